Background: an optimization exercise with open tools, aiming at a short achievable clock period and few clock cycles. Do not read the settings as production practice. At most, simulation tests tie the RTL to the original design; equivalence was not proved. Order is by start time. A run may have started before the one above it ended, and the first run may already hold edits. The series may have gaps, and a smaller design here may also do less where the tests do not look. Only the layout flow was run in runs 5 to 19, 21 to 24 and 29; the RTL was not checked for function there.

===== run.sh =====
#!/bin/bash
# synth_recipe.tcl (not shown) runs the flow's synth.tcl, then flattens the netlist and writes it again
# the make line also repeats each setting of config.mk as NAME=value (left out here)
make -C /OpenROAD-flow-scripts/flow DESIGN_CONFIG=/design/flow/config.mk WORK_HOME=/design/flow/orfs CLKGATE_MAP_FILE= SYNTH_SCRIPT=/design/flow/synth_recipe.tcl finish

===== config.mk =====
export PLATFORM = sky130hd
export DESIGN_NAME = microprocessor
export DESIGN_NICKNAME = microprocessor
export VERILOG_FILES = /design/flow/design.v
export SDC_FILE = /design/flow/constraint.sdc
export NUM_CORES = 4
export LEC_CHECK = 0
export CAP_MARGIN = 20
export CORE_MARGIN = 2
export CORE_UTILIZATION = 40
export SLEW_MARGIN = 20

===== constraint.sdc =====
create_clock -name core_clock -period 6.0 [get_ports {clk}]
set_input_delay 1.2000 -clock core_clock [delete_from_list [all_inputs] [get_ports {clk}]]
set_output_delay 1.2000 -clock core_clock [all_outputs]
set_load 0.01 [all_outputs]

===== design.v =====
parameter ADD     = 4'b0000;
parameter SUB     = 4'b0001;
parameter AND     = 4'b0010;
parameter OR      = 4'b0011;
parameter XOR     = 4'b0100;
parameter NOT     = 4'b0101;
parameter MOV     = 4'b0110;
parameter NOP     = 4'b0111;
parameter LOAD    = 4'b1000;
parameter STORE   = 4'b1001;
parameter LOAD_IM = 4'b1010;
parameter BRN_Z   = 4'b1011;
parameter BRN_N   = 4'b1100;
parameter BRN_O   = 4'b1101;
parameter BRN     = 4'b1110;
module ALU  #(parameter N = 8) (
    input logic clk, arstn, rst, en,
    input logic [2:0] OP, 
    input logic signed [N-1:0] A, 
    input logic signed [N-1:0] B, 
    output logic  [2:0] ONZ,
    output logic signed [N-1:0] Result 
);
logic [2:0] temp_ONZ;
logic signed [N-1:0] temp_result;
always_comb begin
    logic Overflow;
    Overflow = 1'b0;
    case (OP)
        3'b000: begin  
            {Overflow, temp_result} = A + B;
            temp_ONZ[2] = Overflow ^ temp_result[N-1];
            temp_ONZ[1] = temp_result[N-1];
            temp_ONZ[0] = &(~temp_result);
        end
        3'b001: begin  
            {Overflow, temp_result} = A - B;
            temp_ONZ[2] = Overflow ^ temp_result[N-1];
            temp_ONZ[1] = temp_result[N-1];
            temp_ONZ[0] = &(~temp_result);
        end
        3'b010: begin  
            temp_result = A & B;
            temp_ONZ[2] = 0;
            temp_ONZ[1] = temp_result[N-1];
            temp_ONZ[0] = &(~temp_result);
        end
        3'b011: begin  
            temp_result = A | B;
            temp_ONZ[2] = 0;
            temp_ONZ[1] = temp_result[N-1];
            temp_ONZ[0] = &(~temp_result);
        end
        3'b100 : begin  
            temp_result = A ^ B;
            temp_ONZ[2] = 0;
            temp_ONZ[1] = temp_result[N-1];
            temp_ONZ[0] = &(~temp_result);
            end
        3'b101 : begin  
            {Overflow, temp_result} = A + 1;
            temp_ONZ[2] = Overflow ^ temp_result[N-1];
            temp_ONZ[1] = temp_result[N-1];
            temp_ONZ[0] = &(~temp_result);
            end
        3'b110 : begin  
            temp_result = A;
            temp_ONZ[2] = 0;
            temp_ONZ[1] = temp_result[N-1];
            temp_ONZ[0] = &(~temp_result);      
            end
        3'b111 : begin  
            temp_result = B;
            temp_ONZ[2] = 0;
            temp_ONZ[1] = temp_result[N-1];
            temp_ONZ[0] = &(~temp_result);
            end
        default: begin
            temp_ONZ = 3'h0;
            temp_result = 0;
        end
    endcase
end
always_ff @(posedge clk or negedge arstn) begin
    if (!arstn) begin
        Result <= 0;
    end
    else begin
        Result <= temp_result;
    end
end
always_ff @(posedge clk or negedge arstn) begin
    if (!arstn) begin
        ONZ <= 0;
    end 
    else if (rst) begin
        ONZ <= 0;
    end 
    else if (en) begin
        ONZ <= temp_ONZ;
    end
end
endmodule
module RF  #(parameter N = 8, parameter addressBits = 2) ( 
    input logic clk,
    input logic rst_n,
    input logic selectDestinationA,
    input logic selectDestinationB,
    input logic [1:0] selectSource,
    input logic [addressBits-1:0] writeAddress,
    input logic write_en,
    input logic [addressBits-1:0] readAddressA,
    input logic [addressBits-1:0] readAddressB,
    input logic [N-1:0] A, 
    input logic [N-1:0] B, 
    input logic [N-1:0] C, 
    output logic [N-1:0] destination1A,
    output logic [N-1:0] destination2A,
    output logic [N-1:0] destination1B,
    output logic [N-1:0] destination2B
);
    logic [N-1:0] mem [(2**addressBits)-1:0];
    logic [N-1:0] sourceData;
    logic [N-1:0] readA, readB;
    always_ff @(posedge clk, negedge rst_n) begin
        if(!rst_n) begin
            for(int i = 0; i < 2**addressBits; i++) begin
                if (i == 1) begin
                    mem[i] <= -1;
                end else begin
                    mem[i] <= 0;
                end
            end
        end else begin
            for(int i = 0; i < 2**addressBits; i++) begin
                if(write_en && writeAddress == i) begin
                    mem[i] <= sourceData;
                end
            end
        end
    end
    always_comb begin
        case (selectSource)
            2'b00: sourceData = A;
            2'b01: sourceData = B;
            2'b10: sourceData = C;
            default: sourceData = 0;
        endcase
        readA = 0;
        readB = 0;
        for(int i = 0; i < 2**addressBits; i++) begin
            if(readAddressA == i) begin
                readA = mem[i];
            end
            if(readAddressB == i) begin
                readB = mem[i];
            end
        end
        if(selectDestinationA) begin
            destination1A = 0;
            destination2A = readA;
        end else begin
            destination1A = readA;
            destination2A = 0;
        end
        if(selectDestinationB) begin
            destination1B = 0;
            destination2B = readB;
        end else begin
            destination1B = readB;
            destination2B = 0;
        end
    end
endmodule
module FSM #(
  parameter M = 4,  
  parameter N = 4,  
  parameter P = 6   
) (
  input  logic clk,
  input  logic rst_n,
  output logic ov_warning,
  output logic [  1:0] select_source,
  output logic [M-1:0] write_address,
  output logic             write_en,
  output logic [M-1:0] read_address_A, read_address_B,
  output logic select_destination_A, select_destination_B,
  output logic [N-1:0] immediate_value,
  output logic [2:0] OP,
  output logic       s_rst,
  input  logic [2:0] ONZ,
  output logic enable,
  input  logic [4+2*M-1:0] instruction_in,
  output logic              en_read_instr,
  output logic [P-1:0] read_address_instr,
  output logic SRAM_readEnable,
  output logic SRAM_writeEnable
);
parameter ADD     = 4'b0000;
parameter SUB     = 4'b0001;
parameter AND     = 4'b0010;
parameter OR      = 4'b0011;
parameter XOR     = 4'b0100;
parameter NOT     = 4'b0101;
parameter MOV     = 4'b0110;
parameter NOP     = 4'b0111;
parameter LOAD    = 4'b1000;
parameter STORE   = 4'b1001;
parameter LOAD_IM = 4'b1010;
parameter BRN_Z   = 4'b1011;
parameter BRN_N   = 4'b1100;
parameter BRN_O   = 4'b1101;
parameter BRN     = 4'b1110;
enum logic [1:0] { idle = 2'b11, fetch = 2'b00, decode = 2'b01, execute= 2'b10} state, next;
logic [  P-1:0] PC     ;
logic [  P-1:0] PC_next;
logic           ov     ;
logic           ov_reg ;
logic [2*M-1:0] offset ;
logic [3:0]       instruction_code;
logic [M-1:0]     ra, rb;
logic [2:0]       ONZ_next, ONZ_reg;
logic [4+2*M-1:0] instruction_next, instruction_reg;
assign ov_warning = ov_reg;
always @(posedge clk, negedge rst_n) begin
  if (!rst_n) begin
    state <= idle;
  end else begin
    state <= next;
  end
end
always_comb begin
  case (state)
    idle:    next = ov_reg ? idle : fetch;
    fetch:   next = decode;
    decode:  next = execute;
    execute: next = ov ? idle : fetch;
    default: next = idle;
  endcase
end
always_comb begin
  instruction_code     = 0;
  read_address_instr   = PC;
  en_read_instr        = 0;
  enable               = 0;
  read_address_A       = 0;
  read_address_B       = 0;
  OP                   = 0;
  select_destination_A = 0;
  select_destination_B = 0;
  SRAM_readEnable      = 0;
  SRAM_writeEnable     = 0;
  select_source        = 0;
  immediate_value      = 0;
  write_address        = 0;
  write_en             = 0;
  s_rst                = 0;
  PC_next              = PC;
  ONZ_next             = 0;
  ov                   = ov_reg;
  offset               = 1;
  ra                   = 0;
  rb                   = 0;
  instruction_next     = instruction_reg;
  case (state)
    idle: begin
      select_source        = 2'b00;
      write_address        = 0;
      write_en             = 1'b0;
      read_address_A       = 0;    
      read_address_B       = 0;
      select_destination_A = 1'b0;
      select_destination_B = 1'b0;
      immediate_value      = 0;
      OP                   = 3'b000;
      s_rst                = 1'b0;
      enable               = 1'b0;
      en_read_instr        = 1'b0;
      read_address_instr   = PC;
      offset               = 1;
      SRAM_readEnable      = 1'b0;
      SRAM_writeEnable     = 1'b0;
    end
    fetch: begin
      select_source        = 2'b00;
      write_address        = 0;
      write_en             = 1'b0;
      read_address_A       = 0;    
      read_address_B       = 0;
      select_destination_A = 1'b0;
      select_destination_B = 1'b0;
      immediate_value      = 0;
      OP                   = 3'b000;
      s_rst                = 1'b0;
      enable               = 1'b0;
      en_read_instr        = 1'b1;
      read_address_instr   = PC;
    end
    decode: begin 
      ONZ_next         = ONZ;
      instruction_next = instruction_in;
      instruction_code = instruction_in[4+2*M-1:2*M];
      ra               = instruction_in[2*M-1 : M];
      rb               = instruction_in[M-1:0];
      case (instruction_code)
        ADD, SUB, AND, OR, XOR     : begin
          read_address_A       = ra;    
          read_address_B       = rb;
          OP                   = instruction_code[2:0];
          enable               = 1'b1;
        end
        NOT     : begin
          read_address_A       = 1;    
          read_address_B       = rb;
          OP                   = 3'b100;
          enable               = 1'b1;
        end
        MOV     : begin
          read_address_A       = ra;    
          read_address_B       = rb;
          OP                   = 3'b111;
          enable               = 1'b1;
        end
        NOP     : begin
        end
        LOAD    : begin
          read_address_A       = ra;    
          read_address_B       = rb;
          select_destination_A = 1'b1;
          select_destination_B = 1'b1;
          SRAM_readEnable      = 1'b1;
        end
        STORE   : begin
          read_address_A       = rb;    
          read_address_B       = ra;
          select_destination_A = 1'b1;
          select_destination_B = 1'b1;
          SRAM_writeEnable     = 1'b1;
        end
        LOAD_IM : begin
          select_source        = 2'b10;
          write_address        = ra;
          write_en             = 1'b1;
          immediate_value      = $signed(rb);
        end
        BRN_Z, BRN_N, BRN_O, BRN : begin
          s_rst                = 1'b1;
        end
      endcase
    end
    execute: begin
      instruction_code = instruction_reg[4+2*M-1:2*M];
      ra               = instruction_reg[2*M-1 : M];
      rb               = instruction_reg[M-1:0];
      case (instruction_code)
        ADD, SUB, AND, OR, XOR, NOT, MOV: begin
          select_source        = 2'b00;
          write_address        = ra;
          write_en             = 1'b1;
          enable               = 1'b0;
          {ov,PC_next}         = PC+1;          
        end
        NOP     : begin
          {ov,PC_next}         = PC+1; 
        end
        LOAD    : begin
          select_source        = 2'b01;
          write_address        = ra;
          write_en             = 1'b1;
          {ov,PC_next}         = PC+1;
        end
        STORE   : begin
          {ov,PC_next}         = PC+1;
        end
        LOAD_IM : begin
          {ov,PC_next}         = PC+1;
        end
        BRN_Z   : begin
          s_rst = 0;
          if(ONZ_reg[0] == 1) 
            offset  = {ra, rb};
          else 
            offset = 1;
          if (offset[2*M-1]==1) begin
            {ov,PC_next} = PC - offset[2*M-2:0];
          end else begin
            {ov,PC_next} = PC + offset[2*M-2:0];
          end
        end
        BRN_N : begin
          s_rst = 0;
          if(ONZ_reg[1] == 1) 
            offset  = {ra, rb};
          else 
            offset = 1;
          if (offset[2*M-1]==1) begin
            {ov,PC_next} = PC - offset[2*M-2:0];
          end else begin
            {ov,PC_next} = PC + offset[2*M-2:0];
          end
        end
        BRN_O   : begin
          s_rst = 0;
          if(ONZ_reg[2] == 1) 
            offset  = {ra, rb};
          else 
            offset = 1;
          if (offset[2*M-1]==1) begin
            {ov,PC_next} = PC - offset[2*M-2:0];
          end else begin
            {ov,PC_next} = PC + offset[2*M-2:0];
          end
        end
        BRN     : begin
          s_rst  = 0;
          offset = {ra, rb};
          if (offset[2*M-1]==1) begin
            {ov,PC_next} = PC - offset[2*M-2:0];
          end else begin
            {ov,PC_next} = PC + offset[2*M-2:0];
          end
        end
      endcase
    end
  endcase
end
always_ff @(posedge clk, negedge rst_n) begin
  if (!rst_n) begin
    instruction_reg <= 0;
    ONZ_reg         <= 0;
    ov_reg          <= 0;
    PC              <= 0;
  end else begin
    instruction_reg <= instruction_next;
    ONZ_reg         <= ONZ_next;
    ov_reg          <= ov;
    PC              <= PC_next;
  end
end
endmodule
module microprocessor #(parameter N = 8, ROM_addressBits = 6, RF_addressBits = 3) (
  input  logic                           clk             ,
  input  logic                           rst_n           ,
  input  logic [ 3+2*(RF_addressBits):0] ROM_data        ,
  input  logic [                  N-1:0] SRAM_data       ,
  output logic                           overflowPC      ,
  output logic                           ROM_readEnable  ,
  output logic                           SRAM_readEnable ,
  output logic                           SRAM_writeEnable,
  output logic [    ROM_addressBits-1:0] ROM_address     ,
  output logic [(2**RF_addressBits)-1:0] SRAM_address    ,
  output logic [                  N-1:0] SRAM_data_in
);
  logic RF_selectDestA, RF_selectDestB, RF_writeEnable;
  logic [1:0] RF_selectSource;
  logic [RF_addressBits-1:0] RF_writeAddress, RF_readAddressA, RF_readAddressB;
  logic [N-1:0] RF_AluRes, RF_Im, RF_destAluA, RF_destAluB;
  RF #(.N(N), .addressBits(RF_addressBits)) rf (
    clk,
    rst_n,
    RF_selectDestA,
    RF_selectDestB,
    RF_selectSource,
    RF_writeAddress,
    RF_writeEnable,
    RF_readAddressA,
    RF_readAddressB,
    RF_AluRes, SRAM_data, RF_Im,
    RF_destAluA, SRAM_data_in, RF_destAluB, SRAM_address);
  logic ALU_rst, ALU_en;
  logic [2:0] ALU_OP, ALU_ONZ;
  ALU #(N) alu (
    clk,
    rst_n,
    ALU_rst,
    ALU_en,
    ALU_OP,
    RF_destAluA,
    RF_destAluB,
    ALU_ONZ,
    RF_AluRes
  );
  FSM #(.N(N), .M(RF_addressBits), .P(ROM_addressBits)) fsm (
    clk,
    rst_n,
    overflowPC,
    RF_selectSource,
    RF_writeAddress,
    RF_writeEnable,
    RF_readAddressA,
    RF_readAddressB,
    RF_selectDestA,
    RF_selectDestB,
    RF_Im,
    ALU_OP,
    ALU_rst,
    ALU_ONZ,
    ALU_en,
    ROM_data,
    ROM_readEnable,
    ROM_address,
    SRAM_readEnable,
    SRAM_writeEnable
  );
endmodule

==> results.py, run 1 <==
metrics = {
    "critical_path": {
        "worstPathMaxFanout": 8,
        "crit_path_start_kind": "input pin",
        "r2r_end": "alu.ONZ[2]",
        "r2r_setup_slack_ns": 0.90,
        "endpoint_kind": "output pin",
        "reg2reg_depth": 20,
        "timing.rr.start": "fsm.state[0]",
        "crit_type": "in2out",
        "cp.required_ns": 4.80,
        "cp_data_arrival_time_ns": 4.60,
    },
    "clock_tree": {
        "numCtsBuffers": 9,
        "path_clk_slew_ns": 0.08,
        "post_cts_buffers": 0,
        "clock_latency_ns": 0.37,
        "clock_path_buffers": 2,
        "cts_max_level": 3,
        "cts_tree": "yes",
        "root_buffer": "clkbuf_16",
        "clock-sinks": 97,
    },
    "cells_and_area": {
        "multi_input_area_mm2": 0.00583,
        "design_area_mm2": 0.0101,
        "fin_cells": 1476,
        "final_layout_size_suffix_gt1_frac": 0.110,
        "fillers": 2197,
        "area_growth_pct": 15.6,
        "largest_reg_flops": 64,
        "nNetsFinal": 1272,
        "register_area_mm2": 0.00244,
    },
    "timing": {
        "setup_viol": 0,
        "report.final.slew_viol_count": 0,
        "rsz0062_at_grt": "no",
        "fin_skew_ns": 0.0148,
        "worstMarginPinSlew_ns": 1.15,
        "period_share": 0.967,
        "slew_headroom": 0.233,
        "hold_viol_final": 0,
        "max_freq_mhz": 172,
        "min_period_ns": 5.80,
    },
    "route": {
        "vias_per_cell": 5.96,
        "drt-pass1-iter-count": 6,
        "drtIter0Drc": 858,
        "ant_nets": 0,
        "drt-wirelength-per-cell_um": 20.3,
        "vias": 8796,
        "routed_wl_um": 30000,
        "drcViolationCount": 0,
    },
    "logic_synthesis": {
        "synthesis.area_mm2": 0.00875,
        "synth_edf_count": 0,
        "yosys_register_bits": 97,
        "yosysTopAreaCellShare": 0.249,
        "yosysSeqAreaShare": 0.279,
        "syn_nets": 1216,
        "ys_top_cells_by_count": "nand2_1 (168), o21ai_0 (123), dfrtp_1 (87), a21oi_1 (85), nor2_1 (78)",
        "synth-async-reset-ratio": 1.00,
        "synth_warnings": 4,
        "ys_types": 85,
        "yosysTopAreaCell": "dfrtp_1",
        "syn_area_per_cell_um2": 7.72,
        "yosysMostFrequentCell": "nand2_1",
        "synth_area_leaders": "dfrtp_1 (25%), ha_1 (8.0%), nand2_1 (7.2%)",
        "syn_inst": 1134,
        "synthFlopType": "dfrtp_1",
    },
    "global_routing": {
        "grt_pass1_vias": 8386,
        "overflow": 0,
        "track_usage": 0.259,
        "antenna_found_initial": 0,
        "grt_start_max_net_pins": 61,
        "grt_pass1_wl_um": 47900,
    },
    "placed_design": {
        "place_area_mm2": 0.00979,
        "finalWeightedCongestion": 0.986,
        "dp.cells": 1459,
        "portBuffers": 45,
        "dpl.hpwl_um": 23100,
    },
    "floorplan": {
        "initial_core_util": 0.405,
        "die_h_um": 152,
        "rows": 54,
        "core_mm2": 0.0216,
        "die_w_um": 152,
        "dieArea_mm2": 0.0231,
        "ios": 46,
    },
    "hold_path": {
        "hp-class": "reg2reg",
        "min-delay-start": "rf.mem[1][3]",
        "min_to": "rf.mem[1][3]",
        "hold_depth": 2,
    },
    "status": {
        "run_status": "finished clean",
    },
    "flow_run": {
        "maxCapViolCount": 0,
    },
}
-- layout make-up --
class                   instances  area share
diodes                          1    0.000247
clock buffers                   9      0.0223
clock inverters                 7     0.00928
inverters                      58      0.0215
multi-input cells             916       0.576
flip-flops and latches         97       0.241
well taps                     280      0.0346
repair buffers                108      0.0947
-- worst max path at each step --
stage	start	end	slack [ns]	cells after the start
2_1_floorplan	ROM_data[7]	alu.ONZ[1]	0.57	22
4_1_cts	ROM_data[7]	SRAM_data_in[4]	0.17	13
3_3_place_gp	ROM_data[7]	alu.ONZ[1]	-0.02	20
5_1_grt	ROM_data[7]	SRAM_data_in[7]	0.02	12
6_report	ROM_data[7]	SRAM_data_in[7]	0.20	12
3_5_place_dp	ROM_data[7]	alu.Result[6]	-0.09	21
-- routing by layer --
metal  GRT usage  up-vias  wire (um)
li1            -     4191          -
met1       0.373     4210      14100
met2       0.401      330      13200
met3      0.0382       65       1890
met4      0.0810        0        806
met5           0        -          0
-- worst max-delay path, stage by stage --
cell and delay [ns]:
clkdlybuf4s50_1 0.56, buf_4 0.24, o21ai_2 0.31, a32o_1 0.49, buf_4 0.23, nand2_1 0.18
a221oi_1 0.29, a21oi_1 0.08, o21ai_0 0.09, o41a_1 0.25, and2_1 0.15, clkdlybuf4s50_1 0.54
-- through the flow --
stage               setup slack, ns  hold WS [ns]  TNS [ns]   util
finish                        0.196         0.496         0  0.468
global route                 0.0186         0.515         0  0.468
CTS                           0.175         0.496         0  0.467
detailed placement          -0.0889         0.480    -0.290  0.453
global placement            -0.0223         0.472   -0.0436  0.453
floorplan                     0.575         0.448         0      -
-- cells in the final DEF (no fill, tap or decap), types with 6 or more instances in the layout --
cell	count
clkbuf_16	9
o21ai_0	123
mux2i_1	19
mux2_2	7
inv_1	58
and2_1	22
a21boi_0	9
nand4_1	8
a31oi_1	24
o21ai_1	9
nor2b_1	22
nor3_1	19
dfrtp_1	87
ha_1	56
nand3_1	36
xor2_1	10
nand2_1	168
dfstp_2	10
a211oi_1	12
xnor2_1	16
buf_4	61
a21oi_1	84
and3_1	9
o211ai_1	11
a22o_1	6
fa_1	6
a21o_1	8
o22ai_1	10
clkdlybuf4s50_1	44
nand2b_1	15
a22oi_1	11
nor2_1	78
a221oi_1	8
or2_2	8
-- repair_timing --
item	in CTS	in global routing
endpoints found under the hold margin	0	0
hold buffers	0	0
resized for setup	0	1
setup endpoints to repair	0	2
-- logic make-up after synthesis --
group,share of synthesized area
simple gates,0.224
mux,0.0307
compound gates,0.288
flops,0.279
xor+xnor,0.0279
fa+ha+maj,0.0938
buf+inv,0.0565
Power of run 1 is not shown: the default activity estimate is doubtful for this run.
==> run 2: changes to the inputs <==
==> design.v (replaced) <==
parameter ADD     = 4'b0000;
parameter SUB     = 4'b0001;
parameter AND     = 4'b0010;
parameter OR      = 4'b0011;
parameter XOR     = 4'b0100;
parameter NOT     = 4'b0101;
parameter MOV     = 4'b0110;
parameter NOP     = 4'b0111;
parameter LOAD    = 4'b1000;
parameter STORE   = 4'b1001;
parameter LOAD_IM = 4'b1010;
parameter BRN_Z   = 4'b1011;
parameter BRN_N   = 4'b1100;
parameter BRN_O   = 4'b1101;
parameter BRN     = 4'b1110;
module microprocessor #(parameter N = 8, ROM_addressBits = 6, RF_addressBits = 3) (
  input  logic                           clk             ,
  input  logic                           rst_n           ,
  input  logic [ 3+2*(RF_addressBits):0] ROM_data        ,
  input  logic [                  N-1:0] SRAM_data       ,
  output logic                           overflowPC      ,
  output logic                           ROM_readEnable  ,
  output logic                           SRAM_readEnable ,
  output logic                           SRAM_writeEnable,
  output logic [    ROM_addressBits-1:0] ROM_address     ,
  output logic [(2**RF_addressBits)-1:0] SRAM_address    ,
  output logic [                  N-1:0] SRAM_data_in
);
parameter ADD     = 4'b0000;
parameter SUB     = 4'b0001;
parameter AND     = 4'b0010;
parameter OR      = 4'b0011;
parameter XOR     = 4'b0100;
parameter NOT     = 4'b0101;
parameter MOV     = 4'b0110;
parameter NOP     = 4'b0111;
parameter LOAD    = 4'b1000;
parameter STORE   = 4'b1001;
parameter LOAD_IM = 4'b1010;
parameter BRN_Z   = 4'b1011;
parameter BRN_N   = 4'b1100;
parameter BRN_O   = 4'b1101;
parameter BRN     = 4'b1110;
  logic [7:0] R [0:7];           
  logic [2:0] F;                 
  logic       ov_reg;            
  logic       dead;              
  logic [5:0] FA;                
  logic       dv;                
  logic [5:0] dpc;               
  logic       dpred;             
  logic       stl;               
  logic [9:0] skid_ir;
  logic [5:0] skid_pc;
  logic [63:0] pv;               
  logic [5:0]  pt [0:63];
  logic       e_v;
  logic       e_wr;              
  logic       e_fl;              
  logic       e_clr;             
  logic       e_ld;              
  logic [2:0] e_dst;
  logic [1:0] e_fn;              
  logic [7:0] e_A, e_B;
  logic       e_cin;
  logic       e_cbr;             
  logic [1:0] e_csel;            
  logic [5:0] e_tgt;
  logic       e_toor;            
  logic       e_last;            
  logic       w_v;
  logic [2:0] w_dst;
  logic [8:0] sum;
  logic [7:0] e_res;
  logic       e_ovf;
  always_comb begin
    sum = {1'b0, e_A} + {1'b0, e_B} + {8'd0, e_cin};
    case (e_fn)
      2'd0: e_res = sum[7:0];
      2'd1: e_res = e_A & e_B;
      2'd2: e_res = e_A | e_B;
      default: e_res = e_A ^ e_B;
    endcase
    e_ovf = (e_fn == 2'd0) & (e_A[7] == e_B[7]) & (sum[7] != e_A[7]);
  end
  logic e_cond, e_redirect, e_halt;
  always_comb begin
    case (e_csel)
      2'd0: e_cond = F[0];
      2'd1: e_cond = F[1];
      default: e_cond = F[2];
    endcase
    e_redirect = e_v & e_cbr & e_cond & ~e_toor;
    e_halt     = e_v & e_cbr & (e_cond ? e_toor : e_last);
  end
  wire e_kill = e_redirect | e_halt;
  wire e_wen  = e_v & e_wr;
  wire [9:0] ir   = stl ? skid_ir : ROM_data;
  wire [5:0] pc   = stl ? skid_pc : dpc;
  wire       ivld = (stl | dv) & ~e_kill & ~ov_reg & ~dead;
  wire [3:0] op   = ir[9:6];
  wire [2:0] fa   = ir[5:3];
  wire [2:0] fb   = ir[2:0];
  wire is_alu2 = (op == ADD) | (op == SUB) | (op == AND) | (op == OR) | (op == XOR);
  wire is_not  = (op == NOT);
  wire is_mov  = (op == MOV);
  wire is_ld   = (op == LOAD);
  wire is_st   = (op == STORE);
  wire is_ldi  = (op == LOAD_IM);
  wire is_cbr  = (op == BRN_Z) | (op == BRN_N) | (op == BRN_O);
  wire is_brn  = (op == BRN);
  wire is_und  = (op == 4'hF);
  wire is_br   = is_cbr | is_brn;
  wire [2:0] sa = is_not ? 3'd1 : fa;
  logic [7:0] va, vb;
  always_comb begin
    if (e_wen && e_dst == sa)    va = e_res;
    else if (w_v && w_dst == sa) va = SRAM_data;
    else                         va = R[sa];
    if (e_wen && e_dst == fb)    vb = e_res;
    else if (w_v && w_dst == fb) vb = SRAM_data;
    else                         vb = R[fb];
  end
  wire uses_a = is_alu2 | is_not | is_st;
  wire uses_b = is_alu2 | is_not | is_mov | is_ld | is_st;
  wire stall  = ivld & e_v & e_ld & ((uses_a & (e_dst == sa)) | (uses_b & (e_dst == fb)));
  wire go     = ivld & ~stall;
  wire [6:0] tgt7 = fa[2] ? ({1'b0, pc} - {2'b00, fa[1:0], fb})
                          : ({1'b0, pc} + {2'b00, fa[1:0], fb});
  wire       toor = tgt7[6];
  wire       last = (pc == 6'd63);
  wire       brn_redirect = go & is_brn & ~toor & ~dpred;
  assign ROM_address    = e_redirect ? e_tgt : FA;
  assign ROM_readEnable = ~stl;
  wire [5:0] ra_next    = pv[ROM_address] ? pt[ROM_address] : ROM_address + 6'd1;
  wire d_halt = go & ((is_brn & toor) | (~is_br & ~is_und & last));
  assign overflowPC = ov_reg;
  always_ff @(posedge clk or negedge rst_n) begin
    if (!rst_n) begin
      FA <= 0; dv <= 0; dpred <= 0; stl <= 0;
      ov_reg <= 0; dead <= 0;
      pv <= 0;
      e_v <= 0; w_v <= 0;
      SRAM_readEnable <= 0; SRAM_writeEnable <= 0;
      F <= 0;
    end else begin
      if (stl) begin
        stl <= 0;
      end else begin
        dpred <= pv[ROM_address];
        dv    <= ~brn_redirect;
        if (brn_redirect) FA <= tgt7[5:0];
        else              FA <= ra_next;
        if (stall)        stl <= 1;
      end
      if (go & is_brn & ~toor) pv[pc] <= 1'b1;
      if (d_halt | e_halt) ov_reg <= 1;
      if (go & is_und) dead <= 1;
      e_v <= go;
      w_v <= e_v & e_ld;
      SRAM_readEnable  <= go & is_ld;
      SRAM_writeEnable <= go & is_st;
      if (e_v & e_fl)       F <= {e_ovf, e_res[7], e_res == 8'd0};
      else if (e_v & e_clr) F <= 3'b000;
    end
  end
  always_ff @(posedge clk) begin
    if (!stl) begin
      dpc <= ROM_address;
      if (stall) begin
        skid_ir <= ROM_data;
        skid_pc <= dpc;
      end
    end
    e_wr  <= is_alu2 | is_not | is_mov | is_ldi;
    e_fl  <= is_alu2 | is_not | is_mov;
    e_clr <= is_br;
    e_ld  <= is_ld;
    e_cbr <= is_cbr;
    e_dst <= fa;
    e_csel <= (op == BRN_Z) ? 2'd0 : (op == BRN_N) ? 2'd1 : 2'd2;
    e_tgt  <= tgt7[5:0];
    e_toor <= toor;
    e_last <= last;
    case (op)
      ADD:     begin e_fn <= 2'd0; e_A <= va;   e_B <= vb;  e_cin <= 0; end
      SUB:     begin e_fn <= 2'd0; e_A <= va;   e_B <= ~vb; e_cin <= 1; end
      AND:     begin e_fn <= 2'd1; e_A <= va;   e_B <= vb;  e_cin <= 0; end
      OR:      begin e_fn <= 2'd2; e_A <= va;   e_B <= vb;  e_cin <= 0; end
      XOR,NOT: begin e_fn <= 2'd3; e_A <= va;   e_B <= vb;  e_cin <= 0; end
      MOV:     begin e_fn <= 2'd2; e_A <= 8'd0; e_B <= vb;  e_cin <= 0; end
      default: begin e_fn <= 2'd2; e_A <= 8'd0; e_B <= {{5{fb[2]}}, fb}; e_cin <= 0; end
    endcase
    SRAM_address <= is_st ? va : vb;
    SRAM_data_in <= vb;
    w_dst <= e_dst;
  end
  always_ff @(posedge clk) begin
    if (go & is_brn & ~toor) pt[pc] <= tgt7[5:0];
  end
  always_ff @(posedge clk or negedge rst_n) begin
    if (!rst_n) begin
      for (int i = 0; i < 8; i++) R[i] <= (i == 1) ? 8'hFF : 8'h00;
    end else begin
      for (int i = 0; i < 8; i++) begin
        if (e_wen && e_dst == i)      R[i] <= e_res;
        else if (w_v && w_dst == i)   R[i] <= SRAM_data;
      end
    end
  end
endmodule
==> run 2 against run 1 <==
Sequential share of layout area increased by 30 points. Critical endpoint is now pt[9][4]. Maximum frequency increased by 12%. Utilization decreased by 0.37 points.
==> results.py, run 2 <==
metrics = {
    "status": {
        "run_status": "finished clean",
    },
    "cells_and_area": {
        "n_antenna_cell": 0,
        "final_layout_size_suffix_gt1_frac": 0.0972,
        "area_growth_pct": 14.4,
        "fin_cells": 3363,
        "layout_common_cells": "nand2_1 (490), edfxtp_1 (406), nor2_1 (165)",
        "fillers": 6050,
        "largest_reg_flops": 384,
        "nNetsFinal": 2495,
        "top_register": "pt",
        "final_common_cell": "nand2_1",
    },
    "placed_design": {
        "dpl.hpwl_um": 53000,
        "portBuffers": 45,
        "dp.cells": 3244,
        "finalWeightedCongestion": 0.934,
    },
    "critical_path": {
        "crit_path_top_delay_cell": "clkdlybuf4s50_1",
        "reg2reg_depth": 17,
        "endpoint_kind": "flop",
        "crit_path_start_kind": "input pin",
        "r2r_end": "pt[9][4]",
        "timing.rr.start": "stl",
        "worstPathMaxFanout": 6,
        "cp.required_ns": 6.27,
        "path_cells": "clkdlybuf4s50_1, mux2i_1, ha_1, ha_1, nand2_1, o21ai_0, ha_1, a21o_1, a21oi_1, o21bai_1, a21oi_1, xor2_1, a2111oi_2, buf_4, and2_1, nand3_1, buf_4, nor2_1",
        "slowest_delay_ns": 0.60,
        "cp_data_arrival_time_ns": 5.46,
        "crit_family": "compound AO/OA/AOI/OAI gates",
        "crit_buf_inv": 3,
        "crit_type": "in2reg",
        "r2r_setup_slack_ns": 0.93,
        "crit_top_cell": "ha_1",
    },
    "timing": {
        "period_share": 0.866,
        "setup_viol": 0,
        "max_freq_mhz": 192,
        "hold_viol_final": 0,
        "min_period_ns": 5.20,
        "report.final.slew_viol_count": 0,
        "slew_headroom": 0.319,
        "rsz0062_at_grt": "no",
        "fin_tns_setup_ns": 0,
        "worstMarginPinSlew_ns": 1.02,
        "fin_skew_ns": 0.0347,
        "hold_ws_ns": 0.421,
    },
    "route": {
        "drt-wirelength-per-cell_um": 24.4,
        "routed_wl_um": 82100,
        "ant_nets": 0,
        "vias_per_cell": 5.90,
        "vias": 19800,
        "drcViolationCount": 0,
        "drtIter0Drc": 2218,
        "drt-pass1-iter-count": 6,
    },
    "floorplan": {
        "die_h_um": 266,
        "rows": 95,
        "die_w_um": 266,
        "ios": 46,
        "core_mm2": 0.0675,
        "initial_core_util": 0.406,
        "dieArea_mm2": 0.0706,
    },
    "logic_synthesis": {
        "synth-async-reset-ratio": 0.240,
        "synthFlopType": "edfxtp_1",
        "yosys_register_bits": 608,
        "yosysTopAreaCell": "edfxtp_1",
        "syn_inst": 2382,
        "ys_top_cells_by_count": "nand2_1 (490), edfxtp_1 (406), nor2_1 (174), mux2i_1 (165), dfrtp_1 (138)",
        "syn_nets": 2437,
        "synth_area_leaders": "edfxtp_1 (45%), dfrtp_1 (13%), nand2_1 (6.7%)",
        "synth_warnings": 2,
        "yosysTopAreaCellShare": 0.445,
        "yosysSeqAreaShare": 0.620,
        "synthesis.area_mm2": 0.0274,
        "synth_edf_count": 406,
        "yosysMostFrequentCell": "nand2_1",
        "ys_types": 74,
        "syn_area_per_cell_um2": 11.5,
    },
    "clock_tree": {
        "cts_max_level": 3,
        "clock-sinks": 608,
        "cts_tree": "yes",
        "cts_hold_buffers": 0,
        "clock_latency_ns": 0.63,
        "numCtsBuffers": 67,
        "path_clk_slew_ns": 0.06,
        "root_buffer": "clkbuf_16",
        "post_cts_buffers": 0,
        "clock_path_buffers": 3,
        "cts-resized-gates": 0,
    },
    "hold_path": {
        "min_to": "w_dst[0]",
        "hold_depth": 0,
        "min-delay-start": "e_dst[0]",
        "hp-class": "reg2reg",
    },
    "global_routing": {
        "grt_pass1_vias": 19500,
        "overflow": 0,
        "track_usage": 0.232,
        "antenna_found_initial": 2,
        "grt_pass1_wl_um": 123000,
        "grt_start_max_net_pins": 129,
    },
    "flow_run": {
        "maxCapViolCount": 0,
    },
}
## run 2: cell count changes after synthesis, moves of 25 or more
cell / change
nor2_1: +96
nand3_1: +72
o21bai_1: +58
dfrtp_1: +51
dfxtp_1: +56
a32oi_1: +25
mux2i_1: +146
clkbuf_1: +28
edfxtp_1: +406
nand2_1: +322
## run 2: worst max path at each step
stage	startpoint	to	slack (ns)	cells past startpoint
2_1_floorplan	ROM_data[2]	pt[0][5]	0.43	11
3_3_place_gp	ROM_data[1]	pt[8][1]	0.30	17
3_5_place_dp	ROM_data[1]	pt[9][4]	0.23	18
4_1_cts	ROM_data[1]	pt[9][4]	0.85	18
5_1_grt	ROM_data[1]	pt[9][3]	0.56	18
6_report	ROM_data[1]	pt[9][4]	0.80	18
## run 2: layer usage
metal / global-route usage / wire (um) / up-vias
met2: 0.368 / 37900 / 1067
li1: - / - / 8788
met3: 0.0398 / 6660 / 210
met4: 0.0922 / 3010 / 2
met5: 0 / 13 / -
met1: 0.318 / 34500 / 9782
## run 2: area by class of cell
cell class / instances / area (um2) / share of cell area
flip-flops and latches: 608 / 17000 / 0.542
multi-input cells: 1582 / 9740 / 0.311
clock buffers: 88 / 1840 / 0.0586
well taps: 873 / 1090 / 0.0349
repair buffers: 114 / 1060 / 0.0337
clock inverters: 31 / 373 / 0.0119
inverters: 67 / 259 / 0.00826
## run 2: logic make-up after synthesis
family | synth area share
AO/OA/AOI/OAI | 0.111
XOR/XNOR | 0.00991
adder cells (fa/ha/maj) | 0.0168
buffers and inverters | 0.0286
flip-flops | 0.620
multiplexers | 0.0814
AND/OR/NAND/NOR | 0.133
## run 2: per-stage QoR
| stage | util | area (um2) | setup slack, ns |
|---|---|---|---|
| floorplan | - | 27400 | 0.430 |
| global placement | 0.431 | 29100 | 0.305 |
| detailed placement | 0.431 | 29100 | 0.230 |
| CTS | 0.464 | 31300 | 0.846 |
| global route | 0.464 | 31300 | 0.564 |
| finish | 0.464 | 31300 | 0.801 |
Testbench counts for the RTL of run 2, summed over its fixed seeds: cycles 23,296.
Power of run 2 is not shown: the default activity estimate is doubtful for this run.
==> run 3: changes to the inputs <==
--- a/config.mk
+++ b/config.mk
@@ -6,6 +6,8 @@
 export NUM_CORES = 4
 export LEC_CHECK = 0
+export ABC_CLOCK_PERIOD_IN_PS = 2500
 export CAP_MARGIN = 20
 export CORE_MARGIN = 2
 export CORE_UTILIZATION = 40
+export SETUP_SLACK_MARGIN = 3.5
 export SLEW_MARGIN = 20
==> run 3 against run 2 <==
Maximum frequency increased by 30%. Synthesized area unchanged. Clock-buffer cell count shrank 12. Register-to-register slack better by 1.1 ns. Final cell count grew 7.4%. Clock skew rose by 0.0096 ns. Wire length up 19%. First-iteration DRC count increased by 13%. Synthesized cell count is the same. Critical endpoint is now pt[50][2]. Design area rose by 19%. Via count is 9.7% higher. Flip-flop and latch count unchanged.
==> results.py, run 3 <==
metrics = {
    "logic_synthesis": {
        "synthesis.area_mm2": 0.0274,
        "synth_edf_count": 406,
        "yosysSeqAreaShare": 0.620,
        "synth-compound-area-share": 0.111,
        "yosys_register_bits": 608,
        "yosysMostFrequentCell": "nand2_1",
        "syn_nets": 2437,
        "synth_top_family_by_area": "simple AND/OR/NAND/NOR gates",
        "ys_types": 74,
        "synth-adder-area-share": 0.0168,
        "syn_area_per_cell_um2": 11.5,
        "synthFlopType": "edfxtp_1",
        "synthSimpleGateAreaFrac": 0.133,
        "synth-async-reset-ratio": 0.240,
        "yosysTopAreaCell": "edfxtp_1",
        "synthMuxAreaShare": 0.0814,
        "yosysTopAreaCellShare": 0.445,
        "syn_inst": 2382,
        "synth_warnings": 2,
        "synth_area_leaders": "edfxtp_1 (45%), dfrtp_1 (13%), nand2_1 (6.7%)",
        "synth_xor_area_frac": 0.00991,
        "ys_top_cells_by_count": "nand2_1 (490), edfxtp_1 (406), nor2_1 (174), mux2i_1 (165), dfrtp_1 (138)",
    },
    "timing": {
        "hold_viol_final": 0,
        "slew_headroom": 0.0721,
        "report.final.slew_viol_count": 0,
        "fin_skew_ns": 0.0443,
        "setup_viol": 0,
        "min_period_ns": 3.99,
        "worstMarginPinSlew_ns": 1.39,
        "period_share": 0.665,
        "hold_ws_ns": 0.418,
        "rsz0062_at_grt": "yes",
        "max_freq_mhz": 250,
        "fin_tns_setup_ns": 0,
        "finalWorstSetupSlack_ns": 2.01,
    },
    "clock_tree": {
        "clock-sinks": 608,
        "root_buffer": "clkbuf_16",
        "cts_hold_buffers": 0,
        "path_clk_slew_ns": 0.06,
        "cts_tree": "yes",
        "clock_latency_ns": 0.64,
        "clock_path_buffers": 3,
        "cts_max_level": 3,
        "numCtsBuffers": 67,
    },
    "global_routing": {
        "antenna_found_initial": 3,
        "grt_pass1_vias": 21300,
        "grt_pass1_wl_um": 139000,
        "track_usage": 0.266,
        "overflow": 0,
        "grt_start_max_net_pins": 100,
    },
    "cells_and_area": {
        "top_register": "pt",
        "largest_reg_flops": 384,
        "fin_cells": 3613,
        "final_layout_size_suffix_gt1_frac": 0.291,
        "area_growth_pct": 36.5,
        "final_common_cell": "nand2_1",
        "layout_common_cells": "nand2_1 (443), edfxtp_1 (406), mux2i_1 (145)",
        "nNetsFinal": 2738,
    },
    "floorplan": {
        "ios": 46,
        "core_mm2": 0.0675,
        "dieArea_mm2": 0.0706,
        "rows": 95,
        "die_h_um": 266,
        "initial_core_util": 0.406,
        "die_w_um": 266,
    },
    "route": {
        "drt-wirelength-per-cell_um": 27.1,
        "ant_nets": 0,
        "vias_per_cell": 6.03,
        "drcViolationCount": 0,
        "drtIter0Drc": 2508,
        "vias": 21800,
        "drt-pass1-iter-count": 7,
        "routed_wl_um": 97900,
    },
    "hold_path": {
        "hold_depth": 0,
        "hp-class": "reg2reg",
    },
    "critical_path": {
        "cp_data_arrival_time_ns": 4.28,
        "crit_type": "in2reg",
        "cp.required_ns": 6.29,
        "reg2reg_depth": 18,
        "crit_path_start_kind": "input pin",
        "worstPathMaxFanout": 8,
        "endpoint_kind": "flop",
    },
    "placed_design": {
        "pre_cts_ws_ns": 0.134,
        "dp.cells": 3232,
        "finalWeightedCongestion": 0.899,
        "dpl.hpwl_um": 52700,
        "portBuffers": 45,
    },
    "status": {
        "run_status": "finished clean",
    },
    "flow_run": {
        "maxCapViolCount": 0,
    },
}
[run 3: per-layer routing]
layer / routed length (um) / vias to the layer above / track usage
met1: 37300 / 10800 / 0.336
li1: - / 9363 / -
met3: 8930 / 332 / 0.0527
met4: 5620 / 2 / 0.141
met2: 46100 / 1320 / 0.434
met5: 12 / - / 0
[run 3: worst paths after layout]
check	endpoint	slack, ns	startpoint
min	w_dst[0]	0.42	e_dst[0]
max reg2reg	pt[50][2]	2.04	stl
min in group asynchronous	R[7][4]	0.71	rst_n
max	pt[50][2]	2.01	ROM_data[0]
min reg2reg	w_dst[0]	0.42	e_dst[0]
max in group asynchronous	pv[28]	4.09	rst_n
[run 3: stage by stage]
stage / utilization / instance area, um2
after global placement: 0.440 / 29700
after floorplan: - / 28400
after detailed placement: 0.441 / 29700
after global routing: 0.554 / 37400
final: 0.554 / 37400
after CTS: 0.534 / 36000
[run 3: kinds of logic (layout without fill, tap and decap cells)]
logic type / after synthesis / in the layout
AND/OR/NAND/NOR: 868 / 869
flip-flops: 608 / 608
AO/OA/AOI/OAI: 452 / 452
multiplexers: 196 / 196
buffers and inverters: 192 / 547
adder cells (fa/ha/maj): 35 / 35
XOR/XNOR: 31 / 31
other: 0 / 2
[run 3: cell type report]
type                    instances  area, um2
clock inverters                48        636
inverters                      67        339
diodes                          2       5.00
flip-flops and latches        608      17000
repair buffers                352       4730
multi-input cells            1583      11800
well taps                     873       1090
repair inverters                4       35.0
fillers                      5377      30100
clock buffers                  76       1760
[run 3: timing repair]
| item | in CTS | in global routing |
|---|---|---|
| pin swaps | 92 | 81 |
| gates cloned | 46 | 7 |
| gates resized for setup | 428 | 181 |
| setup endpoints to repair | 964 | 879 |
| buffers inserted | 141 | 60 |
[run 3: worst max-delay path, stage by stage]
cell and delay (ns):
buf_4 0.12, mux2i_4 0.27, ha_4 0.21, ha_4 0.21, nand2_4 0.06, o21ai_4 0.06, ha_4 0.22, a21o_1 0.20
a21oi_4 0.14, o21bai_1 0.10, a21oi_2 0.20, xor2_2 0.13, a2111oi_4 0.23, buf_6 0.18, and2_4 0.23, buf_12 0.12
nand2_8 0.14, nor2_4 0.25
Power of run 3 is not shown: the default activity estimate is doubtful for this run.
==> run 4: changes to the inputs <==
--- a/config.mk
+++ b/config.mk
@@ -6,8 +6,7 @@
 export NUM_CORES = 4
 export LEC_CHECK = 0
-export ABC_CLOCK_PERIOD_IN_PS = 2500
 export CAP_MARGIN = 20
 export CORE_MARGIN = 2
 export CORE_UTILIZATION = 40
-export SETUP_SLACK_MARGIN = 3.5
+export SETUP_SLACK_MARGIN = 2.5
 export SLEW_MARGIN = 20
==> run 4 against run 3 <==
Still clean on timing, DRC and antenna. Maximum frequency down 4.9%. Synthesized area did not move. Critical path depth down 1. Clock skew shrank 0.018 ns. Critical path type unchanged. Largest cell class unchanged. Highest routed layer is now met4.
==> results.py, run 4 <==
metrics = {
    "status": {
        "run_status": "finished clean",
    },
    "global_routing": {
        "track_usage": 0.248,
        "grt_start_max_net_pins": 78,
        "grt_pass1_vias": 20300,
        "antenna_found_initial": 1,
        "grt_pass1_wl_um": 131000,
        "overflow": 0,
    },
    "floorplan": {
        "core_mm2": 0.0675,
        "initial_core_util": 0.406,
        "rows": 95,
        "dieArea_mm2": 0.0706,
        "die_w_um": 266,
        "die_h_um": 266,
        "ios": 46,
    },
    "logic_synthesis": {
        "syn_nets": 2437,
        "synthSimpleGateAreaFrac": 0.133,
        "yosys_register_bits": 608,
        "syn_area_per_cell_um2": 11.5,
        "synth_xor_area_frac": 0.00991,
        "synthesis.area_mm2": 0.0274,
        "synth-async-reset-ratio": 0.240,
        "yosysTopAreaCell": "edfxtp_1",
        "yosysMostFrequentCell": "nand2_1",
        "syn_inst": 2382,
        "synth_area_leaders": "edfxtp_1 (45%), dfrtp_1 (13%), nand2_1 (6.7%)",
        "yosysTopAreaCellShare": 0.445,
        "synth-compound-area-share": 0.111,
        "synth_warnings": 2,
        "yosysSeqAreaShare": 0.620,
        "synth_edf_count": 406,
        "synth-adder-area-share": 0.0168,
        "synth_top_family_by_area": "simple AND/OR/NAND/NOR gates",
        "synthMuxAreaShare": 0.0814,
        "ys_types": 74,
        "ys_top_cells_by_count": "nand2_1 (490), edfxtp_1 (406), nor2_1 (174), mux2i_1 (165), dfrtp_1 (138)",
        "synthFlopType": "edfxtp_1",
    },
    "cells_and_area": {
        "largest_reg_flops": 384,
        "n_antenna_cell": 0,
        "top_register": "pt",
        "nNetsFinal": 2603,
        "final_layout_size_suffix_gt1_frac": 0.202,
        "area_growth_pct": 24.8,
        "layout_common_cells": "nand2_1 (472), edfxtp_1 (406), mux2i_1 (153)",
        "fin_util": 0.506,
        "final_common_cell": "nand2_1",
    },
    "route": {
        "vias_per_cell": 5.95,
        "vias": 20700,
        "drcViolationCount": 0,
        "drt-wirelength-per-cell_um": 25.3,
        "ant_nets": 0,
        "drtIter0Drc": 2667,
        "routed_wl_um": 88000,
        "drt-pass1-iter-count": 6,
    },
    "hold_path": {
        "min-delay-start": "e_dst[0]",
        "hold_depth": 0,
        "hp-class": "reg2reg",
        "min_to": "w_dst[0]",
    },
    "timing": {
        "setup_viol": 0,
        "slew_headroom": 0.296,
        "hold_viol_final": 0,
        "report.final.slew_viol_count": 0,
        "fin_tns_setup_ns": 0,
        "rsz0062_at_grt": "yes",
        "min_period_ns": 4.20,
        "worstMarginPinSlew_ns": 1.05,
        "max_freq_mhz": 238,
        "fin_skew_ns": 0.0261,
        "period_share": 0.699,
    },
    "clock_tree": {
        "path_clk_slew_ns": 0.06,
        "clock_path_buffers": 3,
        "numCtsBuffers": 69,
        "cts_tree": "yes",
        "clock-sinks": 608,
        "cts_hold_buffers": 0,
        "root_buffer": "clkbuf_16",
        "cts_max_level": 3,
        "clock_latency_ns": 0.63,
    },
    "critical_path": {
        "r2r_setup_slack_ns": 1.80,
        "crit_path_top_delay_cell": "a2111oi_4",
        "reg2reg_depth": 18,
        "slowest_delay_ns": 0.45,
        "path_cells": "buf_2, mux2i_4, buf_4, nand3_1, nand2_1, xnor2_1, ha_2, a21oi_4, o21bai_1, a21oi_2, xor2_2, a2111oi_4, buf_4, and2_4, nand3_4, buf_12, nor2_4",
        "crit_start": "ROM_data[0]",
        "endpoint_kind": "flop",
        "crit_type": "in2reg",
        "cp_data_arrival_time_ns": 4.48,
        "crit_family": "compound AO/OA/AOI/OAI gates",
        "timing.rr.start": "stl",
        "crit_buf_inv": 4,
        "crit_top_cell": "buf_4",
        "worstPathMaxFanout": 6,
        "r2r_end": "pt[41][3]",
        "crit_path_start_kind": "input pin",
        "cp.required_ns": 6.29,
    },
    "placed_design": {
        "dpl.hpwl_um": 53700,
        "finalWeightedCongestion": 0.924,
        "portBuffers": 45,
    },
    "flow_run": {
        "maxCapViolCount": 0,
    },
}
[run 4: worst max-delay path by stage]
stage / end / cells after the start
5_1_grt: pt[41][3] / 17
2_1_floorplan: pt[6][0] / 16
4_1_cts: pt[62][2] / 17
6_report: pt[41][3] / 17
3_3_place_gp: pt[42][1] / 16
3_5_place_dp: pt[42][4] / 16
[run 4: cells by family after synthesis]
| family | after synthesis |
|---|---|
| and+or+nand+nor | 868 |
| buffers and inverters | 192 |
| xor gates and xnor gates | 31 |
| AOI/OAI and AO/OA | 452 |
| adders and majority gates | 35 |
| DFF | 608 |
| muxes | 196 |
[run 4: routing by layer]
metal / vias up / share of wire / global-route usage
li1: 9031 / - / -
met3: 219 / 0.089 / 0.0482
met2: 1095 / 0.46 / 0.389
met1: 10300 / 0.41 / 0.342
met4: 0 / 0.035 / 0.0916
met5: - / 0 / 0
[run 4: per-stage QoR]
step                      std cells  hold slack (ns)  cell area (um2)  worst slack (ns)
after global placement         3239            0.401            29500             0.209
after detailed placement       3239            0.415            29500             0.134
after floorplan                2382            0.329            27900              1.54
after global routing           3477            0.442            34200              1.68
final                          3477            0.432            34200              1.80
after CTS                      3458            0.424            33700              1.91
[run 4: timing repair]
action                     4_1_cts  5_1_grt
pin swaps                       63       46
setup endpoints to repair      641      507
resized for setup              245       68
gates cloned                     9        0
buffers inserted                83       18
[run 4: layout make-up]
type / count / area, um2
inverters: 67 / 309
multi-input cells: 1582 / 11000
clock inverters: 37 / 430
well taps: 873 / 1090
repair inverters: 3 / 33.8
flip-flops and latches: 608 / 17000
clock buffers: 90 / 1940
fillers: 5761 / 33300
repair buffers: 217 / 2350
Power of run 4 is not shown: the default activity estimate is doubtful for this run.
==> run 5: changes to the inputs <==
--- a/design.v
+++ b/design.v
@@ -50,9 +50,17 @@
   logic [5:0] dpc;               
   logic       dpred;             
+  logic       dfold;             
   logic       stl;               
   logic [9:0] skid_ir;
   logic [5:0] skid_pc;
+  logic       skid_fold;
   logic [63:0] pv;               
-  logic [5:0]  pt [0:63];
+  logic [63:0] pf;               
+  logic [5:0]  pt [0:63];        
+  logic       ta_v, tb_v;
+  logic [5:0] ta_i, t_tgt;
+  logic       l_v;               
+  logic [5:0] l_pc;              
+  logic       l_brn;             
   logic       e_v;
   logic       e_wr;              
@@ -64,39 +72,32 @@
   logic [7:0] e_A, e_B;
   logic       e_cin;
-  logic       e_cbr;             
-  logic [1:0] e_csel;            
-  logic [5:0] e_tgt;
-  logic       e_toor;            
-  logic       e_last;            
   logic       w_v;
   logic [2:0] w_dst;
   logic [8:0] sum;
-  logic [7:0] e_res;
-  logic       e_ovf;
+  logic [7:0] e_lg, e_res;
+  logic       e_ovf, e_z;
   always_comb begin
     sum = {1'b0, e_A} + {1'b0, e_B} + {8'd0, e_cin};
     case (e_fn)
-      2'd0: e_res = sum[7:0];
-      2'd1: e_res = e_A & e_B;
-      2'd2: e_res = e_A | e_B;
-      default: e_res = e_A ^ e_B;
+      2'd1: e_lg = e_A & e_B;
+      2'd2: e_lg = e_A | e_B;
+      default: e_lg = e_A ^ e_B;
     endcase
+    e_res = (e_fn == 2'd0) ? sum[7:0] : e_lg;
     e_ovf = (e_fn == 2'd0) & (e_A[7] == e_B[7]) & (sum[7] != e_A[7]);
-  end
-  logic e_cond, e_redirect, e_halt;
-  always_comb begin
-    case (e_csel)
-      2'd0: e_cond = F[0];
-      2'd1: e_cond = F[1];
-      default: e_cond = F[2];
-    endcase
-    e_redirect = e_v & e_cbr & e_cond & ~e_toor;
-    e_halt     = e_v & e_cbr & (e_cond ? e_toor : e_last);
-  end
-  wire e_kill = e_redirect | e_halt;
-  wire e_wen  = e_v & e_wr;
+    e_z   = (e_fn == 2'd0) ? &(~((e_A ^ e_B) ^ {e_A[6:0] | e_B[6:0], e_cin}))
+                           : ~|e_lg;
+  end
+  wire e_wen = e_v & e_wr;
+  logic [2:0] Fn;
+  always_comb begin
+    if (e_v & e_clr)     Fn = 3'b000;
+    else if (e_v & e_fl) Fn = {e_ovf, e_res[7], e_z};
+    else                 Fn = F;
+  end
   wire [9:0] ir   = stl ? skid_ir : ROM_data;
   wire [5:0] pc   = stl ? skid_pc : dpc;
-  wire       ivld = (stl | dv) & ~e_kill & ~ov_reg & ~dead;
+  wire       fold = stl ? skid_fold : dfold;
+  wire       ivld = (stl | dv) & ~ov_reg & ~dead;
   wire [3:0] op   = ir[9:6];
   wire [2:0] fa   = ir[5:3];
@@ -126,19 +127,31 @@
   wire stall  = ivld & e_v & e_ld & ((uses_a & (e_dst == sa)) | (uses_b & (e_dst == fb)));
   wire go     = ivld & ~stall;
-  wire [6:0] tgt7 = fa[2] ? ({1'b0, pc} - {2'b00, fa[1:0], fb})
-                          : ({1'b0, pc} + {2'b00, fa[1:0], fb});
+  wire [6:0] tpl  = {1'b0, pc} + {2'b00, fa[1:0], fb};
+  wire [6:0] tmi  = {1'b0, pc} - {2'b00, fa[1:0], fb};
+  wire [6:0] tgt7 = fa[2] ? tmi : tpl;
   wire       toor = tgt7[6];
   wire       last = (pc == 6'd63);
-  wire       brn_redirect = go & is_brn & ~toor & ~dpred;
-  assign ROM_address    = e_redirect ? e_tgt : FA;
+  logic cond;
+  always_comb begin
+    case (op)
+      BRN_Z:   cond = Fn[0];
+      BRN_N:   cond = Fn[1];
+      BRN_O:   cond = Fn[2];
+      default: cond = 1'b1;
+    endcase
+  end
+  wire taken    = is_brn | (is_cbr & cond);
+  wire redirect = go & ~toor & ((is_brn & ~dpred) | (is_cbr & cond));
+  wire d_halt   = go & (taken ? toor : (~is_und & last));
+  assign ROM_address    = FA;
   assign ROM_readEnable = ~stl;
-  wire [5:0] ra_next    = pv[ROM_address] ? pt[ROM_address] : ROM_address + 6'd1;
-  wire d_halt = go & ((is_brn & toor) | (~is_br & ~is_und & last));
-  assign overflowPC = ov_reg;
+  assign overflowPC     = ov_reg;
+  wire [5:0] fa_next    = pv[FA] ? pt[FA] : FA + 6'd1;
   always_ff @(posedge clk or negedge rst_n) begin
     if (!rst_n) begin
-      FA <= 0; dv <= 0; dpred <= 0; stl <= 0;
+      FA <= 0; dv <= 0; dpred <= 0; dfold <= 0; stl <= 0;
+      ta_v <= 0; tb_v <= 0; l_v <= 0;
       ov_reg <= 0; dead <= 0;
-      pv <= 0;
+      pv <= 0; pf <= 0;
       e_v <= 0; w_v <= 0;
       SRAM_readEnable <= 0; SRAM_writeEnable <= 0;
@@ -148,12 +161,16 @@
         stl <= 0;
       end else begin
-        dpred <= pv[ROM_address];
-        dv    <= ~brn_redirect;
-        if (brn_redirect) FA <= tgt7[5:0];
-        else              FA <= ra_next;
-        if (stall)        stl <= 1;
+        dpred <= pv[FA];
+        dfold <= pf[FA];
+        dv    <= ~redirect;
+        FA    <= redirect ? tgt7[5:0] : fa_next;
+        if (stall) stl <= 1;
       end
-      if (go & is_brn & ~toor) pv[pc] <= 1'b1;
-      if (d_halt | e_halt) ov_reg <= 1;
+      ta_v <= go & is_brn & ~toor;
+      tb_v <= go & is_brn & ~toor & l_v & ~l_brn & (l_pc == pc - 6'd1);
+      if (go) l_v <= 1;
+      if (ta_v) begin pv[ta_i] <= 1'b1; pf[ta_i] <= 1'b0; end
+      if (tb_v) begin pv[ta_i - 6'd1] <= 1'b1; pf[ta_i - 6'd1] <= 1'b1; end
+      if (d_halt) ov_reg <= 1;
       if (go & is_und) dead <= 1;
       e_v <= go;
@@ -161,26 +178,21 @@
       SRAM_readEnable  <= go & is_ld;
       SRAM_writeEnable <= go & is_st;
-      if (e_v & e_fl)       F <= {e_ovf, e_res[7], e_res == 8'd0};
-      else if (e_v & e_clr) F <= 3'b000;
+      F <= Fn;
     end
   end
   always_ff @(posedge clk) begin
     if (!stl) begin
-      dpc <= ROM_address;
+      dpc <= FA;
       if (stall) begin
-        skid_ir <= ROM_data;
-        skid_pc <= dpc;
+        skid_ir   <= ROM_data;
+        skid_pc   <= dpc;
+        skid_fold <= dfold;
       end
     end
     e_wr  <= is_alu2 | is_not | is_mov | is_ldi;
     e_fl  <= is_alu2 | is_not | is_mov;
-    e_clr <= is_br;
+    e_clr <= is_br | fold;
     e_ld  <= is_ld;
-    e_cbr <= is_cbr;
     e_dst <= fa;
-    e_csel <= (op == BRN_Z) ? 2'd0 : (op == BRN_N) ? 2'd1 : 2'd2;
-    e_tgt  <= tgt7[5:0];
-    e_toor <= toor;
-    e_last <= last;
     case (op)
       ADD:     begin e_fn <= 2'd0; e_A <= va;   e_B <= vb;  e_cin <= 0; end
@@ -195,7 +207,12 @@
     SRAM_data_in <= vb;
     w_dst <= e_dst;
-  end
-  always_ff @(posedge clk) begin
-    if (go & is_brn & ~toor) pt[pc] <= tgt7[5:0];
+    ta_i  <= pc;
+    t_tgt <= tgt7[5:0];
+    if (go) begin
+      l_pc  <= pc;
+      l_brn <= is_brn;
+    end
+    if (ta_v) pt[ta_i] <= t_tgt;
+    if (tb_v) pt[ta_i - 6'd1] <= t_tgt;
   end
   always_ff @(posedge clk or negedge rst_n) begin
--- a/config.mk
+++ b/config.mk
@@ -9,4 +9,4 @@
 export CORE_MARGIN = 2
 export CORE_UTILIZATION = 40
-export SETUP_SLACK_MARGIN = 2.5
+export SETUP_SLACK_MARGIN = 3.5
 export SLEW_MARGIN = 20
==> run 5 against run 4 <==
Synthesized cell count is 4.7% higher. Register-to-register slack better by 0.69 ns. Clock skew is 0.0053 ns higher. First-iteration DRC count is 6.3% lower. Die area is 15% higher. Wire length is 15% higher. Design area is 18% higher. Critical path depth is 2 higher. Setup slack better by 0.69 ns. Non-clock buffer count is 72 higher. Maximum frequency is 20% higher. Critical path type is now reg2reg. Critical endpoint is now FA[3]. Largest cell class unchanged.
==> results.py, run 5 <==
metrics = {
    "floorplan": {
        "rows": 103,
        "ios": 46,
        "dieArea_mm2": 0.0813,
        "die_h_um": 285,
        "initial_core_util": 0.402,
        "core_mm2": 0.0786,
        "die_w_um": 285,
    },
    "cells_and_area": {
        "nNetsFinal": 2778,
        "area_growth_pct": 27.1,
        "final_common_cell": "edfxtp_1",
        "largest_reg_flops": 384,
        "n_antenna_cell": 0,
        "layout_common_cells": "edfxtp_1 (414), o21ai_0 (232), nand2_1 (221)",
        "fillers": 6459,
        "final_layout_size_suffix_gt1_frac": 0.312,
        "top_register": "pt",
    },
    "logic_synthesis": {
        "synth-compound-area-share": 0.113,
        "synthesis.area_mm2": 0.0316,
        "synthFlopType": "edfxtp_1",
        "yosysSeqAreaShare": 0.599,
        "synth-async-reset-ratio": 0.312,
        "yosys_register_bits": 685,
        "yosysMostFrequentCell": "edfxtp_1",
        "synth_edf_count": 414,
        "synthMuxAreaShare": 0.129,
        "synth_warnings": 2,
        "synthSimpleGateAreaFrac": 0.0964,
        "syn_nets": 2556,
        "yosysTopAreaCellShare": 0.393,
        "synth-adder-area-share": 0.0173,
        "synth_top_family_by_area": "multiplexers",
        "synth_area_leaders": "edfxtp_1 (39%), dfrtp_1 (16%), mux4_2 (8.5%)",
        "synth_xor_area_frac": 0.0141,
        "syn_inst": 2494,
        "yosysTopAreaCell": "edfxtp_1",
        "ys_types": 90,
        "syn_area_per_cell_um2": 12.7,
        "ys_top_cells_by_count": "edfxtp_1 (414), o21ai_0 (270), nand2_1 (266), nor2_1 (218), dfrtp_1 (206)",
    },
    "timing": {
        "fin_skew_ns": 0.0314,
        "report.final.slew_viol_count": 0,
        "setup_viol": 0,
        "max_freq_mhz": 285,
        "min_period_ns": 3.50,
        "worstMarginPinSlew_ns": 1.08,
        "hold_viol_final": 0,
        "slew_headroom": 0.275,
        "period_share": 0.584,
        "rsz0062_at_grt": "yes",
        "fin_tns_setup_ns": 0,
    },
    "route": {
        "drcViolationCount": 0,
        "drtIter0Drc": 2499,
        "drt-wirelength-per-cell_um": 26.5,
        "vias_per_cell": 6.06,
        "routed_wl_um": 101000,
        "vias": 23200,
        "drt-pass1-iter-count": 6,
        "ant_nets": 0,
    },
    "global_routing": {
        "grt_pass1_wl_um": 149000,
        "overflow": 0,
        "antenna_found_initial": 1,
        "track_usage": 0.244,
        "grt_pass1_vias": 22800,
        "grt_start_max_net_pins": 105,
    },
    "clock_tree": {
        "path_clk_slew_ns": 0.06,
        "cts_max_level": 3,
        "root_buffer": "clkbuf_16",
        "clock_path_buffers": 3,
        "clock_latency_ns": 0.66,
        "numCtsBuffers": 74,
        "cts_hold_buffers": 0,
        "cts_tree": "yes",
        "clock-sinks": 685,
    },
    "critical_path": {
        "crit_type": "reg2reg",
        "crit_top_cell": "a21oi_2",
        "crit_path_start_kind": "flop",
        "path_cells": "buf_12, buf_8, mux2i_4, inv_2, ha_4, nand2_2, o21ai_2, ha_1, a21o_1, a21oi_2, o21bai_1, a21oi_2, xor2_1, buf_4, nand2_4, a31oi_4, buf_6, a21oi_1, a2bb2oi_1",
        "cp.required_ns": 6.53,
        "endpoint_kind": "flop",
        "slowest_delay_ns": 0.52,
        "worstPathMaxFanout": 4,
        "cp_data_arrival_time_ns": 4.03,
        "crit_path_top_delay_cell": "dfrtp_4",
        "reg2reg_depth": 19,
    },
    "placed_design": {
        "portBuffers": 45,
        "finalWeightedCongestion": 0.900,
        "dpl.hpwl_um": 60600,
    },
    "hold_path": {
        "hp-class": "reg2reg",
        "hold_depth": 0,
    },
    "status": {
        "run_status": "finished clean",
    },
    "flow_run": {
        "maxCapViolCount": 0,
    },
}
## run 5: changes by cell type in the layout (fill, tap and decap cells not counted), sizes merged, moves of 27 or more
| cell | previous run | this run |
|---|---|---|
| nand3 | 108 | 41 |
| buf | 176 | 249 |
| nor2 | 174 | 218 |
| o22ai | 18 | 84 |
| o21bai | 62 | 2 |
| mux4 | 19 | 128 |
| dfrtp | 138 | 206 |
| a32oi | 30 | 3 |
| nand2 | 490 | 274 |
| o21ai | 107 | 278 |
| mux2i | 167 | 84 |
## run 5: worst paths after layout
path                               start       end  slack (ns)
worst min register to register  e_dst[0]  w_dst[0]        0.44
worst max-delay path                 stl     FA[3]        2.50
worst min-delay path            e_dst[0]  w_dst[0]        0.44
max in group asynchronous          rst_n    pv[27]        4.22
min in group asynchronous          rst_n   R[4][2]        0.50
worst max register to register       stl     FA[3]        2.50
## run 5: worst max-delay path, delay by kind of cell, from the launching register on
family / cells / cell delay [ns]
and+or+nand+nor: 2 / 0.12
DFF: 1 / 0.52
xor gates and xnor gates: 1 / 0.15
muxes: 1 / 0.24
buffers and inverters: 5 / 0.68
adders and majority gates: 2 / 0.54
AOI/OAI and AO/OA: 8 / 1.13
## run 5: cell families (layout without fill, tap and decap cells)
family,Yosys count,after routing
DFF,685,685
and+or+nand+nor,685,692
AOI/OAI and AO/OA,590,590
muxes,235,235
buffers and inverters,207,482
xor gates and xnor gates,50,50
adders and majority gates,42,42
## run 5: area by class of cell
cell class | count | area, um2 | share of cell area
flip-flops and latches | 685 | 19000 | 0.473
well taps | 1050 | 1310 | 0.0327
clock inverters | 40 | 455 | 0.0113
clock buffers | 96 | 2000 | 0.0497
inverters | 57 | 277 | 0.00688
repair buffers | 289 | 3150 | 0.0783
multi-input cells | 1609 | 14000 | 0.348
## run 5: per-stage QoR
stage | hold slack [ns] | utilization | cells | setup WS [ns] | instance area [um2]
floorplan | 0.329 | - | 2494 | 2.14 | 32200
global placement | 0.417 | 0.426 | 3474 | 1.33 | 33500
detailed placement | 0.424 | 0.426 | 3475 | 1.28 | 33500
CTS | 0.434 | 0.498 | 3773 | 2.59 | 39200
global route | 0.446 | 0.511 | 3826 | 2.33 | 40200
finish | 0.440 | 0.511 | 3826 | 2.50 | 40200
## run 5: repair_timing
| action | in CTS | in global routing |
|---|---|---|
| endpoints found under the setup margin | 643 | 618 |
| gates resized for setup | 434 | 131 |
| pin swaps | 73 | 54 |
| hold endpoints to repair | 0 | 0 |
| cloned | 13 | 2 |
| setup buffers | 149 | 51 |
## run 5: routing by layer
layer  GRT usage  share of wire  up-vias
met3      0.0433          0.087      251
met5           0       0.000069        -
met4      0.0880          0.036        2
li1            -              -     9881
met2       0.381           0.46     1218
met1       0.344           0.41    11800
Power of run 5 is not shown: the default activity estimate is doubtful for this run.
==> run 6: changes to the inputs <==
--- a/config.mk
+++ b/config.mk
@@ -6,4 +6,5 @@
 export NUM_CORES = 4
 export LEC_CHECK = 0
+export ABC_CLOCK_PERIOD_IN_PS = 2000
 export CAP_MARGIN = 20
 export CORE_MARGIN = 2
==> run 6 against run 5 <==
Clock skew did not move. Design area unchanged. Critical path depth unchanged. Die area unchanged. Worst hold slack stayed put. First-iteration DRC count unchanged. Synthesized cell count unchanged. Via count unchanged.
==> results.py, run 6 <==
metrics = {
    "status": {
        "run_status": "finished clean",
    },
    "route": {
        "drt-wirelength-per-cell_um": 26.5,
        "vias": 23200,
        "vias_per_cell": 6.06,
        "drt-pass1-iter-count": 6,
        "drcViolationCount": 0,
        "ant_nets": 0,
        "routed_wl_um": 101000,
        "drtIter0Drc": 2499,
    },
    "floorplan": {
        "die_h_um": 285,
        "rows": 103,
        "die_w_um": 285,
        "dieArea_mm2": 0.0813,
        "ios": 46,
        "initial_core_util": 0.402,
        "core_mm2": 0.0786,
    },
    "hold_path": {
        "hp-class": "reg2reg",
        "hold_depth": 0,
        "min_to": "w_dst[0]",
        "min-delay-start": "e_dst[0]",
    },
    "clock_tree": {
        "numCtsBuffers": 74,
        "clock_latency_ns": 0.66,
        "path_clk_slew_ns": 0.06,
        "cts_tree": "yes",
        "cts_hold_buffers": 0,
        "clock-sinks": 685,
        "clock_path_buffers": 3,
        "root_buffer": "clkbuf_16",
        "cts_max_level": 3,
    },
    "flow_run": {
        "maxCapViolCount": 0,
    },
    "cells_and_area": {
        "fillers": 6459,
        "final_common_cell": "edfxtp_1",
        "design_area_mm2": 0.0402,
        "n_antenna_cell": 0,
        "nNetsFinal": 2778,
        "register_area_mm2": 0.0190,
        "final_layout_size_suffix_gt1_frac": 0.312,
        "area_growth_pct": 27.1,
        "top_register": "pt",
        "largest_reg_flops": 384,
        "multi_input_area_mm2": 0.0140,
        "layout_common_cells": "edfxtp_1 (414), o21ai_0 (232), nand2_1 (221)",
    },
    "logic_synthesis": {
        "yosysSeqAreaShare": 0.599,
        "syn_inst": 2494,
        "yosysMostFrequentCell": "edfxtp_1",
        "ys_top_cells_by_count": "edfxtp_1 (414), o21ai_0 (270), nand2_1 (266), nor2_1 (218), dfrtp_1 (206)",
        "ys_types": 90,
        "synth_edf_count": 414,
        "syn_area_per_cell_um2": 12.7,
        "synthFlopType": "edfxtp_1",
        "yosysTopAreaCell": "edfxtp_1",
        "yosys_register_bits": 685,
        "synthesis.area_mm2": 0.0316,
        "yosysTopAreaCellShare": 0.393,
        "synth_warnings": 2,
        "syn_nets": 2556,
        "synth-async-reset-ratio": 0.312,
        "synth_area_leaders": "edfxtp_1 (39%), dfrtp_1 (16%), mux4_2 (8.5%)",
    },
    "critical_path": {
        "path_cells": "buf_12, buf_8, mux2i_4, inv_2, ha_4, nand2_2, o21ai_2, ha_1, a21o_1, a21oi_2, o21bai_1, a21oi_2, xor2_1, buf_4, nand2_4, a31oi_4, buf_6, a21oi_1, a2bb2oi_1",
        "crit_path_start_kind": "flop",
        "worstPathMaxFanout": 4,
        "crit_type": "reg2reg",
        "endpoint_kind": "flop",
        "crit_buf_inv": 5,
        "r2r_setup_slack_ns": 2.50,
        "cp.required_ns": 6.53,
        "crit_family": "compound AO/OA/AOI/OAI gates",
        "r2r_end": "FA[3]",
        "crit_path_top_delay_cell": "dfrtp_4",
        "crit_top_cell": "a21oi_2",
        "slowest_delay_ns": 0.52,
        "cp_data_arrival_time_ns": 4.03,
        "timing.rr.start": "stl",
        "reg2reg_depth": 19,
    },
    "timing": {
        "worstMarginPinSlew_ns": 1.08,
        "hold_viol_final": 0,
        "min_period_ns": 3.50,
        "max_freq_mhz": 285,
        "hold_ws_ns": 0.440,
        "rsz0062_at_grt": "yes",
        "period_share": 0.584,
        "fin_tns_setup_ns": 0,
        "slew_headroom": 0.275,
        "setup_viol": 0,
        "report.final.slew_viol_count": 0,
        "fin_skew_ns": 0.0314,
    },
    "global_routing": {
        "grt_pass1_wl_um": 149000,
        "grt_start_max_net_pins": 105,
        "overflow": 0,
        "track_usage": 0.244,
        "grt_pass1_vias": 22800,
        "antenna_found_initial": 1,
    },
    "placed_design": {
        "place_area_mm2": 0.0335,
        "finalWeightedCongestion": 0.900,
        "portBuffers": 45,
        "dpl.hpwl_um": 60600,
    },
}
-- run 6: how the worst max path moves through the flow --
stage                      from  endpoint  depth (start not counted)
global placement    ROM_data[0]     FA[2]                         16
floorplan           ROM_data[2]     FA[2]                         16
CTS                         stl     FA[2]                         18
detailed placement  ROM_data[1]     FA[2]                         16
global route                stl     FA[3]                         19
finish                      stl     FA[3]                         19
-- run 6: cells by family (layout without fill, tap and decap cells) --
logic type	Yosys count	in the layout	synth area share
flip-flops	685	685	0.599
AND/OR/NAND/NOR	685	692	0.0964
AO/OA/AOI/OAI	590	590	0.113
multiplexers	235	235	0.129
buffers and inverters	207	482	0.0305
XOR/XNOR	50	50	0.0141
adder cells (fa/ha/maj)	42	42	0.0173
-- run 6: repair_timing --
action / 4_1_cts / 5_1_grt
pin swaps: 73 / 54
endpoints found under the setup margin: 643 / 618
resized for setup: 434 / 131
setup buffers: 149 / 51
cloned: 13 / 2
-- run 6: per-stage QoR --
step	setup WS (ns)	util	instances
floorplan	2.14	-	2494
global placement	1.33	0.426	3474
detailed placement	1.28	0.426	3475
CTS	2.59	0.498	3773
global route	2.33	0.511	3826
finish	2.50	0.511	3826
-- run 6: layer usage --
layer  vias to the layer above  GRT usage  share of wire  routed length (um)
met5                         -          0       0.000069                   7
met4                         2     0.0880          0.036                3670
met3                       251     0.0433          0.087                8840
met2                      1218      0.381           0.46               47100
met1                     11800      0.344           0.41               41700
li1                       9881          -              -                   -
-- run 6: final cells by class --
type,count,area share
Tap cell,1050,0.0327
Timing Repair Buffer,289,0.0783
Multi-Input combinational cell,1609,0.348
Inverter,57,0.00688
Clock inverter,40,0.0113
Clock buffer,96,0.0497
Sequential cell,685,0.473
Power of run 6 is not shown: the default activity estimate is doubtful for this run.
==> run 7: changes to the inputs <==
--- a/design.v
+++ b/design.v
@@ -42,4 +42,7 @@
 parameter BRN_O   = 4'b1101;
 parameter BRN     = 4'b1110;
+  function automatic logic [5:0] inc6(input logic [5:0] x);
+    inc6 = x ^ {&x[4:0], &x[3:0], &x[2:0], &x[1:0], x[0], 1'b1};
+  endfunction
   logic [7:0] R [0:7];           
   logic [2:0] F;                 
@@ -49,15 +52,23 @@
   logic       dv;                
   logic [5:0] dpc;               
+  logic       dfold;             
   logic       dpred;             
-  logic       dfold;             
+  logic       dcv;               
+  logic [5:0] dcT;               
+  logic       dctoor;            
   logic       stl;               
   logic [9:0] skid_ir;
-  logic [5:0] skid_pc;
-  logic       skid_fold;
-  logic [63:0] pv;               
-  logic [63:0] pf;               
-  logic [5:0]  pt [0:63];        
-  logic       ta_v, tb_v;
-  logic [5:0] ta_i, t_tgt;
+  logic [5:0] pc;                
+  logic       fold;              
+  logic       pend;              
+  logic [5:0] p_tgt;
+  logic       p_toor;
+  logic [63:0] nv, nf;
+  logic [5:0]  nT [0:63];
+  logic [63:0] cv, ctoor;
+  logic [5:0]  cT [0:63];
+  logic       ta_v, tb_v, tc_v;
+  logic [5:0] t_i, t_tgt;
+  logic       t_toor;
   logic       l_v;               
   logic [5:0] l_pc;              
@@ -97,7 +108,5 @@
   end
   wire [9:0] ir   = stl ? skid_ir : ROM_data;
-  wire [5:0] pc   = stl ? skid_pc : dpc;
-  wire       fold = stl ? skid_fold : dfold;
-  wire       ivld = (stl | dv) & ~ov_reg & ~dead;
+  wire       ivld = (stl | dv) & ~pend & ~ov_reg & ~dead;
   wire [3:0] op   = ir[9:6];
   wire [2:0] fa   = ir[5:3];
@@ -130,5 +139,4 @@
   wire [6:0] tmi  = {1'b0, pc} - {2'b00, fa[1:0], fb};
   wire [6:0] tgt7 = fa[2] ? tmi : tpl;
-  wire       toor = tgt7[6];
   wire       last = (pc == 6'd63);
   logic cond;
@@ -138,20 +146,22 @@
       BRN_N:   cond = Fn[1];
       BRN_O:   cond = Fn[2];
-      default: cond = 1'b1;
+      default: cond = 1'b0;
     endcase
   end
-  wire taken    = is_brn | (is_cbr & cond);
-  wire redirect = go & ~toor & ((is_brn & ~dpred) | (is_cbr & cond));
-  wire d_halt   = go & (taken ? toor : (~is_und & last));
+  wire c_tk     = is_cbr & cond;                        
+  wire redirect = go & c_tk & dcv & ~dctoor;            
+  wire pend_set = go & ((is_brn & ~dpred) | (c_tk & ~dcv));
+  wire d_halt   = go & ((c_tk & dcv & dctoor) | (~is_brn & ~c_tk & ~is_und & last));
   assign ROM_address    = FA;
   assign ROM_readEnable = ~stl;
   assign overflowPC     = ov_reg;
-  wire [5:0] fa_next    = pv[FA] ? pt[FA] : FA + 6'd1;
+  wire [5:0] fa_next    = nv[FA] ? nT[FA] : inc6(FA);
   always_ff @(posedge clk or negedge rst_n) begin
     if (!rst_n) begin
-      FA <= 0; dv <= 0; dpred <= 0; dfold <= 0; stl <= 0;
-      ta_v <= 0; tb_v <= 0; l_v <= 0;
+      FA <= 0; dv <= 0; stl <= 0; pend <= 0;
+      dpred <= 0; dcv <= 0;
+      ta_v <= 0; tb_v <= 0; tc_v <= 0; l_v <= 0;
       ov_reg <= 0; dead <= 0;
-      pv <= 0; pf <= 0;
+      nv <= 0; nf <= 0; cv <= 0; ctoor <= 0;
       e_v <= 0; w_v <= 0;
       SRAM_readEnable <= 0; SRAM_writeEnable <= 0;
@@ -161,17 +171,23 @@
         stl <= 0;
       end else begin
-        dpred <= pv[FA];
-        dfold <= pf[FA];
-        dv    <= ~redirect;
-        FA    <= redirect ? tgt7[5:0] : fa_next;
+        dpred <= nv[FA] & ~nf[FA];
+        dcv   <= cv[FA];
+        dv    <= ~pend & ~redirect;
+        if (pend)          FA <= p_tgt;
+        else if (redirect) FA <= dcT;
+        else               FA <= fa_next;
         if (stall) stl <= 1;
       end
-      ta_v <= go & is_brn & ~toor;
-      tb_v <= go & is_brn & ~toor & l_v & ~l_brn & (l_pc == pc - 6'd1);
-      if (go) l_v <= 1;
-      if (ta_v) begin pv[ta_i] <= 1'b1; pf[ta_i] <= 1'b0; end
-      if (tb_v) begin pv[ta_i - 6'd1] <= 1'b1; pf[ta_i - 6'd1] <= 1'b1; end
+      pend <= pend_set;
+      if (pend & p_toor) ov_reg <= 1;
       if (d_halt) ov_reg <= 1;
       if (go & is_und) dead <= 1;
+      ta_v <= go & is_brn;
+      tb_v <= go & is_brn & l_v & ~l_brn & (inc6(l_pc) == pc);
+      tc_v <= go & is_cbr;
+      if (go) l_v <= 1;
+      if (ta_v & ~t_toor) begin nv[t_i] <= 1'b1; nf[t_i] <= 1'b0; end
+      if (tb_v & ~t_toor) begin nv[t_i - 6'd1] <= 1'b1; nf[t_i - 6'd1] <= 1'b1; end
+      if (tc_v) begin cv[t_i] <= 1'b1; ctoor[t_i] <= t_toor; end
       e_v <= go;
       w_v <= e_v & e_ld;
@@ -183,11 +199,19 @@
   always_ff @(posedge clk) begin
     if (!stl) begin
-      dpc <= FA;
-      if (stall) begin
-        skid_ir   <= ROM_data;
-        skid_pc   <= dpc;
-        skid_fold <= dfold;
+      dpc    <= FA;
+      dfold  <= nv[FA] & nf[FA];
+      dcT    <= cT[FA];
+      dctoor <= ctoor[FA];
+      if (stall) skid_ir <= ROM_data;
+      else begin
+        pc   <= FA;
+        fold <= nv[FA] & nf[FA];
       end
-    end
+    end else begin
+      pc   <= dpc;
+      fold <= dfold;
+    end
+    p_tgt  <= tgt7[5:0];
+    p_toor <= tgt7[6];
     e_wr  <= is_alu2 | is_not | is_mov | is_ldi;
     e_fl  <= is_alu2 | is_not | is_mov;
@@ -207,12 +231,14 @@
     SRAM_data_in <= vb;
     w_dst <= e_dst;
-    ta_i  <= pc;
-    t_tgt <= tgt7[5:0];
+    t_i    <= pc;
+    t_tgt  <= tgt7[5:0];
+    t_toor <= tgt7[6];
     if (go) begin
       l_pc  <= pc;
       l_brn <= is_brn;
     end
-    if (ta_v) pt[ta_i] <= t_tgt;
-    if (tb_v) pt[ta_i - 6'd1] <= t_tgt;
+    if (ta_v & ~t_toor) nT[t_i] <= t_tgt;
+    if (tb_v & ~t_toor) nT[t_i - 6'd1] <= t_tgt;
+    if (tc_v) cT[t_i] <= t_tgt;
   end
   always_ff @(posedge clk or negedge rst_n) begin
--- a/config.mk
+++ b/config.mk
@@ -6,5 +6,4 @@
 export NUM_CORES = 4
 export LEC_CHECK = 0
-export ABC_CLOCK_PERIOD_IN_PS = 2000
 export CAP_MARGIN = 20
 export CORE_MARGIN = 2
==> run 7 against run 6 <==
Still clean on timing, DRC and antenna. Final cell count up 51%. Die area up 65%. Non-clock buffer count rose by 148. Clock-buffer cell count grew 96. Wire length grew 64%. Global-route usage decreased by 0.92 points. First-iteration DRC count grew 75%. Worst hold slack got worse by 0.058 ns. Critical path type unchanged.
==> results.py, run 7 <==
metrics = {
    "status": {
        "run_status": "finished clean",
    },
    "logic_synthesis": {
        "syn_area_per_cell_um2": 14.6,
        "synth_edf_count": 806,
        "synth-async-reset-ratio": 0.285,
        "synthFlopType": "edfxtp_1",
        "yosysTopAreaCell": "edfxtp_1",
        "synthesis.area_mm2": 0.0524,
        "synth_area_leaders": "edfxtp_1 (46%), dfrtp_1 (16%), mux4_2 (11%)",
        "yosysSeqAreaShare": 0.649,
        "yosys_register_bits": 1208,
        "syn_nets": 3654,
        "ys_types": 87,
        "synth_warnings": 2,
        "syn_inst": 3589,
        "ys_top_cells_by_count": "edfxtp_1 (806), o21ai_0 (350), dfrtp_1 (336), nor2_1 (308), mux4_2 (266)",
        "yosysTopAreaCellShare": 0.462,
        "yosysMostFrequentCell": "edfxtp_1",
    },
    "route": {
        "drt-wirelength-per-cell_um": 28.7,
        "vias_per_cell": 6.06,
        "drcViolationCount": 0,
        "drtIter0Drc": 4361,
        "drt-pass1-iter-count": 6,
        "ant_nets": 0,
        "vias": 35000,
        "routed_wl_um": 166000,
    },
    "floorplan": {
        "ios": 46,
        "initial_core_util": 0.404,
        "die_h_um": 366,
        "rows": 132,
        "dieArea_mm2": 0.134,
        "core_mm2": 0.130,
        "die_w_um": 366,
    },
    "cells_and_area": {
        "layout_common_cells": "edfxtp_1 (806), dfrtp_1 (330), mux4_2 (266)",
        "final_common_cell": "edfxtp_1",
        "area_growth_pct": 28.5,
        "final_layout_size_suffix_gt1_frac": 0.362,
        "n_antenna_cell": 0,
        "nNetsFinal": 4002,
    },
    "critical_path": {
        "crit_path_start_kind": "flop",
        "cp_data_arrival_time_ns": 3.54,
        "endpoint_kind": "flop",
        "crit_type": "reg2reg",
        "worstPathMaxFanout": 7,
        "cp.required_ns": 6.48,
        "r2r_setup_slack_ns": 2.93,
    },
    "clock_tree": {
        "cts_max_level": 4,
        "cts_tree": "yes",
        "clock-sinks": 1208,
        "clock_latency_ns": 0.79,
        "clock_path_buffers": 3,
        "numCtsBuffers": 131,
        "root_buffer": "clkbuf_16",
        "path_clk_slew_ns": 0.06,
    },
    "timing": {
        "hold_viol_final": 0,
        "fin_skew_ns": 0.0241,
        "rsz0062_at_grt": "yes",
        "period_share": 0.511,
        "worstMarginPinSlew_ns": 1.07,
        "setup_viol": 0,
        "slew_headroom": 0.289,
        "fin_tns_setup_ns": 0,
        "min_period_ns": 3.07,
        "report.final.slew_viol_count": 0,
        "max_freq_mhz": 326,
    },
    "placed_design": {
        "finalWeightedCongestion": 0.897,
        "portBuffers": 45,
        "dpl.hpwl_um": 90100,
    },
    "global_routing": {
        "track_usage": 0.235,
        "overflow": 0,
        "grt_pass1_vias": 34100,
        "grt_start_max_net_pins": 126,
        "grt_pass1_wl_um": 234000,
        "antenna_found_initial": 1,
    },
    "hold_path": {
        "hp-class": "in2async",
    },
    "flow_run": {
        "maxCapViolCount": 0,
    },
}
==> run 7: cell count changes after synthesis, sizes merged, moves of 65 or more <==
| cell | before | now |
|---|---|---|
| nor2 | 218 | 309 |
| edfxtp | 414 | 806 |
| clkbuf | 97 | 169 |
| mux2i | 84 | 153 |
| nand2 | 270 | 205 |
| dfrtp | 206 | 336 |
| o21ai | 278 | 380 |
| mux4 | 128 | 266 |
==> run 7: path summary, 6_finish.rpt <==
| check | from | end | depth (start not counted) |
|---|---|---|---|
| min in group core_clock | nv[8] | nv[8] | 2 |
| worst min register to register | nv[8] | nv[8] | 2 |
| worst min-delay path | rst_n | R[5][4] | 1 |
| max in group asynchronous | rst_n | ctoor[54] | 2 |
| worst max-delay path | FA[0] | dcT[2] | 7 |
| worst max register to register | FA[0] | dcT[2] | 7 |
==> run 7: per-layer routing <==
metal / track usage / part of all wire / vias to the layer above
li1: - / - / 14700
met1: 0.321 / 0.39 / 18000
met2: 0.374 / 0.48 / 1898
met3: 0.0494 / 0.092 / 452
met4: 0.0829 / 0.040 / 2
met5: 0 / 0.00012 / -
==> run 7: final cells by class <==
class / count / area, um2
clock buffer: 192 / 3720
clock inverter: 45 / 562
fill: 10400 / 62500
inverter: 55 / 283
multi-input combinational: 2103 / 21000
sequential: 1208 / 34100
tap: 1742 / 2180
timing repair buffer: 437 / 5510
timing repair inverter: 1 / 8.76
==> run 7: cells by family after synthesis <==
logic type      after synthesis  synth area share
fa+ha+maj                    45            0.0112
simple gates                738            0.0633
mux                         460             0.153
buf+inv                     295            0.0225
flops                      1208             0.649
compound gates              794            0.0927
xor+xnor                     49           0.00877
==> run 7: through the flow <==
stage                     area [um2]  hold WS [ns]   util  worst slack (ns)  std cells
after global routing           67300         0.427  0.518              2.92       5783
after global placement         55400         0.433  0.427              1.55       5208
after CTS                      64200         0.379  0.495              2.93       5655
after detailed placement       55500         0.444  0.427              1.46       5208
after floorplan                53500         0.329      -              2.69       3589
final                          67300         0.381  0.518              2.93       5783
==> run 7: worst max-delay path, cell delays in order, from the launching register on <==
cell	delay, ns
dfrtp_4	0.54
buf_6	0.14
buf_12	0.16
buf_12	0.13
buf_16	0.13
mux4_2	0.49
mux4_2	0.51
mux4_2	0.62
==> run 7: what timing repair did <==
action | in CTS | in global routing
resized for setup | 565 | 530
pin swaps | 90 | 159
hold buffers | 0 | 0
endpoints found under the setup margin | 877 | 815
buffers inserted | 170 | 107
cloned | 40 | 21
Power of run 7 is not shown: the default activity estimate is doubtful for this run.
==> run 8: changes to the inputs <==
--- a/design.v
+++ b/design.v
@@ -50,25 +50,24 @@
   logic       dead;              
   logic [5:0] FA;                
-  logic       dv;                
-  logic [5:0] dpc;               
-  logic       dfold;             
-  logic       dpred;             
-  logic       dcv;               
-  logic [5:0] dcT;               
-  logic       dctoor;            
+  logic       rv;                
+  logic [5:0] rpc;               
+  logic       rpred;             
+  logic       rfold;             
   logic       stl;               
-  logic [9:0] skid_ir;
-  logic [5:0] pc;                
-  logic       fold;              
-  logic       pend;              
-  logic [5:0] p_tgt;
-  logic       p_toor;
+  logic       kv;
+  logic [9:0] kir;
+  logic [5:0] kpc;
+  logic       kpred, kfold;
+  logic       iv;
+  logic [9:0] ir;
+  logic [5:0] ipc;
+  logic       ipred, ifold;
+  logic [5:0] itgt;              
+  logic       itoor;             
+  logic       ilast;             
   logic [63:0] nv, nf;
   logic [5:0]  nT [0:63];
-  logic [63:0] cv, ctoor;
-  logic [5:0]  cT [0:63];
-  logic       ta_v, tb_v, tc_v;
+  logic       ta_v, tb_v;
   logic [5:0] t_i, t_tgt;
-  logic       t_toor;
   logic       l_v;               
   logic [5:0] l_pc;              
@@ -107,6 +106,5 @@
     else                 Fn = F;
   end
-  wire [9:0] ir   = stl ? skid_ir : ROM_data;
-  wire       ivld = (stl | dv) & ~pend & ~ov_reg & ~dead;
+  wire       ivld = iv & ~ov_reg & ~dead;
   wire [3:0] op   = ir[9:6];
   wire [2:0] fa   = ir[5:3];
@@ -136,8 +134,4 @@
   wire stall  = ivld & e_v & e_ld & ((uses_a & (e_dst == sa)) | (uses_b & (e_dst == fb)));
   wire go     = ivld & ~stall;
-  wire [6:0] tpl  = {1'b0, pc} + {2'b00, fa[1:0], fb};
-  wire [6:0] tmi  = {1'b0, pc} - {2'b00, fa[1:0], fb};
-  wire [6:0] tgt7 = fa[2] ? tmi : tpl;
-  wire       last = (pc == 6'd63);
   logic cond;
   always_comb begin
@@ -149,8 +143,15 @@
     endcase
   end
-  wire c_tk     = is_cbr & cond;                        
-  wire redirect = go & c_tk & dcv & ~dctoor;            
-  wire pend_set = go & ((is_brn & ~dpred) | (c_tk & ~dcv));
-  wire d_halt   = go & ((c_tk & dcv & dctoor) | (~is_brn & ~c_tk & ~is_und & last));
+  wire c_tk     = is_cbr & cond;
+  wire redirect = go & ~itoor & ((is_brn & ~ipred) | c_tk);
+  wire d_halt   = go & ((is_brn | c_tk) ? itoor : (~is_und & ilast));
+  wire [9:0] s_ir   = stl ? kir   : ROM_data;
+  wire       s_v    = stl ? kv    : rv;
+  wire [5:0] s_pc   = stl ? kpc   : rpc;
+  wire       s_pred = stl ? kpred : rpred;
+  wire       s_fold = stl ? kfold : rfold;
+  wire [4:0] s_off  = s_ir[4:0];
+  wire [6:0] s_tgt  = s_ir[5] ? ({1'b0, s_pc} - {2'b00, s_off})
+                              : ({1'b0, s_pc} + {2'b00, s_off});
   assign ROM_address    = FA;
   assign ROM_readEnable = ~stl;
@@ -159,35 +160,41 @@
   always_ff @(posedge clk or negedge rst_n) begin
     if (!rst_n) begin
-      FA <= 0; dv <= 0; stl <= 0; pend <= 0;
-      dpred <= 0; dcv <= 0;
-      ta_v <= 0; tb_v <= 0; tc_v <= 0; l_v <= 0;
+      FA <= 0; rv <= 0; rpred <= 0; stl <= 0; kv <= 0; kpred <= 0;
+      iv <= 0; ipred <= 0;
+      ta_v <= 0; tb_v <= 0; l_v <= 0;
       ov_reg <= 0; dead <= 0;
-      nv <= 0; nf <= 0; cv <= 0; ctoor <= 0;
+      nv <= 0; nf <= 0;
       e_v <= 0; w_v <= 0;
       SRAM_readEnable <= 0; SRAM_writeEnable <= 0;
       F <= 0;
     end else begin
-      if (stl) begin
+      if (redirect) begin
+        FA  <= itgt;
+        rv  <= 0;
         stl <= 0;
+        iv  <= 0;
       end else begin
-        dpred <= nv[FA] & ~nf[FA];
-        dcv   <= cv[FA];
-        dv    <= ~pend & ~redirect;
-        if (pend)          FA <= p_tgt;
-        else if (redirect) FA <= dcT;
-        else               FA <= fa_next;
-        if (stall) stl <= 1;
+        if (!stl) begin
+          FA    <= fa_next;
+          rv    <= 1'b1;
+          rpred <= nv[FA] & ~nf[FA];
+        end
+        if (stall) begin
+          stl   <= 1;
+          kv    <= rv;
+          kpred <= rpred;
+        end else begin
+          stl   <= 0;
+          iv    <= s_v;
+          ipred <= s_pred;
+        end
       end
-      pend <= pend_set;
-      if (pend & p_toor) ov_reg <= 1;
       if (d_halt) ov_reg <= 1;
       if (go & is_und) dead <= 1;
-      ta_v <= go & is_brn;
-      tb_v <= go & is_brn & l_v & ~l_brn & (inc6(l_pc) == pc);
-      tc_v <= go & is_cbr;
+      ta_v <= go & is_brn & ~itoor;
+      tb_v <= go & is_brn & ~itoor & l_v & ~l_brn & (inc6(l_pc) == ipc);
       if (go) l_v <= 1;
-      if (ta_v & ~t_toor) begin nv[t_i] <= 1'b1; nf[t_i] <= 1'b0; end
-      if (tb_v & ~t_toor) begin nv[t_i - 6'd1] <= 1'b1; nf[t_i - 6'd1] <= 1'b1; end
-      if (tc_v) begin cv[t_i] <= 1'b1; ctoor[t_i] <= t_toor; end
+      if (ta_v) begin nv[t_i] <= 1'b1; nf[t_i] <= 1'b0; end
+      if (tb_v) begin nv[t_i - 6'd1] <= 1'b1; nf[t_i - 6'd1] <= 1'b1; end
       e_v <= go;
       w_v <= e_v & e_ld;
@@ -199,22 +206,22 @@
   always_ff @(posedge clk) begin
     if (!stl) begin
-      dpc    <= FA;
-      dfold  <= nv[FA] & nf[FA];
-      dcT    <= cT[FA];
-      dctoor <= ctoor[FA];
-      if (stall) skid_ir <= ROM_data;
-      else begin
-        pc   <= FA;
-        fold <= nv[FA] & nf[FA];
-      end
+      rpc   <= FA;
+      rfold <= nv[FA] & nf[FA];
+    end
+    if (stall) begin
+      kir   <= ROM_data;
+      kpc   <= rpc;
+      kfold <= rfold;
     end else begin
-      pc   <= dpc;
-      fold <= dfold;
-    end
-    p_tgt  <= tgt7[5:0];
-    p_toor <= tgt7[6];
+      ir    <= s_ir;
+      ipc   <= s_pc;
+      ifold <= s_fold;
+      itgt  <= s_tgt[5:0];
+      itoor <= s_tgt[6];
+      ilast <= (s_pc == 6'd63);
+    end
     e_wr  <= is_alu2 | is_not | is_mov | is_ldi;
     e_fl  <= is_alu2 | is_not | is_mov;
-    e_clr <= is_br | fold;
+    e_clr <= is_br | ifold;
     e_ld  <= is_ld;
     e_dst <= fa;
@@ -231,14 +238,12 @@
     SRAM_data_in <= vb;
     w_dst <= e_dst;
-    t_i    <= pc;
-    t_tgt  <= tgt7[5:0];
-    t_toor <= tgt7[6];
+    t_i   <= ipc;
+    t_tgt <= itgt;
     if (go) begin
-      l_pc  <= pc;
+      l_pc  <= ipc;
       l_brn <= is_brn;
     end
-    if (ta_v & ~t_toor) nT[t_i] <= t_tgt;
-    if (tb_v & ~t_toor) nT[t_i - 6'd1] <= t_tgt;
-    if (tc_v) cT[t_i] <= t_tgt;
+    if (ta_v) nT[t_i] <= t_tgt;
+    if (tb_v) nT[t_i - 6'd1] <= t_tgt;
   end
   always_ff @(posedge clk or negedge rst_n) begin
==> run 8 against run 7 <==
Still clean. Maximum frequency increased by 8.2%. Utilization decreased by 0.47 points. Global-route usage increased by 0.54 points. Largest cell class unchanged.
==> results.py, run 8 <==
metrics = {
    "placed_design": {
        "finalWeightedCongestion": 0.888,
        "portBuffers": 45,
        "dpl.hpwl_um": 60400,
    },
    "timing": {
        "setup_viol": 0,
        "worstMarginPinSlew_ns": 0.997,
        "rsz0062_at_grt": "yes",
        "period_share": 0.473,
        "fin_tns_setup_ns": 0,
        "min_period_ns": 2.84,
        "max_freq_mhz": 353,
        "hold_viol_final": 0,
        "fin_skew_ns": 0.0267,
        "slew_headroom": 0.335,
        "report.final.slew_viol_count": 0,
    },
    "logic_synthesis": {
        "yosysTopAreaCell": "edfxtp_1",
        "syn_area_per_cell_um2": 13.3,
        "synth_warnings": 2,
        "yosysMostFrequentCell": "edfxtp_1",
        "syn_inst": 2449,
        "syn_nets": 2510,
        "synthFlopType": "edfxtp_1",
        "yosys_register_bits": 714,
        "yosysTopAreaCellShare": 0.405,
        "synth-async-reset-ratio": 0.304,
        "yosysSeqAreaShare": 0.607,
        "synth_area_leaders": "edfxtp_1 (41%), dfrtp_1 (16%), mux4_2 (9.4%)",
        "ys_top_cells_by_count": "edfxtp_1 (440), o21ai_0 (221), dfrtp_1 (209), nand2_1 (167), mux4_2 (136)",
        "synth_edf_count": 440,
        "synthesis.area_mm2": 0.0326,
        "ys_types": 88,
    },
    "clock_tree": {
        "clock-sinks": 714,
        "clock_path_buffers": 3,
        "clock_latency_ns": 0.63,
        "numCtsBuffers": 78,
        "root_buffer": "clkbuf_16",
        "cts_hold_buffers": 0,
        "cts_tree": "yes",
        "path_clk_slew_ns": 0.06,
        "cts_max_level": 3,
    },
    "cells_and_area": {
        "largest_reg_flops": 384,
        "fillers": 6581,
        "final_common_cell": "edfxtp_1",
        "area_growth_pct": 27.1,
        "final_layout_size_suffix_gt1_frac": 0.335,
        "layout_common_cells": "edfxtp_1 (440), dfrtp_1 (202), buf_4 (175)",
        "nNetsFinal": 2732,
        "top_register": "nT",
    },
    "route": {
        "drcViolationCount": 0,
        "routed_wl_um": 102000,
        "vias_per_cell": 6.14,
        "drt-pass1-iter-count": 7,
        "ant_nets": 0,
        "drt-wirelength-per-cell_um": 26.9,
        "drtIter0Drc": 2911,
        "vias": 23300,
    },
    "flow_run": {
        "maxCapViolCount": 0,
    },
    "floorplan": {
        "die_w_um": 290,
        "initial_core_util": 0.404,
        "core_mm2": 0.0807,
        "dieArea_mm2": 0.0839,
        "rows": 104,
        "die_h_um": 290,
        "ios": 46,
    },
    "global_routing": {
        "grt_start_max_net_pins": 158,
        "grt_pass1_wl_um": 150000,
        "grt_pass1_vias": 22800,
        "antenna_found_initial": 3,
        "track_usage": 0.240,
        "overflow": 0,
    },
    "critical_path": {
        "worstPathMaxFanout": 7,
        "crit_path_start_kind": "flop",
        "cp_data_arrival_time_ns": 3.35,
        "endpoint_kind": "flop",
        "crit_type": "reg2reg",
        "cp.required_ns": 6.52,
    },
    "status": {
        "run_status": "finished clean",
    },
    "hold_path": {
        "hp-class": "reg2reg",
    },
}
[run 8: worst max-delay path, cell delays in order, from the launching register on]
cell,delay [ns]
dfrtp_4,0.44
buf_12,0.15
buf_16,0.16
mux4_2,0.53
a32oi_2,0.30
nand4_1,0.18
mux2i_4,0.21
buf_6,0.19
nand4b_1,0.19
a2bb2oi_2,0.08
mux2_2,0.26
[run 8: cell families after synthesis]
| kind of cell | after synthesis | share of synthesized area |
|---|---|---|
| flops | 714 | 0.607 |
| compound gates | 657 | 0.124 |
| simple gates | 504 | 0.0742 |
| mux | 266 | 0.136 |
| buf+inv | 220 | 0.0289 |
| xor+xnor | 47 | 0.0134 |
| fa+ha+maj | 41 | 0.0164 |
[run 8: repair_timing]
item	4_1_cts	5_1_grt
pin swaps	68	67
gates resized for setup	337	167
endpoints found under the setup margin	668	502
endpoints found under the hold margin	0	0
cloned	19	5
setup buffers	137	53
[run 8: layer usage]
| metal | wire (um) | GRT usage |
|---|---|---|
| met4 | 3740 | 0.0801 |
| met3 | 8960 | 0.0499 |
| met5 | 7 | 0 |
| met1 | 41800 | 0.332 |
| met2 | 47600 | 0.380 |
[run 8: final timing paths]
kind | depth (start not counted) | end | from | slack (ns)
min | 0 | t_tgt[0] | itgt[0] | 0.42
min reg2reg | 0 | t_tgt[0] | itgt[0] | 0.42
min in group asynchronous | 1 | R[7][1] | rst_n | 0.52
max | 10 | FA[1] | FA[0] | 3.16
max in group asynchronous | 2 | nv[50] | rst_n | 4.14
max reg2reg | 10 | FA[1] | FA[0] | 3.16
[run 8: area by class of cell]
cell class	instances	area (um2)	share of cell area
Antenna cell	1	2.50	0.0000604
Clock buffer	103	2150	0.0519
Clock inverter	39	450	0.0109
Inverter	60	265	0.00640
Multi-Input combinational cell	1524	14300	0.344
Sequential cell	714	19800	0.479
Tap cell	1060	1330	0.0320
Timing Repair Buffer	292	3140	0.0758
Timing Repair inverter	1	7.51	0.000181
[run 8: metrics by stage]
step / instance area [um2] / cells / hold slack, ns / utilization / worst slack [ns]
3_3_place_gp: 34900 / 3436 / 0.407 / 0.432 / 2.22
6_report: 41400 / 3794 / 0.420 / 0.514 / 3.16
2_1_floorplan: 33500 / 2449 / 0.329 / - / 3.08
5_1_grt: 41400 / 3794 / 0.430 / 0.514 / 3.14
3_5_place_dp: 34900 / 3437 / 0.414 / 0.432 / 2.09
4_1_cts: 40300 / 3735 / 0.422 / 0.500 / 3.22
Power of run 8 is not shown: the default activity estimate is doubtful for this run.
==> run 9: changes to the inputs <==
--- a/design.v
+++ b/design.v
@@ -50,4 +50,6 @@
   logic       dead;              
   logic [5:0] FA;                
+  logic [5:0] FAo;               
+  logic       re;                
   logic       rv;                
   logic [5:0] rpc;               
@@ -66,7 +68,8 @@
   logic       itoor;             
   logic       ilast;             
+  logic [5:0] ipc1;              
   logic [63:0] nv, nf;
   logic [5:0]  nT [0:63];
-  logic       ta_v, tb_v;
+  logic       ta_v, tb_v, tc_v, tn_v;
   logic [5:0] t_i, t_tgt;
   logic       l_v;               
@@ -144,5 +147,8 @@
   end
   wire c_tk     = is_cbr & cond;
-  wire redirect = go & ~itoor & ((is_brn & ~ipred) | c_tk);
+  wire c_nt     = is_cbr & ~cond;
+  wire redirect = go & ((~itoor & ((is_brn & ~ipred) | (c_tk & ~ipred))) |
+                        (c_nt & ipred & ~ilast));
+  wire [5:0] rd_tgt = c_nt ? ipc1 : itgt;
   wire d_halt   = go & ((is_brn | c_tk) ? itoor : (~is_und & ilast));
   wire [9:0] s_ir   = stl ? kir   : ROM_data;
@@ -154,13 +160,24 @@
   wire [6:0] s_tgt  = s_ir[5] ? ({1'b0, s_pc} - {2'b00, s_off})
                               : ({1'b0, s_pc} + {2'b00, s_off});
-  assign ROM_address    = FA;
-  assign ROM_readEnable = ~stl;
+  wire r_redirect   = s_v & (s_ir[9:6] == BRN) & ~s_pred & ~stall;
+  assign ROM_address    = FAo;
+  assign ROM_readEnable = re;
   assign overflowPC     = ov_reg;
   wire [5:0] fa_next    = nv[FA] ? nT[FA] : inc6(FA);
+  logic [5:0] FA_n;
+  logic       stl_n;
+  always_comb begin
+    if (redirect)        begin FA_n = rd_tgt;     stl_n = 0; end
+    else if (r_redirect) begin FA_n = s_tgt[5:0]; stl_n = 0; end
+    else begin
+      FA_n  = stl ? FA : fa_next;
+      stl_n = stall;
+    end
+  end
   always_ff @(posedge clk or negedge rst_n) begin
     if (!rst_n) begin
-      FA <= 0; rv <= 0; rpred <= 0; stl <= 0; kv <= 0; kpred <= 0;
+      FA <= 0; FAo <= 0; re <= 1; rv <= 0; rpred <= 0; stl <= 0; kv <= 0; kpred <= 0;
       iv <= 0; ipred <= 0;
-      ta_v <= 0; tb_v <= 0; l_v <= 0;
+      ta_v <= 0; tb_v <= 0; tc_v <= 0; tn_v <= 0; l_v <= 0;
       ov_reg <= 0; dead <= 0;
       nv <= 0; nf <= 0;
@@ -169,21 +186,24 @@
       F <= 0;
     end else begin
+      FA  <= FA_n;
+      FAo <= FA_n;
+      stl <= stl_n;
+      re  <= ~stl_n;
       if (redirect) begin
-        FA  <= itgt;
         rv  <= 0;
-        stl <= 0;
         iv  <= 0;
+      end else if (r_redirect) begin
+        rv    <= 0;
+        iv    <= 1;
+        ipred <= 1;
       end else begin
         if (!stl) begin
-          FA    <= fa_next;
           rv    <= 1'b1;
           rpred <= nv[FA] & ~nf[FA];
         end
         if (stall) begin
-          stl   <= 1;
           kv    <= rv;
           kpred <= rpred;
         end else begin
-          stl   <= 0;
           iv    <= s_v;
           ipred <= s_pred;
@@ -194,6 +214,9 @@
       ta_v <= go & is_brn & ~itoor;
       tb_v <= go & is_brn & ~itoor & l_v & ~l_brn & (inc6(l_pc) == ipc);
+      tc_v <= go & c_tk & ~itoor & ~ipred;
+      tn_v <= go & c_nt & ipred;
       if (go) l_v <= 1;
-      if (ta_v) begin nv[t_i] <= 1'b1; nf[t_i] <= 1'b0; end
+      if (ta_v | tc_v) begin nv[t_i] <= 1'b1; nf[t_i] <= 1'b0; end
+      if (tn_v) nv[t_i] <= 1'b0;
       if (tb_v) begin nv[t_i - 6'd1] <= 1'b1; nf[t_i - 6'd1] <= 1'b1; end
       e_v <= go;
@@ -220,4 +243,5 @@
       itoor <= s_tgt[6];
       ilast <= (s_pc == 6'd63);
+      ipc1  <= inc6(s_pc);
     end
     e_wr  <= is_alu2 | is_not | is_mov | is_ldi;
@@ -244,5 +268,5 @@
       l_brn <= is_brn;
     end
-    if (ta_v) nT[t_i] <= t_tgt;
+    if (ta_v | tc_v) nT[t_i] <= t_tgt;
     if (tb_v) nT[t_i - 6'd1] <= t_tgt;
   end
==> run 9 against run 8 <==
Global-route usage up 0.49 points. Via count up 7.9%. Setup slack worse by 0.16 ns. Critical endpoint is now rfold. Critical path depth down 3. First-iteration DRC count up 3.3%. Sequential share of layout area down 2.0 points. Maximum frequency down 5.4%. Synthesized cell count up 5.0%.
==> results.py, run 9 <==
metrics = {
    "status": {
        "run_status": "finished clean",
    },
    "critical_path": {
        "endpoint_kind": "flop",
        "crit_top_cell": "mux4_2",
        "path_cells": "buf_4, buf_12, buf_12, mux4_2, mux4_2, mux4_2, and2_4",
        "worstPathMaxFanout": 6,
        "crit_path_start_kind": "flop",
        "cp_data_arrival_time_ns": 3.41,
        "r2r_setup_slack_ns": 3.00,
        "crit_path_top_delay_cell": "mux4_2",
        "slowest_delay_ns": 0.60,
        "crit_type": "reg2reg",
        "cp.required_ns": 6.42,
    },
    "cells_and_area": {
        "top_register": "nT",
        "layout_common_cells": "edfxtp_1 (446), buf_4 (212), dfrtp_1 (203)",
        "final_layout_size_suffix_gt1_frac": 0.364,
        "area_growth_pct": 30.5,
        "fillers": 6674,
        "largest_reg_flops": 384,
        "nNetsFinal": 2923,
        "final_common_cell": "edfxtp_1",
        "fin_util": 0.526,
    },
    "route": {
        "drcViolationCount": 0,
        "drt-wirelength-per-cell_um": 28.0,
        "drt-pass1-iter-count": 9,
        "drtIter0Drc": 3006,
        "vias_per_cell": 6.28,
        "routed_wl_um": 112000,
        "ant_nets": 0,
        "vias": 25200,
    },
    "floorplan": {
        "ios": 46,
        "dieArea_mm2": 0.0864,
        "die_w_um": 294,
        "rows": 106,
        "core_mm2": 0.0834,
        "die_h_um": 294,
        "initial_core_util": 0.403,
    },
    "global_routing": {
        "track_usage": 0.245,
        "antenna_found_initial": 3,
        "grt_start_max_net_pins": 147,
        "overflow": 0,
        "grt_pass1_vias": 24500,
        "grt_pass1_wl_um": 159000,
    },
    "timing": {
        "period_share": 0.499,
        "fin_skew_ns": 0.0501,
        "worstMarginPinSlew_ns": 1.09,
        "min_period_ns": 3.00,
        "max_freq_mhz": 334,
        "finalWorstSetupSlack_ns": 3.00,
        "hold_viol_final": 0,
        "fin_tns_setup_ns": 0,
        "rsz0062_at_grt": "yes",
        "setup_viol": 0,
        "report.final.slew_viol_count": 0,
        "slew_headroom": 0.277,
    },
    "logic_synthesis": {
        "syn_nets": 2636,
        "yosysMostFrequentCell": "edfxtp_1",
        "syn_area_per_cell_um2": 13.1,
        "syn_inst": 2572,
        "ys_types": 85,
        "synthFlopType": "edfxtp_1",
        "yosysTopAreaCell": "edfxtp_1",
        "synth-async-reset-ratio": 0.304,
        "yosysTopAreaCellShare": 0.398,
        "ys_top_cells_by_count": "edfxtp_1 (446), o21ai_0 (250), dfrtp_1 (211), nor2_1 (182), nand2_1 (167)",
        "synthesis.area_mm2": 0.0336,
        "yosys_register_bits": 723,
        "synth_area_leaders": "edfxtp_1 (40%), dfrtp_1 (16%), mux4_2 (10%)",
        "yosysSeqAreaShare": 0.596,
        "synth_edf_count": 446,
        "synth_warnings": 2,
    },
    "hold_path": {
        "hp-class": "reg2reg",
    },
    "placed_design": {
        "portBuffers": 45,
        "dpl.hpwl_um": 62300,
        "finalWeightedCongestion": 0.877,
        "pre_cts_ws_ns": 1.73,
    },
    "clock_tree": {
        "cts_tree": "yes",
        "clock-sinks": 723,
        "cts_hold_buffers": 0,
        "clock_path_buffers": 3,
        "root_buffer": "clkbuf_16",
        "clock_latency_ns": 0.69,
        "cts_max_level": 3,
        "path_clk_slew_ns": 0.06,
        "numCtsBuffers": 78,
    },
    "flow_run": {
        "maxCapViolCount": 0,
    },
}
[run 9: cell types whose count changed after synthesis, sizes merged, moves of 10 or more]
cell	before	now
o22ai	73	136
nor2	126	182
a21oi	127	83
clkbuf	98	129
a22oi	38	18
mux4	136	155
a31oi	29	16
buf	62	49
nand3	40	52
o2bb2ai	15	5
[run 9: layout make-up]
cell class,instances,area [um2],area share
diodes,1,2.50,0.0000570
clock buffers,106,2110,0.0480
clock inverters,37,437,0.00995
inverters,63,270,0.00616
multi-input cells,1621,15500,0.353
flip-flops and latches,723,20100,0.458
well taps,1080,1350,0.0308
repair buffers,372,4110,0.0936
[run 9: worst max-delay path, delay by kind of cell (launching register included)]
kind / cells / cell delay, ns
mux: 3 / 1.64
buf+inv: 3 / 0.44
flops: 1 / 0.46
simple gates: 1 / 0.20
[run 9: final timing paths]
| check | startpoint | endpoint | cells after the start |
|---|---|---|---|
| worst max-delay path | FAo[0] | rfold | 7 |
| worst min-delay path | itgt[2] | t_tgt[2] | 0 |
| worst max register to register | FAo[0] | rfold | 7 |
| worst min register to register | itgt[2] | t_tgt[2] | 0 |
| max in group asynchronous | rst_n | R[2][0] | 2 |
| min in group asynchronous | rst_n | R[2][5] | 1 |
[run 9: logic make-up (layout without fill, tap and decap cells)]
kind of cell / Yosys count / after routing / share of synthesized area
adder cells (fa/ha/maj): 44 / 44 / 0.0170
AO/OA/AOI/OAI: 647 / 647 / 0.117
other: 0 / 1 / 0
multiplexers: 288 / 288 / 0.146
buffers and inverters: 241 / 578 / 0.0297
AND/OR/NAND/NOR: 585 / 596 / 0.0826
flip-flops: 723 / 723 / 0.596
XOR/XNOR: 44 / 46 / 0.0115
[run 9: layer usage]
layer	global-route usage	up-vias	wire [um]
li1	-	10500	-
met1	0.314	12700	41400
met2	0.408	1516	54600
met3	0.0422	452	9450
met4	0.110	0	6540
met5	0	-	0
[run 9: stage by stage]
stage	cell area (um2)	instances	hold WS (ns)
global route	43900	4003	0.419
CTS	41800	3888	0.392
detailed placement	35600	3561	0.362
floorplan	34200	2572	0.326
global placement	35500	3559	0.362
finish	43900	4003	0.393
[run 9: what timing repair did]
| action | in CTS | in global routing |
|---|---|---|
| setup buffers | 161 | 103 |
| gates resized for setup | 481 | 231 |
| endpoints found under the setup margin | 688 | 606 |
| gates cloned | 23 | 11 |
| pin swaps | 99 | 102 |
Power of run 9 is not shown: the default activity estimate is doubtful for this run.
==> run 10: changes to the inputs <==
--- a/design.v
+++ b/design.v
@@ -51,4 +51,5 @@
   logic [5:0] FA;                
   logic [5:0] FAo;               
+  logic [63:0] FAh;              
   logic       re;                
   logic       rv;                
@@ -164,5 +165,14 @@
   assign ROM_readEnable = re;
   assign overflowPC     = ov_reg;
-  wire [5:0] fa_next    = nv[FA] ? nT[FA] : inc6(FA);
+  logic       f_hit, f_pred, f_fold;
+  logic [5:0] f_tgt;
+  always_comb begin
+    f_hit  = |(FAh & nv);
+    f_pred = |(FAh & nv & ~nf);
+    f_fold = |(FAh & nv & nf);
+    f_tgt  = 6'd0;
+    for (int i = 0; i < 64; i++) f_tgt = f_tgt | (nT[i] & {6{FAh[i]}});
+  end
+  wire [5:0] fa_next    = f_hit ? f_tgt : inc6(FA);
   logic [5:0] FA_n;
   logic       stl_n;
@@ -177,5 +187,5 @@
   always_ff @(posedge clk or negedge rst_n) begin
     if (!rst_n) begin
-      FA <= 0; FAo <= 0; re <= 1; rv <= 0; rpred <= 0; stl <= 0; kv <= 0; kpred <= 0;
+      FA <= 0; FAo <= 0; FAh <= 64'd1; re <= 1; rv <= 0; rpred <= 0; stl <= 0; kv <= 0; kpred <= 0;
       iv <= 0; ipred <= 0;
       ta_v <= 0; tb_v <= 0; tc_v <= 0; tn_v <= 0; l_v <= 0;
@@ -188,4 +198,5 @@
       FA  <= FA_n;
       FAo <= FA_n;
+      FAh <= 64'd1 << FA_n;
       stl <= stl_n;
       re  <= ~stl_n;
@@ -200,5 +211,5 @@
         if (!stl) begin
           rv    <= 1'b1;
-          rpred <= nv[FA] & ~nf[FA];
+          rpred <= f_pred;
         end
         if (stall) begin
@@ -230,5 +241,5 @@
     if (!stl) begin
       rpc   <= FA;
-      rfold <= nv[FA] & nf[FA];
+      rfold <= f_fold;
     end
     if (stall) begin
==> run 10 against run 9 <==
Synthesized area rose by 5.1%. Still clean. Die area is 5.1% higher. First-iteration DRC count rose by 48%. Maximum frequency shrank 17%. Sequential share of layout area decreased by 0.55 points. Critical path depth grew 1. Wire length rose by 40%. Flip-flop and latch count grew 64. Synthesized cell count is 19% higher. Highest routed layer is now met5. Clock-buffer cell count increased by 18.
==> results.py, run 10 <==
metrics = {
    "critical_path": {
        "cp_data_arrival_time_ns": 4.16,
        "path_cells": "a22o_1, a221oi_2, nand4_1, nor3_2, a311oi_2, o22ai_2, nand4b_1, o22ai_1",
        "crit_type": "reg2reg",
        "cp.required_ns": 6.56,
        "reg2reg_depth": 8,
        "slowest_delay_ns": 0.60,
        "endpoint_kind": "flop",
        "timing.rr.start": "FAh[58]",
        "crit_path_top_delay_cell": "dfrtp_4",
        "crit_path_start_kind": "flop",
        "worstPathMaxFanout": 9,
        "r2r_end": "FAh[12]",
        "r2r_setup_slack_ns": 2.40,
    },
    "timing": {
        "hold_viol_final": 0,
        "fin_skew_ns": 0.0473,
        "slew_headroom": 0.249,
        "rsz0062_at_grt": "yes",
        "max_freq_mhz": 278,
        "worstMarginPinSlew_ns": 1.12,
        "period_share": 0.600,
        "report.final.slew_viol_count": 0,
        "hold_ws_ns": 0.447,
        "fin_tns_setup_ns": 0,
        "min_period_ns": 3.60,
        "setup_viol": 0,
    },
    "hold_path": {
        "min-delay-start": "rpc[3]",
        "hp-class": "reg2reg",
        "hold_depth": 0,
        "min_to": "kpc[3]",
    },
    "clock_tree": {
        "numCtsBuffers": 86,
        "cts_max_level": 3,
        "path_clk_slew_ns": 0.06,
        "root_buffer": "clkbuf_16",
        "clock_latency_ns": 0.69,
        "cts_hold_buffers": 0,
        "clock_path_buffers": 3,
        "clock-sinks": 787,
        "cts_tree": "yes",
    },
    "cells_and_area": {
        "top_register": "nT",
        "final_layout_size_suffix_gt1_frac": 0.355,
        "area_growth_pct": 36.1,
        "multi_input_area_mm2": 0.0166,
        "nNetsFinal": 3473,
        "layout_common_cells": "edfxtp_1 (446), dfrtp_1 (221), buf_4 (217)",
        "final_common_cell": "edfxtp_1",
        "register_area_mm2": 0.0218,
        "largest_reg_flops": 384,
        "fillers": 7025,
    },
    "route": {
        "vias_per_cell": 6.58,
        "drt-pass1-iter-count": 6,
        "drtIter0Drc": 4451,
        "routed-wl-met3_um": 16800,
        "drcViolationCount": 0,
        "dr.max_layer_used": "met5",
        "wirelength_met1_um": 58500,
        "vias": 30600,
        "drt-wirelength-per-cell_um": 33.8,
        "wl_met2_um": 71200,
        "ant_nets": 0,
        "routed_wl_um": 157000,
    },
    "logic_synthesis": {
        "synthFlopType": "edfxtp_1",
        "syn_area_per_cell_um2": 11.5,
        "yosysSeqAreaShare": 0.612,
        "synth_area_leaders": "edfxtp_1 (38%), dfrtp_1 (19%), o22ai_1 (3.9%)",
        "syn_nets": 3133,
        "synthesis.area_mm2": 0.0354,
        "synth_warnings": 2,
        "ys_top_cells_by_count": "edfxtp_1 (446), dfrtp_1 (274), o21ai_0 (270), nand2_1 (250), o22ai_1 (222)",
        "yosysTopAreaCellShare": 0.379,
        "yosys_register_bits": 787,
        "synth_edf_count": 446,
        "syn_inst": 3069,
        "yosysMostFrequentCell": "edfxtp_1",
        "ys_types": 84,
        "yosysTopAreaCell": "edfxtp_1",
        "synth-async-reset-ratio": 0.361,
    },
    "global_routing": {
        "antenna_found_initial": 1,
        "grt_pass1_vias": 27800,
        "track_usage": 0.325,
        "overflow": 0,
        "grt_pass1_wl_um": 211000,
        "grt_start_max_net_pins": 111,
    },
    "floorplan": {
        "initial_core_util": 0.402,
        "rows": 109,
        "die_w_um": 301,
        "die_h_um": 301,
        "core_mm2": 0.0880,
        "dieArea_mm2": 0.0908,
        "ios": 46,
    },
    "placed_design": {
        "finalWeightedCongestion": 0.997,
        "dpl.hpwl_um": 97100,
        "portBuffers": 45,
    },
    "flow_run": {
        "maxCapViolCount": 0,
    },
    "status": {
        "run_status": "finished clean",
    },
}
[run 10: cell families after synthesis]
logic type	Yosys count	share of synthesized area
AO/OA/AOI/OAI	905	0.166
AND/OR/NAND/NOR	857	0.118
adder cells (fa/ha/maj)	44	0.0162
multiplexers	148	0.0443
flip-flops	787	0.612
XOR/XNOR	45	0.0111
buffers and inverters	283	0.0314
[run 10: repair_timing]
action,CTS,global route
pin swaps,129,137
setup buffers,175,123
gates resized for setup,599,529
gates cloned,18,19
setup endpoints to repair,746,592
[run 10: critical path, delay by kind of cell, from the launching register on]
| kind | cells | cell delay [ns] |
|---|---|---|
| and+or+nand+nor | 3 | 1.16 |
| DFF | 1 | 0.60 |
| AOI/OAI and AO/OA | 5 | 1.69 |
[run 10: how the worst max path moves through the flow]
stage	start	endpoint	slack, ns	depth (start not counted)
finish	FAh[58]	FAh[12]	2.40	8
global route	e_A[1]	FAh[27]	2.36	15
CTS	e_A[1]	FAh[27]	2.51	15
detailed placement	ROM_data[1]	FAh[62]	1.25	13
global placement	ROM_data[1]	FAh[62]	1.31	13
floorplan	ROM_data[1]	FAh[30]	2.23	13
[run 10: through the flow]
stage	util	instances	area, um2	setup slack [ns]
final	0.547	4649	48100	2.40
after global routing	0.547	4648	48100	2.36
after CTS	0.508	4506	44700	2.51
after detailed placement	0.427	4151	37500	1.25
after global placement	0.426	4146	37500	1.31
after floorplan	-	3069	35800	2.23
[run 10: per-layer routing]
metal	track usage	vias up
met1	0.427	15500
met2	0.503	2091
li1	-	12500
met4	0.177	2
met3	0.0700	481
met5	0	-
[run 10: layout make-up]
class,count,area share
diodes,1,0.0000520
repair buffers,449,0.104
clock inverters,38,0.00993
inverters,66,0.00582
well taps,1165,0.0303
repair inverters,3,0.000416
clock buffers,124,0.0513
flip-flops and latches,787,0.453
multi-input cells,2016,0.345
Power of run 10 is not shown: the default activity estimate is doubtful for this run.
==> run 11: changes to the inputs <==
--- a/design.v
+++ b/design.v
@@ -42,4 +42,22 @@
 parameter BRN_O   = 4'b1101;
 parameter BRN     = 4'b1110;
+  function automatic logic [15:0] prefix8(input logic [7:0] g, input logic [7:0] t);
+    logic [7:0] G, T;
+    G = g; T = t;
+    for (int l = 0; l < 3; l++)
+      for (int i = 0; i < 8; i++)
+        if ((i >> l) & 1) begin
+          G[i] = G[i] | (T[i] & G[((i >> l) << l) - 1]);
+          T[i] = T[i] & T[((i >> l) << l) - 1];
+        end
+    prefix8 = {G, T};
+  endfunction
+  function automatic logic [7:0] add8(input logic [7:0] a, input logic [7:0] b,
+                                      input logic cin);
+    logic [7:0] G, T, c;
+    {G, T} = prefix8(a & b, a | b);
+    c = {G[6:0] | (T[6:0] & {7{cin}}), cin};
+    add8 = (a ^ c) ^ b;
+  endfunction
   function automatic logic [5:0] inc6(input logic [5:0] x);
     inc6 = x ^ {&x[4:0], &x[3:0], &x[2:0], &x[1:0], x[0], 1'b1};
@@ -51,5 +69,4 @@
   logic [5:0] FA;                
   logic [5:0] FAo;               
-  logic [63:0] FAh;              
   logic       re;                
   logic       rv;                
@@ -66,12 +83,17 @@
   logic [5:0] ipc;
   logic       ipred, ifold;
-  logic [5:0] itgt;              
-  logic       itoor;             
   logic       ilast;             
   logic [5:0] ipc1;              
-  logic [63:0] nv, nf;
-  logic [5:0]  nT [0:63];
+  localparam int NA = 8, NB = 4;
+  logic [NA-1:0] av;
+  logic [5:0]    atag [NA];
+  logic [5:0]    aT   [NA];
+  logic [2:0]    aptr;
+  logic [NB-1:0] bv;
+  logic [5:0]    btag [NB];
+  logic [5:0]    bT   [NB];
+  logic [1:0]    bptr;
   logic       ta_v, tb_v, tc_v, tn_v;
-  logic [5:0] t_i, t_tgt;
+  logic [5:0] t_i, t_im1, t_tgt;
   logic       l_v;               
   logic [5:0] l_pc;              
@@ -83,23 +105,23 @@
   logic       e_ld;              
   logic [2:0] e_dst;
-  logic [1:0] e_fn;              
+  logic       e_cen;             
+  logic       e_and, e_or;       
   logic [7:0] e_A, e_B;
   logic       e_cin;
   logic       w_v;
   logic [2:0] w_dst;
-  logic [8:0] sum;
-  logic [7:0] e_lg, e_res;
-  logic       e_ovf, e_z;
-  always_comb begin
-    sum = {1'b0, e_A} + {1'b0, e_B} + {8'd0, e_cin};
-    case (e_fn)
-      2'd1: e_lg = e_A & e_B;
-      2'd2: e_lg = e_A | e_B;
-      default: e_lg = e_A ^ e_B;
-    endcase
-    e_res = (e_fn == 2'd0) ? sum[7:0] : e_lg;
-    e_ovf = (e_fn == 2'd0) & (e_A[7] == e_B[7]) & (sum[7] != e_A[7]);
-    e_z   = (e_fn == 2'd0) ? &(~((e_A ^ e_B) ^ {e_A[6:0] | e_B[6:0], e_cin}))
-                           : ~|e_lg;
+  logic [7:0] e_g, e_t, e_G, e_T, e_c, e_k, sum, e_res;
+  logic       e_cout, e_ovf, e_z;
+  always_comb begin
+    e_g   = e_A & e_B;
+    e_t   = e_A | e_B;
+    {e_G, e_T} = prefix8(e_g, e_t);
+    e_c   = {(e_G[6:0] & {7{e_cen}}) | (e_T[6:0] & {7{e_cin}}), e_cin};
+    sum   = (e_A ^ e_c) ^ e_B;
+    e_res = e_and ? e_g : e_or ? e_t : sum;
+    e_cout = e_G[7] | (e_T[7] & e_cin);
+    e_ovf = e_cen & (e_c[7] ^ e_cout);
+    e_k   = e_cen ? {e_t[6:0], e_cin} : 8'd0;
+    e_z   = e_and ? ~|e_g : e_or ? ~|e_t : &(~((e_A ^ e_k) ^ e_B));
   end
   wire e_wen = e_v & e_wr;
@@ -138,4 +160,7 @@
   wire stall  = ivld & e_v & e_ld & ((uses_a & (e_dst == sa)) | (uses_b & (e_dst == fb)));
   wire go     = ivld & ~stall;
+  wire [7:0] tsum  = add8({2'b00, ipc}, {3'b000, ir[4:0]} ^ {8{ir[5]}}, ir[5]);
+  wire [5:0] itgt  = tsum[5:0];
+  wire       itoor = tsum[6];
   logic cond;
   always_comb begin
@@ -158,38 +183,42 @@
   wire       s_pred = stl ? kpred : rpred;
   wire       s_fold = stl ? kfold : rfold;
-  wire [4:0] s_off  = s_ir[4:0];
-  wire [6:0] s_tgt  = s_ir[5] ? ({1'b0, s_pc} - {2'b00, s_off})
-                              : ({1'b0, s_pc} + {2'b00, s_off});
-  wire r_redirect   = s_v & (s_ir[9:6] == BRN) & ~s_pred & ~stall;
   assign ROM_address    = FAo;
   assign ROM_readEnable = re;
   assign overflowPC     = ov_reg;
-  logic       f_hit, f_pred, f_fold;
-  logic [5:0] f_tgt;
+  logic       f_hita, f_hitb;
+  logic [5:0] f_ta, f_tb;
+  always_comb begin
+    f_hita = 1'b0; f_ta = 6'd0;
+    for (int i = 0; i < NA; i++)
+      if (av[i] && atag[i] == FA) begin f_hita = 1'b1; f_ta = f_ta | aT[i]; end
+    f_hitb = 1'b0; f_tb = 6'd0;
+    for (int i = 0; i < NB; i++)
+      if (bv[i] && btag[i] == FA) begin f_hitb = 1'b1; f_tb = f_tb | bT[i]; end
+  end
+  wire [5:0] fa_next    = f_hita ? f_ta : f_hitb ? f_tb : inc6(FA);
+  logic [NA-1:0] wa_m;
+  logic [NB-1:0] wb_m;
   always_comb begin
-    f_hit  = |(FAh & nv);
-    f_pred = |(FAh & nv & ~nf);
-    f_fold = |(FAh & nv & nf);
-    f_tgt  = 6'd0;
-    for (int i = 0; i < 64; i++) f_tgt = f_tgt | (nT[i] & {6{FAh[i]}});
+    for (int i = 0; i < NA; i++) wa_m[i] = av[i] && atag[i] == t_i;
+    for (int i = 0; i < NB; i++) wb_m[i] = bv[i] && btag[i] == t_im1;
   end
-  wire [5:0] fa_next    = f_hit ? f_tgt : inc6(FA);
-  logic [5:0] FA_n;
+  logic [5:0] FA_n, FAo_n;
   logic       stl_n;
   always_comb begin
     if (redirect)        begin FA_n = rd_tgt;     stl_n = 0; end
-    else if (r_redirect) begin FA_n = s_tgt[5:0]; stl_n = 0; end
     else begin
       FA_n  = stl ? FA : fa_next;
       stl_n = stall;
     end
+    if (redirect)        FAo_n = rd_tgt;
+    else                 FAo_n = stl ? FAo : fa_next;
   end
   always_ff @(posedge clk or negedge rst_n) begin
     if (!rst_n) begin
-      FA <= 0; FAo <= 0; FAh <= 64'd1; re <= 1; rv <= 0; rpred <= 0; stl <= 0; kv <= 0; kpred <= 0;
+      FA <= 0; FAo <= 0; re <= 1; rv <= 0; rpred <= 0; stl <= 0; kv <= 0; kpred <= 0;
       iv <= 0; ipred <= 0;
       ta_v <= 0; tb_v <= 0; tc_v <= 0; tn_v <= 0; l_v <= 0;
       ov_reg <= 0; dead <= 0;
-      nv <= 0; nf <= 0;
+      av <= 0; aptr <= 0; bv <= 0; bptr <= 0;
       e_v <= 0; w_v <= 0;
       SRAM_readEnable <= 0; SRAM_writeEnable <= 0;
@@ -197,6 +226,5 @@
     end else begin
       FA  <= FA_n;
-      FAo <= FA_n;
-      FAh <= 64'd1 << FA_n;
+      FAo <= FAo_n;
       stl <= stl_n;
       re  <= ~stl_n;
@@ -204,12 +232,8 @@
         rv  <= 0;
         iv  <= 0;
-      end else if (r_redirect) begin
-        rv    <= 0;
-        iv    <= 1;
-        ipred <= 1;
       end else begin
         if (!stl) begin
           rv    <= 1'b1;
-          rpred <= f_pred;
+          rpred <= f_hita;
         end
         if (stall) begin
@@ -228,7 +252,11 @@
       tn_v <= go & c_nt & ipred;
       if (go) l_v <= 1;
-      if (ta_v | tc_v) begin nv[t_i] <= 1'b1; nf[t_i] <= 1'b0; end
-      if (tn_v) nv[t_i] <= 1'b0;
-      if (tb_v) begin nv[t_i - 6'd1] <= 1'b1; nf[t_i - 6'd1] <= 1'b1; end
+      if (ta_v | tc_v) begin
+        if (wa_m == 0) begin av[aptr] <= 1'b1; aptr <= aptr + 3'd1; end
+      end
+      if (tn_v) av <= av & ~wa_m;
+      if (tb_v) begin
+        if (wb_m == 0) begin bv[bptr] <= 1'b1; bptr <= bptr + 2'd1; end
+      end
       e_v <= go;
       w_v <= e_v & e_ld;
@@ -241,5 +269,5 @@
     if (!stl) begin
       rpc   <= FA;
-      rfold <= f_fold;
+      rfold <= ~f_hita & f_hitb;
     end
     if (stall) begin
@@ -251,6 +279,4 @@
       ipc   <= s_pc;
       ifold <= s_fold;
-      itgt  <= s_tgt[5:0];
-      itoor <= s_tgt[6];
       ilast <= (s_pc == 6'd63);
       ipc1  <= inc6(s_pc);
@@ -261,17 +287,15 @@
     e_ld  <= is_ld;
     e_dst <= fa;
-    case (op)
-      ADD:     begin e_fn <= 2'd0; e_A <= va;   e_B <= vb;  e_cin <= 0; end
-      SUB:     begin e_fn <= 2'd0; e_A <= va;   e_B <= ~vb; e_cin <= 1; end
-      AND:     begin e_fn <= 2'd1; e_A <= va;   e_B <= vb;  e_cin <= 0; end
-      OR:      begin e_fn <= 2'd2; e_A <= va;   e_B <= vb;  e_cin <= 0; end
-      XOR,NOT: begin e_fn <= 2'd3; e_A <= va;   e_B <= vb;  e_cin <= 0; end
-      MOV:     begin e_fn <= 2'd2; e_A <= 8'd0; e_B <= vb;  e_cin <= 0; end
-      default: begin e_fn <= 2'd2; e_A <= 8'd0; e_B <= {{5{fb[2]}}, fb}; e_cin <= 0; end
-    endcase
+    e_cen <= (op == ADD) | (op == SUB);
+    e_and <= (op == AND);
+    e_or  <= (op == OR) | (op == MOV) | ~(is_alu2 | is_not);
+    e_A   <= (is_mov | ~(is_alu2 | is_not)) ? 8'd0 : va;
+    e_B   <= (op == SUB) ? ~vb : (is_alu2 | is_not | is_mov) ? vb : {{5{fb[2]}}, fb};
+    e_cin <= (op == SUB);
     SRAM_address <= is_st ? va : vb;
     SRAM_data_in <= vb;
     w_dst <= e_dst;
     t_i   <= ipc;
+    t_im1 <= ipc - 6'd1;
     t_tgt <= itgt;
     if (go) begin
@@ -279,6 +303,14 @@
       l_brn <= is_brn;
     end
-    if (ta_v | tc_v) nT[t_i] <= t_tgt;
-    if (tb_v) nT[t_i - 6'd1] <= t_tgt;
+    for (int i = 0; i < NA; i++)
+      if ((ta_v | tc_v) && (wa_m[i] || (wa_m == 0 && aptr == i))) begin
+        atag[i] <= t_i;
+        aT[i]   <= t_tgt;
+      end
+    for (int i = 0; i < NB; i++)
+      if (tb_v && (wb_m[i] || (wb_m == 0 && bptr == i))) begin
+        btag[i] <= t_im1;
+        bT[i]   <= t_tgt;
+      end
   end
   always_ff @(posedge clk or negedge rst_n) begin
==> run 11 against run 10 <==
Die area shrank 46%. Setup slack gained 0.84 ns. Final cell count fell by 45%. Clock-buffer cell count is 71 lower. Synthesized cell count decreased by 44%. Utilization is 4.2 points lower. Critical path depth increased by 4. Synthesized area down 46%. Design area shrank 50%. Register-to-register slack better by 0.84 ns. Worst hold slack got worse by 0.0080 ns. Critical endpoint is now FAo[5]. Largest cell class unchanged.
==> results.py, run 11 <==
metrics = {
    "status": {
        "run_status": "finished clean",
    },
    "clock_tree": {
        "numCtsBuffers": 42,
        "clock_path_buffers": 3,
        "path_clk_slew_ns": 0.06,
        "root_buffer": "clkbuf_16",
        "clock_latency_ns": 0.58,
        "cts_hold_buffers": 0,
        "cts_max_level": 2,
        "cts_tree": "yes",
        "clock-sinks": 372,
    },
    "route": {
        "vias_per_cell": 5.68,
        "drt-wirelength-per-cell_um": 21.6,
        "routed_wl_um": 55100,
        "vias": 14500,
        "drcViolationCount": 0,
        "drt-pass1-iter-count": 6,
        "ant_nets": 0,
        "drtIter0Drc": 1522,
    },
    "placed_design": {
        "finalWeightedCongestion": 0.849,
        "dpl.hpwl_um": 34600,
        "portBuffers": 45,
        "dp.cells": 2287,
    },
    "logic_synthesis": {
        "yosysMostFrequentCell": "edfxtp_1",
        "synth-async-reset-ratio": 0.293,
        "synthesis.area_mm2": 0.0191,
        "syn_inst": 1727,
        "synth_area_leaders": "edfxtp_1 (31%), dfrtp_1 (13%), dfxtp_1 (6.7%)",
        "ys_top_cells_by_count": "edfxtp_1 (199), nand2_1 (158), xnor2_1 (111), dfrtp_1 (100), o21ai_0 (89)",
        "synthFlopType": "edfxtp_1",
        "synth_warnings": 6,
        "yosysSeqAreaShare": 0.524,
        "syn_nets": 1772,
        "synth_edf_count": 199,
        "syn_area_per_cell_um2": 11.0,
        "ys_types": 91,
        "yosysTopAreaCell": "edfxtp_1",
        "yosys_register_bits": 372,
        "yosysTopAreaCellShare": 0.313,
    },
    "floorplan": {
        "rows": 80,
        "die_h_um": 222,
        "core_mm2": 0.0474,
        "die_w_um": 222,
        "initial_core_util": 0.402,
        "ios": 46,
        "dieArea_mm2": 0.0494,
    },
    "global_routing": {
        "grt_pass1_vias": 13700,
        "track_usage": 0.211,
        "grt_start_max_net_pins": 110,
        "overflow": 0,
        "grt_pass1_wl_um": 81600,
        "antenna_found_initial": 0,
    },
    "critical_path": {
        "crit_path_start_kind": "flop",
        "cp_data_arrival_time_ns": 3.22,
        "r2r_setup_slack_ns": 3.24,
        "cp.required_ns": 6.46,
        "crit_type": "reg2reg",
        "r2r_end": "FAo[5]",
        "worstPathMaxFanout": 5,
        "timing.rr.start": "ir[0]",
        "reg2reg_depth": 12,
        "endpoint_kind": "flop",
    },
    "cells_and_area": {
        "area_growth_pct": 25.6,
        "final_common_cell": "edfxtp_1",
        "top_register": "R",
        "n_antenna_cell": 0,
        "fin_cells": 2548,
        "layout_common_cells": "edfxtp_1 (199), buf_4 (154), nand2_1 (141)",
        "fillers": 4161,
        "nNetsFinal": 1944,
        "final_layout_size_suffix_gt1_frac": 0.267,
        "largest_reg_flops": 64,
    },
    "timing": {
        "min_period_ns": 2.76,
        "setup_viol": 0,
        "max_freq_mhz": 362,
        "report.final.slew_viol_count": 0,
        "rsz0062_at_grt": "yes",
        "hold_viol_final": 0,
        "period_share": 0.460,
        "hold_ws_ns": 0.439,
        "fin_skew_ns": 0.0299,
        "slew_headroom": 0.349,
        "fin_tns_setup_ns": 0,
        "worstMarginPinSlew_ns": 0.974,
    },
    "hold_path": {
        "min_to": "e_clr",
        "hold_depth": 1,
        "min-delay-start": "ifold",
        "hp-class": "reg2reg",
    },
    "flow_run": {
        "maxCapViolCount": 0,
    },
}
-- run 11: changes by cell type in the layout (fill, tap and decap cells not counted), sizes merged, moves of 114 or more --
cell / previous run / this run
buf: 402 / 196
dfrtp: 274 / 100
edfxtp: 446 / 199
nor2: 199 / 85
o21ai: 274 / 101
o22ai: 223 / 16
-- run 11: stage by stage --
stage | instance area (um2) | setup WS, ns | util
5_1_grt | 24000 | 3.16 | 0.505
2_1_floorplan | 19400 | 3.42 | -
3_3_place_gp | 20200 | 2.52 | 0.426
6_report | 24000 | 3.24 | 0.505
4_1_cts | 22700 | 3.26 | 0.479
3_5_place_dp | 20200 | 2.50 | 0.426
-- run 11: how the worst max path moves through the flow --
stage,start,endpoint,cells past startpoint
4_1_cts,ir[9],FAo[5],10
2_1_floorplan,e_B[1],FAo[3],11
6_report,ir[0],FAo[5],12
5_1_grt,e_A[2],FAo[3],9
3_5_place_dp,ir[2],FAo[5],9
3_3_place_gp,ir[2],FAo[3],8
-- run 11: layout make-up --
cell class / count / area (um2) / share of cell area
Sequential cell: 372 / 10100 / 0.422
Multi-Input combinational cell: 1199 / 9380 / 0.392
Timing Repair Buffer: 240 / 2140 / 0.0892
Clock buffer: 53 / 1140 / 0.0477
Tap cell: 615 / 769 / 0.0321
Clock inverter: 25 / 233 / 0.00971
Inverter: 43 / 178 / 0.00741
Timing Repair inverter: 1 / 5.00 / 0.000209
-- run 11: per-layer routing --
| metal | global-route usage | up-vias | share of wire |
|---|---|---|---|
| met5 | 0 | - | 0 |
| met4 | 0.0576 | 0 | 0.020 |
| met3 | 0.0350 | 81 | 0.069 |
| met2 | 0.326 | 517 | 0.45 |
| met1 | 0.308 | 7187 | 0.46 |
| li1 | - | 6691 | - |
-- run 11: logic make-up after synthesis --
family,synth area share
xor+xnor,0.0900
buf+inv,0.0350
compound gates,0.129
flops,0.524
simple gates,0.125
mux,0.0793
fa+ha+maj,0.0174
-- run 11: repair_timing --
item                                    in CTS  in global routing
resized for setup                          162                131
endpoints found under the setup margin     304                234
setup buffers                               90                 81
cloned                                       1                 10
pin swaps                                   26                 49
-- run 11: worst max-delay path: stages, from the launching register on --
cell,delay (ns)
edfxtp_1,0.43
buf_12,0.16
nand3b_1,0.19
o2111ai_4,0.13
buf_4,0.17
a221oi_2,0.07
nor4_2,0.30
buf_4,0.17
a221o_1,0.16
nand3_2,0.09
o21bai_4,0.21
o32ai_4,0.22
mux2_4,0.33
Power of run 11 is not shown: the default activity estimate is doubtful for this run.
==> run 12: changes to the inputs <==
--- a/design.v
+++ b/design.v
@@ -75,4 +75,5 @@
   logic       rfold;             
   logic       stl;               
+  logic       hz;                
   logic       kv;
   logic [9:0] kir;
@@ -156,7 +157,5 @@
     else                         vb = R[fb];
   end
-  wire uses_a = is_alu2 | is_not | is_st;
-  wire uses_b = is_alu2 | is_not | is_mov | is_ld | is_st;
-  wire stall  = ivld & e_v & e_ld & ((uses_a & (e_dst == sa)) | (uses_b & (e_dst == fb)));
+  wire stall  = ivld & hz;
   wire go     = ivld & ~stall;
   wire [7:0] tsum  = add8({2'b00, ipc}, {3'b000, ir[4:0]} ^ {8{ir[5]}}, ir[5]);
@@ -179,4 +178,11 @@
   wire d_halt   = go & ((is_brn | c_tk) ? itoor : (~is_und & ilast));
   wire [9:0] s_ir   = stl ? kir   : ROM_data;
+  wire [3:0] s_op   = s_ir[9:6];
+  wire       s_not  = (s_op == NOT);
+  wire       s_alu2 = (s_op == ADD) | (s_op == SUB) | (s_op == AND) | (s_op == OR) | (s_op == XOR);
+  wire       s_usea = s_alu2 | s_not | (s_op == STORE);
+  wire       s_useb = s_alu2 | s_not | (s_op == MOV) | (s_op == LOAD) | (s_op == STORE);
+  wire [2:0] s_sa   = s_not ? 3'd1 : s_ir[5:3];
+  wire       hz_n   = go & is_ld & s_v & ((s_usea & (s_sa == fa)) | (s_useb & (s_ir[2:0] == fa)));
   wire       s_v    = stl ? kv    : rv;
   wire [5:0] s_pc   = stl ? kpc   : rpc;
@@ -221,5 +227,5 @@
       ov_reg <= 0; dead <= 0;
       av <= 0; aptr <= 0; bv <= 0; bptr <= 0;
-      e_v <= 0; w_v <= 0;
+      e_v <= 0; w_v <= 0; hz <= 0;
       SRAM_readEnable <= 0; SRAM_writeEnable <= 0;
       F <= 0;
@@ -261,4 +267,5 @@
       e_v <= go;
       w_v <= e_v & e_ld;
+      hz  <= hz_n;
       SRAM_readEnable  <= go & is_ld;
       SRAM_writeEnable <= go & is_st;
==> run 12 against run 11 <==
Still clean on timing, DRC and antenna. Maximum frequency shrank 1.6%. Setup slack got worse by 0.046 ns. Clock skew decreased by 0.0099 ns. Final cell count shrank 2.5%. Design area decreased by 0.57%. Wire length grew 0.52%. Critical path type unchanged. Highest routed layer unchanged.
==> results.py, run 12 <==
metrics = {
    "critical_path": {
        "slowest_delay_ns": 0.52,
        "cp_data_arrival_time_ns": 3.27,
        "crit_family": "compound AO/OA/AOI/OAI gates",
        "crit_path_top_delay_cell": "edfxtp_1",
        "cp.required_ns": 6.47,
        "endpoint_kind": "flop",
        "worstPathMaxFanout": 7,
        "crit_path_start_kind": "flop",
        "crit_type": "reg2reg",
        "crit_buf_inv": 2,
        "path_cells": "buf_6, a21oi_4, o31ai_4, nor2_4, a211o_1, maj3_2, a22oi_2, buf_4, a31o_4, mux2_4",
    },
    "logic_synthesis": {
        "yosys_register_bits": 373,
        "synth-async-reset-ratio": 0.295,
        "syn_nets": 1745,
        "synthesis.area_mm2": 0.0191,
        "syn_inst": 1701,
        "syn_area_per_cell_um2": 11.2,
        "yosysMostFrequentCell": "edfxtp_1",
        "yosysSeqAreaShare": 0.525,
        "ys_top_cells_by_count": "edfxtp_1 (199), nand2_1 (157), xnor2_1 (108), dfrtp_1 (101), mux2i_1 (99)",
        "synth_warnings": 6,
        "yosysTopAreaCell": "edfxtp_1",
        "yosysTopAreaCellShare": 0.313,
        "ys_types": 98,
        "synth_area_leaders": "edfxtp_1 (31%), dfrtp_1 (13%), dfxtp_1 (6.7%)",
        "synth_edf_count": 199,
        "synthFlopType": "edfxtp_1",
    },
    "placed_design": {
        "dpl.hpwl_um": 35600,
        "portBuffers": 45,
        "dp.cells": 2279,
        "finalWeightedCongestion": 0.866,
    },
    "floorplan": {
        "ios": 46,
        "die_h_um": 222,
        "die_w_um": 222,
        "initial_core_util": 0.402,
        "dieArea_mm2": 0.0495,
        "rows": 80,
        "core_mm2": 0.0474,
    },
    "route": {
        "ant_nets": 0,
        "drt-wirelength-per-cell_um": 22.3,
        "vias": 14400,
        "vias_per_cell": 5.79,
        "drtIter0Drc": 1491,
        "drt-pass1-iter-count": 7,
        "routed_wl_um": 55400,
        "drcViolationCount": 0,
    },
    "cells_and_area": {
        "fillers": 4110,
        "fin_util": 0.502,
        "n_antenna_cell": 0,
        "fin_cells": 2484,
        "final_layout_size_suffix_gt1_frac": 0.266,
        "area_growth_pct": 24.8,
        "top_register": "R",
        "final_common_cell": "edfxtp_1",
        "nNetsFinal": 1880,
        "largest_reg_flops": 64,
        "layout_common_cells": "edfxtp_1 (199), nand2_1 (142), buf_4 (125)",
    },
    "global_routing": {
        "track_usage": 0.222,
        "busiest_layer": "met2",
        "use_met3": 0.0341,
        "grtUsageMet1": 0.288,
        "use_met2": 0.377,
        "overflow": 0,
        "antenna_found_initial": 0,
        "grt_start_max_net_pins": 68,
        "grt_pass1_wl_um": 85300,
        "grt_pass1_vias": 14300,
    },
    "timing": {
        "report.final.slew_viol_count": 0,
        "slew_headroom": 0.203,
        "fin_tns_setup_ns": 0,
        "rsz0062_at_grt": "yes",
        "min_period_ns": 2.81,
        "fin_skew_ns": 0.0199,
        "hold_viol_final": 0,
        "setup_viol": 0,
        "period_share": 0.468,
        "max_freq_mhz": 356,
        "worstMarginPinSlew_ns": 1.19,
    },
    "clock_tree": {
        "cts_tree": "yes",
        "clock-sinks": 373,
        "numCtsBuffers": 41,
        "path_clk_slew_ns": 0.07,
        "cts_max_level": 2,
        "clock_latency_ns": 0.58,
        "clock_path_buffers": 3,
        "root_buffer": "clkbuf_16",
    },
    "hold_path": {
        "hp-class": "reg2reg",
    },
    "flow_run": {
        "maxCapViolCount": 0,
    },
    "status": {
        "run_status": "finished clean",
    },
}
run 12: changes by cell type after synthesis, moves of 6 or more:
| cell | change |
|---|---|
| nor3_1 | +11 |
| o21a_1 | -9 |
| a21oi_1 | +10 |
| or3_1 | -8 |
| mux2i_1 | +12 |
| nor2_1 | +9 |
| a221o_1 | -6 |
| o211ai_1 | -19 |
| nand3_1 | -7 |
| a31oi_1 | +10 |
| nand3b_1 | -6 |
run 12: cells by family after synthesis:
kind of cell,after synthesis,synth area share
and+or+nand+nor,450,0.116
DFF,373,0.525
AOI/OAI and AO/OA,344,0.124
xor gates and xnor gates,196,0.0899
buffers and inverters,156,0.0348
muxes,156,0.0932
adders and majority gates,26,0.0168
run 12: cell type report:
class / count / area [um2] / share of cell area
Tap cell: 615 / 769 / 0.0323
Multi-Input combinational cell: 1173 / 9440 / 0.396
Inverter: 40 / 159 / 0.00667
Clock buffer: 53 / 1100 / 0.0462
Clock inverter: 23 / 280 / 0.0118
Timing Repair Buffer: 207 / 1970 / 0.0829
Sequential cell: 373 / 10100 / 0.424
run 12: through the flow:
stage / area [um2] / worst slack, ns / hold WS [ns]
finish: 23800 / 3.19 / 0.441
CTS: 23300 / 3.24 / 0.442
detailed placement: 20300 / 2.68 / 0.430
global placement: 20300 / 2.72 / 0.437
global route: 23800 / 3.16 / 0.450
floorplan: 19400 / 3.38 / 0.329
run 12: what timing repair did:
item	CTS	global route
pin swaps	41	32
cloned	4	1
resized for setup	206	97
hold buffers	0	0
buffers inserted	101	22
endpoints found under the setup margin	255	89
run 12: worst paths after layout:
kind,start,end,slack [ns],depth (start not counted)
hold reg to reg,ifold,e_clr,0.44,1
min in group asynchronous,rst_n,R[0][4],0.75,1
max in group asynchronous,rst_n,FAo[1],3.95,2
hold / removal,ifold,e_clr,0.44,1
setup reg to reg,ir[0],FAo[3],3.19,10
setup / recovery,ir[0],FAo[3],3.19,10
run 12: routing by layer:
layer  vias to the layer above  share of wire
met5                         -              0
met2                       541           0.49
met3                       120          0.059
li1                       6515              -
met4                         0          0.034
met1                      7203           0.42
Power of run 12 is not shown: the default activity estimate is doubtful for this run.
==> run 13: changes to the inputs <==
--- a/config.mk
+++ b/config.mk
@@ -8,5 +8,5 @@
 export CAP_MARGIN = 20
 export CORE_MARGIN = 2
-export CORE_UTILIZATION = 40
+export CORE_UTILIZATION = 65
 export SETUP_SLACK_MARGIN = 3.5
 export SLEW_MARGIN = 20
==> run 13 against run 12 <==
Still clean. Utilization rose by 30 points. Design area fell by 3.1%. Maximum frequency grew 0.43%. Final cell count decreased by 10%. Via count grew 0.27%. Critical endpoint is now FAo[2]. Largest cell class unchanged. Highest routed layer is now met5.
==> results.py, run 13 <==
metrics = {
    "global_routing": {
        "antenna_found_initial": 1,
        "track_usage": 0.332,
        "grt_start_max_net_pins": 57,
        "grt_pass1_vias": 14300,
        "grt_pass1_wl_um": 79600,
        "overflow": 0,
    },
    "logic_synthesis": {
        "syn_area_per_cell_um2": 11.2,
        "synthFlopType": "edfxtp_1",
        "yosysTopAreaCellShare": 0.313,
        "yosys_register_bits": 373,
        "synth_warnings": 6,
        "ys_top_cells_by_count": "edfxtp_1 (199), nand2_1 (157), xnor2_1 (108), dfrtp_1 (101), mux2i_1 (99)",
        "synthesis.area_mm2": 0.0191,
        "synth-async-reset-ratio": 0.295,
        "synth_area_leaders": "edfxtp_1 (31%), dfrtp_1 (13%), dfxtp_1 (6.7%)",
        "syn_inst": 1701,
        "ys_types": 98,
        "yosysSeqAreaShare": 0.525,
        "yosysMostFrequentCell": "edfxtp_1",
        "syn_nets": 1745,
        "synth_edf_count": 199,
        "yosysTopAreaCell": "edfxtp_1",
    },
    "timing": {
        "min_period_ns": 2.79,
        "worstMarginPinSlew_ns": 1.12,
        "max_freq_mhz": 358,
        "fin_skew_ns": 0.0253,
        "period_share": 0.466,
        "slew_headroom": 0.250,
        "fin_tns_setup_ns": 0,
        "rsz0062_at_grt": "yes",
        "hold_ws_ns": 0.432,
        "setup_viol": 0,
        "hold_viol_final": 0,
        "report.final.slew_viol_count": 0,
    },
    "hold_path": {
        "hp-class": "reg2reg",
    },
    "clock_tree": {
        "root_buffer": "clkbuf_16",
        "cts_max_level": 2,
        "numCtsBuffers": 37,
        "clock_path_buffers": 3,
        "clock_latency_ns": 0.55,
        "path_clk_slew_ns": 0.07,
        "cts_hold_buffers": 0,
        "cts_tree": "yes",
        "clock-sinks": 373,
    },
    "critical_path": {
        "slowest_delay_ns": 0.42,
        "r2r_setup_slack_ns": 3.21,
        "cp_data_arrival_time_ns": 3.25,
        "endpoint_kind": "flop",
        "crit_path_top_delay_cell": "edfxtp_1",
        "crit_type": "reg2reg",
        "worstPathMaxFanout": 6,
        "cp.required_ns": 6.45,
        "crit_path_start_kind": "flop",
        "path_cells": "buf_12, nor2b_4, o32ai_4, a211oi_2, a211o_1, maj3_2, a22oi_2, buf_4, a31o_4, buf_6, mux2i_1",
    },
    "cells_and_area": {
        "layout_common_cells": "edfxtp_1 (199), nand2_1 (148), buf_4 (119)",
        "fillers": 1754,
        "multi_input_area_mm2": 0.00925,
        "register_area_mm2": 0.0101,
        "fin_cells": 2231,
        "final_layout_size_suffix_gt1_frac": 0.240,
        "largest_reg_flops": 64,
        "top_register": "R",
        "area_growth_pct": 20.9,
        "final_common_cell": "edfxtp_1",
        "n_antenna_cell": 0,
        "nNetsFinal": 1862,
    },
    "floorplan": {
        "core_mm2": 0.0288,
        "die_h_um": 175,
        "rows": 62,
        "die_w_um": 175,
        "ios": 46,
        "initial_core_util": 0.663,
        "dieArea_mm2": 0.0308,
    },
    "route": {
        "vias_per_cell": 6.46,
        "ant_nets": 0,
        "drt-pass1-iter-count": 5,
        "vias": 14400,
        "drtIter0Drc": 1439,
        "drt-wirelength-per-cell_um": 23.3,
        "drcViolationCount": 0,
        "routed_wl_um": 52000,
    },
    "placed_design": {
        "portBuffers": 45,
        "finalWeightedCongestion": 0.920,
        "dp.cells": 2041,
        "dpl.hpwl_um": 32300,
    },
    "flow_run": {
        "maxCapViolCount": 0,
    },
    "status": {
        "run_status": "finished clean",
    },
}
-- run 13: cell counts after synthesis --
Identical to the previous run, type by type.
-- run 13: cell type report --
type                       count  share of cell area
sequential                   373               0.438
tap                          384              0.0208
clock buffer                  57              0.0479
clock inverter                11             0.00569
timing repair buffer         194              0.0797
inverter                      40             0.00699
multi-input combinational   1172               0.401
-- run 13: critical path, delay by kind of cell, from the launching register on --
kind | cells | cell delay, ns
compound gates | 5 | 1.18
fa+ha+maj | 1 | 0.31
buf+inv | 3 | 0.44
flops | 1 | 0.42
mux | 1 | 0.22
simple gates | 1 | 0.12
-- run 13: logic make-up after synthesis --
family          count (synthesis)  synth area share
simple gates                  450             0.116
flops                         373             0.525
compound gates                344             0.124
xor+xnor                      196            0.0899
buf+inv                       156            0.0348
mux                           156            0.0932
fa+ha+maj                      26            0.0168
-- run 13: final timing paths --
| path | start | endpoint | cells past startpoint |
|---|---|---|---|
| max in group asynchronous | rst_n | R[0][0] | 2 |
| min reg2reg | e_ld | w_v | 1 |
| max | ir[1] | FAo[2] | 11 |
| max reg2reg | ir[1] | FAo[2] | 11 |
| min in group asynchronous | rst_n | aptr[0] | 1 |
| min | e_ld | w_v | 1 |
-- run 13: timing repair --
item,CTS,global route
endpoints found under the setup margin,238,198
setup buffers,80,39
resized for setup,150,98
cloned,2,1
pin swaps,28,32
-- run 13: through the flow --
step	instance area (um2)	worst slack, ns	utilization
CTS	22400	3.24	0.777
finish	23100	3.21	0.802
floorplan	19400	3.38	-
global placement	20000	2.83	0.694
detailed placement	20000	2.73	0.694
global route	23100	3.08	0.802
-- run 13: per-layer routing --
| metal | GRT usage | wire, um |
|---|---|---|
| met5 | 0 | 13 |
| met1 | 0.425 | 20200 |
| met4 | 0.134 | 2110 |
| met2 | 0.579 | 26400 |
| met3 | 0.0390 | 3270 |
Power of run 13 is not shown: the default activity estimate is doubtful for this run.
==> run 14: changes to the inputs <==
--- a/design.v
+++ b/design.v
@@ -84,5 +84,11 @@
   logic [5:0] ipc;
   logic       ipred, ifold;
+  logic       i_brn_np;          
+  logic       i_cbr_np;          
+  logic       i_cbr_p;           
+  logic [2:0] i_csel;            
   logic       ilast;             
+  logic [2:0] i_sa, i_sm;        
+  logic [5:0] i_pcm1;            
   logic [5:0] ipc1;              
   localparam int NA = 8, NB = 4;
@@ -97,4 +103,5 @@
   logic       ta_v, tb_v, tc_v, tn_v;
   logic [5:0] t_i, t_im1, t_tgt;
+  logic       t_toor;
   logic       l_v;               
   logic [5:0] l_pc;              
@@ -129,6 +136,6 @@
   logic [2:0] Fn;
   always_comb begin
-    if (e_v & e_clr)     Fn = 3'b000;
-    else if (e_v & e_fl) Fn = {e_ovf, e_res[7], e_z};
+    if (e_clr)     Fn = 3'b000;
+    else if (e_fl) Fn = {e_ovf, e_res[7], e_z};
     else                 Fn = F;
   end
@@ -147,13 +154,15 @@
   wire is_und  = (op == 4'hF);
   wire is_br   = is_cbr | is_brn;
-  wire [2:0] sa = is_not ? 3'd1 : fa;
-  logic [7:0] va, vb;
+  logic [7:0] va, vb, vm;
   always_comb begin
-    if (e_wen && e_dst == sa)    va = e_res;
-    else if (w_v && w_dst == sa) va = SRAM_data;
-    else                         va = R[sa];
-    if (e_wen && e_dst == fb)    vb = e_res;
-    else if (w_v && w_dst == fb) vb = SRAM_data;
-    else                         vb = R[fb];
+    if (e_wen && e_dst == i_sa)    va = e_res;
+    else if (w_v && w_dst == i_sa) va = SRAM_data;
+    else                           va = R[i_sa];
+    if (e_wen && e_dst == fb)      vb = e_res;
+    else if (w_v && w_dst == fb)   vb = SRAM_data;
+    else                           vb = R[fb];
+    if (e_wen && e_dst == i_sm)    vm = e_res;
+    else if (w_v && w_dst == i_sm) vm = SRAM_data;
+    else                           vm = R[i_sm];
   end
   wire stall  = ivld & hz;
@@ -162,26 +171,19 @@
   wire [5:0] itgt  = tsum[5:0];
   wire       itoor = tsum[6];
-  logic cond;
-  always_comb begin
-    case (op)
-      BRN_Z:   cond = Fn[0];
-      BRN_N:   cond = Fn[1];
-      BRN_O:   cond = Fn[2];
-      default: cond = 1'b0;
-    endcase
-  end
+  wire cond = |(i_csel & Fn);
   wire c_tk     = is_cbr & cond;
   wire c_nt     = is_cbr & ~cond;
-  wire redirect = go & ((~itoor & ((is_brn & ~ipred) | (c_tk & ~ipred))) |
-                        (c_nt & ipred & ~ilast));
-  wire [5:0] rd_tgt = c_nt ? ipc1 : itgt;
+  wire redirect = go & (i_brn_np | (i_cbr_np & cond) | (i_cbr_p & ~cond));
+  wire [5:0] rd_tgt = ipred ? ipc1 : itgt;
   wire d_halt   = go & ((is_brn | c_tk) ? itoor : (~is_und & ilast));
   wire [9:0] s_ir   = stl ? kir   : ROM_data;
   wire [3:0] s_op   = s_ir[9:6];
   wire       s_not  = (s_op == NOT);
+  wire       s_cbr  = (s_op == BRN_Z) | (s_op == BRN_N) | (s_op == BRN_O);
   wire       s_alu2 = (s_op == ADD) | (s_op == SUB) | (s_op == AND) | (s_op == OR) | (s_op == XOR);
   wire       s_usea = s_alu2 | s_not | (s_op == STORE);
   wire       s_useb = s_alu2 | s_not | (s_op == MOV) | (s_op == LOAD) | (s_op == STORE);
   wire [2:0] s_sa   = s_not ? 3'd1 : s_ir[5:3];
+  wire [2:0] s_sm   = (s_op == STORE) ? s_ir[5:3] : s_ir[2:0];
   wire       hz_n   = go & is_ld & s_v & ((s_usea & (s_sa == fa)) | (s_useb & (s_ir[2:0] == fa)));
   wire       s_v    = stl ? kv    : rv;
@@ -203,9 +205,9 @@
   end
   wire [5:0] fa_next    = f_hita ? f_ta : f_hitb ? f_tb : inc6(FA);
-  logic [NA-1:0] wa_m;
-  logic [NB-1:0] wb_m;
+  logic [NA-1:0] wa_m, wa_mn;
+  logic [NB-1:0] wb_m, wb_mn;
   always_comb begin
-    for (int i = 0; i < NA; i++) wa_m[i] = av[i] && atag[i] == t_i;
-    for (int i = 0; i < NB; i++) wb_m[i] = bv[i] && btag[i] == t_im1;
+    for (int i = 0; i < NA; i++) wa_mn[i] = av[i] && atag[i] == ipc;
+    for (int i = 0; i < NB; i++) wb_mn[i] = bv[i] && btag[i] == i_pcm1;
   end
   logic [5:0] FA_n, FAo_n;
@@ -223,9 +225,9 @@
     if (!rst_n) begin
       FA <= 0; FAo <= 0; re <= 1; rv <= 0; rpred <= 0; stl <= 0; kv <= 0; kpred <= 0;
-      iv <= 0; ipred <= 0;
+      iv <= 0; ipred <= 0; i_brn_np <= 0; i_cbr_np <= 0; i_cbr_p <= 0;
       ta_v <= 0; tb_v <= 0; tc_v <= 0; tn_v <= 0; l_v <= 0;
       ov_reg <= 0; dead <= 0;
       av <= 0; aptr <= 0; bv <= 0; bptr <= 0;
-      e_v <= 0; w_v <= 0; hz <= 0;
+      e_v <= 0; w_v <= 0; hz <= 0; e_fl <= 0; e_clr <= 0;
       SRAM_readEnable <= 0; SRAM_writeEnable <= 0;
       F <= 0;
@@ -235,35 +237,39 @@
       stl <= stl_n;
       re  <= ~stl_n;
+      if (!stl) rpred <= f_hita;
+      if (stall) begin
+        kv    <= rv;
+        kpred <= rpred;
+      end else
+        ipred <= s_pred;
       if (redirect) begin
         rv  <= 0;
         iv  <= 0;
       end else begin
-        if (!stl) begin
-          rv    <= 1'b1;
-          rpred <= f_hita;
-        end
-        if (stall) begin
-          kv    <= rv;
-          kpred <= rpred;
-        end else begin
-          iv    <= s_v;
-          ipred <= s_pred;
-        end
+        if (!stl)   rv <= 1'b1;
+        if (!stall) iv <= s_v;
+      end
+      if (!stall) begin
+        i_brn_np <= (s_ir[9:6] == BRN) & ~s_pred;
+        i_cbr_np <= s_cbr & ~s_pred;
+        i_cbr_p  <= s_cbr & s_pred & (s_pc != 6'd63);
       end
       if (d_halt) ov_reg <= 1;
       if (go & is_und) dead <= 1;
-      ta_v <= go & is_brn & ~itoor;
-      tb_v <= go & is_brn & ~itoor & l_v & ~l_brn & (inc6(l_pc) == ipc);
-      tc_v <= go & c_tk & ~itoor & ~ipred;
+      ta_v <= go & is_brn;
+      tb_v <= go & is_brn & l_v & ~l_brn & (inc6(l_pc) == ipc);
+      tc_v <= go & c_tk & ~ipred;
       tn_v <= go & c_nt & ipred;
       if (go) l_v <= 1;
-      if (ta_v | tc_v) begin
+      if ((ta_v | tc_v) & ~t_toor) begin
         if (wa_m == 0) begin av[aptr] <= 1'b1; aptr <= aptr + 3'd1; end
       end
       if (tn_v) av <= av & ~wa_m;
-      if (tb_v) begin
+      if (tb_v & ~t_toor) begin
         if (wb_m == 0) begin bv[bptr] <= 1'b1; bptr <= bptr + 2'd1; end
       end
-      e_v <= go;
+      e_v   <= go;
+      e_fl  <= go & (is_alu2 | is_not | is_mov);
+      e_clr <= go & (is_br | ifold);
       w_v <= e_v & e_ld;
       hz  <= hz_n;
@@ -284,4 +290,8 @@
     end else begin
       ir    <= s_ir;
+      i_sa  <= s_sa;
+      i_csel <= {s_op == BRN_O, s_op == BRN_N, s_op == BRN_Z};
+      i_sm  <= s_sm;
+      i_pcm1 <= s_pc - 6'd1;
       ipc   <= s_pc;
       ifold <= s_fold;
@@ -290,6 +300,4 @@
     end
     e_wr  <= is_alu2 | is_not | is_mov | is_ldi;
-    e_fl  <= is_alu2 | is_not | is_mov;
-    e_clr <= is_br | ifold;
     e_ld  <= is_ld;
     e_dst <= fa;
@@ -300,10 +308,13 @@
     e_B   <= (op == SUB) ? ~vb : (is_alu2 | is_not | is_mov) ? vb : {{5{fb[2]}}, fb};
     e_cin <= (op == SUB);
-    SRAM_address <= is_st ? va : vb;
+    SRAM_address <= vm;
     SRAM_data_in <= vb;
     w_dst <= e_dst;
     t_i   <= ipc;
-    t_im1 <= ipc - 6'd1;
+    t_im1 <= i_pcm1;
+    wa_m  <= wa_mn;
+    wb_m  <= wb_mn;
     t_tgt <= itgt;
+    t_toor <= itoor;
     if (go) begin
       l_pc  <= ipc;
@@ -311,10 +322,10 @@
     end
     for (int i = 0; i < NA; i++)
-      if ((ta_v | tc_v) && (wa_m[i] || (wa_m == 0 && aptr == i))) begin
+      if ((ta_v | tc_v) && !t_toor && (wa_m[i] || (wa_m == 0 && aptr == i))) begin
         atag[i] <= t_i;
         aT[i]   <= t_tgt;
       end
     for (int i = 0; i < NB; i++)
-      if (tb_v && (wb_m[i] || (wb_m == 0 && bptr == i))) begin
+      if (tb_v && !t_toor && (wb_m[i] || (wb_m == 0 && bptr == i))) begin
         btag[i] <= t_im1;
         bT[i]   <= t_tgt;
--- a/config.mk
+++ b/config.mk
@@ -8,5 +8,5 @@
 export CAP_MARGIN = 20
 export CORE_MARGIN = 2
-export CORE_UTILIZATION = 65
+export CORE_UTILIZATION = 40
 export SETUP_SLACK_MARGIN = 3.5
 export SLEW_MARGIN = 20
==> run 14 against run 13 <==
Clock skew about the same. Synthesized area up 7.1%. Die area rose by 72%. Via count grew 6.1%. Worst hold slack gained 0.011 ns. Final cell count increased by 19%. Design area is 6.9% higher. Setup slack worse by 0.049 ns. Maximum frequency fell by 1.7%. First-iteration DRC count decreased by 2.0%. Global-route usage down 11 points. Largest cell class unchanged. Highest routed layer is now met4.
==> results.py, run 14 <==
metrics = {
    "status": {
        "run_status": "finished clean",
    },
    "logic_synthesis": {
        "syn_area_per_cell_um2": 11.0,
        "synth_warnings": 6,
        "synth-async-reset-ratio": 0.285,
        "yosysTopAreaCellShare": 0.313,
        "ys_types": 80,
        "syn_nets": 1901,
        "yosysMostFrequentCell": "edfxtp_1",
        "yosysSeqAreaShare": 0.528,
        "ys_top_cells_by_count": "edfxtp_1 (213), nand2_1 (141), nor2_1 (118), xnor2_1 (111), dfrtp_1 (106)",
        "syn_inst": 1857,
        "synthesis.area_mm2": 0.0204,
        "yosys_register_bits": 403,
        "synth_edf_count": 213,
        "synth_area_leaders": "edfxtp_1 (31%), dfrtp_1 (13%), dfxtp_1 (7.3%)",
        "synthFlopType": "edfxtp_1",
        "yosysTopAreaCell": "edfxtp_1",
    },
    "route": {
        "drtIter0Drc": 1410,
        "vias_per_cell": 5.74,
        "ant_nets": 0,
        "drt-wirelength-per-cell_um": 22.3,
        "vias": 15300,
        "routed_wl_um": 59400,
        "drt-pass1-iter-count": 5,
        "drcViolationCount": 0,
    },
    "global_routing": {
        "grt_pass1_vias": 15000,
        "track_usage": 0.220,
        "grt_start_max_net_pins": 49,
        "grt_pass1_wl_um": 89900,
        "antenna_found_initial": 1,
        "overflow": 0,
    },
    "hold_path": {
        "hold_depth": 0,
        "hp-class": "reg2reg",
        "min_to": "kpc[1]",
        "min-delay-start": "rpc[1]",
    },
    "critical_path": {
        "crit_type": "reg2reg",
        "r2r_setup_slack_ns": 3.16,
        "cp.required_ns": 6.49,
        "endpoint_kind": "flop",
        "crit_path_start_kind": "flop",
        "r2r_end": "FAo[3]",
        "timing.rr.start": "e_B[3]",
        "worstPathMaxFanout": 11,
        "crit_start": "e_B[3]",
        "reg2reg_depth": 10,
        "cp_data_arrival_time_ns": 3.33,
    },
    "floorplan": {
        "core_mm2": 0.0503,
        "die_h_um": 230,
        "rows": 82,
        "ios": 46,
        "initial_core_util": 0.407,
        "die_w_um": 230,
        "dieArea_mm2": 0.0529,
    },
    "timing": {
        "period_share": 0.474,
        "setup_viol": 0,
        "min_period_ns": 2.84,
        "report.final.slew_viol_count": 0,
        "fin_skew_ns": 0.0257,
        "max_freq_mhz": 352,
        "fin_tns_setup_ns": 0,
        "hold_viol_final": 0,
        "worstMarginPinSlew_ns": 1.04,
        "rsz0062_at_grt": "yes",
        "slew_headroom": 0.304,
    },
    "cells_and_area": {
        "final_layout_size_suffix_gt1_frac": 0.213,
        "top_register": "R",
        "fin_util": 0.491,
        "layout_common_cells": "edfxtp_1 (213), nand2_1 (130), buf_4 (114)",
        "nNetsFinal": 1999,
        "largest_reg_flops": 64,
        "n_antenna_cell": 0,
        "fillers": 4491,
        "area_growth_pct": 20.7,
        "final_common_cell": "edfxtp_1",
    },
    "clock_tree": {
        "cts_tree": "yes",
        "clock-sinks": 403,
        "cts_max_level": 2,
        "clock_path_buffers": 3,
        "cts_hold_buffers": 0,
        "clock_latency_ns": 0.60,
        "numCtsBuffers": 44,
        "root_buffer": "clkbuf_16",
        "path_clk_slew_ns": 0.06,
    },
    "placed_design": {
        "dpl.hpwl_um": 38100,
        "finalWeightedCongestion": 0.907,
        "portBuffers": 45,
    },
    "flow_run": {
        "maxCapViolCount": 0,
    },
}
run 14: how the worst max path moves through the flow:
stage | end | slack, ns | cells after the start
4_1_cts | FAo[3] | 3.18 | 9
6_report | FAo[3] | 3.16 | 10
5_1_grt | FAo[1] | 3.04 | 8
3_5_place_dp | FAo[3] | 2.29 | 9
3_3_place_gp | FAo[3] | 2.38 | 9
2_1_floorplan | FAo[3] | 3.29 | 10
run 14: area by class of cell:
class | instances | area, um2 | share of cell area
flip-flops and latches | 403 | 10900 | 0.440
multi-input cells | 1274 | 9720 | 0.394
repair buffers | 178 | 1540 | 0.0625
clock buffers | 62 | 1290 | 0.0524
well taps | 672 | 841 | 0.0341
inverters | 54 | 219 | 0.00887
clock inverters | 20 | 194 | 0.00786
run 14: cells by family after synthesis:
group | after synthesis | synth area share
and+or+nand+nor | 467 | 0.110
AOI/OAI and AO/OA | 426 | 0.139
DFF | 403 | 0.528
xor gates and xnor gates | 210 | 0.0900
buffers and inverters | 180 | 0.0362
muxes | 147 | 0.0820
adders and majority gates | 24 | 0.0147
run 14: metal layers:
layer | vias to the layer above | part of all wire | track usage | routed length (um)
li1 | 7042 | - | - | -
met1 | 7556 | 0.42 | 0.288 | 25200
met2 | 541 | 0.48 | 0.364 | 28200
met3 | 156 | 0.061 | 0.0389 | 3640
met4 | 0 | 0.040 | 0.0808 | 2400
met5 | - | 0 | 0 | 0
run 14: timing repair:
| action | in CTS | in global routing |
|---|---|---|
| endpoints found under the setup margin | 196 | 66 |
| pin swaps | 14 | 33 |
| hold endpoints to repair | 0 | 0 |
| cloned | 1 | 1 |
| buffers inserted | 51 | 50 |
| resized for setup | 144 | 113 |
run 14: stage by stage:
| step | instance area, um2 | std cells | setup slack, ns | hold slack (ns) |
|---|---|---|---|---|
| after floorplan | 20600 | 1857 | 3.29 | 0.329 |
| after global placement | 21600 | 2478 | 2.38 | 0.425 |
| after detailed placement | 21600 | 2478 | 2.29 | 0.432 |
| after CTS | 23800 | 2612 | 3.18 | 0.440 |
| after global routing | 24700 | 2663 | 3.04 | 0.451 |
| final | 24700 | 2663 | 3.16 | 0.443 |
run 14: worst max-delay path: stages, from the launching register on:
cell and delay [ns]:
dfxtp_4 0.43, o22ai_4 0.12, a211oi_4 0.28, o31ai_4 0.10, buf_4 0.16, o31a_1 0.26
nor4b_4 0.38, a311oi_4 0.20, nand2b_4 0.19, a21oi_4 0.29, mux2_4 0.33
Power of run 14 is not shown: the default activity estimate is doubtful for this run.
==> run 15: changes to the inputs <==
--- a/design.v
+++ b/design.v
@@ -84,8 +84,4 @@
   logic [5:0] ipc;
   logic       ipred, ifold;
-  logic       i_brn_np;          
-  logic       i_cbr_np;          
-  logic       i_cbr_p;           
-  logic [2:0] i_csel;            
   logic       ilast;             
   logic [2:0] i_sa, i_sm;        
@@ -103,5 +99,4 @@
   logic       ta_v, tb_v, tc_v, tn_v;
   logic [5:0] t_i, t_im1, t_tgt;
-  logic       t_toor;
   logic       l_v;               
   logic [5:0] l_pc;              
@@ -136,6 +131,6 @@
   logic [2:0] Fn;
   always_comb begin
-    if (e_clr)     Fn = 3'b000;
-    else if (e_fl) Fn = {e_ovf, e_res[7], e_z};
+    if (e_v & e_clr)     Fn = 3'b000;
+    else if (e_v & e_fl) Fn = {e_ovf, e_res[7], e_z};
     else                 Fn = F;
   end
@@ -171,14 +166,22 @@
   wire [5:0] itgt  = tsum[5:0];
   wire       itoor = tsum[6];
-  wire cond = |(i_csel & Fn);
+  logic cond;
+  always_comb begin
+    case (op)
+      BRN_Z:   cond = Fn[0];
+      BRN_N:   cond = Fn[1];
+      BRN_O:   cond = Fn[2];
+      default: cond = 1'b0;
+    endcase
+  end
   wire c_tk     = is_cbr & cond;
   wire c_nt     = is_cbr & ~cond;
-  wire redirect = go & (i_brn_np | (i_cbr_np & cond) | (i_cbr_p & ~cond));
-  wire [5:0] rd_tgt = ipred ? ipc1 : itgt;
+  wire redirect = go & ((~itoor & ((is_brn & ~ipred) | (c_tk & ~ipred))) |
+                        (c_nt & ipred & ~ilast));
+  wire [5:0] rd_tgt = c_nt ? ipc1 : itgt;
   wire d_halt   = go & ((is_brn | c_tk) ? itoor : (~is_und & ilast));
   wire [9:0] s_ir   = stl ? kir   : ROM_data;
   wire [3:0] s_op   = s_ir[9:6];
   wire       s_not  = (s_op == NOT);
-  wire       s_cbr  = (s_op == BRN_Z) | (s_op == BRN_N) | (s_op == BRN_O);
   wire       s_alu2 = (s_op == ADD) | (s_op == SUB) | (s_op == AND) | (s_op == OR) | (s_op == XOR);
   wire       s_usea = s_alu2 | s_not | (s_op == STORE);
@@ -225,9 +228,9 @@
     if (!rst_n) begin
       FA <= 0; FAo <= 0; re <= 1; rv <= 0; rpred <= 0; stl <= 0; kv <= 0; kpred <= 0;
-      iv <= 0; ipred <= 0; i_brn_np <= 0; i_cbr_np <= 0; i_cbr_p <= 0;
+      iv <= 0; ipred <= 0;
       ta_v <= 0; tb_v <= 0; tc_v <= 0; tn_v <= 0; l_v <= 0;
       ov_reg <= 0; dead <= 0;
       av <= 0; aptr <= 0; bv <= 0; bptr <= 0;
-      e_v <= 0; w_v <= 0; hz <= 0; e_fl <= 0; e_clr <= 0;
+      e_v <= 0; w_v <= 0; hz <= 0;
       SRAM_readEnable <= 0; SRAM_writeEnable <= 0;
       F <= 0;
@@ -237,39 +240,35 @@
       stl <= stl_n;
       re  <= ~stl_n;
-      if (!stl) rpred <= f_hita;
-      if (stall) begin
-        kv    <= rv;
-        kpred <= rpred;
-      end else
-        ipred <= s_pred;
       if (redirect) begin
         rv  <= 0;
         iv  <= 0;
       end else begin
-        if (!stl)   rv <= 1'b1;
-        if (!stall) iv <= s_v;
-      end
-      if (!stall) begin
-        i_brn_np <= (s_ir[9:6] == BRN) & ~s_pred;
-        i_cbr_np <= s_cbr & ~s_pred;
-        i_cbr_p  <= s_cbr & s_pred & (s_pc != 6'd63);
+        if (!stl) begin
+          rv    <= 1'b1;
+          rpred <= f_hita;
+        end
+        if (stall) begin
+          kv    <= rv;
+          kpred <= rpred;
+        end else begin
+          iv    <= s_v;
+          ipred <= s_pred;
+        end
       end
       if (d_halt) ov_reg <= 1;
       if (go & is_und) dead <= 1;
-      ta_v <= go & is_brn;
-      tb_v <= go & is_brn & l_v & ~l_brn & (inc6(l_pc) == ipc);
-      tc_v <= go & c_tk & ~ipred;
+      ta_v <= go & is_brn & ~itoor;
+      tb_v <= go & is_brn & ~itoor & l_v & ~l_brn & (inc6(l_pc) == ipc);
+      tc_v <= go & c_tk & ~itoor & ~ipred;
       tn_v <= go & c_nt & ipred;
       if (go) l_v <= 1;
-      if ((ta_v | tc_v) & ~t_toor) begin
+      if (ta_v | tc_v) begin
         if (wa_m == 0) begin av[aptr] <= 1'b1; aptr <= aptr + 3'd1; end
       end
       if (tn_v) av <= av & ~wa_m;
-      if (tb_v & ~t_toor) begin
+      if (tb_v) begin
         if (wb_m == 0) begin bv[bptr] <= 1'b1; bptr <= bptr + 2'd1; end
       end
-      e_v   <= go;
-      e_fl  <= go & (is_alu2 | is_not | is_mov);
-      e_clr <= go & (is_br | ifold);
+      e_v <= go;
       w_v <= e_v & e_ld;
       hz  <= hz_n;
@@ -291,5 +290,4 @@
       ir    <= s_ir;
       i_sa  <= s_sa;
-      i_csel <= {s_op == BRN_O, s_op == BRN_N, s_op == BRN_Z};
       i_sm  <= s_sm;
       i_pcm1 <= s_pc - 6'd1;
@@ -300,4 +298,6 @@
     end
     e_wr  <= is_alu2 | is_not | is_mov | is_ldi;
+    e_fl  <= is_alu2 | is_not | is_mov;
+    e_clr <= is_br | ifold;
     e_ld  <= is_ld;
     e_dst <= fa;
@@ -316,5 +316,4 @@
     wb_m  <= wb_mn;
     t_tgt <= itgt;
-    t_toor <= itoor;
     if (go) begin
       l_pc  <= ipc;
@@ -322,10 +321,10 @@
     end
     for (int i = 0; i < NA; i++)
-      if ((ta_v | tc_v) && !t_toor && (wa_m[i] || (wa_m == 0 && aptr == i))) begin
+      if ((ta_v | tc_v) && (wa_m[i] || (wa_m == 0 && aptr == i))) begin
         atag[i] <= t_i;
         aT[i]   <= t_tgt;
       end
     for (int i = 0; i < NB; i++)
-      if (tb_v && !t_toor && (wb_m[i] || (wb_m == 0 && bptr == i))) begin
+      if (tb_v && (wb_m[i] || (wb_m == 0 && bptr == i))) begin
         btag[i] <= t_im1;
         bT[i]   <= t_tgt;
==> run 15 against run 14 <==
Still clean on timing, DRC and antenna. Synthesized cell count down 1.3%. Design area down 0.31%. Register-to-register slack about the same. First-iteration DRC count up 12%. Final cell count down 0.53%. Utilization down 0.15 points. Non-clock buffer count up 14. Critical path depth unchanged.
==> results.py, run 15 <==
metrics = {
    "status": {
        "run_status": "finished clean",
    },
    "floorplan": {
        "rows": 82,
        "die_h_um": 230,
        "die_w_um": 230,
        "dieArea_mm2": 0.0528,
        "ios": 46,
        "initial_core_util": 0.406,
        "core_mm2": 0.0503,
    },
    "clock_tree": {
        "clock_latency_ns": 0.60,
        "clock_path_buffers": 3,
        "root_buffer": "clkbuf_16",
        "path_clk_slew_ns": 0.06,
        "cts_hold_buffers": 0,
        "cts_max_level": 2,
        "cts_tree": "yes",
        "numCtsBuffers": 44,
        "clock-sinks": 396,
    },
    "logic_synthesis": {
        "synthMuxAreaShare": 0.0822,
        "ys_top_cells_by_count": "edfxtp_1 (210), nand2_1 (117), a21oi_1 (113), nor2_1 (109), xnor2_1 (107)",
        "syn_nets": 1876,
        "yosysSeqAreaShare": 0.519,
        "synth-compound-area-share": 0.145,
        "ys_types": 99,
        "syn_inst": 1832,
        "synth_edf_count": 210,
        "syn_area_per_cell_um2": 11.1,
        "synth_warnings": 6,
        "synth_top_family_by_area": "compound AO/OA/AOI/OAI gates",
        "synthSimpleGateAreaFrac": 0.108,
        "synthesis.area_mm2": 0.0204,
        "synth-async-reset-ratio": 0.278,
        "yosys_register_bits": 396,
        "yosysMostFrequentCell": "edfxtp_1",
        "synth-adder-area-share": 0.0153,
        "yosysTopAreaCell": "edfxtp_1",
        "synth_xor_area_frac": 0.0906,
        "synth_area_leaders": "edfxtp_1 (31%), dfrtp_1 (12%), dfxtp_1 (7.5%)",
        "yosysTopAreaCellShare": 0.309,
        "synthFlopType": "edfxtp_1",
    },
    "placed_design": {
        "finalWeightedCongestion": 0.940,
        "pre_cts_ws_ns": 2.56,
        "portBuffers": 45,
        "dpl.hpwl_um": 37800,
    },
    "global_routing": {
        "overflow": 0,
        "grt_pass1_vias": 15100,
        "antenna_found_initial": 1,
        "grt_start_max_net_pins": 61,
        "grt_pass1_wl_um": 90500,
        "track_usage": 0.220,
    },
    "timing": {
        "report.final.slew_viol_count": 0,
        "fin_tns_setup_ns": 0,
        "period_share": 0.474,
        "hold_viol_final": 0,
        "setup_viol": 0,
        "min_period_ns": 2.85,
        "worstMarginPinSlew_ns": 0.969,
        "fin_skew_ns": 0.0491,
        "max_freq_mhz": 351,
        "finalWorstSetupSlack_ns": 3.15,
        "rsz0062_at_grt": "yes",
        "slew_headroom": 0.354,
    },
    "cells_and_area": {
        "largest_reg_flops": 64,
        "top_register": "R",
        "n_antenna_cell": 0,
        "nNetsFinal": 1985,
        "final_layout_size_suffix_gt1_frac": 0.223,
        "layout_common_cells": "edfxtp_1 (210), buf_4 (124), nand2_1 (114)",
        "area_growth_pct": 20.6,
        "final_common_cell": "edfxtp_1",
        "fin_util": 0.489,
        "fillers": 4507,
    },
    "hold_path": {
        "hp-class": "reg2reg",
    },
    "flow_run": {
        "maxCapViolCount": 0,
    },
    "critical_path": {
        "crit_type": "reg2reg",
        "cp.required_ns": 6.48,
        "cp_data_arrival_time_ns": 3.33,
        "endpoint_kind": "flop",
        "worstPathMaxFanout": 15,
        "crit_path_start_kind": "flop",
    },
    "route": {
        "drtIter0Drc": 1576,
        "vias": 15400,
        "wirelength_met1_um": 26200,
        "vias_per_cell": 5.80,
        "drcViolationCount": 0,
        "drt-wirelength-per-cell_um": 22.4,
        "wl_met2_um": 27000,
        "routed_wl_um": 59300,
        "routed-wl-met3_um": 4070,
        "drt-pass1-iter-count": 5,
        "ant_nets": 0,
        "dr.max_layer_used": "met4",
    },
}
-- run 15: cell count changes in the layout (fill, tap and decap cells not counted), sizes merged, moves of 6 or more --
cell    previous run  this run
nand2            142       117
mux2              41        35
a211oi            18        29
buf              138       153
o21ai            106        97
nand2b            17        10
nor3b              6        12
clkinv            19        10
a22oi             32        21
nor2             119       109
a21oi             98       114
-- run 15: timing repair --
item / CTS / global route
setup endpoints to repair: 120 / 104
cloned: 2 / 0
pin swaps: 30 / 41
resized for setup: 154 / 102
buffers inserted: 71 / 32
-- run 15: per-stage QoR --
step                      instances  hold WS, ns  cell area, um2
after floorplan                1832        0.329           20400
final                          2649        0.443           24600
after global placement         2462        0.427           21500
after global routing           2649        0.459           24600
after detailed placement       2462        0.433           21500
after CTS                      2617        0.445           24000
-- run 15: cell families after synthesis --
| kind of cell | Yosys count |
|---|---|
| fa+ha+maj | 25 |
| mux | 144 |
| simple gates | 438 |
| compound gates | 439 |
| xor+xnor | 210 |
| flops | 396 |
| buf+inv | 180 |
-- run 15: worst max-delay path: stages (launching register included) --
cell and delay [ns]:
dfxtp_4 0.47, o21ai_0 0.18, xnor2_1 0.16, or4_1 0.50, a2111o_1 0.39, a31oi_2 0.19
or3_1 0.14, a21o_2 0.12, o2111ai_4 0.17, o211ai_4 0.13, mux2_4 0.31
-- run 15: worst paths after layout --
kind                       slack, ns  cells after the start  startpoint      end
setup reg to reg                3.15                     10       e_cen    rpred
max in group asynchronous       3.98                      2       rst_n  R[2][1]
hold reg to reg                 0.44                      1        e_ld      w_v
setup / recovery                3.15                     10       e_cen    rpred
min in group asynchronous       0.73                      1       rst_n    av[2]
hold / removal                  0.44                      1        e_ld      w_v
-- run 15: area by class of cell --
type / instances / area [um2] / share of cell area
clock buffers: 66 / 1260 / 0.0514
clock inverters: 16 / 226 / 0.00921
inverters: 51 / 226 / 0.00921
multi-input cells: 1256 / 9640 / 0.392
flip-flops and latches: 396 / 10700 / 0.433
well taps: 672 / 841 / 0.0342
repair buffers: 192 / 1750 / 0.0710
-- run 15: metal layers --
metal	track usage	up-vias
met5	0	-
met4	0.0782	0
met3	0.0327	124
met2	0.345	577
met1	0.309	7665
li1	-	6990
Power of run 15 is not shown: the default activity estimate is doubtful for this run.
==> run 16: changes to the inputs <==
--- a/design.v
+++ b/design.v
@@ -84,4 +84,8 @@
   logic [5:0] ipc;
   logic       ipred, ifold;
+  logic       i_brn_np;          
+  logic       i_cbr_np;          
+  logic       i_cbr_p;           
+  logic [2:0] i_csel;            
   logic       ilast;             
   logic [2:0] i_sa, i_sm;        
@@ -99,4 +103,5 @@
   logic       ta_v, tb_v, tc_v, tn_v;
   logic [5:0] t_i, t_im1, t_tgt;
+  logic       t_toor;
   logic       l_v;               
   logic [5:0] l_pc;              
@@ -112,4 +117,10 @@
   logic [7:0] e_A, e_B;
   logic       e_cin;
+  logic       e_cbr_np, e_cbr_p;   
+  logic       e_cbr_l;           
+  logic [2:0] e_csel;
+  logic [5:0] e_tgt, e_pc, e_pc1;
+  logic       e_toor;
+  logic [7:0] e_wam;             
   logic       w_v;
   logic [2:0] w_dst;
@@ -131,9 +142,15 @@
   logic [2:0] Fn;
   always_comb begin
-    if (e_v & e_clr)     Fn = 3'b000;
-    else if (e_v & e_fl) Fn = {e_ovf, e_res[7], e_z};
+    if (e_clr)     Fn = 3'b000;
+    else if (e_fl) Fn = {e_ovf, e_res[7], e_z};
     else                 Fn = F;
   end
-  wire       ivld = iv & ~ov_reg & ~dead;
+  wire       e_cond  = |(e_csel & F);
+  wire       e_cbr   = e_cbr_np | e_cbr_p | e_cbr_l;
+  wire       e_redir = (e_cbr_np & e_cond & ~e_toor) | (e_cbr_p & ~e_cond);
+  wire       e_halt  = e_cbr & (e_cond ? e_toor : e_cbr_l);
+  wire       e_kill  = e_redir | e_halt;
+  wire [5:0] e_rdt   = e_cond ? e_tgt : e_pc1;
+  wire       ivld = iv & ~ov_reg & ~dead & ~e_kill;
   wire [3:0] op   = ir[9:6];
   wire [2:0] fa   = ir[5:3];
@@ -166,22 +183,11 @@
   wire [5:0] itgt  = tsum[5:0];
   wire       itoor = tsum[6];
-  logic cond;
-  always_comb begin
-    case (op)
-      BRN_Z:   cond = Fn[0];
-      BRN_N:   cond = Fn[1];
-      BRN_O:   cond = Fn[2];
-      default: cond = 1'b0;
-    endcase
-  end
-  wire c_tk     = is_cbr & cond;
-  wire c_nt     = is_cbr & ~cond;
-  wire redirect = go & ((~itoor & ((is_brn & ~ipred) | (c_tk & ~ipred))) |
-                        (c_nt & ipred & ~ilast));
-  wire [5:0] rd_tgt = c_nt ? ipc1 : itgt;
-  wire d_halt   = go & ((is_brn | c_tk) ? itoor : (~is_und & ilast));
+  wire redirect = e_redir | (go & i_brn_np);
+  wire [5:0] rd_tgt = e_redir ? e_rdt : itgt;
+  wire d_halt   = go & (is_brn ? itoor : (~is_cbr & ~is_und & ilast));
   wire [9:0] s_ir   = stl ? kir   : ROM_data;
   wire [3:0] s_op   = s_ir[9:6];
   wire       s_not  = (s_op == NOT);
+  wire       s_cbr  = (s_op == BRN_Z) | (s_op == BRN_N) | (s_op == BRN_O);
   wire       s_alu2 = (s_op == ADD) | (s_op == SUB) | (s_op == AND) | (s_op == OR) | (s_op == XOR);
   wire       s_usea = s_alu2 | s_not | (s_op == STORE);
@@ -222,15 +228,14 @@
       stl_n = stall;
     end
-    if (redirect)        FAo_n = rd_tgt;
-    else                 FAo_n = stl ? FAo : fa_next;
+    FAo_n = stl_n ? 6'd0 : FA_n;
   end
   always_ff @(posedge clk or negedge rst_n) begin
     if (!rst_n) begin
       FA <= 0; FAo <= 0; re <= 1; rv <= 0; rpred <= 0; stl <= 0; kv <= 0; kpred <= 0;
-      iv <= 0; ipred <= 0;
+      iv <= 0; ipred <= 0; i_brn_np <= 0; i_cbr_np <= 0; i_cbr_p <= 0;
       ta_v <= 0; tb_v <= 0; tc_v <= 0; tn_v <= 0; l_v <= 0;
       ov_reg <= 0; dead <= 0;
       av <= 0; aptr <= 0; bv <= 0; bptr <= 0;
-      e_v <= 0; w_v <= 0; hz <= 0;
+      e_v <= 0; e_cbr_np <= 0; e_cbr_p <= 0; e_cbr_l <= 0; w_v <= 0; hz <= 0; e_fl <= 0; e_clr <= 0;
       SRAM_readEnable <= 0; SRAM_writeEnable <= 0;
       F <= 0;
@@ -240,35 +245,42 @@
       stl <= stl_n;
       re  <= ~stl_n;
+      if (!stl) rpred <= f_hita;
+      if (stall) begin
+        kv    <= rv;
+        kpred <= rpred;
+      end else
+        ipred <= s_pred;
       if (redirect) begin
         rv  <= 0;
         iv  <= 0;
       end else begin
-        if (!stl) begin
-          rv    <= 1'b1;
-          rpred <= f_hita;
-        end
-        if (stall) begin
-          kv    <= rv;
-          kpred <= rpred;
-        end else begin
-          iv    <= s_v;
-          ipred <= s_pred;
-        end
+        if (!stl)   rv <= 1'b1;
+        if (!stall) iv <= s_v;
+      end
+      if (!stall) begin
+        i_brn_np <= (s_ir[9:6] == BRN) & ~s_pred;
+        i_cbr_np <= s_cbr & ~s_pred;
+        i_cbr_p  <= s_cbr & s_pred & (s_pc != 6'd63);
       end
-      if (d_halt) ov_reg <= 1;
+      if (d_halt | e_halt) ov_reg <= 1;
       if (go & is_und) dead <= 1;
-      ta_v <= go & is_brn & ~itoor;
-      tb_v <= go & is_brn & ~itoor & l_v & ~l_brn & (inc6(l_pc) == ipc);
-      tc_v <= go & c_tk & ~itoor & ~ipred;
-      tn_v <= go & c_nt & ipred;
+      ta_v <= go & is_brn;
+      tb_v <= go & is_brn & l_v & ~l_brn & (inc6(l_pc) == ipc);
+      tc_v <= e_cbr_np & e_cond;
+      tn_v <= e_cbr_p & ~e_cond;
       if (go) l_v <= 1;
-      if (ta_v | tc_v) begin
+      if ((ta_v | tc_v) & ~t_toor) begin
         if (wa_m == 0) begin av[aptr] <= 1'b1; aptr <= aptr + 3'd1; end
       end
       if (tn_v) av <= av & ~wa_m;
-      if (tb_v) begin
+      if (tb_v & ~t_toor) begin
         if (wb_m == 0) begin bv[bptr] <= 1'b1; bptr <= bptr + 2'd1; end
       end
-      e_v <= go;
+      e_v   <= go;
+      e_cbr_np <= go & i_cbr_np;
+      e_cbr_p  <= go & i_cbr_p;
+      e_cbr_l  <= go & is_cbr & ilast & ~i_cbr_p;
+      e_fl  <= go & (is_alu2 | is_not | is_mov);
+      e_clr <= go & (is_br | ifold);
       w_v <= e_v & e_ld;
       hz  <= hz_n;
@@ -290,4 +302,5 @@
       ir    <= s_ir;
       i_sa  <= s_sa;
+      i_csel <= {s_op == BRN_O, s_op == BRN_N, s_op == BRN_Z};
       i_sm  <= s_sm;
       i_pcm1 <= s_pc - 6'd1;
@@ -298,6 +311,4 @@
     end
     e_wr  <= is_alu2 | is_not | is_mov | is_ldi;
-    e_fl  <= is_alu2 | is_not | is_mov;
-    e_clr <= is_br | ifold;
     e_ld  <= is_ld;
     e_dst <= fa;
@@ -311,9 +322,16 @@
     SRAM_data_in <= vb;
     w_dst <= e_dst;
-    t_i   <= ipc;
+    t_i   <= e_redir ? e_pc : ipc;
+    wa_m  <= e_redir ? e_wam : wa_mn;
+    t_tgt <= e_redir ? e_tgt : itgt;
+    t_toor <= e_redir ? e_toor : itoor;
     t_im1 <= i_pcm1;
-    wa_m  <= wa_mn;
     wb_m  <= wb_mn;
-    t_tgt <= itgt;
+    e_csel <= i_csel;
+    e_tgt  <= itgt;
+    e_toor <= itoor;
+    e_pc   <= ipc;
+    e_pc1  <= ipc1;
+    e_wam  <= wa_mn;
     if (go) begin
       l_pc  <= ipc;
@@ -321,10 +339,10 @@
     end
     for (int i = 0; i < NA; i++)
-      if ((ta_v | tc_v) && (wa_m[i] || (wa_m == 0 && aptr == i))) begin
+      if ((ta_v | tc_v) && !t_toor && (wa_m[i] || (wa_m == 0 && aptr == i))) begin
         atag[i] <= t_i;
         aT[i]   <= t_tgt;
       end
     for (int i = 0; i < NB; i++)
-      if (tb_v && (wb_m[i] || (wb_m == 0 && bptr == i))) begin
+      if (tb_v && !t_toor && (wb_m[i] || (wb_m == 0 && bptr == i))) begin
         btag[i] <= t_im1;
         bT[i]   <= t_tgt;
==> run 16 against run 15 <==
Utilization shrank 0.12 points. Worst hold slack lost 0.10 ns. Design area grew 4.9%. Global-route usage is essentially flat. Die area grew 5.3%. First-iteration DRC count shrank 6.0%. Largest cell class unchanged.
==> results.py, run 16 <==
metrics = {
    "timing": {
        "rsz0062_at_grt": "yes",
        "fin_tns_setup_ns": 0,
        "min_period_ns": 2.74,
        "worstMarginPinSlew_ns": 1.16,
        "report.final.slew_viol_count": 0,
        "slew_headroom": 0.226,
        "period_share": 0.456,
        "setup_viol": 0,
        "max_freq_mhz": 365,
        "fin_skew_ns": 0.0428,
        "hold_viol_final": 0,
    },
    "logic_synthesis": {
        "yosysSeqAreaShare": 0.538,
        "synth_edf_count": 213,
        "yosysTopAreaCellShare": 0.298,
        "ys_top_cells_by_count": "edfxtp_1 (213), nand2_1 (195), dfrtp_1 (114), nor2_1 (114), xnor2_1 (108)",
        "synth_warnings": 6,
        "synth_area_leaders": "edfxtp_1 (30%), dfrtp_1 (13%), dfxtp_1 (9.7%)",
        "syn_nets": 1971,
        "yosysTopAreaCell": "edfxtp_1",
        "synthFlopType": "edfxtp_1",
        "syn_area_per_cell_um2": 11.2,
        "ys_types": 85,
        "syn_inst": 1927,
        "synthesis.area_mm2": 0.0215,
        "yosys_register_bits": 440,
        "synth-async-reset-ratio": 0.280,
        "yosysMostFrequentCell": "edfxtp_1",
    },
    "floorplan": {
        "die_h_um": 236,
        "die_w_um": 236,
        "initial_core_util": 0.407,
        "ios": 46,
        "rows": 84,
        "core_mm2": 0.0529,
        "dieArea_mm2": 0.0556,
    },
    "global_routing": {
        "antenna_found_initial": 0,
        "grt_pass1_vias": 15300,
        "grt_start_max_net_pins": 83,
        "track_usage": 0.220,
        "grt_pass1_wl_um": 94700,
        "overflow": 0,
    },
    "clock_tree": {
        "clock_latency_ns": 0.61,
        "cts_max_level": 2,
        "numCtsBuffers": 49,
        "clock_path_buffers": 3,
        "path_clk_slew_ns": 0.06,
        "cts_hold_buffers": 0,
        "cts_tree": "yes",
        "clock-sinks": 440,
        "root_buffer": "clkbuf_16",
    },
    "placed_design": {
        "dpl.hpwl_um": 41700,
        "place_area_mm2": 0.0227,
        "portBuffers": 45,
        "finalWeightedCongestion": 0.941,
    },
    "cells_and_area": {
        "design_area_mm2": 0.0258,
        "n_antenna_cell": 0,
        "layout_common_cells": "edfxtp_1 (213), nand2_1 (190), nor2_1 (111)",
        "final_common_cell": "edfxtp_1",
        "fillers": 4646,
        "top_register": "R",
        "area_growth_pct": 20.1,
        "largest_reg_flops": 64,
        "final_layout_size_suffix_gt1_frac": 0.207,
        "nNetsFinal": 2065,
    },
    "route": {
        "drtIter0Drc": 1482,
        "ant_nets": 0,
        "drt-pass1-iter-count": 7,
        "drt-wirelength-per-cell_um": 22.7,
        "drcViolationCount": 0,
        "routed_wl_um": 62500,
        "vias_per_cell": 5.83,
        "vias": 16000,
    },
    "critical_path": {
        "cp.required_ns": 6.49,
        "crit_type": "reg2reg",
        "crit_path_start_kind": "flop",
        "cp_data_arrival_time_ns": 3.23,
        "worstPathMaxFanout": 5,
        "endpoint_kind": "flop",
    },
    "status": {
        "run_status": "finished clean",
    },
    "hold_path": {
        "hp-class": "reg2reg",
    },
    "flow_run": {
        "maxCapViolCount": 0,
    },
}
==> run 16: cells by family (layout without fill, tap and decap cells) <==
logic type / Yosys count / in the layout / share of synthesized area
DFF: 440 / 440 / 0.538
buffers and inverters: 175 / 310 / 0.0330
adders and majority gates: 25 / 25 / 0.0144
muxes: 157 / 157 / 0.0852
AOI/OAI and AO/OA: 405 / 405 / 0.126
xor gates and xnor gates: 207 / 207 / 0.0844
and+or+nand+nor: 518 / 518 / 0.118
==> run 16: layout make-up <==
cell class	instances	area [um2]	share of cell area
timing repair buffer	164	1450	0.0563
clock buffer	72	1470	0.0568
tap	688	861	0.0334
clock inverter	20	299	0.0116
inverter	53	209	0.00810
timing repair inverter	1	7.51	0.000291
sequential	440	11600	0.450
multi-input combinational	1312	9890	0.383
==> run 16: repair_timing <==
item	in CTS	in global routing
cloned	3	0
endpoints found under the setup margin	241	203
gates resized for setup	149	70
buffers inserted	32	48
pin swaps	15	28
==> run 16: through the flow <==
step           setup WS (ns)   util  cells  hold WS, ns
6_report                3.26  0.488   2750        0.342
5_1_grt                 3.20  0.488   2750        0.354
4_1_cts                 3.27  0.475   2702        0.343
3_5_place_dp            2.55  0.429   2575        0.327
3_3_place_gp            2.62  0.428   2575        0.328
2_1_floorplan           3.18      -   1927        0.323
==> run 16: routing by layer <==
metal  up-vias  GRT usage  part of all wire
met4         0     0.0569             0.025
met1      7975      0.319              0.45
met3       113     0.0307             0.070
li1       7245          -                 -
met2       696      0.347              0.46
met5         -          0                 0
==> run 16: path summary, 6_finish.rpt <==
path / start / endpoint / slack, ns / cells past startpoint
min in group asynchronous: rst_n / aptr[1] / 0.60 / 1
hold / removal: ipc1[3] / e_pc1[3] / 0.34 / 0
setup reg to reg: ir[1] / t_tgt[5] / 3.26 / 9
hold reg to reg: ipc1[3] / e_pc1[3] / 0.34 / 0
setup / recovery: ir[1] / t_tgt[5] / 3.26 / 9
max in group asynchronous: rst_n / FA[2] / 4.18 / 2
==> run 16: worst max-delay path, cell delays in order, from the launching register on <==
cell       delay, ns
edfxtp_1        0.43
buf_12          0.16
o21a_1          0.19
a221o_1         0.33
or3_4           0.35
o2bb2ai_4       0.15
a221o_1         0.31
a22oi_4         0.30
xnor2_2         0.13
mux2_4          0.30
Power of run 16 is not shown: the default activity estimate is doubtful for this run.
==> run 17: changes to the inputs <==
--- a/config.mk
+++ b/config.mk
@@ -9,4 +9,4 @@
 export CORE_MARGIN = 2
 export CORE_UTILIZATION = 40
-export SETUP_SLACK_MARGIN = 3.5
+export SETUP_SLACK_MARGIN = 3.0
 export SLEW_MARGIN = 20
==> run 17 against run 16 <==
Still clean on timing, DRC and antenna. Clock-buffer cell count down 12. Synthesized area did not move. Via count shrank 3.5%. Clock skew rose by 0.021 ns. Maximum frequency shrank 7.0%. Non-clock buffer count decreased by 73. Utilization shrank 2.2 points. Global-route usage is 0.75 points lower. Worst hold slack lost 0.0013 ns. Flip-flop and latch count stayed put. Sequential share of layout area is 2.0 points higher. Register-to-register slack got worse by 0.21 ns. Critical path type is now reg2out.
==> results.py, run 17 <==
metrics = {
    "status": {
        "run_status": "finished clean",
    },
    "logic_synthesis": {
        "synth_warnings": 6,
        "yosysMostFrequentCell": "edfxtp_1",
        "syn_nets": 1971,
        "syn_area_per_cell_um2": 11.2,
        "syn_inst": 1927,
        "synth-async-reset-ratio": 0.280,
        "ys_types": 85,
        "synth_edf_count": 213,
        "yosysSeqAreaShare": 0.538,
        "synthesis.area_mm2": 0.0215,
        "synth_area_leaders": "edfxtp_1 (30%), dfrtp_1 (13%), dfxtp_1 (9.7%)",
        "yosysTopAreaCell": "edfxtp_1",
        "ys_top_cells_by_count": "edfxtp_1 (213), nand2_1 (195), dfrtp_1 (114), nor2_1 (114), xnor2_1 (108)",
        "yosysTopAreaCellShare": 0.298,
        "yosys_register_bits": 440,
        "synthFlopType": "edfxtp_1",
    },
    "cells_and_area": {
        "fillers": 4723,
        "final_common_cell": "edfxtp_1",
        "area_growth_pct": 14.7,
        "n_antenna_cell": 0,
        "fin_util": 0.466,
        "largest_reg_flops": 64,
        "multi_input_area_mm2": 0.00944,
        "register_area_mm2": 0.0116,
        "nNetsFinal": 1991,
        "layout_common_cells": "edfxtp_1 (213), nand2_1 (194), nor2_1 (113)",
        "final_layout_size_suffix_gt1_frac": 0.135,
        "top_register": "R",
    },
    "route": {
        "ant_nets": 0,
        "wirelength_met1_um": 27100,
        "dr.max_layer_used": "met4",
        "drcViolationCount": 0,
        "drt-wirelength-per-cell_um": 22.4,
        "routed-wl-met3_um": 4020,
        "wl_met2_um": 27000,
        "routed_wl_um": 60000,
        "vias_per_cell": 5.78,
        "drtIter0Drc": 1570,
        "drt-pass1-iter-count": 6,
        "vias": 15500,
    },
    "global_routing": {
        "track_usage": 0.212,
        "grt_pass1_vias": 15000,
        "antenna_found_initial": 0,
        "grt_start_max_net_pins": 78,
        "overflow": 0,
        "grt_pass1_wl_um": 91600,
    },
    "critical_path": {
        "crit_buf_inv": 1,
        "endpoint_kind": "output pin",
        "r2r_end": "e_B[6]",
        "r2r_setup_slack_ns": 3.06,
        "crit_path_start_kind": "flop",
        "path_cells": "clkdlybuf4s50_1",
        "crit_type": "reg2out",
        "crit_path_top_delay_cell": "dfstp_2",
        "cp_data_arrival_time_ns": 1.74,
        "reg2reg_depth": 8,
        "worstPathMaxFanout": 1,
        "crit_family": "flip-flops",
        "cp.required_ns": 4.80,
        "slowest_delay_ns": 0.56,
        "timing.rr.start": "e_B[1]",
    },
    "hold_path": {
        "min-delay-start": "ipc1[3]",
        "hp-class": "reg2reg",
        "hold_depth": 0,
        "min_to": "e_pc1[3]",
    },
    "clock_tree": {
        "numCtsBuffers": 48,
        "cts_max_level": 2,
        "root_buffer": "clkbuf_16",
        "clock_latency_ns": 0.63,
        "path_clk_slew_ns": 0.06,
        "clock-sinks": 440,
        "cts_tree": "yes",
        "clock_path_buffers": 3,
        "cts_hold_buffers": 0,
    },
    "placed_design": {
        "pre_cts_ws_ns": 2.54,
        "finalWeightedCongestion": 0.909,
        "portBuffers": 45,
        "dpl.hpwl_um": 41100,
    },
    "floorplan": {
        "die_h_um": 236,
        "ios": 46,
        "rows": 84,
        "core_mm2": 0.0529,
        "dieArea_mm2": 0.0556,
        "initial_core_util": 0.407,
        "die_w_um": 236,
    },
    "timing": {
        "fin_tns_setup_ns": 0,
        "fin_skew_ns": 0.0639,
        "period_share": 0.491,
        "slew_headroom": 0.237,
        "hold_viol_final": 0,
        "setup_viol": 0,
        "max_freq_mhz": 340,
        "worstMarginPinSlew_ns": 1.13,
        "rsz0062_at_grt": "no",
        "report.final.slew_viol_count": 0,
        "finalWorstSetupSlack_ns": 3.06,
        "min_period_ns": 2.94,
    },
    "flow_run": {
        "maxCapViolCount": 0,
    },
}
run 17: cell count changes in the layout (fill, tap and decap cells not counted), sizes merged, moves of 3 or more:
cell	change
dlygate4sd2	-18
buf	-77
clkbuf	-13
clkdlybuf4s15	-3
clkdlybuf4s50	+28
clkinv	+8
run 17: logic make-up after synthesis:
family	Yosys count	synth area share
buffers and inverters	175	0.0330
multiplexers	157	0.0852
adder cells (fa/ha/maj)	25	0.0144
flip-flops	440	0.538
AND/OR/NAND/NOR	518	0.118
XOR/XNOR	207	0.0844
AO/OA/AOI/OAI	405	0.126
run 17: stage by stage:
step	instances	cell area, um2	hold WS, ns
2_1_floorplan	1927	21500	0.323
3_3_place_gp	2574	22600	0.327
3_5_place_dp	2574	22600	0.329
4_1_cts	2675	24500	0.343
5_1_grt	2675	24600	0.346
6_report	2675	24600	0.341
run 17: per-layer routing:
| metal | vias up | global-route usage |
|---|---|---|
| li1 | 7089 | - |
| met1 | 7664 | 0.302 |
| met2 | 591 | 0.328 |
| met3 | 125 | 0.0393 |
| met4 | 0 | 0.0689 |
| met5 | - | 0 |
run 17: how the worst max path moves through the flow:
stage | startpoint | end | slack, ns | cells past startpoint
3_3_place_gp | ROM_data[7] | hz | 2.57 | 9
3_5_place_dp | ROM_data[7] | hz | 2.54 | 9
6_report | re | ROM_readEnable | 3.06 | 1
2_1_floorplan | F[0] | i_csel[0] | 3.18 | 7
4_1_cts | e_A[0] | e_B[5] | 3.00 | 8
5_1_grt | ir[0] | t_tgt[5] | 3.01 | 9
run 17: layout make-up:
cell class                 instances  area share
timing repair buffer              91      0.0326
clock buffer                      60      0.0540
timing repair inverter             1    0.000305
multi-input combinational       1312       0.383
tap                              688      0.0349
clock inverter                    30      0.0171
inverter                          53     0.00843
sequential                       440       0.470
run 17: what timing repair did:
item	4_1_cts	5_1_grt
endpoints found under the setup margin	96	61
resized for setup	16	28
buffers inserted	10	0
pin swaps	0	0
cloned	1	0
Power of run 17 is not shown: the default activity estimate is doubtful for this run.
==> run 18: changes to the inputs <==
--- a/design.v
+++ b/design.v
@@ -89,4 +89,6 @@
   logic [2:0] i_csel;            
   logic       ilast;             
+  logic [3:0] i_hp [5];          
+  logic [3:0] i_hm [5];          
   logic [2:0] i_sa, i_sm;        
   logic [5:0] i_pcm1;            
@@ -105,5 +107,5 @@
   logic       t_toor;
   logic       l_v;               
-  logic [5:0] l_pc;              
+  logic [5:0] l_pc1;             
   logic       l_brn;             
   logic       e_v;
@@ -122,4 +124,6 @@
   logic [5:0] e_tgt, e_pc, e_pc1;
   logic       e_toor;
+  logic       e_cond;            
+  logic       e_brn_oor;         
   logic [7:0] e_wam;             
   logic       w_v;
@@ -146,8 +150,7 @@
     else                 Fn = F;
   end
-  wire       e_cond  = |(e_csel & F);
   wire       e_cbr   = e_cbr_np | e_cbr_p | e_cbr_l;
   wire       e_redir = (e_cbr_np & e_cond & ~e_toor) | (e_cbr_p & ~e_cond);
-  wire       e_halt  = e_cbr & (e_cond ? e_toor : e_cbr_l);
+  wire       e_halt  = (e_cbr & (e_cond ? e_toor : e_cbr_l)) | e_brn_oor;
   wire       e_kill  = e_redir | e_halt;
   wire [5:0] e_rdt   = e_cond ? e_tgt : e_pc1;
@@ -180,10 +183,18 @@
   wire stall  = ivld & hz;
   wire go     = ivld & ~stall;
-  wire [7:0] tsum  = add8({2'b00, ipc}, {3'b000, ir[4:0]} ^ {8{ir[5]}}, ir[5]);
-  wire [5:0] itgt  = tsum[5:0];
-  wire       itoor = tsum[6];
+  wire [3:0] t_lo  = ir[5] ? ({1'b0, ipc[2:0]} - {1'b0, ir[2:0]})
+                           : ({1'b0, ipc[2:0]} + {1'b0, ir[2:0]});
+  wire [2:0] t_j   = {1'b0, ir[4:3]} + {2'b00, t_lo[3]};
+  logic [3:0] t_hi;
+  always_comb begin
+    t_hi = 4'd0;
+    for (int j = 0; j < 5; j++)
+      if (t_j == j) t_hi = ir[5] ? i_hm[j] : i_hp[j];
+  end
+  wire [5:0] itgt  = {t_hi[2:0], t_lo[2:0]};
+  wire       itoor = t_hi[3];
   wire redirect = e_redir | (go & i_brn_np);
   wire [5:0] rd_tgt = e_redir ? e_rdt : itgt;
-  wire d_halt   = go & (is_brn ? itoor : (~is_cbr & ~is_und & ilast));
+  wire d_halt   = go & ~is_br & ~is_und & ilast;
   wire [9:0] s_ir   = stl ? kir   : ROM_data;
   wire [3:0] s_op   = s_ir[9:6];
@@ -237,5 +248,5 @@
       ov_reg <= 0; dead <= 0;
       av <= 0; aptr <= 0; bv <= 0; bptr <= 0;
-      e_v <= 0; e_cbr_np <= 0; e_cbr_p <= 0; e_cbr_l <= 0; w_v <= 0; hz <= 0; e_fl <= 0; e_clr <= 0;
+      e_v <= 0; e_brn_oor <= 0; e_cbr_np <= 0; e_cbr_p <= 0; e_cbr_l <= 0; w_v <= 0; hz <= 0; e_fl <= 0; e_clr <= 0;
       SRAM_readEnable <= 0; SRAM_writeEnable <= 0;
       F <= 0;
@@ -266,5 +277,5 @@
       if (go & is_und) dead <= 1;
       ta_v <= go & is_brn;
-      tb_v <= go & is_brn & l_v & ~l_brn & (inc6(l_pc) == ipc);
+      tb_v <= go & is_brn & l_v & ~l_brn & (l_pc1 == ipc);
       tc_v <= e_cbr_np & e_cond;
       tn_v <= e_cbr_p & ~e_cond;
@@ -281,4 +292,5 @@
       e_cbr_p  <= go & i_cbr_p;
       e_cbr_l  <= go & is_cbr & ilast & ~i_cbr_p;
+      e_brn_oor <= go & is_brn & itoor;
       e_fl  <= go & (is_alu2 | is_not | is_mov);
       e_clr <= go & (is_br | ifold);
@@ -308,4 +320,8 @@
       ifold <= s_fold;
       ilast <= (s_pc == 6'd63);
+      for (int j = 0; j < 5; j++) begin
+        i_hp[j] <= {1'b0, s_pc[5:3]} + 4'(j);
+        i_hm[j] <= {1'b0, s_pc[5:3]} - 4'(j);
+      end
       ipc1  <= inc6(s_pc);
     end
@@ -331,9 +347,10 @@
     e_tgt  <= itgt;
     e_toor <= itoor;
+    e_cond <= |(i_csel & Fn);
     e_pc   <= ipc;
     e_pc1  <= ipc1;
     e_wam  <= wa_mn;
     if (go) begin
-      l_pc  <= ipc;
+      l_pc1 <= ipc1;
       l_brn <= is_brn;
     end
--- a/config.mk
+++ b/config.mk
@@ -9,4 +9,4 @@
 export CORE_MARGIN = 2
 export CORE_UTILIZATION = 40
-export SETUP_SLACK_MARGIN = 3.0
+export SETUP_SLACK_MARGIN = 3.5
 export SLEW_MARGIN = 20
==> run 18 against run 17 <==
Still clean. Synthesized area up 2.1%. Via count up 1.7%. Register-to-register slack worse by 0.35 ns. Clock skew down 0.014 ns. Non-clock buffer count up 57. Wire length up 1.2%. First-iteration DRC count up 4.6%.
==> results.py, run 18 <==
metrics = {
    "clock_tree": {
        "cts_hold_buffers": 0,
        "root_buffer": "clkbuf_16",
        "path_clk_slew_ns": 0.06,
        "clock_latency_ns": 0.62,
        "cts_tree": "yes",
        "clock-sinks": 456,
        "numCtsBuffers": 50,
        "cts_max_level": 2,
        "clock_path_buffers": 3,
    },
    "cells_and_area": {
        "layout_common_cells": "edfxtp_1 (230), nand2_1 (189), nor2_1 (112)",
        "nNetsFinal": 2085,
        "largest_reg_flops": 64,
        "final_layout_size_suffix_gt1_frac": 0.202,
        "fin_cells": 2764,
        "top_register": "R",
        "final_common_cell": "edfxtp_1",
        "area_growth_pct": 18.3,
    },
    "placed_design": {
        "portBuffers": 45,
        "dp.cells": 2607,
        "dpl.hpwl_um": 39600,
        "finalWeightedCongestion": 0.873,
    },
    "timing": {
        "max_freq_mhz": 303,
        "setup_viol": 0,
        "report.final.slew_viol_count": 0,
        "slew_headroom": 0.368,
        "hold_viol_final": 0,
        "period_share": 0.549,
        "min_period_ns": 3.30,
        "fin_tns_setup_ns": 0,
        "fin_skew_ns": 0.0501,
        "rsz0062_at_grt": "yes",
        "worstMarginPinSlew_ns": 0.948,
    },
    "logic_synthesis": {
        "yosysSeqAreaShare": 0.550,
        "synth_edf_count": 230,
        "yosysMostFrequentCell": "edfxtp_1",
        "synth_area_leaders": "edfxtp_1 (31%), dfrtp_1 (13%), dfxtp_1 (9.3%)",
        "syn_nets": 2005,
        "ys_top_cells_by_count": "edfxtp_1 (230), nand2_1 (195), nor2_1 (118), dfrtp_1 (115), o21ai_0 (114)",
        "synth-async-reset-ratio": 0.272,
        "yosys_register_bits": 456,
        "ys_types": 77,
        "synthFlopType": "edfxtp_1",
        "synthesis.area_mm2": 0.0219,
        "yosysTopAreaCellShare": 0.315,
        "synth_warnings": 8,
        "yosysTopAreaCell": "edfxtp_1",
        "syn_inst": 1945,
        "syn_area_per_cell_um2": 11.3,
    },
    "critical_path": {
        "cp.required_ns": 6.50,
        "worstPathMaxFanout": 7,
        "crit_family": "compound AO/OA/AOI/OAI gates",
        "timing.rr.start": "ir[1]",
        "endpoint_kind": "flop",
        "slowest_delay_ns": 0.41,
        "crit_type": "reg2reg",
        "cp_data_arrival_time_ns": 3.79,
        "r2r_end": "FAo[5]",
        "r2r_setup_slack_ns": 2.70,
        "crit_buf_inv": 2,
        "crit_path_top_delay_cell": "edfxtp_1",
        "reg2reg_depth": 16,
        "path_cells": "inv_2, ha_4, mux2_4, inv_2, ha_4, a21o_1, a21oi_2, xor2_2, ha_4, mux4_2, nand3b_1, o21ai_2, nand2b_4, a21boi_2, o21a_1, and2_1",
        "crit_top_cell": "ha_4",
        "crit_path_start_kind": "flop",
    },
    "floorplan": {
        "core_mm2": 0.0540,
        "ios": 46,
        "dieArea_mm2": 0.0567,
        "die_w_um": 238,
        "rows": 85,
        "initial_core_util": 0.406,
        "die_h_um": 238,
    },
    "route": {
        "routed-wl-met3_um": 4580,
        "wl_met2_um": 27700,
        "ant_nets": 0,
        "routed_wl_um": 60700,
        "vias": 15700,
        "wirelength_met1_um": 26800,
        "drcViolationCount": 0,
        "drt-wirelength-per-cell_um": 22.0,
        "vias_per_cell": 5.69,
        "drtIter0Drc": 1642,
        "dr.max_layer_used": "met5",
        "drt-pass1-iter-count": 7,
    },
    "hold_path": {
        "hp-class": "reg2reg",
        "min_to": "e_pc1[2]",
        "min-delay-start": "ipc1[2]",
        "hold_depth": 0,
    },
    "global_routing": {
        "grt_pass1_wl_um": 91700,
        "grt_start_max_net_pins": 85,
        "grt_pass1_vias": 15200,
        "overflow": 0,
        "antenna_found_initial": 3,
        "track_usage": 0.211,
    },
    "flow_run": {
        "maxCapViolCount": 0,
    },
    "status": {
        "run_status": "finished clean",
    },
}
==> run 18: cell types whose count changed in the layout (fill, tap and decap cells not counted), moves of 11 or more <==
| cell | previous run | this run |
|---|---|---|
| nand3_1 | 18 | 31 |
| nor2b_1 | 19 | 5 |
| edfxtp_1 | 213 | 230 |
| a22oi_1 | 21 | 8 |
| dfxtp_1 | 98 | 83 |
| a211oi_1 | 32 | 18 |
| a222oi_1 | 13 | 28 |
| mux2i_1 | 87 | 74 |
| o21ai_0 | 76 | 104 |
| nor3_1 | 31 | 20 |
| a22o_1 | 17 | 6 |
| buf_4 | 44 | 83 |
| clkdlybuf4s50_1 | 44 | 16 |
| dlygate4sd2_1 | 0 | 18 |
==> run 18: final cells by class <==
cell class / instances / area (um2)
sequential: 456 / 12100
fill: 4856 / 28100
clock buffer: 71 / 1540
multi-input combinational: 1310 / 9680
timing repair buffer: 148 / 1320
antenna: 1 / 2.50
tap: 696 / 871
clock inverter: 23 / 200
inverter: 58 / 226
timing repair inverter: 1 / 7.51
==> run 18: cells by family after synthesis <==
kind of cell,share of synthesized area
xor+xnor,0.0786
compound gates,0.117
simple gates,0.113
flops,0.550
mux,0.0832
fa+ha+maj,0.0232
buf+inv,0.0348
==> run 18: metal layers <==
metal,up-vias,track usage
met5,-,0
met4,4,0.0595
met3,103,0.0377
met2,638,0.329
met1,7749,0.301
li1,7240,-
==> run 18: repair_timing <==
item | in CTS | in global routing
pin swaps | 16 | 22
endpoints found under the setup margin | 283 | 215
gates cloned | 1 | 0
setup buffers | 37 | 24
gates resized for setup | 129 | 77
==> run 18: how the worst max path moves through the flow <==
stage          start     end  slack (ns)  depth (start not counted)
6_report       ir[1]  FAo[5]        2.70                         16
2_1_floorplan  ir[1]  FAo[5]        2.69                         18
5_1_grt        ir[1]  FAo[5]        2.58                         16
4_1_cts        ir[1]  FAo[4]        2.76                         18
3_5_place_dp   ir[1]  FAo[5]        2.27                         16
3_3_place_gp   ir[1]  FAo[5]        2.37                         16
==> run 18: through the flow <==
step	instance area (um2)	util	hold WS (ns)	setup slack (ns)
final	26000	0.481	0.372	2.70
after global routing	26000	0.481	0.403	2.58
after CTS	25500	0.472	0.373	2.76
after detailed placement	23100	0.428	0.361	2.27
after global placement	23100	0.428	0.358	2.37
after floorplan	22000	-	0.329	2.69
Power of run 18 is not shown: the default activity estimate is doubtful for this run.
==> run 19: changes to the inputs <==
--- a/config.mk
+++ b/config.mk
@@ -9,4 +9,4 @@
 export CORE_MARGIN = 2
 export CORE_UTILIZATION = 40
-export SETUP_SLACK_MARGIN = 3.5
+export SETUP_SLACK_MARGIN = 4.5
 export SLEW_MARGIN = 20
==> run 19 against run 18 <==
Die area stayed put. Non-clock buffer count up 274. Wire length increased by 19%. Synthesized area stayed put. Clock-buffer cell count fell by 12. Flip-flop and latch count unchanged. Largest cell class unchanged.
==> results.py, run 19 <==
metrics = {
    "floorplan": {
        "ios": 46,
        "die_w_um": 238,
        "core_mm2": 0.0540,
        "dieArea_mm2": 0.0567,
        "rows": 85,
        "initial_core_util": 0.406,
        "die_h_um": 238,
    },
    "logic_synthesis": {
        "synthesis.area_mm2": 0.0219,
        "syn_nets": 2005,
        "synth_warnings": 8,
        "yosysTopAreaCellShare": 0.315,
        "synth_edf_count": 230,
        "syn_inst": 1945,
        "yosysTopAreaCell": "edfxtp_1",
        "synthFlopType": "edfxtp_1",
        "yosys_register_bits": 456,
        "synth-async-reset-ratio": 0.272,
        "synth_area_leaders": "edfxtp_1 (31%), dfrtp_1 (13%), dfxtp_1 (9.3%)",
        "yosysMostFrequentCell": "edfxtp_1",
        "yosysSeqAreaShare": 0.550,
        "syn_area_per_cell_um2": 11.3,
        "ys_top_cells_by_count": "edfxtp_1 (230), nand2_1 (195), nor2_1 (118), dfrtp_1 (115), o21ai_0 (114)",
        "ys_types": 77,
    },
    "route": {
        "drcViolationCount": 0,
        "vias": 17800,
        "drtIter0Drc": 1618,
        "vias_per_cell": 5.83,
        "routed_wl_um": 72500,
        "drt-pass1-iter-count": 5,
        "drt-wirelength-per-cell_um": 23.8,
        "ant_nets": 0,
    },
    "timing": {
        "fin_tns_setup_ns": 0,
        "max_freq_mhz": 306,
        "fin_skew_ns": 0.0292,
        "period_share": 0.544,
        "report.final.slew_viol_count": 0,
        "slew_headroom": 0.482,
        "rsz0062_at_grt": "yes",
        "min_period_ns": 3.27,
        "setup_viol": 0,
        "hold_viol_final": 0,
        "worstMarginPinSlew_ns": 0.769,
    },
    "critical_path": {
        "path_cells": "inv_4, ha_4, mux2_4, inv_4, ha_4, a21o_1, a21oi_2, xor2_2, ha_4, mux4_2, nand3b_1, o21ai_2, nand2b_4, a21boi_1, o21a_1, and2_1",
        "crit_buf_inv": 2,
        "crit_type": "reg2reg",
        "path_depth": 16,
        "reg2reg_depth": 16,
        "slowest_delay_ns": 0.43,
        "cp_data_arrival_time_ns": 3.76,
        "endpoint_kind": "flop",
        "cp.required_ns": 6.49,
        "worstPathMaxFanout": 5,
        "crit_path_start_kind": "flop",
        "crit_family": "compound AO/OA/AOI/OAI gates",
        "crit_top_cell": "ha_4",
        "crit_path_top_delay_cell": "edfxtp_1",
    },
    "clock_tree": {
        "cts_max_level": 2,
        "path_clk_slew_ns": 0.06,
        "numCtsBuffers": 47,
        "clock-sinks": 456,
        "cts_tree": "yes",
        "root_buffer": "clkbuf_16",
        "clock_latency_ns": 0.61,
        "cts_hold_buffers": 0,
        "clock_path_buffers": 3,
    },
    "cells_and_area": {
        "final_common_cell": "edfxtp_1",
        "layout_common_cells": "edfxtp_1 (230), buf_4 (191), nand2_1 (166)",
        "fin_util": 0.587,
        "final_layout_size_suffix_gt1_frac": 0.450,
        "nNetsFinal": 2371,
        "area_growth_pct": 44.5,
        "top_register": "R",
        "fin_cells": 3046,
        "design_area_mm2": 0.0317,
        "largest_reg_flops": 64,
        "n_antenna_cell": 0,
    },
    "global_routing": {
        "grt_start_max_net_pins": 71,
        "overflow": 0,
        "grt_pass1_wl_um": 106000,
        "track_usage": 0.244,
        "grt_pass1_vias": 17300,
        "antenna_found_initial": 0,
    },
    "flow_run": {
        "maxCapViolCount": 0,
    },
    "placed_design": {
        "dpl.hpwl_um": 40200,
        "portBuffers": 45,
        "finalWeightedCongestion": 0.846,
        "place_area_mm2": 0.0239,
        "dp.cells": 2586,
    },
    "hold_path": {
        "hold_depth": 0,
        "hp-class": "reg2reg",
    },
    "status": {
        "run_status": "finished clean",
    },
}
==> run 19: through the flow <==
stage	hold slack, ns	worst slack, ns
after floorplan	0.329	2.72
after global placement	0.373	2.21
after detailed placement	0.377	2.14
after CTS	0.387	2.77
after global routing	0.406	2.59
final	0.388	2.73
==> run 19: timing repair <==
action                                  CTS  global route
gates cloned                             26             4
pin swaps                               128           144
endpoints found under the setup margin  547           500
resized for setup                       550           266
buffers inserted                        252            90
==> run 19: kinds of logic (layout without fill, tap and decap cells) <==
kind of cell | Yosys count | in the layout | synth area share
adders and majority gates | 40 | 40 | 0.0232
DFF | 456 | 456 | 0.550
AOI/OAI and AO/OA | 399 | 407 | 0.117
xor gates and xnor gates | 197 | 197 | 0.0786
and+or+nand+nor | 520 | 527 | 0.113
buffers and inverters | 179 | 569 | 0.0348
muxes | 154 | 154 | 0.0832
==> run 19: worst paths after layout <==
| path | from | end | slack (ns) |
|---|---|---|---|
| max | ir[1] | FAo[5] | 2.73 |
| min | ipc1[2] | e_pc1[2] | 0.39 |
| max reg2reg | ir[1] | FAo[5] | 2.73 |
| min reg2reg | ipc1[2] | e_pc1[2] | 0.39 |
| max in group asynchronous | rst_n | R[1][2] | 4.71 |
| min in group asynchronous | rst_n | R[4][1] | 0.57 |
==> run 19: worst register-to-register path, stage by stage (launching register included) <==
cell and delay, ns:
edfxtp_1 0.43, inv_4 0.09, ha_4 0.19, mux2_4 0.28, inv_4 0.06, ha_4 0.18, a21o_1 0.16, a21oi_2 0.16
xor2_2 0.21, ha_4 0.25, mux4_2 0.30, nand3b_1 0.15, o21ai_2 0.09, nand2b_4 0.14, a21boi_1 0.12, o21a_1 0.20
and2_1 0.16
==> run 19: metal layers <==
metal	wire length [um]	track usage
met1	29300	0.324
met2	35300	0.408
met3	5100	0.0398
met4	2720	0.0805
met5	0	0
==> run 19: final cells by class <==
type / instances / area [um2]
fillers: 4115 / 22300
inverters: 58 / 255
clock inverters: 29 / 437
repair inverters: 1 / 7.51
flip-flops and latches: 456 / 12200
clock buffers: 59 / 1300
well taps: 696 / 871
multi-input cells: 1325 / 12200
repair buffers: 422 / 4470
Power of run 19 is not shown: the default activity estimate is doubtful for this run.
==> run 20: changes to the inputs <==
--- a/design.v
+++ b/design.v
@@ -183,13 +183,10 @@
   wire stall  = ivld & hz;
   wire go     = ivld & ~stall;
-  wire [3:0] t_lo  = ir[5] ? ({1'b0, ipc[2:0]} - {1'b0, ir[2:0]})
-                           : ({1'b0, ipc[2:0]} + {1'b0, ir[2:0]});
-  wire [2:0] t_j   = {1'b0, ir[4:3]} + {2'b00, t_lo[3]};
-  logic [3:0] t_hi;
-  always_comb begin
-    t_hi = 4'd0;
-    for (int j = 0; j < 5; j++)
-      if (t_j == j) t_hi = ir[5] ? i_hm[j] : i_hp[j];
-  end
+  wire [7:0] t_lo  = add8({5'd0, ipc[2:0]}, {5'd0, ir[2:0] ^ {3{ir[5]}}}, ir[5]);
+  wire       t_st  = t_lo[3] ^ ir[5];
+  wire [3:0] t_h0  = ir[5] ? i_hm[ir[4:3]]        : i_hp[ir[4:3]];
+  wire [2:0] t_j1  = {1'b0, ir[4:3]} + 3'd1;
+  wire [3:0] t_h1  = ir[5] ? i_hm[t_j1] : i_hp[t_j1];
+  wire [3:0] t_hi  = t_st ? t_h1 : t_h0;
   wire [5:0] itgt  = {t_hi[2:0], t_lo[2:0]};
   wire       itoor = t_hi[3];
--- a/config.mk
+++ b/config.mk
@@ -9,4 +9,4 @@
 export CORE_MARGIN = 2
 export CORE_UTILIZATION = 40
-export SETUP_SLACK_MARGIN = 4.5
+export SETUP_SLACK_MARGIN = 3.5
 export SLEW_MARGIN = 20
==> run 20 against run 19 <==
Synthesized area rose by 2.4%. Worst hold slack got worse by 0.016 ns. Non-clock buffer count fell by 228. Maximum frequency rose by 26%. Critical path type unchanged.
==> results.py, run 20 <==
metrics = {
    "status": {
        "run_status": "finished clean",
    },
    "placed_design": {
        "finalWeightedCongestion": 0.905,
        "dp.cells": 2709,
        "dpl.hpwl_um": 40700,
        "portBuffers": 45,
    },
    "cells_and_area": {
        "final_layout_size_suffix_gt1_frac": 0.213,
        "layout_common_cells": "edfxtp_1 (230), nand2_1 (189), nor2_1 (119)",
        "nNetsFinal": 2173,
        "top_register": "R",
        "fillers": 4958,
        "final_common_cell": "edfxtp_1",
        "register_area_mm2": 0.0121,
        "largest_reg_flops": 64,
        "n_antenna_cell": 0,
        "area_growth_pct": 20.9,
        "fin_cells": 2914,
        "fin_util": 0.491,
        "multi_input_area_mm2": 0.0104,
    },
    "floorplan": {
        "core_mm2": 0.0553,
        "die_h_um": 241,
        "ios": 46,
        "die_w_um": 241,
        "dieArea_mm2": 0.0581,
        "initial_core_util": 0.406,
        "rows": 86,
    },
    "logic_synthesis": {
        "ys_top_cells_by_count": "edfxtp_1 (230), nand2_1 (192), nor2_1 (125), a21oi_1 (122), dfrtp_1 (115)",
        "syn_inst": 2009,
        "syn_nets": 2057,
        "synth_edf_count": 230,
        "yosysSeqAreaShare": 0.537,
        "synth-async-reset-ratio": 0.272,
        "syn_area_per_cell_um2": 11.2,
        "yosysTopAreaCell": "edfxtp_1",
        "yosysTopAreaCellShare": 0.307,
        "synthFlopType": "edfxtp_1",
        "ys_types": 93,
        "synth_warnings": 8,
        "yosysMostFrequentCell": "edfxtp_1",
        "yosys_register_bits": 456,
        "synthesis.area_mm2": 0.0225,
        "synth_area_leaders": "edfxtp_1 (31%), dfrtp_1 (13%), dfxtp_1 (9.1%)",
    },
    "critical_path": {
        "crit_path_start_kind": "flop",
        "worstPathMaxFanout": 6,
        "cp.required_ns": 6.49,
        "endpoint_kind": "flop",
        "crit_type": "reg2reg",
        "cp_data_arrival_time_ns": 3.09,
    },
    "clock_tree": {
        "clock-sinks": 456,
        "cts_tree": "yes",
        "root_buffer": "clkbuf_16",
        "clock_latency_ns": 0.62,
        "cts_max_level": 2,
        "path_clk_slew_ns": 0.06,
        "clock_path_buffers": 3,
        "numCtsBuffers": 49,
        "cts_hold_buffers": 0,
    },
    "timing": {
        "report.final.slew_viol_count": 0,
        "min_period_ns": 2.60,
        "hold_viol_final": 0,
        "slew_headroom": 0.383,
        "worstMarginPinSlew_ns": 0.926,
        "fin_tns_setup_ns": 0,
        "setup_viol": 0,
        "fin_skew_ns": 0.0348,
        "max_freq_mhz": 384,
        "period_share": 0.434,
        "rsz0062_at_grt": "yes",
    },
    "route": {
        "vias_per_cell": 5.68,
        "drt-wirelength-per-cell_um": 22.2,
        "ant_nets": 0,
        "drtIter0Drc": 1423,
        "routed_wl_um": 64800,
        "drcViolationCount": 0,
        "drt-pass1-iter-count": 7,
        "vias": 16500,
    },
    "global_routing": {
        "antenna_found_initial": 0,
        "track_usage": 0.221,
        "grt_pass1_wl_um": 98200,
        "grt_pass1_vias": 16400,
        "overflow": 0,
        "grt_start_max_net_pins": 89,
    },
    "flow_run": {
        "maxCapViolCount": 0,
    },
    "hold_path": {
        "hp-class": "reg2reg",
    },
}
[run 20: changes by cell type in the layout (fill, tap and decap cells not counted), sizes merged, moves of 14 or more]
cell,change
a21oi,+20
a222oi,-16
buf,-252
clkbuf,+16
clkdlybuf4s50,+14
inv,+15
mux2,-32
nor2b,+15
[run 20: repair_timing]
item | 4_1_cts | 5_1_grt
pin swaps | 24 | 51
setup endpoints to repair | 236 | 84
buffers inserted | 70 | 38
endpoints found under the hold margin | 0 | 0
cloned | 5 | 0
gates resized for setup | 137 | 117
[run 20: final timing paths]
| kind | startpoint | to | slack, ns | depth (start not counted) |
|---|---|---|---|---|
| worst min register to register | ipc1[3] | e_pc1[3] | 0.37 | 0 |
| worst max register to register | ir[5] | t_tgt[4] | 3.40 | 9 |
| worst min-delay path | ipc1[3] | e_pc1[3] | 0.37 | 0 |
| min in group asynchronous | rst_n | R[4][2] | 0.66 | 1 |
| worst max-delay path | ir[5] | t_tgt[4] | 3.40 | 9 |
| max in group asynchronous | rst_n | F[2] | 4.12 | 2 |
[run 20: stage by stage]
| step | hold slack [ns] | cell area, um2 | setup slack, ns |
|---|---|---|---|
| 6_report | 0.372 | 27200 | 3.40 |
| 5_1_grt | 0.387 | 27200 | 3.33 |
| 4_1_cts | 0.377 | 26400 | 3.40 |
| 3_5_place_dp | 0.357 | 23600 | 2.77 |
| 3_3_place_gp | 0.353 | 23600 | 2.50 |
| 2_1_floorplan | 0.329 | 22500 | 3.43 |
[run 20: routing by layer]
| metal | wire [um] | share of wire | global-route usage | vias up |
|---|---|---|---|---|
| li1 | - | - | - | 7540 |
| met1 | 27100 | 0.42 | 0.288 | 8147 |
| met2 | 30600 | 0.47 | 0.363 | 692 |
| met3 | 4390 | 0.068 | 0.0372 | 170 |
| met4 | 2720 | 0.042 | 0.0933 | 0 |
| met5 | 0 | 0 | 0 | - |
[run 20: logic make-up (layout without fill, tap and decap cells)]
kind of cell    Yosys count  count (layout)  synth area share
mux                     143             143            0.0796
xor+xnor                203             203            0.0791
flops                   456             456             0.537
compound gates          429             430             0.127
simple gates            548             549             0.123
fa+ha+maj                31              31            0.0170
buf+inv                 199             354            0.0380
[run 20: worst max-delay path, cell delays in order, from the launching register on]
cell	delay, ns
edfxtp_1	0.53
buf_6	0.18
or3_1	0.31
o221a_4	0.14
o21ai_4	0.15
a2bb2oi_4	0.27
buf_6	0.15
mux2_4	0.28
o2111a_2	0.18
mux2_4	0.29
[run 20: area by class of cell]
cell class	count	share of cell area
Sequential cell	456	0.446
Multi-Input combinational cell	1356	0.382
Timing Repair Buffer	194	0.0663
Clock buffer	77	0.0560
Tap cell	748	0.0344
Inverter	68	0.00976
Clock inverter	15	0.00599
Testbench counts for the RTL of run 20, summed over its fixed seeds: cycles 22,799.
Power of run 20 is not shown: the default activity estimate is doubtful for this run.
==> run 21: changes to the inputs <==
--- a/design.v
+++ b/design.v
@@ -135,7 +135,8 @@
     e_t   = e_A | e_B;
     {e_G, e_T} = prefix8(e_g, e_t);
-    e_c   = {(e_G[6:0] & {7{e_cen}}) | (e_T[6:0] & {7{e_cin}}), e_cin};
+    e_c   = {(e_G[6:0] & {7{e_cen}}) | (e_T[6:0] & {7{e_cin}}), e_cin} |
+            (e_g & {8{e_or}}) | (e_t & {8{e_and}});
     sum   = (e_A ^ e_c) ^ e_B;
-    e_res = e_and ? e_g : e_or ? e_t : sum;
+    e_res = sum;
     e_cout = e_G[7] | (e_T[7] & e_cin);
     e_ovf = e_cen & (e_c[7] ^ e_cout);
==> run 21 against run 20 <==
Still clean on timing, DRC and antenna. Register-to-register slack about the same. Clock skew fell by 0.0055 ns. Worst hold slack better by 0.017 ns. Non-clock buffer count is 7 lower. Setup slack improved by 0.0013 ns. Utilization down 0.47 points. Clock-buffer cell count decreased by 15. Design area is 1.5% lower. Wire length down 0.59%. Synthesized cell count shrank 0.65%. Final cell count shrank 0.72%. Critical path type unchanged. Critical endpoint is now FAo[1].
==> results.py, run 21 <==
metrics = {
    "status": {
        "run_status": "finished clean",
    },
    "cells_and_area": {
        "final_layout_size_suffix_gt1_frac": 0.202,
        "largest_reg_flops": 64,
        "top_register": "R",
        "area_growth_pct": 20.3,
        "final_common_cell": "edfxtp_1",
        "n_antenna_cell": 0,
        "layout_common_cells": "edfxtp_1 (230), nand2_1 (182), nor2_1 (140)",
        "nNetsFinal": 2154,
    },
    "logic_synthesis": {
        "synth_warnings": 8,
        "yosysTopAreaCell": "edfxtp_1",
        "yosysTopAreaCellShare": 0.311,
        "yosys_register_bits": 456,
        "synthesis.area_mm2": 0.0222,
        "synth_area_leaders": "edfxtp_1 (31%), dfrtp_1 (13%), dfxtp_1 (9.2%)",
        "synthFlopType": "edfxtp_1",
        "synth_edf_count": 230,
        "syn_nets": 2044,
        "synth-async-reset-ratio": 0.272,
        "ys_top_cells_by_count": "edfxtp_1 (230), nand2_1 (186), nor2_1 (145), xnor2_1 (118), dfrtp_1 (115)",
        "yosysSeqAreaShare": 0.543,
        "syn_area_per_cell_um2": 11.1,
        "yosysMostFrequentCell": "edfxtp_1",
        "syn_inst": 1996,
        "ys_types": 85,
    },
    "critical_path": {
        "crit_start": "FA[4]",
        "timing.rr.start": "FA[4]",
        "r2r_end": "FAo[1]",
        "cp.required_ns": 6.50,
        "crit_type": "reg2reg",
        "endpoint_kind": "flop",
        "reg2reg_depth": 11,
        "crit_path_start_kind": "flop",
        "r2r_setup_slack_ns": 3.40,
        "worstPathMaxFanout": 5,
        "crit_end": "FAo[1]",
        "cp_data_arrival_time_ns": 3.10,
    },
    "timing": {
        "fin_tns_setup_ns": 0,
        "rsz0062_at_grt": "yes",
        "worstMarginPinSlew_ns": 1.03,
        "hold_viol_final": 0,
        "min_period_ns": 2.60,
        "setup_viol": 0,
        "slew_headroom": 0.309,
        "report.final.slew_viol_count": 0,
        "max_freq_mhz": 385,
        "fin_skew_ns": 0.0293,
        "period_share": 0.433,
    },
    "floorplan": {
        "ios": 46,
        "die_h_um": 240,
        "core_mm2": 0.0550,
        "initial_core_util": 0.404,
        "dieArea_mm2": 0.0575,
        "die_w_um": 240,
        "rows": 86,
    },
    "global_routing": {
        "grt_pass1_wl_um": 98700,
        "use_met2": 0.372,
        "grt_pass1_vias": 16300,
        "grt_start_max_net_pins": 78,
        "grtUsageMet1": 0.295,
        "use_met3": 0.0366,
        "antenna_found_initial": 0,
        "track_usage": 0.225,
        "overflow": 0,
        "busiest_layer": "met2",
    },
    "clock_tree": {
        "cts_max_level": 2,
        "path_clk_slew_ns": 0.06,
        "cts_tree": "yes",
        "clock_path_buffers": 3,
        "clock_latency_ns": 0.61,
        "root_buffer": "clkbuf_16",
        "numCtsBuffers": 47,
        "clock-sinks": 456,
    },
    "hold_path": {
        "hp-class": "reg2reg",
    },
    "route": {
        "vias": 16300,
        "ant_nets": 0,
        "routed_wl_um": 64400,
        "vias_per_cell": 5.65,
        "drt-wirelength-per-cell_um": 22.3,
        "drtIter0Drc": 1397,
        "drcViolationCount": 0,
        "drt-pass1-iter-count": 6,
    },
    "placed_design": {
        "dpl.hpwl_um": 41700,
        "portBuffers": 45,
        "finalWeightedCongestion": 0.891,
    },
    "flow_run": {
        "maxCapViolCount": 0,
    },
}
-- run 21: changes by cell type after synthesis, sizes merged, moves of 10 or more --
cell	previous run	this run
a21oi	123	110
mux4	26	15
mux2	25	43
nor2	127	145
nand3	37	24
xnor2	108	118
buf	54	42
-- run 21: per-layer routing --
layer  up-vias  share of wire
met4         0          0.035
met5         -              0
met3       141          0.066
met1      8103           0.42
met2       622           0.48
li1       7467              -
-- run 21: critical path: stages (launching register included) --
cell	delay, ns
dfrtp_4	0.53
buf_12	0.15
xnor2_2	0.12
nand4_1	0.12
nor4_4	0.04
buf_4	0.16
buf_6	0.11
a222oi_1	0.39
o211a_1	0.23
o2111ai_2	0.14
a221o_1	0.34
and2_1	0.14
-- run 21: repair_timing --
item                       in CTS  in global routing
setup endpoints to repair     276                152
pin swaps                      36                 34
setup buffers                  76                 26
resized for setup             151                 63
hold buffers                    0                  0
cloned                          0                  1
-- run 21: worst min path at each step --
stage	from	to	slack [ns]	cells past startpoint
5_1_grt	ipc1[3]	e_pc1[3]	0.40	0
3_3_place_gp	ipc1[3]	e_pc1[3]	0.37	0
6_report	ipc1[3]	e_pc1[3]	0.39	0
2_1_floorplan	e_dst[0]	w_dst[0]	0.33	0
4_1_cts	ipc1[3]	e_pc1[3]	0.38	0
3_5_place_dp	ipc1[3]	e_pc1[3]	0.36	0
-- run 21: kinds of logic (layout without fill, tap and decap cells) --
family	after synthesis	after routing	synth area share
AOI/OAI and AO/OA	420	420	0.125
muxes	150	150	0.0784
and+or+nand+nor	532	532	0.117
adders and majority gates	31	31	0.0172
xor gates and xnor gates	213	213	0.0839
buffers and inverters	194	343	0.0353
DFF	456	456	0.543
-- run 21: final cells by class --
class | instances | area (um2)
Clock inverter | 26 | 278
Multi-Input combinational cell | 1346 | 10100
Fill cell | 4791 | 28200
Inverter | 68 | 270
Clock buffer | 62 | 1350
Sequential cell | 456 | 12100
Timing Repair Buffer | 187 | 1720
Tap cell | 748 | 936
-- run 21: metrics by stage --
step                instance area [um2]  cells  hold slack, ns   util  setup WS [ns]
floorplan                         22200   1996           0.329      -           3.30
global placement                  23500   2702           0.371  0.427           2.48
detailed placement                23500   2702           0.363  0.427           2.42
CTS                               26200   2866           0.384  0.477           3.36
global route                      26800   2893           0.399  0.487           3.31
finish                            26800   2893           0.389  0.487           3.40
Power of run 21 is not shown: the default activity estimate is doubtful for this run.
==> run 22: changes to the inputs <==
--- a/design.v
+++ b/design.v
@@ -92,4 +92,5 @@
   logic [3:0] i_hm [5];          
   logic [2:0] i_sa, i_sm;        
+  logic [2:0] bE, bW;            
   logic [5:0] i_pcm1;            
   logic [5:0] ipc1;              
@@ -122,5 +123,7 @@
   logic       e_cbr_l;           
   logic [2:0] e_csel;
-  logic [5:0] e_tgt, e_pc, e_pc1;
+  logic [5:0] e_tgt, e_pc, e_pc1, e_pcm1;
+  logic       e_isbrn, e_tbv;    
+  logic [3:0] e_wbm;
   logic       e_toor;
   logic       e_cond;            
@@ -170,15 +173,16 @@
   wire is_und  = (op == 4'hF);
   wire is_br   = is_cbr | is_brn;
+  wire d_wr    = is_alu2 | is_not | is_mov | is_ldi;
   logic [7:0] va, vb, vm;
   always_comb begin
-    if (e_wen && e_dst == i_sa)    va = e_res;
-    else if (w_v && w_dst == i_sa) va = SRAM_data;
-    else                           va = R[i_sa];
-    if (e_wen && e_dst == fb)      vb = e_res;
-    else if (w_v && w_dst == fb)   vb = SRAM_data;
-    else                           vb = R[fb];
-    if (e_wen && e_dst == i_sm)    vm = e_res;
-    else if (w_v && w_dst == i_sm) vm = SRAM_data;
-    else                           vm = R[i_sm];
+    if (e_v && bE[0])  va = e_res;
+    else if (bW[0])    va = SRAM_data;
+    else               va = R[i_sa];
+    if (e_v && bE[1])  vb = e_res;
+    else if (bW[1])    vb = SRAM_data;
+    else               vb = R[fb];
+    if (e_v && bE[2])  vm = e_res;
+    else if (bW[2])    vm = SRAM_data;
+    else               vm = R[i_sm];
   end
   wire stall  = ivld & hz;
@@ -243,5 +247,5 @@
       FA <= 0; FAo <= 0; re <= 1; rv <= 0; rpred <= 0; stl <= 0; kv <= 0; kpred <= 0;
       iv <= 0; ipred <= 0; i_brn_np <= 0; i_cbr_np <= 0; i_cbr_p <= 0;
-      ta_v <= 0; tb_v <= 0; tc_v <= 0; tn_v <= 0; l_v <= 0;
+      ta_v <= 0; tb_v <= 0; e_isbrn <= 0; e_tbv <= 0; tc_v <= 0; tn_v <= 0; l_v <= 0;
       ov_reg <= 0; dead <= 0;
       av <= 0; aptr <= 0; bv <= 0; bptr <= 0;
@@ -274,6 +278,8 @@
       if (d_halt | e_halt) ov_reg <= 1;
       if (go & is_und) dead <= 1;
-      ta_v <= go & is_brn;
-      tb_v <= go & is_brn & l_v & ~l_brn & (l_pc1 == ipc);
+      e_isbrn <= go & is_brn;
+      e_tbv   <= go & is_brn & l_v & ~l_brn & (l_pc1 == ipc);
+      ta_v <= e_isbrn;
+      tb_v <= e_tbv;
       tc_v <= e_cbr_np & e_cond;
       tn_v <= e_cbr_p & ~e_cond;
@@ -306,4 +312,7 @@
     end
     if (stall) begin
+      bE    <= 3'b000;
+      bW    <= {e_v & e_ld & (e_dst == i_sm), e_v & e_ld & (e_dst == fb),
+                e_v & e_ld & (e_dst == i_sa)};
       kir   <= ROM_data;
       kpc   <= rpc;
@@ -311,4 +320,7 @@
     end else begin
       ir    <= s_ir;
+      bE    <= {d_wr & (fa == s_sm), d_wr & (fa == s_ir[2:0]), d_wr & (fa == s_sa)};
+      bW    <= {e_v & e_ld & (e_dst == s_sm), e_v & e_ld & (e_dst == s_ir[2:0]),
+                e_v & e_ld & (e_dst == s_sa)};
       i_sa  <= s_sa;
       i_csel <= {s_op == BRN_O, s_op == BRN_N, s_op == BRN_Z};
@@ -324,5 +336,5 @@
       ipc1  <= inc6(s_pc);
     end
-    e_wr  <= is_alu2 | is_not | is_mov | is_ldi;
+    e_wr  <= d_wr;
     e_ld  <= is_ld;
     e_dst <= fa;
@@ -336,10 +348,12 @@
     SRAM_data_in <= vb;
     w_dst <= e_dst;
-    t_i   <= e_redir ? e_pc : ipc;
-    wa_m  <= e_redir ? e_wam : wa_mn;
-    t_tgt <= e_redir ? e_tgt : itgt;
-    t_toor <= e_redir ? e_toor : itoor;
-    t_im1 <= i_pcm1;
-    wb_m  <= wb_mn;
+    t_i   <= e_pc;
+    wa_m  <= e_wam;
+    t_tgt <= e_tgt;
+    t_toor <= e_toor;
+    t_im1 <= e_pcm1;
+    wb_m  <= e_wbm;
+    e_pcm1 <= i_pcm1;
+    e_wbm  <= wb_mn;
     e_csel <= i_csel;
     e_tgt  <= itgt;
==> run 22 against run 21 <==
Via count shrank 0.26%. Still clean. First-iteration DRC count grew 12%. Synthesized area increased by 2.5%. Critical path type unchanged. Clock skew increased by 0.0026 ns. Critical path depth decreased by 1.
==> results.py, run 22 <==
metrics = {
    "route": {
        "drt-pass1-iter-count": 5,
        "vias": 16300,
        "ant_nets": 0,
        "drtIter0Drc": 1562,
        "routed_wl_um": 64700,
        "drcViolationCount": 0,
        "drt-wirelength-per-cell_um": 22.3,
        "vias_per_cell": 5.61,
    },
    "critical_path": {
        "reg2reg_depth": 10,
        "crit_family": "compound AO/OA/AOI/OAI gates",
        "timing.rr.start": "ir[0]",
        "worstPathMaxFanout": 7,
        "endpoint_kind": "flop",
        "slowest_delay_ns": 0.41,
        "r2r_setup_slack_ns": 3.40,
        "path_cells": "buf_6, nor2b_4, maj3_2, maj3_2, mux2i_4, buf_4, buf_6, a41oi_2, a32o_2, a311oi_2",
        "crit_path_start_kind": "flop",
        "crit_type": "reg2reg",
        "crit_buf_inv": 3,
        "crit_path_top_delay_cell": "edfxtp_1",
        "cp.required_ns": 6.52,
        "r2r_end": "FAo[4]",
        "cp_data_arrival_time_ns": 3.12,
    },
    "logic_synthesis": {
        "synth_warnings": 8,
        "yosysTopAreaCell": "edfxtp_1",
        "synth-async-reset-ratio": 0.266,
        "syn_area_per_cell_um2": 11.5,
        "ys_top_cells_by_count": "edfxtp_1 (230), nand2_1 (155), dfxtp_1 (118), dfrtp_1 (117), mux2i_1 (114)",
        "yosysSeqAreaShare": 0.546,
        "yosysTopAreaCellShare": 0.303,
        "yosys_register_bits": 474,
        "yosysMostFrequentCell": "edfxtp_1",
        "syn_nets": 2023,
        "synthesis.area_mm2": 0.0228,
        "synthFlopType": "edfxtp_1",
        "synth_area_leaders": "edfxtp_1 (30%), dfrtp_1 (13%), dfxtp_1 (10%)",
        "synth_edf_count": 230,
        "ys_types": 95,
        "syn_inst": 1973,
    },
    "clock_tree": {
        "clock_path_buffers": 3,
        "cts_max_level": 2,
        "root_buffer": "clkbuf_16",
        "clock-sinks": 474,
        "numCtsBuffers": 51,
        "path_clk_slew_ns": 0.07,
        "cts_tree": "yes",
        "clock_latency_ns": 0.61,
    },
    "global_routing": {
        "track_usage": 0.215,
        "antenna_found_initial": 0,
        "overflow": 0,
        "grt_pass1_wl_um": 98000,
        "grt_pass1_vias": 16000,
        "grt_start_max_net_pins": 85,
    },
    "placed_design": {
        "dpl.hpwl_um": 42500,
        "portBuffers": 45,
        "finalWeightedCongestion": 0.889,
    },
    "timing": {
        "slew_headroom": 0.302,
        "worstMarginPinSlew_ns": 1.04,
        "hold_viol_final": 0,
        "setup_viol": 0,
        "fin_skew_ns": 0.0318,
        "period_share": 0.434,
        "hold_ws_ns": 0.324,
        "fin_tns_setup_ns": 0,
        "min_period_ns": 2.60,
        "report.final.slew_viol_count": 0,
        "rsz0062_at_grt": "yes",
        "max_freq_mhz": 384,
    },
    "floorplan": {
        "die_w_um": 243,
        "ios": 46,
        "dieArea_mm2": 0.0589,
        "rows": 87,
        "die_h_um": 243,
        "initial_core_util": 0.404,
        "core_mm2": 0.0564,
    },
    "cells_and_area": {
        "top_register": "R",
        "nNetsFinal": 2155,
        "area_growth_pct": 20.7,
        "n_antenna_cell": 0,
        "fillers": 5060,
        "layout_common_cells": "edfxtp_1 (230), nand2_1 (154), buf_4 (124)",
        "largest_reg_flops": 64,
        "final_layout_size_suffix_gt1_frac": 0.217,
        "fin_util": 0.488,
        "final_common_cell": "edfxtp_1",
    },
    "status": {
        "run_status": "finished clean",
    },
    "flow_run": {
        "maxCapViolCount": 0,
    },
    "hold_path": {
        "min_to": "t_i[4]",
        "hp-class": "reg2reg",
        "min-delay-start": "e_pc[4]",
        "hold_depth": 0,
    },
}
-- run 22: changes by cell type in the layout (fill, tap and decap cells not counted), sizes merged, moves of 7 or more --
cell   previous run  this run
dfxtp           102       118
mux2             43        29
a22o             17        24
mux2i            92       118
nand2           186       156
xnor2           118       109
buf             146       159
nor3             19        41
nor2            145       110
-- run 22: what timing repair did --
action                                  4_1_cts  5_1_grt
hold buffers                                  0        0
resized for setup                           158       85
cloned                                        1        0
endpoints found under the setup margin      288      106
setup buffers                                88       42
pin swaps                                    46       41
-- run 22: worst max path at each step --
stage	from	to	slack (ns)	cells after the start
finish	ir[0]	FAo[4]	3.40	10
CTS	ir[0]	FA[4]	3.42	10
global placement	ROM_data[8]	bW[2]	2.60	7
detailed placement	ROM_data[8]	bW[2]	2.58	7
floorplan	e_cond	i_csel[0]	2.65	5
global route	ir[0]	FAo[4]	3.31	11
-- run 22: layout make-up --
type / instances / area (um2) / share of cell area
clock buffer: 66 / 1380 / 0.0503
clock inverter: 30 / 397 / 0.0144
inverter: 68 / 262 / 0.00951
multi-input combinational: 1308 / 10200 / 0.372
sequential: 474 / 12500 / 0.454
tap: 756 / 946 / 0.0344
timing repair buffer: 202 / 1820 / 0.0661
-- run 22: per-stage QoR --
stage / instances / setup slack, ns / cell area (um2)
after detailed placement: 2677 / 2.58 / 23900
after CTS: 2862 / 3.42 / 26800
after floorplan: 1973 / 2.65 / 22900
after global routing: 2904 / 3.31 / 27500
final: 2904 / 3.40 / 27500
after global placement: 2677 / 2.60 / 23900
-- run 22: routing by layer --
metal	share of wire	track usage	wire [um]
met1	0.43	0.289	27900
met2	0.47	0.347	30300
met3	0.059	0.0336	3840
met4	0.040	0.0866	2560
met5	0	0	0
-- run 22: cells by family (layout without fill, tap and decap cells) --
logic type,count (synthesis),in the layout,share of synthesized area
buffers and inverters,191,366,0.0395
AO/OA/AOI/OAI,413,413,0.120
multiplexers,162,162,0.0834
flip-flops,474,474,0.546
XOR/XNOR,202,202,0.0776
adder cells (fa/ha/maj),34,34,0.0183
AND/OR/NAND/NOR,497,497,0.116
Power of run 22 is not shown: the default activity estimate is doubtful for this run.
==> run 23: changes to the inputs <==
--- a/design.v
+++ b/design.v
@@ -95,13 +95,13 @@
   logic [5:0] i_pcm1;            
   logic [5:0] ipc1;              
-  localparam int NA = 8, NB = 4;
+  localparam int NA = 2, NB = 2;
   logic [NA-1:0] av;
   logic [5:0]    atag [NA];
   logic [5:0]    aT   [NA];
-  logic [2:0]    aptr;
+  logic [$clog2(NA)-1:0] aptr;
   logic [NB-1:0] bv;
   logic [5:0]    btag [NB];
   logic [5:0]    bT   [NB];
-  logic [1:0]    bptr;
+  logic [$clog2(NB)-1:0] bptr;
   logic       ta_v, tb_v, tc_v, tn_v;
   logic [5:0] t_i, t_im1, t_tgt;
@@ -125,9 +125,9 @@
   logic [5:0] e_tgt, e_pc, e_pc1, e_pcm1;
   logic       e_isbrn, e_tbv;    
-  logic [3:0] e_wbm;
+  logic [NB-1:0] e_wbm;
   logic       e_toor;
   logic       e_cond;            
   logic       e_brn_oor;         
-  logic [7:0] e_wam;             
+  logic [NA-1:0] e_wam;          
   logic       w_v;
   logic [2:0] w_dst;
@@ -286,9 +286,9 @@
       if (go) l_v <= 1;
       if ((ta_v | tc_v) & ~t_toor) begin
-        if (wa_m == 0) begin av[aptr] <= 1'b1; aptr <= aptr + 3'd1; end
+        if (wa_m == 0) begin av[aptr] <= 1'b1; aptr <= aptr + 1'b1; end
       end
       if (tn_v) av <= av & ~wa_m;
       if (tb_v & ~t_toor) begin
-        if (wb_m == 0) begin bv[bptr] <= 1'b1; bptr <= bptr + 2'd1; end
+        if (wb_m == 0) begin bv[bptr] <= 1'b1; bptr <= bptr + 1'b1; end
       end
       e_v   <= go;
==> run 23 against run 22 <==
Critical path type unchanged. Setup slack worse by 0.11 ns. Via count fell by 21%. Register-to-register slack got worse by 0.11 ns. Wire length fell by 24%. Worst hold slack better by 0.00063 ns. First-iteration DRC count shrank 20%. Clock skew fell by 0.0093 ns.
==> results.py, run 23 <==
metrics = {
    "cells_and_area": {
        "largest_reg_flops": 64,
        "final_layout_size_suffix_gt1_frac": 0.191,
        "final_common_cell": "nor2_1",
        "multi_input_area_mm2": 0.00821,
        "fillers": 3728,
        "layout_common_cells": "nor2_1 (163), edfxtp_1 (134), a21oi_1 (133)",
        "nNetsFinal": 1713,
        "top_register": "R",
        "area_growth_pct": 21.4,
        "n_antenna_cell": 0,
        "register_area_mm2": 0.00899,
    },
    "status": {
        "run_status": "finished clean",
    },
    "timing": {
        "worstMarginPinSlew_ns": 1.02,
        "fin_skew_ns": 0.0225,
        "rsz0062_at_grt": "yes",
        "fin_tns_setup_ns": 0,
        "period_share": 0.452,
        "slew_headroom": 0.318,
        "setup_viol": 0,
        "min_period_ns": 2.71,
        "hold_viol_final": 0,
        "max_freq_mhz": 368,
        "report.final.slew_viol_count": 0,
    },
    "clock_tree": {
        "root_buffer": "clkbuf_16",
        "numCtsBuffers": 38,
        "cts_hold_buffers": 0,
        "cts_tree": "yes",
        "cts_max_level": 2,
        "clock-sinks": 351,
        "clock_path_buffers": 3,
        "clock_latency_ns": 0.56,
        "path_clk_slew_ns": 0.07,
    },
    "route": {
        "drt-wirelength-per-cell_um": 21.8,
        "drt-pass1-iter-count": 5,
        "drcViolationCount": 0,
        "ant_nets": 0,
        "vias": 12900,
        "vias_per_cell": 5.73,
        "routed_wl_um": 49000,
        "drtIter0Drc": 1246,
    },
    "hold_path": {
        "hold_depth": 0,
        "hp-class": "reg2reg",
    },
    "critical_path": {
        "endpoint_kind": "flop",
        "crit_family": "multiplexers",
        "reg2reg_depth": 10,
        "slowest_delay_ns": 0.53,
        "cp.required_ns": 6.49,
        "worstPathMaxFanout": 4,
        "cp_data_arrival_time_ns": 3.21,
        "r2r_setup_slack_ns": 3.29,
        "crit_buf_inv": 2,
        "path_cells": "buf_6, or3_4, o221a_4, nor2_4, a2bb2oi_4, buf_6, mux2_4, mux2_4, mux2i_4, and2_1",
        "path_depth": 10,
        "crit_path_start_kind": "flop",
        "crit_type": "reg2reg",
        "crit_path_top_delay_cell": "edfxtp_1",
    },
    "flow_run": {
        "maxCapViolCount": 0,
    },
    "logic_synthesis": {
        "syn_inst": 1617,
        "synth_edf_count": 134,
        "synth-async-reset-ratio": 0.328,
        "synth_area_leaders": "edfxtp_1 (24%), dfrtp_1 (16%), dfxtp_1 (12%)",
        "yosysTopAreaCell": "edfxtp_1",
        "syn_area_per_cell_um2": 10.5,
        "yosysMostFrequentCell": "nor2_1",
        "synthFlopType": "edfxtp_1",
        "yosys_register_bits": 351,
        "ys_top_cells_by_count": "nor2_1 (175), a21oi_1 (145), edfxtp_1 (134), mux2i_1 (132), dfrtp_1 (106)",
        "syn_nets": 1651,
        "yosysTopAreaCellShare": 0.237,
        "synthesis.area_mm2": 0.0170,
        "synth_warnings": 8,
        "ys_types": 77,
        "yosysSeqAreaShare": 0.527,
    },
    "floorplan": {
        "rows": 75,
        "die_h_um": 210,
        "dieArea_mm2": 0.0442,
        "die_w_um": 210,
        "initial_core_util": 0.405,
        "core_mm2": 0.0419,
        "ios": 46,
    },
    "global_routing": {
        "grt_pass1_wl_um": 74100,
        "grt_start_max_net_pins": 64,
        "grt_pass1_vias": 12300,
        "track_usage": 0.217,
        "overflow": 0,
        "antenna_found_initial": 0,
    },
    "placed_design": {
        "portBuffers": 45,
        "finalWeightedCongestion": 0.910,
        "dpl.hpwl_um": 32700,
    },
}
[run 23: cell count changes in the layout (fill, tap and decap cells not counted), sizes merged, moves of 47 or more]
cell    before  now
edfxtp     230  134
buf        159   84
nand2      156   89
nor2       110  176
xor2        93   42
o21ai      104   57
[run 23: cells by family after synthesis]
family / after synthesis / share of synthesized area
adder cells (fa/ha/maj): 15 / 0.0110
AND/OR/NAND/NOR: 438 / 0.122
multiplexers: 161 / 0.105
flip-flops: 351 / 0.527
AO/OA/AOI/OAI: 376 / 0.142
buffers and inverters: 170 / 0.0389
XOR/XNOR: 106 / 0.0546
[run 23: through the flow]
stage	setup slack (ns)	instances	hold slack, ns	instance area [um2]	util
2_1_floorplan	3.24	1617	0.310	17100	-
3_3_place_gp	2.57	2110	0.310	17900	0.426
3_5_place_dp	2.47	2110	0.312	17900	0.427
4_1_cts	3.31	2219	0.326	20000	0.477
5_1_grt	3.21	2248	0.333	20600	0.492
6_report	3.29	2248	0.325	20600	0.492
[run 23: timing repair]
action / CTS / global route
pin swaps: 24 / 36
gates resized for setup: 146 / 88
setup buffers: 37 / 28
hold endpoints to repair: 0 / 0
cloned: 2 / 1
endpoints found under the setup margin: 171 / 57
[run 23: cell type report]
class | instances | area share
Timing Repair Buffer | 129 | 0.0563
Tap cell | 539 | 0.0327
Sequential cell | 351 | 0.436
Clock inverter | 19 | 0.0132
Clock buffer | 51 | 0.0524
Inverter | 61 | 0.0119
Multi-Input combinational cell | 1098 | 0.398
[run 23: worst reg2reg max path, stage by stage (launching register included)]
cell and delay (ns):
edfxtp_1 0.53, buf_6 0.20, or3_4 0.32, o221a_4 0.14, nor2_4 0.17, a2bb2oi_4 0.23
buf_6 0.14, mux2_4 0.32, mux2_4 0.29, mux2i_4 0.15, and2_1 0.15
[run 23: routing by layer]
layer	GRT usage	part of all wire	vias up
met1	0.317	0.45	6392
met4	0.0543	0.021	0
met5	0	0	-
met2	0.341	0.46	453
met3	0.0307	0.068	82
li1	-	-	5957
[run 23: path summary, 6_finish.rpt]
| kind | start | endpoint |
|---|---|---|
| min in group asynchronous | rst_n | R[0][0] |
| hold reg to reg | e_pcm1[5] | t_im1[5] |
| setup reg to reg | ir[1] | FAo[5] |
| hold / removal | e_pcm1[5] | t_im1[5] |
| max in group asynchronous | rst_n | FA[1] |
| setup / recovery | ir[1] | FAo[5] |
Power of run 23 is not shown: the default activity estimate is doubtful for this run.
==> run 24: changes to the inputs <==
--- a/design.v
+++ b/design.v
@@ -91,4 +91,7 @@
   logic [3:0] i_hp [5];          
   logic [3:0] i_hm [5];          
+  logic [2:0] i_lo;              
+  logic       i_st;              
+  logic [7:0] i_oa, i_ob, i_om;  
   logic [2:0] i_sa, i_sm;        
   logic [2:0] bE, bW;            
@@ -132,4 +135,8 @@
   logic       w_v;
   logic [2:0] w_dst;
+  function automatic logic [7:0] rf_rd(input logic [7:0] oh);
+    rf_rd = 8'd0;
+    for (int i = 0; i < 8; i++) rf_rd = rf_rd | (R[i] & {8{oh[i]}});
+  endfunction
   logic [7:0] e_g, e_t, e_G, e_T, e_c, e_k, sum, e_res;
   logic       e_cout, e_ovf, e_z;
@@ -178,16 +185,16 @@
     if (e_v && bE[0])  va = e_res;
     else if (bW[0])    va = SRAM_data;
-    else               va = R[i_sa];
+    else               va = rf_rd(i_oa);
     if (e_v && bE[1])  vb = e_res;
     else if (bW[1])    vb = SRAM_data;
-    else               vb = R[fb];
+    else               vb = rf_rd(i_ob);
     if (e_v && bE[2])  vm = e_res;
     else if (bW[2])    vm = SRAM_data;
-    else               vm = R[i_sm];
+    else               vm = rf_rd(i_om);
   end
   wire stall  = ivld & hz;
   wire go     = ivld & ~stall;
-  wire [7:0] t_lo  = add8({5'd0, ipc[2:0]}, {5'd0, ir[2:0] ^ {3{ir[5]}}}, ir[5]);
-  wire       t_st  = t_lo[3] ^ ir[5];
+  wire [2:0] t_lo  = i_lo;
+  wire       t_st  = i_st;
   wire [3:0] t_h0  = ir[5] ? i_hm[ir[4:3]]        : i_hp[ir[4:3]];
   wire [2:0] t_j1  = {1'b0, ir[4:3]} + 3'd1;
@@ -208,4 +215,5 @@
   wire [2:0] s_sa   = s_not ? 3'd1 : s_ir[5:3];
   wire [2:0] s_sm   = (s_op == STORE) ? s_ir[5:3] : s_ir[2:0];
+  wire [7:0] s_lo   = add8({5'd0, s_pc[2:0]}, {5'd0, s_ir[2:0] ^ {3{s_ir[5]}}}, s_ir[5]);
   wire       hz_n   = go & is_ld & s_v & ((s_usea & (s_sa == fa)) | (s_useb & (s_ir[2:0] == fa)));
   wire       s_v    = stl ? kv    : rv;
@@ -324,4 +332,8 @@
                 e_v & e_ld & (e_dst == s_sa)};
       i_sa  <= s_sa;
+      i_oa  <= 8'd1 << s_sa;
+      i_ob  <= 8'd1 << s_ir[2:0];
+      i_om  <= 8'd1 << s_sm;
+      {i_st, i_lo} <= s_lo[3:0] ^ {s_ir[5], 3'b000};
       i_csel <= {s_op == BRN_O, s_op == BRN_N, s_op == BRN_Z};
       i_sm  <= s_sm;
==> run 24 against run 23 <==
Design area decreased by 1.6%. Die area increased by 2.2%. Maximum frequency increased by 10%. Wire length increased by 2.1%. Critical path type is now in2reg. Clock skew decreased by 0.0035 ns. Highest routed layer unchanged. Synthesized cell count decreased by 3.3%. Sequential share of layout area increased by 4.8 points. Utilization decreased by 2.0 points. Clock-buffer cell count increased by 6. Global-route usage increased by 0.59 points. Final cell count decreased by 0.80%.
==> results.py, run 24 <==
metrics = {
    "status": {
        "run_status": "finished clean",
    },
    "logic_synthesis": {
        "yosysSeqAreaShare": 0.564,
        "yosys_register_bits": 379,
        "synth_warnings": 8,
        "syn_nets": 1598,
        "yosysTopAreaCell": "edfxtp_1",
        "yosysTopAreaCellShare": 0.280,
        "synthesis.area_mm2": 0.0174,
        "synthFlopType": "edfxtp_1",
        "ys_types": 89,
        "synth_edf_count": 162,
        "yosysMostFrequentCell": "edfxtp_1",
        "synth-async-reset-ratio": 0.303,
        "synth_area_leaders": "edfxtp_1 (28%), dfrtp_1 (15%), dfxtp_1 (12%)",
        "syn_area_per_cell_um2": 11.1,
        "syn_inst": 1564,
        "ys_top_cells_by_count": "edfxtp_1 (162), nor2_1 (118), nand2_1 (110), dfrtp_1 (106), a22oi_1 (104)",
    },
    "timing": {
        "setup_viol": 0,
        "max_freq_mhz": 407,
        "period_share": 0.410,
        "fin_skew_ns": 0.0190,
        "hold_viol_final": 0,
        "fin_tns_setup_ns": 0,
        "worstMarginPinSlew_ns": 0.906,
        "slew_headroom": 0.396,
        "rsz0062_at_grt": "yes",
        "hold_ws_ns": 0.325,
        "report.final.slew_viol_count": 0,
        "min_period_ns": 2.46,
    },
    "route": {
        "vias": 12700,
        "drt-wirelength-per-cell_um": 22.5,
        "drtIter0Drc": 1202,
        "drcViolationCount": 0,
        "drt-pass1-iter-count": 6,
        "vias_per_cell": 5.68,
        "ant_nets": 0,
        "routed_wl_um": 50100,
    },
    "floorplan": {
        "core_mm2": 0.0430,
        "die_w_um": 212,
        "ios": 46,
        "dieArea_mm2": 0.0451,
        "die_h_um": 212,
        "initial_core_util": 0.404,
        "rows": 76,
    },
    "cells_and_area": {
        "final_layout_size_suffix_gt1_frac": 0.150,
        "layout_common_cells": "edfxtp_1 (162), nor2_1 (108), nand2_1 (108)",
        "fillers": 3971,
        "largest_reg_flops": 64,
        "top_register": "R",
        "n_antenna_cell": 0,
        "register_area_mm2": 0.00981,
        "fin_util": 0.472,
        "final_common_cell": "edfxtp_1",
        "nNetsFinal": 1647,
        "fin_cells": 2230,
        "multi_input_area_mm2": 0.00722,
        "area_growth_pct": 16.9,
    },
    "global_routing": {
        "antenna_found_initial": 0,
        "overflow": 0,
        "grt_pass1_wl_um": 75300,
        "grt_start_max_net_pins": 49,
        "grt_pass1_vias": 12400,
        "track_usage": 0.223,
    },
    "critical_path": {
        "cp_data_arrival_time_ns": 2.95,
        "crit_type": "in2reg",
        "endpoint_kind": "flop",
        "worstPathMaxFanout": 8,
        "crit_path_start_kind": "input pin",
        "cp.required_ns": 6.49,
    },
    "clock_tree": {
        "numCtsBuffers": 40,
        "clock_latency_ns": 0.58,
        "cts_hold_buffers": 0,
        "root_buffer": "clkbuf_16",
        "clock_path_buffers": 3,
        "cts_max_level": 2,
        "clock-sinks": 379,
        "path_clk_slew_ns": 0.06,
        "cts_tree": "yes",
    },
    "hold_path": {
        "hp-class": "reg2reg",
    },
    "placed_design": {
        "dp.cells": 2110,
        "dpl.hpwl_um": 33700,
        "finalWeightedCongestion": 0.952,
        "portBuffers": 45,
    },
    "flow_run": {
        "maxCapViolCount": 0,
    },
}
==> run 24: cell count changes after synthesis, sizes merged, moves of 15 or more <==
cell    before  now
mux2i      132   75
a21oi      146   83
nand2       88  110
o21ai       57  105
a22oi       17  104
edfxtp     134  162
nand4       12   29
inv         59   44
nor2       176  119
==> run 24: cell type report <==
type | instances | share of cell area
clock buffers | 57 | 0.0576
well taps | 585 | 0.0361
inverters | 48 | 0.00961
flip-flops and latches | 379 | 0.483
clock inverters | 17 | 0.0102
multi-input cells | 1036 | 0.356
repair buffers | 108 | 0.0476
==> run 24: metrics by stage <==
step | setup slack [ns] | area (um2)
global route | 3.44 | 20300
detailed placement | 2.68 | 18300
floorplan | 1.74 | 17400
CTS | 3.51 | 20000
finish | 3.54 | 20300
global placement | 2.73 | 18300
==> run 24: repair_timing <==
item / 4_1_cts / 5_1_grt
resized for setup: 63 / 29
setup endpoints to repair: 164 / 42
setup buffers: 26 / 20
pin swaps: 4 / 8
==> run 24: final timing paths <==
check	to	slack, ns	cells after the start	from
max	i_brn_np	3.54	5	ROM_data[6]
min	t_i[5]	0.33	0	e_pc[5]
max reg2reg	e_cond	3.60	7	e_B[0]
min reg2reg	t_i[5]	0.33	0	e_pc[5]
max in group asynchronous	R[3][6]	4.35	2	rst_n
min in group asynchronous	R[4][5]	0.61	1	rst_n
==> run 24: per-layer routing <==
layer / vias up / share of wire / global-route usage
met3: 148 / 0.068 / 0.0473
li1: 5857 / - / -
met5: - / 0 / 0
met1: 6178 / 0.42 / 0.287
met2: 477 / 0.47 / 0.363
met4: 0 / 0.043 / 0.0965
==> run 24: kinds of logic (layout without fill, tap and decap cells) <==
family,after synthesis,count (layout),share of synthesized area
xor gates and xnor gates,110,110,0.0555
and+or+nand+nor,394,394,0.111
DFF,379,379,0.564
AOI/OAI and AO/OA,412,412,0.157
muxes,101,101,0.0636
buffers and inverters,149,230,0.0358
adders and majority gates,19,19,0.0130
==> run 24: worst max-delay path, stage by stage <==
cell	delay, ns
clkdlybuf4s50_1	0.43
mux2_4	0.33
or3_1	0.42
or4_1	0.48
o21ai_0	0.09
Power of run 24 is not shown: the default activity estimate is doubtful for this run.
==> run 25: changes to the inputs <==
--- a/design.v
+++ b/design.v
@@ -102,9 +102,9 @@
   logic [5:0]    atag [NA];
   logic [5:0]    aT   [NA];
-  logic [$clog2(NA)-1:0] aptr;
+  logic          aptr;          
   logic [NB-1:0] bv;
   logic [5:0]    btag [NB];
   logic [5:0]    bT   [NB];
-  logic [$clog2(NB)-1:0] bptr;
+  logic          bptr;          
   logic       ta_v, tb_v, tc_v, tn_v;
   logic [5:0] t_i, t_im1, t_tgt;
==> run 25 against run 24 <==
Final cell count did not move. Clock skew did not move. Non-clock buffer count did not move. Sequential share of layout area did not move. Maximum frequency did not move. Utilization did not move. Clock-buffer cell count did not move. Design area did not move. Synthesized area did not move. Via count did not move. Setup slack did not move. Global-route usage did not move. Largest cell class unchanged.
==> results.py, run 25 <==
metrics = {
    "status": {
        "run_status": "finished clean",
    },
    "route": {
        "drt-pass1-iter-count": 6,
        "drcViolationCount": 0,
        "routed_wl_um": 50100,
        "drt-wirelength-per-cell_um": 22.5,
        "drtIter0Drc": 1202,
        "ant_nets": 0,
        "vias_per_cell": 5.68,
        "vias": 12700,
    },
    "cells_and_area": {
        "final_layout_size_suffix_gt1_frac": 0.150,
        "n_antenna_cell": 0,
        "top_register": "R",
        "fillers": 3971,
        "area_growth_pct": 16.9,
        "final_common_cell": "edfxtp_1",
        "nNetsFinal": 1647,
        "layout_common_cells": "edfxtp_1 (162), nor2_1 (108), nand2_1 (108)",
        "largest_reg_flops": 64,
    },
    "clock_tree": {
        "cts_tree": "yes",
        "numCtsBuffers": 40,
        "clock_latency_ns": 0.58,
        "clock_path_buffers": 3,
        "clock-sinks": 379,
        "cts_hold_buffers": 0,
        "root_buffer": "clkbuf_16",
        "cts_max_level": 2,
        "path_clk_slew_ns": 0.06,
    },
    "logic_synthesis": {
        "syn_inst": 1564,
        "yosys_register_bits": 379,
        "syn_nets": 1598,
        "yosysMostFrequentCell": "edfxtp_1",
        "synth-async-reset-ratio": 0.303,
        "ys_top_cells_by_count": "edfxtp_1 (162), nor2_1 (118), nand2_1 (110), dfrtp_1 (106), a22oi_1 (104)",
        "yosysTopAreaCellShare": 0.280,
        "synthFlopType": "edfxtp_1",
        "synthesis.area_mm2": 0.0174,
        "syn_area_per_cell_um2": 11.1,
        "synth_edf_count": 162,
        "synth_area_leaders": "edfxtp_1 (28%), dfrtp_1 (15%), dfxtp_1 (12%)",
        "yosysSeqAreaShare": 0.564,
        "yosysTopAreaCell": "edfxtp_1",
        "ys_types": 89,
        "synth_warnings": 8,
    },
    "placed_design": {
        "portBuffers": 45,
        "finalWeightedCongestion": 0.952,
        "dpl.hpwl_um": 33700,
    },
    "timing": {
        "setup_viol": 0,
        "period_share": 0.410,
        "hold_viol_final": 0,
        "report.final.slew_viol_count": 0,
        "min_period_ns": 2.46,
        "fin_skew_ns": 0.0190,
        "fin_tns_setup_ns": 0,
        "rsz0062_at_grt": "yes",
        "slew_headroom": 0.396,
        "worstMarginPinSlew_ns": 0.906,
        "max_freq_mhz": 407,
    },
    "global_routing": {
        "overflow": 0,
        "grt_pass1_wl_um": 75300,
        "track_usage": 0.223,
        "grt_start_max_net_pins": 49,
        "grt_pass1_vias": 12400,
        "antenna_found_initial": 0,
    },
    "critical_path": {
        "worstPathMaxFanout": 8,
        "timing.rr.start": "e_B[0]",
        "path_cells": "clkdlybuf4s50_1, mux2_4, or3_1, or4_1, o21ai_0",
        "cp.required_ns": 6.49,
        "crit_path_top_delay_cell": "or4_1",
        "cp_data_arrival_time_ns": 2.95,
        "crit_path_start_kind": "input pin",
        "crit_buf_inv": 1,
        "crit_type": "in2reg",
        "endpoint_kind": "flop",
        "crit_start": "ROM_data[6]",
        "slowest_delay_ns": 0.48,
        "crit_family": "simple AND/OR/NAND/NOR gates",
    },
    "floorplan": {
        "die_h_um": 212,
        "initial_core_util": 0.404,
        "core_mm2": 0.0430,
        "ios": 46,
        "die_w_um": 212,
        "dieArea_mm2": 0.0451,
        "rows": 76,
    },
    "hold_path": {
        "hp-class": "reg2reg",
        "min-delay-start": "e_pc[5]",
    },
    "flow_run": {
        "maxCapViolCount": 0,
    },
}
## run 25: cell counts after synthesis
No cell type changed its count.
## run 25: repair_timing
action | in CTS | in global routing
endpoints found under the hold margin | 0 | 0
gates resized for setup | 63 | 29
pin swaps | 4 | 8
setup buffers | 26 | 20
endpoints found under the setup margin | 164 | 42
## run 25: through the flow
stage | std cells | setup slack (ns) | utilization | cell area (um2) | hold slack [ns]
CTS | 2210 | 3.51 | 0.466 | 20000 | 0.325
global placement | 2109 | 2.73 | 0.426 | 18300 | 0.310
finish | 2230 | 3.54 | 0.472 | 20300 | 0.325
floorplan | 1564 | 1.74 | - | 17400 | 0.310
global route | 2230 | 3.44 | 0.472 | 20300 | 0.329
detailed placement | 2110 | 2.68 | 0.426 | 18300 | 0.312
## run 25: per-layer routing
layer  vias up  global-route usage  routed length (um)  share of wire
met3       148              0.0473                3400          0.068
met1      6178               0.287               21100           0.42
li1       5857                   -                   -              -
met5         -                   0                   0              0
met2       477               0.363               23400           0.47
met4         0              0.0965                2170          0.043
## run 25: cell type report
type	count	area [um2]	area share
clock inverter	17	208	0.0102
timing repair buffer	108	967	0.0476
tap	585	732	0.0361
multi-input combinational	1036	7220	0.356
clock buffer	57	1170	0.0576
inverter	48	195	0.00961
sequential	379	9810	0.483
## run 25: cells by family after synthesis
| kind of cell | after synthesis | synth area share |
|---|---|---|
| compound gates | 412 | 0.157 |
| simple gates | 394 | 0.111 |
| flops | 379 | 0.564 |
| buf+inv | 149 | 0.0358 |
| xor+xnor | 110 | 0.0555 |
| mux | 101 | 0.0636 |
| fa+ha+maj | 19 | 0.0130 |
## run 25: path summary, 6_finish.rpt
kind | end | slack, ns | cells past startpoint
worst max-delay path | i_brn_np | 3.54 | 5
worst min-delay path | t_i[5] | 0.33 | 0
worst max register to register | e_cond | 3.60 | 7
worst min register to register | t_i[5] | 0.33 | 0
max in group asynchronous | R[3][6] | 4.35 | 2
min in group asynchronous | R[4][5] | 0.61 | 1
Testbench counts for the RTL of run 25, summed over its fixed seeds: cycles 22,799.
Power of run 25 is not shown: the default activity estimate is doubtful for this run.
==> run 26: changes to the inputs <==
==> flow/run.sh (new file) <==
#!/bin/bash
# The standard layout (standard.sh), with one change: the input and output
# port buffers that global placement inserts are sky130_fd_sc_hd__buf_4
# cells instead of the clkdlybuf4s50_1 delay cells buffer_ports picks by
# default.  Synthesis is the standard one, run unchanged.
set -euo pipefail
cd "$(dirname "$0")/.."
bash standard.sh synth > synth.log 2>&1
sed 's|CLKGATE_MAP_FILE= |CLKGATE_MAP_FILE= "BUFFER_PORTS_ARGS=-buffer_cell sky130_fd_sc_hd__buf_4" |' standard.sh > layout.sh
bash layout.sh > layout.log 2>&1
==> standard.sh (new file) <==
#!/bin/bash
# synth_recipe.tcl (not shown) runs the flow's synth.tcl, then flattens the netlist and writes it again
# the make line also repeats each setting of config.mk as NAME=value (left out here)
make -C /OpenROAD-flow-scripts/flow DESIGN_CONFIG=/design/flow/config.mk WORK_HOME=/design/flow/orfs CLKGATE_MAP_FILE= SYNTH_SCRIPT=/design/flow/synth_recipe.tcl "${@:-finish}"
removed: run.sh
==> run 26 against run 25 <==
Critical path depth up 2. Register-to-register slack about the same. Via count decreased by 0.24%. Worst hold slack worse by 0.0012 ns. Critical endpoint is now e_cond. Maximum frequency increased by 2.3%. Clock-buffer cell count decreased by 3. Sequential share of layout area grew 0.94 points. Die area unchanged. Largest cell class unchanged. Still clean on timing, DRC and antenna.
==> results.py, run 26 <==
metrics = {
    "cells_and_area": {
        "largest_reg_flops": 64,
        "final_common_cell": "edfxtp_1",
        "layout_common_cells": "edfxtp_1 (162), nor2_1 (110), nand2_1 (109)",
        "nNetsFinal": 1627,
        "final_layout_size_suffix_gt1_frac": 0.168,
        "multi_input_area_mm2": 0.00724,
        "register_area_mm2": 0.00982,
        "top_register": "R",
        "n_antenna_cell": 0,
        "fin_cells": 2209,
        "area_growth_pct": 14.7,
        "fillers": 3992,
    },
    "logic_synthesis": {
        "yosysTopAreaCellShare": 0.280,
        "syn_inst": 1564,
        "synthesis.area_mm2": 0.0174,
        "ys_types": 89,
        "syn_area_per_cell_um2": 11.1,
        "yosysTopAreaCell": "edfxtp_1",
        "synth_warnings": 8,
        "synth-compound-area-share": 0.157,
        "synth-adder-area-share": 0.0130,
        "synthFlopType": "edfxtp_1",
        "synth_xor_area_frac": 0.0555,
        "yosysSeqAreaShare": 0.564,
        "synthSimpleGateAreaFrac": 0.111,
        "synth-async-reset-ratio": 0.303,
        "synth_area_leaders": "edfxtp_1 (28%), dfrtp_1 (15%), dfxtp_1 (12%)",
        "syn_nets": 1598,
        "synthMuxAreaShare": 0.0636,
        "synth_top_family_by_area": "compound AO/OA/AOI/OAI gates",
        "yosys_register_bits": 379,
        "ys_top_cells_by_count": "edfxtp_1 (162), nor2_1 (118), nand2_1 (110), dfrtp_1 (106), a22oi_1 (104)",
        "synth_edf_count": 162,
        "yosysMostFrequentCell": "edfxtp_1",
    },
    "critical_path": {
        "path_cells": "maj3_2, or3_1, a31oi_1, maj3_1, xor2_1, o22ai_1, a311o_1",
        "worstPathMaxFanout": 12,
        "crit_path_top_delay_cell": "a311o_1",
        "timing.rr.start": "e_B[0]",
        "crit_type": "reg2reg",
        "crit_family": "compound AO/OA/AOI/OAI gates",
        "crit_buf_inv": 0,
        "slowest_delay_ns": 0.43,
        "cp.required_ns": 6.43,
        "cp_data_arrival_time_ns": 2.83,
        "crit_start": "e_B[0]",
        "crit_path_start_kind": "flop",
        "endpoint_kind": "flop",
    },
    "global_routing": {
        "antenna_found_initial": 0,
        "grt_pass1_wl_um": 74200,
        "overflow": 0,
        "grt_pass1_vias": 12200,
        "grt_start_max_net_pins": 67,
        "track_usage": 0.220,
    },
    "timing": {
        "hold_ws_ns": 0.324,
        "max_freq_mhz": 416,
        "slew_headroom": 0.297,
        "rsz0062_at_grt": "yes",
        "fin_tns_setup_ns": 0,
        "report.final.slew_viol_count": 0,
        "setup_viol": 0,
        "min_period_ns": 2.40,
        "finalWorstSetupSlack_ns": 3.60,
        "hold_viol_final": 0,
        "period_share": 0.400,
        "fin_skew_ns": 0.0153,
        "worstMarginPinSlew_ns": 1.05,
    },
    "floorplan": {
        "die_w_um": 212,
        "dieArea_mm2": 0.0451,
        "ios": 46,
        "die_h_um": 212,
        "core_mm2": 0.0430,
        "initial_core_util": 0.404,
        "rows": 76,
    },
    "route": {
        "drt-pass1-iter-count": 7,
        "drtIter0Drc": 1420,
        "ant_nets": 0,
        "routed_wl_um": 49100,
        "drt-wirelength-per-cell_um": 22.2,
        "vias": 12600,
        "vias_per_cell": 5.72,
        "drcViolationCount": 0,
    },
    "clock_tree": {
        "clock_latency_ns": 0.57,
        "root_buffer": "clkbuf_16",
        "clock_path_buffers": 3,
        "cts_tree": "yes",
        "numCtsBuffers": 39,
        "clock-sinks": 379,
        "path_clk_slew_ns": 0.06,
        "cts_max_level": 2,
        "cts_hold_buffers": 0,
    },
    "placed_design": {
        "finalWeightedCongestion": 0.915,
        "portBuffers": 45,
        "dp.cells": 2108,
        "pre_cts_ws_ns": 2.46,
        "dpl.hpwl_um": 33400,
    },
    "hold_path": {
        "min-delay-start": "e_wbm[0]",
        "hp-class": "reg2reg",
    },
    "status": {
        "run_status": "finished clean",
    },
    "flow_run": {
        "maxCapViolCount": 0,
    },
}
[run 26: cell counts after synthesis]
Identical to the previous run, type by type.
[run 26: metal layers]
layer  GRT usage  up-vias  wire (um)
met5           0        -          0
met4      0.0933        0       2290
met3      0.0446      161       3520
met2       0.355      554      22900
met1       0.290     6104      20300
li1            -     5810          -
[run 26: path summary, 6_finish.rpt]
path	to	slack (ns)	cells past startpoint
setup / recovery	e_cond	3.60	7
hold reg to reg	wb_m[0]	0.32	0
min in group asynchronous	R[6][4]	0.77	1
max in group asynchronous	R[2][6]	3.91	2
setup reg to reg	e_cond	3.60	7
hold / removal	wb_m[0]	0.32	0
[run 26: repair_timing]
item / CTS / global route
resized for setup: 21 / 30
pin swaps: 2 / 4
endpoints found under the hold margin: 0 / 0
setup buffers: 8 / 20
setup endpoints to repair: 153 / 76
gates cloned: 1 / 0
[run 26: kinds of logic after synthesis]
| kind of cell | after synthesis |
|---|---|
| buffers and inverters | 149 |
| adder cells (fa/ha/maj) | 19 |
| multiplexers | 101 |
| flip-flops | 379 |
| AO/OA/AOI/OAI | 412 |
| AND/OR/NAND/NOR | 394 |
| XOR/XNOR | 110 |
[run 26: metrics by stage]
stage	area, um2	util
after floorplan	17400	-
after global placement	18200	0.423
after CTS	19600	0.456
after global routing	19900	0.464
after detailed placement	18200	0.423
final	19900	0.464
[run 26: final cells by class]
class / count / share of cell area
sequential: 379 / 0.493
multi-input combinational: 1037 / 0.364
clock buffer: 54 / 0.0553
tap: 585 / 0.0367
timing repair buffer: 88 / 0.0352
inverter: 48 / 0.00992
clock inverter: 18 / 0.00653
[run 26: worst register-to-register path, delay by kind of cell, from the launching register on]
kind,cells,cell delay (ns)
AO/OA/AOI/OAI,3,0.78
flip-flops,1,0.40
adder cells (fa/ha/maj),2,0.54
XOR/XNOR,1,0.25
AND/OR/NAND/NOR,1,0.31
Power of run 26 is not shown: the default activity estimate is doubtful for this run.
==> run 27: changes to the inputs <==
==> flow/run.sh (replaced) <==
#!/bin/bash
# The standard layout (standard.sh), with one change: the input and output
# port buffers that global placement inserts are sky130_fd_sc_hd__buf_4
# cells instead of the clkdlybuf4s50_1 delay cells buffer_ports picks by
# default, and timing repair may resize cells across footprints.  Synthesis is the standard one, run unchanged.
set -euo pipefail
cd "$(dirname "$0")/.."
bash standard.sh synth > synth.log 2>&1
sed 's|CLKGATE_MAP_FILE= |CLKGATE_MAP_FILE= MATCH_CELL_FOOTPRINT=0 "BUFFER_PORTS_ARGS=-buffer_cell sky130_fd_sc_hd__buf_4" |' standard.sh > layout.sh
bash layout.sh > layout.log 2>&1
==> run 27 against run 26 <==
Synthesized area unchanged. Still clean on timing, DRC and antenna. Die area unchanged. Clock skew increased by 0.0061 ns. Sequential share of layout area decreased by 0.43 points. Critical path depth unchanged. First-iteration DRC count decreased by 12%. Worst hold slack got worse by 0.0035 ns. Via count increased by 1.0%. Global-route usage increased by 0.40 points. Register-to-register slack about the same.
==> results.py, run 27 <==
metrics = {
    "route": {
        "routed_wl_um": 50500,
        "drt-wirelength-per-cell_um": 22.7,
        "drtIter0Drc": 1254,
        "ant_nets": 0,
        "vias": 12800,
        "vias_per_cell": 5.75,
        "drcViolationCount": 0,
        "drt-pass1-iter-count": 8,
    },
    "floorplan": {
        "initial_core_util": 0.404,
        "core_mm2": 0.0430,
        "die_h_um": 212,
        "ios": 46,
        "dieArea_mm2": 0.0451,
        "rows": 76,
        "die_w_um": 212,
    },
    "timing": {
        "report.final.slew_viol_count": 0,
        "max_freq_mhz": 418,
        "fin_skew_ns": 0.0214,
        "slew_headroom": 0.350,
        "fin_tns_setup_ns": 0,
        "setup_viol": 0,
        "period_share": 0.399,
        "rsz0062_at_grt": "no",
        "min_period_ns": 2.39,
        "finalWorstSetupSlack_ns": 3.61,
        "worstMarginPinSlew_ns": 0.975,
        "hold_viol_final": 0,
        "hold_ws_ns": 0.320,
    },
    "placed_design": {
        "portBuffers": 45,
        "pre_cts_ws_ns": 2.70,
        "finalWeightedCongestion": 0.925,
        "place_area_mm2": 0.0182,
        "dpl.hpwl_um": 34100,
    },
    "hold_path": {
        "hold_depth": 0,
        "min-delay-start": "e_pcm1[2]",
        "hp-class": "reg2reg",
        "min_to": "t_im1[2]",
    },
    "cells_and_area": {
        "area_growth_pct": 15.7,
        "design_area_mm2": 0.0201,
        "top_register": "R",
        "largest_reg_flops": 64,
        "final_common_cell": "edfxtp_1",
        "layout_common_cells": "edfxtp_1 (162), nor2_1 (109), nand2_1 (109)",
        "nNetsFinal": 1635,
        "n_antenna_cell": 0,
        "final_layout_size_suffix_gt1_frac": 0.174,
    },
    "logic_synthesis": {
        "ys_top_cells_by_count": "edfxtp_1 (162), nor2_1 (118), nand2_1 (110), dfrtp_1 (106), a22oi_1 (104)",
        "syn_nets": 1598,
        "ys_types": 89,
        "synthFlopType": "edfxtp_1",
        "yosysTopAreaCell": "edfxtp_1",
        "yosys_register_bits": 379,
        "synth_warnings": 8,
        "synth-async-reset-ratio": 0.303,
        "synth_edf_count": 162,
        "syn_inst": 1564,
        "yosysSeqAreaShare": 0.564,
        "syn_area_per_cell_um2": 11.1,
        "synth_area_leaders": "edfxtp_1 (28%), dfrtp_1 (15%), dfxtp_1 (12%)",
        "yosysTopAreaCellShare": 0.280,
        "synthesis.area_mm2": 0.0174,
        "yosysMostFrequentCell": "edfxtp_1",
    },
    "critical_path": {
        "crit_type": "reg2reg",
        "worstPathMaxFanout": 7,
        "timing.rr.start": "e_cin",
        "reg2reg_depth": 7,
        "crit_path_start_kind": "flop",
        "cp.required_ns": 6.40,
        "cp_data_arrival_time_ns": 2.79,
        "endpoint_kind": "flop",
        "r2r_end": "e_cond",
        "r2r_setup_slack_ns": 3.61,
    },
    "clock_tree": {
        "clock-sinks": 379,
        "cts_tree": "yes",
        "clock_path_buffers": 3,
        "path_clk_slew_ns": 0.06,
        "cts_max_level": 2,
        "clock_latency_ns": 0.56,
        "numCtsBuffers": 42,
        "root_buffer": "clkbuf_16",
    },
    "status": {
        "run_status": "finished clean",
    },
    "global_routing": {
        "track_usage": 0.224,
        "grt_pass1_vias": 12500,
        "overflow": 0,
        "antenna_found_initial": 0,
        "grt_pass1_wl_um": 76400,
        "grt_start_max_net_pins": 68,
    },
    "flow_run": {
        "maxCapViolCount": 0,
    },
}
==> run 27: changes by cell type in the layout (fill, tap and decap cells not counted), sizes merged, moves of 2 or more <==
| cell | before | now |
|---|---|---|
| clkinvlp | 3 | 7 |
| buf | 88 | 93 |
| inv | 47 | 49 |
| bufinv | 0 | 4 |
| clkbuf | 54 | 50 |
==> run 27: what timing repair did <==
item	in CTS	in global routing
hold buffers	0	0
endpoints found under the setup margin	158	79
resized for setup	25	29
setup buffers	11	23
pin swaps	3	8
cloned	1	0
==> run 27: through the flow <==
| step | util | std cells |
|---|---|---|
| after global placement | 0.423 | 2107 |
| after detailed placement | 0.423 | 2107 |
| after global routing | 0.468 | 2220 |
| final | 0.468 | 2220 |
| after CTS | 0.460 | 2197 |
| after floorplan | - | 1564 |
==> run 27: worst max-delay path, stage by stage (launching register included) <==
cell	delay, ns
dfxtp_1	0.38
maj3_2	0.35
or3_1	0.32
a31oi_1	0.18
maj3_1	0.20
xor2_1	0.23
o22ai_1	0.15
a311o_1	0.44
==> run 27: area by class of cell <==
class / instances / area (um2)
clock buffer: 50 / 1090
tap: 585 / 732
sequential: 379 / 9820
fill: 4008 / 22900
multi-input combinational: 1036 / 7220
timing repair inverter: 1 / 7.51
timing repair buffer: 93 / 768
inverter: 48 / 195
clock inverter: 28 / 275
==> run 27: cell families (layout without fill, tap and decap cells) <==
| group | count (synthesis) | in the layout | share of synthesized area |
|---|---|---|---|
| AOI/OAI and AO/OA | 412 | 412 | 0.157 |
| and+or+nand+nor | 394 | 394 | 0.111 |
| DFF | 379 | 379 | 0.564 |
| buffers and inverters | 149 | 220 | 0.0358 |
| xor gates and xnor gates | 110 | 110 | 0.0555 |
| muxes | 101 | 101 | 0.0636 |
| adders and majority gates | 19 | 19 | 0.0130 |
==> run 27: worst max path at each step <==
| stage | start | end | slack (ns) | cells after the start |
|---|---|---|---|---|
| finish | e_cin | e_cond | 3.61 | 7 |
| global route | e_B[4] | e_cond | 3.50 | 7 |
| detailed placement | ROM_data[1] | i_st | 2.70 | 8 |
| global placement | ROM_data[1] | i_st | 2.78 | 8 |
| CTS | e_v | R[0][7] | 3.34 | 6 |
| floorplan | e_cbr_np | i_csel[0] | 1.74 | 3 |
==> run 27: per-layer routing <==
metal | GRT usage | wire, um | part of all wire
met1 | 0.298 | 21600 | 0.43
met2 | 0.375 | 23900 | 0.47
met3 | 0.0316 | 3240 | 0.064
met4 | 0.0796 | 1730 | 0.034
met5 | 0 | 0 | 0
Power of run 27 is not shown: the default activity estimate is doubtful for this run.
==> run 28: changes to the inputs <==
--- a/config.mk
+++ b/config.mk
@@ -9,4 +9,4 @@
 export CORE_MARGIN = 2
 export CORE_UTILIZATION = 40
-export SETUP_SLACK_MARGIN = 3.5
+export SETUP_SLACK_MARGIN = 4.5
 export SLEW_MARGIN = 20
==> run 28 against run 27 <==
Synthesized cell count is the same. Worst hold slack gained 0.0040 ns. Final cell count grew 14%. Maximum frequency grew 0.12%. Register-to-register slack gained 0.08 ns. First-iteration DRC count grew 20%. Clock skew shrank 0.0039 ns. Die area is the same. Flip-flop and latch count is the same. Global-route usage grew 3.7 points. Setup slack gained 0.0029 ns. Design area grew 29%. Critical path type is now reg2out. Critical endpoint is now ROM_readEnable.
==> results.py, run 28 <==
metrics = {
    "critical_path": {
        "slowest_delay_ns": 0.52,
        "crit_path_top_delay_cell": "dfstp_2",
        "worstPathMaxFanout": 1,
        "crit_family": "flip-flops",
        "crit_buf_inv": 1,
        "endpoint_kind": "output pin",
        "path_cells": "buf_6",
        "crit_path_start_kind": "flop",
        "cp_data_arrival_time_ns": 1.19,
        "crit_type": "reg2out",
        "cp.required_ns": 4.80,
    },
    "cells_and_area": {
        "n_antenna_cell": 0,
        "area_growth_pct": 49.4,
        "nNetsFinal": 1948,
        "largest_reg_flops": 64,
        "fin_cells": 2532,
        "final_common_cell": "buf_4",
        "layout_common_cells": "buf_4 (188), buf_6 (164), edfxtp_1 (162)",
        "final_layout_size_suffix_gt1_frac": 0.481,
        "top_register": "R",
    },
    "placed_design": {
        "portBuffers": 45,
        "finalWeightedCongestion": 0.904,
        "dp.cells": 2108,
        "dpl.hpwl_um": 34400,
    },
    "logic_synthesis": {
        "synthFlopType": "edfxtp_1",
        "synth-async-reset-ratio": 0.303,
        "synth_edf_count": 162,
        "syn_nets": 1598,
        "synth_area_leaders": "edfxtp_1 (28%), dfrtp_1 (15%), dfxtp_1 (12%)",
        "synthesis.area_mm2": 0.0174,
        "yosys_register_bits": 379,
        "yosysSeqAreaShare": 0.564,
        "yosysMostFrequentCell": "edfxtp_1",
        "ys_top_cells_by_count": "edfxtp_1 (162), nor2_1 (118), nand2_1 (110), dfrtp_1 (106), a22oi_1 (104)",
        "yosysTopAreaCellShare": 0.280,
        "ys_types": 89,
        "syn_area_per_cell_um2": 11.1,
        "synth_warnings": 8,
        "yosysTopAreaCell": "edfxtp_1",
        "syn_inst": 1564,
    },
    "global_routing": {
        "overflow": 0,
        "grt_start_max_net_pins": 66,
        "grt_pass1_vias": 14500,
        "track_usage": 0.262,
        "grt_pass1_wl_um": 88400,
        "antenna_found_initial": 0,
    },
    "clock_tree": {
        "clock-sinks": 379,
        "clock_latency_ns": 0.59,
        "clock_path_buffers": 3,
        "cts_tree": "yes",
        "root_buffer": "clkbuf_16",
        "path_clk_slew_ns": 0.06,
        "cts_max_level": 2,
        "numCtsBuffers": 41,
    },
    "hold_path": {
        "hp-class": "reg2reg",
    },
    "route": {
        "vias_per_cell": 5.86,
        "routed_wl_um": 62400,
        "drt-pass1-iter-count": 6,
        "drtIter0Drc": 1510,
        "vias": 14800,
        "drt-wirelength-per-cell_um": 24.6,
        "ant_nets": 0,
        "drcViolationCount": 0,
    },
    "timing": {
        "min_period_ns": 2.39,
        "fin_skew_ns": 0.0174,
        "worstMarginPinSlew_ns": 0.908,
        "fin_tns_setup_ns": 0,
        "report.final.slew_viol_count": 0,
        "max_freq_mhz": 418,
        "period_share": 0.399,
        "rsz0062_at_grt": "yes",
        "setup_viol": 0,
        "hold_viol_final": 0,
        "slew_headroom": 0.394,
    },
    "floorplan": {
        "core_mm2": 0.0430,
        "rows": 76,
        "die_w_um": 212,
        "die_h_um": 212,
        "initial_core_util": 0.404,
        "dieArea_mm2": 0.0451,
        "ios": 46,
    },
    "flow_run": {
        "maxCapViolCount": 0,
    },
    "status": {
        "run_status": "finished clean",
    },
}
[run 28: cell families after synthesis]
family,share of synthesized area
AO/OA/AOI/OAI,0.157
buffers and inverters,0.0358
AND/OR/NAND/NOR,0.111
multiplexers,0.0636
flip-flops,0.564
adder cells (fa/ha/maj),0.0130
XOR/XNOR,0.0555
[run 28: stage by stage]
step / hold WS (ns) / setup slack, ns / util / cell area (um2)
floorplan: 0.310 / 1.74 / - / 18400
global placement: 0.311 / 2.97 / 0.440 / 18900
detailed placement: 0.312 / 2.75 / 0.440 / 18900
CTS: 0.326 / 3.57 / 0.560 / 24000
global route: 0.328 / 3.58 / 0.604 / 26000
finish: 0.324 / 3.61 / 0.604 / 26000
[run 28: worst paths after layout]
path | startpoint | to | slack [ns] | cells after the start
min in group asynchronous | rst_n | R[2][5] | 0.56 | 1
setup reg to reg | stl | i_st | 3.69 | 10
setup / recovery | re | ROM_readEnable | 3.61 | 1
hold / removal | e_pc[1] | t_i[1] | 0.32 | 0
max in group asynchronous | rst_n | R[1][1] | 4.70 | 2
hold reg to reg | e_pc[1] | t_i[1] | 0.32 | 0
[run 28: final cells by class]
type | instances | area (um2)
Multi-Input combinational cell | 1038 | 9450
Sequential cell | 379 | 9910
Clock inverter | 22 | 179
Fill cell | 3207 | 17000
Inverter | 48 | 249
Timing Repair Buffer | 405 | 4310
Timing Repair inverter | 1 | 7.51
Tap cell | 585 | 732
Clock buffer | 54 | 1130
[run 28: per-layer routing]
| layer | GRT usage | part of all wire | vias up |
|---|---|---|---|
| met1 | 0.325 | 0.38 | 7325 |
| met4 | 0.136 | 0.067 | 0 |
| met3 | 0.0583 | 0.081 | 262 |
| met2 | 0.428 | 0.47 | 795 |
| li1 | - | - | 6455 |
| met5 | 0.00334 | 0 | - |
[run 28: repair_timing]
action,in CTS,in global routing
endpoints found under the setup margin,441,378
buffers inserted,230,101
endpoints found under the hold margin,0,0
gates cloned,15,2
resized for setup,413,246
hold buffers,0,0
pin swaps,126,111
Power of run 28 is not shown: the default activity estimate is doubtful for this run.
==> run 29: changes to the inputs <==
--- a/design.v
+++ b/design.v
@@ -220,4 +220,17 @@
   wire [5:0] s_pc   = stl ? kpc   : rpc;
   wire       s_pred = stl ? kpred : rpred;
+  wire       s_brn  = s_v & (s_op == BRN) & ~s_pred;
+  wire       r_redir = s_brn & ~stall;
+  wire       r_st   = s_lo[3] ^ s_ir[5];
+  wire [2:0] r_j0   = {1'b0, s_ir[4:3]};
+  wire [2:0] r_j1   = {1'b0, s_ir[4:3]} + 3'd1;
+  logic [2:0] r_hi;
+  always_comb begin
+    r_hi = 3'd0;
+    for (int j = 0; j < 5; j++)
+      if ((r_st ? r_j1 : r_j0) == j)
+        r_hi = s_ir[5] ? s_pc[5:3] - 3'(j) : s_pc[5:3] + 3'(j);
+  end
+  wire [5:0] r_tgt  = {r_hi, s_lo[2:0]};
   wire       s_fold = stl ? kfold : rfold;
   assign ROM_address    = FAo;
@@ -245,4 +258,5 @@
   always_comb begin
     if (redirect)        begin FA_n = rd_tgt;     stl_n = 0; end
+    else if (r_redir)    begin FA_n = r_tgt;      stl_n = 0; end
     else begin
       FA_n  = stl ? FA : fa_next;
@@ -271,8 +285,11 @@
         kpred <= rpred;
       end else
-        ipred <= s_pred;
+        ipred <= s_pred | s_brn;
       if (redirect) begin
         rv  <= 0;
         iv  <= 0;
+      end else if (r_redir) begin
+        rv  <= 0;
+        iv  <= 1;
       end else begin
         if (!stl)   rv <= 1'b1;
@@ -280,5 +297,5 @@
       end
       if (!stall) begin
-        i_brn_np <= (s_ir[9:6] == BRN) & ~s_pred;
+        i_brn_np <= (s_ir[9:6] == BRN) & ~s_pred & ~s_v;
         i_cbr_np <= s_cbr & ~s_pred;
         i_cbr_p  <= s_cbr & s_pred & (s_pc != 6'd63);
--- a/config.mk
+++ b/config.mk
@@ -9,4 +9,4 @@
 export CORE_MARGIN = 2
 export CORE_UTILIZATION = 40
-export SETUP_SLACK_MARGIN = 4.5
+export SETUP_SLACK_MARGIN = 4.0
 export SLEW_MARGIN = 20
==> run 29 against run 28 <==
Critical endpoint is now FAo[5]. Wire length shrank 6.6%. Critical path depth grew 10. Utilization shrank 6.7 points. Highest routed layer unchanged. Clock skew grew 0.0015 ns. First-iteration DRC count shrank 12%. Synthesized cell count grew 8.6%. Setup slack lost 0.39 ns. Global-route usage shrank 2.4 points. Sequential share of layout area grew 2.6 points. Register-to-register slack lost 0.44 ns.
==> results.py, run 29 <==
metrics = {
    "cells_and_area": {
        "largest_reg_flops": 64,
        "top_register": "R",
        "fin_cells": 2530,
        "fillers": 3833,
        "layout_common_cells": "edfxtp_1 (162), buf_4 (158), nor2_1 (112)",
        "register_area_mm2": 0.00988,
        "area_growth_pct": 33.3,
        "n_antenna_cell": 0,
        "final_layout_size_suffix_gt1_frac": 0.361,
        "final_common_cell": "edfxtp_1",
        "multi_input_area_mm2": 0.00927,
        "nNetsFinal": 1933,
    },
    "clock_tree": {
        "numCtsBuffers": 41,
        "clock_path_buffers": 3,
        "root_buffer": "clkbuf_16",
        "cts_tree": "yes",
        "clock-sinks": 379,
        "clock_latency_ns": 0.59,
        "cts_max_level": 2,
        "path_clk_slew_ns": 0.06,
        "cts_hold_buffers": 0,
    },
    "flow_run": {
        "maxCapViolCount": 0,
    },
    "logic_synthesis": {
        "ys_types": 85,
        "synthesis.area_mm2": 0.0182,
        "yosysMostFrequentCell": "edfxtp_1",
        "syn_inst": 1698,
        "synth_warnings": 8,
        "synth_area_leaders": "edfxtp_1 (27%), dfrtp_1 (15%), dfxtp_1 (11%)",
        "yosysSeqAreaShare": 0.539,
        "yosysTopAreaCellShare": 0.268,
        "synth_edf_count": 162,
        "synthFlopType": "edfxtp_1",
        "synth-async-reset-ratio": 0.303,
        "yosysTopAreaCell": "edfxtp_1",
        "syn_nets": 1734,
        "yosys_register_bits": 379,
        "ys_top_cells_by_count": "edfxtp_1 (162), nor2_1 (155), nand2_1 (115), a21oi_1 (110), dfrtp_1 (106)",
        "syn_area_per_cell_um2": 10.7,
    },
    "floorplan": {
        "dieArea_mm2": 0.0471,
        "die_w_um": 217,
        "initial_core_util": 0.403,
        "core_mm2": 0.0451,
        "ios": 46,
        "die_h_um": 217,
        "rows": 78,
    },
    "critical_path": {
        "crit_family": "compound AO/OA/AOI/OAI gates",
        "crit_path_top_delay_cell": "fa_2",
        "crit_path_start_kind": "input pin",
        "crit_start": "ROM_data[5]",
        "path_depth": 11,
        "r2r_end": "FAo[5]",
        "slowest_delay_ns": 0.40,
        "crit_type": "in2reg",
        "r2r_setup_slack_ns": 3.25,
        "crit_buf_inv": 2,
        "timing.rr.start": "stl",
        "worstPathMaxFanout": 14,
        "reg2reg_depth": 12,
        "path_cells": "buf_4, mux2i_4, inv_2, fa_2, xnor2_2, and3_1, a211oi_2, o21ai_1, a21o_1, mux2i_1, a211oi_1",
        "cp.required_ns": 6.44,
        "endpoint_kind": "flop",
        "cp_data_arrival_time_ns": 3.22,
    },
    "timing": {
        "hold_ws_ns": 0.325,
        "fin_skew_ns": 0.0189,
        "max_freq_mhz": 359,
        "report.final.slew_viol_count": 0,
        "worstMarginPinSlew_ns": 0.917,
        "rsz0062_at_grt": "yes",
        "slew_headroom": 0.387,
        "hold_viol_final": 0,
        "min_period_ns": 2.78,
        "setup_viol": 0,
        "fin_tns_setup_ns": 0,
        "period_share": 0.464,
    },
    "placed_design": {
        "dpl.hpwl_um": 35400,
        "portBuffers": 45,
        "finalWeightedCongestion": 0.898,
        "dp.cells": 2242,
    },
    "global_routing": {
        "track_usage": 0.238,
        "antenna_found_initial": 0,
        "grt_pass1_vias": 14200,
        "grt_start_max_net_pins": 76,
        "grt_pass1_wl_um": 85700,
        "overflow": 0,
    },
    "route": {
        "ant_nets": 0,
        "drtIter0Drc": 1332,
        "drt-pass1-iter-count": 6,
        "vias_per_cell": 5.78,
        "drcViolationCount": 0,
        "routed_wl_um": 58200,
        "drt-wirelength-per-cell_um": 23.0,
        "vias": 14600,
    },
    "hold_path": {
        "hold_depth": 0,
        "min_to": "t_i[0]",
        "min-delay-start": "e_pc[0]",
        "hp-class": "reg2reg",
    },
    "status": {
        "run_status": "finished clean",
    },
}
-- run 29: cell count changes after synthesis, sizes merged, moves of 12 or more --
cell and change:
a21oi +27, mux2i +24, nor2 +38, o21ai -29
a22oi -15, inv +12, xnor2 +12, clkbuf +17
-- run 29: layout make-up --
| type | instances | share of cell area |
|---|---|---|
| Timing Repair inverter | 1 | 0.000310 |
| Clock inverter | 25 | 0.00961 |
| Inverter | 58 | 0.0122 |
| Clock buffer | 51 | 0.0456 |
| Timing Repair Buffer | 276 | 0.111 |
| Tap cell | 600 | 0.0310 |
| Sequential cell | 379 | 0.408 |
| Multi-Input combinational cell | 1140 | 0.383 |
-- run 29: worst reg2reg max path, cell delays in order, from the launching register on --
cell	delay (ns)
dfrtp_4	0.54
buf_6	0.15
mux2i_4	0.19
buf_6	0.15
fa_2	0.37
xnor2_2	0.15
or3_1	0.34
a21oi_2	0.15
a211oi_2	0.05
o21ai_1	0.14
a21o_1	0.13
mux2i_1	0.08
a211oi_1	0.21
-- run 29: cells by family (layout without fill, tap and decap cells) --
family,after synthesis,in the layout,synth area share
AO/OA/AOI/OAI,430,430,0.162
multiplexers,123,123,0.0740
AND/OR/NAND/NOR,456,456,0.118
XOR/XNOR,113,113,0.0549
adder cells (fa/ha/maj),18,18,0.0129
buffers and inverters,179,411,0.0393
flip-flops,379,379,0.539
-- run 29: how the worst max path moves through the flow --
| stage | slack (ns) | to |
|---|---|---|
| 6_report | 3.22 | FAo[5] |
| 3_5_place_dp | 2.08 | FAo[4] |
| 5_1_grt | 3.10 | FAo[5] |
| 4_1_cts | 3.20 | FAo[5] |
| 3_3_place_gp | 2.10 | FAo[4] |
| 2_1_floorplan | 2.88 | FAo[5] |
-- run 29: routing by layer --
layer,up-vias,wire length (um),track usage
met5,-,0,0
met4,0,2660,0.104
met3,177,4580,0.0471
met2,676,27300,0.382
met1,7171,23700,0.314
li1,6605,-,-
-- run 29: repair_timing --
| item | 4_1_cts | 5_1_grt |
|---|---|---|
| hold endpoints to repair | 0 | 0 |
| pin swaps | 70 | 79 |
| gates resized for setup | 278 | 173 |
| setup buffers | 146 | 58 |
| setup endpoints to repair | 338 | 245 |
| gates cloned | 3 | 4 |
-- run 29: metrics by stage --
step | instance area (um2) | utilization | setup WS (ns)
after CTS | 22900 | 0.509 | 3.20
after floorplan | 18700 | - | 2.88
final | 24200 | 0.537 | 3.22
after detailed placement | 19300 | 0.429 | 2.08
after global placement | 19300 | 0.429 | 2.10
after global routing | 24200 | 0.537 | 3.10
Power of run 29 is not shown: the default activity estimate is doubtful for this run.
==> run 30: changes to the inputs <==
--- a/design.v
+++ b/design.v
@@ -220,17 +220,4 @@
   wire [5:0] s_pc   = stl ? kpc   : rpc;
   wire       s_pred = stl ? kpred : rpred;
-  wire       s_brn  = s_v & (s_op == BRN) & ~s_pred;
-  wire       r_redir = s_brn & ~stall;
-  wire       r_st   = s_lo[3] ^ s_ir[5];
-  wire [2:0] r_j0   = {1'b0, s_ir[4:3]};
-  wire [2:0] r_j1   = {1'b0, s_ir[4:3]} + 3'd1;
-  logic [2:0] r_hi;
-  always_comb begin
-    r_hi = 3'd0;
-    for (int j = 0; j < 5; j++)
-      if ((r_st ? r_j1 : r_j0) == j)
-        r_hi = s_ir[5] ? s_pc[5:3] - 3'(j) : s_pc[5:3] + 3'(j);
-  end
-  wire [5:0] r_tgt  = {r_hi, s_lo[2:0]};
   wire       s_fold = stl ? kfold : rfold;
   assign ROM_address    = FAo;
@@ -258,5 +245,4 @@
   always_comb begin
     if (redirect)        begin FA_n = rd_tgt;     stl_n = 0; end
-    else if (r_redir)    begin FA_n = r_tgt;      stl_n = 0; end
     else begin
       FA_n  = stl ? FA : fa_next;
@@ -285,11 +271,8 @@
         kpred <= rpred;
       end else
-        ipred <= s_pred | s_brn;
+        ipred <= s_pred;
       if (redirect) begin
         rv  <= 0;
         iv  <= 0;
-      end else if (r_redir) begin
-        rv  <= 0;
-        iv  <= 1;
       end else begin
         if (!stl)   rv <= 1'b1;
@@ -297,5 +280,5 @@
       end
       if (!stall) begin
-        i_brn_np <= (s_ir[9:6] == BRN) & ~s_pred & ~s_v;
+        i_brn_np <= (s_ir[9:6] == BRN) & ~s_pred;
         i_cbr_np <= s_cbr & ~s_pred;
         i_cbr_p  <= s_cbr & s_pred & (s_pc != 6'd63);
==> run 30 against run 29 <==
Still clean on timing, DRC and antenna. Non-clock buffer count is 6 lower. Maximum frequency is 17% higher. Sequential share of layout area is 2.1 points higher. Synthesized cell count is 7.9% lower.
==> results.py, run 30 <==
metrics = {
    "floorplan": {
        "rows": 76,
        "ios": 46,
        "initial_core_util": 0.404,
        "die_h_um": 212,
        "die_w_um": 212,
        "core_mm2": 0.0430,
        "dieArea_mm2": 0.0451,
    },
    "critical_path": {
        "slowest_delay_ns": 0.53,
        "endpoint_kind": "output pin",
        "crit_path_start_kind": "flop",
        "crit_family": "flip-flops",
        "worstPathMaxFanout": 1,
        "cp_data_arrival_time_ns": 1.18,
        "cp.required_ns": 4.80,
        "path_cells": "buf_6",
        "crit_path_top_delay_cell": "dfstp_2",
        "crit_buf_inv": 1,
        "crit_type": "reg2out",
    },
    "route": {
        "drcViolationCount": 0,
        "ant_nets": 0,
        "drt-wirelength-per-cell_um": 23.2,
        "drt-pass1-iter-count": 8,
        "vias_per_cell": 5.74,
        "vias": 13800,
        "drtIter0Drc": 1496,
        "routed_wl_um": 55700,
    },
    "logic_synthesis": {
        "syn_area_per_cell_um2": 11.1,
        "synthFlopType": "edfxtp_1",
        "yosysTopAreaCell": "edfxtp_1",
        "yosysTopAreaCellShare": 0.280,
        "synthesis.area_mm2": 0.0174,
        "synth_warnings": 8,
        "yosysMostFrequentCell": "edfxtp_1",
        "yosysSeqAreaShare": 0.564,
        "syn_inst": 1564,
        "yosys_register_bits": 379,
        "ys_types": 89,
        "synth_area_leaders": "edfxtp_1 (28%), dfrtp_1 (15%), dfxtp_1 (12%)",
        "synth_edf_count": 162,
        "syn_nets": 1598,
        "synth-async-reset-ratio": 0.303,
        "ys_top_cells_by_count": "edfxtp_1 (162), nor2_1 (118), nand2_1 (110), dfrtp_1 (106), a22oi_1 (104)",
    },
    "cells_and_area": {
        "fillers": 3642,
        "area_growth_pct": 32.8,
        "top_register": "R",
        "design_area_mm2": 0.0231,
        "final_common_cell": "buf_4",
        "nNetsFinal": 1813,
        "layout_common_cells": "buf_4 (183), edfxtp_1 (162), a22oi_1 (101)",
        "largest_reg_flops": 64,
        "final_layout_size_suffix_gt1_frac": 0.363,
        "n_antenna_cell": 0,
    },
    "clock_tree": {
        "clock_path_buffers": 3,
        "cts_tree": "yes",
        "clock-sinks": 379,
        "cts_hold_buffers": 0,
        "path_clk_slew_ns": 0.06,
        "root_buffer": "clkbuf_16",
        "cts_max_level": 2,
        "numCtsBuffers": 41,
        "clock_latency_ns": 0.58,
    },
    "global_routing": {
        "antenna_found_initial": 0,
        "grt_pass1_vias": 13200,
        "grt_start_max_net_pins": 71,
        "overflow": 0,
        "grt_pass1_wl_um": 80200,
        "track_usage": 0.238,
    },
    "timing": {
        "report.final.slew_viol_count": 0,
        "fin_skew_ns": 0.0128,
        "setup_viol": 0,
        "rsz0062_at_grt": "yes",
        "max_freq_mhz": 419,
        "slew_headroom": 0.392,
        "worstMarginPinSlew_ns": 0.910,
        "period_share": 0.397,
        "finalWorstSetupSlack_ns": 3.62,
        "min_period_ns": 2.38,
        "fin_tns_setup_ns": 0,
        "hold_viol_final": 0,
    },
    "hold_path": {
        "hp-class": "reg2reg",
    },
    "flow_run": {
        "maxCapViolCount": 0,
    },
    "placed_design": {
        "dpl.hpwl_um": 34000,
        "place_area_mm2": 0.0183,
        "finalWeightedCongestion": 0.927,
        "pre_cts_ws_ns": 2.52,
        "portBuffers": 45,
    },
    "status": {
        "run_status": "finished clean",
    },
}
-- run 30: timing repair --
| item | in CTS | in global routing |
|---|---|---|
| gates resized for setup | 241 | 208 |
| setup endpoints to repair | 332 | 157 |
| setup buffers | 128 | 75 |
| endpoints found under the hold margin | 0 | 0 |
| pin swaps | 66 | 108 |
| cloned | 5 | 3 |
-- run 30: routing by layer --
layer	global-route usage	share of wire	routed length [um]	vias to the layer above
met5	0	0	0	-
met4	0.110	0.048	2690	0
met3	0.0425	0.077	4300	176
met2	0.390	0.48	26500	635
met1	0.306	0.40	22200	6780
li1	-	-	-	6174
-- run 30: layout make-up --
| type | instances | area (um2) | area share |
|---|---|---|---|
| Clock buffer | 65 | 1210 | 0.0524 |
| Clock inverter | 11 | 105 | 0.00456 |
| Inverter | 48 | 219 | 0.00949 |
| Multi-Input combinational cell | 1038 | 8420 | 0.365 |
| Sequential cell | 379 | 9880 | 0.428 |
| Tap cell | 585 | 732 | 0.0317 |
| Timing Repair Buffer | 270 | 2490 | 0.108 |
| Timing Repair inverter | 1 | 7.51 | 0.000325 |
-- run 30: kinds of logic (layout without fill, tap and decap cells) --
family          after synthesis  after routing  synth area share
compound gates              412            412             0.157
simple gates                394            396             0.111
flops                       379            379             0.564
buf+inv                     149            395            0.0358
xor+xnor                    110            110            0.0555
mux                         101            101            0.0636
fa+ha+maj                    19             19            0.0130
-- run 30: final timing paths --
| path | slack, ns | depth (start not counted) | endpoint | startpoint |
|---|---|---|---|---|
| hold / removal | 0.32 | 0 | t_im1[3] | e_pcm1[3] |
| setup / recovery | 3.62 | 1 | ROM_readEnable | re |
| max in group asynchronous | 4.44 | 2 | FA[3] | rst_n |
| hold reg to reg | 0.32 | 0 | t_im1[3] | e_pcm1[3] |
| setup reg to reg | 3.72 | 7 | e_cond | e_B[2] |
| min in group asynchronous | 0.64 | 1 | R[4][4] | rst_n |
-- run 30: through the flow --
step	hold WS, ns	util	std cells
after floorplan	0.310	-	1564
after global placement	0.310	0.425	2110
after detailed placement	0.313	0.425	2110
after CTS	0.324	0.503	2319
after global routing	0.331	0.537	2397
final	0.324	0.537	2397
Testbench counts for the RTL of run 30, summed over its fixed seeds: cycles 22,799.
Power of run 30 is not shown: the default activity estimate is doubtful for this run.
==> run 31: changes to the inputs <==
--- a/config.mk
+++ b/config.mk
@@ -8,5 +8,5 @@
 export CAP_MARGIN = 20
 export CORE_MARGIN = 2
-export CORE_UTILIZATION = 40
+export CORE_UTILIZATION = 60
 export SETUP_SLACK_MARGIN = 4.0
 export SLEW_MARGIN = 20
==> run 31 against run 30 <==
Via count rose by 8.1%. Maximum frequency fell by 2.0%. Clock-buffer cell count fell by 6. Worst hold slack got worse by 0.00090 ns. First-iteration DRC count rose by 20%. Synthesized cell count did not move. Sequential share of layout area fell by 0.84 points. Critical path type is now reg2reg. Setup slack got worse by 0.050 ns. Register-to-register slack got worse by 0.15 ns. Final cell count fell by 6.8%. Highest routed layer unchanged.
==> results.py, run 31 <==
metrics = {
    "logic_synthesis": {
        "synthesis.area_mm2": 0.0174,
        "synth_area_leaders": "edfxtp_1 (28%), dfrtp_1 (15%), dfxtp_1 (12%)",
        "ys_types": 89,
        "synth_edf_count": 162,
        "yosysTopAreaCell": "edfxtp_1",
        "yosys_register_bits": 379,
        "synth-async-reset-ratio": 0.303,
        "ys_top_cells_by_count": "edfxtp_1 (162), nor2_1 (118), nand2_1 (110), dfrtp_1 (106), a22oi_1 (104)",
        "syn_nets": 1598,
        "syn_inst": 1564,
        "yosysTopAreaCellShare": 0.280,
        "yosysSeqAreaShare": 0.564,
        "synthFlopType": "edfxtp_1",
        "yosysMostFrequentCell": "edfxtp_1",
        "synth_warnings": 8,
        "syn_area_per_cell_um2": 11.1,
    },
    "route": {
        "drcViolationCount": 0,
        "vias_per_cell": 6.66,
        "drt-pass1-iter-count": 5,
        "ant_nets": 0,
        "drt-wirelength-per-cell_um": 27.2,
        "drtIter0Drc": 1801,
        "vias": 14900,
        "routed_wl_um": 60900,
    },
    "placed_design": {
        "finalWeightedCongestion": 0.925,
        "dpl.hpwl_um": 32800,
        "place_area_mm2": 0.0180,
        "portBuffers": 45,
    },
    "clock_tree": {
        "cts_tree": "yes",
        "root_buffer": "clkbuf_16",
        "clock-sinks": 379,
        "cts_max_level": 2,
        "clock_latency_ns": 0.56,
        "path_clk_slew_ns": 0.06,
        "cts_hold_buffers": 0,
        "numCtsBuffers": 40,
        "clock_path_buffers": 3,
    },
    "critical_path": {
        "r2r_setup_slack_ns": 3.57,
        "reg2reg_depth": 8,
        "endpoint_kind": "flop",
        "cp.required_ns": 6.41,
        "crit_path_start_kind": "flop",
        "cp_data_arrival_time_ns": 2.84,
        "crit_type": "reg2reg",
        "timing.rr.start": "e_B[3]",
        "worstPathMaxFanout": 5,
        "r2r_end": "e_cond",
    },
    "floorplan": {
        "rows": 62,
        "die_w_um": 174,
        "core_mm2": 0.0286,
        "die_h_um": 174,
        "ios": 46,
        "initial_core_util": 0.607,
        "dieArea_mm2": 0.0303,
    },
    "hold_path": {
        "hp-class": "reg2reg",
        "hold_depth": 0,
        "min_to": "t_im1[4]",
        "min-delay-start": "e_pcm1[4]",
    },
    "global_routing": {
        "grtUsageMet1": 0.457,
        "grt_start_max_net_pins": 50,
        "busiest_layer": "met2",
        "use_met2": 0.583,
        "antenna_found_initial": 0,
        "track_usage": 0.357,
        "overflow": 0,
        "use_met3": 0.0569,
        "grt_pass1_vias": 13700,
        "grt_pass1_wl_um": 82100,
    },
    "cells_and_area": {
        "design_area_mm2": 0.0235,
        "final_common_cell": "buf_4",
        "layout_common_cells": "buf_4 (195), edfxtp_1 (162), a22oi_1 (99)",
        "final_layout_size_suffix_gt1_frac": 0.394,
        "largest_reg_flops": 64,
        "top_register": "R",
        "n_antenna_cell": 0,
        "area_growth_pct": 35.5,
        "nNetsFinal": 1853,
    },
    "timing": {
        "report.final.slew_viol_count": 0,
        "max_freq_mhz": 411,
        "rsz0062_at_grt": "yes",
        "fin_tns_setup_ns": 0,
        "setup_viol": 0,
        "fin_skew_ns": 0.0264,
        "period_share": 0.406,
        "hold_viol_final": 0,
        "slew_headroom": 0.356,
        "min_period_ns": 2.43,
        "worstMarginPinSlew_ns": 0.964,
    },
    "flow_run": {
        "maxCapViolCount": 0,
    },
    "status": {
        "run_status": "finished clean",
    },
}
run 31: cell counts after synthesis:
No cell type changed its count.
run 31: repair_timing:
| item | CTS | global route |
|---|---|---|
| buffers inserted | 154 | 90 |
| gates cloned | 5 | 3 |
| setup endpoints to repair | 290 | 183 |
| pin swaps | 97 | 102 |
| gates resized for setup | 292 | 222 |
run 31: worst max path at each step:
stage              from             end  slack (ns)
6_report         e_B[3]          e_cond        3.57
5_1_grt          e_B[3]          e_cond        3.53
4_1_cts              re  ROM_readEnable        3.61
3_5_place_dp     e_cond        i_brn_np        2.20
3_3_place_gp     e_cond        i_brn_np        2.35
2_1_floorplan  e_cbr_np       i_csel[0]        1.74
run 31: metal layers:
metal	part of all wire	vias to the layer above
met5	0	-
met4	0.070	0
met3	0.092	269
met2	0.48	1052
met1	0.36	7279
li1	-	6280
run 31: final cells by class:
cell class | count | area [um2]
well taps | 384 | 480
fillers | 1514 | 5090
clock inverters | 15 | 189
repair buffers | 309 | 2960
clock buffers | 59 | 1170
inverters | 48 | 223
repair inverters | 1 | 7.51
multi-input cells | 1040 | 8620
flip-flops and latches | 379 | 9890
run 31: logic make-up (layout without fill, tap and decap cells):
logic type / after synthesis / after routing / synth area share
xor gates and xnor gates: 110 / 110 / 0.0555
AOI/OAI and AO/OA: 412 / 412 / 0.157
DFF: 379 / 379 / 0.564
muxes: 101 / 102 / 0.0636
and+or+nand+nor: 394 / 397 / 0.111
buffers and inverters: 149 / 432 / 0.0358
adders and majority gates: 19 / 19 / 0.0130
run 31: critical path, stage by stage, from the launching register on:
cell and delay (ns):
dfxtp_4 0.36, buf_4 0.15, xnor2_1 0.38, xor2_1 0.22, o21ai_0 0.13, a32oi_1 0.33, o31ai_2 0.14, and2_1 0.17
a311o_1 0.41
run 31: through the flow:
| stage | cells | setup WS [ns] | utilization | hold WS, ns |
|---|---|---|---|---|
| floorplan | 1564 | 1.74 | - | 0.310 |
| global placement | 1907 | 2.35 | 0.629 | 0.310 |
| detailed placement | 1909 | 2.20 | 0.630 | 0.312 |
| CTS | 2142 | 3.61 | 0.763 | 0.325 |
| global route | 2235 | 3.53 | 0.822 | 0.329 |
| finish | 2235 | 3.57 | 0.822 | 0.323 |
Power of run 31 is not shown: the default activity estimate is doubtful for this run.
==> run 32: changes to the inputs <==
--- a/config.mk
+++ b/config.mk
@@ -8,5 +8,5 @@
 export CAP_MARGIN = 20
 export CORE_MARGIN = 2
-export CORE_UTILIZATION = 60
-export SETUP_SLACK_MARGIN = 4.0
+export CORE_UTILIZATION = 40
+export SETUP_SLACK_MARGIN = 5.0
 export SLEW_MARGIN = 20
==> run 32 against run 31 <==
Still clean on timing, DRC and antenna. Die area rose by 49%. Synthesized cell count did not move. Clock skew fell by 0.011 ns. Critical endpoint is now ROM_readEnable. Utilization fell by 20 points. Largest cell class unchanged. Via count rose by 0.82%. Final cell count rose by 15%. Non-clock buffer count rose by 124. Synthesized area did not move. Flip-flop and latch count did not move. Highest routed layer unchanged.
==> results.py, run 32 <==
metrics = {
    "status": {
        "run_status": "finished clean",
    },
    "critical_path": {
        "reg2reg_depth": 7,
        "path_cells": "buf_6",
        "crit_type": "reg2out",
        "timing.rr.start": "e_B[0]",
        "slowest_delay_ns": 0.52,
        "crit_start": "re",
        "crit_family": "flip-flops",
        "cp_data_arrival_time_ns": 1.19,
        "r2r_end": "e_cond",
        "crit_end": "ROM_readEnable",
        "crit_path_top_delay_cell": "dfstp_2",
        "cp.required_ns": 4.80,
        "endpoint_kind": "output pin",
        "crit_buf_inv": 1,
        "crit_path_start_kind": "flop",
        "worstPathMaxFanout": 1,
        "path_depth": 1,
        "r2r_setup_slack_ns": 3.66,
    },
    "route": {
        "drtIter0Drc": 1536,
        "drcViolationCount": 0,
        "drt-pass1-iter-count": 10,
        "ant_nets": 0,
        "drt-wirelength-per-cell_um": 24.7,
        "vias": 15000,
        "vias_per_cell": 5.86,
        "routed_wl_um": 63300,
    },
    "clock_tree": {
        "cts_max_level": 2,
        "numCtsBuffers": 41,
        "cts_hold_buffers": 0,
        "clock-sinks": 379,
        "clock_path_buffers": 3,
        "path_clk_slew_ns": 0.06,
        "root_buffer": "clkbuf_16",
        "cts_tree": "yes",
        "clock_latency_ns": 0.59,
    },
    "global_routing": {
        "grt_pass1_wl_um": 88400,
        "grt_pass1_vias": 14600,
        "antenna_found_initial": 0,
        "grt_start_max_net_pins": 36,
        "overflow": 0,
        "track_usage": 0.262,
    },
    "cells_and_area": {
        "fin_cells": 2560,
        "top_register": "R",
        "final_layout_size_suffix_gt1_frac": 0.509,
        "area_growth_pct": 54.0,
        "final_common_cell": "buf_4",
        "layout_common_cells": "buf_4 (183), buf_6 (178), edfxtp_1 (162)",
        "largest_reg_flops": 64,
        "nNetsFinal": 1976,
        "n_antenna_cell": 0,
        "fillers": 3157,
    },
    "flow_run": {
        "maxCapViolCount": 0,
    },
    "logic_synthesis": {
        "yosysTopAreaCellShare": 0.280,
        "yosysSeqAreaShare": 0.564,
        "synth_area_leaders": "edfxtp_1 (28%), dfrtp_1 (15%), dfxtp_1 (12%)",
        "ys_types": 89,
        "yosys_register_bits": 379,
        "ys_top_cells_by_count": "edfxtp_1 (162), nor2_1 (118), nand2_1 (110), dfrtp_1 (106), a22oi_1 (104)",
        "synth_edf_count": 162,
        "synthFlopType": "edfxtp_1",
        "syn_nets": 1598,
        "syn_inst": 1564,
        "yosysTopAreaCell": "edfxtp_1",
        "yosysMostFrequentCell": "edfxtp_1",
        "synth-async-reset-ratio": 0.303,
        "synthesis.area_mm2": 0.0174,
        "synth_warnings": 8,
        "syn_area_per_cell_um2": 11.1,
    },
    "timing": {
        "fin_skew_ns": 0.0152,
        "min_period_ns": 2.39,
        "report.final.slew_viol_count": 0,
        "worstMarginPinSlew_ns": 0.873,
        "rsz0062_at_grt": "yes",
        "period_share": 0.398,
        "max_freq_mhz": 418,
        "hold_viol_final": 0,
        "slew_headroom": 0.417,
        "fin_tns_setup_ns": 0,
        "setup_viol": 0,
    },
    "placed_design": {
        "portBuffers": 45,
        "dpl.hpwl_um": 33500,
        "dp.cells": 2105,
        "finalWeightedCongestion": 0.942,
    },
    "floorplan": {
        "dieArea_mm2": 0.0451,
        "initial_core_util": 0.404,
        "core_mm2": 0.0430,
        "rows": 76,
        "ios": 46,
        "die_h_um": 212,
        "die_w_um": 212,
    },
    "hold_path": {
        "hp-class": "reg2reg",
    },
}
-- run 32: cell counts after synthesis --
No cell type changed its count.
-- run 32: kinds of logic (layout without fill, tap and decap cells) --
logic type | count (synthesis) | count (layout) | synth area share
AOI/OAI and AO/OA | 412 | 412 | 0.157
xor gates and xnor gates | 110 | 110 | 0.0555
adders and majority gates | 19 | 19 | 0.0130
buffers and inverters | 149 | 558 | 0.0358
DFF | 379 | 379 | 0.564
muxes | 101 | 101 | 0.0636
and+or+nand+nor | 394 | 396 | 0.111
-- run 32: area by class of cell --
class / instances / area, um2 / share of cell area
repair inverters: 1 / 7.51 / 0.000281
clock inverters: 16 / 149 / 0.00556
inverters: 48 / 260 / 0.00973
flip-flops and latches: 379 / 9910 / 0.370
repair buffers: 433 / 4840 / 0.181
multi-input cells: 1038 / 9640 / 0.360
well taps: 585 / 732 / 0.0274
clock buffers: 60 / 1220 / 0.0456
-- run 32: layer usage --
metal,vias up,routed length [um],part of all wire,global-route usage
met5,-,0,0,0
met4,0,3810,0.060,0.136
met3,232,5080,0.080,0.0523
met2,855,30000,0.47,0.423
met1,7397,24400,0.39,0.334
li1,6518,-,-,-
-- run 32: timing repair --
action / 4_1_cts / 5_1_grt
resized for setup: 437 / 235
gates cloned: 15 / 7
pin swaps: 149 / 134
endpoints found under the hold margin: 0 / 0
buffers inserted: 264 / 93
setup endpoints to repair: 555 / 445
-- run 32: worst min path at each step --
stage	startpoint	end	depth (start not counted)
2_1_floorplan	e_pc[0]	t_i[0]	0
3_3_place_gp	e_pcm1[3]	t_im1[3]	0
3_5_place_dp	e_pc[2]	t_i[2]	0
4_1_cts	e_pc[2]	t_i[2]	0
5_1_grt	e_pc[1]	t_i[1]	0
6_report	e_pc[1]	t_i[1]	0
-- run 32: stage by stage --
step,instance area [um2],util,hold WS [ns],worst slack (ns)
detailed placement,19000,0.442,0.312,2.72
floorplan,18600,-,0.310,1.74
CTS,24800,0.576,0.326,3.59
global route,26800,0.623,0.329,3.58
global placement,19000,0.441,0.310,2.77
finish,26800,0.623,0.326,3.61
Power of run 32 is not shown: the default activity estimate is doubtful for this run.

==> re-timing with driven ports <==
In the flow no input, the clock included, has a driving cell. The finished layouts below were timed again as built, in two steps. Step 1 (the two cells are an assumption about what drives the block):
set clk [get_ports {clk}]
set_driving_cell -lib_cell sky130_fd_sc_hd__clkbuf_16 $clk
set_driving_cell -lib_cell sky130_fd_sc_hd__buf_2 [delete_from_list [all_inputs] $clk]
Step 2 adds t to the input delays and takes it off the output delays; t is the mean of the earliest and latest rising clock arrival at the registers after step 1. Input paths then give back, and output paths get back, about the clock's delay inside the block. Slacks: ideal / step 1 / step 2; pairs: ideal / step 1.
| run | t, ns | slack for setup (ns) | clock arrival spread, ns | slew at the worst register clock pin (ns) |
|---|---|---|---|---|
| run 1 | 0.413 | 0.196 / 0.173 / -0.159 | 0.015 / 0.015 | 0.09 / 0.09 |
| run 2 | 0.680 | 0.801 / 0.829 / 0.165 | 0.043 / 0.044 | 0.06 / 0.06 |
| run 3 | 0.686 | 2.007 / 2.038 / 1.362 | 0.044 / 0.044 | 0.07 / 0.07 |
| run 4 | 0.680 | 1.803 / 1.805 / 1.149 | 0.029 / 0.029 | 0.07 / 0.07 |
| run 5 | 0.705 | 2.497 / 2.497 / 1.846 | 0.036 / 0.036 | 0.07 / 0.07 |
| run 6 | 0.705 | 2.497 / 2.497 / 1.846 | 0.036 / 0.036 | 0.07 / 0.07 |
| run 7 | 0.859 | 2.933 / 2.888 / 2.261 | 0.032 / 0.033 | 0.08 / 0.08 |
| run 8 | 0.689 | 3.165 / 3.165 / 2.786 | 0.036 / 0.035 | 0.06 / 0.06 |
| run 9 | 0.729 | 3.004 / 3.004 / 2.465 | 0.052 / 0.052 | 0.07 / 0.07 |
| run 10 | 0.744 | 2.402 / 2.402 / 1.780 | 0.047 / 0.047 | 0.07 / 0.07 |
| run 11 | 0.624 | 3.240 / 3.240 / 3.138 | 0.030 / 0.030 | 0.06 / 0.06 |
| run 12 | 0.629 | 3.194 / 3.194 / 2.995 | 0.020 / 0.020 | 0.07 / 0.07 |
| run 13 | 0.587 | 3.206 / 3.206 / 2.749 | 0.027 / 0.027 | 0.07 / 0.07 |
| run 14 | 0.639 | 3.158 / 3.158 / 2.889 | 0.026 / 0.027 | 0.07 / 0.07 |
| run 15 | 0.635 | 3.155 / 3.155 / 2.976 | 0.050 / 0.050 | 0.07 / 0.07 |
| run 16 | 0.653 | 3.261 / 3.261 / 2.920 | 0.044 / 0.044 | 0.07 / 0.07 |
| run 17 | 0.655 | 3.056 / 2.999 / 2.503 | 0.068 / 0.069 | 0.06 / 0.06 |
| run 18 | 0.650 | 2.704 / 2.704 / 2.704 | 0.050 / 0.050 | 0.07 / 0.07 |
| run 19 | 0.656 | 2.734 / 2.734 / 2.734 | 0.030 / 0.030 | 0.07 / 0.07 |
| run 20 | 0.657 | 3.398 / 3.398 / 2.952 | 0.036 / 0.037 | 0.06 / 0.06 |
| run 21 | 0.651 | 3.399 / 3.399 / 2.916 | 0.030 / 0.030 | 0.07 / 0.07 |
| run 22 | 0.659 | 3.396 / 3.396 / 2.936 | 0.033 / 0.033 | 0.07 / 0.07 |
| run 23 | 0.599 | 3.286 / 3.286 / 2.892 | 0.026 / 0.025 | 0.07 / 0.07 |
| run 24 | 0.619 | 3.542 / 3.494 / 2.948 | 0.020 / 0.020 | 0.07 / 0.07 |
| run 25 | 0.619 | 3.542 / 3.494 / 2.948 | 0.020 / 0.020 | 0.07 / 0.07 |
| run 26 | 0.611 | 3.597 / 3.552 / 3.060 | 0.019 / 0.019 | 0.06 / 0.06 |
| run 27 | 0.601 | 3.605 / 3.567 / 3.051 | 0.025 / 0.025 | 0.06 / 0.06 |
| run 28 | 0.633 | 3.608 / 3.552 / 3.075 | 0.017 / 0.017 | 0.07 / 0.07 |
| run 29 | 0.636 | 3.217 / 3.252 / 2.616 | 0.020 / 0.020 | 0.07 / 0.07 |
| run 30 | 0.623 | 3.616 / 3.562 / 3.166 | 0.014 / 0.013 | 0.07 / 0.07 |
| run 31 | 0.605 | 3.566 / 3.549 / 3.153 | 0.029 / 0.028 | 0.07 / 0.07 |
| run 32 | 0.630 | 3.610 / 3.559 / 3.120 | 0.016 / 0.016 | 0.07 / 0.07 |
Met with ideal ports but missed after step 2: setup timing in run 1. For run 7, which loses most, drivers alone change the setup slack by -0.045 ns; drivers and shift together by -0.672 ns.
